This is an optimization exercise on Yosys and OpenROAD, whose aim is small area and a short achievable clock period, not a production implementation. Where RTL was checked, it was by simulation tests only, not by an equivalence proof against the original. Runs are listed by start time; runs that overlapped did not see each other's results, and the first one shown may already differ from the original design. Some runs may be left out. An edit can pass the tests and still lose a function that they never use. The RTL of runs 2 to 4, 6, 8 to 11, 19, 23 and 24 was laid out without a check of its function.

File: flow/config.mk
export PLATFORM = sky130hd
export DESIGN_NAME = notch_filter_q15
export DESIGN_NICKNAME = notch_filter_q15
export VERILOG_FILES = /design/flow/design.v
export SDC_FILE = /design/flow/constraint.sdc
export NUM_CORES = 4
export LEC_CHECK = 0
export CAP_MARGIN = 20
export CORE_MARGIN = 2
export CORE_UTILIZATION = 40
export SLEW_MARGIN = 20
File: flow/constraint.sdc
create_clock -name core_clock -period 20.5 [get_ports {clk}]
set_input_delay 4.1000 -clock core_clock [delete_from_list [all_inputs] [get_ports {clk}]]
set_output_delay 4.1000 -clock core_clock [all_outputs]
set_load 0.01 [all_outputs]
File: flow/design.v
module notch_filter_q15 (
    input logic clk,
    input logic reset,
    input logic signed [15:0] x_in,      
    output logic signed [15:0] y_out,    
    input logic signed [15:0] b0,
    input logic signed [15:0] b1,
    input logic signed [15:0] b2,
    input logic signed [15:0] a1,
    input logic signed [15:0] a2
);
    logic signed [31:0] w1, w2;
    logic signed [31:0] w0;
    logic signed [31:0] fb, ff;
    always_ff @(posedge clk or posedge reset) begin
        if (reset) begin
            w1 <= 0;
            w2 <= 0;
            y_out <= 0;
        end else begin
            fb = x_in <<< 15;  
            fb = fb - ((a1 * w1) >>> 15);
            fb = fb - ((a2 * w2) >>> 15);
            w0 = fb;
            ff = (b0 * w0) >>> 15;
            ff = ff + ((b1 * w1) >>> 15);
            ff = ff + ((b2 * w2) >>> 15);
            w2 <= w1;
            w1 <= w0;
            y_out <= ff[30:15];   
        end
    end
endmodule
File: flow/run.sh
#!/bin/bash
# synth_recipe.tcl (not shown) runs the flow's synth.tcl, then flattens the netlist and writes it again
# the make line also repeats each setting of config.mk as NAME=value (left out here)
make -C /OpenROAD-flow-scripts/flow DESIGN_CONFIG=/design/flow/config.mk WORK_HOME=/design/flow/orfs CLKGATE_MAP_FILE= SYNTH_SCRIPT=/design/flow/synth_recipe.tcl finish
==> results.tsv, run 1 <==
stage	metric	value	unit
grt	grt-ovfl-total	0	
clocking	hold_buffers	0	
layout	layout.nets	9192	
hold_path	hold_depth	1	
logic_synthesis	ys_types	67	
route	vias	45000	
grt	grt_pass1_vias	49400	
logic_synthesis	synth_edf_count	0	
clocking	htreeDepth	3	
floorplan	die_area	157000	um^2
timing	finalSetupViolCount	0	
route	drtIter0Drc	2822	
timing	slew-limit-headroom	30.2	%
layout	drive_gt1_share	4.50	%
flow_run	maxCapViolCount	0	
place	routabilityCongestion	0.880	
status	status	no timing/DRC/antenna violations	
setup_path	crit_path_max_incr_delay	0.59	ns
logic_synthesis	synth_area	61600	um^2
logic_synthesis	async_reset_ff_share	100	%
layout	area_delta_synth_final	7.73	%
clocking	cts_root_buf	clkbuf_16	
setup_path	required	20.76	ns
grt	grt_max_degree	49	
grt	grt_use_total	22.5	%
logic_synthesis	synth-seq-cells	68	
setup_path	startpoint	a1[3]	
route	via_per_inst	4.94	
clocking	cts_tree	yes	
layout	fill_cells	15200	
floorplan	coreArea	154000	um^2
grt	antenna_found_initial	11	
timing	min_period_over_period	96.1	%
logic_synthesis	avgSynthCellArea	8.77	um^2
timing	hold_viol	0	
floorplan	ios	114	
place	port_buffers	113	
clocking	numCtsBuffers	9	
place	dp_cells	9073	
timing	clock_skew	0.0114	ns
setup_path	cp.arrival	19.96	ns
setup_path	ff2ff_path_depth	67	
floorplan	die_y	396	um
clocking	clockBufferDepth	2	
timing	tightest_slew	1.05	ns
route	ant_nets	0	
setup_path	r2r_start	w2[7]	
setup_path	startpoint_type	input pin	
floorplan	rows	144	
clocking	clk_latency	0.36	ns
route	drtPass1Iterations	7	
clocking	cts_sinks	68	
hold_path	worst_hold_path_type	reg -> reg	
floorplan	initial_core_util	40.1	%
route	drt-total-wl	169	mm
floorplan	die-width	396	um
logic_synthesis	ys_warn_count	1	
setup_path	criticalPathCategory	in -> reg	
route	drc	0	
place	hpwl	131	mm
setup_path	end_kind	flop	
clocking	clk_pin_slew	0.06	ns
logic_synthesis	synthCells	7027	
logic_synthesis	synthFlopType	dfrtp_1	
timing	maxSlewViolCount	0	
timing	period_needed	19.70	ns
logic_synthesis	synth_seq_area_share	2.76	%
timing	maxClockFrequency	50.8	MHz
setup_path	crit_fanout	18	
hold_path	worstHoldStart	w1[29]	
layout	post-route-util	43.2	%
layout	stdcell_count	9092	
setup_path	crit_path_frequent_cell	fa_1	
grt	grt_pass1_wl	276	mm
setup_path	crit_slowest_cell	fa_2	
route	wl_per_cell	18.6	um
cells in the mapped netlist, types with 3 or more instances:
library cell | count | area [um^2]
and2_1 | 659 | 4120
ha_1 | 505 | 6320
buf_4 | 12 | 90.1
o21bai_1 | 10 | 75.1
a41o_1 | 5 | 50.1
and3_1 | 16 | 100
o21a_1 | 11 | 82.6
nor2_1 | 84 | 315
fa_1 | 1548 | 31000
inv_1 | 1880 | 7060
nand2b_1 | 69 | 432
a21o_1 | 58 | 435
xor2_1 | 73 | 639
o31ai_1 | 3 | 22.5
o211ai_1 | 3 | 22.5
a41oi_1 | 3 | 26.3
buf_1 | 6 | 22.5
nor3_1 | 21 | 105
nand3_1 | 17 | 85.1
o21ai_1 | 8 | 40.0
xnor2_1 | 178 | 1560
a211oi_1 | 8 | 60.1
a31oi_1 | 8 | 50.1
dfrtp_1 | 68 | 1700
nand2_1 | 1225 | 4600
a211o_1 | 4 | 35.0
or3_1 | 4 | 25.0
a31o_2 | 3 | 26.3
a21boi_0 | 4 | 30.0
nand4_1 | 11 | 68.8
a21oi_1 | 81 | 405
o21ai_0 | 38 | 190
nor2b_1 | 19 | 119
or2_2 | 4 | 25.0
clkbuf_1 | 343 | 1290
worst max-delay path, delay by kind of cell:
family	cells	cell delay, ns
fa+ha+maj	16	7.60
compound gates	15	2.87
xor+xnor	13	2.76
simple gates	9	1.10
buf+inv	9	1.48
logic make-up after synthesis:
| logic type | Yosys count | share of synthesized area, % |
|---|---|---|
| multiplexers | 1 | 0.0162 |
| buffers and inverters | 2242 | 13.7 |
| flip-flops | 68 | 2.76 |
| adder cells (fa/ha/maj) | 2053 | 60.6 |
| AO/OA/AOI/OAI | 271 | 2.88 |
| XOR/XNOR | 255 | 3.72 |
| AND/OR/NAND/NOR | 2137 | 16.3 |
repair_timing:
| item | CTS | global route |
|---|---|---|
| hold endpoints to repair | 0 | 0 |
| setup buffers | 0 | 1 |
| endpoints found under the setup margin | 0 | 4 |
| resized for setup | 0 | 49 |
through the flow:
stage	cell area, um^2	hold slack, ns	setup slack [ns]	setup TNS (ns)
2_1_floorplan	61600	0.352	0.0985	0
3_3_place_gp	65900	0.606	0.171	0
3_5_place_dp	65900	0.581	-0.0476	-0.0476
4_1_cts	66200	0.601	0.269	0
5_1_grt	66400	0.643	-0.0146	-0.0146
6_report	66400	0.613	0.801	0
area by class of cell:
cell class | instances | area, um^2 | share of cell area [%]
flip-flops and latches | 68 | 1710 | 2.57
multi-input cells | 4717 | 51600 | 77.7
clock inverters | 3 | 42.5 | 0.0641
well taps | 2044 | 2560 | 3.85
repair buffers | 365 | 3140 | 4.74
inverters | 1880 | 7060 | 10.6
clock buffers | 13 | 280 | 0.422
diodes | 2 | 5.00 | 0.00754
registers in the layout, summed over array words and instances, names as in the netlist:
signal,count
w1,32
y_out,4
w2,32
worst paths after layout:
kind                       endpoint  slack (ns)
max in group asynchronous     w2[7]       15.28
min                          w2[29]        0.61
max reg2reg                y_out[2]        4.02
min in group asynchronous    w1[27]        4.10
max                        y_out[2]        0.80
min reg2reg                  w2[29]        0.61
layout by cell type, fill, tap and decap left out, drive strengths merged, types with 3 or more instances in the layout:
cell	instances
nor2	84
nand3	18
o31ai	3
nand4	11
inv	1880
nor2b	19
o211ai	3
a31oi	8
a211o	5
a41o	6
buf	254
or2	5
a211oi	8
nor3	21
a41oi	3
xnor2	178
o21ai	47
nand2b	69
o21a	11
nand2	1225
xor2	74
a21oi	81
o21bai	10
dfrtp	68
dlymetal6s2s	12
and2	659
ha	505
a21boi	4
or3	4
a21o	58
clkdlybuf4s50	98
nor4	3
a31o	4
and3	16
fa	1548
clkbuf	14
metal layers:
layer,up-vias,GRT usage [%],share of wire [%]
met3,223,1.98,5.8
met1,23500,30.5,42
li1,19900,-,-
met2,1331,38.7,50
met5,-,0,0
met4,0,5.59,2.5
Power of run 1 is not shown: default switching activity piles up to over one toggle a cycle in this logic, so the estimate is an artifact.
--- run 2: outline of the changes from run 1 ---
flow/design.v: 33 -> 14708 lines; modules unchanged: 0
  notch_filter_q15: edited, 33 -> 14708 lines, shown in part
==> module notch_filter_q15, changes in run 2, first 100 of 14715 lines <==
@@ -3,4 +3,4 @@
     input logic reset,
-    input logic signed [15:0] x_in,      
-    output logic signed [15:0] y_out,    
+    input logic signed [15:0] x_in,
+    output logic signed [15:0] y_out,
     input logic signed [15:0] b0,
@@ -12,4 +12,14685 @@
     logic signed [31:0] w1, w2;
-    logic signed [31:0] w0;
-    logic signed [31:0] fb, ff;
+    logic [31:0] w0;
+    logic [3:0] y4;
+    logic [3:0] yq;
+    wire n162;
+    wire n163;
+    wire n164;
+    wire n165;
+    wire n166;
+    wire n167;
+    wire n168;
+    wire n169;
+    wire n170;
+    wire n171;
+    wire n172;
+    wire n173;
+    wire n174;
+    wire n175;
+    wire n176;
+    wire n177;
+    wire n178;
+    wire n179;
+    wire n180;
+    wire n181;
+    wire n182;
+    wire n183;
+    wire n184;
+    wire n185;
+    wire n186;
+    wire n187;
+    wire n188;
+    wire n189;
+    wire n190;
+    wire n191;
+    wire n192;
+    wire n193;
+    wire n194;
+    wire n195;
+    wire n196;
+    wire n197;
+    wire n198;
+    wire n199;
+    wire n200;
+    wire n201;
+    wire n202;
+    wire n203;
+    wire n204;
+    wire n205;
+    wire n206;
+    wire n207;
+    wire n208;
+    wire n209;
+    wire n210;
+    wire n211;
+    wire n212;
+    wire n213;
+    wire n214;
+    wire n215;
+    wire n216;
+    wire n217;
+    wire n218;
+    wire n219;
+    wire n220;
+    wire n221;
+    wire n222;
+    wire n223;
+    wire n224;
+    wire n225;
+    wire n226;
+    wire n227;
+    wire n228;
+    wire n229;
+    wire n230;
+    wire n231;
+    wire n232;
+    wire n233;
+    wire n234;
+    wire n235;
+    wire n236;
+    wire n237;
+    wire n238;
+    wire n239;
+    wire n240;
+    wire n241;
+    wire n242;
+    wire n243;
+    wire n244;
+    wire n245;
+    wire n246;
+    wire n247;
--- a/flow/config.mk
+++ b/flow/config.mk
@@ -7,2 +7,3 @@
 export LEC_CHECK = 0
+export ABC_AREA = 1
 export CAP_MARGIN = 20
==> results.tsv, run 2 <==
stage	metric	value	unit	change
place	place_ws	1.74	ns	was -0.0476 ns
layout	area_delta_synth_final	5.54	%	was 7.73%
floorplan	initial_core_util	40.3	%	was 40.1%
route	drtPass1Iterations	5		was 7
layout	mostFrequentLayoutCell	inv_1		unchanged
setup_path	cp.arrival	18.68	ns	was 19.96 ns
timing	fin_ws	2.09	ns	was 0.801 ns
logic_synthesis	synthCells	5745		was 7027
floorplan	die_area	118000	um^2	was 157000 um^2
route	drc	0		unchanged
layout	reg_top3	w1 (32), w2 (32), yq (4)		was w1 (32), w2 (32), y_out (4)
timing	maxSlewViolCount	0		unchanged
floorplan	coreArea	114000	um^2	was 154000 um^2
clocking	cts_sinks	68		unchanged
logic_synthesis	yosysTopAreaCell	fa_1		unchanged
logic_synthesis	avgSynthCellArea	8.02	um^2	was 8.77 um^2
place	hpwl	117	mm	was 131 mm
timing	slew-limit-headroom	24.9	%	was 30.2%
grt	grt_pass1_vias	41600		was 49.4k
setup_path	crit_path_frequent_cell	fa_1		unchanged
setup_path	r2r-end	yq[3]		was y_out[2]
timing	tightest_slew	1.12	ns	was 1.05 ns
grt	grt_max_degree	69		was 49
clocking	cts-resized-gates	0		unchanged
clocking	postCtsSetupBuffers	0		unchanged
layout	layout.nets	6627		was 9192
logic_synthesis	yosys.cell_count.top_type	inv_1		unchanged
timing	hold_viol	0		unchanged
timing	finalSetupViolCount	0		unchanged
clocking	cts_tree	yes		unchanged
layout	final_cell_mix	990 x inv_1, 962 x xor2_1, 947 x o22ai_1		was 1879 x inv_1, 1546 x fa_1, 1225 x nand2_1
clocking	clk_latency	0.37	ns	was 0.36 ns
clocking	clk_pin_slew	0.07	ns	was 0.06 ns
setup_path	crit_fanout	22		was 18
hold_path	worst_hold_path_type	reg -> reg		unchanged
clocking	hold_buffers	0		unchanged
logic_synthesis	synthFlopType	dfrtp_1		unchanged
setup_path	crit_path_max_incr_delay	1.12	ns	was 0.59 ns
floorplan	die-width	343	um	was 396 um
logic_synthesis	ys_types	56		was 67
setup_path	crit_slowest_cell	fa_1		was fa_2
clocking	htreeDepth	3		unchanged
floorplan	rows	124		was 144
grt	grt-ovfl-total	0		unchanged
grt	antenna_found_initial	8		was 11
setup_path	r2r_setup_slack	6.44	ns	was 4.02 ns
route	vias	41000		was 45.0k
setup_path	startpoint_type	input pin		unchanged
hold_path	hold-path-endpoint	w2[9]		was w2[29]
layout	post-route-util	42.6	%	was 43.2%
timing	clock_skew	0.0150	ns	was 0.0114 ns
timing	holdWs	0.385	ns	was 0.613 ns
grt	grt_use_total	26.9	%	was 22.5%
logic_synthesis	synth_top_cell_area_share	33.5	%	was 50.3%
setup_path	required	20.77	ns	was 20.76 ns
route	ant_nets	0		unchanged
route	wl_per_cell	22.4	um	was 18.6 um
floorplan	die_y	343	um	was 396 um
timing	grt_setup_unrepaired	no		
setup_path	r2r_start	w1[10]		was w2[7]
logic_synthesis	synthTopCellsByArea	fa_1 34%, xor2_1 18%, o22ai_1 13%		was fa_1 50%, inv_1 11%, ha_1 10%
layout	drive_gt1_share	4.33	%	was 4.50%
route	via_per_inst	5.80		was 4.94
logic_synthesis	synth_common_cells	991 x inv_1, 962 x xor2_1, 947 x o22ai_1, 771 x fa_1, 592 x nand2_1		was 1880 x inv_1, 1548 x fa_1, 1225 x nand2_1, 659 x and2_1, 505 x ha_1
place	routabilityCongestion	0.935		was 0.880
setup_path	end_kind	flop		unchanged
route	drtIter0Drc	4268		was 2822
route	drt-total-wl	158	mm	was 169 mm
flow_run	maxCapViolCount	0		unchanged
logic_synthesis	synth_edf_count	0		unchanged
grt	grt_pass1_wl	247	mm	was 276 mm
logic_synthesis	synth_area	46000	um^2	was 61600 um^2
setup_path	startpoint	a1[9]		was a1[3]
timing	setup_tns	0	ns	unchanged
status	status	no timing/DRC/antenna violations		unchanged
logic_synthesis	synth-seq-cells	68		unchanged
floorplan	ios	114		unchanged
logic_synthesis	synth_seq_area_share	3.70	%	was 2.76%
setup_path	criticalPathCategory	in -> reg		unchanged
timing	maxClockFrequency	54.3	MHz	was 50.8 MHz
timing	period_needed	18.41	ns	was 19.70 ns
logic_synthesis	async_reset_ff_share	100	%	unchanged
hold_path	hold_depth	0		was 1
clocking	numCtsBuffers	9		unchanged
clocking	clockBufferDepth	2		unchanged
place	port_buffers	113		unchanged
timing	min_period_over_period	89.8	%	was 96.1%
logic_synthesis	ys_warn_count	1		unchanged
hold_path	worstHoldStart	w1[9]		was w1[29]
setup_path	ff2ff_path_depth	64		was 67
clocking	cts_root_buf	clkbuf_16		unchanged
## run 2: cell families (layout without fill, tap and decap cells)
family | after synthesis | after routing | synth area share (%)
compound gates | 1221 | 1221 | 16.4
simple gates | 983 | 983 | 8.99
other cells | 0 | 3 | 0
fa+ha+maj | 972 | 972 | 39.0
mux | 1 | 1 | 0.0217
flops | 68 | 68 | 3.70
xor+xnor | 1023 | 1023 | 19.6
buf+inv | 1477 | 1295 | 12.3
## run 2: worst max-delay path by stage
stage	slack, ns	to	cells after the start
after floorplan	3.62	yq[3]	65
after global placement	1.81	yq[3]	68
after detailed placement	1.74	yq[3]	68
after CTS	2.12	yq[3]	68
after global routing	1.32	yq[3]	68
final	2.09	yq[3]	68
## run 2: cell type report
type / instances / area (um^2)
antenna: 3 / 7.51
clock buffer: 9 / 225
clock inverter: 7 / 81.3
fill: 11600 / 65600
inverter: 1036 / 3890
multi-input combinational: 4200 / 38700
sequential: 68 / 1700
tap: 1512 / 1890
timing repair buffer: 243 / 2110
## run 2: metrics by stage
stage	cells	area, um^2
3_5_place_dp	7059	48300
4_1_cts	7075	48600
3_3_place_gp	7059	48300
2_1_floorplan	5745	46000
6_report	7078	48600
5_1_grt	7076	48600
## run 2: routing by layer
| layer | vias up | GRT usage (%) | wire, um |
|---|---|---|---|
| met2 | 2247 | 41.3 | 69300 |
| met1 | 20200 | 36.9 | 65500 |
| met4 | 6 | 9.02 | 5730 |
| met3 | 378 | 6.63 | 17700 |
| met5 | - | 0 | 29 |
| li1 | 18200 | - | - |
## run 2: critical path, delay by kind of cell
family / cells / cell delay, ns
adders and majority gates: 20 / 8.82
and+or+nand+nor: 22 / 1.91
AOI/OAI and AO/OA: 7 / 1.01
buffers and inverters: 16 / 2.26
xor gates and xnor gates: 3 / 0.54
Power of run 2 is left out for the same reason.
## Run 3: large edit since run 2, in outline
flow/design.v: 14708 -> 17001 lines; modules unchanged: 0
  notch_filter_q15: edited, 14708 -> 16990 lines, shown in part
  nf_x2: new, 3 lines
  nf_ha: new, 4 lines
  nf_fa: new, 4 lines
==> module notch_filter_q15, changes in run 3, first 92 of 9602 lines <==
@@ -830,330 +830,498 @@
     wire n976;
+    wire hs977, hc977;
     wire n977;
     wire n978;
+    wire hs979, hc979;
     wire n979;
     wire n980;
+    wire fs981, fc981;
     wire n981;
     wire n982;
+    wire hs983, hc983;
     wire n983;
     wire n984;
+    wire fs985, fc985;
     wire n985;
     wire n986;
+    wire hs987, hc987;
     wire n987;
     wire n988;
+    wire fs989, fc989;
     wire n989;
     wire n990;
+    wire fs991, fc991;
     wire n991;
     wire n992;
+    wire hs993, hc993;
     wire n993;
     wire n994;
+    wire fs995, fc995;
     wire n995;
     wire n996;
+    wire fs997, fc997;
     wire n997;
     wire n998;
+    wire hs999, hc999;
     wire n999;
     wire n1000;
+    wire fs1001, fc1001;
     wire n1001;
     wire n1002;
+    wire fs1003, fc1003;
     wire n1003;
     wire n1004;
+    wire fs1005, fc1005;
     wire n1005;
     wire n1006;
+    wire hs1007, hc1007;
     wire n1007;
     wire n1008;
+    wire fs1009, fc1009;
     wire n1009;
     wire n1010;
+    wire fs1011, fc1011;
     wire n1011;
     wire n1012;
+    wire fs1013, fc1013;
     wire n1013;
     wire n1014;
+    wire hs1015, hc1015;
     wire n1015;
     wire n1016;
+    wire fs1017, fc1017;
     wire n1017;
     wire n1018;
+    wire fs1019, fc1019;
     wire n1019;
     wire n1020;
+    wire fs1021, fc1021;
     wire n1021;
     wire n1022;
+    wire fs1023, fc1023;
     wire n1023;
     wire n1024;
+    wire hs1025, hc1025;
     wire n1025;
     wire n1026;
+    wire fs1027, fc1027;
     wire n1027;
     wire n1028;
+    wire fs1029, fc1029;
     wire n1029;
     wire n1030;
+    wire fs1031, fc1031;
     wire n1031;
     wire n1032;
+    wire fs1033, fc1033;
     wire n1033;
     wire n1034;
+    wire hs1035, hc1035;
     wire n1035;
     wire n1036;
==> module nf_x2 as of run 3 <==
module nf_x2 (input logic a, input logic b, output logic y);
    assign y = a ^ b;
endmodule
==> module nf_ha as of run 3 <==
module nf_ha (input logic a, input logic b, output logic s, output logic co);
    assign s = a ^ b;
    assign co = a & b;
endmodule
==> module nf_fa as of run 3 <==
module nf_fa (input logic a, input logic b, input logic c, output logic s, output logic co);
    assign s = a ^ b ^ c;
    assign co = (a & b) | (a & c) | (b & c);
endmodule
--- a/flow/config.mk
+++ b/flow/config.mk
@@ -12 +12,3 @@
 export SLEW_MARGIN = 20
+export SYNTH_HIERARCHICAL = 1
+export SYNTH_MINIMUM_KEEP_SIZE = 0
==> results.tsv, run 3 <==
stage	metric	value	unit	change
status	status	no timing/DRC/antenna violations		unchanged
setup_path	crit_slowest_cell	clkdlybuf4s50_1		was fa_1
floorplan	initial_core_util	40.4	%	was 40.3%
route	highest_layer	met5		unchanged
hold_path	hold-path-endpoint	w2[3]		was w2[9]
floorplan	ios	114		unchanged
logic_synthesis	synth.area.mux_share	0	%	was 0.0217%
logic_synthesis	synth-xor-area-share	20.6	%	was 19.6%
grt	grt-ovfl-total	0		unchanged
timing	min_period_over_period	84.7	%	was 89.8%
logic_synthesis	synth-seq-cells	68		unchanged
grt	grt_max_degree	64		was 69
route	drtIter0Drc	3831		was 4268
setup_path	r2r_setup_slack	7.64	ns	was 6.44 ns
logic_synthesis	yosys.area_share.adder	43.8	%	was 39.0%
logic_synthesis	yosys.cell_count.top_type	xor2_1		was inv_1
route	wl_per_cell	23.1	um	was 22.4 um
layout	area_delta_synth_final	5.52	%	was 5.54%
clocking	hold_buffers	0		unchanged
route	dr_wl_met3	11.8	mm	was 17.7 mm
route	wl_met2	67.6	mm	was 69.3 mm
setup_path	required	20.76	ns	was 20.77 ns
setup_path	r2r-end	yq[3]		unchanged
timing	holdWs	0.375	ns	was 0.385 ns
floorplan	die_y	336	um	was 343 um
logic_synthesis	synth_common_cells	1012 x xor2_1, 960 x o22ai_1, 812 x fa_1, 416 x nand2_1, 360 x clkbuf_1		was 991 x inv_1, 962 x xor2_1, 947 x o22ai_1, 771 x fa_1, 592 x nand2_1
clocking	clockBufferDepth	2		unchanged
route	drt-total-wl	144	mm	was 158 mm
timing	maxSlewViolCount	0		unchanged
logic_synthesis	ys_types	58		was 56
clocking	htreeDepth	3		unchanged
grt	grt_pass1_vias	38500		was 41.6k
setup_path	end_kind	flop		unchanged
logic_synthesis	synthCells	4956		was 5745
timing	slew-limit-headroom	21.1	%	was 24.9%
timing	tightest_slew	1.18	ns	was 1.12 ns
timing	clock_skew	0.0184	ns	was 0.0150 ns
route	ant_nets	0		unchanged
place	port_buffers	113		unchanged
grt	grt_pass1_wl	226	mm	was 247 mm
clocking	cts-resized-gates	0		unchanged
hold_path	worst_hold_path_type	reg -> reg		unchanged
logic_synthesis	synth_seq_area_share	3.86	%	was 3.70%
setup_path	crit_path_frequent_cell	fa_1		unchanged
logic_synthesis	ys_warn_count	7		was 1
route	drt-met1-wl	58.0	mm	was 65.5 mm
timing	maxClockFrequency	57.6	MHz	was 54.3 MHz
logic_synthesis	synthFlopType	dfrtp_1		unchanged
logic_synthesis	avgSynthCellArea	8.90	um^2	was 8.02 um^2
timing	grt_setup_unrepaired	no		unchanged
logic_synthesis	synth_edf_count	0		unchanged
setup_path	criticalPathCategory	in -> reg		unchanged
flow_run	maxCapViolCount	0		unchanged
clocking	postCtsSetupBuffers	0		unchanged
logic_synthesis	synth_top_family_by_area	adder cells		unchanged
floorplan	rows	121		was 124
place	hpwl	102	mm	was 117 mm
layout	mostFrequentLayoutCell	xor2_1		was inv_1
setup_path	crit_path_max_incr_delay	0.94	ns	was 1.12 ns
logic_synthesis	synth_top_cell_area_share	36.9	%	was 33.5%
clocking	cts_root_buf	clkbuf_16		unchanged
layout	reg_top3	w1 (32), w2 (32), yq (4)		unchanged
clocking	numCtsBuffers	9		unchanged
floorplan	coreArea	109000	um^2	was 114000 um^2
clocking	cts_tree	yes		unchanged
floorplan	die-width	336	um	was 343 um
logic_synthesis	synth-simple-area-share	7.86	%	was 8.99%
hold_path	worstHoldStart	w1[3]		was w1[9]
logic_synthesis	synth_area	44100	um^2	was 46000 um^2
grt	grt_use_total	25.4	%	was 26.9%
timing	setup_tns	0	ns	unchanged
timing	finalSetupViolCount	0		unchanged
layout	drive_gt1_share	5.36	%	was 4.33%
layout	final_cell_mix	1012 x xor2_1, 960 x o22ai_1, 812 x fa_1		was 990 x inv_1, 962 x xor2_1, 947 x o22ai_1
setup_path	r2r_start	w1[23]		was w1[10]
route	vias	37600		was 41.0k
place	routabilityCongestion	0.877		was 0.935
grt	antenna_found_initial	3		was 8
route	via_per_inst	6.03		was 5.80
route	drc	0		unchanged
setup_path	cp.arrival	17.62	ns	was 18.68 ns
timing	period_needed	17.36	ns	was 18.41 ns
floorplan	die_area	113000	um^2	was 118000 um^2
logic_synthesis	synth_compound_area_share	17.1	%	was 16.4%
hold_path	hold_depth	0		unchanged
setup_path	startpoint_type	input pin		unchanged
clocking	clk_latency	0.36	ns	was 0.37 ns
route	drtPass1Iterations	5		unchanged
timing	hold_viol	0		unchanged
logic_synthesis	yosysTopAreaCell	fa_1		unchanged
logic_synthesis	async_reset_ff_share	100	%	unchanged
logic_synthesis	synthTopCellsByArea	fa_1 37%, xor2_1 20%, o22ai_1 14%		was fa_1 34%, xor2_1 18%, o22ai_1 13%
setup_path	ff2ff_path_depth	47		was 64
clocking	clk_pin_slew	0.07	ns	about the same
clocking	cts_sinks	68		unchanged
setup_path	crit_fanout	20		was 22
layout	layout.nets	5903		was 6627
-- run 3: cell count changes in the layout (fill, tap and decap cells not counted), sizes merged, moves of 18 or more --
cell,delta
xor2,+51
clkdlybuf4s50,-18
ha,+43
o22ai,+18
inv,-755
o21ai,-37
fa,+41
nand2,-164
nor2,+88
or2,-28
a21oi,+28
buf,+26
xnor2,-40
nand3,-64
-- run 3: worst max-delay path by stage --
stage / slack, ns / end / cells after the start / from
final: 3.14 / yq[3] / 50 / a1[11]
after CTS: 3.24 / yq[3] / 50 / a1[11]
after global routing: 2.18 / yq[3] / 59 / a1[11]
after detailed placement: 2.87 / yq[3] / 49 / a1[11]
after floorplan: 5.58 / yq[3] / 53 / a1[3]
after global placement: 3.01 / yq[3] / 49 / a1[11]
-- run 3: cell type report --
cell class | instances | area [um^2]
Timing Repair Buffer | 251 | 2080
Clock inverter | 6 | 63.8
Fill cell | 10700 | 62600
Inverter | 289 | 1090
Multi-Input combinational cell | 4131 | 39500
Clock buffer | 10 | 239
Antenna cell | 2 | 5.00
Sequential cell | 68 | 1700
Tap cell | 1476 | 1850
-- run 3: cell families (layout without fill, tap and decap cells) --
| logic type | count (synthesis) | after routing |
|---|---|---|
| fa+ha+maj | 1057 | 1057 |
| flops | 68 | 68 |
| compound gates | 1217 | 1217 |
| xor+xnor | 1034 | 1034 |
| other cells | 0 | 2 |
| buf+inv | 757 | 556 |
| simple gates | 823 | 823 |
-- run 3: worst max-delay path, delay by kind of cell --
kind                     cells  cell delay [ns]
AND/OR/NAND/NOR             20             3.17
buffers and inverters        5             1.48
AO/OA/AOI/OAI                4             1.64
XOR/XNOR                     3             0.48
adder cells (fa/ha/maj)     18             6.71
-- run 3: Yosys stat by module (local to each module, per instance) --
| module | cells inside | flip-flops and latches |
|---|---|---|
| nf_x2 | 5 | 0 |
| nf_ha | 1 | 0 |
| notch_filter_q15 | 3909 | 68 |
| nf_fa | 1 | 0 |
-- run 3: stage by stage --
stage                     instance area (um^2)  instances  setup slack [ns]  utilization [%]
final                                    46500       6233              3.14             42.6
after global placement                   46200       6215              3.01             42.3
after floorplan                          44100       4956              5.58                -
after CTS                                46500       6231              3.24             42.6
after detailed placement                 46200       6215              2.87             42.3
after global routing                     46500       6232              2.18             42.6
-- run 3: routing by layer --
metal  vias up  GRT usage (%)
li1      16400              -
met1     18900           34.3
met2      1910           40.9
met3       346           3.19
met4         2           11.6
met5         -              0
Power of run 3 is left out for the same reason.
==> run 4: changes to the inputs <==
--- a/flow/config.mk
+++ b/flow/config.mk
@@ -11,2 +11,3 @@
 export CORE_UTILIZATION = 40
+export SETUP_SLACK_MARGIN = 5
 export SLEW_MARGIN = 20
==> results.tsv, run 4 <==
stage	metric	value	unit	change
floorplan	coreArea	109000	um^2	unchanged
setup_path	ff2ff_path_depth	44		was 47
layout	mostFrequentLayoutCell	xor2_1		unchanged
floorplan	ios	114		unchanged
timing	fin_ws	5.58	ns	was 3.14 ns
route	vias	37600		about the same
grt	grt_use_total	25.5	%	was 25.4%
logic_synthesis	yosys.area_share.adder	43.8	%	unchanged
clocking	hold_buffers	0		unchanged
setup_path	r2r-end	yq[3]		unchanged
place	port_buffers	113		unchanged
setup_path	cp-endpoint	yq[3]		unchanged
setup_path	startpoint	a1[0]		was a1[11]
timing	slew-limit-headroom	26.9	%	was 21.1%
timing	period_needed	14.92	ns	was 17.36 ns
floorplan	rows	121		unchanged
grt	grt_pass1_wl	226	mm	about the same
clocking	numCtsBuffers	9		unchanged
timing	clock_skew	0.0171	ns	was 0.0184 ns
logic_synthesis	synth_common_cells	1012 x xor2_1, 960 x o22ai_1, 812 x fa_1, 416 x nand2_1, 360 x clkbuf_1		unchanged
logic_synthesis	synth-simple-area-share	7.86	%	unchanged
layout	postLayoutCellArea	47200	um^2	was 46500 um^2
layout	final_cell_mix	1011 x xor2_1, 957 x o22ai_1, 809 x fa_1		was 1012 x xor2_1, 960 x o22ai_1, 812 x fa_1
logic_synthesis	synthCells	4956		unchanged
grt	grt_pass1_vias	38500		about the same
place	place_ws	2.87	ns	unchanged
clocking	cts_sinks	68		unchanged
grt	grt.met3_usage	3.24	%	was 3.19%
logic_synthesis	synth_seq_area_share	3.86	%	unchanged
setup_path	end_kind	flop		unchanged
place	dpl_cell_area	46200	um^2	unchanged
hold_path	worst_hold_path_type	reg -> reg		unchanged
logic_synthesis	yosys.cell_count.top_type	xor2_1		unchanged
floorplan	initial_core_util	40.4	%	unchanged
logic_synthesis	synthTopCellsByArea	fa_1 37%, xor2_1 20%, o22ai_1 14%		unchanged
layout	reg_top3	w1 (32), w2 (32), yq (4)		unchanged
setup_path	startpoint_type	input pin		unchanged
setup_path	r2r_start	w1[23]		unchanged
layout	area_delta_synth_final	7.12	%	was 5.52%
logic_synthesis	synth.area.mux_share	0	%	unchanged
logic_synthesis	avgSynthCellArea	8.90	um^2	unchanged
clocking	cts_tree	yes		unchanged
clocking	cts_root_buf	clkbuf_16		unchanged
clocking	clk_latency	0.36	ns	about the same
logic_synthesis	synth_edf_count	0		unchanged
setup_path	required	20.76	ns	about the same
place	hpwl	102	mm	unchanged
timing	setup_tns	0	ns	unchanged
logic_synthesis	synth_top_family_by_area	adder cells		unchanged
setup_path	criticalPathCategory	in -> reg		unchanged
logic_synthesis	synth-seq-cells	68		unchanged
setup_path	crit_path_max_incr_delay	0.55	ns	was 0.94 ns
floorplan	die_y	336	um	unchanged
route	ant_nets	0		unchanged
timing	maxSlewViolCount	0		unchanged
layout	layout.nets	5922		was 5903
setup_path	r2r_setup_slack	9.02	ns	was 7.64 ns
logic_synthesis	async_reset_ff_share	100	%	unchanged
logic_synthesis	synth_compound_area_share	17.1	%	unchanged
logic_synthesis	ys_types	58		unchanged
layout	drive_gt1_share	6.68	%	was 5.36%
clocking	clockBufferDepth	2		unchanged
floorplan	die-width	336	um	unchanged
timing	tightest_slew	1.10	ns	was 1.18 ns
timing	finalSetupViolCount	0		unchanged
hold_path	worstHoldStart	w1[3]		unchanged
setup_path	crit_slowest_cell	fa_1		was clkdlybuf4s50_1
timing	maxClockFrequency	67.0	MHz	was 57.6 MHz
logic_synthesis	synthFlopType	dfrtp_1		unchanged
route	drtPass1Iterations	7		was 5
route	drt-total-wl	145	mm	was 144 mm
logic_synthesis	yosysTopAreaCell	fa_1		unchanged
logic_synthesis	ys_warn_count	7		unchanged
timing	grt_setup_unrepaired	no		unchanged
logic_synthesis	synth_area	44100	um^2	unchanged
setup_path	crit_path_frequent_cell	fa_1		unchanged
grt	antenna_found_initial	3		unchanged
timing	min_period_over_period	72.8	%	was 84.7%
grt	grt_use_met1	34.2	%	was 34.3%
setup_path	crit_fanout	30		was 20
route	drc	0		unchanged
floorplan	die_area	113000	um^2	unchanged
timing	holdWs	0.377	ns	was 0.375 ns
setup_path	cp.arrival	15.17	ns	was 17.62 ns
logic_synthesis	synth-xor-area-share	20.6	%	unchanged
route	drtIter0Drc	3619		was 3831
grt	grt-busiest-layer	met2		unchanged
timing	hold_viol	0		unchanged
grt	grt_util_met2	41.0	%	was 40.9%
clocking	htreeDepth	3		unchanged
place	routabilityCongestion	0.877		unchanged
logic_synthesis	synth_top_cell_area_share	36.9	%	unchanged
grt	grt-ovfl-total	0		unchanged
status	status	no timing/DRC/antenna violations		unchanged
clocking	clk_pin_slew	0.07	ns	about the same
route	wl_per_cell	23.2	um	was 23.1 um
route	via_per_inst	6.02		was 6.03
flow_run	maxCapViolCount	0		unchanged
grt	grt_max_degree	64		unchanged
[run 4: cell count changes in the layout (fill, tap and decap cells not counted), moves of 8 or more]
cell,delta
buf_12,+9
buf_4,-8
buf_6,+10
nand2_1,-13
nand2_4,+8
[run 4: how the worst min path moves through the flow]
| stage | endpoint | slack [ns] | cells past startpoint |
|---|---|---|---|
| after floorplan | w2[10] | 0.35 | 0 |
| after global placement | w2[5] | 0.36 | 0 |
| after detailed placement | w2[5] | 0.37 | 0 |
| after CTS | w2[3] | 0.37 | 0 |
| after global routing | w2[3] | 0.39 | 0 |
| final | w2[3] | 0.38 | 0 |
[run 4: logic make-up (layout without fill, tap and decap cells)]
group | after synthesis | after routing
other cells | 0 | 2
flops | 68 | 68
buf+inv | 757 | 575
fa+ha+maj | 1057 | 1057
simple gates | 823 | 823
xor+xnor | 1034 | 1034
compound gates | 1217 | 1217
[run 4: what timing repair did]
action,in CTS,in global routing
pin swaps,0,9
cloned,0,5
resized for setup,56,95
endpoints found under the setup margin,4,4
setup buffers,1,13
[run 4: per-layer routing]
layer / wire (um) / part of all wire, %
met5: 21 / 0.015
met4: 6850 / 4.7
met3: 11800 / 8.1
met2: 67800 / 47
met1: 58300 / 40
[run 4: Yosys stat by module (local to each module, per instance)]
module | cells inside | copies in the design | area, um^2 | flip-flops and latches
nf_ha | 1 | 220 | 12.5 | 0
notch_filter_q15 | 3909 | 1 | 25000 | 68
nf_x2 | 5 | 3 | 18.8 | 0
nf_fa | 1 | 812 | 20.0 | 0
[run 4: area by class of cell]
type	instances	area, um^2
inverter	289	1130
multi-input combinational	4131	39800
fill	10600	61900
antenna	2	5.00
tap	1476	1850
sequential	68	1700
timing repair buffer	270	2480
clock inverter	6	63.8
clock buffer	10	239
[run 4: through the flow]
| stage | instances | utilization (%) |
|---|---|---|
| after floorplan | 4956 | - |
| after global placement | 6215 | 42.3 |
| after detailed placement | 6215 | 42.3 |
| after CTS | 6232 | 42.7 |
| after global routing | 6251 | 43.3 |
| final | 6252 | 43.3 |
[run 4: critical path, delay by kind of cell]
kind                       cells  cell delay [ns]
adders and majority gates     18             7.00
and+or+nand+nor               17             1.48
buffers and inverters          7             1.15
AOI/OAI and AO/OA              5             0.84
xor gates and xnor gates       3             0.59
Power of run 4 is left out for the same reason.
## Run 5: large edit since run 4, in outline
flow/design.v: 17001 -> 16851 lines; modules unchanged: 3
  notch_filter_q15: edited, 16990 -> 16840 lines, shown in part
==> module notch_filter_q15, changes in run 5, first 104 of 13196 lines <==
@@ -3295,5 +3295,2 @@
     wire n3087;
-    wire n3088;
-    wire n3089;
-    wire n3090;
     wire n3091;
@@ -3303,15 +3300,6 @@
     wire n3095;
-    wire n3096;
-    wire n3097;
-    wire n3098;
     wire n3099;
     wire n3100;
-    wire n3101;
-    wire n3102;
-    wire n3103;
-    wire n3105;
-    wire n3106;
     wire n3107;
     wire n3108;
-    wire n3109;
     wire n3110;
@@ -3319,6 +3307,4 @@
     wire n3112;
-    wire n3113;
     wire n3114;
     wire n3115;
-    wire n3116;
     wire n3117;
@@ -3328,14 +3314,11 @@
     wire n3121;
-    wire n3122;
     wire n3123;
     wire n3124;
-    wire n3125;
     wire n3126;
     wire n3127;
-    wire n3128;
     wire n3129;
     wire n3130;
-    wire n3131;
     wire n3132;
     wire n3133;
+    wire n3134;
     wire n3135;
@@ -3346,56 +3329,65 @@
     wire n3140;
-    wire n3141;
     wire n3142;
     wire n3143;
-    wire n3144;
     wire n3145;
     wire n3146;
-    wire n3147;
     wire n3148;
     wire n3149;
-    wire n3150;
     wire n3151;
     wire n3152;
-    wire n3153;
     wire n3154;
     wire n3155;
-    wire n3156;
     wire n3157;
     wire n3158;
-    wire n3159;
     wire n3160;
     wire n3161;
-    wire n3162;
     wire n3163;
     wire n3164;
+    wire n3165;
     wire n3166;
     wire n3167;
+    wire n3168;
     wire n3169;
     wire n3170;
+    wire n3171;
     wire n3172;
     wire n3173;
+    wire n3174;
     wire n3175;
     wire n3176;
+    wire n3177;
     wire n3178;
     wire n3179;
+    wire n3180;
     wire n3181;
     wire n3182;
+    wire n3183;
     wire n3184;
     wire n3185;
+    wire n3186;
     wire n3187;
     wire n3188;
+    wire n3189;
     wire n3190;
     wire n3191;
+    wire n3192;
     wire n3193;
     wire n3194;
+    wire n3195;
     wire n3196;
     wire n3197;
==> results.tsv, run 5 <==
stage	metric	value	unit	change
setup_path	required	20.72	ns	was 20.76 ns
timing	period_needed	15.11	ns	was 14.92 ns
timing	clock_skew	0.0165	ns	was 0.0171 ns
timing	setup_tns	0	ns	unchanged
grt	grt_pass1_wl	233	mm	was 226 mm
logic_synthesis	synthTopCellsByArea	fa_1 37%, xor2_1 20%, o22ai_1 14%		unchanged
route	wl_per_cell	25.1	um	was 23.2 um
grt	grt-ovfl-total	0		unchanged
clocking	htreeDepth	3		unchanged
timing	min_period_over_period	73.7	%	was 72.8%
layout	layout.nets	5836		was 5922
floorplan	die_y	334	um	was 336 um
timing	hold_viol	0		unchanged
route	drt-total-wl	153	mm	was 145 mm
floorplan	die_area	112000	um^2	was 113000 um^2
grt	grt_max_degree	69		was 64
logic_synthesis	synth_seq_area_share	3.90	%	was 3.86%
timing	holdWs	0.378	ns	was 0.377 ns
clocking	clockBufferDepth	2		unchanged
layout	area_delta_synth_final	8.91	%	was 7.12%
route	drc	0		unchanged
logic_synthesis	synth_area	43600	um^2	was 44100 um^2
floorplan	initial_core_util	40.2	%	was 40.4%
setup_path	crit_path_frequent_cell	fa_1		unchanged
setup_path	r2r-end	yq[3]		unchanged
place	hpwl	105	mm	was 102 mm
logic_synthesis	yosys.cell_count.top_type	xor2_1		unchanged
setup_path	criticalPathCategory	in -> reg		unchanged
timing	finalSetupViolCount	0		unchanged
setup_path	critPathTopFamily	adder cells		unchanged
hold_path	hold_depth	0		unchanged
logic_synthesis	ys_types	54		was 58
layout	final_cell_mix	1011 x xor2_1, 963 x o22ai_1, 799 x fa_1		was 1011 x xor2_1, 957 x o22ai_1, 809 x fa_1
setup_path	crit_path_max_incr_delay	0.56	ns	was 0.55 ns
setup_path	cp.arrival	15.33	ns	was 15.17 ns
hold_path	hold-path-endpoint	w2[17]		was w2[3]
clocking	numCtsBuffers	9		unchanged
route	vias	37800		was 37.6k
clocking	cts_sinks	68		unchanged
hold_path	worstHoldStart	w1[17]		was w1[3]
grt	antenna_found_initial	2		was 3
setup_path	ff2ff_path_depth	40		was 44
logic_synthesis	avgSynthCellArea	9.07	um^2	was 8.90 um^2
logic_synthesis	synth_top_cell_area_share	37.3	%	was 36.9%
logic_synthesis	synth_common_cells	1011 x xor2_1, 969 x o22ai_1, 812 x fa_1, 363 x clkbuf_1, 346 x nand2_1		was 1012 x xor2_1, 960 x o22ai_1, 812 x fa_1, 416 x nand2_1, 360 x clkbuf_1
floorplan	ios	114		unchanged
setup_path	crit_slowest_cell	fa_1		unchanged
logic_synthesis	ys_warn_count	7		unchanged
clocking	hold_buffers	0		unchanged
status	status	no timing/DRC/antenna violations		unchanged
logic_synthesis	synth_edf_count	0		unchanged
timing	fin_ws	5.39	ns	was 5.58 ns
logic_synthesis	async_reset_ff_share	100	%	unchanged
hold_path	worst_hold_path_type	reg -> reg		unchanged
route	drtIter0Drc	3897		was 3619
place	place_ws	3.09	ns	was 2.87 ns
timing	maxClockFrequency	66.2	MHz	was 67.0 MHz
place	port_buffers	113		unchanged
layout	reg_top3	w1 (32), w2 (32), yq (4)		unchanged
timing	maxSlewViolCount	0		unchanged
route	ant_nets	0		unchanged
floorplan	die-width	334	um	was 336 um
timing	tightest_slew	1.12	ns	was 1.10 ns
grt	grt_use_total	26.7	%	was 25.5%
floorplan	rows	121		unchanged
place	routabilityCongestion	0.912		was 0.877
logic_synthesis	synth-seq-cells	68		unchanged
setup_path	critPathBufInv	5		was 7
clocking	clk_pin_slew	0.05	ns	was 0.07 ns
setup_path	end_kind	flop		unchanged
route	via_per_inst	6.21		was 6.02
clocking	cts_tree	yes		unchanged
timing	slew-limit-headroom	25.6	%	was 26.9%
setup_path	startpoint_type	input pin		unchanged
clocking	cts_root_buf	clkbuf_16		unchanged
setup_path	r2r_setup_slack	8.80	ns	was 9.02 ns
flow_run	maxCapViolCount	0		unchanged
setup_path	crit_fanout	18		was 30
layout	mostFrequentLayoutCell	xor2_1		unchanged
setup_path	r2r_start	w2[4]		was w1[23]
logic_synthesis	synthCells	4803		was 4956
grt	grt_pass1_vias	38100		was 38.5k
clocking	clk_latency	0.34	ns	was 0.36 ns
timing	grt_setup_unrepaired	no		unchanged
floorplan	coreArea	108000	um^2	was 109000 um^2
layout	drive_gt1_share	8.26	%	was 6.68%
route	drtPass1Iterations	6		was 7
logic_synthesis	yosysTopAreaCell	fa_1		unchanged
logic_synthesis	synthFlopType	dfrtp_1		unchanged
run 5: worst max path at each step:
| stage | slack, ns | end | cells after the start | startpoint |
|---|---|---|---|---|
| after floorplan | 5.53 | yq[3] | 56 | a1[3] |
| after global placement | 3.36 | yq[3] | 56 | a1[1] |
| after detailed placement | 3.09 | yq[3] | 56 | a1[1] |
| after CTS | 5.01 | yq[3] | 49 | a2[9] |
| after global routing | 4.96 | yq[3] | 55 | a1[10] |
| final | 5.39 | yq[3] | 43 | a1[10] |
run 5: cell families (layout without fill, tap and decap cells):
group / Yosys count / in the layout / synth area share [%]
AO/OA/AOI/OAI: 1216 / 1218 / 17.4
XOR/XNOR: 1039 / 1039 / 20.9
adder cells (fa/ha/maj): 1070 / 1070 / 44.7
buffers and inverters: 738 / 605 / 6.61
flip-flops: 68 / 68 / 3.90
other: 0 / 1 / 0
AND/OR/NAND/NOR: 672 / 673 / 6.39
run 5: layout make-up:
type | instances | area, um^2
Clock buffer | 9 | 225
Antenna cell | 1 | 2.50
Timing Repair Buffer | 318 | 3050
Inverter | 269 | 1060
Tap cell | 1414 | 1770
Timing Repair inverter | 2 | 15.0
Multi-Input combinational cell | 4000 | 39600
Sequential cell | 68 | 1700
Fill cell | 10500 | 60900
Clock inverter | 7 | 75.1
run 5: per-stage QoR:
step / instance area (um^2) / util [%] / instances
6_report: 47500 / 43.8 / 6088
5_1_grt: 47500 / 43.8 / 6087
3_5_place_dp: 45600 / 42.1 / 6001
3_3_place_gp: 45600 / 42.1 / 6001
4_1_cts: 46300 / 42.7 / 6032
2_1_floorplan: 43600 / - / 4803
run 5: repair_timing:
item	4_1_cts	5_1_grt
pin swaps	3	21
gates cloned	2	17
setup endpoints to repair	4	4
resized for setup	63	158
buffers inserted	13	38
run 5: per-module statistics from Yosys (local to each module, per instance):
module,cells inside,times used,flops+latches
notch_filter_q15,3756,1,68
nf_fa,1,812,0
nf_x2,5,3,0
nf_ha,1,220,0
run 5: per-layer routing:
metal | global-route usage [%] | wire length, um
met1 | 36.3 | 61300
met4 | 10.0 | 6000
met5 | 0 | 0
met3 | 4.18 | 14200
met2 | 42.8 | 71400
run 5: worst register-to-register path: cells and delay by family (launching register included):
| kind | cells | cell delay, ns |
|---|---|---|
| DFF | 1 | 0.37 |
| adders and majority gates | 18 | 7.49 |
| xor gates and xnor gates | 3 | 0.49 |
| buffers and inverters | 5 | 1.43 |
| AOI/OAI and AO/OA | 9 | 1.30 |
| and+or+nand+nor | 5 | 0.50 |
Power of run 5 is left out for the same reason.
## Run 6: large edit since run 5, in outline
flow/design.v: 16851 -> 17143 lines; modules unchanged: 3
  notch_filter_q15: edited, 16840 -> 17132 lines, shown in part
==> module notch_filter_q15, changes in run 6, first 84 of 15228 lines <==
@@ -872,6 +872,6 @@
     wire n1004;
-    wire fs1005, fc1005;
+    wire hs1005, hc1005;
     wire n1005;
     wire n1006;
-    wire hs1007, hc1007;
+    wire fs1007, fc1007;
     wire n1007;
@@ -881,3 +881,3 @@
     wire n1010;
-    wire fs1011, fc1011;
+    wire hs1011, hc1011;
     wire n1011;
@@ -887,6 +887,6 @@
     wire n1014;
-    wire hs1015, hc1015;
+    wire fs1015, fc1015;
     wire n1015;
     wire n1016;
-    wire fs1017, fc1017;
+    wire hs1017, hc1017;
     wire n1017;
@@ -899,6 +899,6 @@
     wire n1022;
-    wire fs1023, fc1023;
+    wire hs1023, hc1023;
     wire n1023;
     wire n1024;
-    wire hs1025, hc1025;
+    wire fs1025, fc1025;
     wire n1025;
@@ -908,3 +908,3 @@
     wire n1028;
-    wire fs1029, fc1029;
+    wire hs1029, hc1029;
     wire n1029;
@@ -926,3 +926,3 @@
     wire n1040;
-    wire fs1041, fc1041;
+    wire hs1041, hc1041;
     wire n1041;
@@ -944,3 +944,3 @@
     wire n1052;
-    wire fs1053, fc1053;
+    wire hs1053, hc1053;
     wire n1053;
@@ -962,3 +962,3 @@
     wire n1064;
-    wire fs1065, fc1065;
+    wire hs1065, hc1065;
     wire n1065;
@@ -971,6 +971,6 @@
     wire n1070;
-    wire fs1071, fc1071;
+    wire hs1071, hc1071;
     wire n1071;
     wire n1072;
-    wire hs1073, hc1073;
+    wire fs1073, fc1073;
     wire n1073;
@@ -980,3 +980,3 @@
     wire n1076;
-    wire fs1077, fc1077;
+    wire hs1077, hc1077;
     wire n1077;
@@ -989,3 +989,3 @@
     wire n1082;
-    wire fs1083, fc1083;
+    wire hs1083, hc1083;
     wire n1083;
@@ -995,6 +995,6 @@
     wire n1086;
-    wire hs1087, hc1087;
+    wire fs1087, fc1087;
     wire n1087;
     wire n1088;
-    wire fs1089, fc1089;
+    wire hs1089, hc1089;
     wire n1089;
@@ -1003,19 +1003,16 @@
     wire n1091;
-    wire n1092;
     wire fs1093, fc1093;
==> results.tsv, run 6 <==
stage	metric	value	unit	change
layout	multi_input_area	39900	um^2	was 39600 um^2
logic_synthesis	synth_edf_count	0		unchanged
route	drtPass1Iterations	6		unchanged
place	routabilityCongestion	0.880		was 0.912
clocking	cts_sinks	68		unchanged
clocking	clk_pin_slew	0.09	ns	was 0.05 ns
logic_synthesis	async_reset_ff_share	100	%	unchanged
clocking	htreeDepth	3		unchanged
logic_synthesis	synthCells	4853		was 4803
layout	fill_cells	10400		was 10.5k
floorplan	coreArea	109000	um^2	was 108000 um^2
setup_path	crit_path_max_incr_delay	0.63	ns	was 0.56 ns
layout	mostFrequentLayoutCell	xor2_1		unchanged
setup_path	crit_fanout	33		was 18
route	via_per_inst	6.18		was 6.21
setup_path	criticalPathCategory	in -> reg		unchanged
timing	hold_viol	0		unchanged
timing	period_needed	14.98	ns	was 15.11 ns
route	drc	0		unchanged
place	place_ws	2.80	ns	was 3.09 ns
logic_synthesis	synthFlopType	dfrtp_1		unchanged
grt	grt_pass1_vias	39000		was 38.1k
hold_path	worst_hold_path_type	reg -> reg		unchanged
logic_synthesis	avgSynthCellArea	9.05	um^2	was 9.07 um^2
timing	clock_skew	0.0274	ns	was 0.0165 ns
timing	min_period_over_period	73.1	%	was 73.7%
place	port_buffers	113		unchanged
route	drt-total-wl	149	mm	was 153 mm
logic_synthesis	synth_area	43900	um^2	was 43600 um^2
logic_synthesis	synth-seq-cells	68		unchanged
timing	slew-limit-headroom	21.9	%	was 25.6%
grt	grt_use_met1	34.9	%	was 36.3%
layout	area_delta_synth_final	8.20	%	was 8.91%
floorplan	rows	121		unchanged
logic_synthesis	synth_top_cell_area_share	36.3	%	was 37.3%
status	status	no timing/DRC/antenna violations		unchanged
layout	layout.nets	5889		was 5836
setup_path	crit_path_frequent_cell	nand2_1		was fa_1
timing	tightest_slew	1.17	ns	was 1.12 ns
grt	grt_use_total	26.2	%	was 26.7%
place	hpwl	104	mm	was 105 mm
grt	grt_util_met2	42.9	%	was 42.8%
grt	grt_pass1_wl	231	mm	was 233 mm
timing	grt_setup_unrepaired	no		unchanged
setup_path	cp.arrival	15.24	ns	was 15.33 ns
logic_synthesis	synthTopCellsByArea	fa_1 36%, xor2_1 20%, o22ai_1 14%		was fa_1 37%, xor2_1 20%, o22ai_1 14%
setup_path	crit_slowest_cell	fa_2		was fa_1
layout	drive_gt1_share	7.52	%	was 8.26%
route	wl_per_cell	24.4	um	was 25.1 um
logic_synthesis	yosys.cell_count.top_type	xor2_1		unchanged
flow_run	maxCapViolCount	0		unchanged
route	drtIter0Drc	3853		was 3897
floorplan	die_area	112000	um^2	about the same
timing	setup_tns	0	ns	unchanged
timing	maxSlewViolCount	0		unchanged
timing	finalSetupViolCount	0		unchanged
grt	grt_max_degree	69		unchanged
floorplan	initial_core_util	40.3	%	was 40.2%
route	vias	37700		was 37.8k
floorplan	die_y	335	um	was 334 um
clocking	cts_root_buf	clkbuf_16		unchanged
layout	final_cell_mix	1013 x xor2_1, 964 x o22ai_1, 782 x fa_1		was 1011 x xor2_1, 963 x o22ai_1, 799 x fa_1
clocking	clockBufferDepth	2		unchanged
logic_synthesis	ys_warn_count	7		unchanged
logic_synthesis	yosysTopAreaCell	fa_1		unchanged
grt	grt.met3_usage	3.51	%	was 4.18%
layout	reg_top3	w1 (32), w2 (32), yq (4)		unchanged
setup_path	required	20.76	ns	was 20.72 ns
floorplan	ios	114		unchanged
grt	grt-busiest-layer	met2		unchanged
logic_synthesis	ys_types	58		was 54
timing	fin_ws	5.52	ns	was 5.39 ns
clocking	cts_tree	yes		unchanged
layout	post-route-util	43.7	%	was 43.8%
layout	seq_area	1700	um^2	unchanged
grt	grt-ovfl-total	0		unchanged
clocking	clk_latency	0.37	ns	was 0.34 ns
logic_synthesis	synth_seq_area_share	3.87	%	was 3.90%
grt	antenna_found_initial	3		was 2
clocking	numCtsBuffers	9		unchanged
floorplan	die-width	335	um	was 334 um
setup_path	end_kind	flop		unchanged
route	ant_nets	0		unchanged
setup_path	startpoint_type	input pin		unchanged
logic_synthesis	synth_common_cells	1015 x xor2_1, 975 x o22ai_1, 796 x fa_1, 397 x clkbuf_1, 329 x nand2_1		was 1011 x xor2_1, 969 x o22ai_1, 812 x fa_1, 363 x clkbuf_1, 346 x nand2_1
timing	holdWs	0.374	ns	was 0.378 ns
timing	maxClockFrequency	66.8	MHz	was 66.2 MHz
[run 6: cell types whose count changed in the layout (fill, tap and decap cells not counted), moves of 5 or more]
cell / delta
nand2_1: -15
ha_1: +53
xnor2_1: +7
o21bai_1: -5
buf_4: -22
nand3_1: -10
inv_1: -12
clkinv_4: -5
a22o_1: -7
ha_4: -5
o211a_1: -5
nor2_1: +46
fa_1: -17
[run 6: final timing paths]
path,startpoint,end,slack (ns),cells past startpoint
setup / recovery,a1[5],yq[3],5.52,57
max in group asynchronous,reset,w1[24],15.48,3
setup reg to reg,w1[19],yq[3],8.87,46
hold / removal,w1[8],w2[8],0.37,0
hold reg to reg,w1[8],w2[8],0.37,0
min in group asynchronous,reset,yq[3],4.32,3
[run 6: through the flow]
stage,instance area [um^2],instances
floorplan,43900,4853
global placement,46100,6057
detailed placement,46100,6057
CTS,46600,6075
global route,47500,6110
finish,47500,6111
[run 6: what timing repair did]
action | CTS | global route
setup endpoints to repair | 4 | 3
pin swaps | 1 | 29
buffers inserted | 2 | 23
resized for setup | 34 | 153
gates cloned | 0 | 12
hold buffers | 0 | 0
[run 6: logic make-up after synthesis]
family / Yosys count / synth area share, %
compound gates: 1217 / 17.2
xor+xnor: 1052 / 21.1
fa+ha+maj: 1102 / 45.0
buf+inv: 725 / 6.32
flops: 68 / 3.87
simple gates: 689 / 6.48
[run 6: final cells by class]
type                            instances  share of cell area [%]
Multi-Input combinational cell       4063                    84.0
Timing Repair Buffer                  295                    5.98
Tap cell                             1414                    3.72
Sequential cell                        68                    3.58
Inverter                              253                    2.05
Clock buffer                            9                   0.474
Clock inverter                          7                   0.174
Timing Repair inverter                  1                  0.0184
Antenna cell                            1                 0.00527
[run 6: routing by layer]
metal | wire length (um) | up-vias
met4 | 6650 | 4
met3 | 12100 | 331
li1 | - | 16300
met2 | 70000 | 2030
met1 | 60400 | 19100
met5 | 21 | -
[run 6: per-module statistics from Yosys (local to each module, per instance)]
module / flops+latches / cells inside / copies in the design
nf_fa: 0 / 1 / 796
nf_ha: 0 / 1 / 259
nf_x2: 0 / 5 / 3
notch_filter_q15: 68 / 3783 / 1
[run 6: critical path, delay by kind of cell]
| family | cells | cell delay, ns |
|---|---|---|
| simple gates | 24 | 2.58 |
| fa+ha+maj | 17 | 6.31 |
| buf+inv | 6 | 0.79 |
| xor+xnor | 4 | 0.62 |
| compound gates | 6 | 0.81 |
Power of run 6 is left out for the same reason.
==> run 7: changes to the inputs <==
==> flow/design.v: back to that of run 5 <==
==> flow/flow/run.sh (new file) <==
#!/bin/bash
export SETUP_SLACK_MARGIN=${NF_SETUP_MARGIN:-8}
bash standard.sh > standard.log 2>&1
==> flow/standard.sh (new file) <==
#!/bin/bash
# synth_recipe.tcl (not shown) runs the flow's synth.tcl, then flattens the netlist and writes it again
# the make line also repeats each setting of config.mk as NAME=value (left out here)
make -C /OpenROAD-flow-scripts/flow DESIGN_CONFIG=/design/flow/config.mk WORK_HOME=/design/flow/orfs CLKGATE_MAP_FILE= SYNTH_SCRIPT=/design/flow/synth_recipe.tcl "${@:-finish}"
--- a/flow/config.mk
+++ b/flow/config.mk
@@ -11,3 +11,2 @@
 export CORE_UTILIZATION = 40
-export SETUP_SLACK_MARGIN = 5
 export SLEW_MARGIN = 20
removed: flow/run.sh
==> results.tsv, run 7 <==
stage	metric	value	unit	change
route	wl_per_cell	25.9	um	was 24.4 um
logic_synthesis	synth_top_family_by_area	adder cells		unchanged
route	drc	0		unchanged
floorplan	die_y	334	um	was 335 um
place	dp_cells	5998		was 6057
timing	clock_skew	0.0180	ns	was 0.0274 ns
timing	period_needed	14.58	ns	was 14.98 ns
grt	grt_use_total	28.3	%	was 26.2%
floorplan	die_area	112000	um^2	about the same
logic_synthesis	synthTopCellsByArea	fa_1 37%, xor2_1 20%, o22ai_1 14%		was fa_1 36%, xor2_1 20%, o22ai_1 14%
timing	hold_viol	0		unchanged
grt	grt_pass1_vias	39900		was 39.0k
route	drt-total-wl	161	mm	was 149 mm
setup_path	crit_fanout	18		was 33
floorplan	ios	114		unchanged
layout	mostFrequentLayoutCell	xor2_1		unchanged
grt	grt_pass1_wl	247	mm	was 231 mm
logic_synthesis	synth_edf_count	0		unchanged
layout	layout.nets	5940		was 5889
setup_path	criticalPathCategory	in -> reg		unchanged
logic_synthesis	synth.area.mux_share	0	%	unchanged
floorplan	rows	121		unchanged
route	vias	39100		was 37.7k
setup_path	crit_slowest_cell	fa_1		was fa_2
clocking	cts_sinks	68		unchanged
route	ant_nets	0		unchanged
logic_synthesis	yosysTopAreaCell	fa_1		unchanged
route	drtPass1Iterations	8		was 6
place	port_buffers	113		unchanged
logic_synthesis	synth-seq-cells	68		unchanged
logic_synthesis	ys_types	54		was 58
route	drtIter0Drc	4251		was 3853
logic_synthesis	synthCells	4803		was 4853
setup_path	r2r_start	w1[19]		unchanged
clocking	clk_pin_slew	0.06	ns	was 0.09 ns
setup_path	ff2ff_path_depth	42		was 46
grt	grt-ovfl-total	0		unchanged
hold_path	hold_depth	0		unchanged
floorplan	die-width	334	um	was 335 um
flow_run	maxCapViolCount	0		unchanged
timing	finalSetupViolCount	0		unchanged
timing	slew-limit-headroom	26.2	%	was 21.9%
setup_path	crit_path_frequent_cell	fa_1		was nand2_1
setup_path	end_kind	flop		unchanged
timing	grt_setup_unrepaired	yes		was no
layout	stdcell_count	6193		was 6111
status	status	no timing/DRC/antenna violations		unchanged
hold_path	worst_hold_path_type	reg -> reg		unchanged
setup_path	startpoint	a1[7]		was a1[5]
clocking	clk_latency	0.35	ns	was 0.37 ns
logic_synthesis	avgSynthCellArea	9.07	um^2	was 9.05 um^2
logic_synthesis	synth_common_cells	1011 x xor2_1, 969 x o22ai_1, 812 x fa_1, 363 x clkbuf_1, 346 x nand2_1		was 1015 x xor2_1, 975 x o22ai_1, 796 x fa_1, 397 x clkbuf_1, 329 x nand2_1
layout	drive_gt1_share	14.0	%	was 7.52%
setup_path	cp.arrival	14.82	ns	was 15.24 ns
timing	maxClockFrequency	68.6	MHz	was 66.8 MHz
floorplan	coreArea	108000	um^2	was 109000 um^2
clocking	clockBufferDepth	2		unchanged
place	routabilityCongestion	0.905		was 0.880
grt	antenna_found_initial	2		was 3
layout	area_delta_synth_final	15.4	%	was 8.20%
timing	setup_tns	0	ns	unchanged
setup_path	startpoint_type	input pin		unchanged
logic_synthesis	yosys.cell_count.top_type	xor2_1		unchanged
clocking	cts_tree	yes		unchanged
layout	final_cell_mix	1001 x xor2_1, 935 x o22ai_1, 765 x fa_1		was 1013 x xor2_1, 964 x o22ai_1, 782 x fa_1
logic_synthesis	synth_seq_area_share	3.90	%	was 3.87%
logic_synthesis	synth_area	43600	um^2	was 43900 um^2
logic_synthesis	synth_top_cell_area_share	37.3	%	was 36.3%
logic_synthesis	yosys.area_share.adder	44.7	%	was 45.0%
grt	grt_max_degree	68		was 69
logic_synthesis	async_reset_ff_share	100	%	unchanged
timing	fin_ws	5.92	ns	was 5.52 ns
timing	tightest_slew	1.10	ns	was 1.17 ns
floorplan	initial_core_util	40.2	%	was 40.3%
hold_path	worstHoldStart	w1[8]		unchanged
place	hpwl	104	mm	about the same
setup_path	crit_path_max_incr_delay	0.59	ns	was 0.63 ns
logic_synthesis	synth-simple-area-share	6.39	%	was 6.48%
timing	min_period_over_period	71.1	%	was 73.1%
logic_synthesis	synth-xor-area-share	20.9	%	was 21.1%
route	via_per_inst	6.31		was 6.18
timing	maxSlewViolCount	0		unchanged
clocking	numCtsBuffers	9		unchanged
logic_synthesis	synthFlopType	dfrtp_1		unchanged
logic_synthesis	ys_warn_count	7		unchanged
layout	fill_cells	10200		was 10.4k
logic_synthesis	synth_compound_area_share	17.4	%	was 17.2%
setup_path	required	20.74	ns	was 20.76 ns
place	place_ws	3.58	ns	was 2.80 ns
clocking	htreeDepth	3		unchanged
clocking	cts_root_buf	clkbuf_16		unchanged
layout	reg_top3	w1 (32), w2 (32), yq (4)		unchanged
-- run 7: changes by cell type after synthesis, sizes merged, moves of 15 or more --
| cell | delta |
|---|---|
| buf | +31 |
| clkbuf | -34 |
| fa | +16 |
| ha | -46 |
| inv | +15 |
| nand2 | +19 |
| nor2 | -44 |
-- run 7: area by class of cell --
type                            count  area (um^2)  share of cell area [%]
Antenna cell                        2         5.00                 0.00995
Clock buffer                        9          225                   0.448
Clock inverter                      7         83.8                   0.167
Inverter                          269         1090                    2.17
Multi-Input combinational cell   4007        40900                    81.4
Sequential cell                    68         1700                    3.38
Tap cell                         1414         1770                    3.52
Timing Repair Buffer              415         4470                    8.90
Timing Repair inverter              2         20.0                  0.0398
-- run 7: logic make-up (layout without fill, tap and decap cells) --
kind of cell	count (synthesis)	after routing
other cells	0	2
simple gates	672	680
xor+xnor	1039	1039
compound gates	1216	1218
flops	68	68
fa+ha+maj	1070	1070
buf+inv	738	702
-- run 7: metal layers --
metal,up-vias,GRT usage [%],wire length (um),part of all wire [%]
met5,-,0,13,0.0081
met4,2,11.4,7960,5.0
met3,512,6.44,17500,11
met2,2469,45.0,73100,46
met1,19700,37.3,61900,39
li1,16400,-,-,-
-- run 7: per-stage QoR --
| stage | instance area [um^2] | utilization [%] | hold WS (ns) |
|---|---|---|---|
| final | 50300 | 46.4 | 0.373 |
| after floorplan | 44100 | - | 0.354 |
| after global placement | 45900 | 42.3 | 0.361 |
| after CTS | 49500 | 45.7 | 0.374 |
| after global routing | 50300 | 46.4 | 0.376 |
| after detailed placement | 45900 | 42.3 | 0.360 |
-- run 7: worst max-delay path: cells and delay by family --
kind | cells | cell delay [ns]
adders and majority gates | 20 | 7.62
AOI/OAI and AO/OA | 9 | 1.32
buffers and inverters | 8 | 0.97
xor gates and xnor gates | 3 | 0.41
and+or+nand+nor | 5 | 0.38
-- run 7: path summary, 6_finish.rpt --
kind / endpoint / slack [ns]
min in group asynchronous: yq[1] / 3.91
worst min-delay path: w2[8] / 0.37
worst max-delay path: yq[3] / 5.92
worst max register to register: yq[3] / 9.04
worst min register to register: w2[8] / 0.37
max in group asynchronous: w2[28] / 15.51
-- run 7: Yosys stat by module (local to each module, per instance) --
| module | cell area [um^2] | times used | cells inside | flip-flops and latches |
|---|---|---|---|---|
| nf_ha | 12.5 | 220 | 1 | 0 |
| nf_fa | 20.0 | 812 | 1 | 0 |
| nf_x2 | 18.8 | 3 | 5 | 0 |
| notch_filter_q15 | 24500 | 1 | 3756 | 68 |
-- run 7: timing repair --
action,CTS,global route
cloned,36,3
hold buffers,0,0
gates resized for setup,369,93
setup buffers,110,28
pin swaps,105,86
endpoints found under the setup margin,19,6
Power of run 7 is left out for the same reason.
==> run 8: changes to the inputs <==
==> flow/design.v: back to that of run 6 <==
==> flow/run.sh (new file) <==
#!/bin/bash
# synth_recipe.tcl (not shown) runs the flow's synth.tcl, then flattens the netlist and writes it again
# the make line also repeats each setting of config.mk as NAME=value (left out here)
make -C /OpenROAD-flow-scripts/flow DESIGN_CONFIG=/design/flow/config.mk WORK_HOME=/design/flow/orfs CLKGATE_MAP_FILE= SYNTH_SCRIPT=/design/flow/synth_recipe.tcl finish
--- a/flow/config.mk
+++ b/flow/config.mk
@@ -10,3 +10,5 @@
 export CORE_MARGIN = 2
-export CORE_UTILIZATION = 40
+export CORE_UTILIZATION = 60
+export PLACE_DENSITY = 0.75
+export SETUP_SLACK_MARGIN = 5
 export SLEW_MARGIN = 20
removed: flow/flow/run.sh
removed: flow/standard.sh
==> results.tsv, run 8 <==
stage	metric	value	unit	change
status	status	no timing/DRC/antenna violations		unchanged
grt	grt_max_degree	69		was 68
route	drc	0		unchanged
layout	reg_top3	w1 (32), w2 (32), yq (4)		unchanged
clocking	hold_buffers	0		unchanged
logic_synthesis	ys_types	58		was 54
timing	maxClockFrequency	66.6	MHz	was 68.6 MHz
floorplan	die_area	75400	um^2	was 112000 um^2
floorplan	die_y	275	um	was 334 um
route	drtPass1Iterations	9		was 8
setup_path	required	20.74	ns	about the same
logic_synthesis	synthFlopType	dfrtp_1		unchanged
timing	grt_setup_unrepaired	no		was yes
clocking	cts_root_buf	clkbuf_16		unchanged
clocking	clockBufferDepth	2		unchanged
route	vias	39000		was 39.1k
grt	grt_use_total	37.7	%	was 28.3%
timing	hold_viol	0		unchanged
layout	drive_gt1_share	7.78	%	was 14.0%
floorplan	ios	114		unchanged
grt	antenna_found_initial	3		was 2
route	ant_nets	0		unchanged
logic_synthesis	avgSynthCellArea	9.05	um^2	was 9.07 um^2
logic_synthesis	synth_seq_area_share	3.87	%	was 3.90%
logic_synthesis	synth-seq-cells	68		unchanged
layout	area_delta_synth_final	7.40	%	was 15.4%
layout	layout.nets	5898		was 5940
timing	clock_skew	0.0147	ns	was 0.0180 ns
route	drtIter0Drc	4637		was 4251
logic_synthesis	synth_edf_count	0		unchanged
timing	maxSlewViolCount	0		unchanged
setup_path	ff2ff_path_depth	39		was 42
timing	min_period_over_period	73.3	%	was 71.1%
clocking	clk_latency	0.35	ns	about the same
setup_path	r2r_start	w2[23]		was w1[19]
setup_path	crit_slowest_cell	fa_1		unchanged
setup_path	critPathTopFamily	adder cells		unchanged
layout	final_cell_mix	1009 x xor2_1, 965 x o22ai_1, 778 x fa_1		was 1001 x xor2_1, 935 x o22ai_1, 765 x fa_1
layout	fill_cells	5884		was 10.2k
setup_path	startpoint_type	input pin		unchanged
setup_path	r2r-end	yq[3]		unchanged
logic_synthesis	yosysTopAreaCell	fa_1		unchanged
layout	mostFrequentLayoutCell	xor2_1		unchanged
grt	grt-ovfl-total	0		unchanged
logic_synthesis	synth_common_cells	1015 x xor2_1, 975 x o22ai_1, 796 x fa_1, 397 x clkbuf_1, 329 x nand2_1		was 1011 x xor2_1, 969 x o22ai_1, 812 x fa_1, 363 x clkbuf_1, 346 x nand2_1
floorplan	coreArea	72700	um^2	was 108000 um^2
setup_path	r2r_setup_slack	9.10	ns	was 9.04 ns
hold_path	worstHoldStart	w1[24]		was w1[8]
place	routabilityCongestion	0.943		was 0.905
clocking	htreeDepth	3		unchanged
timing	setup_tns	0	ns	unchanged
floorplan	die-width	275	um	was 334 um
clocking	cts_tree	yes		unchanged
timing	tightest_slew	1.16	ns	was 1.10 ns
setup_path	criticalPathCategory	in -> reg		unchanged
route	wl_per_cell	25.4	um	was 25.9 um
setup_path	end_kind	flop		unchanged
place	hpwl	99.5	mm	was 104 mm
clocking	numCtsBuffers	9		unchanged
route	drt-total-wl	144	mm	was 161 mm
hold_path	worst_hold_path_type	reg -> reg		unchanged
hold_path	hold-path-endpoint	w2[24]		was w2[8]
grt	grt_pass1_vias	39700		was 39.9k
setup_path	cp.arrival	15.26	ns	was 14.82 ns
floorplan	rows	99		was 121
timing	slew-limit-headroom	22.7	%	was 26.2%
setup_path	startpoint	a1[2]		was a1[7]
place	port_buffers	113		unchanged
hold_path	hold_depth	0		unchanged
floorplan	initial_core_util	60.4	%	was 40.2%
clocking	cts_sinks	68		unchanged
logic_synthesis	async_reset_ff_share	100	%	unchanged
timing	finalSetupViolCount	0		unchanged
setup_path	critPathBufInv	4		was 8
logic_synthesis	synth_top_cell_area_share	36.3	%	was 37.3%
logic_synthesis	synth_area	43900	um^2	was 43600 um^2
setup_path	crit_path_frequent_cell	nand2_1		was fa_1
setup_path	crit_fanout	18		unchanged
flow_run	maxCapViolCount	0		unchanged
route	via_per_inst	6.88		was 6.31
layout	seq_area	1700	um^2	unchanged
logic_synthesis	yosys.cell_count.top_type	xor2_1		unchanged
logic_synthesis	ys_warn_count	7		unchanged
clocking	clk_pin_slew	0.07	ns	was 0.06 ns
grt	grt_pass1_wl	222	mm	was 247 mm
setup_path	crit_path_max_incr_delay	0.56	ns	was 0.59 ns
logic_synthesis	synthTopCellsByArea	fa_1 36%, xor2_1 20%, o22ai_1 14%		was fa_1 37%, xor2_1 20%, o22ai_1 14%
logic_synthesis	synthCells	4853		was 4803
layout	multi_input_area	40000	um^2	was 40900 um^2
timing	period_needed	15.02	ns	was 14.58 ns
[run 8: Yosys stat by module (local to each module, per instance)]
module / copies in the design / flip-flops and latches / cell area [um^2]
nf_fa: 796 / 0 / 20.0
notch_filter_q15: 1 / 68 / 24700
nf_x2: 3 / 0 / 18.8
nf_ha: 259 / 0 / 12.5
[run 8: cells by family after synthesis]
group / synth area share, %
AO/OA/AOI/OAI: 17.2
XOR/XNOR: 21.1
adder cells (fa/ha/maj): 45.0
AND/OR/NAND/NOR: 6.48
buffers and inverters: 6.32
flip-flops: 3.87
[run 8: metal layers]
metal | vias up | wire [um] | global-route usage, % | share of wire [%]
met5 | - | 117 | 1.00 | 0.081
met4 | 4 | 8590 | 20.6 | 6.0
met3 | 590 | 17600 | 7.79 | 12
met2 | 2891 | 65100 | 59.3 | 45
met1 | 19200 | 52300 | 48.9 | 36
li1 | 16300 | - | - | -
[run 8: per-stage QoR]
| step | cell area, um^2 | utilization (%) | std cells | hold slack [ns] | setup WS [ns] |
|---|---|---|---|---|---|
| after floorplan | 43900 | - | 4853 | 0.354 | 5.43 |
| after global placement | 45500 | 62.6 | 5598 | 0.363 | 2.94 |
| after detailed placement | 45500 | 62.6 | 5598 | 0.367 | 2.68 |
| after CTS | 46000 | 63.3 | 5619 | 0.376 | 5.00 |
| after global routing | 47200 | 64.9 | 5664 | 0.388 | 4.85 |
| final | 47200 | 64.9 | 5666 | 0.376 | 5.48 |
[run 8: final cells by class]
cell class	instances	share of cell area (%)
multi-input combinational	4061	84.7
timing repair inverter	3	0.0477
antenna	2	0.0106
sequential	68	3.61
clock inverter	6	0.186
tap	959	2.54
inverter	253	2.07
clock buffer	10	0.485
timing repair buffer	304	6.31
[run 8: how the worst max path moves through the flow]
stage | endpoint | slack (ns) | cells after the start
finish | yq[3] | 5.48 | 48
global route | yq[3] | 4.85 | 59
CTS | yq[3] | 5.00 | 53
detailed placement | yq[3] | 2.68 | 58
global placement | yq[3] | 2.94 | 58
floorplan | yq[3] | 5.43 | 54
[run 8: what timing repair did]
action	CTS	global route
resized for setup	47	152
buffers inserted	4	32
pin swaps	0	35
cloned	1	13
endpoints found under the setup margin	4	4
endpoints found under the hold margin	0	0
Power of run 8 is left out for the same reason.
==> run 9: changes to the inputs <==
--- a/flow/config.mk
+++ b/flow/config.mk
@@ -10,4 +10,3 @@
 export CORE_MARGIN = 2
-export CORE_UTILIZATION = 60
-export PLACE_DENSITY = 0.75
+export CORE_UTILIZATION = 55
 export SETUP_SLACK_MARGIN = 5
==> results.tsv, run 9 <==
stage	metric	value	unit	change
route	wl_per_cell	26.2	um	was 25.4 um
logic_synthesis	synthFlopType	dfrtp_1		unchanged
layout	reg_top3	w1 (32), w2 (32), yq (4)		unchanged
layout	area_delta_synth_final	6.89	%	was 7.40%
place	routabilityCongestion	0.950		was 0.943
layout	fill_cells	7065		was 5884
layout	final_cell_mix	1013 x xor2_1, 970 x o22ai_1, 789 x fa_1		was 1009 x xor2_1, 965 x o22ai_1, 778 x fa_1
timing	grt_setup_unrepaired	no		unchanged
timing	fin_ws	5.43	ns	was 5.48 ns
floorplan	rows	103		was 99
clocking	cts_sinks	68		unchanged
hold_path	worst_hold_path_type	reg -> reg		unchanged
logic_synthesis	yosysTopAreaCell	fa_1		unchanged
timing	maxClockFrequency	66.4	MHz	was 66.6 MHz
place	port_buffers	113		unchanged
layout	seq_area	1700	um^2	unchanged
grt	grt-ovfl-total	0		unchanged
route	drtPass1Iterations	6		was 9
timing	tightest_slew	1.17	ns	was 1.16 ns
logic_synthesis	synth_area	43900	um^2	unchanged
logic_synthesis	synth-seq-cells	68		unchanged
logic_synthesis	ys_warn_count	7		unchanged
layout	mostFrequentLayoutCell	xor2_1		unchanged
grt	grt_use_total	36.6	%	was 37.7%
floorplan	die_y	287	um	was 275 um
logic_synthesis	ys_types	58		unchanged
floorplan	ios	114		unchanged
layout	post-route-util	59.4	%	was 64.9%
floorplan	initial_core_util	55.6	%	was 60.4%
timing	setup_tns	0	ns	unchanged
hold_path	worstHoldStart	w1[23]		was w1[24]
setup_path	startpoint_type	input pin		unchanged
clocking	numCtsBuffers	9		unchanged
timing	period_needed	15.07	ns	was 15.02 ns
grt	grt_pass1_wl	231	mm	was 222 mm
setup_path	end_kind	flop		unchanged
logic_synthesis	synth_common_cells	1015 x xor2_1, 975 x o22ai_1, 796 x fa_1, 397 x clkbuf_1, 329 x nand2_1		unchanged
timing	holdWs	0.358	ns	was 0.376 ns
logic_synthesis	synth_top_cell_area_share	36.3	%	unchanged
setup_path	criticalPathCategory	in -> reg		unchanged
logic_synthesis	async_reset_ff_share	100	%	unchanged
clocking	clk_pin_slew	0.07	ns	about the same
timing	clock_skew	0.0217	ns	was 0.0147 ns
logic_synthesis	synthCells	4853		unchanged
status	status	no timing/DRC/antenna violations		unchanged
route	drc	0		unchanged
floorplan	die_area	82100	um^2	was 75400 um^2
timing	maxSlewViolCount	0		unchanged
setup_path	crit_slowest_cell	clkinv_1		was fa_1
route	via_per_inst	6.58		was 6.88
setup_path	cp.arrival	15.33	ns	was 15.26 ns
grt	grt_max_degree	69		unchanged
setup_path	required	20.77	ns	was 20.74 ns
clocking	clockBufferDepth	2		unchanged
grt	grt_pass1_vias	38300		was 39.7k
grt	antenna_found_initial	7		was 3
clocking	cts_root_buf	clkbuf_16		unchanged
logic_synthesis	synth_edf_count	0		unchanged
setup_path	crit_fanout	27		was 18
floorplan	coreArea	79000	um^2	was 72700 um^2
logic_synthesis	yosys.cell_count.top_type	xor2_1		unchanged
timing	hold_viol	0		unchanged
layout	multi_input_area	39800	um^2	was 40000 um^2
floorplan	die-width	287	um	was 275 um
setup_path	startpoint	a2[4]		was a1[2]
timing	finalSetupViolCount	0		unchanged
layout	layout.nets	5890		was 5898
layout	drive_gt1_share	7.07	%	was 7.78%
clocking	clk_latency	0.38	ns	was 0.35 ns
clocking	hold_buffers	0		unchanged
route	ant_nets	0		unchanged
timing	min_period_over_period	73.5	%	was 73.3%
route	drt-total-wl	151	mm	was 144 mm
logic_synthesis	avgSynthCellArea	9.05	um^2	unchanged
flow_run	maxCapViolCount	0		unchanged
logic_synthesis	synthTopCellsByArea	fa_1 36%, xor2_1 20%, o22ai_1 14%		unchanged
place	place_ws	2.53	ns	was 2.68 ns
setup_path	crit_path_frequent_cell	fa_1		was nand2_1
place	hpwl	106	mm	was 99.5 mm
timing	slew-limit-headroom	22.0	%	was 22.7%
route	drtIter0Drc	3587		was 4637
clocking	htreeDepth	3		unchanged
route	vias	37800		was 39.0k
logic_synthesis	synth_seq_area_share	3.87	%	unchanged
setup_path	crit_path_max_incr_delay	0.71	ns	was 0.56 ns
clocking	cts_tree	yes		unchanged
setup_path	r2r_start	w1[1]		was w2[23]
-- run 9: layer usage --
layer	routed length [um]	global-route usage, %	share of wire, %	up-vias
met1	60900	50.1	40	19000
li1	-	-	-	16300
met2	68000	56.6	45	2160
met4	6940	15.7	4.6	2
met5	13	0	0.0086	-
met3	14800	7.54	9.8	344
-- run 9: what timing repair did --
item / CTS / global route
resized for setup: 38 / 125
setup endpoints to repair: 4 / 3
gates cloned: 2 / 11
setup buffers: 4 / 25
pin swaps: 1 / 18
-- run 9: per-module statistics from Yosys, one instance, submodules excluded --
| module | area [um^2] | cells inside |
|---|---|---|
| nf_ha | 12.5 | 1 |
| notch_filter_q15 | 24700 | 3783 |
| nf_fa | 20.0 | 1 |
| nf_x2 | 18.8 | 5 |
-- run 9: layout make-up --
class / count / area share, %
multi-input cells: 4061 / 84.8
repair buffers: 297 / 6.09
flip-flops and latches: 68 / 3.62
well taps: 1050 / 2.80
inverters: 253 / 2.08
clock buffers: 10 / 0.488
clock inverters: 5 / 0.0640
repair inverters: 2 / 0.0293
diodes: 4 / 0.0213
-- run 9: path summary, 6_finish.rpt --
path | endpoint | slack [ns] | depth (start not counted)
max | yq[3] | 5.43 | 48
min | w2[23] | 0.36 | 0
max reg2reg | yq[3] | 8.54 | 40
min reg2reg | w2[23] | 0.36 | 0
max in group asynchronous | w1[4] | 15.52 | 3
min in group asynchronous | w1[24] | 4.33 | 3
-- run 9: logic make-up (layout without fill, tap and decap cells) --
| logic type | Yosys count | in the layout | share of synthesized area, % |
|---|---|---|---|
| fa+ha+maj | 1102 | 1102 | 45.0 |
| buf+inv | 725 | 567 | 6.32 |
| flops | 68 | 68 | 3.87 |
| compound gates | 1217 | 1218 | 17.2 |
| simple gates | 689 | 689 | 6.48 |
| other cells | 0 | 4 | 0 |
| xor+xnor | 1052 | 1052 | 21.1 |
-- run 9: critical path, delay by kind of cell --
| family | cells | cell delay, ns |
|---|---|---|
| buf+inv | 5 | 1.54 |
| fa+ha+maj | 15 | 5.70 |
| xor+xnor | 3 | 0.50 |
| compound gates | 9 | 1.78 |
| simple gates | 16 | 1.68 |
-- run 9: per-stage QoR --
step	instance area, um^2	instances
2_1_floorplan	43900	4853
3_3_place_gp	45600	5689
3_5_place_dp	45600	5689
4_1_cts	46100	5710
5_1_grt	46900	5746
6_report	46900	5750
Power of run 9 is left out for the same reason.
==> run 10: changes to the inputs <==
--- a/flow/design.v
+++ b/flow/design.v
@@ -3032,56 +3032,56 @@
     wire n2832;
-    wire hs2834, hc2834;
     wire n2834;
+    wire hs2835, hc2835;
     wire n2835;
-    wire hs2836, hc2836;
     wire n2836;
+    wire hs2837, hc2837;
     wire n2837;
-    wire hs2838, hc2838;
     wire n2838;
+    wire hs2839, hc2839;
     wire n2839;
-    wire hs2840, hc2840;
     wire n2840;
+    wire hs2841, hc2841;
     wire n2841;
-    wire hs2842, hc2842;
     wire n2842;
+    wire hs2843, hc2843;
     wire n2843;
-    wire hs2844, hc2844;
     wire n2844;
+    wire hs2845, hc2845;
     wire n2845;
-    wire hs2846, hc2846;
     wire n2846;
+    wire hs2847, hc2847;
     wire n2847;
-    wire hs2848, hc2848;
     wire n2848;
+    wire hs2849, hc2849;
     wire n2849;
-    wire hs2850, hc2850;
     wire n2850;
+    wire hs2851, hc2851;
     wire n2851;
-    wire hs2852, hc2852;
     wire n2852;
+    wire hs2853, hc2853;
     wire n2853;
-    wire hs2854, hc2854;
     wire n2854;
+    wire hs2855, hc2855;
     wire n2855;
-    wire hs2856, hc2856;
     wire n2856;
+    wire hs2857, hc2857;
     wire n2857;
-    wire hs2858, hc2858;
     wire n2858;
+    wire hs2859, hc2859;
     wire n2859;
-    wire hs2860, hc2860;
     wire n2860;
+    wire hs2861, hc2861;
     wire n2861;
-    wire hs2862, hc2862;
     wire n2862;
+    wire hs2863, hc2863;
     wire n2863;
-    wire hs2864, hc2864;
     wire n2864;
+    wire hs2865, hc2865;
     wire n2865;
-    wire hs2866, hc2866;
     wire n2866;
+    wire hs2867, hc2867;
     wire n2867;
-    wire hs2868, hc2868;
     wire n2868;
-    wire n2870;
+    wire hs2869, hc2869;
+    wire n2869;
     wire n2871;
@@ -3089,3 +3089,3 @@
     wire n2873;
-    wire n2875;
+    wire n2874;
     wire n2876;
@@ -3110,7 +3110,7 @@
     wire n2895;
-    wire n2899;
+    wire n2896;
     wire n2900;
-    wire n2902;
+    wire n2901;
     wire n2903;
-    wire n2905;
+    wire n2904;
     wire n2906;
@@ -3134,9 +3134,9 @@
     wire n2924;
-    wire n2926;
+    wire n2925;
     wire n2927;
-    wire n2929;
+    wire n2928;
     wire n2930;
-    wire n2932;
+    wire n2931;
     wire n2933;
-    wire n2935;
+    wire n2934;
     wire n2936;
@@ -3154,19 +3154,19 @@
     wire n2948;
-    wire n2950;
+    wire n2949;
     wire n2951;
-    wire n2953;
+    wire n2952;
     wire n2954;
-    wire n2956;
+    wire n2955;
     wire n2957;
-    wire n2959;
+    wire n2958;
     wire n2960;
-    wire n2962;
+    wire n2961;
     wire n2963;
-    wire n2965;
+    wire n2964;
     wire n2966;
-    wire n2968;
+    wire n2967;
     wire n2969;
-    wire n2971;
+    wire n2970;
     wire n2972;
-    wire n2977;
+    wire n2973;
     wire n2978;
@@ -8508,5 +8508,2 @@
     wire n7757;
-    wire n7758;
-    wire n7759;
-    wire n7760;
     wire n7764;
@@ -8539,4 +8536,2 @@
     wire n7837;
-    wire n7839;
-    wire n7840;
     wire n7860;
@@ -8545,3 +8540,2 @@
     wire n7863;
-    wire n7864;
     wire n7865;
@@ -8549,2 +8543,11 @@
     wire n7867;
+    wire n7868;
+    wire n7869;
+    wire n7870;
+    wire n7871;
+    wire n7872;
+    wire n7873;
+    wire n7874;
+    wire n7875;
+    wire n7876;
     assign n162 = a1[0] ^ a1[1];
@@ -11566,177 +11569,177 @@
     assign n2832 = hs2832;
-    nf_ha u2834 (.a(n2682), .b(n2798), .s(hs2834), .co(hc2834));
-    assign n2834 = hs2834;
-    assign n2835 = hc2834;
-    nf_ha u2836 (.a(n2799), .b(n2800), .s(hs2836), .co(hc2836));
-    assign n2836 = hs2836;
-    assign n2837 = hc2836;
-    nf_ha u2838 (.a(n2801), .b(n2802), .s(hs2838), .co(hc2838));
-    assign n2838 = hs2838;
-    assign n2839 = hc2838;
-    nf_ha u2840 (.a(n2803), .b(n2804), .s(hs2840), .co(hc2840));
-    assign n2840 = hs2840;
-    assign n2841 = hc2840;
-    nf_ha u2842 (.a(n2805), .b(n2806), .s(hs2842), .co(hc2842));
-    assign n2842 = hs2842;
-    assign n2843 = hc2842;
-    nf_ha u2844 (.a(n2807), .b(n2808), .s(hs2844), .co(hc2844));
-    assign n2844 = hs2844;
-    assign n2845 = hc2844;
-    nf_ha u2846 (.a(n2809), .b(n2810), .s(hs2846), .co(hc2846));
-    assign n2846 = hs2846;
-    assign n2847 = hc2846;
-    nf_ha u2848 (.a(n2811), .b(n2812), .s(hs2848), .co(hc2848));
-    assign n2848 = hs2848;
-    assign n2849 = hc2848;
-    nf_ha u2850 (.a(n2813), .b(n2814), .s(hs2850), .co(hc2850));
-    assign n2850 = hs2850;
-    assign n2851 = hc2850;
-    nf_ha u2852 (.a(n2815), .b(n2816), .s(hs2852), .co(hc2852));
-    assign n2852 = hs2852;
-    assign n2853 = hc2852;
-    nf_ha u2854 (.a(n2817), .b(n2818), .s(hs2854), .co(hc2854));
-    assign n2854 = hs2854;
-    assign n2855 = hc2854;
-    nf_ha u2856 (.a(n2819), .b(n2820), .s(hs2856), .co(hc2856));
-    assign n2856 = hs2856;
-    assign n2857 = hc2856;
-    nf_ha u2858 (.a(n2821), .b(n2822), .s(hs2858), .co(hc2858));
-    assign n2858 = hs2858;
-    assign n2859 = hc2858;
-    nf_ha u2860 (.a(n2823), .b(n2824), .s(hs2860), .co(hc2860));
-    assign n2860 = hs2860;
-    assign n2861 = hc2860;
-    nf_ha u2862 (.a(n2825), .b(n2826), .s(hs2862), .co(hc2862));
-    assign n2862 = hs2862;
-    assign n2863 = hc2862;
-    nf_ha u2864 (.a(n2827), .b(n2828), .s(hs2864), .co(hc2864));
-    assign n2864 = hs2864;
-    assign n2865 = hc2864;
-    nf_ha u2866 (.a(n2829), .b(n2830), .s(hs2866), .co(hc2866));
-    assign n2866 = hs2866;
-    assign n2867 = hc2866;
-    nf_ha u2868 (.a(n2831), .b(n2832), .s(hs2868), .co(hc2868));
-    assign n2868 = hs2868;
-    assign n2870 = n2531 & n2834;
-    assign n2871 = n2835 | n2870;
-    assign n2872 = n2836 & n2871;
-    assign n2873 = n2837 | n2872;
-    assign n2875 = n2839 & n2840;
-    assign n2876 = n2841 | n2875;
-    assign n2877 = n2838 & n2840;
-    assign n2878 = n2843 & n2844;
-    assign n2879 = n2845 | n2878;
-    assign n2880 = n2842 & n2844;
-    assign n2881 = n2847 & n2848;
-    assign n2882 = n2849 | n2881;
-    assign n2883 = n2846 & n2848;
-    assign n2884 = n2851 & n2852;
-    assign n2885 = n2853 | n2884;
-    assign n2886 = n2850 & n2852;
-    assign n2887 = n2855 & n2856;
-    assign n2888 = n2857 | n2887;
-    assign n2889 = n2854 & n2856;
-    assign n2890 = n2859 & n2860;
-    assign n2891 = n2861 | n2890;
-    assign n2892 = n2858 & n2860;
-    assign n2893 = n2863 & n2864;
-    assign n2894 = n2865 | n2893;
-    assign n2895 = n2862 & n2864;
-    assign n2899 = n2838 & n2873;
-    assign n2900 = n2839 | n2899;
-    assign n2902 = n2873 & n2877;
-    assign n2903 = n2876 | n2902;
-    assign n2905 = n2846 & n2879;
-    assign n2906 = n2847 | n2905;
-    assign n2907 = n2846 & n2880;
-    assign n2908 = n2879 & n2883;
-    assign n2909 = n2882 | n2908;
-    assign n2910 = n2880 & n2883;
-    assign n2911 = n2854 & n2885;
-    assign n2912 = n2855 | n2911;
-    assign n2913 = n2854 & n2886;
-    assign n2914 = n2885 & n2889;
-    assign n2915 = n2888 | n2914;
-    assign n2916 = n2886 & n2889;
-    assign n2917 = n2862 & n2891;
-    assign n2918 = n2863 | n2917;
-    assign n2919 = n2862 & n2892;
-    assign n2920 = n2891 & n2895;
-    assign n2921 = n2894 | n2920;
-    assign n2922 = n2892 & n2895;
-    assign n2923 = n2842 & n2903;
-    assign n2924 = n2843 | n2923;
-    assign n2926 = n2880 & n2903;
-    assign n2927 = n2879 | n2926;
-    assign n2929 = n2903 & n2907;
-    assign n2930 = n2906 | n2929;
-    assign n2932 = n2903 & n2910;
-    assign n2933 = n2909 | n2932;
-    assign n2935 = n2858 & n2915;
-    assign n2936 = n2859 | n2935;
-    assign n2937 = n2858 & n2916;
-    assign n2938 = n2892 & n2915;
-    assign n2939 = n2891 | n2938;
-    assign n2940 = n2892 & n2916;
-    assign n2941 = n2915 & n2919;
-    assign n2942 = n2918 | n2941;
-    assign n2943 = n2916 & n2919;
-    assign n2944 = n2915 & n2922;
-    assign n2945 = n2921 | n2944;
-    assign n2946 = n2916 & n2922;
-    assign n2947 = n2850 & n2933;
-    assign n2948 = n2851 | n2947;
-    assign n2950 = n2886 & n2933;
-    assign n2951 = n2885 | n2950;
-    assign n2953 = n2913 & n2933;
-    assign n2954 = n2912 | n2953;
-    assign n2956 = n2916 & n2933;
-    assign n2957 = n2915 | n2956;
-    assign n2959 = n2933 & n2937;
-    assign n2960 = n2936 | n2959;
-    assign n2962 = n2933 & n2940;
-    assign n2963 = n2939 | n2962;
-    assign n2965 = n2933 & n2943;
-    assign n2966 = n2942 | n2965;
-    assign n2968 = n2933 & n2946;
-    assign n2969 = n2945 | n2968;
-    assign n2971 = n2866 & n2969;
-    assign n2972 = n2867 | n2971;
-    assign n2977 = n2531 ^ n2834;
-    assign n2978 = n2836 ^ n2871;
-    assign n2979 = n2838 ^ n2873;
-    assign n2980 = n2840 ^ n2900;
-    assign n2981 = n2842 ^ n2903;
-    assign n2982 = n2844 ^ n2924;
-    assign n2983 = n2846 ^ n2927;
-    assign n2984 = n2848 ^ n2930;
-    assign n2985 = n2850 ^ n2933;
-    assign n2986 = n2852 ^ n2948;
-    assign n2987 = n2854 ^ n2951;
-    assign n2988 = n2856 ^ n2954;
-    assign n2989 = n2858 ^ n2957;
-    assign n2990 = n2860 ^ n2960;
-    assign n2991 = n2862 ^ n2963;
-    assign n2992 = n2864 ^ n2966;
-    assign n2993 = n2866 ^ n2969;
-    assign n2994 = n2868 ^ n2972;
-    assign n2995 = n2614 ^ n2765;
-    nf_x2 u2996 (.a(n2994), .b(n2995), .y(n2996));
-    assign n2997 = ~n2977;
-    assign n2998 = ~n2978;
-    assign n2999 = ~n2979;
-    assign n3000 = ~n2980;
-    assign n3001 = ~n2981;
-    assign n3002 = ~n2982;
-    assign n3003 = ~n2983;
-    assign n3004 = ~n2984;
-    assign n3005 = ~n2985;
-    assign n3006 = ~n2986;
-    assign n3007 = ~n2987;
-    assign n3008 = ~n2988;
-    assign n3009 = ~n2989;
-    assign n3010 = ~n2990;
-    assign n3011 = ~n2991;
-    assign n3012 = ~n2992;
-    assign n3013 = ~n2993;
+    assign n2834 = n2614 ^ n2765;
+    nf_ha u2835 (.a(n2682), .b(n2798), .s(hs2835), .co(hc2835));
+    assign n2835 = hs2835;
+    assign n2836 = hc2835;
+    nf_ha u2837 (.a(n2799), .b(n2800), .s(hs2837), .co(hc2837));
+    assign n2837 = hs2837;
+    assign n2838 = hc2837;
+    nf_ha u2839 (.a(n2801), .b(n2802), .s(hs2839), .co(hc2839));
+    assign n2839 = hs2839;
+    assign n2840 = hc2839;
+    nf_ha u2841 (.a(n2803), .b(n2804), .s(hs2841), .co(hc2841));
+    assign n2841 = hs2841;
+    assign n2842 = hc2841;
+    nf_ha u2843 (.a(n2805), .b(n2806), .s(hs2843), .co(hc2843));
+    assign n2843 = hs2843;
+    assign n2844 = hc2843;
+    nf_ha u2845 (.a(n2807), .b(n2808), .s(hs2845), .co(hc2845));
+    assign n2845 = hs2845;
+    assign n2846 = hc2845;
+    nf_ha u2847 (.a(n2809), .b(n2810), .s(hs2847), .co(hc2847));
+    assign n2847 = hs2847;
+    assign n2848 = hc2847;
+    nf_ha u2849 (.a(n2811), .b(n2812), .s(hs2849), .co(hc2849));
+    assign n2849 = hs2849;
+    assign n2850 = hc2849;
+    nf_ha u2851 (.a(n2813), .b(n2814), .s(hs2851), .co(hc2851));
+    assign n2851 = hs2851;
+    assign n2852 = hc2851;
+    nf_ha u2853 (.a(n2815), .b(n2816), .s(hs2853), .co(hc2853));
+    assign n2853 = hs2853;
+    assign n2854 = hc2853;
+    nf_ha u2855 (.a(n2817), .b(n2818), .s(hs2855), .co(hc2855));
+    assign n2855 = hs2855;
+    assign n2856 = hc2855;
+    nf_ha u2857 (.a(n2819), .b(n2820), .s(hs2857), .co(hc2857));
+    assign n2857 = hs2857;
+    assign n2858 = hc2857;
+    nf_ha u2859 (.a(n2821), .b(n2822), .s(hs2859), .co(hc2859));
+    assign n2859 = hs2859;
+    assign n2860 = hc2859;
+    nf_ha u2861 (.a(n2823), .b(n2824), .s(hs2861), .co(hc2861));
+    assign n2861 = hs2861;
+    assign n2862 = hc2861;
+    nf_ha u2863 (.a(n2825), .b(n2826), .s(hs2863), .co(hc2863));
+    assign n2863 = hs2863;
+    assign n2864 = hc2863;
+    nf_ha u2865 (.a(n2827), .b(n2828), .s(hs2865), .co(hc2865));
+    assign n2865 = hs2865;
+    assign n2866 = hc2865;
+    nf_ha u2867 (.a(n2829), .b(n2830), .s(hs2867), .co(hc2867));
+    assign n2867 = hs2867;
+    assign n2868 = hc2867;
+    nf_ha u2869 (.a(n2831), .b(n2832), .s(hs2869), .co(hc2869));
+    assign n2869 = hs2869;
+    assign n2871 = n2531 & n2835;
+    assign n2872 = n2836 | n2871;
+    assign n2873 = n2837 & n2872;
+    assign n2874 = n2838 | n2873;
+    assign n2876 = n2840 & n2841;
+    assign n2877 = n2842 | n2876;
+    assign n2878 = n2839 & n2841;
+    assign n2879 = n2844 & n2845;
+    assign n2880 = n2846 | n2879;
+    assign n2881 = n2843 & n2845;
+    assign n2882 = n2848 & n2849;
+    assign n2883 = n2850 | n2882;
+    assign n2884 = n2847 & n2849;
+    assign n2885 = n2852 & n2853;
+    assign n2886 = n2854 | n2885;
+    assign n2887 = n2851 & n2853;
+    assign n2888 = n2856 & n2857;
+    assign n2889 = n2858 | n2888;
+    assign n2890 = n2855 & n2857;
+    assign n2891 = n2860 & n2861;
+    assign n2892 = n2862 | n2891;
+    assign n2893 = n2859 & n2861;
+    assign n2894 = n2864 & n2865;
+    assign n2895 = n2866 | n2894;
+    assign n2896 = n2863 & n2865;
+    assign n2900 = n2839 & n2874;
+    assign n2901 = n2840 | n2900;
+    assign n2903 = n2874 & n2878;
+    assign n2904 = n2877 | n2903;
+    assign n2906 = n2847 & n2880;
+    assign n2907 = n2848 | n2906;
+    assign n2908 = n2847 & n2881;
+    assign n2909 = n2880 & n2884;
+    assign n2910 = n2883 | n2909;
+    assign n2911 = n2881 & n2884;
+    assign n2912 = n2855 & n2886;
+    assign n2913 = n2856 | n2912;
+    assign n2914 = n2855 & n2887;
+    assign n2915 = n2886 & n2890;
+    assign n2916 = n2889 | n2915;
+    assign n2917 = n2887 & n2890;
+    assign n2918 = n2863 & n2892;
+    assign n2919 = n2864 | n2918;
+    assign n2920 = n2863 & n2893;
+    assign n2921 = n2892 & n2896;
+    assign n2922 = n2895 | n2921;
+    assign n2923 = n2893 & n2896;
+    assign n2924 = n2843 & n2904;
+    assign n2925 = n2844 | n2924;
+    assign n2927 = n2881 & n2904;
+    assign n2928 = n2880 | n2927;
+    assign n2930 = n2904 & n2908;
+    assign n2931 = n2907 | n2930;
+    assign n2933 = n2904 & n2911;
+    assign n2934 = n2910 | n2933;
+    assign n2936 = n2859 & n2916;
+    assign n2937 = n2860 | n2936;
+    assign n2938 = n2859 & n2917;
+    assign n2939 = n2893 & n2916;
+    assign n2940 = n2892 | n2939;
+    assign n2941 = n2893 & n2917;
+    assign n2942 = n2916 & n2920;
+    assign n2943 = n2919 | n2942;
+    assign n2944 = n2917 & n2920;
+    assign n2945 = n2916 & n2923;
+    assign n2946 = n2922 | n2945;
+    assign n2947 = n2917 & n2923;
+    assign n2948 = n2851 & n2934;
+    assign n2949 = n2852 | n2948;
+    assign n2951 = n2887 & n2934;
+    assign n2952 = n2886 | n2951;
+    assign n2954 = n2914 & n2934;
+    assign n2955 = n2913 | n2954;
+    assign n2957 = n2917 & n2934;
+    assign n2958 = n2916 | n2957;
+    assign n2960 = n2934 & n2938;
+    assign n2961 = n2937 | n2960;
+    assign n2963 = n2934 & n2941;
+    assign n2964 = n2940 | n2963;
+    assign n2966 = n2934 & n2944;
+    assign n2967 = n2943 | n2966;
+    assign n2969 = n2934 & n2947;
+    assign n2970 = n2946 | n2969;
+    assign n2972 = n2867 & n2970;
+    assign n2973 = n2868 | n2972;
+    assign n2978 = n2531 ^ n2835;
+    assign n2979 = n2837 ^ n2872;
+    assign n2980 = n2839 ^ n2874;
+    assign n2981 = n2841 ^ n2901;
+    assign n2982 = n2843 ^ n2904;
+    assign n2983 = n2845 ^ n2925;
+    assign n2984 = n2847 ^ n2928;
+    assign n2985 = n2849 ^ n2931;
+    assign n2986 = n2851 ^ n2934;
+    assign n2987 = n2853 ^ n2949;
+    assign n2988 = n2855 ^ n2952;
+    assign n2989 = n2857 ^ n2955;
+    assign n2990 = n2859 ^ n2958;
+    assign n2991 = n2861 ^ n2961;
+    assign n2992 = n2863 ^ n2964;
+    assign n2993 = n2865 ^ n2967;
+    assign n2994 = n2867 ^ n2970;
+    assign n2995 = n2834 ^ n2869;
+    assign n2996 = n2973 ^ n2995;
+    assign n2997 = ~n2978;
+    assign n2998 = ~n2979;
+    assign n2999 = ~n2980;
+    assign n3000 = ~n2981;
+    assign n3001 = ~n2982;
+    assign n3002 = ~n2983;
+    assign n3003 = ~n2984;
+    assign n3004 = ~n2985;
+    assign n3005 = ~n2986;
+    assign n3006 = ~n2987;
+    assign n3007 = ~n2988;
+    assign n3008 = ~n2989;
+    assign n3009 = ~n2990;
+    assign n3010 = ~n2991;
+    assign n3011 = ~n2992;
+    assign n3012 = ~n2993;
+    assign n3013 = ~n2994;
     assign n3014 = ~n2996;
@@ -11943,66 +11946,66 @@
     assign n3228 = ~b0[1];
-    assign n3229 = b0[0] & n2977;
+    assign n3229 = b0[0] & n2978;
     assign n3230 = n3228 ^ n3229;
-    assign n3231 = b0[0] & n2978;
-    assign n3232 = n2977 & n3199;
+    assign n3231 = b0[0] & n2979;
+    assign n3232 = n2978 & n3199;
     assign n3233 = n3231 | n3232;
     assign n3234 = n3228 ^ n3233;
-    assign n3235 = b0[0] & n2979;
-    assign n3236 = n2978 & n3199;
+    assign n3235 = b0[0] & n2980;
+    assign n3236 = n2979 & n3199;
     assign n3237 = n3235 | n3236;
     assign n3238 = n3228 ^ n3237;
-    assign n3239 = b0[0] & n2980;
-    assign n3240 = n2979 & n3199;
+    assign n3239 = b0[0] & n2981;
+    assign n3240 = n2980 & n3199;
     assign n3241 = n3239 | n3240;
     assign n3242 = n3228 ^ n3241;
-    assign n3243 = b0[0] & n2981;
-    assign n3244 = n2980 & n3199;
+    assign n3243 = b0[0] & n2982;
+    assign n3244 = n2981 & n3199;
     assign n3245 = n3243 | n3244;
     assign n3246 = n3228 ^ n3245;
-    assign n3247 = b0[0] & n2982;
-    assign n3248 = n2981 & n3199;
+    assign n3247 = b0[0] & n2983;
+    assign n3248 = n2982 & n3199;
     assign n3249 = n3247 | n3248;
     assign n3250 = n3228 ^ n3249;
-    assign n3251 = b0[0] & n2983;
-    assign n3252 = n2982 & n3199;
+    assign n3251 = b0[0] & n2984;
+    assign n3252 = n2983 & n3199;
     assign n3253 = n3251 | n3252;
     assign n3254 = n3228 ^ n3253;
-    assign n3255 = b0[0] & n2984;
-    assign n3256 = n2983 & n3199;
+    assign n3255 = b0[0] & n2985;
+    assign n3256 = n2984 & n3199;
     assign n3257 = n3255 | n3256;
     assign n3258 = n3228 ^ n3257;
-    assign n3259 = b0[0] & n2985;
-    assign n3260 = n2984 & n3199;
+    assign n3259 = b0[0] & n2986;
+    assign n3260 = n2985 & n3199;
     assign n3261 = n3259 | n3260;
     assign n3262 = n3228 ^ n3261;
-    assign n3263 = b0[0] & n2986;
-    assign n3264 = n2985 & n3199;
+    assign n3263 = b0[0] & n2987;
+    assign n3264 = n2986 & n3199;
     assign n3265 = n3263 | n3264;
     assign n3266 = n3228 ^ n3265;
-    assign n3267 = b0[0] & n2987;
-    assign n3268 = n2986 & n3199;
+    assign n3267 = b0[0] & n2988;
+    assign n3268 = n2987 & n3199;
     assign n3269 = n3267 | n3268;
     assign n3270 = n3228 ^ n3269;
-    assign n3271 = b0[0] & n2988;
-    assign n3272 = n2987 & n3199;
+    assign n3271 = b0[0] & n2989;
+    assign n3272 = n2988 & n3199;
     assign n3273 = n3271 | n3272;
     assign n3274 = n3228 ^ n3273;
-    assign n3275 = b0[0] & n2989;
-    assign n3276 = n2988 & n3199;
+    assign n3275 = b0[0] & n2990;
+    assign n3276 = n2989 & n3199;
     assign n3277 = n3275 | n3276;
     assign n3278 = n3228 ^ n3277;
-    assign n3279 = b0[0] & n2990;
-    assign n3280 = n2989 & n3199;
+    assign n3279 = b0[0] & n2991;
+    assign n3280 = n2990 & n3199;
     assign n3281 = n3279 | n3280;
     assign n3282 = n3228 ^ n3281;
-    assign n3283 = b0[0] & n2991;
-    assign n3284 = n2990 & n3199;
+    assign n3283 = b0[0] & n2992;
+    assign n3284 = n2991 & n3199;
     assign n3285 = n3283 | n3284;
     assign n3286 = n3228 ^ n3285;
-    assign n3287 = b0[0] & n2992;
-    assign n3288 = n2991 & n3199;
+    assign n3287 = b0[0] & n2993;
+    assign n3288 = n2992 & n3199;
     assign n3289 = n3287 | n3288;
     assign n3290 = n3228 ^ n3289;
-    assign n3291 = b0[0] & n2993;
-    assign n3292 = n2992 & n3199;
+    assign n3291 = b0[0] & n2994;
+    assign n3292 = n2993 & n3199;
     assign n3293 = n3291 | n3292;
@@ -12010,3 +12013,3 @@
     assign n3295 = b0[0] & n2996;
-    assign n3296 = n2993 & n3199;
+    assign n3296 = n2994 & n3199;
     assign n3297 = n3295 | n3296;
@@ -12018,66 +12021,66 @@
     assign n3303 = ~b0[3];
-    assign n3304 = n2977 & n3200;
+    assign n3304 = n2978 & n3200;
     assign n3305 = n3303 ^ n3304;
-    assign n3306 = n2978 & n3200;
-    assign n3307 = n2977 & n3203;
+    assign n3306 = n2979 & n3200;
+    assign n3307 = n2978 & n3203;
     assign n3308 = n3306 | n3307;
     assign n3309 = n3303 ^ n3308;
-    assign n3310 = n2979 & n3200;
-    assign n3311 = n2978 & n3203;
+    assign n3310 = n2980 & n3200;
+    assign n3311 = n2979 & n3203;
     assign n3312 = n3310 | n3311;
     assign n3313 = n3303 ^ n3312;
-    assign n3314 = n2980 & n3200;
-    assign n3315 = n2979 & n3203;
+    assign n3314 = n2981 & n3200;
+    assign n3315 = n2980 & n3203;
     assign n3316 = n3314 | n3315;
     assign n3317 = n3303 ^ n3316;
-    assign n3318 = n2981 & n3200;
-    assign n3319 = n2980 & n3203;
+    assign n3318 = n2982 & n3200;
+    assign n3319 = n2981 & n3203;
     assign n3320 = n3318 | n3319;
     assign n3321 = n3303 ^ n3320;
-    assign n3322 = n2982 & n3200;
-    assign n3323 = n2981 & n3203;
+    assign n3322 = n2983 & n3200;
+    assign n3323 = n2982 & n3203;
     assign n3324 = n3322 | n3323;
     assign n3325 = n3303 ^ n3324;
-    assign n3326 = n2983 & n3200;
-    assign n3327 = n2982 & n3203;
+    assign n3326 = n2984 & n3200;
+    assign n3327 = n2983 & n3203;
     assign n3328 = n3326 | n3327;
     assign n3329 = n3303 ^ n3328;
-    assign n3330 = n2984 & n3200;
-    assign n3331 = n2983 & n3203;
+    assign n3330 = n2985 & n3200;
+    assign n3331 = n2984 & n3203;
     assign n3332 = n3330 | n3331;
     assign n3333 = n3303 ^ n3332;
-    assign n3334 = n2985 & n3200;
-    assign n3335 = n2984 & n3203;
+    assign n3334 = n2986 & n3200;
+    assign n3335 = n2985 & n3203;
     assign n3336 = n3334 | n3335;
     assign n3337 = n3303 ^ n3336;
-    assign n3338 = n2986 & n3200;
-    assign n3339 = n2985 & n3203;
+    assign n3338 = n2987 & n3200;
+    assign n3339 = n2986 & n3203;
     assign n3340 = n3338 | n3339;
     assign n3341 = n3303 ^ n3340;
-    assign n3342 = n2987 & n3200;
-    assign n3343 = n2986 & n3203;
+    assign n3342 = n2988 & n3200;
+    assign n3343 = n2987 & n3203;
     assign n3344 = n3342 | n3343;
     assign n3345 = n3303 ^ n3344;
-    assign n3346 = n2988 & n3200;
-    assign n3347 = n2987 & n3203;
+    assign n3346 = n2989 & n3200;
+    assign n3347 = n2988 & n3203;
     assign n3348 = n3346 | n3347;
     assign n3349 = n3303 ^ n3348;
-    assign n3350 = n2989 & n3200;
-    assign n3351 = n2988 & n3203;
+    assign n3350 = n2990 & n3200;
+    assign n3351 = n2989 & n3203;
     assign n3352 = n3350 | n3351;
     assign n3353 = n3303 ^ n3352;
-    assign n3354 = n2990 & n3200;
-    assign n3355 = n2989 & n3203;
+    assign n3354 = n2991 & n3200;
+    assign n3355 = n2990 & n3203;
     assign n3356 = n3354 | n3355;
     assign n3357 = n3303 ^ n3356;
-    assign n3358 = n2991 & n3200;
-    assign n3359 = n2990 & n3203;
+    assign n3358 = n2992 & n3200;
+    assign n3359 = n2991 & n3203;
     assign n3360 = n3358 | n3359;
     assign n3361 = n3303 ^ n3360;
-    assign n3362 = n2992 & n3200;
-    assign n3363 = n2991 & n3203;
+    assign n3362 = n2993 & n3200;
+    assign n3363 = n2992 & n3203;
     assign n3364 = n3362 | n3363;
     assign n3365 = n3303 ^ n3364;
-    assign n3366 = n2993 & n3200;
-    assign n3367 = n2992 & n3203;
+    assign n3366 = n2994 & n3200;
+    assign n3367 = n2993 & n3203;
     assign n3368 = n3366 | n3367;
@@ -12085,3 +12088,3 @@
     assign n3370 = n2996 & n3200;
-    assign n3371 = n2993 & n3203;
+    assign n3371 = n2994 & n3203;
     assign n3372 = n3370 | n3371;
@@ -12093,66 +12096,66 @@
     assign n3378 = ~b0[5];
-    assign n3379 = n2977 & n3204;
+    assign n3379 = n2978 & n3204;
     assign n3380 = n3378 ^ n3379;
-    assign n3381 = n2978 & n3204;
-    assign n3382 = n2977 & n3207;
+    assign n3381 = n2979 & n3204;
+    assign n3382 = n2978 & n3207;
     assign n3383 = n3381 | n3382;
     assign n3384 = n3378 ^ n3383;
-    assign n3385 = n2979 & n3204;
-    assign n3386 = n2978 & n3207;
+    assign n3385 = n2980 & n3204;
+    assign n3386 = n2979 & n3207;
     assign n3387 = n3385 | n3386;
     assign n3388 = n3378 ^ n3387;
-    assign n3389 = n2980 & n3204;
-    assign n3390 = n2979 & n3207;
+    assign n3389 = n2981 & n3204;
+    assign n3390 = n2980 & n3207;
     assign n3391 = n3389 | n3390;
     assign n3392 = n3378 ^ n3391;
-    assign n3393 = n2981 & n3204;
-    assign n3394 = n2980 & n3207;
+    assign n3393 = n2982 & n3204;
+    assign n3394 = n2981 & n3207;
     assign n3395 = n3393 | n3394;
     assign n3396 = n3378 ^ n3395;
-    assign n3397 = n2982 & n3204;
-    assign n3398 = n2981 & n3207;
+    assign n3397 = n2983 & n3204;
+    assign n3398 = n2982 & n3207;
     assign n3399 = n3397 | n3398;
     assign n3400 = n3378 ^ n3399;
-    assign n3401 = n2983 & n3204;
-    assign n3402 = n2982 & n3207;
+    assign n3401 = n2984 & n3204;
+    assign n3402 = n2983 & n3207;
     assign n3403 = n3401 | n3402;
     assign n3404 = n3378 ^ n3403;
-    assign n3405 = n2984 & n3204;
-    assign n3406 = n2983 & n3207;
+    assign n3405 = n2985 & n3204;
+    assign n3406 = n2984 & n3207;
     assign n3407 = n3405 | n3406;
     assign n3408 = n3378 ^ n3407;
-    assign n3409 = n2985 & n3204;
-    assign n3410 = n2984 & n3207;
+    assign n3409 = n2986 & n3204;
+    assign n3410 = n2985 & n3207;
     assign n3411 = n3409 | n3410;
     assign n3412 = n3378 ^ n3411;
-    assign n3413 = n2986 & n3204;
-    assign n3414 = n2985 & n3207;
+    assign n3413 = n2987 & n3204;
+    assign n3414 = n2986 & n3207;
     assign n3415 = n3413 | n3414;
     assign n3416 = n3378 ^ n3415;
-    assign n3417 = n2987 & n3204;
-    assign n3418 = n2986 & n3207;
+    assign n3417 = n2988 & n3204;
+    assign n3418 = n2987 & n3207;
     assign n3419 = n3417 | n3418;
     assign n3420 = n3378 ^ n3419;
-    assign n3421 = n2988 & n3204;
-    assign n3422 = n2987 & n3207;
+    assign n3421 = n2989 & n3204;
+    assign n3422 = n2988 & n3207;
     assign n3423 = n3421 | n3422;
     assign n3424 = n3378 ^ n3423;
-    assign n3425 = n2989 & n3204;
-    assign n3426 = n2988 & n3207;
+    assign n3425 = n2990 & n3204;
+    assign n3426 = n2989 & n3207;
     assign n3427 = n3425 | n3426;
     assign n3428 = n3378 ^ n3427;
-    assign n3429 = n2990 & n3204;
-    assign n3430 = n2989 & n3207;
+    assign n3429 = n2991 & n3204;
+    assign n3430 = n2990 & n3207;
     assign n3431 = n3429 | n3430;
     assign n3432 = n3378 ^ n3431;
-    assign n3433 = n2991 & n3204;
-    assign n3434 = n2990 & n3207;
+    assign n3433 = n2992 & n3204;
+    assign n3434 = n2991 & n3207;
     assign n3435 = n3433 | n3434;
     assign n3436 = n3378 ^ n3435;
-    assign n3437 = n2992 & n3204;
-    assign n3438 = n2991 & n3207;
+    assign n3437 = n2993 & n3204;
+    assign n3438 = n2992 & n3207;
     assign n3439 = n3437 | n3438;
     assign n3440 = n3378 ^ n3439;
-    assign n3441 = n2993 & n3204;
-    assign n3442 = n2992 & n3207;
+    assign n3441 = n2994 & n3204;
+    assign n3442 = n2993 & n3207;
     assign n3443 = n3441 | n3442;
@@ -12160,3 +12163,3 @@
     assign n3445 = n2996 & n3204;
-    assign n3446 = n2993 & n3207;
+    assign n3446 = n2994 & n3207;
     assign n3447 = n3445 | n3446;
@@ -12168,66 +12171,66 @@
     assign n3453 = ~b0[7];
-    assign n3454 = n2977 & n3208;
+    assign n3454 = n2978 & n3208;
     assign n3455 = n3453 ^ n3454;
-    assign n3456 = n2978 & n3208;
-    assign n3457 = n2977 & n3211;
+    assign n3456 = n2979 & n3208;
+    assign n3457 = n2978 & n3211;
     assign n3458 = n3456 | n3457;
     assign n3459 = n3453 ^ n3458;
-    assign n3460 = n2979 & n3208;
-    assign n3461 = n2978 & n3211;
+    assign n3460 = n2980 & n3208;
+    assign n3461 = n2979 & n3211;
     assign n3462 = n3460 | n3461;
     assign n3463 = n3453 ^ n3462;
-    assign n3464 = n2980 & n3208;
-    assign n3465 = n2979 & n3211;
+    assign n3464 = n2981 & n3208;
+    assign n3465 = n2980 & n3211;
     assign n3466 = n3464 | n3465;
     assign n3467 = n3453 ^ n3466;
-    assign n3468 = n2981 & n3208;
-    assign n3469 = n2980 & n3211;
+    assign n3468 = n2982 & n3208;
+    assign n3469 = n2981 & n3211;
     assign n3470 = n3468 | n3469;
     assign n3471 = n3453 ^ n3470;
-    assign n3472 = n2982 & n3208;
-    assign n3473 = n2981 & n3211;
+    assign n3472 = n2983 & n3208;
+    assign n3473 = n2982 & n3211;
     assign n3474 = n3472 | n3473;
     assign n3475 = n3453 ^ n3474;
-    assign n3476 = n2983 & n3208;
-    assign n3477 = n2982 & n3211;
+    assign n3476 = n2984 & n3208;
+    assign n3477 = n2983 & n3211;
     assign n3478 = n3476 | n3477;
     assign n3479 = n3453 ^ n3478;
-    assign n3480 = n2984 & n3208;
-    assign n3481 = n2983 & n3211;
+    assign n3480 = n2985 & n3208;
+    assign n3481 = n2984 & n3211;
     assign n3482 = n3480 | n3481;
     assign n3483 = n3453 ^ n3482;
-    assign n3484 = n2985 & n3208;
-    assign n3485 = n2984 & n3211;
+    assign n3484 = n2986 & n3208;
+    assign n3485 = n2985 & n3211;
     assign n3486 = n3484 | n3485;
     assign n3487 = n3453 ^ n3486;
-    assign n3488 = n2986 & n3208;
-    assign n3489 = n2985 & n3211;
+    assign n3488 = n2987 & n3208;
+    assign n3489 = n2986 & n3211;
     assign n3490 = n3488 | n3489;
     assign n3491 = n3453 ^ n3490;
-    assign n3492 = n2987 & n3208;
-    assign n3493 = n2986 & n3211;
+    assign n3492 = n2988 & n3208;
+    assign n3493 = n2987 & n3211;
     assign n3494 = n3492 | n3493;
     assign n3495 = n3453 ^ n3494;
-    assign n3496 = n2988 & n3208;
-    assign n3497 = n2987 & n3211;
+    assign n3496 = n2989 & n3208;
+    assign n3497 = n2988 & n3211;
     assign n3498 = n3496 | n3497;
     assign n3499 = n3453 ^ n3498;
-    assign n3500 = n2989 & n3208;
-    assign n3501 = n2988 & n3211;
+    assign n3500 = n2990 & n3208;
+    assign n3501 = n2989 & n3211;
     assign n3502 = n3500 | n3501;
     assign n3503 = n3453 ^ n3502;
-    assign n3504 = n2990 & n3208;
-    assign n3505 = n2989 & n3211;
+    assign n3504 = n2991 & n3208;
+    assign n3505 = n2990 & n3211;
     assign n3506 = n3504 | n3505;
     assign n3507 = n3453 ^ n3506;
-    assign n3508 = n2991 & n3208;
-    assign n3509 = n2990 & n3211;
+    assign n3508 = n2992 & n3208;
+    assign n3509 = n2991 & n3211;
     assign n3510 = n3508 | n3509;
     assign n3511 = n3453 ^ n3510;
-    assign n3512 = n2992 & n3208;
-    assign n3513 = n2991 & n3211;
+    assign n3512 = n2993 & n3208;
+    assign n3513 = n2992 & n3211;
     assign n3514 = n3512 | n3513;
     assign n3515 = n3453 ^ n3514;
-    assign n3516 = n2993 & n3208;
-    assign n3517 = n2992 & n3211;
+    assign n3516 = n2994 & n3208;
+    assign n3517 = n2993 & n3211;
     assign n3518 = n3516 | n3517;
@@ -12235,3 +12238,3 @@
     assign n3520 = n2996 & n3208;
-    assign n3521 = n2993 & n3211;
+    assign n3521 = n2994 & n3211;
     assign n3522 = n3520 | n3521;
@@ -12243,66 +12246,66 @@
     assign n3528 = ~b0[9];
-    assign n3529 = n2977 & n3212;
+    assign n3529 = n2978 & n3212;
     assign n3530 = n3528 ^ n3529;
-    assign n3531 = n2978 & n3212;
-    assign n3532 = n2977 & n3215;
+    assign n3531 = n2979 & n3212;
+    assign n3532 = n2978 & n3215;
     assign n3533 = n3531 | n3532;
     assign n3534 = n3528 ^ n3533;
-    assign n3535 = n2979 & n3212;
-    assign n3536 = n2978 & n3215;
+    assign n3535 = n2980 & n3212;
+    assign n3536 = n2979 & n3215;
     assign n3537 = n3535 | n3536;
     assign n3538 = n3528 ^ n3537;
-    assign n3539 = n2980 & n3212;
-    assign n3540 = n2979 & n3215;
+    assign n3539 = n2981 & n3212;
+    assign n3540 = n2980 & n3215;
     assign n3541 = n3539 | n3540;
     assign n3542 = n3528 ^ n3541;
-    assign n3543 = n2981 & n3212;
-    assign n3544 = n2980 & n3215;
+    assign n3543 = n2982 & n3212;
+    assign n3544 = n2981 & n3215;
     assign n3545 = n3543 | n3544;
     assign n3546 = n3528 ^ n3545;
-    assign n3547 = n2982 & n3212;
-    assign n3548 = n2981 & n3215;
+    assign n3547 = n2983 & n3212;
+    assign n3548 = n2982 & n3215;
     assign n3549 = n3547 | n3548;
     assign n3550 = n3528 ^ n3549;
-    assign n3551 = n2983 & n3212;
-    assign n3552 = n2982 & n3215;
+    assign n3551 = n2984 & n3212;
+    assign n3552 = n2983 & n3215;
     assign n3553 = n3551 | n3552;
     assign n3554 = n3528 ^ n3553;
-    assign n3555 = n2984 & n3212;
-    assign n3556 = n2983 & n3215;
+    assign n3555 = n2985 & n3212;
+    assign n3556 = n2984 & n3215;
     assign n3557 = n3555 | n3556;
     assign n3558 = n3528 ^ n3557;
-    assign n3559 = n2985 & n3212;
-    assign n3560 = n2984 & n3215;
+    assign n3559 = n2986 & n3212;
+    assign n3560 = n2985 & n3215;
     assign n3561 = n3559 | n3560;
     assign n3562 = n3528 ^ n3561;
-    assign n3563 = n2986 & n3212;
-    assign n3564 = n2985 & n3215;
+    assign n3563 = n2987 & n3212;
+    assign n3564 = n2986 & n3215;
     assign n3565 = n3563 | n3564;
     assign n3566 = n3528 ^ n3565;
-    assign n3567 = n2987 & n3212;
-    assign n3568 = n2986 & n3215;
+    assign n3567 = n2988 & n3212;
+    assign n3568 = n2987 & n3215;
     assign n3569 = n3567 | n3568;
     assign n3570 = n3528 ^ n3569;
-    assign n3571 = n2988 & n3212;
-    assign n3572 = n2987 & n3215;
+    assign n3571 = n2989 & n3212;
+    assign n3572 = n2988 & n3215;
     assign n3573 = n3571 | n3572;
     assign n3574 = n3528 ^ n3573;
-    assign n3575 = n2989 & n3212;
-    assign n3576 = n2988 & n3215;
+    assign n3575 = n2990 & n3212;
+    assign n3576 = n2989 & n3215;
     assign n3577 = n3575 | n3576;
     assign n3578 = n3528 ^ n3577;
-    assign n3579 = n2990 & n3212;
-    assign n3580 = n2989 & n3215;
+    assign n3579 = n2991 & n3212;
+    assign n3580 = n2990 & n3215;
     assign n3581 = n3579 | n3580;
     assign n3582 = n3528 ^ n3581;
-    assign n3583 = n2991 & n3212;
-    assign n3584 = n2990 & n3215;
+    assign n3583 = n2992 & n3212;
+    assign n3584 = n2991 & n3215;
     assign n3585 = n3583 | n3584;
     assign n3586 = n3528 ^ n3585;
-    assign n3587 = n2992 & n3212;
-    assign n3588 = n2991 & n3215;
+    assign n3587 = n2993 & n3212;
+    assign n3588 = n2992 & n3215;
     assign n3589 = n3587 | n3588;
     assign n3590 = n3528 ^ n3589;
-    assign n3591 = n2993 & n3212;
-    assign n3592 = n2992 & n3215;
+    assign n3591 = n2994 & n3212;
+    assign n3592 = n2993 & n3215;
     assign n3593 = n3591 | n3592;
@@ -12310,3 +12313,3 @@
     assign n3595 = n2996 & n3212;
-    assign n3596 = n2993 & n3215;
+    assign n3596 = n2994 & n3215;
     assign n3597 = n3595 | n3596;
@@ -12318,66 +12321,66 @@
     assign n3603 = ~b0[11];
-    assign n3604 = n2977 & n3216;
+    assign n3604 = n2978 & n3216;
     assign n3605 = n3603 ^ n3604;
-    assign n3606 = n2978 & n3216;
-    assign n3607 = n2977 & n3219;
+    assign n3606 = n2979 & n3216;
+    assign n3607 = n2978 & n3219;
     assign n3608 = n3606 | n3607;
     assign n3609 = n3603 ^ n3608;
-    assign n3610 = n2979 & n3216;
-    assign n3611 = n2978 & n3219;
+    assign n3610 = n2980 & n3216;
+    assign n3611 = n2979 & n3219;
     assign n3612 = n3610 | n3611;
     assign n3613 = n3603 ^ n3612;
-    assign n3614 = n2980 & n3216;
-    assign n3615 = n2979 & n3219;
+    assign n3614 = n2981 & n3216;
+    assign n3615 = n2980 & n3219;
     assign n3616 = n3614 | n3615;
     assign n3617 = n3603 ^ n3616;
-    assign n3618 = n2981 & n3216;
-    assign n3619 = n2980 & n3219;
+    assign n3618 = n2982 & n3216;
+    assign n3619 = n2981 & n3219;
     assign n3620 = n3618 | n3619;
     assign n3621 = n3603 ^ n3620;
-    assign n3622 = n2982 & n3216;
-    assign n3623 = n2981 & n3219;
+    assign n3622 = n2983 & n3216;
+    assign n3623 = n2982 & n3219;
     assign n3624 = n3622 | n3623;
     assign n3625 = n3603 ^ n3624;
-    assign n3626 = n2983 & n3216;
-    assign n3627 = n2982 & n3219;
+    assign n3626 = n2984 & n3216;
+    assign n3627 = n2983 & n3219;
     assign n3628 = n3626 | n3627;
     assign n3629 = n3603 ^ n3628;
-    assign n3630 = n2984 & n3216;
-    assign n3631 = n2983 & n3219;
+    assign n3630 = n2985 & n3216;
+    assign n3631 = n2984 & n3219;
     assign n3632 = n3630 | n3631;
     assign n3633 = n3603 ^ n3632;
-    assign n3634 = n2985 & n3216;
-    assign n3635 = n2984 & n3219;
+    assign n3634 = n2986 & n3216;
+    assign n3635 = n2985 & n3219;
     assign n3636 = n3634 | n3635;
     assign n3637 = n3603 ^ n3636;
-    assign n3638 = n2986 & n3216;
-    assign n3639 = n2985 & n3219;
+    assign n3638 = n2987 & n3216;
+    assign n3639 = n2986 & n3219;
     assign n3640 = n3638 | n3639;
     assign n3641 = n3603 ^ n3640;
-    assign n3642 = n2987 & n3216;
-    assign n3643 = n2986 & n3219;
+    assign n3642 = n2988 & n3216;
+    assign n3643 = n2987 & n3219;
     assign n3644 = n3642 | n3643;
     assign n3645 = n3603 ^ n3644;
-    assign n3646 = n2988 & n3216;
-    assign n3647 = n2987 & n3219;
+    assign n3646 = n2989 & n3216;
+    assign n3647 = n2988 & n3219;
     assign n3648 = n3646 | n3647;
     assign n3649 = n3603 ^ n3648;
-    assign n3650 = n2989 & n3216;
-    assign n3651 = n2988 & n3219;
+    assign n3650 = n2990 & n3216;
+    assign n3651 = n2989 & n3219;
     assign n3652 = n3650 | n3651;
     assign n3653 = n3603 ^ n3652;
-    assign n3654 = n2990 & n3216;
-    assign n3655 = n2989 & n3219;
+    assign n3654 = n2991 & n3216;
+    assign n3655 = n2990 & n3219;
     assign n3656 = n3654 | n3655;
     assign n3657 = n3603 ^ n3656;
-    assign n3658 = n2991 & n3216;
-    assign n3659 = n2990 & n3219;
+    assign n3658 = n2992 & n3216;
+    assign n3659 = n2991 & n3219;
     assign n3660 = n3658 | n3659;
     assign n3661 = n3603 ^ n3660;
-    assign n3662 = n2992 & n3216;
-    assign n3663 = n2991 & n3219;
+    assign n3662 = n2993 & n3216;
+    assign n3663 = n2992 & n3219;
     assign n3664 = n3662 | n3663;
     assign n3665 = n3603 ^ n3664;
-    assign n3666 = n2993 & n3216;
-    assign n3667 = n2992 & n3219;
+    assign n3666 = n2994 & n3216;
+    assign n3667 = n2993 & n3219;
     assign n3668 = n3666 | n3667;
@@ -12385,3 +12388,3 @@
     assign n3670 = n2996 & n3216;
-    assign n3671 = n2993 & n3219;
+    assign n3671 = n2994 & n3219;
     assign n3672 = n3670 | n3671;
@@ -12393,66 +12396,66 @@
     assign n3678 = ~b0[13];
-    assign n3679 = n2977 & n3220;
+    assign n3679 = n2978 & n3220;
     assign n3680 = n3678 ^ n3679;
-    assign n3681 = n2978 & n3220;
-    assign n3682 = n2977 & n3223;
+    assign n3681 = n2979 & n3220;
+    assign n3682 = n2978 & n3223;
     assign n3683 = n3681 | n3682;
     assign n3684 = n3678 ^ n3683;
-    assign n3685 = n2979 & n3220;
-    assign n3686 = n2978 & n3223;
+    assign n3685 = n2980 & n3220;
+    assign n3686 = n2979 & n3223;
     assign n3687 = n3685 | n3686;
     assign n3688 = n3678 ^ n3687;
-    assign n3689 = n2980 & n3220;
-    assign n3690 = n2979 & n3223;
+    assign n3689 = n2981 & n3220;
+    assign n3690 = n2980 & n3223;
     assign n3691 = n3689 | n3690;
     assign n3692 = n3678 ^ n3691;
-    assign n3693 = n2981 & n3220;
-    assign n3694 = n2980 & n3223;
+    assign n3693 = n2982 & n3220;
+    assign n3694 = n2981 & n3223;
     assign n3695 = n3693 | n3694;
     assign n3696 = n3678 ^ n3695;
-    assign n3697 = n2982 & n3220;
-    assign n3698 = n2981 & n3223;
+    assign n3697 = n2983 & n3220;
+    assign n3698 = n2982 & n3223;
     assign n3699 = n3697 | n3698;
     assign n3700 = n3678 ^ n3699;
-    assign n3701 = n2983 & n3220;
-    assign n3702 = n2982 & n3223;
+    assign n3701 = n2984 & n3220;
+    assign n3702 = n2983 & n3223;
     assign n3703 = n3701 | n3702;
     assign n3704 = n3678 ^ n3703;
-    assign n3705 = n2984 & n3220;
-    assign n3706 = n2983 & n3223;
+    assign n3705 = n2985 & n3220;
+    assign n3706 = n2984 & n3223;
     assign n3707 = n3705 | n3706;
     assign n3708 = n3678 ^ n3707;
-    assign n3709 = n2985 & n3220;
-    assign n3710 = n2984 & n3223;
+    assign n3709 = n2986 & n3220;
+    assign n3710 = n2985 & n3223;
     assign n3711 = n3709 | n3710;
     assign n3712 = n3678 ^ n3711;
-    assign n3713 = n2986 & n3220;
-    assign n3714 = n2985 & n3223;
+    assign n3713 = n2987 & n3220;
+    assign n3714 = n2986 & n3223;
     assign n3715 = n3713 | n3714;
     assign n3716 = n3678 ^ n3715;
-    assign n3717 = n2987 & n3220;
-    assign n3718 = n2986 & n3223;
+    assign n3717 = n2988 & n3220;
+    assign n3718 = n2987 & n3223;
     assign n3719 = n3717 | n3718;
     assign n3720 = n3678 ^ n3719;
-    assign n3721 = n2988 & n3220;
-    assign n3722 = n2987 & n3223;
+    assign n3721 = n2989 & n3220;
+    assign n3722 = n2988 & n3223;
     assign n3723 = n3721 | n3722;
     assign n3724 = n3678 ^ n3723;
-    assign n3725 = n2989 & n3220;
-    assign n3726 = n2988 & n3223;
+    assign n3725 = n2990 & n3220;
+    assign n3726 = n2989 & n3223;
     assign n3727 = n3725 | n3726;
     assign n3728 = n3678 ^ n3727;
-    assign n3729 = n2990 & n3220;
-    assign n3730 = n2989 & n3223;
+    assign n3729 = n2991 & n3220;
+    assign n3730 = n2990 & n3223;
     assign n3731 = n3729 | n3730;
     assign n3732 = n3678 ^ n3731;
-    assign n3733 = n2991 & n3220;
-    assign n3734 = n2990 & n3223;
+    assign n3733 = n2992 & n3220;
+    assign n3734 = n2991 & n3223;
     assign n3735 = n3733 | n3734;
     assign n3736 = n3678 ^ n3735;
-    assign n3737 = n2992 & n3220;
-    assign n3738 = n2991 & n3223;
+    assign n3737 = n2993 & n3220;
+    assign n3738 = n2992 & n3223;
     assign n3739 = n3737 | n3738;
     assign n3740 = n3678 ^ n3739;
-    assign n3741 = n2993 & n3220;
-    assign n3742 = n2992 & n3223;
+    assign n3741 = n2994 & n3220;
+    assign n3742 = n2993 & n3223;
     assign n3743 = n3741 | n3742;
@@ -12460,3 +12463,3 @@
     assign n3745 = n2996 & n3220;
-    assign n3746 = n2993 & n3223;
+    assign n3746 = n2994 & n3223;
     assign n3747 = n3745 | n3746;
@@ -12468,66 +12471,66 @@
     assign n3753 = ~b0[15];
-    assign n3754 = n2977 & n3224;
+    assign n3754 = n2978 & n3224;
     assign n3755 = n3753 ^ n3754;
-    assign n3756 = n2978 & n3224;
-    assign n3757 = n2977 & n3227;
+    assign n3756 = n2979 & n3224;
+    assign n3757 = n2978 & n3227;
     assign n3758 = n3756 | n3757;
     assign n3759 = n3753 ^ n3758;
-    assign n3760 = n2979 & n3224;
-    assign n3761 = n2978 & n3227;
+    assign n3760 = n2980 & n3224;
+    assign n3761 = n2979 & n3227;
     assign n3762 = n3760 | n3761;
     assign n3763 = n3753 ^ n3762;
-    assign n3764 = n2980 & n3224;
-    assign n3765 = n2979 & n3227;
+    assign n3764 = n2981 & n3224;
+    assign n3765 = n2980 & n3227;
     assign n3766 = n3764 | n3765;
     assign n3767 = n3753 ^ n3766;
-    assign n3768 = n2981 & n3224;
-    assign n3769 = n2980 & n3227;
+    assign n3768 = n2982 & n3224;
+    assign n3769 = n2981 & n3227;
     assign n3770 = n3768 | n3769;
     assign n3771 = n3753 ^ n3770;
-    assign n3772 = n2982 & n3224;
-    assign n3773 = n2981 & n3227;
+    assign n3772 = n2983 & n3224;
+    assign n3773 = n2982 & n3227;
     assign n3774 = n3772 | n3773;
     assign n3775 = n3753 ^ n3774;
-    assign n3776 = n2983 & n3224;
-    assign n3777 = n2982 & n3227;
+    assign n3776 = n2984 & n3224;
+    assign n3777 = n2983 & n3227;
     assign n3778 = n3776 | n3777;
     assign n3779 = n3753 ^ n3778;
-    assign n3780 = n2984 & n3224;
-    assign n3781 = n2983 & n3227;
+    assign n3780 = n2985 & n3224;
+    assign n3781 = n2984 & n3227;
     assign n3782 = n3780 | n3781;
     assign n3783 = n3753 ^ n3782;
-    assign n3784 = n2985 & n3224;
-    assign n3785 = n2984 & n3227;
+    assign n3784 = n2986 & n3224;
+    assign n3785 = n2985 & n3227;
     assign n3786 = n3784 | n3785;
     assign n3787 = n3753 ^ n3786;
-    assign n3788 = n2986 & n3224;
-    assign n3789 = n2985 & n3227;
+    assign n3788 = n2987 & n3224;
+    assign n3789 = n2986 & n3227;
     assign n3790 = n3788 | n3789;
     assign n3791 = n3753 ^ n3790;
-    assign n3792 = n2987 & n3224;
-    assign n3793 = n2986 & n3227;
+    assign n3792 = n2988 & n3224;
+    assign n3793 = n2987 & n3227;
     assign n3794 = n3792 | n3793;
     assign n3795 = n3753 ^ n3794;
-    assign n3796 = n2988 & n3224;
-    assign n3797 = n2987 & n3227;
+    assign n3796 = n2989 & n3224;
+    assign n3797 = n2988 & n3227;
     assign n3798 = n3796 | n3797;
     assign n3799 = n3753 ^ n3798;
-    assign n3800 = n2989 & n3224;
-    assign n3801 = n2988 & n3227;
+    assign n3800 = n2990 & n3224;
+    assign n3801 = n2989 & n3227;
     assign n3802 = n3800 | n3801;
     assign n3803 = n3753 ^ n3802;
-    assign n3804 = n2990 & n3224;
-    assign n3805 = n2989 & n3227;
+    assign n3804 = n2991 & n3224;
+    assign n3805 = n2990 & n3227;
     assign n3806 = n3804 | n3805;
     assign n3807 = n3753 ^ n3806;
-    assign n3808 = n2991 & n3224;
-    assign n3809 = n2990 & n3227;
+    assign n3808 = n2992 & n3224;
+    assign n3809 = n2991 & n3227;
     assign n3810 = n3808 | n3809;
     assign n3811 = n3753 ^ n3810;
-    assign n3812 = n2992 & n3224;
-    assign n3813 = n2991 & n3227;
+    assign n3812 = n2993 & n3224;
+    assign n3813 = n2992 & n3227;
     assign n3814 = n3812 | n3813;
     assign n3815 = n3753 ^ n3814;
-    assign n3816 = n2993 & n3224;
-    assign n3817 = n2992 & n3227;
+    assign n3816 = n2994 & n3224;
+    assign n3817 = n2993 & n3227;
     assign n3818 = n3816 | n3817;
@@ -12535,3 +12538,3 @@
     assign n3820 = n2996 & n3224;
-    assign n3821 = n2993 & n3227;
+    assign n3821 = n2994 & n3227;
     assign n3822 = n3820 | n3821;
@@ -13326,15 +13329,15 @@
     assign n4504 = fc4503;
-    nf_fa u4505 (.a(n4435), .b(n4432), .c(n4437), .s(fs4505), .co(fc4505));
+    nf_fa u4505 (.a(n4432), .b(n4435), .c(n4437), .s(fs4505), .co(fc4505));
     assign n4505 = fs4505;
     assign n4506 = fc4505;
-    nf_fa u4507 (.a(n4434), .b(n4436), .c(n4439), .s(fs4507), .co(fc4507));
+    nf_fa u4507 (.a(n4434), .b(n3448), .c(n4436), .s(fs4507), .co(fc4507));
     assign n4507 = fs4507;
     assign n4508 = fc4507;
-    nf_fa u4509 (.a(n3448), .b(n4441), .c(n4438), .s(fs4509), .co(fc4509));
+    nf_fa u4509 (.a(n4439), .b(n4441), .c(n4438), .s(fs4509), .co(fc4509));
     assign n4509 = fs4509;
     assign n4510 = fc4509;
-    nf_fa u4511 (.a(n3720), .b(n4445), .c(n4440), .s(fs4511), .co(fc4511));
+    nf_fa u4511 (.a(n3720), .b(n3452), .c(n4445), .s(fs4511), .co(fc4511));
     assign n4511 = fs4511;
     assign n4512 = fc4511;
-    nf_fa u4513 (.a(n4442), .b(n4443), .c(n3452), .s(fs4513), .co(fc4513));
+    nf_fa u4513 (.a(n4440), .b(n4442), .c(n4443), .s(fs4513), .co(fc4513));
     assign n4513 = fs4513;
@@ -13344,3 +13347,3 @@
     assign n4516 = fc4515;
-    nf_fa u4517 (.a(n4444), .b(n3523), .c(n4447), .s(fs4517), .co(fc4517));
+    nf_fa u4517 (.a(n3523), .b(n4444), .c(n4447), .s(fs4517), .co(fc4517));
     assign n4517 = fs4517;
@@ -13350,3 +13353,3 @@
     assign n4520 = fc4519;
-    nf_fa u4521 (.a(n4449), .b(n4448), .c(n3527), .s(fs4521), .co(fc4521));
+    nf_fa u4521 (.a(n3527), .b(n4449), .c(n4448), .s(fs4521), .co(fc4521));
     assign n4521 = fs4521;
@@ -13425,3 +13428,3 @@
     assign n4570 = fc4569;
-    nf_fa u4571 (.a(n4511), .b(n4508), .c(n4513), .s(fs4571), .co(fc4571));
+    nf_fa u4571 (.a(n4508), .b(n4511), .c(n4510), .s(fs4571), .co(fc4571));
     assign n4571 = fs4571;
@@ -13434,12 +13437,12 @@
     assign n4576 = fc4575;
-    nf_fa u4577 (.a(n4520), .b(n4523), .c(n4522), .s(fs4577), .co(fc4577));
+    nf_fa u4577 (.a(n4520), .b(n4523), .c(n4525), .s(fs4577), .co(fc4577));
     assign n4577 = fs4577;
     assign n4578 = fc4577;
-    nf_fa u4579 (.a(n4524), .b(n4527), .c(n4526), .s(fs4579), .co(fc4579));
+    nf_fa u4579 (.a(n4524), .b(n4527), .c(n4529), .s(fs4579), .co(fc4579));
     assign n4579 = fs4579;
     assign n4580 = fc4579;
-    nf_fa u4581 (.a(n4528), .b(n3673), .c(n4531), .s(fs4581), .co(fc4581));
+    nf_fa u4581 (.a(n3673), .b(n4528), .c(n4531), .s(fs4581), .co(fc4581));
     assign n4581 = fs4581;
     assign n4582 = fc4581;
-    nf_fa u4583 (.a(n3811), .b(n4533), .c(n4532), .s(fs4583), .co(fc4583));
+    nf_fa u4583 (.a(n3811), .b(n3677), .c(n4533), .s(fs4583), .co(fc4583));
     assign n4583 = fs4583;
@@ -13497,6 +13500,6 @@
     assign n4618 = fc4617;
-    nf_fa u4619 (.a(n4560), .b(n4561), .c(n4493), .s(fs4619), .co(fc4619));
+    nf_fa u4619 (.a(n4493), .b(n4560), .c(n4561), .s(fs4619), .co(fc4619));
     assign n4619 = fs4619;
     assign n4620 = fc4619;
-    nf_fa u4621 (.a(n4562), .b(n4497), .c(n4563), .s(fs4621), .co(fc4621));
+    nf_fa u4621 (.a(n4497), .b(n4562), .c(n4563), .s(fs4621), .co(fc4621));
     assign n4621 = fs4621;
@@ -13512,3 +13515,3 @@
     assign n4628 = fc4627;
-    nf_fa u4629 (.a(n4510), .b(n4571), .c(n4570), .s(fs4629), .co(fc4629));
+    nf_fa u4629 (.a(n4513), .b(n4570), .c(n4571), .s(fs4629), .co(fc4629));
     assign n4629 = fs4629;
@@ -13521,6 +13524,6 @@
     assign n4634 = fc4633;
-    nf_fa u4635 (.a(n4525), .b(n4576), .c(n4577), .s(fs4635), .co(fc4635));
+    nf_fa u4635 (.a(n4522), .b(n4577), .c(n4576), .s(fs4635), .co(fc4635));
     assign n4635 = fs4635;
     assign n4636 = fc4635;
-    nf_fa u4637 (.a(n4529), .b(n4578), .c(n4579), .s(fs4637), .co(fc4637));
+    nf_fa u4637 (.a(n4526), .b(n4579), .c(n4578), .s(fs4637), .co(fc4637));
     assign n4637 = fs4637;
@@ -13530,3 +13533,3 @@
     assign n4640 = fc4639;
-    nf_fa u4641 (.a(n3677), .b(n4583), .c(n4582), .s(fs4641), .co(fc4641));
+    nf_fa u4641 (.a(n4532), .b(n4583), .c(n4582), .s(fs4641), .co(fc4641));
     assign n4641 = fs4641;
@@ -13536,3 +13539,3 @@
     assign n4644 = fc4643;
-    nf_fa u4645 (.a(n4587), .b(n3752), .c(n4586), .s(fs4645), .co(fc4645));
+    nf_fa u4645 (.a(n3752), .b(n4587), .c(n4586), .s(fs4645), .co(fc4645));
     assign n4645 = fs4645;
@@ -16926,6 +16929,6 @@
     assign n7669 = fc7668;
-    nf_fa u7670 (.a(n7493), .b(n4629), .c(n4628), .s(fs7670), .co(fc7670));
+    nf_fa u7670 (.a(n7493), .b(n4628), .c(n4629), .s(fs7670), .co(fc7670));
     assign n7670 = fs7670;
     assign n7671 = fc7670;
-    nf_fa u7672 (.a(n7494), .b(n4631), .c(n4630), .s(fs7672), .co(fc7672));
+    nf_fa u7672 (.a(n7494), .b(n4630), .c(n4631), .s(fs7672), .co(fc7672));
     assign n7672 = fs7672;
@@ -16938,3 +16941,3 @@
     assign n7677 = fc7676;
-    nf_fa u7678 (.a(n7497), .b(n4636), .c(n4637), .s(fs7678), .co(fc7678));
+    nf_fa u7678 (.a(n7497), .b(n4637), .c(n4636), .s(fs7678), .co(fc7678));
     assign n7678 = fs7678;
@@ -17042,5 +17045,2 @@
     assign n7757 = n7722 & n7724;
-    assign n7758 = n7727 & n7728;
-    assign n7759 = n7729 | n7758;
-    assign n7760 = n7726 & n7728;
     assign n7764 = n7735 & n7739;
@@ -17073,13 +17073,19 @@
     assign n7837 = n7727 | n7836;
-    assign n7839 = n7760 & n7834;
-    assign n7840 = n7759 | n7839;
     assign n7860 = n7724 ^ n7831;
     assign n7861 = n7726 ^ n7834;
-    assign n7862 = n7728 ^ n7837;
-    assign n7863 = n7730 ^ n7840;
-    nf_x2 u7864 (.a(n7655), .b(n7862), .y(n7864));
-    assign n7865 = ~n7862;
-    assign n7866 = n7655 & n7865;
-    nf_x2 u7867 (.a(n7863), .b(n7866), .y(n7867));
-    assign w0[0] = n2977;
+    assign n7862 = n7655 ^ n7728;
+    assign n7863 = n7837 ^ n7862;
+    assign n7865 = n7729 ^ n7730;
+    assign n7866 = ~n7728;
+    assign n7867 = n7655 & n7866;
+    assign n7868 = n7865 ^ n7867;
+    assign n7869 = n7728 | n7729;
+    assign n7870 = n7730 ^ n7869;
+    assign n7871 = n7655 & n7728;
+    assign n7872 = n7870 ^ n7871;
+    assign n7873 = n7837 & n7872;
+    assign n7874 = ~n7837;
+    assign n7875 = n7868 & n7874;
+    assign n7876 = n7873 | n7875;
+    assign w0[0] = n2978;
     assign w0[1] = n3166;
@@ -17117,4 +17123,4 @@
     assign y4[1] = n7861;
-    assign y4[2] = n7864;
-    assign y4[3] = n7867;
+    assign y4[2] = n7863;
+    assign y4[3] = n7876;
     always_ff @(posedge clk or posedge reset) begin
--- a/flow/config.mk
+++ b/flow/config.mk
@@ -10,3 +10,3 @@
 export CORE_MARGIN = 2
-export CORE_UTILIZATION = 55
+export CORE_UTILIZATION = 40
 export SETUP_SLACK_MARGIN = 5
==> results.tsv, run 10 <==
stage	metric	value	unit	change
timing	tightest_slew	1.20	ns	was 1.17 ns
clocking	clk_pin_slew	0.08	ns	was 0.07 ns
timing	grt_setup_unrepaired	no		unchanged
setup_path	criticalPathCategory	in -> reg		unchanged
clocking	numCtsBuffers	9		unchanged
logic_synthesis	synthFlopType	dfrtp_1		unchanged
layout	layout.nets	5935		was 5890
setup_path	crit_path_max_incr_delay	0.64	ns	was 0.71 ns
setup_path	startpoint_type	input pin		unchanged
logic_synthesis	synth_seq_area_share	3.86	%	was 3.87%
logic_synthesis	synth_edf_count	0		unchanged
floorplan	ios	114		unchanged
route	vias	37900		was 37.8k
floorplan	coreArea	109000	um^2	was 79000 um^2
logic_synthesis	yosys.cell_count.top_type	xor2_1		unchanged
setup_path	cp-endpoint	yq[3]		unchanged
place	hpwl	106	mm	about the same
clocking	cts_tree	yes		unchanged
grt	grt-ovfl-total	0		unchanged
route	wl_per_cell	24.3	um	was 26.2 um
layout	drive_gt1_share	7.68	%	was 7.07%
logic_synthesis	async_reset_ff_share	100	%	unchanged
floorplan	die_y	336	um	was 287 um
timing	clock_skew	0.0253	ns	was 0.0217 ns
timing	hold_viol	0		unchanged
grt	grt_pass1_vias	38900		was 38.3k
hold_path	worstHoldStart	w1[6]		was w1[23]
place	port_buffers	113		unchanged
setup_path	crit_slowest_cell	fa_2		was clkinv_1
setup_path	startpoint	a1[13]		was a2[4]
layout	mostFrequentLayoutCell	xor2_1		unchanged
clocking	htreeDepth	3		unchanged
hold_path	worst_hold_path_type	reg -> reg		unchanged
place	routabilityCongestion	0.922		was 0.950
grt	grt_use_total	26.5	%	was 36.6%
route	drtIter0Drc	3781		was 3587
clocking	clockBufferDepth	2		unchanged
logic_synthesis	synth_top_cell_area_share	36.1	%	was 36.3%
timing	min_period_over_period	73.7	%	was 73.5%
timing	maxSlewViolCount	0		unchanged
setup_path	cp.arrival	15.40	ns	was 15.33 ns
floorplan	initial_core_util	40.4	%	was 55.6%
layout	postLayoutCellArea	47800	um^2	was 46900 um^2
place	dpl_cell_area	46300	um^2	was 45600 um^2
grt	grt_pass1_wl	233	mm	was 231 mm
logic_synthesis	synth_common_cells	1012 x xor2_1, 966 x o22ai_1, 796 x fa_1, 373 x clkbuf_1, 352 x nand2_1		was 1015 x xor2_1, 975 x o22ai_1, 796 x fa_1, 397 x clkbuf_1, 329 x nand2_1
layout	area_delta_synth_final	8.39	%	was 6.89%
route	ant_nets	0		unchanged
setup_path	r2r_setup_slack	9.09	ns	was 8.54 ns
logic_synthesis	synthTopCellsByArea	fa_1 36%, xor2_1 20%, o22ai_1 14%		unchanged
logic_synthesis	ys_types	56		was 58
clocking	clk_latency	0.36	ns	was 0.38 ns
logic_synthesis	synth-seq-cells	68		unchanged
setup_path	r2r-end	yq[3]		unchanged
layout	final_cell_mix	1008 x xor2_1, 959 x o22ai_1, 786 x fa_1		was 1013 x xor2_1, 970 x o22ai_1, 789 x fa_1
timing	slew-limit-headroom	19.5	%	was 22.0%
setup_path	crit_path_frequent_cell	nand2_1		was fa_1
route	via_per_inst	6.10		was 6.58
logic_synthesis	yosysTopAreaCell	fa_1		unchanged
setup_path	ff2ff_path_depth	39		was 40
setup_path	crit_fanout	13		was 27
floorplan	rows	121		was 103
logic_synthesis	synthCells	4903		was 4853
clocking	cts_root_buf	clkbuf_16		unchanged
clocking	cts_sinks	68		unchanged
flow_run	maxCapViolCount	0		unchanged
timing	finalSetupViolCount	0		unchanged
setup_path	required	20.79	ns	was 20.77 ns
timing	setup_tns	0	ns	unchanged
floorplan	die_area	113000	um^2	was 82100 um^2
logic_synthesis	ys_warn_count	7		unchanged
status	status	no timing/DRC/antenna violations		unchanged
grt	grt_max_degree	69		unchanged
floorplan	die-width	336	um	was 287 um
route	drt-total-wl	151	mm	about the same
setup_path	r2r_start	w1[23]		was w1[1]
setup_path	end_kind	flop		unchanged
route	drtPass1Iterations	6		unchanged
timing	maxClockFrequency	66.2	MHz	was 66.4 MHz
grt	antenna_found_initial	4		was 7
logic_synthesis	avgSynthCellArea	9.00	um^2	was 9.05 um^2
route	drc	0		unchanged
logic_synthesis	synth_area	44100	um^2	was 43900 um^2
timing	period_needed	15.11	ns	was 15.07 ns
layout	reg_top3	w1 (32), w2 (32), yq (4)		unchanged
-- run 10: changes by cell type in the layout (fill, tap and decap cells not counted), moves of 7 or more --
cell,before,now
clkinv_1,12,19
a21oi_1,84,95
o21ai_0,56,43
nand3_1,49,59
a22o_1,2,9
nor2_2,7,14
or2_2,4,16
a221oi_1,12,5
nand2_1,317,335
o22ai_1,970,959
-- run 10: kinds of logic after synthesis --
family	after synthesis	share of synthesized area [%]
and+or+nand+nor	756	7.23
buffers and inverters	729	6.42
AOI/OAI and AO/OA	1206	16.9
DFF	68	3.86
xor gates and xnor gates	1042	20.8
adders and majority gates	1102	44.8
-- run 10: worst min-delay path by stage --
stage	cells past startpoint	to
finish	0	w2[6]
global route	0	w2[3]
CTS	0	w2[3]
detailed placement	0	w2[7]
global placement	0	w2[7]
floorplan	0	w2[10]
-- run 10: worst max-delay path: cells and delay by family --
kind                       cells  cell delay [ns]
AOI/OAI and AO/OA              7             0.93
xor gates and xnor gates       2             0.43
adders and majority gates     17             6.22
buffers and inverters          6             0.90
and+or+nand+nor               23             2.77
-- run 10: modules after synthesis (local to each module, per instance) --
module | cells inside | times used | flip-flops and latches
notch_filter_q15 | 3848 | 1 | 68
nf_fa | 1 | 796 | 0
nf_ha | 1 | 259 | 0
-- run 10: final cells by class --
class	count	area [um^2]
repair inverters	1	5.00
flip-flops and latches	68	1700
well taps	1476	1850
fillers	10600	61300
clock buffers	9	225
repair buffers	290	2880
clock inverters	7	83.8
diodes	3	7.51
inverters	258	985
multi-input cells	4107	40100
-- run 10: layer usage --
| metal | wire length [um] | track usage (%) | share of wire [%] |
|---|---|---|---|
| met1 | 61400 | 36.1 | 41 |
| met5 | 0 | 0 | 0 |
| met2 | 68800 | 41.7 | 45 |
| met4 | 7180 | 11.1 | 4.8 |
| met3 | 13800 | 4.10 | 9.1 |
-- run 10: repair_timing --
action / CTS / global route
pin swaps: 2 / 29
cloned: 2 / 12
hold buffers: 0 / 0
endpoints found under the setup margin: 4 / 4
gates resized for setup: 48 / 135
setup buffers: 2 / 26
-- run 10: per-stage QoR --
stage	util [%]	hold WS (ns)	setup slack (ns)	instances
6_report	43.8	0.376	5.39	6219
5_1_grt	43.8	0.391	4.79	6218
3_5_place_dp	42.4	0.367	3.49	6157
3_3_place_gp	42.4	0.361	3.63	6157
4_1_cts	42.9	0.376	5.01	6177
2_1_floorplan	-	0.354	5.77	4903
Power of run 10 is left out for the same reason.
==> run 11: changes to the inputs <==
==> flow/flow/run.sh (new file) <==
#!/bin/bash
# The standard layout (standard.sh), with two changes to how it is made:
#  - every input and output port still gets its own buffer, but a plain
#    buf_1 (the resizer upsizes it where timing needs it) instead of the
#    clkdlybuf4s50_1 that buffer_ports picks by default;
#  - timing repair aims at a setup margin of 5 ns.
# Clock period, constraints and the synthesis are the standard flow's own.
export BUFFER_PORTS_ARGS="-buffer_cell sky130_fd_sc_hd__buf_1"
export SETUP_SLACK_MARGIN=5
bash standard.sh > standard.log 2>&1
==> flow/standard.sh (new file) <==
#!/bin/bash
# synth_recipe.tcl (not shown) runs the flow's synth.tcl, then flattens the netlist and writes it again
# the make line also repeats each setting of config.mk as NAME=value (left out here)
make -C /OpenROAD-flow-scripts/flow DESIGN_CONFIG=/design/flow/config.mk WORK_HOME=/design/flow/orfs CLKGATE_MAP_FILE= SYNTH_SCRIPT=/design/flow/synth_recipe.tcl "${@:-finish}"
--- a/flow/config.mk
+++ b/flow/config.mk
@@ -10,4 +10,4 @@
 export CORE_MARGIN = 2
-export CORE_UTILIZATION = 40
-export SETUP_SLACK_MARGIN = 5
+export CORE_UTILIZATION = 55
+export CTS_BUF_LIST = sky130_fd_sc_hd__clkbuf_4 sky130_fd_sc_hd__clkbuf_8
 export SLEW_MARGIN = 20
removed: flow/run.sh
==> results.tsv, run 11 <==
stage	metric	value	unit	change
status	status	no timing/DRC/antenna violations		unchanged
layout	reg_top3	w1 (32), w2 (32), yq (4)		unchanged
logic_synthesis	synth-seq-cells	68		unchanged
setup_path	crit_path_max_incr_delay	0.58	ns	was 0.64 ns
grt	grt_pass1_vias	37800		was 38.9k
grt	grt_max_degree	69		unchanged
logic_synthesis	ys_types	56		unchanged
layout	layout.nets	5939		was 5935
place	routabilityCongestion	0.918		was 0.922
floorplan	initial_core_util	55.7	%	was 40.4%
route	vias	37400		was 37.9k
floorplan	coreArea	79100	um^2	was 109000 um^2
layout	mostFrequentLayoutCell	xor2_1		unchanged
logic_synthesis	synth_seq_area_share	3.86	%	unchanged
grt	grt_pass1_wl	227	mm	was 233 mm
clocking	numCtsBuffers	9		unchanged
timing	slew-limit-headroom	25.9	%	was 19.5%
setup_path	cp.arrival	15.27	ns	was 15.40 ns
timing	tightest_slew	1.11	ns	was 1.20 ns
clocking	cts_sinks	68		unchanged
hold_path	worstHoldStart	w1[24]		was w1[6]
floorplan	die-width	287	um	was 336 um
logic_synthesis	async_reset_ff_share	100	%	unchanged
timing	min_period_over_period	72.8	%	was 73.7%
setup_path	criticalPathCategory	in -> reg		unchanged
setup_path	crit_fanout	13		unchanged
grt	grt-ovfl-total	0		unchanged
logic_synthesis	synth_top_cell_area_share	36.1	%	unchanged
place	hpwl	104	mm	was 106 mm
setup_path	critPathBufInv	3		was 6
setup_path	critPathTopFamily	adder cells		unchanged
route	drc	0		unchanged
logic_synthesis	ys_warn_count	7		unchanged
clocking	cts_tree	yes		unchanged
grt	grt_use_total	35.6	%	was 26.5%
floorplan	die_area	82500	um^2	was 113000 um^2
logic_synthesis	synthFlopType	dfrtp_1		unchanged
clocking	cts_root_buf	clkbuf_8		was clkbuf_16
logic_synthesis	synthTopCellsByArea	fa_1 36%, xor2_1 20%, o22ai_1 14%		unchanged
flow_run	maxCapViolCount	0		unchanged
setup_path	end_kind	flop		unchanged
timing	setup_tns	0	ns	unchanged
setup_path	r2r-end	yq[3]		unchanged
logic_synthesis	synth_area	44100	um^2	unchanged
layout	area_delta_synth_final	5.47	%	was 8.39%
place	port_buffers	113		unchanged
place	dpl_cell_area	45100	um^2	was 46300 um^2
logic_synthesis	avgSynthCellArea	9.00	um^2	unchanged
logic_synthesis	synthCells	4903		unchanged
setup_path	required	20.85	ns	was 20.79 ns
setup_path	r2r_start	w1[1]		was w1[23]
layout	fill_cells	7196		was 10.6k
route	ant_nets	0		unchanged
timing	grt_setup_unrepaired	no		unchanged
layout	drive_gt1_share	7.42	%	was 7.68%
layout	postLayoutCellArea	46500	um^2	was 47800 um^2
timing	clock_skew	0.0335	ns	was 0.0253 ns
setup_path	ff2ff_path_depth	49		was 39
timing	period_needed	14.92	ns	was 15.11 ns
route	drt-total-wl	146	mm	was 151 mm
clocking	clk_latency	0.41	ns	was 0.36 ns
floorplan	ios	114		unchanged
timing	maxSlewViolCount	0		unchanged
logic_synthesis	synth_common_cells	1012 x xor2_1, 966 x o22ai_1, 796 x fa_1, 373 x clkbuf_1, 352 x nand2_1		unchanged
logic_synthesis	yosys.cell_count.top_type	xor2_1		unchanged
logic_synthesis	synth_edf_count	0		unchanged
route	via_per_inst	6.46		was 6.10
layout	final_cell_mix	1009 x xor2_1, 962 x o22ai_1, 795 x fa_1		was 1008 x xor2_1, 959 x o22ai_1, 786 x fa_1
floorplan	rows	103		was 121
hold_path	hold_depth	0		unchanged
timing	hold_viol	0		unchanged
clocking	clockBufferDepth	2		unchanged
route	drtIter0Drc	3843		was 3781
timing	maxClockFrequency	67.0	MHz	was 66.2 MHz
grt	antenna_found_initial	2		was 4
clocking	clk_pin_slew	0.12	ns	was 0.08 ns
setup_path	crit_slowest_cell	fa_2		unchanged
route	wl_per_cell	25.2	um	was 24.3 um
route	drtPass1Iterations	6		unchanged
timing	finalSetupViolCount	0		unchanged
setup_path	r2r_setup_slack	8.92	ns	was 9.09 ns
logic_synthesis	yosysTopAreaCell	fa_1		unchanged
setup_path	startpoint_type	input pin		unchanged
floorplan	die_y	287	um	was 336 um
clocking	hold_buffers	0		unchanged
hold_path	hold-path-endpoint	w2[24]		was w2[6]
clocking	htreeDepth	3		unchanged
hold_path	worst_hold_path_type	reg -> reg		unchanged
==> run 11: worst max-delay path by stage <==
stage / from / endpoint / slack, ns / cells after the start
after floorplan: a1[11] / yq[3] / 5.77 / 54
after global placement: a2[1] / yq[3] / 4.15 / 58
after detailed placement: a2[7] / yq[3] / 3.91 / 57
after CTS: a2[1] / yq[3] / 5.01 / 57
after global routing: a1[9] / yq[3] / 4.96 / 56
final: a1[5] / yq[3] / 5.58 / 54
==> run 11: final cells by class <==
class / instances / area, um^2 / area share, %
inverter: 258 / 981 / 2.11
clock inverter: 7 / 108 / 0.231
tap: 1050 / 1310 / 2.82
antenna: 2 / 5.00 / 0.0108
sequential: 68 / 1700 / 3.66
clock buffer: 9 / 124 / 0.266
timing repair buffer: 295 / 2370 / 5.09
multi-input combinational: 4107 / 39900 / 85.8
==> run 11: timing repair <==
action	4_1_cts	5_1_grt
endpoints found under the setup margin	4	4
setup buffers	0	29
gates resized for setup	19	129
gates cloned	0	16
pin swaps	0	13
==> run 11: per-module statistics from Yosys (local to each module, per instance) <==
| module | cells | flops+latches |
|---|---|---|
| nf_fa | 1 | 0 |
| notch_filter_q15 | 3848 | 68 |
| nf_ha | 1 | 0 |
==> run 11: worst reg2reg max path: cells and delay by family (launching register included) <==
family,cells,cell delay [ns]
adder cells (fa/ha/maj),17,6.09
buffers and inverters,1,0.44
XOR/XNOR,2,0.44
flip-flops,1,0.67
AND/OR/NAND/NOR,21,2.65
AO/OA/AOI/OAI,8,1.26
==> run 11: cell families (layout without fill, tap and decap cells) <==
group                    count (synthesis)  in the layout  synth area share, %
adder cells (fa/ha/maj)               1102           1102                 44.8
AO/OA/AOI/OAI                         1206           1206                 16.9
XOR/XNOR                              1042           1042                 20.8
buffers and inverters                  729            569                 6.42
other                                    0              2                    0
flip-flops                              68             68                 3.86
AND/OR/NAND/NOR                        756            757                 7.23
==> run 11: metrics by stage <==
stage | hold WS [ns] | setup WS, ns | util, % | instances
after global placement | 0.360 | 4.15 | 57.0 | 5733
after detailed placement | 0.359 | 3.91 | 57.1 | 5733
after CTS | 0.376 | 5.01 | 57.4 | 5749
after global routing | 0.380 | 4.96 | 58.8 | 5794
final | 0.369 | 5.58 | 58.8 | 5796
after floorplan | 0.354 | 5.77 | - | 4903
==> run 11: per-layer routing <==
| metal | global-route usage (%) | vias up | wire (um) |
|---|---|---|---|
| li1 | - | 16400 | - |
| met1 | 49.4 | 18800 | 59900 |
| met2 | 55.5 | 1914 | 66500 |
| met3 | 5.35 | 301 | 12900 |
| met4 | 15.3 | 0 | 6920 |
| met5 | 0 | - | 0 |
Power of run 11 is left out for the same reason.
## Run 12: large edit since run 11, in outline
flow/design.v: 17149 -> 17173 lines; modules unchanged: 3
  notch_filter_q15: edited, 17138 -> 17162 lines, shown in part
==> module notch_filter_q15, changes in run 12, first 85 of 10819 lines <==
@@ -3032,56 +3032,56 @@
     wire n2832;
+    wire hs2834, hc2834;
     wire n2834;
-    wire hs2835, hc2835;
     wire n2835;
+    wire hs2836, hc2836;
     wire n2836;
-    wire hs2837, hc2837;
     wire n2837;
+    wire hs2838, hc2838;
     wire n2838;
-    wire hs2839, hc2839;
     wire n2839;
+    wire hs2840, hc2840;
     wire n2840;
-    wire hs2841, hc2841;
     wire n2841;
+    wire hs2842, hc2842;
     wire n2842;
-    wire hs2843, hc2843;
     wire n2843;
+    wire hs2844, hc2844;
     wire n2844;
-    wire hs2845, hc2845;
     wire n2845;
+    wire hs2846, hc2846;
     wire n2846;
-    wire hs2847, hc2847;
     wire n2847;
+    wire hs2848, hc2848;
     wire n2848;
-    wire hs2849, hc2849;
     wire n2849;
+    wire hs2850, hc2850;
     wire n2850;
-    wire hs2851, hc2851;
     wire n2851;
+    wire hs2852, hc2852;
     wire n2852;
-    wire hs2853, hc2853;
     wire n2853;
+    wire hs2854, hc2854;
     wire n2854;
-    wire hs2855, hc2855;
     wire n2855;
+    wire hs2856, hc2856;
     wire n2856;
-    wire hs2857, hc2857;
     wire n2857;
+    wire hs2858, hc2858;
     wire n2858;
-    wire hs2859, hc2859;
     wire n2859;
+    wire hs2860, hc2860;
     wire n2860;
-    wire hs2861, hc2861;
     wire n2861;
+    wire hs2862, hc2862;
     wire n2862;
-    wire hs2863, hc2863;
     wire n2863;
+    wire hs2864, hc2864;
     wire n2864;
-    wire hs2865, hc2865;
     wire n2865;
+    wire hs2866, hc2866;
     wire n2866;
-    wire hs2867, hc2867;
     wire n2867;
+    wire hs2868, hc2868;
     wire n2868;
-    wire hs2869, hc2869;
-    wire n2869;
+    wire n2870;
     wire n2871;
@@ -3089,3 +3089,3 @@
     wire n2873;
-    wire n2874;
+    wire n2875;
     wire n2876;
@@ -3110,7 +3110,7 @@
     wire n2895;
-    wire n2896;
+    wire n2899;
==> results.tsv, run 12 <==
stage	metric	value	unit	change
floorplan	die-width	287	um	about the same
setup_path	crit_path_max_incr_delay	0.54	ns	was 0.58 ns
timing	hold_viol	0		unchanged
place	dp_cells	5686		was 5733
timing	setup_tns	0	ns	unchanged
logic_synthesis	synthTopCellsByArea	fa_1 37%, xor2_1 20%, o22ai_1 14%		was fa_1 36%, xor2_1 20%, o22ai_1 14%
logic_synthesis	yosysTopAreaCell	fa_1		unchanged
logic_synthesis	async_reset_ff_share	100	%	unchanged
clocking	cts_root_buf	clkbuf_8		unchanged
timing	tightest_slew	1.16	ns	was 1.11 ns
floorplan	coreArea	79300	um^2	was 79100 um^2
clocking	hold_buffers	0		unchanged
timing	grt_setup_unrepaired	no		unchanged
setup_path	crit_slowest_cell	fa_1		was fa_2
logic_synthesis	yosys.cell_count.top_type	xor2_1		unchanged
layout	reg_top3	w1 (32), w2 (32), yq (4)		unchanged
layout	stdcell_count	5728		was 5796
timing	finalSetupViolCount	0		unchanged
floorplan	rows	103		unchanged
clocking	htreeDepth	3		unchanged
layout	fill_cells	7182		was 7196
setup_path	required	20.80	ns	was 20.85 ns
grt	antenna_found_initial	3		was 2
timing	slew-limit-headroom	22.6	%	was 25.9%
clocking	clk_pin_slew	0.10	ns	was 0.12 ns
route	drtPass1Iterations	6		unchanged
grt	grt_pass1_wl	230	mm	was 227 mm
timing	clock_skew	0.0269	ns	was 0.0335 ns
place	routabilityCongestion	0.884		was 0.918
timing	holdWs	0.382	ns	was 0.369 ns
place	port_buffers	113		unchanged
route	ant_nets	0		unchanged
setup_path	startpoint_type	input pin		unchanged
setup_path	cp.arrival	15.20	ns	was 15.27 ns
hold_path	worstHoldStart	w1[10]		was w1[24]
logic_synthesis	synth_seq_area_share	3.86	%	about the same
floorplan	die_y	287	um	about the same
layout	postLayoutCellArea	46200	um^2	was 46500 um^2
layout	drive_gt1_share	6.63	%	was 7.42%
grt	grt-ovfl-total	0		unchanged
grt	grt_pass1_vias	38000		was 37.8k
grt	grt_use_total	36.2	%	was 35.6%
clocking	cts_sinks	68		unchanged
logic_synthesis	synth_common_cells	1011 x xor2_1, 971 x o22ai_1, 810 x fa_1, 382 x clkbuf_1, 319 x nand2_1		was 1012 x xor2_1, 966 x o22ai_1, 796 x fa_1, 373 x clkbuf_1, 352 x nand2_1
status	status	no timing/DRC/antenna violations		unchanged
setup_path	criticalPathCategory	in -> reg		unchanged
clocking	cts_tree	yes		unchanged
floorplan	ios	114		unchanged
route	via_per_inst	6.54		was 6.46
route	drt-total-wl	149	mm	was 146 mm
setup_path	r2r_setup_slack	8.79	ns	was 8.92 ns
logic_synthesis	ys_warn_count	7		unchanged
place	hpwl	106	mm	was 104 mm
logic_synthesis	synthFlopType	dfrtp_1		unchanged
route	wl_per_cell	26.0	um	was 25.2 um
hold_path	worst_hold_path_type	reg -> reg		unchanged
logic_synthesis	synth_area	44100	um^2	about the same
clocking	numCtsBuffers	9		unchanged
setup_path	startpoint	a2[1]		was a1[5]
setup_path	critPathBufInv	7		was 3
logic_synthesis	synth-seq-cells	68		unchanged
logic_synthesis	avgSynthCellArea	9.10	um^2	was 9.00 um^2
logic_synthesis	synthCells	4847		was 4903
setup_path	end_kind	flop		unchanged
timing	maxSlewViolCount	0		unchanged
logic_synthesis	ys_types	59		was 56
layout	final_cell_mix	1011 x xor2_1, 971 x o22ai_1, 809 x fa_1		was 1009 x xor2_1, 962 x o22ai_1, 795 x fa_1
layout	area_delta_synth_final	4.61	%	was 5.47%
place	dpl_cell_area	45300	um^2	was 45100 um^2
floorplan	initial_core_util	55.7	%	about the same
flow_run	maxCapViolCount	0		unchanged
clocking	clockBufferDepth	2		unchanged
clocking	clk_latency	0.40	ns	was 0.41 ns
route	drc	0		unchanged
setup_path	critPathTopFamily	adder cells		unchanged
setup_path	crit_path_frequent_cell	fa_1		
layout	layout.nets	5885		was 5939
logic_synthesis	synth_edf_count	0		unchanged
layout	mostFrequentLayoutCell	xor2_1		unchanged
logic_synthesis	synth_top_cell_area_share	36.7	%	was 36.1%
route	vias	37400		about the same
timing	period_needed	14.90	ns	was 14.92 ns
route	drtIter0Drc	3686		was 3843
timing	maxClockFrequency	67.1	MHz	was 67.0 MHz
setup_path	crit_fanout	30		was 13
floorplan	die_area	82500	um^2	about the same
timing	min_period_over_period	72.7	%	was 72.8%
setup_path	r2r_start	w1[19]		was w1[1]
grt	grt_max_degree	63		was 69
==> run 12: cell count changes in the layout (fill, tap and decap cells not counted), sizes merged, moves of 8 or more <==
cell    change
nand2      -34
nand3      -25
fa         +14
o21ai      -12
or2        -12
buf        -10
o211ai      +8
==> run 12: Yosys stat by module, one instance, submodules excluded <==
module | flops+latches | cells inside | copies in the design
notch_filter_q15 | 68 | 3762 | 1
nf_fa | 0 | 1 | 810
nf_ha | 0 | 1 | 260
nf_x2 | 0 | 5 | 3
==> run 12: final timing paths <==
check                               to  cells after the start
worst max-delay path             yq[3]                     54
min in group asynchronous       w1[31]                      2
worst max register to register   yq[3]                     39
worst min-delay path            w2[10]                      0
worst min register to register  w2[10]                      0
max in group asynchronous        w2[7]                      3
==> run 12: repair_timing <==
action | CTS | global route
pin swaps | 0 | 4
endpoints found under the setup margin | 4 | 3
cloned | 0 | 8
gates resized for setup | 24 | 103
endpoints found under the hold margin | 0 | 0
setup buffers | 0 | 17
==> run 12: worst register-to-register path, delay by kind of cell (launching register included) <==
kind / cells / cell delay [ns]
AO/OA/AOI/OAI: 8 / 1.80
XOR/XNOR: 3 / 0.59
adder cells (fa/ha/maj): 16 / 6.70
buffers and inverters: 3 / 1.21
flip-flops: 1 / 0.55
AND/OR/NAND/NOR: 9 / 0.75
==> run 12: final cells by class <==
| class | instances | area [um^2] | area share, % |
|---|---|---|---|
| Antenna cell | 1 | 2.50 | 0.00542 |
| Clock inverter | 7 | 51.3 | 0.111 |
| Sequential cell | 68 | 1700 | 3.69 |
| Tap cell | 1050 | 1310 | 2.85 |
| Clock buffer | 9 | 124 | 0.268 |
| Inverter | 261 | 992 | 2.15 |
| Multi-Input combinational cell | 4054 | 39900 | 86.4 |
| Timing Repair Buffer | 278 | 2080 | 4.50 |
==> run 12: routing by layer <==
layer | wire length (um) | track usage [%] | vias to the layer above
met5 | 26 | 0 | -
met4 | 5690 | 12.6 | 4
met3 | 14100 | 7.21 | 340
met2 | 68600 | 57.0 | 1931
met1 | 60400 | 49.8 | 18900
li1 | - | - | 16300
==> run 12: stage by stage <==
stage / util [%] / setup WS, ns
detailed placement: 57.1 / 3.69
global placement: 57.1 / 3.84
finish: 58.2 / 5.60
global route: 58.2 / 4.95
CTS: 57.4 / 5.02
floorplan: - / 5.40
==> run 12: cell families (layout without fill, tap and decap cells) <==
| family | Yosys count | in the layout | share of synthesized area [%] |
|---|---|---|---|
| AOI/OAI and AO/OA | 1221 | 1221 | 17.2 |
| adders and majority gates | 1117 | 1117 | 45.4 |
| xor gates and xnor gates | 1047 | 1047 | 20.9 |
| buffers and inverters | 726 | 555 | 6.32 |
| and+or+nand+nor | 668 | 669 | 6.26 |
| DFF | 68 | 68 | 3.86 |
| other | 0 | 1 | 0 |
Power of run 12 is left out for the same reason.
--- run 13: outline of the changes from run 12 ---
flow/design.v: 17173 -> 17433 lines; modules unchanged: 3
  notch_filter_q15: edited, 17162 -> 17422 lines, shown in part
==> module notch_filter_q15, changes in run 13, first 83 of 12242 lines <==
@@ -2931,3 +2931,3 @@
     wire n2765;
-    wire fs2766, fc2766;
+    wire hs2766, hc2766;
     wire n2766;
@@ -2979,3 +2979,3 @@
     wire n2797;
-    wire hs2798, hc2798;
+    wire fs2798, fc2798;
     wire n2798;
@@ -3032,56 +3032,56 @@
     wire n2832;
-    wire hs2834, hc2834;
     wire n2834;
+    wire hs2835, hc2835;
     wire n2835;
-    wire hs2836, hc2836;
     wire n2836;
+    wire hs2837, hc2837;
     wire n2837;
-    wire hs2838, hc2838;
     wire n2838;
+    wire hs2839, hc2839;
     wire n2839;
-    wire hs2840, hc2840;
     wire n2840;
+    wire hs2841, hc2841;
     wire n2841;
-    wire hs2842, hc2842;
     wire n2842;
+    wire hs2843, hc2843;
     wire n2843;
-    wire hs2844, hc2844;
     wire n2844;
+    wire hs2845, hc2845;
     wire n2845;
-    wire hs2846, hc2846;
     wire n2846;
+    wire hs2847, hc2847;
     wire n2847;
-    wire hs2848, hc2848;
     wire n2848;
+    wire hs2849, hc2849;
     wire n2849;
-    wire hs2850, hc2850;
     wire n2850;
+    wire hs2851, hc2851;
     wire n2851;
-    wire hs2852, hc2852;
     wire n2852;
+    wire hs2853, hc2853;
     wire n2853;
-    wire hs2854, hc2854;
     wire n2854;
+    wire hs2855, hc2855;
     wire n2855;
-    wire hs2856, hc2856;
     wire n2856;
+    wire hs2857, hc2857;
     wire n2857;
-    wire hs2858, hc2858;
     wire n2858;
+    wire hs2859, hc2859;
     wire n2859;
-    wire hs2860, hc2860;
     wire n2860;
+    wire hs2861, hc2861;
     wire n2861;
-    wire hs2862, hc2862;
     wire n2862;
+    wire hs2863, hc2863;
     wire n2863;
-    wire hs2864, hc2864;
     wire n2864;
+    wire hs2865, hc2865;
     wire n2865;
-    wire hs2866, hc2866;
     wire n2866;
+    wire hs2867, hc2867;
     wire n2867;
-    wire hs2868, hc2868;
     wire n2868;
-    wire n2870;
==> results.tsv, run 13 <==
stage	metric	value	unit	change
route	wl_per_cell	26.3	um	was 26.0 um
setup_path	crit_slowest_cell	nor4b_1		was fa_1
clocking	clockBufferDepth	2		unchanged
status	status	no timing/DRC/antenna violations		unchanged
hold_path	worst_hold_path_type	reg -> reg		unchanged
place	routabilityCongestion	0.945		was 0.884
logic_synthesis	synth_top_family_by_area	adder cells		unchanged
setup_path	criticalPathCategory	in -> reg		unchanged
grt	grt_pass1_vias	39300		was 38.0k
route	drc	0		unchanged
clocking	cts_root_buf	clkbuf_8		unchanged
setup_path	crit_fanout	35		was 30
timing	setup_tns	0	ns	unchanged
route	via_per_inst	6.55		was 6.54
logic_synthesis	synth-xor-area-share	20.4	%	was 20.9%
timing	period_needed	15.01	ns	was 14.90 ns
clocking	numCtsBuffers	9		unchanged
flow_run	maxCapViolCount	0		unchanged
timing	maxSlewViolCount	0		unchanged
logic_synthesis	ys_warn_count	7		unchanged
setup_path	end_kind	flop		unchanged
timing	finalSetupViolCount	0		unchanged
timing	fin_ws	5.49	ns	was 5.60 ns
floorplan	rows	104		was 103
layout	n_antenna_cell	0		was 1
timing	tightest_slew	1.12	ns	was 1.16 ns
logic_synthesis	synth_edf_count	0		unchanged
grt	antenna_found_initial	5		was 3
layout	layout.nets	5997		was 5885
place	place_ws	4.59	ns	was 3.69 ns
clocking	cts_tree	yes		unchanged
setup_path	cp.arrival	15.31	ns	was 15.20 ns
timing	maxClockFrequency	66.6	MHz	was 67.1 MHz
grt	grt_use_total	37.2	%	was 36.2%
logic_synthesis	synth-simple-area-share	7.66	%	was 6.26%
logic_synthesis	synth_seq_area_share	3.81	%	was 3.86%
logic_synthesis	synthTopCellsByArea	fa_1 36%, xor2_1 20%, o22ai_1 14%		was fa_1 37%, xor2_1 20%, o22ai_1 14%
grt	grt_pass1_wl	237	mm	was 230 mm
timing	grt_setup_unrepaired	no		unchanged
logic_synthesis	yosys.area_share.adder	44.6	%	was 45.4%
logic_synthesis	synthCells	4994		was 4847
clocking	cts_sinks	68		unchanged
timing	hold_viol	0		unchanged
floorplan	die-width	289	um	was 287 um
logic_synthesis	synth_top_cell_area_share	35.7	%	was 36.7%
grt	grt_max_degree	69		was 63
timing	clock_skew	0.0115	ns	was 0.0269 ns
layout	reg_top3	w1 (32), w2 (32), yq (4)		unchanged
route	vias	38400		was 37.4k
layout	area_delta_synth_final	2.99	%	was 4.61%
route	ant_nets	0		unchanged
timing	min_period_over_period	73.2	%	was 72.7%
logic_synthesis	synth.area.mux_share	0	%	unchanged
place	port_buffers	113		unchanged
setup_path	startpoint_type	input pin		unchanged
floorplan	die_y	289	um	was 287 um
clocking	clk_latency	0.37	ns	was 0.40 ns
setup_path	crit_path_max_incr_delay	0.57	ns	was 0.54 ns
clocking	postCtsSetupBuffers	0		unchanged
clocking	htreeDepth	3		unchanged
setup_path	required	20.80	ns	about the same
timing	slew-limit-headroom	25.0	%	was 22.6%
floorplan	coreArea	80400	um^2	was 79300 um^2
layout	fill_cells	7405		was 7182
floorplan	ios	114		unchanged
grt	grt-ovfl-total	0		unchanged
logic_synthesis	synth-seq-cells	68		unchanged
logic_synthesis	yosysTopAreaCell	fa_1		unchanged
setup_path	crit_path_frequent_cell	fa_1		unchanged
logic_synthesis	avgSynthCellArea	8.94	um^2	was 9.10 um^2
floorplan	die_area	83400	um^2	was 82500 um^2
route	drtIter0Drc	3941		was 3686
clocking	clk_pin_slew	0.08	ns	was 0.10 ns
logic_synthesis	ys_types	61		was 59
route	drtPass1Iterations	6		unchanged
layout	drive_gt1_share	5.88	%	was 6.63%
floorplan	initial_core_util	55.5	%	was 55.7%
layout	final_cell_mix	1012 x xor2_1, 966 x o22ai_1, 796 x fa_1		was 1011 x xor2_1, 971 x o22ai_1, 809 x fa_1
layout	mostFrequentLayoutCell	xor2_1		unchanged
route	drt-total-wl	154	mm	was 149 mm
logic_synthesis	synth_area	44600	um^2	was 44100 um^2
logic_synthesis	synthFlopType	dfrtp_1		unchanged
logic_synthesis	async_reset_ff_share	100	%	unchanged
place	hpwl	111	mm	was 106 mm
logic_synthesis	yosys.cell_count.top_type	xor2_1		unchanged
logic_synthesis	synth_compound_area_share	17.3	%	was 17.2%
logic_synthesis	synth_common_cells	1012 x xor2_1, 966 x o22ai_1, 796 x fa_1, 399 x clkbuf_1, 373 x nand2_1		was 1011 x xor2_1, 971 x o22ai_1, 810 x fa_1, 382 x clkbuf_1, 319 x nand2_1
[run 13: cell families after synthesis]
| kind of cell | Yosys count |
|---|---|
| buffers and inverters | 726 |
| AND/OR/NAND/NOR | 804 |
| adder cells (fa/ha/maj) | 1112 |
| AO/OA/AOI/OAI | 1242 |
| XOR/XNOR | 1042 |
| flip-flops | 68 |
[run 13: stage by stage]
step / instance area, um^2 / hold WS (ns) / utilization, % / instances
global route: 46000 / 0.389 / 57.2 / 5853
detailed placement: 45700 / 0.363 / 56.9 / 5836
finish: 46000 / 0.380 / 57.2 / 5853
global placement: 45700 / 0.361 / 56.9 / 5836
floorplan: 44600 / 0.354 / - / 4994
CTS: 45900 / 0.379 / 57.1 / 5852
[run 13: what timing repair did]
item,4_1_cts,5_1_grt
hold buffers,0,0
setup endpoints to repair,2,4
resized for setup,1,12
cloned,0,1
[run 13: per-module statistics from Yosys (local to each module, per instance)]
module | cells inside | flip-flops and latches | cell area, um^2
notch_filter_q15 | 3925 | 68 | 25300
nf_fa | 1 | 0 | 20.0
nf_ha | 1 | 0 | 12.5
[run 13: critical path: cells and delay by family]
| family | cells | cell delay (ns) |
|---|---|---|
| XOR/XNOR | 3 | 0.58 |
| buffers and inverters | 6 | 1.41 |
| adder cells (fa/ha/maj) | 13 | 5.88 |
| AO/OA/AOI/OAI | 3 | 0.65 |
| AND/OR/NAND/NOR | 15 | 2.64 |
[run 13: final timing paths]
| check | from | endpoint | slack (ns) | cells after the start |
|---|---|---|---|---|
| setup / recovery | a2[1] | yq[0] | 5.49 | 40 |
| hold / removal | w1[16] | w2[16] | 0.38 | 0 |
| setup reg to reg | w1[21] | yq[0] | 9.35 | 36 |
| hold reg to reg | w1[16] | w2[16] | 0.38 | 0 |
| max in group asynchronous | reset | w2[26] | 15.95 | 3 |
| min in group asynchronous | reset | w1[29] | 3.93 | 3 |
[run 13: area by class of cell]
type / count / area, um^2 / share of cell area (%)
multi-input combinational: 4200 / 40300 / 87.6
sequential: 68 / 1700 / 3.70
timing repair buffer: 254 / 1530 / 3.32
tap: 1060 / 1330 / 2.89
inverter: 254 / 961 / 2.09
clock buffer: 10 / 131 / 0.286
clock inverter: 6 / 63.8 / 0.139
timing repair inverter: 1 / 5.00 / 0.0109
[run 13: per-layer routing]
layer | vias to the layer above | global-route usage (%) | wire [um]
met4 | 2 | 17.2 | 7930
met3 | 413 | 7.35 | 14600
li1 | 16700 | - | -
met1 | 19200 | 49.4 | 61000
met5 | - | 0 | 7
met2 | 2037 | 59.0 | 70600
Power of run 13 is left out for the same reason.
==> run 14: changes to the inputs <==
==> flow/design.v: back to that of run 12 <==
--- a/flow/flow/run.sh
+++ b/flow/flow/run.sh
@@ -9,2 +9,3 @@
 export SETUP_SLACK_MARGIN=5
+export REMOVE_ABC_BUFFERS=1
 bash standard.sh > standard.log 2>&1
==> results.tsv, run 14 <==
stage	metric	value	unit	change
status	status	no timing/DRC/antenna violations		unchanged
clocking	cts_root_buf	clkbuf_8		unchanged
setup_path	criticalPathCategory	in -> reg		unchanged
timing	maxSlewViolCount	0		unchanged
layout	drive_gt1_share	7.55	%	was 5.88%
setup_path	end_kind	flop		unchanged
layout	area_delta_synth_final	5.67	%	was 2.99%
logic_synthesis	synth_top_cell_area_share	36.7	%	was 35.7%
route	drtIter0Drc	3598		was 3941
timing	tightest_slew	1.11	ns	was 1.12 ns
timing	clock_skew	0.0246	ns	was 0.0115 ns
clocking	hold_buffers	0		unchanged
logic_synthesis	synthCells	4847		was 4994
clocking	numCtsBuffers	9		unchanged
floorplan	die-width	287	um	was 289 um
route	drt-total-wl	147	mm	was 154 mm
floorplan	ios	114		unchanged
logic_synthesis	synth_common_cells	1011 x xor2_1, 971 x o22ai_1, 810 x fa_1, 382 x clkbuf_1, 319 x nand2_1		was 1012 x xor2_1, 966 x o22ai_1, 796 x fa_1, 399 x clkbuf_1, 373 x nand2_1
timing	min_period_over_period	73.0	%	was 73.2%
timing	hold_viol	0		unchanged
setup_path	critPathTopFamily	adder cells		unchanged
route	via_per_inst	6.52		was 6.55
route	vias	37500		was 38.4k
route	ant_nets	0		unchanged
clocking	cts_sinks	68		unchanged
setup_path	cp.arrival	15.23	ns	was 15.31 ns
setup_path	crit_fanout	18		was 35
layout	reg_top3	w1 (32), w2 (32), yq (4)		unchanged
logic_synthesis	yosys.cell_count.top_type	xor2_1		unchanged
clocking	clockBufferDepth	2		unchanged
grt	grt_use_total	35.5	%	was 37.2%
layout	post-route-util	58.8	%	was 57.2%
grt	grt-ovfl-total	0		unchanged
setup_path	required	20.76	ns	was 20.80 ns
logic_synthesis	ys_warn_count	7		unchanged
floorplan	rows	103		was 104
logic_synthesis	synthTopCellsByArea	fa_1 37%, xor2_1 20%, o22ai_1 14%		was fa_1 36%, xor2_1 20%, o22ai_1 14%
floorplan	initial_core_util	55.7	%	was 55.5%
floorplan	die_area	82500	um^2	was 83400 um^2
layout	final_cell_mix	1010 x xor2_1, 967 x o22ai_1, 806 x fa_1		was 1012 x xor2_1, 966 x o22ai_1, 796 x fa_1
grt	grt_pass1_wl	227	mm	was 237 mm
setup_path	crit_path_frequent_cell	nand2_1		was fa_1
layout	layout.nets	5912		was 5997
setup_path	crit_slowest_cell	fa_2		was nor4b_1
timing	slew-limit-headroom	26.0	%	was 25.0%
logic_synthesis	synth_edf_count	0		unchanged
grt	grt_pass1_vias	38300		was 39.3k
timing	period_needed	14.97	ns	was 15.01 ns
clocking	htreeDepth	3		unchanged
setup_path	critPathBufInv	5		was 6
place	port_buffers	113		unchanged
timing	setup_tns	0	ns	unchanged
clocking	cts_tree	yes		unchanged
clocking	clk_pin_slew	0.09	ns	was 0.08 ns
place	routabilityCongestion	0.931		was 0.945
setup_path	startpoint_type	input pin		unchanged
timing	grt_setup_unrepaired	no		unchanged
grt	antenna_found_initial	4		was 5
timing	finalSetupViolCount	0		unchanged
logic_synthesis	avgSynthCellArea	9.10	um^2	was 8.94 um^2
timing	holdWs	0.380	ns	about the same
route	drc	0		unchanged
floorplan	die_y	287	um	was 289 um
layout	mostFrequentLayoutCell	xor2_1		unchanged
hold_path	worst_hold_path_type	reg -> reg		unchanged
clocking	clk_latency	0.37	ns	about the same
place	hpwl	103	mm	was 111 mm
logic_synthesis	synth_seq_area_share	3.86	%	was 3.81%
grt	grt_max_degree	69		unchanged
route	wl_per_cell	25.6	um	was 26.3 um
logic_synthesis	synthFlopType	dfrtp_1		unchanged
flow_run	maxCapViolCount	0		unchanged
logic_synthesis	async_reset_ff_share	100	%	unchanged
route	drtPass1Iterations	8		was 6
logic_synthesis	ys_types	59		was 61
logic_synthesis	yosysTopAreaCell	fa_1		unchanged
timing	maxClockFrequency	66.8	MHz	was 66.6 MHz
floorplan	coreArea	79300	um^2	was 80400 um^2
logic_synthesis	synth_area	44100	um^2	was 44600 um^2
setup_path	crit_path_max_incr_delay	0.59	ns	was 0.57 ns
logic_synthesis	synth-seq-cells	68		unchanged
[run 14: changes by cell type after synthesis, moves of 7 or more]
cell	delta
buf_1	+9
nand2_1	-54
clkbuf_1	-17
or2_2	-10
a211oi_1	+7
o21ai_0	-25
nand2_2	-12
fa_1	+14
nor2_1	-12
ha_1	-10
nand3_1	-36
[run 14: worst paths after layout]
path | slack, ns | to | depth (start not counted) | start
worst min-delay path | 0.38 | w2[7] | 0 | w1[7]
min in group asynchronous | 3.91 | yq[0] | 3 | reset
worst max-delay path | 5.53 | yq[3] | 45 | a1[1]
max in group asynchronous | 15.91 | w2[21] | 3 | reset
worst max register to register | 8.89 | yq[3] | 40 | w1[23]
worst min register to register | 0.38 | w2[7] | 0 | w1[7]
[run 14: cell type report]
cell class / instances / area, um^2
clock inverter: 6 / 95.1
sequential: 68 / 1700
tap: 1050 / 1310
timing repair buffer: 304 / 2310
clock buffer: 10 / 138
antenna: 1 / 2.50
multi-input combinational: 4055 / 40100
inverter: 261 / 986
fill: 7169 / 32600
[run 14: through the flow]
step           instance area, um^2  instances  setup WS, ns
3_5_place_dp                 45300       5688          3.48
5_1_grt                      46600       5755          4.95
3_3_place_gp                 45300       5688          3.66
2_1_floorplan                42300       4382          5.11
6_report                     46600       5755          5.53
4_1_cts                      45600       5705          5.01
[run 14: logic make-up after synthesis]
kind of cell    count (synthesis)  share of synthesized area [%]
compound gates               1221                           17.2
buf+inv                       726                           6.32
fa+ha+maj                    1117                           45.4
simple gates                  668                           6.26
xor+xnor                     1047                           20.9
flops                          68                           3.86
[run 14: Yosys stat by module (local to each module, per instance)]
| module | cells | times used | flops+latches | cell area [um^2] |
|---|---|---|---|---|
| nf_fa | 1 | 810 | 0 | 20.0 |
| nf_ha | 1 | 260 | 0 | 12.5 |
| nf_x2 | 5 | 3 | 0 | 18.8 |
| notch_filter_q15 | 3762 | 1 | 68 | 24600 |
[run 14: layer usage]
metal  GRT usage (%)  part of all wire [%]  vias up
met5               0                 0.020        -
met4            15.1                   4.7        4
met3            5.83                   9.4      386
met2            56.5                    46     2153
met1            48.1                    40    18700
li1                -                     -    16300
[run 14: timing repair]
item / 4_1_cts / 5_1_grt
pin swaps: 1 / 17
resized for setup: 22 / 132
endpoints found under the setup margin: 4 / 4
cloned: 0 / 13
setup buffers: 1 / 36
endpoints found under the hold margin: 0 / 0
Power of run 14 is left out for the same reason.
==> run 15: changes to the inputs <==
==> flow/design.v: back to that of run 13 <==
--- a/flow/flow/run.sh
+++ b/flow/flow/run.sh
@@ -5,7 +5,6 @@
 #    clkdlybuf4s50_1 that buffer_ports picks by default;
-#  - timing repair aims at a setup margin of 5 ns.
+#  - timing repair aims at a setup margin of 7.5 ns.
 # Clock period, constraints and the synthesis are the standard flow's own.
 export BUFFER_PORTS_ARGS="-buffer_cell sky130_fd_sc_hd__buf_1"
-export SETUP_SLACK_MARGIN=5
-export REMOVE_ABC_BUFFERS=1
+export SETUP_SLACK_MARGIN=7.5
 bash standard.sh > standard.log 2>&1
==> results.tsv, run 15 <==
stage	metric	value	unit	change
status	status	no timing/DRC/antenna violations		unchanged
grt	grt-busiest-layer	met2		unchanged
route	drtIter0Drc	3909		was 3598
floorplan	coreArea	80400	um^2	was 79300 um^2
setup_path	crit_path_frequent_cell	fa_1		was nand2_1
grt	grt.met3_usage	7.40	%	was 5.83%
floorplan	ios	114		unchanged
logic_synthesis	synthCells	4994		was 4847
layout	final_cell_mix	1001 x xor2_1, 941 x o22ai_1, 702 x fa_1		was 1010 x xor2_1, 967 x o22ai_1, 806 x fa_1
place	hpwl	107	mm	was 103 mm
grt	grt_max_degree	69		unchanged
logic_synthesis	synth-seq-cells	68		unchanged
place	routabilityCongestion	0.940		was 0.931
flow_run	maxCapViolCount	0		unchanged
clocking	cts_tree	yes		unchanged
clocking	clockBufferDepth	2		unchanged
grt	grt_pass1_wl	243	mm	was 227 mm
floorplan	die-width	289	um	was 287 um
timing	clock_skew	0.0272	ns	was 0.0246 ns
logic_synthesis	avgSynthCellArea	8.94	um^2	was 9.10 um^2
timing	min_period_over_period	65.9	%	was 73.0%
route	ant_nets	0		unchanged
logic_synthesis	synth_seq_area_share	3.81	%	was 3.86%
setup_path	crit_path_max_incr_delay	0.58	ns	was 0.59 ns
logic_synthesis	async_reset_ff_share	100	%	unchanged
logic_synthesis	synth_edf_count	0		unchanged
floorplan	rows	104		was 103
timing	grt_setup_unrepaired	yes		was no
route	via_per_inst	6.61		was 6.52
setup_path	cp.arrival	13.83	ns	was 15.23 ns
setup_path	crit_fanout	6		was 18
setup_path	criticalPathCategory	in -> reg		unchanged
layout	reg_top3	w1 (32), w2 (32), yq (4)		unchanged
timing	maxSlewViolCount	0		unchanged
grt	grt_util_met2	60.0	%	was 56.5%
timing	finalSetupViolCount	0		unchanged
grt	grt-ovfl-total	0		unchanged
layout	stdcell_count	5991		was 5755
place	dp_cells	5815		was 5688
timing	maxClockFrequency	74.1	MHz	was 66.8 MHz
layout	layout.nets	6135		was 5912
timing	hold_viol	0		unchanged
timing	tightest_slew	1.25	ns	was 1.11 ns
route	drc	0		unchanged
timing	setup_tns	0	ns	unchanged
place	port_buffers	113		unchanged
logic_synthesis	synth_area	44600	um^2	was 44100 um^2
layout	mostFrequentLayoutCell	xor2_1		unchanged
clocking	cts_root_buf	clkbuf_8		unchanged
logic_synthesis	ys_warn_count	7		unchanged
timing	period_needed	13.50	ns	was 14.97 ns
clocking	numCtsBuffers	9		unchanged
setup_path	required	20.83	ns	was 20.76 ns
floorplan	die_y	289	um	was 287 um
route	drtPass1Iterations	6		was 8
grt	grt_pass1_vias	40300		was 38.3k
logic_synthesis	yosys.cell_count.top_type	xor2_1		unchanged
grt	grt_use_met1	50.4	%	was 48.1%
logic_synthesis	synth_top_cell_area_share	35.7	%	was 36.7%
grt	grt_use_total	37.9	%	was 35.5%
route	drt-total-wl	161	mm	was 147 mm
logic_synthesis	synth_common_cells	1012 x xor2_1, 966 x o22ai_1, 796 x fa_1, 399 x clkbuf_1, 373 x nand2_1		was 1011 x xor2_1, 971 x o22ai_1, 810 x fa_1, 382 x clkbuf_1, 319 x nand2_1
floorplan	die_area	83400	um^2	was 82500 um^2
clocking	cts_sinks	68		unchanged
logic_synthesis	synthTopCellsByArea	fa_1 36%, xor2_1 20%, o22ai_1 14%		was fa_1 37%, xor2_1 20%, o22ai_1 14%
logic_synthesis	yosysTopAreaCell	fa_1		unchanged
layout	n_antenna_cell	0		was 1
layout	drive_gt1_share	14.1	%	was 7.55%
setup_path	end_kind	flop		unchanged
setup_path	crit_slowest_cell	fa_2		unchanged
floorplan	initial_core_util	55.5	%	was 55.7%
route	vias	39600		was 37.5k
timing	slew-limit-headroom	15.9	%	was 26.0%
grt	antenna_found_initial	1		was 4
logic_synthesis	ys_types	61		was 59
hold_path	worst_hold_path_type	reg -> reg		unchanged
clocking	htreeDepth	3		unchanged
layout	area_delta_synth_final	11.4	%	was 5.67%
clocking	clk_pin_slew	0.11	ns	was 0.09 ns
setup_path	startpoint_type	input pin		unchanged
clocking	clk_latency	0.40	ns	was 0.37 ns
logic_synthesis	synthFlopType	dfrtp_1		unchanged
route	wl_per_cell	26.8	um	was 25.6 um
layout	fill_cells	6987		was 7169
-- run 15: cell count changes after synthesis, sizes merged, moves of 13 or more --
cell | previous run | this run
nand2 | 334 | 402
clkbuf | 382 | 399
nor2 | 249 | 262
o21ai | 50 | 83
nand3 | 42 | 79
fa | 810 | 796
-- run 15: worst paths after layout --
path | startpoint | slack, ns | end | cells past startpoint
worst min register to register | w1[11] | 0.38 | w2[11] | 0
worst max-delay path | a2[9] | 7.00 | yq[3] | 43
worst max register to register | w1[19] | 9.79 | yq[2] | 36
min in group asynchronous | reset | 3.93 | w1[26] | 3
worst min-delay path | w1[11] | 0.38 | w2[11] | 0
max in group asynchronous | reset | 15.93 | w2[6] | 3
-- run 15: layer usage --
metal / vias to the layer above / share of wire (%)
li1: 17000 / -
met1: 19800 / 39
met2: 2276 / 46
met3: 528 / 9.8
met4: 0 / 5.3
met5: - / 0
-- run 15: per-module statistics from Yosys, one instance, submodules excluded --
module	copies in the design	flip-flops and latches	area (um^2)	cells
notch_filter_q15	1	68	25300	3925
nf_fa	796	0	20.0	1
nf_ha	273	0	12.5	1
-- run 15: what timing repair did --
action / CTS / global route
pin swaps: 81 / 95
cloned: 21 / 10
setup buffers: 90 / 39
endpoints found under the setup margin: 7 / 4
resized for setup: 226 / 177
hold buffers: 0 / 0
hold endpoints to repair: 0 / 0
-- run 15: cells by family (layout without fill, tap and decap cells) --
group           Yosys count  after routing  synth area share, %
simple gates            804            808                 7.66
xor+xnor               1042           1042                 20.4
compound gates         1242           1245                 17.3
fa+ha+maj              1112           1112                 44.6
buf+inv                 726            656                 6.27
flops                    68             68                 3.81
-- run 15: critical path: cells and delay by family --
| kind | cells | cell delay [ns] |
|---|---|---|
| AOI/OAI and AO/OA | 8 | 1.06 |
| xor gates and xnor gates | 4 | 0.67 |
| adders and majority gates | 12 | 5.30 |
| buffers and inverters | 6 | 0.84 |
| and+or+nand+nor | 13 | 1.83 |
-- run 15: cell type report --
type                            count  area [um^2]  share of cell area [%]
Clock buffer                        9          124                   0.249
Clock inverter                      7         82.6                   0.166
Inverter                          254          983                    1.98
Multi-Input combinational cell   4207        41900                    84.3
Sequential cell                    68         1700                    3.42
Tap cell                         1060         1330                    2.67
Timing Repair Buffer              384         3570                    7.19
Timing Repair inverter              2         12.5                  0.0252
-- run 15: stage by stage --
stage / instance area (um^2) / setup slack (ns) / utilization, % / hold WS, ns
after floorplan: 45300 / 7.39 / - / 0.354
after global placement: 45900 / 4.95 / 57.1 / 0.367
after detailed placement: 45900 / 4.81 / 57.1 / 0.365
after CTS: 48400 / 7.09 / 60.2 / 0.373
after global routing: 49700 / 6.70 / 61.8 / 0.388
final: 49700 / 7.00 / 61.8 / 0.380
Power of run 15 is left out for the same reason.
==> run 16: changes to the inputs <==
--- a/flow/flow/run.sh
+++ b/flow/flow/run.sh
@@ -5,6 +5,6 @@
 #    clkdlybuf4s50_1 that buffer_ports picks by default;
-#  - timing repair aims at a setup margin of 7.5 ns.
+#  - timing repair aims at a setup margin of 7 ns.
 # Clock period, constraints and the synthesis are the standard flow's own.
 export BUFFER_PORTS_ARGS="-buffer_cell sky130_fd_sc_hd__buf_1"
-export SETUP_SLACK_MARGIN=7.5
+export SETUP_SLACK_MARGIN=7
 bash standard.sh > standard.log 2>&1
==> results.tsv, run 16 <==
stage	metric	value	unit	change
grt	grt_pass1_wl	246	mm	was 243 mm
route	drt-total-wl	165	mm	was 161 mm
setup_path	crit_fanout	6		unchanged
grt	grt_max_degree	69		unchanged
route	ant_nets	0		unchanged
clocking	hold_buffers	0		unchanged
layout	mostFrequentLayoutCell	xor2_1		unchanged
logic_synthesis	synth_seq_area_share	3.81	%	unchanged
layout	drive_gt1_share	14.8	%	was 14.1%
place	hpwl	110	mm	was 107 mm
logic_synthesis	synth-seq-cells	68		unchanged
route	vias	40300		was 39.6k
timing	clock_skew	0.0200	ns	was 0.0272 ns
logic_synthesis	synth_common_cells	1012 x xor2_1, 966 x o22ai_1, 796 x fa_1, 399 x clkbuf_1, 373 x nand2_1		unchanged
grt	grt_use_total	38.8	%	was 37.9%
setup_path	required	20.75	ns	was 20.83 ns
floorplan	rows	104		unchanged
floorplan	initial_core_util	55.5	%	unchanged
hold_path	hold_depth	0		unchanged
clocking	clk_latency	0.37	ns	was 0.40 ns
setup_path	cp.arrival	13.90	ns	was 13.83 ns
clocking	cts_sinks	68		unchanged
clocking	numCtsBuffers	9		unchanged
timing	tightest_slew	1.20	ns	was 1.25 ns
clocking	cts_tree	yes		unchanged
logic_synthesis	yosys.cell_count.top_type	xor2_1		unchanged
route	wl_met2	74.8	mm	was 73.4 mm
route	drt-met1-wl	62.5	mm	was 62.9 mm
logic_synthesis	ys_types	61		unchanged
setup_path	criticalPathCategory	in -> reg		unchanged
logic_synthesis	avgSynthCellArea	8.94	um^2	unchanged
setup_path	startpoint_type	input pin		unchanged
route	dr_wl_met3	18.3	mm	was 15.8 mm
logic_synthesis	ys_warn_count	7		unchanged
timing	grt_setup_unrepaired	yes		unchanged
timing	setup_tns	0	ns	unchanged
route	via_per_inst	6.67		was 6.61
timing	finalSetupViolCount	0		unchanged
status	status	no timing/DRC/antenna violations		unchanged
place	port_buffers	113		unchanged
setup_path	end_kind	flop		unchanged
logic_synthesis	async_reset_ff_share	100	%	unchanged
logic_synthesis	synth_edf_count	0		unchanged
floorplan	die_y	289	um	unchanged
floorplan	ios	114		unchanged
setup_path	crit_path_max_incr_delay	0.58	ns	about the same
grt	antenna_found_initial	6		was 1
layout	reg_top3	w1 (32), w2 (32), yq (4)		unchanged
logic_synthesis	synthTopCellsByArea	fa_1 36%, xor2_1 20%, o22ai_1 14%		unchanged
clocking	clockBufferDepth	2		unchanged
logic_synthesis	synth_area	44600	um^2	unchanged
layout	area_delta_synth_final	12.0	%	was 11.4%
route	drc	0		unchanged
setup_path	ff2ff_path_depth	41		was 36
floorplan	die-width	289	um	unchanged
floorplan	coreArea	80400	um^2	unchanged
timing	maxSlewViolCount	0		unchanged
place	dp_cells	5832		was 5815
setup_path	crit_path_frequent_cell	fa_1		unchanged
layout	n_antenna_cell	0		unchanged
route	wl_per_cell	27.3	um	was 26.8 um
grt	grt-ovfl-total	0		unchanged
route	drtPass1Iterations	8		was 6
setup_path	crit_slowest_cell	fa_2		unchanged
timing	period_needed	13.65	ns	was 13.50 ns
logic_synthesis	synthFlopType	dfrtp_1		unchanged
timing	min_period_over_period	66.6	%	was 65.9%
logic_synthesis	synth_top_cell_area_share	35.7	%	unchanged
floorplan	die_area	83400	um^2	unchanged
timing	slew-limit-headroom	19.6	%	was 15.9%
logic_synthesis	synthCells	4994		unchanged
clocking	htreeDepth	3		unchanged
layout	final_cell_mix	1003 x xor2_1, 939 x o22ai_1, 706 x fa_1		was 1001 x xor2_1, 941 x o22ai_1, 702 x fa_1
hold_path	worst_hold_path_type	reg -> reg		unchanged
layout	layout.nets	6177		was 6135
layout	stdcell_count	6033		was 5991
flow_run	maxCapViolCount	0		unchanged
route	highest_layer	met5		was met4
clocking	clk_pin_slew	0.09	ns	was 0.11 ns
grt	grt_pass1_vias	40000		was 40.3k
route	drtIter0Drc	4742		was 3909
timing	hold_viol	0		unchanged
timing	maxClockFrequency	73.3	MHz	was 74.1 MHz
clocking	cts_root_buf	clkbuf_8		unchanged
logic_synthesis	yosysTopAreaCell	fa_1		unchanged
place	routabilityCongestion	0.930		was 0.940
-- run 16: cell counts after synthesis --
No cell type changed its count.
-- run 16: worst max-delay path, delay by kind of cell --
| kind | cells | cell delay, ns |
|---|---|---|
| buffers and inverters | 8 | 1.16 |
| XOR/XNOR | 4 | 0.74 |
| AO/OA/AOI/OAI | 9 | 1.38 |
| AND/OR/NAND/NOR | 10 | 1.25 |
| adder cells (fa/ha/maj) | 12 | 5.25 |
-- run 16: per-layer routing --
layer,track usage (%),up-vias
met5,0,-
met4,17.3,4
met3,9.01,612
met2,61.1,2535
met1,51.0,20000
li1,-,17100
-- run 16: repair_timing --
item	CTS	global route
gates cloned	25	10
resized for setup	254	223
endpoints found under the setup margin	4	4
setup buffers	56	94
pin swaps	43	133
-- run 16: final cells by class --
type                            instances  area [um^2]
Multi-Input combinational cell       4205        41800
Fill cell                            6873        30400
Clock inverter                          6         63.8
Tap cell                             1060         1330
Inverter                              254          973
Timing Repair inverter                  1         7.51
Timing Repair Buffer                  429         4020
Clock buffer                           10          131
Sequential cell                        68         1700
-- run 16: cells by family after synthesis --
| family | after synthesis | synth area share (%) |
|---|---|---|
| AOI/OAI and AO/OA | 1242 | 17.3 |
| adders and majority gates | 1112 | 44.6 |
| xor gates and xnor gates | 1042 | 20.4 |
| and+or+nand+nor | 804 | 7.66 |
| buffers and inverters | 726 | 6.27 |
| DFF | 68 | 3.81 |
-- run 16: metrics by stage --
stage	util (%)	hold slack (ns)	cell area [um^2]	setup slack, ns
2_1_floorplan	-	0.354	44700	7.01
3_3_place_gp	56.8	0.360	45700	4.96
3_5_place_dp	56.8	0.361	45700	4.74
4_1_cts	59.9	0.361	48100	6.95
5_1_grt	62.2	0.375	50000	6.54
6_report	62.2	0.365	50000	6.85
-- run 16: path summary, 6_finish.rpt --
| path | start | end | slack [ns] |
|---|---|---|---|
| min in group asynchronous | reset | w1[31] | 3.94 |
| setup / recovery | a1[3] | yq[3] | 6.85 |
| hold / removal | w1[5] | w2[5] | 0.37 |
| setup reg to reg | w1[23] | yq[3] | 9.84 |
| max in group asynchronous | reset | w1[10] | 15.91 |
| hold reg to reg | w1[5] | w2[5] | 0.37 |
-- run 16: modules after synthesis (local to each module, per instance) --
module	area, um^2	cells inside
notch_filter_q15	25300	3925
nf_ha	12.5	1
nf_fa	20.0	1
Power of run 16 is left out for the same reason.
==> run 17: changes to the inputs <==
--- a/flow/flow/run.sh
+++ b/flow/flow/run.sh
@@ -5,6 +5,6 @@
 #    clkdlybuf4s50_1 that buffer_ports picks by default;
-#  - timing repair aims at a setup margin of 7 ns.
+#  - timing repair aims at a setup margin of 6.5 ns.
 # Clock period, constraints and the synthesis are the standard flow's own.
 export BUFFER_PORTS_ARGS="-buffer_cell sky130_fd_sc_hd__buf_1"
-export SETUP_SLACK_MARGIN=7
+export SETUP_SLACK_MARGIN=6.5
 bash standard.sh > standard.log 2>&1
==> results.tsv, run 17 <==
stage	metric	value	unit	change
setup_path	crit_path_frequent_cell	fa_1		unchanged
clocking	numCtsBuffers	9		unchanged
timing	setup_tns	0	ns	unchanged
clocking	cts_tree	yes		unchanged
clocking	cts_root_buf	clkbuf_8		unchanged
logic_synthesis	synth_top_cell_area_share	35.7	%	unchanged
setup_path	crit_slowest_cell	fa_1		was fa_2
logic_synthesis	synth-seq-cells	68		unchanged
logic_synthesis	ys_types	61		unchanged
setup_path	critPathBufInv	8		unchanged
route	ant_nets	0		unchanged
logic_synthesis	synthCells	4994		unchanged
route	drtPass1Iterations	9		was 8
place	routabilityCongestion	0.945		was 0.930
floorplan	die_area	83400	um^2	unchanged
timing	slew-limit-headroom	22.9	%	was 19.6%
layout	n_antenna_cell	0		unchanged
layout	final_cell_mix	1012 x xor2_1, 960 x o22ai_1, 762 x fa_1		was 1003 x xor2_1, 939 x o22ai_1, 706 x fa_1
timing	tightest_slew	1.15	ns	was 1.20 ns
route	drc	0		unchanged
grt	antenna_found_initial	6		unchanged
clocking	htreeDepth	3		unchanged
logic_synthesis	synth_edf_count	0		unchanged
route	wl_per_cell	26.9	um	was 27.3 um
setup_path	end_kind	flop		unchanged
floorplan	die_y	289	um	unchanged
floorplan	ios	114		unchanged
setup_path	critPathTopFamily	adder cells		unchanged
setup_path	required	20.76	ns	was 20.75 ns
logic_synthesis	synthFlopType	dfrtp_1		unchanged
floorplan	die-width	289	um	unchanged
route	drt-total-wl	160	mm	was 165 mm
timing	holdWs	0.381	ns	was 0.365 ns
timing	grt_setup_unrepaired	no		was yes
logic_synthesis	synth_area	44600	um^2	unchanged
flow_run	maxCapViolCount	0		unchanged
layout	postLayoutCellArea	48200	um^2	was 50000 um^2
timing	period_needed	13.80	ns	was 13.65 ns
route	via_per_inst	6.62		was 6.67
layout	layout.nets	6095		was 6177
place	dp_cells	5836		was 5832
timing	min_period_over_period	67.3	%	was 66.6%
floorplan	rows	104		unchanged
route	vias	39400		was 40.3k
clocking	hold_buffers	0		unchanged
layout	multi_input_area	41000	um^2	was 41800 um^2
layout	fill_cells	7161		was 6873
grt	grt_pass1_wl	238	mm	was 246 mm
grt	grt-ovfl-total	0		unchanged
setup_path	cp.arrival	14.06	ns	was 13.90 ns
setup_path	startpoint	a1[3]		unchanged
timing	maxSlewViolCount	0		unchanged
place	port_buffers	113		unchanged
floorplan	initial_core_util	55.5	%	unchanged
hold_path	worstHoldStart	w1[17]		was w1[5]
floorplan	coreArea	80400	um^2	unchanged
layout	drive_gt1_share	10.2	%	was 14.8%
logic_synthesis	synth_seq_area_share	3.81	%	unchanged
logic_synthesis	avgSynthCellArea	8.94	um^2	unchanged
setup_path	startpoint_type	input pin		unchanged
timing	finalSetupViolCount	0		unchanged
layout	seq_area	1700	um^2	unchanged
clocking	clk_latency	0.37	ns	about the same
logic_synthesis	yosysTopAreaCell	fa_1		unchanged
timing	hold_viol	0		unchanged
place	dpl_cell_area	45700	um^2	about the same
logic_synthesis	yosys.cell_count.top_type	xor2_1		unchanged
status	status	no timing/DRC/antenna violations		unchanged
layout	reg_top3	w1 (32), w2 (32), yq (4)		unchanged
grt	grt_pass1_vias	39500		was 40.0k
layout	mostFrequentLayoutCell	xor2_1		unchanged
timing	maxClockFrequency	72.5	MHz	was 73.3 MHz
setup_path	criticalPathCategory	in -> reg		unchanged
logic_synthesis	async_reset_ff_share	100	%	unchanged
clocking	clk_pin_slew	0.08	ns	was 0.09 ns
layout	area_delta_synth_final	7.97	%	was 12.0%
clocking	cts_sinks	68		unchanged
setup_path	crit_fanout	5		was 6
route	drtIter0Drc	4397		was 4742
grt	grt_max_degree	69		unchanged
place	hpwl	111	mm	was 110 mm
timing	clock_skew	0.0117	ns	was 0.0200 ns
hold_path	worst_hold_path_type	reg -> reg		unchanged
grt	grt_use_total	37.3	%	was 38.8%
logic_synthesis	ys_warn_count	7		unchanged
logic_synthesis	synth_common_cells	1012 x xor2_1, 966 x o22ai_1, 796 x fa_1, 399 x clkbuf_1, 373 x nand2_1		unchanged
setup_path	r2r_start	w1[23]		unchanged
setup_path	crit_path_max_incr_delay	0.54	ns	was 0.58 ns
layout	stdcell_count	5951		was 6033
logic_synthesis	synthTopCellsByArea	fa_1 36%, xor2_1 20%, o22ai_1 14%		unchanged
clocking	clockBufferDepth	2		unchanged
-- run 17: cell counts after synthesis --
No cell type changed its count.
-- run 17: per-module statistics from Yosys (local to each module, per instance) --
module | cells inside | times used | area (um^2) | flip-flops and latches
nf_fa | 1 | 796 | 20.0 | 0
notch_filter_q15 | 3925 | 1 | 25300 | 68
nf_ha | 1 | 273 | 12.5 | 0
-- run 17: area by class of cell --
| type | instances | share of cell area, % |
|---|---|---|
| clock buffer | 10 | 0.273 |
| clock inverter | 6 | 0.132 |
| inverter | 254 | 2.01 |
| multi-input combinational | 4201 | 85.0 |
| sequential | 68 | 3.53 |
| tap | 1060 | 2.75 |
| timing repair buffer | 350 | 6.26 |
| timing repair inverter | 2 | 0.0312 |
-- run 17: cell families (layout without fill, tap and decap cells) --
kind of cell    Yosys count  in the layout  synth area share, %
compound gates         1242           1242                 17.3
xor+xnor               1042           1042                 20.4
fa+ha+maj              1112           1112                 44.6
buf+inv                 726            622                 6.27
flops                    68             68                 3.81
simple gates            804            805                 7.66
-- run 17: routing by layer --
metal	vias to the layer above	wire (um)	GRT usage, %
li1	16900	-	-
met1	19700	62200	49.3
met2	2315	72700	59.3
met3	500	16600	7.49
met4	4	8380	17.1
met5	-	21	0
-- run 17: path summary, 6_finish.rpt --
path,endpoint,slack (ns),depth (start not counted)
setup / recovery,yq[3],6.70,46
hold / removal,w2[17],0.38,0
setup reg to reg,yq[3],9.86,40
hold reg to reg,w2[17],0.38,0
max in group asynchronous,w2[26],15.95,3
min in group asynchronous,w1[29],3.94,3
-- run 17: timing repair --
action | 4_1_cts | 5_1_grt
endpoints found under the setup margin | 4 | 4
pin swaps | 2 | 50
buffers inserted | 6 | 69
resized for setup | 68 | 208
gates cloned | 2 | 22
-- run 17: metrics by stage --
| step | utilization (%) | setup slack (ns) |
|---|---|---|
| after floorplan | - | 6.74 |
| after global placement | 56.9 | 4.81 |
| after detailed placement | 56.9 | 4.59 |
| after CTS | 57.5 | 6.53 |
| after global routing | 59.9 | 6.31 |
| final | 59.9 | 6.70 |
Power of run 17 is left out for the same reason.
==> run 18: changes to the inputs <==
--- a/flow/flow/run.sh
+++ b/flow/flow/run.sh
@@ -5,6 +5,6 @@
 #    clkdlybuf4s50_1 that buffer_ports picks by default;
-#  - timing repair aims at a setup margin of 6.5 ns.
+#  - timing repair aims at a setup margin of 5.5 ns.
 # Clock period, constraints and the synthesis are the standard flow's own.
 export BUFFER_PORTS_ARGS="-buffer_cell sky130_fd_sc_hd__buf_1"
-export SETUP_SLACK_MARGIN=6.5
+export SETUP_SLACK_MARGIN=5.5
 bash standard.sh > standard.log 2>&1
==> results.tsv, run 18 <==
stage	metric	value	unit	change
status	status	no timing/DRC/antenna violations		unchanged
timing	min_period_over_period	70.2	%	was 67.3%
setup_path	crit_path_frequent_cell	fa_1		unchanged
place	port_buffers	113		unchanged
layout	mostFrequentLayoutCell	xor2_1		unchanged
route	wl_per_cell	26.4	um	was 26.9 um
layout	stdcell_count	5861		was 5951
setup_path	criticalPathCategory	in -> reg		unchanged
timing	maxSlewViolCount	0		unchanged
route	drtIter0Drc	3700		was 4397
logic_synthesis	ys_warn_count	7		unchanged
floorplan	ios	114		unchanged
hold_path	worst_hold_path_type	reg -> reg		unchanged
floorplan	die_y	289	um	unchanged
route	drc	0		unchanged
clocking	cts_tree	yes		unchanged
timing	hold_viol	0		unchanged
logic_synthesis	synth_edf_count	0		unchanged
setup_path	end_kind	flop		unchanged
layout	final_cell_mix	1012 x xor2_1, 966 x o22ai_1, 796 x fa_1		was 1012 x xor2_1, 960 x o22ai_1, 762 x fa_1
logic_synthesis	avgSynthCellArea	8.94	um^2	unchanged
setup_path	r2r_start	w1[23]		unchanged
logic_synthesis	ys_types	61		unchanged
layout	postLayoutCellArea	46100	um^2	was 48200 um^2
layout	fill_cells	7397		was 7161
timing	tightest_slew	1.13	ns	was 1.15 ns
logic_synthesis	synthFlopType	dfrtp_1		unchanged
grt	grt-ovfl-total	0		unchanged
timing	slew-limit-headroom	24.2	%	was 22.9%
timing	clock_skew	0.0125	ns	was 0.0117 ns
floorplan	die_area	83400	um^2	unchanged
timing	finalSetupViolCount	0		unchanged
logic_synthesis	synthTopCellsByArea	fa_1 36%, xor2_1 20%, o22ai_1 14%		unchanged
setup_path	startpoint	a2[9]		was a1[3]
setup_path	required	20.76	ns	about the same
logic_synthesis	yosys.cell_count.top_type	xor2_1		unchanged
grt	grt_max_degree	69		unchanged
setup_path	crit_path_max_incr_delay	0.58	ns	was 0.54 ns
route	ant_nets	0		unchanged
logic_synthesis	synthCells	4994		unchanged
clocking	clockBufferDepth	2		unchanged
place	routabilityCongestion	0.945		unchanged
place	dpl_cell_area	45700	um^2	unchanged
logic_synthesis	synth_seq_area_share	3.81	%	unchanged
floorplan	rows	104		unchanged
clocking	clk_pin_slew	0.08	ns	about the same
timing	period_needed	14.40	ns	was 13.80 ns
route	vias	38600		was 39.4k
route	drt-total-wl	155	mm	was 160 mm
flow_run	maxCapViolCount	0		unchanged
place	place_ws	4.59	ns	unchanged
layout	drive_gt1_share	6.21	%	was 10.2%
timing	fin_ws	6.10	ns	was 6.70 ns
clocking	htreeDepth	3		unchanged
floorplan	initial_core_util	55.5	%	unchanged
setup_path	startpoint_type	input pin		unchanged
layout	reg_top3	w1 (32), w2 (32), yq (4)		unchanged
clocking	cts_sinks	68		unchanged
logic_synthesis	async_reset_ff_share	100	%	unchanged
logic_synthesis	synth_top_cell_area_share	35.7	%	unchanged
timing	grt_setup_unrepaired	no		unchanged
setup_path	crit_fanout	29		was 5
clocking	numCtsBuffers	9		unchanged
route	drtPass1Iterations	6		was 9
floorplan	coreArea	80400	um^2	unchanged
place	hpwl	111	mm	unchanged
grt	grt_pass1_vias	39300		was 39.5k
hold_path	hold_depth	0		unchanged
hold_path	worstHoldStart	w1[17]		unchanged
grt	grt_use_total	37.2	%	was 37.3%
timing	maxClockFrequency	69.4	MHz	was 72.5 MHz
logic_synthesis	synth_common_cells	1012 x xor2_1, 966 x o22ai_1, 796 x fa_1, 399 x clkbuf_1, 373 x nand2_1		unchanged
clocking	clk_latency	0.37	ns	about the same
logic_synthesis	yosysTopAreaCell	fa_1		unchanged
setup_path	crit_slowest_cell	fa_1		unchanged
logic_synthesis	synth_area	44600	um^2	unchanged
floorplan	die-width	289	um	unchanged
layout	layout.nets	6003		was 6095
timing	setup_tns	0	ns	unchanged
setup_path	ff2ff_path_depth	36		was 40
route	via_per_inst	6.59		was 6.62
clocking	cts_root_buf	clkbuf_8		unchanged
grt	grt_pass1_wl	237	mm	was 238 mm
setup_path	cp.arrival	14.66	ns	was 14.06 ns
clocking	hold_buffers	0		unchanged
place	dp_cells	5836		unchanged
layout	area_delta_synth_final	3.33	%	was 7.97%
logic_synthesis	synth-seq-cells	68		unchanged
grt	antenna_found_initial	6		unchanged
[run 18: cell counts after synthesis]
No cell type changed its count.
[run 18: kinds of logic after synthesis]
group           count (synthesis)  share of synthesized area [%]
xor+xnor                     1042                           20.4
compound gates               1242                           17.3
simple gates                  804                           7.66
flops                          68                           3.81
fa+ha+maj                    1112                           44.6
buf+inv                       726                           6.27
[run 18: per-layer routing]
metal	track usage [%]	wire, um	up-vias
met5	0	7	-
met4	17.2	7670	2
met3	7.31	15200	413
met2	59.0	71000	2176
met1	49.4	60800	19300
li1	-	-	16700
[run 18: path summary, 6_finish.rpt]
path | slack [ns] | to
worst max-delay path | 6.10 | yq[3]
worst min-delay path | 0.38 | w2[17]
worst max register to register | 9.55 | yq[3]
worst min register to register | 0.38 | w2[17]
max in group asynchronous | 15.95 | w2[26]
min in group asynchronous | 3.94 | w1[29]
[run 18: through the flow]
step                hold WS [ns]  utilization [%]
CTS                        0.379             57.1
floorplan                  0.354                -
global route               0.389             57.3
finish                     0.379             57.4
detailed placement         0.363             56.9
global placement           0.361             56.9
[run 18: what timing repair did]
item | in CTS | in global routing
gates resized for setup | 6 | 38
cloned | 0 | 2
setup buffers | 0 | 5
endpoints found under the setup margin | 4 | 4
[run 18: per-module statistics from Yosys (local to each module, per instance)]
| module | flops+latches | cells |
|---|---|---|
| nf_ha | 0 | 1 |
| nf_fa | 0 | 1 |
| notch_filter_q15 | 68 | 3925 |
[run 18: critical path, delay by kind of cell]
family | cells | cell delay (ns)
fa+ha+maj | 13 | 5.85
compound gates | 8 | 1.56
buf+inv | 6 | 1.49
simple gates | 11 | 1.21
xor+xnor | 2 | 0.40
[run 18: cell type report]
cell class | instances | area, um^2 | share of cell area, %
multi-input cells | 4200 | 40300 | 87.4
inverters | 254 | 965 | 2.09
clock inverters | 6 | 63.8 | 0.138
repair inverters | 2 | 10.0 | 0.0217
diodes | 2 | 5.00 | 0.0109
flip-flops and latches | 68 | 1700 | 3.69
clock buffers | 10 | 131 | 0.285
repair buffers | 259 | 1620 | 3.50
well taps | 1060 | 1330 | 2.88
Power of run 18 is left out for the same reason.
==> run 19: changes to the inputs <==
--- a/flow/design.v
+++ b/flow/design.v
@@ -8273,66 +8273,2 @@
     wire n7538;
-    wire n7539;
-    wire n7540;
-    wire n7541;
-    wire n7542;
-    wire n7543;
-    wire n7544;
-    wire n7545;
-    wire n7546;
-    wire n7547;
-    wire n7548;
-    wire n7549;
-    wire n7550;
-    wire n7551;
-    wire n7552;
-    wire n7554;
-    wire n7555;
-    wire n7556;
-    wire n7557;
-    wire n7558;
-    wire n7559;
-    wire n7560;
-    wire n7561;
-    wire n7562;
-    wire n7563;
-    wire n7564;
-    wire n7565;
-    wire n7566;
-    wire n7567;
-    wire n7569;
-    wire n7570;
-    wire n7571;
-    wire n7572;
-    wire n7573;
-    wire n7574;
-    wire n7575;
-    wire n7576;
-    wire n7577;
-    wire n7578;
-    wire n7579;
-    wire n7580;
-    wire n7581;
-    wire n7582;
-    wire n7583;
-    wire n7584;
-    wire n7585;
-    wire n7586;
-    wire n7587;
-    wire n7588;
-    wire n7590;
-    wire n7591;
-    wire n7592;
-    wire n7593;
-    wire n7594;
-    wire n7595;
-    wire n7596;
-    wire n7597;
-    wire n7598;
-    wire n7599;
-    wire n7600;
-    wire n7602;
-    wire n7603;
-    wire n7604;
-    wire n7605;
-    wire n7606;
     wire n7608;
@@ -8414,7 +8350,4 @@
     wire n7684;
-    wire n7685;
-    wire n7686;
     wire n7687;
     wire n7688;
-    wire n7689;
     wire hs7690, hc7690;
@@ -8626,2 +8559,5 @@
     wire n7861;
+    wire n7862;
+    wire n7863;
+    wire n7864;
     wire n7865;
@@ -8646,2 +8582,5 @@
     wire n7902;
+    wire n7910;
+    wire n7911;
+    wire n7912;
     wire n7913;
@@ -8661,2 +8600,4 @@
     wire n7939;
+    wire n7958;
+    wire n7959;
     wire n7961;
@@ -8680,4 +8621,3 @@
     wire n8072;
-    wire n8073;
-    wire n8074;
+    wire n8075;
     wire n8076;
@@ -8694,2 +8634,6 @@
     wire n8087;
+    wire n8088;
+    wire n8089;
+    wire n8090;
+    wire n8091;
     assign n162 = a1[0] ^ a1[1];
@@ -16952,66 +16896,2 @@
     assign n7538 = n7429 ^ n7492;
-    assign n7539 = n3262 & n3264;
-    assign n7540 = n3272 & n4623;
-    assign n7541 = n4624 & n4625;
-    assign n7542 = n4626 & n4627;
-    assign n7543 = n4628 & n4629;
-    assign n7544 = n4630 & n4631;
-    assign n7545 = n4632 & n4633;
-    assign n7546 = n4634 & n4635;
-    assign n7547 = n4636 & n4637;
-    assign n7548 = n4638 & n4639;
-    assign n7549 = n4640 & n4641;
-    assign n7550 = n4642 & n4643;
-    assign n7551 = n4644 & n4645;
-    assign n7552 = n4646 & n4647;
-    assign n7554 = n3272 | n4623;
-    assign n7555 = n4624 | n4625;
-    assign n7556 = n4626 | n4627;
-    assign n7557 = n4628 | n4629;
-    assign n7558 = n4630 | n4631;
-    assign n7559 = n4632 | n4633;
-    assign n7560 = n4634 | n4635;
-    assign n7561 = n4636 | n4637;
-    assign n7562 = n4638 | n4639;
-    assign n7563 = n4640 | n4641;
-    assign n7564 = n4642 | n4643;
-    assign n7565 = n4644 | n4645;
-    assign n7566 = n4646 | n4647;
-    assign n7567 = n3268 & n7539;
-    assign n7569 = n7540 & n7555;
-    assign n7570 = n7541 | n7569;
-    assign n7571 = n7554 & n7555;
-    assign n7572 = n7542 & n7557;
-    assign n7573 = n7543 | n7572;
-    assign n7574 = n7556 & n7557;
-    assign n7575 = n7544 & n7559;
-    assign n7576 = n7545 | n7575;
-    assign n7577 = n7558 & n7559;
-    assign n7578 = n7546 & n7561;
-    assign n7579 = n7547 | n7578;
-    assign n7580 = n7560 & n7561;
-    assign n7581 = n7548 & n7563;
-    assign n7582 = n7549 | n7581;
-    assign n7583 = n7562 & n7563;
-    assign n7584 = n7550 & n7565;
-    assign n7585 = n7551 | n7584;
-    assign n7586 = n7564 & n7565;
-    assign n7587 = n7567 & n7571;
-    assign n7588 = n7570 | n7587;
-    assign n7590 = n7573 & n7577;
-    assign n7591 = n7576 | n7590;
-    assign n7592 = n7574 & n7577;
-    assign n7593 = n7579 & n7583;
-    assign n7594 = n7582 | n7593;
-    assign n7595 = n7580 & n7583;
-    assign n7596 = n7566 & n7585;
-    assign n7597 = n7552 | n7596;
-    assign n7598 = n7566 & n7586;
-    assign n7599 = n7588 & n7592;
-    assign n7600 = n7591 | n7599;
-    assign n7602 = n7594 & n7598;
-    assign n7603 = n7597 | n7602;
-    assign n7604 = n7595 & n7598;
-    assign n7605 = n7600 & n7604;
-    assign n7606 = n7603 | n7605;
     assign n7608 = n4648 & n4649;
@@ -17093,7 +16973,4 @@
     assign n7684 = n7678 & n7681;
-    assign n7685 = n7606 & n7684;
-    assign n7686 = n7683 | n7685;
     assign n7687 = n4680 ^ n4681;
     assign n7688 = ~n7687;
-    assign n7689 = n7686 & n7688;
     nf_ha u7690 (.a(n4648), .b(n7393), .s(hs7690), .co(hc7690));
@@ -17305,2 +17182,5 @@
     assign n7861 = n7807 & n7810;
+    assign n7862 = n7754 & n7812;
+    assign n7863 = n7755 | n7862;
+    assign n7864 = n7754 & n7813;
     assign n7865 = n7812 & n7816;
@@ -17325,2 +17205,5 @@
     assign n7902 = n7854 | n7901;
+    assign n7910 = n7860 & n7864;
+    assign n7911 = n7863 | n7910;
+    assign n7912 = n7861 & n7864;
     assign n7913 = n7860 & n7867;
@@ -17340,2 +17223,4 @@
     assign n7939 = n7885 & n7891;
+    assign n7958 = n7902 & n7912;
+    assign n7959 = n7911 | n7958;
     assign n7961 = n7902 & n7915;
@@ -17359,16 +17244,19 @@
     assign n8072 = n7788 ^ n8031;
-    assign n8073 = n7689 ^ n7790;
-    assign n8074 = n8034 ^ n8073;
-    assign n8076 = n7791 ^ n7792;
-    assign n8077 = ~n7790;
-    assign n8078 = n7689 & n8077;
-    assign n8079 = n8076 ^ n8078;
-    assign n8080 = n7790 | n7791;
-    assign n8081 = n7792 ^ n8080;
-    assign n8082 = n7689 & n7790;
-    assign n8083 = n8081 ^ n8082;
-    assign n8084 = n8034 & n8083;
-    assign n8085 = ~n8034;
-    assign n8086 = n8079 & n8085;
-    assign n8087 = n8084 | n8086;
+    assign n8075 = n7684 & n7959;
+    assign n8076 = n7683 | n8075;
+    assign n8077 = n7688 & n8076;
+    assign n8078 = n7790 ^ n8077;
+    assign n8079 = n8034 ^ n8078;
+    assign n8080 = n7791 ^ n7792;
+    assign n8081 = ~n7790;
+    assign n8082 = n8077 & n8081;
+    assign n8083 = n8080 ^ n8082;
+    assign n8084 = n7790 | n7791;
+    assign n8085 = n7792 ^ n8084;
+    assign n8086 = n7790 & n8077;
+    assign n8087 = n8085 ^ n8086;
+    assign n8088 = n8034 & n8087;
+    assign n8089 = ~n8034;
+    assign n8090 = n8083 & n8089;
+    assign n8091 = n8088 | n8090;
     assign w0[0] = n3012;
@@ -17407,4 +17295,4 @@
     assign y4[1] = n8072;
-    assign y4[2] = n8074;
-    assign y4[3] = n8087;
+    assign y4[2] = n8079;
+    assign y4[3] = n8091;
     always_ff @(posedge clk or posedge reset) begin
--- a/flow/flow/run.sh
+++ b/flow/flow/run.sh
@@ -5,6 +5,6 @@
 #    clkdlybuf4s50_1 that buffer_ports picks by default;
-#  - timing repair aims at a setup margin of 5.5 ns.
+#  - timing repair aims at a setup margin of 6 ns.
 # Clock period, constraints and the synthesis are the standard flow's own.
 export BUFFER_PORTS_ARGS="-buffer_cell sky130_fd_sc_hd__buf_1"
-export SETUP_SLACK_MARGIN=5.5
+export SETUP_SLACK_MARGIN=6
 bash standard.sh > standard.log 2>&1
==> results.tsv, run 19 <==
stage	metric	value	unit	change
place	routabilityCongestion	0.974		was 0.945
route	drc	0		unchanged
setup_path	crit_path_frequent_cell	fa_1		unchanged
route	wl_per_cell	25.3	um	was 26.4 um
logic_synthesis	synth_area	44500	um^2	was 44600 um^2
grt	grt_pass1_wl	230	mm	was 237 mm
timing	grt_setup_unrepaired	no		unchanged
floorplan	die_y	288	um	was 289 um
layout	reg_top3	w1 (32), w2 (32), yq (4)		unchanged
timing	setup_tns	0	ns	unchanged
layout	mostFrequentLayoutCell	xor2_1		unchanged
place	port_buffers	113		unchanged
logic_synthesis	synth_seq_area_share	3.83	%	was 3.81%
timing	hold_viol	0		unchanged
layout	multi_input_area	40200	um^2	was 40300 um^2
route	drt-total-wl	148	mm	was 155 mm
route	drtPass1Iterations	6		unchanged
logic_synthesis	yosys.cell_count.top_type	xor2_1		unchanged
setup_path	criticalPathCategory	in -> reg		unchanged
clocking	numCtsBuffers	9		unchanged
setup_path	startpoint_type	input pin		unchanged
layout	final_cell_mix	1009 x xor2_1, 965 x o22ai_1, 795 x fa_1		was 1012 x xor2_1, 966 x o22ai_1, 796 x fa_1
flow_run	maxCapViolCount	0		unchanged
timing	period_needed	13.92	ns	was 14.40 ns
layout	seq_area	1700	um^2	unchanged
floorplan	rows	104		unchanged
grt	grt_use_total	35.9	%	was 37.2%
clocking	cts_root_buf	clkbuf_8		unchanged
clocking	cts_tree	yes		unchanged
timing	min_period_over_period	67.9	%	was 70.2%
floorplan	initial_core_util	55.4	%	was 55.5%
logic_synthesis	synthFlopType	dfrtp_1		unchanged
clocking	htreeDepth	3		unchanged
logic_synthesis	async_reset_ff_share	100	%	unchanged
clocking	cts_sinks	68		unchanged
setup_path	crit_slowest_cell	inv_1		was fa_1
setup_path	end_kind	flop		unchanged
layout	drive_gt1_share	6.48	%	was 6.21%
timing	maxClockFrequency	71.8	MHz	was 69.4 MHz
setup_path	cp.arrival	14.27	ns	was 14.66 ns
grt	antenna_found_initial	1		was 6
hold_path	worst_hold_path_type	reg -> reg		unchanged
route	via_per_inst	6.47		was 6.59
timing	tightest_slew	1.09	ns	was 1.13 ns
logic_synthesis	synth_common_cells	1009 x xor2_1, 965 x o22ai_1, 796 x fa_1, 395 x clkbuf_1, 370 x nand2_1		was 1012 x xor2_1, 966 x o22ai_1, 796 x fa_1, 399 x clkbuf_1, 373 x nand2_1
setup_path	cp-endpoint	yq[1]		was yq[3]
layout	layout.nets	5986		was 6003
route	drtIter0Drc	3662		was 3700
setup_path	crit_path_max_incr_delay	0.58	ns	about the same
clocking	clockBufferDepth	2		unchanged
clocking	clk_latency	0.41	ns	was 0.37 ns
logic_synthesis	synth_edf_count	0		unchanged
route	vias	37800		was 38.6k
timing	maxSlewViolCount	0		unchanged
setup_path	startpoint	a2[3]		was a2[9]
layout	area_delta_synth_final	4.36	%	was 3.33%
route	ant_nets	0		unchanged
setup_path	r2r_start	w1[1]		was w1[23]
layout	post-route-util	57.8	%	was 57.4%
floorplan	die-width	288	um	was 289 um
logic_synthesis	ys_warn_count	7		unchanged
timing	clock_skew	0.0351	ns	was 0.0125 ns
floorplan	die_area	83200	um^2	was 83400 um^2
logic_synthesis	synthTopCellsByArea	fa_1 36%, xor2_1 20%, o22ai_1 14%		unchanged
logic_synthesis	synthCells	4971		was 4994
timing	slew-limit-headroom	27.0	%	was 24.2%
logic_synthesis	synth-seq-cells	68		unchanged
setup_path	required	20.84	ns	was 20.76 ns
logic_synthesis	yosysTopAreaCell	fa_1		unchanged
status	status	no timing/DRC/antenna violations		unchanged
grt	grt_pass1_vias	38600		was 39.3k
clocking	clk_pin_slew	0.12	ns	was 0.08 ns
grt	grt_max_degree	69		unchanged
logic_synthesis	synth_top_cell_area_share	35.8	%	was 35.7%
setup_path	r2r_setup_slack	9.74	ns	was 9.55 ns
logic_synthesis	avgSynthCellArea	8.95	um^2	was 8.94 um^2
grt	grt-ovfl-total	0		unchanged
floorplan	coreArea	80300	um^2	was 80400 um^2
layout	fill_cells	7222		was 7397
logic_synthesis	ys_types	60		was 61
timing	finalSetupViolCount	0		unchanged
setup_path	crit_fanout	18		was 29
timing	holdWs	0.367	ns	was 0.379 ns
place	hpwl	105	mm	was 111 mm
setup_path	r2r-end	yq[1]		was yq[3]
setup_path	ff2ff_path_depth	36		unchanged
floorplan	ios	114		unchanged
## run 19: cell count changes after synthesis, moves of 4 or more
cell / delta
o21ai_0: -13
inv_1: +9
nand3_1: -7
or2_2: -7
or2_1: +6
xnor2_1: +6
nand2_2: -5
a21oi_2: +4
a22o_1: -4
buf_2: +4
clkbuf_1: -4
nand2_4: -4
## run 19: layout make-up
| cell class | count | share of cell area (%) |
|---|---|---|
| Antenna cell | 1 | 0.00539 |
| Clock buffer | 9 | 0.267 |
| Clock inverter | 7 | 0.178 |
| Inverter | 265 | 2.17 |
| Multi-Input combinational cell | 4166 | 86.7 |
| Sequential cell | 68 | 3.67 |
| Tap cell | 1060 | 2.86 |
| Timing Repair Buffer | 267 | 4.18 |
| Timing Repair inverter | 1 | 0.0108 |
## run 19: how the worst min path moves through the flow
stage | endpoint | cells past startpoint | from
4_1_cts | w2[22] | 0 | w1[22]
3_3_place_gp | w2[6] | 0 | w1[6]
2_1_floorplan | w2[0] | 0 | w1[0]
3_5_place_dp | w2[6] | 0 | w1[6]
5_1_grt | w2[22] | 0 | w1[22]
6_report | w2[22] | 0 | w1[22]
## run 19: repair_timing
item / CTS / global route
setup buffers: 0 / 26
gates resized for setup: 21 / 100
pin swaps: 0 / 3
gates cloned: 0 / 6
endpoints found under the setup margin: 4 / 4
hold buffers: 0 / 0
## run 19: kinds of logic (layout without fill, tap and decap cells)
kind of cell               after synthesis  after routing  share of synthesized area [%]
AOI/OAI and AO/OA                     1227           1228                           17.1
xor gates and xnor gates              1047           1047                           20.7
adders and majority gates             1110           1110                           44.7
buffers and inverters                  738            549                           6.43
DFF                                     68             68                           3.83
other                                    0              1                              0
and+or+nand+nor                        781            781                           7.32
## run 19: per-stage QoR
step | std cells | setup slack [ns] | cell area (um^2)
global route | 5844 | 5.99 | 46400
CTS | 5810 | 6.00 | 45700
global placement | 5794 | 4.96 | 45400
floorplan | 4971 | 6.79 | 44500
finish | 5844 | 6.58 | 46400
detailed placement | 5794 | 4.90 | 45400
## run 19: routing by layer
layer | routed length, um | track usage [%] | share of wire [%]
met3 | 13200 | 6.76 | 8.9
met2 | 66900 | 55.7 | 45
met4 | 7570 | 17.2 | 5.1
met1 | 60100 | 48.6 | 41
met5 | 34 | 0.284 | 0.023
## run 19: Yosys stat by module, one instance, submodules excluded
module            area [um^2]  cells inside
nf_ha                    12.5             1
nf_fa                    20.0             1
notch_filter_q15        25100          3902
## run 19: worst max-delay path, delay by kind of cell
family | cells | cell delay (ns)
fa+ha+maj | 13 | 5.76
simple gates | 16 | 2.18
buf+inv | 5 | 1.18
xor+xnor | 3 | 0.62
compound gates | 3 | 0.38
Power of run 19 is left out for the same reason.
==> run 20: changes to the inputs <==
==> flow/design.v: back to that of run 13 <==
==> results.tsv, run 20 <==
stage	metric	value	unit	change
setup_path	startpoint_type	input pin		unchanged
layout	final_cell_mix	1012 x xor2_1, 966 x o22ai_1, 795 x fa_1		was 1009 x xor2_1, 965 x o22ai_1, 795 x fa_1
logic_synthesis	ys_warn_count	7		unchanged
timing	grt_setup_unrepaired	no		unchanged
route	ant_nets	0		unchanged
clocking	cts_tree	yes		unchanged
floorplan	die_y	289	um	was 288 um
setup_path	cp.arrival	14.21	ns	was 14.27 ns
setup_path	end_kind	flop		unchanged
hold_path	worstHoldStart	w1[17]		was w1[22]
logic_synthesis	synth_area	44600	um^2	was 44500 um^2
setup_path	crit_slowest_cell	fa_1		was inv_1
logic_synthesis	ys_types	61		was 60
hold_path	hold_depth	0		unchanged
layout	post-route-util	57.8	%	about the same
grt	grt_pass1_wl	238	mm	was 230 mm
clocking	cts_sinks	68		unchanged
layout	reg_top3	w1 (32), w2 (32), yq (4)		unchanged
place	port_buffers	113		unchanged
setup_path	criticalPathCategory	in -> reg		unchanged
clocking	clk_pin_slew	0.08	ns	was 0.12 ns
floorplan	die_area	83400	um^2	was 83200 um^2
place	hpwl	111	mm	was 105 mm
logic_synthesis	synth_common_cells	1012 x xor2_1, 966 x o22ai_1, 796 x fa_1, 399 x clkbuf_1, 373 x nand2_1		was 1009 x xor2_1, 965 x o22ai_1, 796 x fa_1, 395 x clkbuf_1, 370 x nand2_1
logic_synthesis	async_reset_ff_share	100	%	unchanged
clocking	clk_latency	0.38	ns	was 0.41 ns
grt	grt_util_met2	59.2	%	was 55.7%
logic_synthesis	synth-seq-cells	68		unchanged
grt	grt.met3_usage	7.84	%	was 6.76%
timing	finalSetupViolCount	0		unchanged
grt	grt_pass1_vias	39400		was 38.6k
setup_path	required	20.77	ns	was 20.84 ns
route	drtPass1Iterations	6		unchanged
hold_path	worst_hold_path_type	reg -> reg		unchanged
layout	area_delta_synth_final	4.23	%	was 4.36%
logic_synthesis	synthTopCellsByArea	fa_1 36%, xor2_1 20%, o22ai_1 14%		unchanged
setup_path	r2r_setup_slack	9.83	ns	was 9.74 ns
setup_path	crit_path_max_incr_delay	0.58	ns	about the same
route	drt-total-wl	155	mm	was 148 mm
hold_path	hold-path-endpoint	w2[17]		was w2[22]
grt	grt_use_total	37.3	%	was 35.9%
layout	fill_cells	7361		was 7222
clocking	htreeDepth	3		unchanged
logic_synthesis	synthCells	4994		was 4971
route	drtIter0Drc	3940		was 3662
flow_run	maxCapViolCount	0		unchanged
clocking	hold_buffers	0		unchanged
floorplan	die-width	289	um	was 288 um
logic_synthesis	synthFlopType	dfrtp_1		unchanged
timing	min_period_over_period	68.0	%	was 67.9%
clocking	numCtsBuffers	9		unchanged
logic_synthesis	yosysTopAreaCell	fa_1		unchanged
floorplan	rows	104		unchanged
place	routabilityCongestion	0.945		was 0.974
layout	mostFrequentLayoutCell	xor2_1		unchanged
logic_synthesis	avgSynthCellArea	8.94	um^2	was 8.95 um^2
timing	period_needed	13.95	ns	was 13.92 ns
clocking	cts_root_buf	clkbuf_8		unchanged
grt	grt-ovfl-total	0		unchanged
setup_path	r2r_start	w1[23]		was w1[1]
setup_path	crit_path_frequent_cell	fa_1		unchanged
status	status	no timing/DRC/antenna violations		unchanged
logic_synthesis	synth_top_cell_area_share	35.7	%	was 35.8%
timing	slew-limit-headroom	24.9	%	was 27.0%
route	via_per_inst	6.55		was 6.47
timing	hold_viol	0		unchanged
timing	maxClockFrequency	71.7	MHz	was 71.8 MHz
logic_synthesis	synth_seq_area_share	3.81	%	was 3.83%
clocking	clockBufferDepth	2		unchanged
timing	tightest_slew	1.13	ns	was 1.09 ns
floorplan	ios	114		unchanged
grt	grt_max_degree	69		unchanged
setup_path	ff2ff_path_depth	37		was 36
layout	drive_gt1_share	6.67	%	was 6.48%
grt	grt_use_met1	49.1	%	was 48.6%
timing	setup_tns	0	ns	unchanged
floorplan	coreArea	80400	um^2	was 80300 um^2
floorplan	initial_core_util	55.5	%	was 55.4%
route	drc	0		unchanged
grt	antenna_found_initial	7		was 1
setup_path	r2r-end	yq[3]		was yq[1]
layout	seq_area	1700	um^2	unchanged
route	wl_per_cell	26.3	um	was 25.3 um
layout	n_antenna_cell	0		was 1
setup_path	crit_fanout	18		unchanged
timing	maxSlewViolCount	0		unchanged
grt	grt-busiest-layer	met2		unchanged
route	vias	38500		was 37.8k
logic_synthesis	synth_edf_count	0		unchanged
timing	clock_skew	0.0126	ns	was 0.0351 ns
layout	multi_input_area	40400	um^2	was 40200 um^2
layout	layout.nets	6017		was 5986
logic_synthesis	yosys.cell_count.top_type	xor2_1		unchanged
setup_path	startpoint	a1[5]		was a2[3]
-- run 20: cell types whose count changed after synthesis, sizes merged, moves of 4 or more --
cell	change
clkbuf	+4
buf	-5
a22o	+4
nand2	+12
inv	-8
nand3	+6
xnor2	-7
a21oi	-5
o21ai	+12
-- run 20: area by class of cell --
cell class | count | area share, %
clock buffers | 10 | 0.282
clock inverters | 6 | 0.137
inverters | 254 | 2.08
multi-input cells | 4200 | 86.8
flip-flops and latches | 68 | 3.66
well taps | 1060 | 2.85
repair buffers | 273 | 4.19
repair inverters | 2 | 0.0269
-- run 20: how the worst max path moves through the flow --
stage	cells after the start	end
6_report	42	yq[3]
5_1_grt	46	yq[3]
4_1_cts	45	yq[0]
3_5_place_dp	40	yq[0]
3_3_place_gp	38	yq[1]
2_1_floorplan	40	yq[0]
-- run 20: per-module statistics from Yosys, one instance, submodules excluded --
module            cell area, um^2  flops+latches  cells inside  copies in the design
notch_filter_q15            25300             68          3925                     1
nf_fa                        20.0              0             1                   796
nf_ha                        12.5              0             1                   273
-- run 20: worst max-delay path: cells and delay by family --
kind	cells	cell delay, ns
buffers and inverters	7	1.02
AND/OR/NAND/NOR	12	1.71
adder cells (fa/ha/maj)	13	5.84
XOR/XNOR	2	0.41
AO/OA/AOI/OAI	8	1.12
-- run 20: cell families (layout without fill, tap and decap cells) --
kind of cell               count (synthesis)  count (layout)  share of synthesized area [%]
DFF                                       68              68                           3.81
adders and majority gates               1112            1112                           44.6
and+or+nand+nor                          804             804                           7.66
xor gates and xnor gates                1042            1042                           20.4
AOI/OAI and AO/OA                       1242            1242                           17.3
buffers and inverters                    726             545                           6.27
-- run 20: per-layer routing --
layer	share of wire (%)	wire length (um)	vias to the layer above
met5	0.021	33	-
li1	-	-	16700
met3	9.6	14800	430
met1	39	60700	19300
met4	5.2	8080	6
met2	46	71000	2047
-- run 20: metrics by stage --
step           instances  area [um^2]  hold WS [ns]  setup slack [ns]
2_1_floorplan       4994        44600         0.354              6.74
3_3_place_gp        5836        45700         0.361              4.81
3_5_place_dp        5836        45700         0.363              4.59
4_1_cts             5855        46000         0.379              6.06
5_1_grt             5873        46500         0.389              5.99
6_report            5873        46500         0.378              6.55
-- run 20: timing repair --
item | CTS | global route
setup endpoints to repair | 4 | 4
pin swaps | 0 | 1
setup buffers | 1 | 16
gates cloned | 2 | 2
gates resized for setup | 24 | 88
Power of run 20 is left out for the same reason.
==> run 21: changes to the inputs <==
--- a/flow/config.mk
+++ b/flow/config.mk
@@ -10,3 +10,3 @@
 export CORE_MARGIN = 2
-export CORE_UTILIZATION = 55
+export CORE_UTILIZATION = 45
 export CTS_BUF_LIST = sky130_fd_sc_hd__clkbuf_4 sky130_fd_sc_hd__clkbuf_8
==> results.tsv, run 21 <==
stage	metric	value	unit	change
setup_path	required	20.78	ns	was 20.77 ns
clocking	cts_sinks	68		unchanged
logic_synthesis	synth_seq_area_share	3.81	%	unchanged
setup_path	end_kind	flop		unchanged
floorplan	die_area	102000	um^2	was 83400 um^2
grt	grt-ovfl-total	0		unchanged
floorplan	ios	114		unchanged
floorplan	rows	115		was 104
setup_path	crit_path_frequent_cell	fa_1		unchanged
route	ant_nets	0		unchanged
timing	min_period_over_period	68.4	%	was 68.0%
place	routabilityCongestion	0.932		was 0.945
setup_path	criticalPathCategory	in -> reg		unchanged
grt	grt_pass1_wl	239	mm	was 238 mm
timing	slew-limit-headroom	25.2	%	was 24.9%
layout	area_delta_synth_final	4.92	%	was 4.23%
logic_synthesis	synth-seq-cells	68		unchanged
route	vias	38500		about the same
logic_synthesis	async_reset_ff_share	100	%	unchanged
layout	layout.nets	6005		was 6017
clocking	cts_root_buf	clkbuf_8		unchanged
route	drt-total-wl	155	mm	about the same
clocking	numCtsBuffers	9		unchanged
grt	grt_pass1_vias	39600		was 39.4k
grt	grt_use_total	30.1	%	was 37.3%
logic_synthesis	synth_common_cells	1012 x xor2_1, 966 x o22ai_1, 796 x fa_1, 399 x clkbuf_1, 373 x nand2_1		unchanged
setup_path	ff2ff_path_depth	41		was 37
timing	clock_skew	0.0236	ns	was 0.0126 ns
logic_synthesis	yosys.cell_count.top_type	xor2_1		unchanged
route	via_per_inst	6.32		was 6.55
floorplan	die-width	319	um	was 289 um
timing	hold_viol	0		unchanged
logic_synthesis	ys_types	61		unchanged
setup_path	crit_slowest_cell	fa_1		unchanged
clocking	cts_tree	yes		unchanged
timing	maxSlewViolCount	0		unchanged
route	drtPass1Iterations	6		unchanged
clocking	clockBufferDepth	2		unchanged
logic_synthesis	synthTopCellsByArea	fa_1 36%, xor2_1 20%, o22ai_1 14%		unchanged
layout	fill_cells	9354		was 7361
timing	setup_tns	0	ns	unchanged
logic_synthesis	synth_edf_count	0		unchanged
place	dp_cells	6052		was 5836
clocking	clk_pin_slew	0.08	ns	about the same
floorplan	initial_core_util	45.4	%	was 55.5%
logic_synthesis	ys_warn_count	7		unchanged
setup_path	r2r_setup_slack	9.84	ns	was 9.83 ns
hold_path	worstHoldStart	w1[5]		was w1[17]
timing	tightest_slew	1.11	ns	was 1.13 ns
logic_synthesis	synth_area	44600	um^2	unchanged
hold_path	worst_hold_path_type	reg -> reg		unchanged
setup_path	cp.arrival	14.30	ns	was 14.21 ns
route	drtIter0Drc	3412		was 3940
layout	mostFrequentLayoutCell	xor2_1		unchanged
place	dpl_cell_area	45900	um^2	was 45700 um^2
floorplan	coreArea	98300	um^2	was 80400 um^2
floorplan	die_y	319	um	was 289 um
logic_synthesis	avgSynthCellArea	8.94	um^2	unchanged
clocking	clk_latency	0.37	ns	was 0.38 ns
grt	grt_max_degree	69		unchanged
setup_path	r2r-end	yq[1]		was yq[3]
setup_path	crit_fanout	35		was 18
timing	holdWs	0.377	ns	was 0.378 ns
timing	grt_setup_unrepaired	no		unchanged
timing	finalSetupViolCount	0		unchanged
setup_path	startpoint_type	input pin		unchanged
logic_synthesis	synth_top_cell_area_share	35.7	%	unchanged
place	hpwl	110	mm	was 111 mm
logic_synthesis	yosysTopAreaCell	fa_1		unchanged
clocking	htreeDepth	3		unchanged
setup_path	crit_path_max_incr_delay	0.55	ns	was 0.58 ns
hold_path	hold_depth	0		unchanged
layout	stdcell_count	6089		was 5873
layout	reg_top3	w1 (32), w2 (32), yq (4)		unchanged
flow_run	maxCapViolCount	0		unchanged
setup_path	r2r_start	w1[23]		unchanged
status	status	no timing/DRC/antenna violations		unchanged
grt	antenna_found_initial	6		was 7
place	port_buffers	113		unchanged
layout	final_cell_mix	1012 x xor2_1, 966 x o22ai_1, 788 x fa_1		was 1012 x xor2_1, 966 x o22ai_1, 795 x fa_1
layout	drive_gt1_share	6.69	%	was 6.67%
timing	maxClockFrequency	71.3	MHz	was 71.7 MHz
layout	postLayoutCellArea	46800	um^2	was 46500 um^2
route	wl_per_cell	25.4	um	was 26.3 um
hold_path	hold-path-endpoint	w2[5]		was w2[17]
timing	period_needed	14.02	ns	was 13.95 ns
route	drc	0		unchanged
logic_synthesis	synthCells	4994		unchanged
logic_synthesis	synthFlopType	dfrtp_1		unchanged
clocking	hold_buffers	0		unchanged
## run 21: cell counts after synthesis
No cell type changed its count.
## run 21: worst max-delay path, delay by kind of cell
kind | cells | cell delay [ns]
and+or+nand+nor | 10 | 1.76
xor gates and xnor gates | 3 | 0.64
buffers and inverters | 5 | 0.72
adders and majority gates | 13 | 5.71
AOI/OAI and AO/OA | 6 | 1.32
## run 21: repair_timing
action | CTS | global route
gates cloned | 2 | 5
gates resized for setup | 28 | 100
endpoints found under the setup margin | 4 | 4
pin swaps | 0 | 2
setup buffers | 1 | 11
## run 21: worst max-delay path by stage
stage,from,to,slack [ns],cells past startpoint
floorplan,a1[7],yq[0],6.74,40
global placement,a2[0],yq[1],4.89,40
detailed placement,a2[0],yq[1],4.61,40
CTS,a2[3],yq[0],6.05,44
global route,a2[3],yq[0],5.96,44
finish,a2[3],yq[0],6.48,37
## run 21: stage by stage
stage                     utilization [%]  setup WS (ns)
after floorplan                         -           6.74
after CTS                            47.1           6.05
after global placement               46.7           4.89
after global routing                 47.6           5.96
after detailed placement             46.7           4.61
final                                47.6           6.48
## run 21: final cells by class
type / instances / area, um^2 / share of cell area (%)
Antenna cell: 1 / 2.50 / 0.00534
Clock buffer: 9 / 124 / 0.265
Clock inverter: 7 / 80.1 / 0.171
Inverter: 254 / 968 / 2.07
Multi-Input combinational cell: 4200 / 40400 / 86.3
Sequential cell: 68 / 1700 / 3.63
Tap cell: 1287 / 1610 / 3.44
Timing Repair Buffer: 260 / 1890 / 4.03
Timing Repair inverter: 3 / 22.5 / 0.0481
## run 21: metal layers
metal,routed length [um],vias up,GRT usage (%)
met3,13800,419,5.60
met1,61300,19300,39.6
met4,7480,6,12.8
li1,-,16700,-
met5,77,-,0
met2,72100,1995,48.7
## run 21: Yosys stat by module (local to each module, per instance)
module,copies in the design,flops+latches
notch_filter_q15,1,68
nf_fa,796,0
nf_ha,273,0
## run 21: cells by family (layout without fill, tap and decap cells)
| group | after synthesis | in the layout | synth area share, % |
|---|---|---|---|
| AO/OA/AOI/OAI | 1242 | 1242 | 17.3 |
| XOR/XNOR | 1042 | 1042 | 20.4 |
| adder cells (fa/ha/maj) | 1112 | 1112 | 44.6 |
| buffers and inverters | 726 | 533 | 6.27 |
| flip-flops | 68 | 68 | 3.81 |
| other | 0 | 1 | 0 |
| AND/OR/NAND/NOR | 804 | 804 | 7.66 |
Power of run 21 is left out for the same reason.
==> run 22: changes to the inputs <==
--- a/flow/config.mk
+++ b/flow/config.mk
@@ -10,3 +10,3 @@
 export CORE_MARGIN = 2
-export CORE_UTILIZATION = 45
+export CORE_UTILIZATION = 65
 export CTS_BUF_LIST = sky130_fd_sc_hd__clkbuf_4 sky130_fd_sc_hd__clkbuf_8
==> results.tsv, run 22 <==
stage	metric	value	unit	change
timing	setup_tns	0	ns	unchanged
status	status	no timing/DRC/antenna violations		unchanged
clocking	clockBufferDepth	2		unchanged
grt	grt_pass1_wl	233	mm	was 239 mm
layout	drive_gt1_share	6.48	%	was 6.69%
floorplan	die_y	266	um	was 319 um
timing	min_period_over_period	69.1	%	was 68.4%
hold_path	hold-path-endpoint	w2[17]		was w2[5]
logic_synthesis	synth_area	44600	um^2	unchanged
setup_path	r2r_setup_slack	9.55	ns	was 9.84 ns
clocking	numCtsBuffers	9		unchanged
timing	maxClockFrequency	70.6	MHz	was 71.3 MHz
logic_synthesis	yosysTopAreaCell	fa_1		unchanged
logic_synthesis	synth_edf_count	0		unchanged
setup_path	ff2ff_path_depth	37		was 41
setup_path	crit_fanout	31		was 35
floorplan	rows	96		was 115
layout	postLayoutCellArea	46200	um^2	was 46800 um^2
layout	mostFrequentLayoutCell	xor2_1		unchanged
setup_path	crit_path_frequent_cell	fa_1		unchanged
layout	reg_top3	w1 (32), w2 (32), yq (4)		unchanged
clocking	cts_sinks	68		unchanged
clocking	cts_root_buf	clkbuf_8		unchanged
grt	antenna_found_initial	3		was 6
setup_path	startpoint	a2[7]		was a2[3]
floorplan	die-width	266	um	was 319 um
hold_path	worstHoldStart	w1[17]		was w1[5]
route	drt-total-wl	151	mm	was 155 mm
setup_path	critPathTopFamily	adder cells		unchanged
logic_synthesis	synthTopCellsByArea	fa_1 36%, xor2_1 20%, o22ai_1 14%		unchanged
route	drc	0		unchanged
layout	layout.nets	6003		was 6005
layout	area_delta_synth_final	3.41	%	was 4.92%
logic_synthesis	synth_top_cell_area_share	35.7	%	unchanged
route	drtIter0Drc	4083		was 3412
timing	period_needed	14.17	ns	was 14.02 ns
grt	grt-ovfl-total	0		unchanged
logic_synthesis	avgSynthCellArea	8.94	um^2	unchanged
hold_path	hold_depth	0		unchanged
timing	grt_setup_unrepaired	no		unchanged
logic_synthesis	ys_warn_count	7		unchanged
timing	slew-limit-headroom	23.7	%	was 25.2%
clocking	htreeDepth	3		unchanged
floorplan	coreArea	68300	um^2	was 98300 um^2
route	via_per_inst	6.89		was 6.32
grt	grt_pass1_vias	39800		was 39.6k
flow_run	maxCapViolCount	0		unchanged
logic_synthesis	synth-seq-cells	68		unchanged
setup_path	r2r_start	w1[23]		unchanged
layout	final_cell_mix	1012 x xor2_1, 964 x o22ai_1, 794 x fa_1		was 1012 x xor2_1, 966 x o22ai_1, 788 x fa_1
logic_synthesis	synth_seq_area_share	3.81	%	unchanged
clocking	clk_pin_slew	0.09	ns	was 0.08 ns
setup_path	criticalPathCategory	in -> reg		unchanged
logic_synthesis	synthFlopType	dfrtp_1		unchanged
logic_synthesis	async_reset_ff_share	100	%	unchanged
grt	grt_use_total	42.7	%	was 30.1%
place	dpl_cell_area	45400	um^2	was 45900 um^2
logic_synthesis	synthCells	4994		unchanged
floorplan	die_area	70800	um^2	was 102000 um^2
setup_path	required	20.80	ns	was 20.78 ns
hold_path	worst_hold_path_type	reg -> reg		unchanged
route	wl_per_cell	26.6	um	was 25.4 um
logic_synthesis	ys_types	61		unchanged
clocking	clk_latency	0.37	ns	about the same
setup_path	cp.arrival	14.47	ns	was 14.30 ns
clocking	cts_tree	yes		unchanged
place	routabilityCongestion	0.975		was 0.932
grt	grt_max_degree	69		unchanged
route	vias	39100		was 38.5k
timing	clock_skew	0.0193	ns	was 0.0236 ns
setup_path	crit_path_max_incr_delay	0.58	ns	was 0.55 ns
floorplan	initial_core_util	65.3	%	was 45.4%
setup_path	critPathBufInv	3		was 5
logic_synthesis	yosys.cell_count.top_type	xor2_1		unchanged
timing	maxSlewViolCount	0		unchanged
floorplan	ios	114		unchanged
setup_path	end_kind	flop		unchanged
logic_synthesis	synth_common_cells	1012 x xor2_1, 966 x o22ai_1, 796 x fa_1, 399 x clkbuf_1, 373 x nand2_1		unchanged
route	drtPass1Iterations	6		unchanged
place	hpwl	107	mm	was 110 mm
place	port_buffers	113		unchanged
setup_path	r2r-end	yq[3]		was yq[1]
timing	hold_viol	0		unchanged
route	ant_nets	0		unchanged
timing	finalSetupViolCount	0		unchanged
setup_path	startpoint_type	input pin		unchanged
setup_path	crit_slowest_cell	fa_1		unchanged
timing	tightest_slew	1.14	ns	was 1.11 ns
-- run 22: area by class of cell --
cell class	count	area, um^2
well taps	882	1100
diodes	1	2.50
fillers	5766	22200
clock inverters	7	57.6
repair buffers	259	1820
clock buffers	9	124
multi-input cells	4200	40400
repair inverters	2	15.0
inverters	254	970
flip-flops and latches	68	1700
-- run 22: worst max path at each step --
stage / end / slack [ns] / cells after the start
after floorplan: yq[0] / 6.74 / 40
after global placement: yq[0] / 4.83 / 39
after detailed placement: yq[1] / 4.63 / 39
after CTS: yq[1] / 6.04 / 45
after global routing: yq[3] / 5.89 / 40
final: yq[3] / 6.33 / 38
-- run 22: kinds of logic (layout without fill, tap and decap cells) --
kind of cell | Yosys count | after routing | share of synthesized area, %
XOR/XNOR | 1042 | 1042 | 20.4
AND/OR/NAND/NOR | 804 | 804 | 7.66
AO/OA/AOI/OAI | 1242 | 1242 | 17.3
adder cells (fa/ha/maj) | 1112 | 1112 | 44.6
other | 0 | 1 | 0
buffers and inverters | 726 | 531 | 6.27
flip-flops | 68 | 68 | 3.81
-- run 22: layer usage --
metal	vias to the layer above	global-route usage [%]	share of wire [%]
met5	-	0	0.0066
met4	2	22.0	6.0
met3	591	9.59	11
met2	2525	67.1	45
met1	19300	55.7	38
li1	16700	-	-
-- run 22: timing repair --
action,4_1_cts,5_1_grt
resized for setup,33,74
cloned,2,3
setup endpoints to repair,4,4
setup buffers,2,10
pin swaps,0,4
hold buffers,0,0
-- run 22: worst reg2reg max path, delay by kind of cell, from the launching register on --
| kind | cells | cell delay [ns] |
|---|---|---|
| AOI/OAI and AO/OA | 9 | 1.97 |
| adders and majority gates | 12 | 5.45 |
| and+or+nand+nor | 11 | 1.49 |
| buffers and inverters | 1 | 0.73 |
| xor gates and xnor gates | 4 | 0.73 |
| DFF | 1 | 0.50 |
-- run 22: per-stage QoR --
step	instances	setup slack, ns	utilization [%]	hold slack [ns]
after global routing	5681	5.89	67.5	0.408
after detailed placement	5648	4.63	66.5	0.372
after global placement	5648	4.83	66.5	0.362
final	5682	6.33	67.5	0.389
after CTS	5668	6.04	66.9	0.393
after floorplan	4994	6.74	-	0.354
-- run 22: Yosys stat by module (local to each module, per instance) --
module	cell area [um^2]	times used	cells inside	flip-flops and latches
notch_filter_q15	25300	1	3925	68
nf_fa	20.0	796	1	0
nf_ha	12.5	273	1	0
Power of run 22 is left out for the same reason.
--- run 23: outline of the changes from run 22 ---
flow/design.v: 17433 -> 17225 lines; modules unchanged: 3
  notch_filter_q15: edited, 17422 -> 17214 lines, shown in part
==> module notch_filter_q15, changes in run 23, first 97 of 12679 lines <==
@@ -3090,3 +3090,2 @@
     wire n2874;
-    wire n2875;
     wire n2876;
@@ -3110,10 +3109,8 @@
     wire n2894;
-    wire n2898;
-    wire n2899;
+    wire n2895;
+    wire n2896;
     wire n2900;
     wire n2901;
-    wire n2902;
     wire n2903;
     wire n2904;
-    wire n2905;
     wire n2906;
@@ -3138,12 +3135,8 @@
     wire n2925;
-    wire n2926;
     wire n2927;
     wire n2928;
-    wire n2929;
     wire n2930;
     wire n2931;
-    wire n2932;
     wire n2933;
     wire n2934;
-    wire n2935;
     wire n2936;
@@ -3162,27 +3155,18 @@
     wire n2949;
-    wire n2950;
     wire n2951;
     wire n2952;
-    wire n2953;
     wire n2954;
     wire n2955;
-    wire n2956;
     wire n2957;
     wire n2958;
-    wire n2959;
     wire n2960;
     wire n2961;
-    wire n2962;
     wire n2963;
     wire n2964;
-    wire n2965;
     wire n2966;
     wire n2967;
-    wire n2968;
     wire n2969;
     wire n2970;
-    wire n2971;
     wire n2972;
-    wire n2976;
-    wire n2977;
+    wire n2973;
     wire n2978;
@@ -3219,2 +3203,4 @@
     wire n3009;
+    wire n3010;
+    wire n3011;
     wire n3012;
@@ -3222,32 +3208,48 @@
     wire n3014;
+    wire hs3015, hc3015;
     wire n3015;
     wire n3016;
+    wire hs3017, hc3017;
     wire n3017;
     wire n3018;
+    wire hs3019, hc3019;
     wire n3019;
     wire n3020;
+    wire hs3021, hc3021;
     wire n3021;
     wire n3022;
+    wire hs3023, hc3023;
     wire n3023;
     wire n3024;
+    wire hs3025, hc3025;
     wire n3025;
     wire n3026;
+    wire hs3027, hc3027;
     wire n3027;
     wire n3028;
+    wire hs3029, hc3029;
     wire n3029;
     wire n3030;
+    wire hs3031, hc3031;
     wire n3031;
     wire n3032;
+    wire hs3033, hc3033;
     wire n3033;
     wire n3034;
+    wire hs3035, hc3035;
--- a/flow/config.mk
+++ b/flow/config.mk
@@ -10,3 +10,3 @@
 export CORE_MARGIN = 2
-export CORE_UTILIZATION = 65
+export CORE_UTILIZATION = 55
 export CTS_BUF_LIST = sky130_fd_sc_hd__clkbuf_4 sky130_fd_sc_hd__clkbuf_8
==> results.tsv, run 23 <==
stage	metric	value	unit	change
status	status	no timing/DRC/antenna violations		unchanged
logic_synthesis	synth_seq_area_share	3.82	%	was 3.81%
timing	min_period_over_period	68.7	%	was 69.1%
timing	setup_tns	0	ns	unchanged
clocking	cts_tree	yes		unchanged
logic_synthesis	synthCells	4954		was 4994
setup_path	crit_path_frequent_cell	fa_1		unchanged
grt	grt_pass1_wl	230	mm	was 233 mm
setup_path	r2r_start	w1[2]		was w1[23]
clocking	numCtsBuffers	9		unchanged
route	drtIter0Drc	3607		was 4083
floorplan	ios	114		unchanged
place	hpwl	105	mm	was 107 mm
route	ant_nets	0		unchanged
logic_synthesis	synthTopCellsByArea	fa_1 36%, xor2_1 20%, o22ai_1 13%		was fa_1 36%, xor2_1 20%, o22ai_1 14%
logic_synthesis	synth_top_cell_area_share	35.7	%	about the same
layout	area_delta_synth_final	6.74	%	was 3.41%
timing	finalSetupViolCount	0		unchanged
route	drc	0		unchanged
layout	final_cell_mix	1012 x xor2_1, 947 x o22ai_1, 781 x fa_1		was 1012 x xor2_1, 964 x o22ai_1, 794 x fa_1
route	vias	38000		was 39.1k
timing	hold_viol	0		unchanged
clocking	hold_buffers	0		unchanged
logic_synthesis	ys_types	61		unchanged
timing	period_needed	14.09	ns	was 14.17 ns
hold_path	worst_hold_path_type	reg -> reg		unchanged
setup_path	cp.arrival	14.40	ns	was 14.47 ns
layout	mostFrequentLayoutCell	xor2_1		unchanged
setup_path	ff2ff_path_depth	41		was 37
layout	drive_gt1_share	9.47	%	was 6.48%
grt	grt_max_degree	69		unchanged
timing	grt_setup_unrepaired	no		unchanged
clocking	cts_root_buf	clkbuf_8		unchanged
setup_path	crit_path_max_incr_delay	0.57	ns	was 0.58 ns
setup_path	required	20.81	ns	was 20.80 ns
floorplan	coreArea	80400	um^2	was 68300 um^2
route	drt-total-wl	149	mm	was 151 mm
logic_synthesis	async_reset_ff_share	100	%	unchanged
setup_path	r2r-end	yq[1]		was yq[3]
grt	grt_use_total	35.8	%	was 42.7%
route	drtPass1Iterations	8		was 6
logic_synthesis	ys_warn_count	7		unchanged
hold_path	hold_depth	0		unchanged
floorplan	die_y	289	um	was 266 um
logic_synthesis	synth-seq-cells	68		unchanged
floorplan	rows	104		was 96
clocking	clockBufferDepth	2		unchanged
hold_path	worstHoldStart	w1[11]		was w1[17]
setup_path	startpoint_type	input pin		unchanged
clocking	cts_sinks	68		unchanged
timing	slew-limit-headroom	20.9	%	was 23.7%
grt	grt-ovfl-total	0		unchanged
layout	reg_top3	w1 (32), w2 (32), yq (4)		unchanged
timing	tightest_slew	1.18	ns	was 1.14 ns
hold_path	hold-path-endpoint	w2[11]		was w2[17]
logic_synthesis	avgSynthCellArea	9.00	um^2	was 8.94 um^2
grt	grt_pass1_vias	38800		was 39.8k
setup_path	criticalPathCategory	in -> reg		unchanged
setup_path	crit_slowest_cell	fa_1		unchanged
floorplan	die-width	289	um	was 266 um
logic_synthesis	yosysTopAreaCell	fa_1		unchanged
logic_synthesis	synth_edf_count	0		unchanged
timing	maxClockFrequency	71.0	MHz	was 70.6 MHz
logic_synthesis	synth_common_cells	1013 x xor2_1, 951 x o22ai_1, 796 x fa_1, 363 x clkbuf_1, 358 x nand2_1		was 1012 x xor2_1, 966 x o22ai_1, 796 x fa_1, 399 x clkbuf_1, 373 x nand2_1
timing	maxSlewViolCount	0		unchanged
logic_synthesis	synth_area	44600	um^2	about the same
route	wl_per_cell	25.4	um	was 26.6 um
place	port_buffers	113		unchanged
layout	layout.nets	6033		was 6003
timing	clock_skew	0.0354	ns	was 0.0193 ns
logic_synthesis	yosys.cell_count.top_type	xor2_1		unchanged
setup_path	end_kind	flop		unchanged
floorplan	die_area	83400	um^2	was 70800 um^2
clocking	htreeDepth	3		unchanged
grt	antenna_found_initial	1		was 3
logic_synthesis	synthFlopType	dfrtp_1		unchanged
route	via_per_inst	6.45		was 6.89
clocking	clk_pin_slew	0.11	ns	was 0.09 ns
clocking	clk_latency	0.40	ns	was 0.37 ns
setup_path	r2r_setup_slack	9.47	ns	was 9.55 ns
setup_path	crit_fanout	8		was 31
flow_run	maxCapViolCount	0		unchanged
floorplan	initial_core_util	55.5	%	was 65.3%
place	routabilityCongestion	0.923		was 0.975
-- run 23: changes by cell type after synthesis, moves of 5 or more --
cell,change
o21ai_0,-18
nor2_1,-19
o22ai_2,+9
clkbuf_1,-36
or2_2,+5
buf_2,+29
o22ai_1,-15
inv_1,+14
nand2_1,-15
-- run 23: logic make-up (layout without fill, tap and decap cells) --
| group | Yosys count | after routing | share of synthesized area [%] |
|---|---|---|---|
| compound gates | 1202 | 1202 | 16.8 |
| fa+ha+maj | 1115 | 1115 | 44.7 |
| xor+xnor | 1046 | 1046 | 20.6 |
| simple gates | 784 | 786 | 7.57 |
| buf+inv | 739 | 608 | 6.51 |
| flops | 68 | 68 | 3.82 |
| other cells | 0 | 1 | 0 |
-- run 23: modules after synthesis (local to each module, per instance) --
module	cells inside	area, um^2
nf_ha	1	12.5
notch_filter_q15	3885	25200
nf_fa	1	20.0
-- run 23: worst max path at each step --
stage / from / end / slack (ns)
6_report: a1[5] / yq[1] / 6.41
5_1_grt: a1[3] / yq[1] / 5.95
4_1_cts: a2[0] / yq[1] / 6.00
3_5_place_dp: a2[1] / yq[1] / 3.95
3_3_place_gp: a2[1] / yq[1] / 4.16
2_1_floorplan: a2[3] / yq[1] / 6.09
-- run 23: layout make-up --
class	instances	area, um^2
multi-input combinational	4149	40600
clock buffer	10	138
fill	7117	32800
clock inverter	6	95.1
timing repair inverter	1	5.00
sequential	68	1700
tap	1060	1330
timing repair buffer	324	2720
antenna	1	2.50
inverter	267	1020
-- run 23: worst max-delay path: cells and delay by family --
family	cells	cell delay (ns)
and+or+nand+nor	13	1.12
AOI/OAI and AO/OA	9	1.41
xor gates and xnor gates	2	0.41
adders and majority gates	15	6.40
buffers and inverters	6	0.93
-- run 23: timing repair --
item | CTS | global route
hold endpoints to repair | 0 | 0
resized for setup | 92 | 128
pin swaps | 6 | 31
buffers inserted | 12 | 40
endpoints found under the setup margin | 4 | 4
cloned | 3 | 21
-- run 23: metrics by stage --
step	util (%)	instances	area, um^2	setup WS [ns]	hold slack (ns)
after floorplan	-	4954	44600	6.09	0.354
after global placement	56.7	5793	45600	4.16	0.358
after detailed placement	56.7	5793	45600	3.95	0.359
after CTS	57.8	5824	46400	6.00	0.366
after global routing	59.2	5885	47600	5.95	0.390
final	59.2	5886	47600	6.41	0.373
-- run 23: layer usage --
metal  share of wire, %  GRT usage (%)  vias to the layer above
li1                   -              -                    16600
met1                 40           48.5                    19000
met2                 45           56.3                     2015
met3                9.4           6.30                      341
met4                5.0           16.1                        0
met5                  0              0                        -
Power of run 23 is left out for the same reason.
==> run 24: changes to the inputs <==
--- a/flow/design.v
+++ b/flow/design.v
@@ -8225,2 +8225,66 @@
     wire n7504;
+    wire n7505;
+    wire n7506;
+    wire n7507;
+    wire n7508;
+    wire n7509;
+    wire n7510;
+    wire n7511;
+    wire n7512;
+    wire n7513;
+    wire n7514;
+    wire n7515;
+    wire n7516;
+    wire n7517;
+    wire n7518;
+    wire n7520;
+    wire n7521;
+    wire n7522;
+    wire n7523;
+    wire n7524;
+    wire n7525;
+    wire n7526;
+    wire n7527;
+    wire n7528;
+    wire n7529;
+    wire n7530;
+    wire n7531;
+    wire n7532;
+    wire n7533;
+    wire n7535;
+    wire n7536;
+    wire n7537;
+    wire n7538;
+    wire n7539;
+    wire n7540;
+    wire n7541;
+    wire n7542;
+    wire n7543;
+    wire n7544;
+    wire n7545;
+    wire n7546;
+    wire n7547;
+    wire n7548;
+    wire n7549;
+    wire n7550;
+    wire n7551;
+    wire n7552;
+    wire n7553;
+    wire n7554;
+    wire n7556;
+    wire n7557;
+    wire n7558;
+    wire n7559;
+    wire n7560;
+    wire n7561;
+    wire n7562;
+    wire n7563;
+    wire n7564;
+    wire n7565;
+    wire n7566;
+    wire n7568;
+    wire n7569;
+    wire n7570;
+    wire n7571;
+    wire n7572;
     wire n7574;
@@ -8302,4 +8366,7 @@
     wire n7650;
+    wire n7651;
+    wire n7652;
     wire n7653;
     wire n7654;
+    wire n7655;
     wire hs7656, hc7656;
@@ -8511,5 +8578,2 @@
     wire n7827;
-    wire n7828;
-    wire n7829;
-    wire n7830;
     wire n7831;
@@ -8534,5 +8598,2 @@
     wire n7868;
-    wire n7876;
-    wire n7877;
-    wire n7878;
     wire n7879;
@@ -8552,4 +8613,2 @@
     wire n7905;
-    wire n7924;
-    wire n7925;
     wire n7927;
@@ -8573,3 +8632,4 @@
     wire n8038;
-    wire n8041;
+    wire n8039;
+    wire n8040;
     wire n8042;
@@ -8586,6 +8646,2 @@
     wire n8053;
-    wire n8054;
-    wire n8055;
-    wire n8056;
-    wire n8057;
     assign n162 = a1[0] ^ a1[1];
@@ -16800,2 +16856,66 @@
     assign n7504 = n7395 ^ n7458;
+    assign n7505 = n3228 & n3230;
+    assign n7506 = n3238 & n4589;
+    assign n7507 = n4590 & n4591;
+    assign n7508 = n4592 & n4593;
+    assign n7509 = n4594 & n4595;
+    assign n7510 = n4596 & n4597;
+    assign n7511 = n4598 & n4599;
+    assign n7512 = n4600 & n4601;
+    assign n7513 = n4602 & n4603;
+    assign n7514 = n4604 & n4605;
+    assign n7515 = n4606 & n4607;
+    assign n7516 = n4608 & n4609;
+    assign n7517 = n4610 & n4611;
+    assign n7518 = n4612 & n4613;
+    assign n7520 = n3238 | n4589;
+    assign n7521 = n4590 | n4591;
+    assign n7522 = n4592 | n4593;
+    assign n7523 = n4594 | n4595;
+    assign n7524 = n4596 | n4597;
+    assign n7525 = n4598 | n4599;
+    assign n7526 = n4600 | n4601;
+    assign n7527 = n4602 | n4603;
+    assign n7528 = n4604 | n4605;
+    assign n7529 = n4606 | n4607;
+    assign n7530 = n4608 | n4609;
+    assign n7531 = n4610 | n4611;
+    assign n7532 = n4612 | n4613;
+    assign n7533 = n3234 & n7505;
+    assign n7535 = n7506 & n7521;
+    assign n7536 = n7507 | n7535;
+    assign n7537 = n7520 & n7521;
+    assign n7538 = n7508 & n7523;
+    assign n7539 = n7509 | n7538;
+    assign n7540 = n7522 & n7523;
+    assign n7541 = n7510 & n7525;
+    assign n7542 = n7511 | n7541;
+    assign n7543 = n7524 & n7525;
+    assign n7544 = n7512 & n7527;
+    assign n7545 = n7513 | n7544;
+    assign n7546 = n7526 & n7527;
+    assign n7547 = n7514 & n7529;
+    assign n7548 = n7515 | n7547;
+    assign n7549 = n7528 & n7529;
+    assign n7550 = n7516 & n7531;
+    assign n7551 = n7517 | n7550;
+    assign n7552 = n7530 & n7531;
+    assign n7553 = n7533 & n7537;
+    assign n7554 = n7536 | n7553;
+    assign n7556 = n7539 & n7543;
+    assign n7557 = n7542 | n7556;
+    assign n7558 = n7540 & n7543;
+    assign n7559 = n7545 & n7549;
+    assign n7560 = n7548 | n7559;
+    assign n7561 = n7546 & n7549;
+    assign n7562 = n7532 & n7551;
+    assign n7563 = n7518 | n7562;
+    assign n7564 = n7532 & n7552;
+    assign n7565 = n7554 & n7558;
+    assign n7566 = n7557 | n7565;
+    assign n7568 = n7560 & n7564;
+    assign n7569 = n7563 | n7568;
+    assign n7570 = n7561 & n7564;
+    assign n7571 = n7566 & n7570;
+    assign n7572 = n7569 | n7571;
     assign n7574 = n4614 & n4615;
@@ -16877,4 +16997,7 @@
     assign n7650 = n7644 & n7647;
+    assign n7651 = n7572 & n7650;
+    assign n7652 = n7649 | n7651;
     assign n7653 = n4646 ^ n4647;
     assign n7654 = ~n7653;
+    assign n7655 = n7652 & n7654;
     nf_ha u7656 (.a(n4614), .b(n7359), .s(hs7656), .co(hc7656));
@@ -17086,5 +17209,2 @@
     assign n7827 = n7773 & n7776;
-    assign n7828 = n7720 & n7778;
-    assign n7829 = n7721 | n7828;
-    assign n7830 = n7720 & n7779;
     assign n7831 = n7778 & n7782;
@@ -17109,5 +17229,2 @@
     assign n7868 = n7820 | n7867;
-    assign n7876 = n7826 & n7830;
-    assign n7877 = n7829 | n7876;
-    assign n7878 = n7827 & n7830;
     assign n7879 = n7826 & n7833;
@@ -17127,4 +17244,2 @@
     assign n7905 = n7851 & n7857;
-    assign n7924 = n7868 & n7878;
-    assign n7925 = n7877 | n7924;
     assign n7927 = n7868 & n7881;
@@ -17148,19 +17263,16 @@
     assign n8038 = n7754 ^ n7997;
-    assign n8041 = n7650 & n7925;
-    assign n8042 = n7649 | n8041;
-    assign n8043 = n7654 & n8042;
-    assign n8044 = n7756 ^ n8043;
-    assign n8045 = n8000 ^ n8044;
-    assign n8046 = n7757 ^ n7758;
-    assign n8047 = ~n7756;
-    assign n8048 = n8043 & n8047;
-    assign n8049 = n8046 ^ n8048;
-    assign n8050 = n7756 | n7757;
-    assign n8051 = n7758 ^ n8050;
-    assign n8052 = n7756 & n8043;
-    assign n8053 = n8051 ^ n8052;
-    assign n8054 = n8000 & n8053;
-    assign n8055 = ~n8000;
-    assign n8056 = n8049 & n8055;
-    assign n8057 = n8054 | n8056;
+    assign n8039 = n7655 ^ n7756;
+    assign n8040 = n8000 ^ n8039;
+    assign n8042 = n7757 ^ n7758;
+    assign n8043 = ~n7756;
+    assign n8044 = n7655 & n8043;
+    assign n8045 = n8042 ^ n8044;
+    assign n8046 = n7756 | n7757;
+    assign n8047 = n7758 ^ n8046;
+    assign n8048 = n7655 & n7756;
+    assign n8049 = n8047 ^ n8048;
+    assign n8050 = n8000 & n8049;
+    assign n8051 = ~n8000;
+    assign n8052 = n8045 & n8051;
+    assign n8053 = n8050 | n8052;
     assign w0[0] = n2978;
@@ -17199,4 +17311,4 @@
     assign y4[1] = n8038;
-    assign y4[2] = n8045;
-    assign y4[3] = n8057;
+    assign y4[2] = n8040;
+    assign y4[3] = n8053;
     always_ff @(posedge clk or posedge reset) begin
==> results.tsv, run 24 <==
stage	metric	value	unit	change
logic_synthesis	synth_seq_area_share	3.81	%	was 3.82%
setup_path	cp.arrival	14.50	ns	was 14.40 ns
timing	maxClockFrequency	70.4	MHz	was 71.0 MHz
timing	setup_tns	0	ns	unchanged
timing	min_period_over_period	69.3	%	was 68.7%
timing	grt_setup_unrepaired	yes		was no
layout	fill_cells	7203		was 7117
logic_synthesis	ys_warn_count	7		unchanged
route	drt-met1-wl	60.8	mm	was 59.9 mm
route	wl_met2	70.9	mm	was 67.8 mm
place	place_ws	4.46	ns	was 3.95 ns
clocking	clk_latency	0.39	ns	was 0.40 ns
timing	tightest_slew	1.08	ns	was 1.18 ns
floorplan	coreArea	80400	um^2	unchanged
setup_path	criticalPathCategory	in -> reg		unchanged
route	ant_nets	0		unchanged
floorplan	die-width	289	um	about the same
clocking	cts_root_buf	clkbuf_8		unchanged
logic_synthesis	avgSynthCellArea	8.95	um^2	was 9.00 um^2
route	via_per_inst	6.50		was 6.45
logic_synthesis	synthFlopType	dfrtp_1		unchanged
place	port_buffers	113		unchanged
place	hpwl	108	mm	was 105 mm
logic_synthesis	synth_top_cell_area_share	35.7	%	about the same
clocking	clk_pin_slew	0.09	ns	was 0.11 ns
layout	reg_top3	w1 (32), w2 (32), yq (4)		unchanged
route	dr_wl_met3	14.6	mm	was 14.0 mm
route	vias	38300		was 38.0k
setup_path	required	20.79	ns	was 20.81 ns
clocking	cts_sinks	68		unchanged
setup_path	r2r-end	yq[1]		unchanged
clocking	htreeDepth	3		unchanged
floorplan	rows	104		unchanged
grt	antenna_found_initial	7		was 1
logic_synthesis	synth-seq-cells	68		unchanged
grt	grt_use_total	36.3	%	was 35.8%
clocking	cts_tree	yes		unchanged
route	drc	0		unchanged
setup_path	crit_fanout	15		was 8
setup_path	r2r_setup_slack	9.54	ns	was 9.47 ns
hold_path	hold_depth	0		unchanged
floorplan	ios	114		unchanged
grt	grt_pass1_wl	232	mm	was 230 mm
hold_path	hold-path-endpoint	w2[8]		was w2[11]
setup_path	end_kind	flop		unchanged
route	drtPass1Iterations	5		was 8
grt	grt_pass1_vias	38600		was 38.8k
route	drt-total-wl	153	mm	was 149 mm
clocking	clockBufferDepth	2		unchanged
logic_synthesis	synth_edf_count	0		unchanged
logic_synthesis	synth_common_cells	1010 x xor2_1, 959 x o22ai_1, 796 x fa_1, 384 x nand2_1, 379 x clkbuf_1		was 1013 x xor2_1, 951 x o22ai_1, 796 x fa_1, 363 x clkbuf_1, 358 x nand2_1
layout	final_cell_mix	1010 x xor2_1, 958 x o22ai_1, 790 x fa_1		was 1012 x xor2_1, 947 x o22ai_1, 781 x fa_1
setup_path	r2r_start	w1[23]		was w1[2]
place	routabilityCongestion	0.893		was 0.923
logic_synthesis	synthTopCellsByArea	fa_1 36%, xor2_1 20%, o22ai_1 13%		unchanged
setup_path	startpoint_type	input pin		unchanged
layout	layout.nets	6044		was 6033
setup_path	ff2ff_path_depth	36		was 41
route	wl_per_cell	25.9	um	was 25.4 um
logic_synthesis	yosysTopAreaCell	fa_1		unchanged
logic_synthesis	synthCells	4984		was 4954
grt	grt_max_degree	69		unchanged
logic_synthesis	yosys.cell_count.top_type	xor2_1		unchanged
timing	fin_ws	6.30	ns	was 6.41 ns
floorplan	die_area	83400	um^2	about the same
layout	area_delta_synth_final	6.28	%	was 6.74%
setup_path	crit_path_max_incr_delay	0.55	ns	was 0.57 ns
timing	period_needed	14.20	ns	was 14.09 ns
grt	grt-ovfl-total	0		unchanged
hold_path	worst_hold_path_type	reg -> reg		unchanged
floorplan	initial_core_util	55.5	%	about the same
logic_synthesis	ys_types	58		was 61
setup_path	crit_slowest_cell	fa_1		unchanged
clocking	numCtsBuffers	9		unchanged
setup_path	crit_path_frequent_cell	nand2_1		was fa_1
status	status	no timing/DRC/antenna violations		unchanged
timing	slew-limit-headroom	27.8	%	was 20.9%
hold_path	worstHoldStart	w1[8]		was w1[11]
route	drtIter0Drc	3470		was 3607
flow_run	maxCapViolCount	0		unchanged
logic_synthesis	async_reset_ff_share	100	%	unchanged
route	highest_layer	met5		was met4
floorplan	die_y	289	um	about the same
timing	hold_viol	0		unchanged
layout	drive_gt1_share	8.05	%	was 9.47%
timing	finalSetupViolCount	0		unchanged
layout	mostFrequentLayoutCell	xor2_1		unchanged
timing	clock_skew	0.0206	ns	was 0.0354 ns
timing	maxSlewViolCount	0		unchanged
logic_synthesis	synth_area	44600	um^2	about the same
run 24: changes by cell type in the layout (fill, tap and decap cells not counted), sizes merged, moves of 6 or more:
cell,before,now
nor2,246,268
nand2,390,406
clkbuf,47,53
nand3,82,73
nor3,24,17
buf,285,260
o211ai,13,21
o221ai,4,10
run 24: stage by stage:
stage                     hold WS, ns  util, %  instance area, um^2  cells
after global placement          0.358     56.8                45700   5822
after global routing            0.379     58.9                47400   5895
after floorplan                 0.354        -                44600   4984
final                           0.364     59.0                47400   5898
after detailed placement        0.358     56.8                45700   5822
after CTS                       0.365     57.3                46100   5842
run 24: Yosys stat by module, one instance, submodules excluded:
module            area [um^2]  cells  flip-flops and latches  times used
nf_fa                    20.0      1                       0         796
nf_ha                    12.5      1                       0         273
notch_filter_q15        25300   3915                      68           1
run 24: logic make-up (layout without fill, tap and decap cells):
kind of cell	after synthesis	after routing	synth area share [%]
and+or+nand+nor	803	805	7.54
buffers and inverters	737	586	6.43
DFF	68	68	3.81
AOI/OAI and AO/OA	1214	1214	16.9
other	0	3	0
adders and majority gates	1117	1117	44.7
xor gates and xnor gates	1045	1045	20.6
run 24: layout make-up:
cell class	count	area, um^2	area share [%]
antenna	3	7.51	0.0158
timing repair inverter	2	12.5	0.0264
multi-input combinational	4181	40500	85.5
clock buffer	9	124	0.261
sequential	68	1700	3.59
clock inverter	7	98.8	0.209
timing repair buffer	304	2580	5.44
tap	1060	1330	2.80
inverter	264	1020	2.16
run 24: worst max path at each step:
stage	from	endpoint	slack, ns	cells after the start
finish	a1[1]	yq[1]	6.30	48
CTS	a2[3]	yq[1]	6.05	55
global placement	a2[1]	yq[1]	4.58	53
global route	a1[1]	yq[1]	5.85	55
detailed placement	a2[1]	yq[1]	4.46	53
floorplan	a1[3]	yq[1]	6.39	53
run 24: what timing repair did:
item,4_1_cts,5_1_grt
gates cloned,2,21
gates resized for setup,52,131
hold buffers,0,0
pin swaps,0,10
endpoints found under the setup margin,4,4
setup buffers,2,32
run 24: worst max-delay path, delay by kind of cell:
kind                       cells  cell delay (ns)
adders and majority gates     16             6.24
and+or+nand+nor               18             1.57
AOI/OAI and AO/OA              7             1.35
buffers and inverters          5             0.76
xor gates and xnor gates       2             0.43
run 24: layer usage:
metal | vias to the layer above | GRT usage [%]
met3 | 370 | 7.57
met2 | 1958 | 58.4
li1 | 16700 | -
met1 | 19300 | 48.4
met5 | - | 0
met4 | 4 | 13.5
Power of run 24 is left out for the same reason.

==> separate check: timing with driven ports <==
No port has a modelled driver above. Below, the same layouts with a new extraction and two added sets of constraints.
Step 1 (the two cells are an assumption about what drives the block):
set clk [get_ports {clk}]
set_driving_cell -lib_cell sky130_fd_sc_hd__clkbuf_16 $clk
set_driving_cell -lib_cell sky130_fd_sc_hd__buf_2 [delete_from_list [all_inputs] $clk]
Step 2, shift: input delay + t, output delay - t, t = (earliest + latest rising clock arrival at the registers) / 2. This alone moves slack from input paths to output paths.
a / b / c = no drivers / after step 1 / after step 2; a / b = the first two.
| run | t (ns) | setup WS [ns] | hold slack, ns | latest minus earliest clock arrival (ns) |
|---|---|---|---|---|
| run 1 | 0.412 | 0.801 / 0.833 / 0.421 | 0.613 / 0.613 / 0.613 | 0.012 / 0.012 |
| run 2 | 0.420 | 2.091 / 2.126 / 1.706 | 0.385 / 0.385 / 0.385 | 0.015 / 0.015 |
| run 3 | 0.409 | 3.143 / 3.175 / 2.766 | 0.375 / 0.375 / 0.375 | 0.018 / 0.018 |
| run 4 | 0.406 | 5.584 / 5.572 / 5.166 | 0.377 / 0.377 / 0.377 | 0.017 / 0.017 |
| run 5 | 0.377 | 5.392 / 5.385 / 5.008 | 0.378 / 0.378 / 0.378 | 0.017 / 0.016 |
| run 6 | 0.406 | 5.520 / 5.553 / 5.147 | 0.374 / 0.374 / 0.374 | 0.027 / 0.028 |
| run 7 | 0.382 | 5.918 / 5.900 / 5.518 | 0.373 / 0.373 / 0.373 | 0.018 / 0.018 |
| run 8 | 0.399 | 5.481 / 5.510 / 5.110 | 0.376 / 0.376 / 0.376 | 0.015 / 0.015 |
| run 9 | 0.428 | 5.433 / 5.465 / 5.037 | 0.358 / 0.358 / 0.358 | 0.022 / 0.022 |
| run 10 | 0.406 | 5.385 / 5.423 / 5.017 | 0.376 / 0.376 / 0.376 | 0.025 / 0.025 |
| run 11 | 0.432 | 5.577 / 5.590 / 5.158 | 0.369 / 0.369 / 0.369 | 0.033 / 0.034 |
| run 12 | 0.434 | 5.605 / 5.619 / 5.185 | 0.382 / 0.382 / 0.382 | 0.027 / 0.027 |
| run 13 | 0.418 | 5.490 / 5.494 / 5.076 | 0.380 / 0.380 / 0.380 | 0.011 / 0.012 |
| run 14 | 0.395 | 5.533 / 5.535 / 5.140 | 0.380 / 0.380 / 0.380 | 0.025 / 0.024 |
| run 15 | 0.433 | 7.000 / 7.000 / 6.567 | 0.380 / 0.380 / 0.380 | 0.027 / 0.027 |
| run 16 | 0.412 | 6.848 / 6.866 / 6.454 | 0.365 / 0.365 / 0.365 | 0.020 / 0.020 |
| run 17 | 0.420 | 6.698 / 6.683 / 6.263 | 0.381 / 0.381 / 0.381 | 0.012 / 0.012 |
| run 18 | 0.416 | 6.099 / 6.053 / 5.637 | 0.379 / 0.379 / 0.379 | 0.012 / 0.013 |
| run 19 | 0.430 | 6.578 / 6.551 / 6.121 | 0.367 / 0.367 / 0.367 | 0.035 / 0.035 |
| run 20 | 0.422 | 6.552 / 6.560 / 6.137 | 0.378 / 0.378 / 0.378 | 0.013 / 0.013 |
| run 21 | 0.410 | 6.478 / 6.383 / 5.972 | 0.377 / 0.377 / 0.377 | 0.024 / 0.023 |
| run 22 | 0.407 | 6.329 / 6.292 / 5.884 | 0.389 / 0.389 / 0.389 | 0.019 / 0.019 |
| run 23 | 0.416 | 6.410 / 6.388 / 5.972 | 0.373 / 0.373 / 0.373 | 0.036 / 0.035 |
| run 24 | 0.425 | 6.297 / 6.273 / 5.848 | 0.364 / 0.364 / 0.364 | 0.021 / 0.021 |
After both steps every run listed still meets setup and hold. The setup slack of run 21, which loses most, moves by -0.095 ns with the drivers and by -0.506 ns with both steps.
